Background: an optimization exercise with open tools, aiming at small area. Do not read the settings as production practice. Where RTL was checked, it was by simulation tests only, not by an equivalence proof against the original. The runs stand in the order in which they began. Some may have run side by side, so a run need not build on the results above it, and the first need not be the original design. Not every run is shown, and edits may drop behaviour that the tests do not exercise. Only the layout flow was run in runs 4, 7, 9 to 16, 22, 26, 27, 37 to 39, 46 and 47; the RTL was not checked for function there. Power figures rest on the tool's default switching activity, not on a simulated workload.

## flow/run.sh

```bash
#!/bin/bash
# synth_recipe.tcl (not shown) runs the flow's synth.tcl, then flattens the netlist and writes it again
# the make line also repeats each setting of config.mk as NAME=value (left out here)
make -C /OpenROAD-flow-scripts/flow DESIGN_CONFIG=/design/flow/config.mk WORK_HOME=/design/flow/orfs CLKGATE_MAP_FILE= SYNTH_SCRIPT=/design/flow/synth_recipe.tcl finish
```

## flow/config.mk

```make
export PLATFORM = sky130hd
export DESIGN_NAME = fp_adder_top
export DESIGN_NICKNAME = fp_adder_top
export VERILOG_FILES = /design/flow/design.v
export SDC_FILE = /design/flow/constraint.sdc
export NUM_CORES = 4
export LEC_CHECK = 0
export CAP_MARGIN = 20
export CORE_MARGIN = 2
export CORE_UTILIZATION = 40
export SLEW_MARGIN = 20
```

## flow/constraint.sdc

```tcl
create_clock -name core_clock -period 15.0 [get_ports {clk}]
set_input_delay 3.0000 -clock core_clock [delete_from_list [all_inputs] [get_ports {clk}]]
set_output_delay 3.0000 -clock core_clock [all_outputs]
set_load 0.01 [all_outputs]
```

## flow/design.v

```verilog
module fp_adder_top ( input  wire        clk,
                      input  wire [31:0] a,
                      input  wire [31:0] b,
                      output wire [31:0] s
                    );
  reg  [31:0] a_q, b_q, s_q;
  wire [31:0] s_d;
  always @(posedge clk) begin
    a_q <= a;
    b_q <= b;
    s_q <= s_d;
  end
  fp_adder u_add ( .a(a_q), .b(b_q), .s(s_d) );
  assign s = s_q;
endmodule

module fp_adder ( input  wire [31:0] a ,
                  input  wire [31:0] b ,
                  output wire [31:0] s 
                );
wire        b_sticky;                   
wire        a_sign  , b_sign, s_sign;
wire [ 7:0] a_exp   , b_exp , d_exp;
wire [ 7:0] s_exp_norm1, s_exp_norm2 ;
wire [22:0] a_mantis, b_mantis;
wire [27:0] oprnd_a, oprnd_norm1, oprnd_norm2, oprnd_round, oprnd_unsigned;
wire [50:0] oprnd_tmp, oprnd_b;
wire [ 4:0] shift_val;
assign  {a_sign  , b_sign  } = (a[30:23] >= b[30:23])? {a[31]   , b[31]   } : {b[31]   , a[31]   }; 
assign  {a_exp   , b_exp   } = (a[30:23] >= b[30:23])? {a[30:23], b[30:23]} : {b[30:23], a[30:23]};
assign  {a_mantis, b_mantis} = (a[30:23] >= b[30:23])? {a[22: 0], b[22: 0]} : {b[22: 0], a[22: 0]};
assign  d_exp     = (a_exp==1 && b_exp==0)? 8'b0 : a_exp - b_exp;
assign  oprnd_tmp = { 1'b0 , {(b_exp==0)? 1'b0 : 1'b1} , b_mantis , {26{1'b0}} } ;
assign  oprnd_b   = ( d_exp >= 50 )? 51'b0 : (oprnd_tmp)>> d_exp ;
assign  b_sticky  = |oprnd_b[23:0];     
assign  oprnd_a   = { 1'b0 , {(a_exp==0)? 1'b0 : 1'b1} , a_mantis , {3{1'b0}} };
assign  oprnd_unsigned[27:0]  = (a_sign == b_sign ) ? oprnd_a + {oprnd_b[50:24],b_sticky} :
                                (a_exp!= b_exp || a_mantis >=  b_mantis) ? oprnd_a - {oprnd_b[50:24],b_sticky} :
                                {oprnd_b[50:24],b_sticky} - oprnd_a;
assign  s_sign    = (a_exp != b_exp || a_mantis >= b_mantis)? a_sign : b_sign;
assign  shift_val   = (oprnd_unsigned[26])? 5'd0  : (oprnd_unsigned[25])? 5'd1  : (oprnd_unsigned[24])? 5'd2  : (oprnd_unsigned[23])? 5'd3  :
                      (oprnd_unsigned[22])? 5'd4  : (oprnd_unsigned[21])? 5'd5  : (oprnd_unsigned[20])? 5'd6  : (oprnd_unsigned[19])? 5'd7  :
                      (oprnd_unsigned[18])? 5'd8  : (oprnd_unsigned[17])? 5'd9  : (oprnd_unsigned[16])? 5'd10 : (oprnd_unsigned[15])? 5'd11 :
                      (oprnd_unsigned[14])? 5'd12 : (oprnd_unsigned[13])? 5'd13 : (oprnd_unsigned[12])? 5'd14 : (oprnd_unsigned[11])? 5'd15 :
                      (oprnd_unsigned[10])? 5'd16 : (oprnd_unsigned[ 9])? 5'd17 : (oprnd_unsigned[ 8])? 5'd18 : (oprnd_unsigned[ 7])? 5'd19 :
                      (oprnd_unsigned[ 6])? 5'd20 : (oprnd_unsigned[ 5])? 5'd21 : (oprnd_unsigned[ 4])? 5'd22 : (oprnd_unsigned[ 3])? 5'd23 :
                      (oprnd_unsigned[ 2])? 5'd24 : (oprnd_unsigned[ 1])? 5'd25 : (oprnd_unsigned[ 0])? 5'd26 : 5'd27 ;    
assign  oprnd_norm1 = ( a_sign != b_sign )? (a_exp==0)? oprnd_unsigned : {((a_exp-1'b1) >= shift_val)? oprnd_unsigned<<shift_val : oprnd_unsigned<<(a_exp-1'b1) } :
                      (oprnd_unsigned[27])? {1'b0, oprnd_unsigned[27:1]} : oprnd_unsigned; 
assign  s_exp_norm1 = ( a_sign != b_sign )? {(oprnd_norm1    [26])? {a_exp-shift_val} : 8'b0 }: 
                                            {(oprnd_unsigned [27])? {a_exp+1'b1     } : a_exp};
assign  oprnd_round =  (~oprnd_norm1[2]                  )? oprnd_norm1 :                             
                       ( oprnd_norm1[1] || oprnd_norm1[0])? oprnd_norm1 + { {25{1'b0}} , 4'b1000 } :  
                         oprnd_norm1 + { {25{1'b0}} , oprnd_norm1[3], 3'b0 } ;                        
assign oprnd_norm2  = (oprnd_round[27])? {1'b0, oprnd_round[27:1]} : oprnd_round;
assign s_exp_norm2  = (oprnd_round[27])? s_exp_norm1 + 1'b1        : s_exp_norm1;
assign s            = {s_sign, s_exp_norm2, oprnd_norm2[25:3]}; 
endmodule
```

==> run notes, run 1 <==
CP peak stage delay 0.61 ns; post-route antenna net violation count 0; top_reg_cell synth dfxtp_1; Final Skew 0.0138 ns; yosys warns 1; Power Dens Cells 134 nW/um^2; leading area contributor after synthesis dfxtp_1; IO buf count 96; Clock Path Buffers 2; crit path launch type flop; Hold Crit Class reg -> reg; H-Tree Depth 3; Skew-Pair Late Insertion Delay 0.39 ns; number of setup violations in the final report 0; vias in the first global route 19.9k; GR peak layer met2; Detailed Routing Iterations Pass 1 7; Data arrival, critical path 14.78 ns; worst setup margin 0.503 ns; Die Ht 213 microns; layout cells sized above 1 13.4%; share of the synthesized area in the top cell type 11.0%; Switching Fraction 54.7%; GRT met3 Usage 6.40%; Avg Inst Size Synth 6.84 sq um; sw power 0.00151 W; post-synthesis register bit count 96; Seq/Total Area, Yosys 11.0%; GRT met1 Usage 50.6%; Root Driver clkbuf_16; Sink Count 96; std cell rows 76; max_slew headroom 24.4%; Int Pwr 0.00125 W; Reg area 1920 sq um; Area after DPL 19,900 sq um; Post-CTS Hold Buffers 0; Fin. Hold Viols 0; synth unique cells 116; gr usage total 36.6%; Fillers 4,466; Logic pwr share 78.8%; die area 45,600 sq um; Req. time, crit path 15.28 ns; largest net degree at the start of global routing 100; Post-DP HPWL 67.6 mm; Post-Synthesis Cells 2,567; period utilization 96.6%; DRT Wirelength 84.7 mm; clock slew at reported path FFs 0.07 ns; Avg WL per Cell 25.7 microns; ys async rst share 0%; pre-CTS WS 0.0734 ns; area grow syn2layout 16.9%; Flop pwr share 12.3%; first-pass GRT wire length 127 mm; Critical Path Fanout Max 11; mapped cell area 17,600 sq um; initial antenna violation count 1; drt drc 0; CP max-delay cell or4b_1; fin. max-slew vios 0; multi-input logic area 14,700 sq um; IO Count 97; Finished Cell Area 20,500 sq um; Initial DRC Count 2,895; core area 43,200 sq um; peak supply drop 0.0898 mV; CTS buffer count 9; GRT Residual Overflow 0; worst-margin pin slew 1.12 ns; RePlAce Congestion 1.05; clock period minus worst slack 14.50 ns; Clk pwr share 8.9%; fmax 69.0 MHz; Crit. End Element flop; routed vias 21.6k; Starting Density 40.7%; nets 2,864; Post-synth EDFFs 0; Via density 6.57; Area contributors post-synth dfxtp_1 11%, ha_1 6.9%, nand2_1 5.9%; Static Leak 8.35 nW; Ant. Diodes 0; die width 213 microns; WS Path Type reg -> reg; met2 usage 55.0%; CTS tree built; status no timing/DRC/antenna violations; crit-path most repeated cell buf_4; max cap viols 0
==> logic make-up (layout without fill, tap and decap cells) <==
kind of cell / count (synthesis) / after routing / synth area share [%]
muxes: 126 / 126 / 7.66
buffers and inverters: 287 / 424 / 7.01
and+or+nand+nor: 989 / 989 / 27.3
AOI/OAI and AO/OA: 872 / 872 / 34.8
adders and majority gates: 113 / 113 / 8.00
DFF: 96 / 96 / 11.0
xor gates and xnor gates: 84 / 84 / 4.28
==> per-stage QoR <==
step | setup TNS [ns] | instances | hold slack, ns | total power [W] | utilization (%)
after CTS | 0 | 3277 | 0.714 | 0.00265 | 46.7
after floorplan | 0 | 2567 | 0.521 | 0.00162 | -
after global placement | 0 | 3261 | 0.683 | 0.00241 | 46.0
final | 0 | 3289 | 0.710 | 0.00275 | 47.5
after global routing | -0.489 | 3289 | 0.738 | 0.00290 | 47.5
after detailed placement | 0 | 3261 | 0.699 | 0.00239 | 46.0
==> sequential cells by signal (all words and copies together), names as in the netlist <==
register / flops
b_q: 32
s_q: 32
a_q: 32
==> cells in the final DEF, fill, tap and decap left out, types with 23 or more instances in the layout <==
cell / count
a211oi_1: 54
a21o_1: 51
a21oi_1: 200
a31oi_1: 28
and2_1: 23
buf_4: 183
clkdlybuf4s50_1: 96
dfxtp_1: 94
ha_1: 92
inv_1: 122
mux2_2: 24
mux2i_1: 95
nand2_1: 277
nand2b_1: 33
nand3_1: 68
nand4_1: 40
nor2_1: 253
nor2b_1: 27
nor3_1: 120
o211ai_1: 32
o21ai_0: 126
o21ai_1: 24
o21bai_1: 26
o22ai_1: 30
o31ai_1: 23
or3_1: 27
xnor2_1: 60
==> synth_stat cells (27+ instances only) <==
library cell and count:
o211ai_1 32, nand2b_1 33, nor2_1 259, a31oi_1 30, a21oi_1 201, a21o_1 51
nand3_1 68, o21ai_0 129, nand4_1 40, dfxtp_1 96, nand2_1 277, nor2b_1 27
or3_1 28, mux2i_1 97, a211oi_1 58, nor3_1 123, ha_1 97, buf_2 37
xnor2_1 61, o22ai_1 30, inv_1 122, clkbuf_1 92
==> layer usage <==
layer	wire length, microns	part of all wire (%)
met2	35900	42
met1	36600	43
met5	13	0.015
met3	7960	9.4
met4	4200	5.0
==> power groups by stage <==
| stage | Clock, W | Combinational, W | Sequential [W] |
|---|---|---|---|
| after floorplan | 0 | 0.00127 | 0.000353 |
| after detailed placement | 0 | 0.00205 | 0.000343 |
| final | 0.000245 | 0.00217 | 0.000338 |
| after global placement | 0 | 0.00206 | 0.000342 |
| after global routing | 0.000262 | 0.00230 | 0.000343 |
| after CTS | 0.000253 | 0.00206 | 0.000337 |
==> cell type report <==
cell class              instances  share of cell area, %
inverters                     124                   2.27
clock buffers                  11                   1.23
clock inverters                 5                  0.262
multi-input cells            2184                   71.5
well taps                     585                   3.57
flip-flops and latches         96                   9.38
repair buffers                284                   11.8
==> final timing paths <==
path	slack, ns	cells after the start	end	from
max reg2reg	0.50	61	s_q[19]	b_q[29]
max	0.50	61	s_q[19]	b_q[29]
min	0.71	1	s_q[31]	a_q[31]
min reg2reg	0.71	1	s_q[31]	a_q[31]
==> critical path, delay by kind of cell, from the launching register on <==
kind / cells / cell delay (ns)
mux: 2 / 0.39
buf+inv: 10 / 1.65
xor+xnor: 2 / 0.58
simple gates: 17 / 4.41
fa+ha+maj: 4 / 1.35
flops: 1 / 0.40
compound gates: 26 / 5.55
==> repair_timing <==
item / CTS / global route
hold endpoints to repair: 0 / 0
pin swaps: 0 / 8
resized for setup: 1 / 61
gates cloned: 0 / 0
endpoints found under the setup margin: 3 / 31
setup buffers: 0 / 12
==> run 2: changes to the inputs <==
==> flow/design.v (replaced) <==
module fp_adder_top ( input  wire        clk,
                      input  wire [31:0] a,
                      input  wire [31:0] b,
                      output wire [31:0] s
                    );
  reg  [31:0] a_q, b_q, s_q;
  wire [31:0] s_d;
  always @(posedge clk) begin
    a_q <= a;
    b_q <= b;
    s_q <= s_d;
  end
  fp_adder u_add ( .a(a_q), .b(b_q), .s(s_d) );
  assign s = s_q;
endmodule

module fp_adder ( input  wire [31:0] a ,
                  input  wire [31:0] b ,
                  output wire [31:0] s
                );
wire        swap = a[30:0] < b[30:0];
wire [31:0] x = swap ? b : a;
wire [31:0] y = swap ? a : b;
wire [7:0]  ex = x[30:23], ey = y[30:23];
wire        hx = |ex, hy = |ey;
wire        sub = x[31] ^ y[31];
wire [7:0]  d = (ex == 8'd1 && ey == 8'd0) ? 8'd0 : ex - ey;
wire        big = |d[7:5];
wire [4:0]  sh = d[4:0] | {5{big}};
wire [25:0] ysig = {hy, y[22:0], 2'b00};
wire [25:0] ysh = ysig >> sh;
wire [25:0] msk = ~(26'h3ffffff << sh);
wire        sticky = |(ysig & msk);
wire [27:0] bs = {1'b0, ysh, sticky};
wire [27:0] aa = {1'b0, hx, x[22:0], 3'b000};
wire [27:0] u = sub ? aa - bs : aa + bs;
reg  [4:0]  lz;
integer i;
always @* begin
  lz = 5'd28;
  for (i = 0; i < 28; i = i + 1)
    if (u[i]) lz = 5'd27 - i;
end
wire [7:0]  cap = (sub && ex != 8'd0) ? ex : 8'd1;
wire [4:0]  t = ({3'b000, lz} <= cap) ? lz : cap[4:0];
wire [28:0] sl = {1'b0, u} << t;
wire [27:0] n1 = sl[28:1];
wire        rnd = n1[2] & (n1[1] | n1[0] | n1[3]);
wire [23:0] mr = {1'b0, n1[25:3]} + rnd;
wire        r27 = mr[23] & n1[26];
wire [7:0]  e1 = n1[26] ? ex + 8'd1 - t : 8'd0;
wire [7:0]  e2 = e1 + r27;
assign s = {x[31], e2, mr[22:0]};
endmodule
--- a/flow/config.mk
+++ b/flow/config.mk
@@ -5,6 +5,7 @@
 export SDC_FILE = /design/flow/constraint.sdc
 export NUM_CORES = 4
 export LEC_CHECK = 0
+export ABC_AREA = 1
 export CAP_MARGIN = 20
 export CORE_MARGIN = 2
 export CORE_UTILIZATION = 40
==> run 2 against run 1 <==
Effect of this change: still clean on timing, DRC and antenna; non-clock buffer count fell by 179; combinational power fell by 44%; hold slack got worse by 0.14 ns.
==> run notes, run 2 <==
Reg area 1920 sq um; initial antenna violation count 0; Sink Count 96; commonest non-fill, non-tap cells in the layout 613 x nand2_1, 299 x nand3_1, 248 x inv_1; mapped cell area 11,700 sq um; utilization after layout 45.5%; ys async rst share 0%; IO Count 97; Finished Cell Area 13,100 sq um; Die Ht 175 microns; Setup crit end s_q[29]; Post-Synthesis Cells 2,006; share of the synthesized area in the top cell type 19.7%; GR peak layer met2; met2 usage 38.5%; largest net degree at the start of global routing 94; top_reg_cell synth dfxtp_1; Synth top cells by count 613 x nand2_1, 299 x nand3_1, 248 x inv_1, 156 x nor2_1, 105 x ha_1; number of setup violations in the final report 0; Seq/Total Area, Yosys 16.5%; Skew-Pair Late Insertion Delay 0.36 ns; worst-margin pin slew 0.931 ns; drt drc 0; clock slew at reported path FFs 0.07 ns; setup repair bufs after CTS 0; crit-path most repeated cell nand2_1; H-Tree Depth 3; leading area contributor after synthesis nand2_1; fin. max-slew vios 0; Avg Inst Size Synth 5.81 sq um; multi-input logic area 8340 sq um; core area 28,700 sq um; Post-synth EDFFs 0; peak supply drop 0.0534 mV; R2R Path End s_q[29]; Largest regs a_q (32), b_q (32), s_q (32); Static Leak 6.87 nW; GRT met3 Usage 2.35%; max cap viols 0; Post-DP HPWL 28.2 mm; clock period minus worst slack 13.49 ns; Worst R2R Path Depth 84; WS Path Type reg -> reg; reg2reg setup slack 1.51 ns; CP max-delay cell nand2_1; Post-CTS Hold Buffers 0; crit path launch type flop; Starting Density 40.6%; Avg WL per Cell 14.2 microns; GRT met1 Usage 29.7%; post-route antenna net violation count 0; Fin Hold WS 0.575 ns; routed vias 12.6k; Fillers 3,182; std cell rows 62; fmax 74.1 MHz; unrepaired setup endpoints after global routing no; CP peak stage delay 0.54 ns; IO buf count 96; Root Driver clkbuf_16; Req. time, crit path 15.26 ns; first-pass GRT wire length 56.6 mm; Crit. End Element flop; CTS tree built; worst setup margin 1.51 ns; Initial DRC Count 1,143; crit path launch b_q[26]; die width 175 microns; post-synthesis register bit count 96; nets 2,221; Critical Path Fanout Max 35; status no timing/DRC/antenna violations; Setup TNS 0 ns; RePlAce Congestion 0.917; yosys warns 2; most common cell after layout, fill and taps aside nand2_1; GRT Residual Overflow 0; vias in the first global route 11.7k; synth unique cells 54; area grow syn2layout 12.1%; Via density 5.16; Power Dens Cells 136 nW/um^2; Area after DPL 12,800 sq um; Clock Path Buffers 2; Final Skew 0.0123 ns; gr usage total 22.5%; die area 30,500 sq um; Detailed Routing Iterations Pass 1 7; max_slew headroom 37.3%; pre-CTS WS 1.74 ns; DRT Wirelength 34.7 mm; cts repair resizes 0; count leader, synth nand2_1; Data arrival, critical path 13.75 ns; CTS buffer count 9; Critical R2R Launch b_q[26]; layout cells sized above 1 5.45%; Ant. Diodes 0; Hold Crit Class reg -> reg; Fin. Hold Viols 0; period utilization 89.9%; Area contributors post-synth nand2_1 20%, dfxtp_1 16%, nand3_1 13%
## run 2: cell count changes in the layout (fill, tap and decap cells not counted), sizes merged, moves of 99 or more
cell,change
inv,+142
mux2i,-99
a21oi,-120
nand2,+353
buf,-179
nand3,+248
nor3,-120
## run 2: area by class of cell
cell class	count	share of cell area (%)
clock inverters	5	0.498
well taps	384	3.68
multi-input cells	1571	63.8
flip-flops and latches	96	14.7
repair buffers	105	7.87
clock buffers	11	1.78
inverters	266	7.64
## run 2: cell families (layout without fill, tap and decap cells)
logic type / Yosys count / after routing / share of synthesized area (%)
AOI/OAI and AO/OA: 252 / 252 / 12.6
buffers and inverters: 339 / 387 / 12.0
and+or+nand+nor: 1171 / 1171 / 44.2
xor gates and xnor gates: 41 / 41 / 3.14
adders and majority gates: 107 / 107 / 11.6
DFF: 96 / 96 / 16.5
## run 2: worst min-delay path by stage
stage | from | end | slack, ns | depth (start not counted)
final | a_q[31] | s_q[31] | 0.57 | 2
after global routing | a_q[31] | s_q[31] | 0.63 | 2
after CTS | a_q[31] | s_q[31] | 0.57 | 2
after detailed placement | a_q[31] | s_q[31] | 0.56 | 2
after global placement | a_q[31] | s_q[31] | 0.57 | 2
after floorplan | a_q[31] | s_q[31] | 0.43 | 2
## run 2: critical path, delay by kind of cell, from the launching register on
| kind | cells | cell delay [ns] |
|---|---|---|
| and+or+nand+nor | 50 | 6.46 |
| AOI/OAI and AO/OA | 17 | 3.47 |
| adders and majority gates | 6 | 1.70 |
| buffers and inverters | 10 | 1.20 |
| DFF | 1 | 0.34 |
| xor gates and xnor gates | 1 | 0.18 |
## run 2: per-stage QoR
stage / total power, W / std cells
floorplan: 0.00121 / 2006
detailed placement: 0.00153 / 2422
global route: 0.00196 / 2438
global placement: 0.00152 / 2422
finish: 0.00178 / 2438
CTS: 0.00178 / 2438
## run 2: power breakdown
part	internal, W	switching [W]	total, W
clock	0.000131	0.000112	0.000243
combinational	0.000418	0.000790	0.00121
sequential	0.000310	0.0000153	0.000326
total	0.000860	0.000917	0.00178
## run 2: layer usage
metal / wire length [microns] / up-vias / part of all wire, %
li1: - / 6594 / -
met1: 16400 / 5586 / 47
met2: 15900 / 341 / 46
met3: 1490 / 64 / 4.3
met4: 912 / 0 / 2.6
met5: 0 / - / 0
==> run 3: changes to the inputs <==
==> flow/design.v (replaced) <==
module fp_adder_top ( input  wire        clk,
                      input  wire [31:0] a,
                      input  wire [31:0] b,
                      output wire [31:0] s
                    );
  reg  [31:0] a_q, b_q, s_q;
  wire [31:0] s_d;
  always @(posedge clk) begin
    a_q <= a;
    b_q <= b;
    s_q <= s_d;
  end
  fp_adder u_add ( .a(a_q), .b(b_q), .s(s_d) );
  assign s = s_q;
endmodule

module fp_adder ( input  wire [31:0] a ,
                  input  wire [31:0] b ,
                  output wire [31:0] s
                );
genvar i;
wire [7:0]  ea = a[30:23], eb = b[30:23];
wire [22:0] ma = a[22:0],  mb = b[22:0];
wire        sub = a[31] ^ b[31];
wire        hx = |ea | |eb;
wire        hy = |ea & |eb;
wire special = ~(|ea[7:1] | |eb[7:1]) & (ea[0] ^ eb[0]);
wire swap = a[30:0] < b[30:0];
wire [31:0] x = swap ? b : a;
wire [31:0] y = swap ? a : b;
wire [7:0]  ex = x[30:23];
wire [7:0] d = swap ? eb - ea : ea - eb;
wire big = |d[7:5];
wire [4:0] sh = special ? 5'd0 : (d[4:0] | {5{big}});
wire [25:0] r0 = {hy, y[22:0], 2'b00};
wire [25:0] r1 = sh[0] ? {1'b0,  r0[25:1]} : r0;
wire [25:0] r2 = sh[1] ? {2'b0,  r1[25:2]} : r1;
wire [25:0] r3 = sh[2] ? {4'b0,  r2[25:4]} : r2;
wire [25:0] r4 = sh[3] ? {8'b0,  r3[25:8]} : r3;
wire [25:0] r5 = sh[4] ? {16'b0, r4[25:16]} : r4;
wire sticky = (sh[1] & r1[1]) | (sh[2] & |r2[3:0]) | (sh[3] & |r3[7:0]) | (sh[4] & |r4[15:0]);
wire [27:0] aa = {1'b0, hx, x[22:0], 3'b000};
wire [27:0] bb = {1'b0, r5, sticky} ^ {28{sub}};
wire [27:0] u;
wire [28:0] c; wire [27:0] p = aa ^ bb, g = aa & bb;
assign c[0] = sub;
generate for (i = 0; i < 28; i = i + 2) begin : g_add
  assign u[i] = p[i] ^ c[i];
  if (i + 1 < 27) begin : g_u
    assign u[i+1] = p[i+1] ^ (g[i] | (p[i] & c[i]));
  end
  assign c[i+2] = g[i+1] | (p[i+1] & g[i]) | (p[i+1] & p[i] & c[i]);
end endgenerate
assign u[27] = (g[26] | (p[26] & c[26])) & ~sub;
reg  [4:0]  lz;
integer k;
always @* begin
  lz = 5'd28;
  for (k = 0; k < 28; k = k + 1)
    if (u[k]) lz = 5'd27 - k;
end
wire [7:0] cap = (sub && ex != 8'd0) ? ex : 8'd1;
wire       le  = (|cap[7:5]) | ~(lz > cap[4:0]);
wire [4:0] t   = le ? lz : cap[4:0];
wire [27:0] l0 = u;
wire [27:0] l1 = t[0] ? {l0[26:0], 1'b0}  : l0;
wire [27:0] l2 = t[1] ? {l1[25:0], 2'b0}  : l1;
wire [27:0] l3 = t[2] ? {l2[23:0], 4'b0}  : l2;
wire [27:0] l4 = t[3] ? {l3[19:0], 8'b0}  : l3;
wire [27:0] l5 = t[4] ? {l4[11:0], 16'b0} : l4;
wire [26:0] n1 = l5[27:1];
wire rnd = n1[2] & (n1[1] | n1[0] | n1[3]);
wire [22:0] m;
wire r27;
wire [23:0] rc;
wire [6:0] gc;
assign gc[0] = rnd;
generate for (i = 0; i < 6; i = i + 1) begin : g_rg
  assign gc[i+1] = gc[i] & (&n1[3+4*i+3:3+4*i]);
end endgenerate
generate for (i = 0; i < 23; i = i + 1) begin : g_rnd
  if ((i % 4) == 0) begin : g0
    assign rc[i] = gc[i/4];
  end else begin : g1
    assign rc[i] = gc[i/4] & (&n1[3+i-1:3+(i/4)*4]);
  end
  assign m[i] = n1[3+i] ^ rc[i];
end endgenerate
assign r27 = gc[5] & (&n1[25:23]) & n1[26];
wire [7:0] e2;
assign e2 = ex + 8'd1 - t + r27;
assign s = {x[31], e2 & {8{n1[26]}}, m};
endmodule
==> run 3 against run 2 <==
Effect of this change: still clean on timing, DRC and antenna; cell count is 18% lower; core utilization is 1.1 points higher; sequential power is 2% higher; global-route usage is 1.8 points lower; first-iteration DRC count is 47% lower; wire length is 22% lower; design area is 13% lower; highest routed layer unchanged.
==> run notes, run 3 <==
IO Count 97; Initial DRC Count 611; max cap viols 0; met2 routed WL 12.8 mm; reg2reg setup slack 1.48 ns; Power Dens Cells 173 nW/um^2; period utilization 90.2%; first-pass GRT wire length 44.7 mm; Root Driver clkbuf_16; CTS buffer count 9; die width 162 microns; Synth top cells by count 478 x nand2_1, 258 x nand3_1, 182 x inv_1, 104 x nor2_1, 96 x dfxtp_1; std cell rows 57; clock slew at reported path FFs 0.08 ns; WS Path Type reg -> reg; Hold Crit Class reg -> reg; crit-path most repeated cell nand2_1; Sink Count 96; core area 24,400 sq um; H-Tree Depth 3; Static Leak 5.82 nW; peak supply drop 0.0882 mV; Data arrival, critical path 13.77 ns; Crit. End Element flop; CP max-delay cell clkinv_1; post-route antenna net violation count 0; Largest regs a_q (32), b_q (32), s_q (32); Max Used Layer met4; RePlAce Congestion 0.929; crit path launch type flop; Post-Synthesis Cells 1,611; status no timing/DRC/antenna violations; die area 26,200 sq um; gr usage total 20.7%; Area contributors post-synth dfxtp_1 19%, nand2_1 18%, nand3_1 13%; Critical Path Fanout Max 25; Avg Inst Size Synth 6.19 sq um; Critical R2R Launch a_q[25]; commonest non-fill, non-tap cells in the layout 476 x nand2_1, 258 x nand3_1, 181 x inv_1; Fin. Hold Viols 0; multi-input logic area 6950 sq um; post-synthesis register bit count 96; Final Skew 0.0122 ns; Fillers 2,659; Post-DP HPWL 22.0 mm; Avg WL per Cell 13.5 microns; yosys warns 2; wire length on met1 12.8 mm; Ant. Diodes 0; share of the synthesized area in the top cell type 19.3%; Reg area 1920 sq um; Starting Density 40.9%; worst-margin pin slew 0.736 ns; largest net degree at the start of global routing 76; fin. max-slew vios 0; Via density 5.05; Setup TNS 0 ns; nets 1,827; vias in the first global route 9,312; crit path launch a_q[25]; mapped cell area 9980 sq um; max_slew headroom 50.4%; number of setup violations in the final report 0; CP peak stage delay 0.58 ns; Worst R2R Path Depth 89; Clock Path Buffers 2; Post-synth EDFFs 0; pre-CTS WS 1.09 ns; IO buf count 96; Fin Hold WS 0.465 ns; clock period minus worst slack 13.52 ns; worst hold start a_q[31]; layout cells sized above 1 5.58%; setup repair bufs after CTS 0; top_reg_cell synth dfxtp_1; most common cell after layout, fill and taps aside nand2_1; fmax 73.9 MHz; Seq/Total Area, Yosys 19.3%; initial antenna violation count 0; hold path depth 2; ys async rst share 0%; routed vias 10.0k; synth unique cells 49; area grow syn2layout 14.1%; Skew-Pair Late Insertion Delay 0.36 ns; GRT Residual Overflow 0; count leader, synth nand2_1; Detailed Routing Iterations Pass 1 7; metal3 WL 1.00 mm; power after layout 0.00197 W; Die Ht 162 microns; Post-CTS Hold Buffers 0; drt drc 0; worst setup margin 1.48 ns; Req. time, crit path 15.25 ns; leading area contributor after synthesis dfxtp_1; DRT Wirelength 26.9 mm; unrepaired setup endpoints after global routing no; CTS tree built
run 3: where the power goes:
part / leakage, nW / switching, W / total (W) / internal (W)
logic: 4.86 / 0.000902 / 0.00140 / 0.000496
clock network: 0.146 / 0.000106 / 0.000241 / 0.000135
registers: 0.809 / 0.0000158 / 0.000331 / 0.000315
run 3: final timing paths:
kind | to
worst max-delay path | s_q[30]
worst max register to register | s_q[30]
worst min-delay path | s_q[31]
worst min register to register | s_q[31]
run 3: metrics by stage:
stage                     cell area, sq um  utilization [%]  instances
final                                11400             46.7       1991
after global routing                 11400             46.7       1991
after CTS                            11300             46.5       1989
after detailed placement             11000             45.2       1973
after global placement               11000             45.2       1973
after floorplan                       9980                -       1611
run 3: repair_timing:
item                                    4_1_cts  5_1_grt
endpoints found under the setup margin        0        6
hold endpoints to repair                      0        0
resized for setup                             0       11
run 3: cell type report:
type | instances | share of cell area (%)
sequential | 96 | 16.9
multi-input combinational | 1253 | 61.1
timing repair buffer | 106 | 9.23
timing repair inverter | 1 | 0.0659
tap | 324 | 3.56
clock buffer | 11 | 2.13
clock inverter | 5 | 0.560
inverter | 195 | 6.48
run 3: kinds of logic after synthesis:
logic type / after synthesis / synth area share (%)
AND/OR/NAND/NOR: 933 / 41.8
adder cells (fa/ha/maj): 100 / 13.7
flip-flops: 96 / 19.3
buffers and inverters: 262 / 11.2
XOR/XNOR: 54 / 4.74
multiplexers: 3 / 0.301
AO/OA/AOI/OAI: 163 / 9.00
run 3: worst max-delay path: cells and delay by family (launching register included):
family	cells	cell delay [ns]
AOI/OAI and AO/OA	14	2.58
DFF	1	0.38
adders and majority gates	7	2.06
xor gates and xnor gates	1	0.14
buffers and inverters	13	1.95
and+or+nand+nor	54	6.25
run 3: per-layer routing:
metal / GRT usage [%] / up-vias
met5: 0 / -
met4: 4.22 / 0
met3: 2.22 / 19
met2: 36.2 / 195
met1: 27.7 / 4522
li1: - / 5313
==> run 4: changes to the inputs <==
--- a/flow/design.v
+++ b/flow/design.v
@@ -44,14 +44,20 @@
 wire [27:0] u;
 wire [28:0] c; wire [27:0] p = aa ^ bb, g = aa & bb;
 assign c[0] = sub;
-generate for (i = 0; i < 28; i = i + 2) begin : g_add
+generate for (i = 0; i < 28; i = i + 4) begin : g_add
+  wire c1 = g[i] | (p[i] & c[i]);
+  wire c2 = g[i+1] | (p[i+1] & g[i]) | (p[i+1] & p[i] & c[i]);
+  wire c3 = g[i+2] | (p[i+2] & g[i+1]) | (p[i+2] & p[i+1] & g[i]) | (p[i+2] & p[i+1] & p[i] & c[i]);
   assign u[i] = p[i] ^ c[i];
-  if (i + 1 < 27) begin : g_u
-    assign u[i+1] = p[i+1] ^ (g[i] | (p[i] & c[i]));
+  assign u[i+1] = p[i+1] ^ c1;
+  assign u[i+2] = p[i+2] ^ c2;
+  if (i + 3 < 27) begin : g_u
+    assign u[i+3] = p[i+3] ^ c3;
+  end else begin : g_u27
+    assign u[27] = c3 & ~sub;
   end
-  assign c[i+2] = g[i+1] | (p[i+1] & g[i]) | (p[i+1] & p[i] & c[i]);
+  assign c[i+4] = g[i+3] | (p[i+3] & g[i+2]) | (p[i+3] & p[i+2] & g[i+1]) | (p[i+3] & p[i+2] & p[i+1] & g[i]) | (p[i+3] & p[i+2] & p[i+1] & p[i] & c[i]);
 end endgenerate
-assign u[27] = (g[26] | (p[26] & c[26])) & ~sub;
 reg  [4:0]  lz;
 integer k;
 always @* begin
==> run 4 against run 3 <==
Effect of this change: sequential cell count unchanged; highest routed layer unchanged; largest cell class unchanged; largest power group unchanged; clock skew down 0.0024 ns; combinational power rose by 6%; still clean on timing, DRC and antenna.
==> run notes, run 4 <==
WS Path Type reg -> reg; vias in the first global route 9,575; commonest non-fill, non-tap cells in the layout 506 x nand2_1, 262 x nand3_1, 182 x inv_1; CTS tree built; status no timing/DRC/antenna violations; area share of and/or/nand/nor cells after synthesis 42.5%; Avg WL per Cell 13.5 microns; Hold Crit Class reg -> reg; die area 27,000 sq um; Data arrival, critical path 13.47 ns; Largest regs a_q (32), b_q (32), s_q (32); CTS buffer count 9; wire length on met1 13.8 mm; DRT Wirelength 27.6 mm; compound-gate portion of the synthesized area 10.8%; top_reg_cell synth dfxtp_1; most common cell after layout, fill and taps aside nand2_1; std cell rows 58; Fin. Hold Viols 0; Max Used Layer met4; die width 164 microns; Die Ht 164 microns; cts repair resizes 0; met2 usage 34.2%; layout cells sized above 1 6.32%; yosys warns 2; post-route antenna net violation count 0; utilization after layout 46.2%; largest family of logic cells by synthesized area simple AND/OR/NAND/NOR gates; Static Leak 5.84 nW; clock period minus worst slack 13.22 ns; Post-synth EDFFs 0; Crit. End Element flop; routed vias 10.4k; IO Count 97; Ant. Diodes 0; period utilization 88.2%; nets 1,867; GR peak layer met2; core area 25,200 sq um; RePlAce Congestion 0.927; Fillers 2,694; mapped cell area 10,300 sq um; max cap viols 0; Critical Path Fanout Max 114; Avg Inst Size Synth 6.19 sq um; peak supply drop 0.119 mV; crit path launch type flop; largest net degree at the start of global routing 115; Req. time, crit path 15.25 ns; Finished Cell Area 11,600 sq um; clock slew at reported path FFs 0.07 ns; GRT met1 Usage 28.9%; H-Tree Depth 3; worst-margin pin slew 0.995 ns; Area contributors post-synth dfxtp_1 19%, nand2_1 18%, nand3_1 13%; met2 routed WL 12.4 mm; Post-CTS Hold Buffers 0; Root Driver clkbuf_16; GRT Residual Overflow 0; first-pass GRT wire length 45.6 mm; Via density 5.09; count leader, synth nand2_1; Seq/Total Area, Yosys 18.7%; Post-Synthesis Cells 1,659; synth unique cells 52; Detailed Routing Iterations Pass 1 5; fmax 75.6 MHz; post-synthesis mux area share 0%; ys async rst share 0%; leading area contributor after synthesis dfxtp_1; Adder-Cell Fraction of Synth Area 12.2%; Power Dens Cells 177 nW/um^2; Skew-Pair Late Insertion Delay 0.36 ns; Synth Area in XOR/XNOR 4.60%; share of the synthesized area in the top cell type 18.7%; CP peak stage delay 0.39 ns; fin. max-slew vios 0; crit-path most repeated cell nand2_1; post-synthesis register bit count 96; Clock Path Buffers 2; Area after DPL 11,300 sq um; Initial DRC Count 846; gr usage total 20.7%; setup repair bufs after CTS 0; metal3 WL 968 microns; Synth top cells by count 506 x nand2_1, 262 x nand3_1, 182 x inv_1, 96 x dfxtp_1, 91 x o21ai_0; Setup TNS 0 ns; IO buf count 96; number of setup violations in the final report 0; Starting Density 40.8%; GRT met3 Usage 2.40%; initial antenna violation count 0; drt drc 0; unrepaired setup endpoints after global routing no; max_slew headroom 33.2%; CP max-delay cell ha_1; area grow syn2layout 13.2%; Final Skew 0.00984 ns; Sink Count 96; Post-DP HPWL 22.3 mm
[run 4: changes by cell type after synthesis, sizes merged, moves of 3 or more]
cell	delta
o21ai	+14
buf	+8
nand2	+27
fa	-6
a21oi	+16
nand3b	+4
clkbuf	-6
nor2	-14
nand3	+7
mux2i	-3
[run 4: per-stage QoR]
| step | setup WS, ns | std cells | total power [W] | hold WS (ns) |
|---|---|---|---|---|
| 3_3_place_gp | 1.61 | 2025 | 0.00181 | 0.459 |
| 2_1_floorplan | 4.11 | 1659 | 0.00147 | 0.433 |
| 6_report | 1.78 | 2040 | 0.00206 | 0.462 |
| 3_5_place_dp | 1.21 | 2025 | 0.00181 | 0.460 |
| 5_1_grt | 0.106 | 2040 | 0.00229 | 0.485 |
| 4_1_cts | 1.15 | 2039 | 0.00206 | 0.469 |
[run 4: power breakdown]
part | switching [W] | total [W] | internal [W]
Sequential | 0.0000155 | 0.000329 | 0.000314
Combinational | 0.000971 | 0.00149 | 0.000515
Clock | 0.000108 | 0.000241 | 0.000133
Total | 0.00109 | 0.00206 | 0.000962
[run 4: final cells by class]
cell class	instances	area (sq um)	share of cell area, %
tap	330	413	3.55
sequential	96	1920	16.5
clock buffer	10	239	2.05
clock inverter	4	55.1	0.473
timing repair buffer	105	1030	8.84
multi-input combinational	1299	7240	62.2
inverter	196	736	6.32
[run 4: worst max-delay path: cells and delay by family, from the launching register on]
family                   cells  cell delay (ns)
XOR/XNOR                     2             0.43
AO/OA/AOI/OAI               13             2.56
AND/OR/NAND/NOR             50             6.51
adder cells (fa/ha/maj)      7             1.90
flip-flops                   1             0.34
buffers and inverters       12             1.32
[run 4: cells by family (layout without fill, tap and decap cells)]
| logic type | Yosys count | after routing |
|---|---|---|
| AND/OR/NAND/NOR | 956 | 956 |
| buffers and inverters | 265 | 315 |
| AO/OA/AOI/OAI | 193 | 194 |
| flip-flops | 96 | 96 |
| adder cells (fa/ha/maj) | 95 | 95 |
| XOR/XNOR | 54 | 54 |
[run 4: path summary, 6_finish.rpt]
| kind | from | slack (ns) | depth (start not counted) | end |
|---|---|---|---|---|
| min reg2reg | b_q[31] | 0.46 | 2 | s_q[31] |
| min | b_q[31] | 0.46 | 2 | s_q[31] |
| max | a_q[28] | 1.78 | 84 | s_q[30] |
| max reg2reg | a_q[28] | 1.78 | 84 | s_q[30] |
==> run 5: changes to the inputs <==
--- a/flow/design.v
+++ b/flow/design.v
@@ -44,20 +44,14 @@
 wire [27:0] u;
 wire [28:0] c; wire [27:0] p = aa ^ bb, g = aa & bb;
 assign c[0] = sub;
-generate for (i = 0; i < 28; i = i + 4) begin : g_add
-  wire c1 = g[i] | (p[i] & c[i]);
-  wire c2 = g[i+1] | (p[i+1] & g[i]) | (p[i+1] & p[i] & c[i]);
-  wire c3 = g[i+2] | (p[i+2] & g[i+1]) | (p[i+2] & p[i+1] & g[i]) | (p[i+2] & p[i+1] & p[i] & c[i]);
+generate for (i = 0; i < 28; i = i + 2) begin : g_add
   assign u[i] = p[i] ^ c[i];
-  assign u[i+1] = p[i+1] ^ c1;
-  assign u[i+2] = p[i+2] ^ c2;
-  if (i + 3 < 27) begin : g_u
-    assign u[i+3] = p[i+3] ^ c3;
-  end else begin : g_u27
-    assign u[27] = c3 & ~sub;
+  if (i + 1 < 27) begin : g_u
+    assign u[i+1] = p[i+1] ^ (g[i] | (p[i] & c[i]));
   end
-  assign c[i+4] = g[i+3] | (p[i+3] & g[i+2]) | (p[i+3] & p[i+2] & g[i+1]) | (p[i+3] & p[i+2] & p[i+1] & g[i]) | (p[i+3] & p[i+2] & p[i+1] & p[i] & c[i]);
+  assign c[i+2] = g[i+1] | (p[i+1] & g[i]) | (p[i+1] & p[i] & c[i]);
 end endgenerate
+assign u[27] = (g[26] | (p[26] & c[26])) & ~sub;
 reg  [4:0]  lz;
 integer k;
 always @* begin
==> flow/flow/run.sh (new file) <==
#!/bin/bash
# Layout flow: the standard ORFS flow with two changes:
#  - synthesis maps logic with the ABC script in flow/abc_area.script (ABC_AREA=1),
#  - port buffers are sky130_fd_sc_hd__buf_1.
# Each tool's output stays in orfs/logs/; make's own output goes to flow_make.log.
set -euo pipefail
F=$(pwd)
mkdir -p "$F/scripts"
for f in "$FLOW_HOME"/scripts/*; do ln -sf "$f" "$F/scripts/"; done
rm -f "$F/scripts/abc_area.script"
cp "$F/flow/abc_area.script" "$F/scripts/abc_area.script"
EXTRA=$(cat "$F/flow/extra_make_args" 2>/dev/null || true)
sed "s#\"\${@:-finish}\"#SCRIPTS_DIR=$F/scripts ABC_AREA=1 BUFFER_PORTS_ARGS='-buffer_cell sky130_fd_sc_hd__buf_1' $EXTRA \"\${@:-finish}\"#" standard.sh > "$F/my_standard.sh"
bash "$F/my_standard.sh" > "$F/flow_make.log" 2>&1
==> flow/flow/abc_area.script (new file) <==
strash
dch -f
amap
topo
stime -c
buffer -c
upsize -c
dnsize -c
==> flow/standard.sh (new file) <==
#!/bin/bash
# synth_recipe.tcl (not shown) runs the flow's synth.tcl, then flattens the netlist and writes it again
# the make line also repeats each setting of config.mk as NAME=value (left out here)
make -C /OpenROAD-flow-scripts/flow DESIGN_CONFIG=/design/flow/config.mk WORK_HOME=/design/flow/orfs CLKGATE_MAP_FILE= SYNTH_SCRIPT=/design/flow/synth_recipe.tcl "${@:-finish}"
--- a/flow/config.mk
+++ b/flow/config.mk
@@ -5,7 +5,6 @@
 export SDC_FILE = /design/flow/constraint.sdc
 export NUM_CORES = 4
 export LEC_CHECK = 0
-export ABC_AREA = 1
 export CAP_MARGIN = 20
 export CORE_MARGIN = 2
 export CORE_UTILIZATION = 40
removed: flow/run.sh
==> run 5 against run 4 <==
Effect of this change: wire length down 13%; register-to-register slack worse by 1.3 ns; core utilization up 4.6 points; clock skew up 0.0062 ns; power down 5.9%; non-clock buffer count up 82.
==> run notes, run 5 <==
worst-margin pin slew 0.940 ns; power after layout 0.00194 W; Post-Synthesis Cells 1,121; layout cells sized above 1 19.0%; die width 148 microns; IO Count 97; setup repair bufs after CTS 17; crit-path most repeated cell nor2_1; commonest non-fill, non-tap cells in the layout 181 x nor2_1, 124 x o22ai_1, 109 x inv_1; unrepaired setup endpoints after global routing yes; synth unique cells 66; compound-gate portion of the synthesized area 33.0%; gr usage total 21.2%; area share of and/or/nand/nor cells after synthesis 18.3%; Post-DP HPWL 18.2 mm; Largest regs a_q (32), b_q (32), s_q (32); Logic pwr share 70.2%; Critical Path Fanout Max 15; routed vias 8,656; CP peak stage delay 0.50 ns; Cells after DPL 1,478; fin. max-slew vios 0; largest family of logic cells by synthesized area compound AO/OA/AOI/OAI gates; Synth top cells by count 191 x nor2_1, 134 x o22ai_1, 113 x inv_1, 104 x a21oi_1, 96 x dfxtp_1; Final Non-Filler Cells 1,531; CP max-delay cell fa_2; CTS tree built; crit path launch type flop; Fin. Hold Viols 0; WS Path Type reg -> reg; die area 21,800 sq um; H-Tree Depth 3; clock period minus worst slack 14.51 ns; share of the synthesized area in the top cell type 23.3%; Power Dens Cells 188 nW/um^2; yosys warns 2; Avg WL per Cell 15.8 microns; Static Leak 4.39 nW; sw power 0.000936 W; CTS buffer count 9; Final Skew 0.0161 ns; leading area contributor after synthesis dfxtp_1; cts repair resizes 16; Seq/Total Area, Yosys 23.3%; Req. time, crit path 15.27 ns; post-route antenna net violation count 0; Via density 5.65; count leader, synth nor2_1; nets 1,421; Ant. Diodes 0; number of setup violations in the final report 0; std cell rows 52; max cap viols 0; post-synthesis mux area share 0%; Synth Area in XOR/XNOR 0.106%; Setup TNS 0 ns; multi-input logic area 6130 sq um; Post-synth EDFFs 0; Die Ht 148 microns; Initial DRC Count 612; Skew-Pair Late Insertion Delay 0.37 ns; initial antenna violation count 0; max_slew headroom 37.3%; Starting Density 40.7%; fmax 68.9 MHz; Switching Fraction 48.4%; status no timing/DRC/antenna violations; mapped cell area 8240 sq um; IO buf count 96; DRT Wirelength 24.1 mm; period utilization 96.7%; Clock Path Buffers 2; Area contributors post-synth dfxtp_1 23%, ha_1 13%, o22ai_1 10%; Root Driver clkbuf_16; top_reg_cell synth dfxtp_1; Adder-Cell Fraction of Synth Area 16.5%; Avg Inst Size Synth 7.35 sq um; Sink Count 96; core area 20,200 sq um; peak supply drop 0.0810 mV; RePlAce Congestion 0.917; ys async rst share 0%; Post-CTS Hold Buffers 0; Crit. End Element flop; GRT Residual Overflow 0; Clk pwr share 12.8%; area grow syn2layout 24.6%; clock slew at reported path FFs 0.07 ns; Data arrival, critical path 14.78 ns; vias in the first global route 7,721; most common cell after layout, fill and taps aside nor2_1; Fillers 1,978; first-pass GRT wire length 37.7 mm; largest net degree at the start of global routing 51; Int Pwr 0.000999 W; Hold Crit Class reg -> reg; post-synthesis register bit count 96; Reg area 1930 sq um; Flop pwr share 17.0%; drt drc 0; Detailed Routing Iterations Pass 1 5
run 5: changes by cell type after synthesis, sizes merged, moves of 57 or more:
| cell | before | now |
|---|---|---|
| nor2 | 101 | 191 |
| a21oi | 51 | 108 |
| o21ai | 113 | 19 |
| inv | 193 | 119 |
| nand2 | 525 | 59 |
| o22ai | 1 | 135 |
| nand3 | 276 | 17 |
| o22a | 0 | 78 |
run 5: final cells by class:
class	count	area share, %
clock buffers	10	2.23
clock inverters	6	0.743
inverters	120	4.47
multi-input cells	840	59.7
flip-flops and latches	96	18.8
well taps	270	3.29
repair buffers	187	10.7
repair inverters	2	0.122
run 5: cells by family (layout without fill, tap and decap cells):
group / Yosys count / count (layout)
fa+ha+maj: 100 / 100
flops: 96 / 96
compound gates: 402 / 402
buf+inv: 185 / 325
simple gates: 337 / 337
xor+xnor: 1 / 1
run 5: worst paths after layout:
check                               end  depth (start not counted)  slack [ns]    start
worst max-delay path            s_q[30]                         94        0.49  b_q[23]
worst min-delay path            s_q[31]                          1        0.57  b_q[31]
worst max register to register  s_q[30]                         94        0.49  b_q[23]
worst min register to register  s_q[31]                          1        0.57  b_q[31]
run 5: power groups by stage:
stage | Sequential (W) | Combinational, W | Clock (W)
6_report | 0.000329 | 0.00136 | 0.000248
4_1_cts | 0.000329 | 0.00123 | 0.000255
3_5_place_dp | 0.000335 | 0.00121 | 0
5_1_grt | 0.000334 | 0.00150 | 0.000266
2_1_floorplan | 0.000356 | 0.000874 | 0
3_3_place_gp | 0.000334 | 0.00122 | 0
run 5: layer usage:
layer / up-vias / part of all wire, % / track usage (%)
met4: 0 / 2.4 / 6.54
met5: - / 0 / 0
li1: 4371 / - / -
met3: 46 / 5.1 / 3.52
met1: 3972 / 46 / 29.0
met2: 267 / 46 / 34.3
run 5: critical path, delay by kind of cell (launching register included):
family / cells / cell delay [ns]
buffers and inverters: 12 / 1.48
and+or+nand+nor: 49 / 5.97
adders and majority gates: 8 / 2.38
DFF: 1 / 0.37
AOI/OAI and AO/OA: 25 / 4.19
run 5: metrics by stage:
step | instance area, sq um | util (%) | hold WS [ns] | setup WS (ns)
finish | 10300 | 50.8 | 0.567 | 0.489
global route | 10300 | 50.8 | 0.600 | -0.608
CTS | 9650 | 47.7 | 0.571 | 0.0106
detailed placement | 9160 | 45.3 | 0.558 | -0.353
global placement | 9160 | 45.3 | 0.565 | -0.148
floorplan | 8240 | - | 0.474 | 0.625
==> run 6: changes to the inputs <==
==> flow/flow/abc_area.script (replaced) <==
strash
&get -n
&st
&dch -f
&nf -R 1000
&put
topo
stime -c
buffer -c
upsize -c
dnsize -c
==> run 6 against run 5 <==
Effect of this change: sequential share of layout area barely moved; critical endpoint unchanged; combinational power increased by 7%; sequential cell count unchanged; wire length decreased by 9.0%; clock power decreased by 11%; via count is 7.5% lower; still clean on timing, DRC and antenna; core utilization decreased by 3.3 points; highest routed layer unchanged.
==> run notes, run 6 <==
Final Skew 0.00867 ns; Int Pwr 0.00100 W; top_reg_cell synth dfxtp_1; post-synthesis register bit count 96; yosys warns 2; Data arrival, critical path 14.41 ns; Req. time, crit path 15.22 ns; Die Ht 152 microns; area grow syn2layout 17.4%; Initial DRC Count 433; CP peak stage delay 0.59 ns; initial antenna violation count 0; Post-DP HPWL 17.4 mm; leading area contributor after synthesis dfxtp_1; core area 21,600 sq um; status no timing/DRC/antenna violations; Starting Density 40.4%; Critical R2R Launch a_q[26]; R2R Path End s_q[30]; RePlAce Congestion 0.869; CTS tree built; Setup crit end s_q[30]; Detailed Routing Iterations Pass 1 5; die width 152 microns; Largest regs a_q (32), b_q (32), s_q (32); period utilization 94.6%; Setup TNS 0 ns; layout cells sized above 1 12.9%; share of the synthesized area in the top cell type 22.0%; Clk pwr share 11.0%; Post-Synthesis Cells 1,165; Area contributors post-synth dfxtp_1 22%, ha_1 12%, mux2i_1 8.7%; Crit path depth 86; multi-input logic area 6600 sq um; CTS buffer count 9; post-route antenna net violation count 0; clock period minus worst slack 14.19 ns; largest power group combinational logic; most common cell after layout, fill and taps aside nor2_1; max_slew headroom 39.9%; fmax 70.5 MHz; Critical Path Fanout Max 10; clock group power 0.000221 W; fin. max-slew vios 0; Seq group 0.000332 W; IO buf count 96; Crit. End Element flop; Flop pwr share 16.5%; Area after DPL 9420 sq um; crit path launch a_q[26]; count leader, synth nor2_1; Seq/Total Area, Yosys 22.0%; Static Leak 4.62 nW; sw power 0.00101 W; drt drc 0; max cap viols 0; DRT Wirelength 22.0 mm; Avg WL per Cell 14.1 microns; Worst R2R Path Depth 86; crit path launch type flop; Clock Path Buffers 2; Avg Inst Size Synth 7.51 sq um; nets 1,435; IO Count 97; WS Path Type reg -> reg; Hold Crit Class reg -> reg; die area 23,100 sq um; Fillers 2,223; Fin. Hold Viols 0; Via density 5.15; worst path bufs/invs 10; combinational power 0.00146 W; std cell rows 54; Reg area 1920 sq um; ys async rst share 0%; Switching Fraction 50.1%; Post-synth EDFFs 0; worst-margin pin slew 0.898 ns; peak supply drop 0.0986 mV; Skew-Pair Late Insertion Delay 0.36 ns; Finished Cell Area 10,300 sq um; worst hold start b_q[31]; mapped cell area 8740 sq um; commonest non-fill, non-tap cells in the layout 179 x nor2_1, 132 x a21oi_1, 113 x nand2_1; number of setup violations in the final report 0; H-Tree Depth 3; Power Dens Cells 196 nW/um^2; delay-heaviest family, CP simple AND/OR/NAND/NOR gates; vias in the first global route 7,121; Logic pwr share 72.6%; first-pass GRT wire length 34.3 mm; reg2reg setup slack 0.81 ns; routed vias 8,003; gr usage total 17.8%; largest net degree at the start of global routing 97; Synth top cells by count 184 x nor2_1, 143 x a21oi_1, 120 x nand2_1, 96 x dfxtp_1, 85 x ha_1; Root Driver clkbuf_16; GRT Residual Overflow 0; clock slew at reported path FFs 0.07 ns; Sink Count 96; Ant. Diodes 0; CP max-delay cell fa_1; synth unique cells 72
run 6: cell types whose count changed after synthesis, sizes merged, moves of 55 or more:
cell and change:
o22ai -133, o22a -78, mux2i +77, nand2 +64, o21ai +64, inv -55
run 6: routing by layer:
layer  wire (microns)  global-route usage [%]
met1            10500                    23.7
met2            10300                    29.8
met3              704                    2.77
met4              506                    5.52
met5                0                       0
run 6: worst register-to-register path, delay by kind of cell (launching register included):
| kind | cells | cell delay (ns) |
|---|---|---|
| AOI/OAI and AO/OA | 24 | 4.08 |
| xor gates and xnor gates | 2 | 0.27 |
| adders and majority gates | 7 | 1.94 |
| buffers and inverters | 10 | 1.29 |
| DFF | 1 | 0.36 |
| muxes | 3 | 0.45 |
| and+or+nand+nor | 40 | 5.60 |
run 6: worst min path at each step:
| stage | slack [ns] | cells past startpoint | end |
|---|---|---|---|
| 5_1_grt | 0.59 | 1 | s_q[31] |
| 2_1_floorplan | 0.48 | 1 | s_q[31] |
| 6_report | 0.57 | 1 | s_q[31] |
| 3_5_place_dp | 0.55 | 1 | s_q[31] |
| 3_3_place_gp | 0.54 | 1 | s_q[31] |
| 4_1_cts | 0.57 | 1 | s_q[31] |
run 6: timing repair:
action,in CTS,in global routing
buffers inserted,0,28
hold buffers,0,0
setup endpoints to repair,0,8
resized for setup,0,73
run 6: through the flow:
step | setup WS (ns) | std cells | utilization, % | hold slack [ns] | total power, W
3_3_place_gp | 0.443 | 1509 | 43.6 | 0.536 | 0.00168
4_1_cts | 0.104 | 1525 | 44.9 | 0.568 | 0.00191
5_1_grt | -0.138 | 1555 | 47.5 | 0.586 | 0.00220
6_report | 0.808 | 1555 | 47.5 | 0.567 | 0.00201
3_5_place_dp | 0.146 | 1509 | 43.6 | 0.549 | 0.00168
2_1_floorplan | 1.52 | 1165 | - | 0.478 | 0.00137
run 6: cell type report:
type | count | area share, %
Sequential cell | 96 | 18.7
Timing Repair Buffer | 149 | 8.30
Multi-Input combinational cell | 946 | 64.3
Clock buffer | 10 | 2.23
Clock inverter | 6 | 0.487
Inverter | 68 | 2.53
Tap cell | 280 | 3.41
run 6: logic make-up after synthesis:
group | Yosys count | synth area share, %
flops | 96 | 22.0
simple gates | 410 | 21.0
xor+xnor | 69 | 7.17
buf+inv | 125 | 5.89
mux | 81 | 9.37
fa+ha+maj | 100 | 15.6
compound gates | 284 | 19.0
==> run 7: changes to the inputs <==
==> flow/design.v (replaced) <==
module fp_adder_top ( input  wire        clk,
                      input  wire [31:0] a,
                      input  wire [31:0] b,
                      output wire [31:0] s
                    );
  reg  [31:0] a_q, b_q, s_q;
  wire [31:0] s_d;
  always @(posedge clk) begin
    a_q <= a;
    b_q <= b;
    s_q <= s_d;
  end
  fp_adder u_add ( .a(a_q), .b(b_q), .s(s_d) );
  assign s = s_q;
endmodule

module fp_adder ( input  wire [31:0] a ,
                  input  wire [31:0] b ,
                  output wire [31:0] s
                );
wire [7:0]  ea = a[30:23], eb = b[30:23];
wire        sub = a[31] ^ b[31];
wire        hx  = |ea | |eb;            
wire        hy  = |ea & |eb;            
wire        special = ~(|ea[7:1] | |eb[7:1]) & (ea[0] ^ eb[0]);
wire        ge = ea >= eb;
wire [7:0]  ex = ge ? ea : eb;
wire [22:0] mx = ge ? a[22:0] : b[22:0];
wire [22:0] my = ge ? b[22:0] : a[22:0];
wire [7:0]  dab = ea - eb, dba = eb - ea;
wire [7:0]  d = ge ? dab : dba;
wire [4:0]  sh = special ? 5'd0 : (d[4:0] | {5{|d[7:5]}});
wire        mlt;
fpa_lt23 u_lt (.a(a[22:0]), .b(b[22:0]), .lt(mlt));
wire        neg = (ea == eb) & mlt;
wire        sgn = (ge & ~neg) ? a[31] : b[31];
wire [25:0] aln;
wire        sticky;
fpa_align u_aln (.m({hy, my, 2'b00}), .sh(sh), .qn(aln), .sticky(sticky));
wire [27:0] u;
fpa_addsub u_add (.aa({1'b0, hx, mx, 3'b000} ^ {28{sub & neg}}),
                  .bb({1'b0, ~aln, sticky} ^ {28{sub & ~neg}}), .sub(sub), .u(u));
wire [4:0]  t;
fpa_lzcap u_lzc (.u(u), .ex(ex), .sub(sub), .t(t));
wire [26:0] n1;
fpa_norm u_nrm (.u(u), .t(t), .n(n1));
wire [22:0] m;
wire        r27;
fpa_round u_rnd (.n(n1), .m(m), .r27(r27));
wire [7:0]  e2 = ex + 8'd1 - t + r27;
assign s = {sgn, e2 & {8{n1[26]}}, m};
endmodule
module fpa_lt23 ( input wire [22:0] a, input wire [22:0] b, output wire lt );
wire [23:0] bw;
assign bw[0] = 1'b0;
genvar i;
generate for (i = 0; i < 23; i = i + 1) begin : g_lt
  assign bw[i+1] = (~a[i] & b[i]) | (~(a[i] ^ b[i]) & bw[i]);
end endgenerate
assign lt = bw[23];
endmodule
module fpa_align ( input wire [25:0] m, input wire [4:0] sh,
                   output wire [25:0] qn, output wire sticky );
wire [4:0]  shn = ~sh;
wire [25:0] r1n, r2, r3n, r4;
fpa_rsh #(.W(26), .S(1),  .INV(0)) u_s1 (.d(m),   .s(sh[0]), .sn(shn[0]), .q(r1n));
fpa_rsh #(.W(26), .S(2),  .INV(1)) u_s2 (.d(r1n), .s(sh[1]), .sn(shn[1]), .q(r2));
fpa_rsh #(.W(26), .S(4),  .INV(0)) u_s3 (.d(r2),  .s(sh[2]), .sn(shn[2]), .q(r3n));
fpa_rsh #(.W(26), .S(8),  .INV(1)) u_s4 (.d(r3n), .s(sh[3]), .sn(shn[3]), .q(r4));
fpa_rsh #(.W(26), .S(16), .INV(0)) u_s5 (.d(r4),  .s(sh[4]), .sn(shn[4]), .q(qn));
assign sticky = (sh[1] & ~r1n[1]) | (sh[2] & |r2[3:0]) | (sh[3] & ~&r3n[7:0]) | (sh[4] & |r4[15:0]);
endmodule
module fpa_rsh #(parameter W = 26, parameter S = 1, parameter INV = 0)
                ( input wire [W-1:0] d, input wire s, input wire sn, output wire [W-1:0] q );
genvar i;
generate for (i = 0; i < W; i = i + 1) begin : g_b
  if (i + S < W) begin : g_m
    fpa_aoi22 u (.a1(d[i+S]), .a2(s), .b1(d[i]), .b2(sn), .y(q[i]));
  end else if (INV == 0) begin : g_z
    fpa_nand2 u (.a(d[i]), .b(sn), .y(q[i]));
  end else begin : g_o
    fpa_aoi21 u (.a1(d[i]), .a2(sn), .b(s), .y(q[i]));
  end
end endgenerate
endmodule
module fpa_aoi22 ( input wire a1, input wire a2, input wire b1, input wire b2, output wire y );
assign y = ~((a1 & a2) | (b1 & b2));
endmodule
module fpa_aoi21 ( input wire a1, input wire a2, input wire b, output wire y );
assign y = ~((a1 & a2) | b);
endmodule
module fpa_nand2 ( input wire a, input wire b, output wire y );
assign y = ~(a & b);
endmodule
module fpa_addsub ( input wire [27:0] aa, input wire [27:0] bb, input wire sub,
                    output wire [27:0] u );
wire [27:0] p = aa ^ bb, g = aa & bb;
wire [28:0] c;
assign c[0] = sub;
genvar i;
generate for (i = 0; i < 26; i = i + 2) begin : g_add
  assign u[i]   = p[i] ^ c[i];
  assign u[i+1] = p[i+1] ^ (g[i] | (p[i] & c[i]));
  assign c[i+2] = g[i+1] | (p[i+1] & g[i]) | (p[i+1] & p[i] & c[i]);
end endgenerate
assign u[26] = p[26] ^ c[26];
assign u[27] = (g[26] | (p[26] & c[26])) & ~sub;    
endmodule
module fpa_lzcap ( input wire [27:0] u, input wire [7:0] ex, input wire sub,
                   output wire [4:0] t );
reg  [4:0] lz;
integer k;
always @* begin
  lz = 5'd28;
  for (k = 0; k < 28; k = k + 1)
    if (u[k]) lz = 5'd27 - k;
end
wire [7:0] cap = (sub && ex != 8'd0) ? ex : 8'd1;
wire       le  = (|cap[7:5]) | ~(lz > cap[4:0]);
assign t = le ? lz : cap[4:0];
endmodule
module fpa_norm ( input wire [27:0] u, input wire [4:0] t, output wire [26:0] n );
wire [27:0] l1 = t[0] ? {u[26:0],  1'b0}  : u;
wire [27:0] l2 = t[1] ? {l1[25:0], 2'b0}  : l1;
wire [27:0] l3 = t[2] ? {l2[23:0], 4'b0}  : l2;
wire [27:0] l4 = t[3] ? {l3[19:0], 8'b0}  : l3;
wire [27:0] l5 = t[4] ? {l4[11:0], 16'b0} : l4;
assign n = l5[27:1];
endmodule
module fpa_round ( input wire [26:0] n, output wire [22:0] m, output wire r27 );
wire rnd = n[2] & (n[1] | n[0] | n[3]);
wire [22:0] x = n[25:3];
wire [6:0]  gc;                         
assign gc[0] = rnd;
genvar i;
generate for (i = 0; i < 6; i = i + 1) begin : g_grp
  if (i < 5) begin : g_full
    assign gc[i+1] = gc[i] & (&x[4*i+3:4*i]);
  end else begin : g_last
    assign gc[i+1] = gc[i] & (&x[22:20]);
  end
end endgenerate
generate for (i = 0; i < 23; i = i + 1) begin : g_bit
  if ((i % 4) == 0) begin : g0
    assign m[i] = x[i] ^ gc[i/4];
  end else begin : g1
    assign m[i] = x[i] ^ (gc[i/4] & (&x[i-1:(i/4)*4]));
  end
end endgenerate
assign r27 = gc[6] & n[26];
endmodule
==> flow/flow/abc_area.script (replaced) <==
strash
&get -n
&st
&dch -f
&nf -R 1000
&put
--- a/flow/config.mk
+++ b/flow/config.mk
@@ -9,3 +9,5 @@
 export CORE_MARGIN = 2
 export CORE_UTILIZATION = 40
 export SLEW_MARGIN = 20
+export SYNTH_HIERARCHICAL = 1
+export SYNTH_MINIMUM_KEEP_SIZE = 0
==> run 7 against run 6 <==
Effect of this change: still clean on timing, DRC and antenna; register-to-register slack improved by 0.20 ns; worst setup slack improved by 0.20 ns; sequential share of layout area increased by 0.20 points; global-route usage increased by 1.8 points; synthesized cell count decreased by 13%; sequential power about the same; maximum frequency increased by 1.4%; clock skew increased by 0.0010 ns; sequential cell count unchanged; power increased by 2.0%; combinational power about the same; critical path type unchanged; highest routed layer unchanged.
==> run notes, run 7 <==
Largest regs a_q (32), b_q (32), s_q (32); hold path depth 1; crit path launch type flop; Crit. End Element flop; CTS buffer count 9; fin. max-slew vios 0; Area after DPL 9630 sq um; post-route antenna net violation count 0; Seq/Total Area, Yosys 23.0%; power after layout 0.00205 W; H-Tree Depth 3; Static Leak 4.03 nW; RePlAce Congestion 0.937; peak supply drop 0.0825 mV; leading area contributor after synthesis dfxtp_1; IO Count 97; GRT met3 Usage 3.01%; period utilization 93.3%; CTS tree built; commonest non-fill, non-tap cells in the layout 96 x buf_1, 91 x dfxtp_1, 90 x nand2_1; Cells after DPL 1,400; WS Path Type reg -> reg; Power Dens Cells 202 nW/um^2; IO buf count 96; CP peak stage delay 0.39 ns; Post-synth EDFFs 0; std cell rows 52; Sink Count 96; worst setup margin 1.01 ns; worst-margin pin slew 1.05 ns; Fillers 2,039; status no timing/DRC/antenna violations; metal3 WL 896 microns; max_slew headroom 30.2%; Finished Cell Area 10,200 sq um; ys async rst share 0%; synth unique cells 45; Die Ht 148 microns; Synth top cells by count 99 x a22oi_1, 96 x dfxtp_1, 93 x nand2_1, 87 x a21oi_1; initial antenna violation count 0; met2 usage 32.9%; fmax 71.5 MHz; Post-DP HPWL 17.6 mm; utilization after layout 50.0%; max cap viols 0; clock slew at reported path FFs 0.07 ns; Skew-Pair Late Insertion Delay 0.36 ns; largest net degree at the start of global routing 53; core area 20,400 sq um; die area 22,000 sq um; die width 148 microns; Critical Path Fanout Max 26; GR peak layer met2; share of the synthesized area in the top cell type 23.0%; post-synthesis register bit count 96; routed vias 7,770; CP max-delay cell fa_1; DRT Wirelength 21.9 mm; top_reg_cell synth dfxtp_1; Avg Inst Size Synth 8.26 sq um; most common cell after layout, fill and taps aside buf_1; Data arrival, critical path 14.25 ns; first-pass GRT wire length 35.4 mm; crit-path most repeated cell nand2_1; count leader, synth a22oi_1; Starting Density 41.0%; Area contributors post-synth dfxtp_1 23%, ha_1 12%, a22oi_1 8.9%; GRT Residual Overflow 0; Setup TNS 0 ns; number of setup violations in the final report 0; clock period minus worst slack 13.99 ns; Max Used Layer met4; pre-CTS WS 0.678 ns; nets 1,326; Hold Crit Class reg -> reg; area grow syn2layout 21.9%; GRT met1 Usage 26.0%; Post-Synthesis Cells 1,010; Root Driver clkbuf_16; Via density 5.42; wire length on met1 10.3 mm; Fin. Hold Viols 0; mapped cell area 8350 sq um; Fin Hold WS 0.488 ns; Initial DRC Count 439; Post-CTS Hold Buffers 0; Avg WL per Cell 15.2 microns; gr usage total 19.6%; Worst R2R Path Depth 87; Ant. Diodes 0; Detailed Routing Iterations Pass 1 5; layout cells sized above 1 12.1%; yosys warns 8; vias in the first global route 7,169; met2 routed WL 10.2 mm; Clock Path Buffers 2; Req. time, crit path 15.26 ns; Final Skew 0.00968 ns; drt drc 0; Final Non-Filler Cells 1,434
## run 7: cell count changes after synthesis, sizes merged, moves of 10 or more
| cell | delta |
|---|---|
| a21oi | -61 |
| a22oi | +99 |
| buf | -26 |
| clkbuf | -30 |
| clkinv | +64 |
| inv | -64 |
| mux2 | +37 |
| mux2i | -34 |
| nand2 | -30 |
| nor2 | -104 |
| nor3 | +10 |
| o21ai | -22 |
| xnor2 | +16 |
## run 7: critical path: cells and delay by family, from the launching register on
kind,cells,cell delay [ns]
fa+ha+maj,8,2.43
simple gates,52,5.98
buf+inv,5,0.76
mux,1,0.31
flops,1,0.36
compound gates,18,3.40
xor+xnor,3,0.66
## run 7: layout make-up
cell class	count	area (sq um)	area share, %
clock inverters	5	106	1.04
repair buffers	139	708	6.96
well taps	270	338	3.32
clock buffers	9	225	2.21
multi-input cells	847	6600	64.9
flip-flops and latches	96	1930	18.9
inverters	68	269	2.64
## run 7: power breakdown
part	internal (W)	switching, W
logic	0.000585	0.000872
registers	0.000317	0.0000167
clock network	0.000162	0.000102
## run 7: modules after synthesis, one instance, submodules excluded, excerpt
| module | cells inside | area, sq um | times used |
|---|---|---|---|
| fpa_lzcap | 88 | 463 | 1 |
| fpa_aoi22 | 1 | 7.51 | 99 |
| fpa_aoi21 | 1 | 5.00 | 10 |
| fp_adder_top | 96 | 1920 | 1 |
| fpa_addsub | 103 | 946 | 1 |
| fpa_round | 48 | 339 | 1 |
| fpa_norm | 180 | 1090 | 1 |
| fp_adder | 275 | 2100 | 1 |
| fpa_lt23 | 74 | 528 | 1 |
| fpa_align | 16 | 88.8 | 1 |
| fpa_nand2 | 1 | 3.75 | 21 |
## run 7: cells by family after synthesis
kind of cell / synth area share, %
adder cells (fa/ha/maj): 16.6
AND/OR/NAND/NOR: 15.8
multiplexers: 11.0
buffers and inverters: 3.15
XOR/XNOR: 9.13
AO/OA/AOI/OAI: 21.3
flip-flops: 23.0
other: 0.0449
## run 7: final timing paths
check,from,endpoint,slack (ns)
max,a_q[23],s_q[30],1.01
max reg2reg,a_q[23],s_q[30],1.01
min,a_q[31],s_q[31],0.49
min reg2reg,a_q[31],s_q[31],0.49
## run 7: repair_timing
item                       4_1_cts  5_1_grt
buffers inserted                 0       20
setup endpoints to repair        0        6
resized for setup                0       17
==> run 8: changes to the inputs <==
==> flow/design.v (replaced) <==
module fp_adder_top ( input  wire        clk,
                      input  wire [31:0] a,
                      input  wire [31:0] b,
                      output wire [31:0] s
                    );
  reg  [31:0] a_q, b_q, s_q;
  wire [31:0] s_d;
  always @(posedge clk) begin
    a_q <= a;
    b_q <= b;
    s_q <= s_d;
  end
  fp_adder u_add ( .a(a_q), .b(b_q), .s(s_d) );
  assign s = s_q;
endmodule

module fp_adder ( input  wire [31:0] a ,
                  input  wire [31:0] b ,
                  output wire [31:0] s
                );
wire [7:0]  ea = a[30:23], eb = b[30:23];
wire        sub = a[31] ^ b[31];
wire        hx  = |ea | |eb;            
wire        hy  = |ea & |eb;            
wire        special = ~(|ea[7:1] | |eb[7:1]) & (ea[0] ^ eb[0]);
wire        ge = a[30:0] >= b[30:0];
wire [22:0] mxn, myn;
wire [7:0]  exn;
fpa_muxi #(.W(23)) u_mx (.a(a[22:0]), .b(b[22:0]), .s(ge), .sn(~ge), .y(mxn));
fpa_muxi #(.W(23)) u_my (.a(b[22:0]), .b(a[22:0]), .s(ge), .sn(~ge), .y(myn));
fpa_muxi #(.W(8))  u_ex (.a(ea), .b(eb), .s(ge), .sn(~ge), .y(exn));
wire [7:0]  ex = ~exn;
wire [7:0]  dab = ea - eb, dba = eb - ea;
wire [7:0]  d = ge ? dab : dba;
wire [4:0]  sh = special ? 5'd0 : (d[4:0] | {5{|d[7:5]}});
wire        sgn = ge ? a[31] : b[31];
wire [25:0] aln;
wire        sticky;
fpa_align u_aln (.mn({~hy, myn}), .sh(sh), .qn(aln), .sticky(sticky));
wire [27:0] u;
fpa_addsub u_add (.hx(hx), .mxn(mxn), .aln(aln), .sticky(sticky), .sub(sub), .u(u));
wire [4:0]  t;
fpa_lzcap u_lzc (.u(u), .ex(ex), .sub(sub), .t(t));
wire [27:0] n1n;
fpa_norm u_nrm (.u(u), .t(t), .nn(n1n));
wire [30:0] em;
fpa_round u_rnd (.nn(n1n[27:1]), .ex(ex), .t(t), .em(em));
assign s = {sgn, em};
endmodule
module fpa_align ( input wire [23:0] mn, input wire [4:0] sh,
                   output wire [25:0] qn, output wire sticky );
wire [4:0]  shn = ~sh;
wire [25:0] r1, r2n, r3, r4n;
fpa_sh #(.W(26), .S(1),  .INV(1), .ZL(2)) u_s1 (.d({mn, 2'b11}), .s(sh[0]), .sn(shn[0]), .q(r1));
fpa_sh #(.W(26), .S(2),  .INV(0), .ZL(1)) u_s2 (.d(r1),  .s(sh[1]), .sn(shn[1]), .q(r2n));
fpa_sh #(.W(26), .S(4),  .INV(1), .ZL(0)) u_s3 (.d(r2n), .s(sh[2]), .sn(shn[2]), .q(r3));
fpa_sh #(.W(26), .S(8),  .INV(0), .ZL(0)) u_s4 (.d(r3),  .s(sh[3]), .sn(shn[3]), .q(r4n));
wire [25:0] q;
fpa_sh #(.W(26), .S(16), .INV(1), .ZL(0)) u_s5 (.d(r4n), .s(sh[4]), .sn(shn[4]), .q(q));
assign qn = ~q;
assign sticky = (sh[1] & r1[1]) | (sh[2] & ~&r2n[3:0]) | (sh[3] & |r3[7:0]) | (sh[4] & ~&r4n[15:0]);
endmodule
module fpa_norm ( input wire [27:0] u, input wire [4:0] t, output wire [27:0] nn );
wire [4:0]  tn = ~t;
wire [27:0] l1n, l2, l3n, l4;
fpa_sh #(.W(28), .S(1),  .INV(0), .LEFT(1)) u_s1 (.d(u),   .s(t[0]), .sn(tn[0]), .q(l1n));
fpa_sh #(.W(28), .S(2),  .INV(1), .LEFT(1)) u_s2 (.d(l1n), .s(t[1]), .sn(tn[1]), .q(l2));
fpa_sh #(.W(28), .S(4),  .INV(0), .LEFT(1)) u_s3 (.d(l2),  .s(t[2]), .sn(tn[2]), .q(l3n));
fpa_sh #(.W(28), .S(8),  .INV(1), .LEFT(1)) u_s4 (.d(l3n), .s(t[3]), .sn(tn[3]), .q(l4));
fpa_sh #(.W(28), .S(16), .INV(0), .LEFT(1)) u_s5 (.d(l4),  .s(t[4]), .sn(tn[4]), .q(nn));
endmodule
module fpa_sh #(parameter W = 26, parameter S = 1, parameter INV = 0,
                parameter LEFT = 0, parameter ZL = 0)
               ( input wire [W-1:0] d, input wire s, input wire sn, output wire [W-1:0] q );
genvar i;
generate for (i = 0; i < W; i = i + 1) begin : g_b
  localparam integer J = LEFT ? i - S : i + S;
  localparam HAS1 = (J >= 0) && (J < W) && (J >= ZL);
  localparam HAS0 = (i >= ZL);
  if (HAS1 && HAS0) begin : g_m
    fpa_aoi22 u (.a1(d[J]), .a2(s), .b1(d[i]), .b2(sn), .y(q[i]));
  end else if (HAS0) begin : g_0
    if (INV == 0) begin : g_t
      fpa_nand2 u (.a(d[i]), .b(sn), .y(q[i]));
    end else begin : g_i
      fpa_nor2 u (.a(d[i]), .b(s), .y(q[i]));
    end
  end else if (HAS1) begin : g_1
    if (INV == 0) begin : g_t
      fpa_nand2 u (.a(d[J]), .b(s), .y(q[i]));
    end else begin : g_i
      fpa_nor2 u (.a(d[J]), .b(sn), .y(q[i]));
    end
  end else begin : g_c
    assign q[i] = (INV == 0);
  end
end endgenerate
endmodule
module fpa_muxi #(parameter W = 1)
                 ( input wire [W-1:0] a, input wire [W-1:0] b, input wire s, input wire sn,
                   output wire [W-1:0] y );
genvar i;
generate for (i = 0; i < W; i = i + 1) begin : g_b
  fpa_aoi22 u (.a1(a[i]), .a2(s), .b1(b[i]), .b2(sn), .y(y[i]));
end endgenerate
endmodule
module fpa_aoi22 ( input wire a1, input wire a2, input wire b1, input wire b2, output wire y );
assign y = ~((a1 & a2) | (b1 & b2));
endmodule
module fpa_nand2 ( input wire a, input wire b, output wire y );
assign y = ~(a & b);
endmodule
module fpa_nor2 ( input wire a, input wire b, output wire y );
assign y = ~(a | b);
endmodule
module fpa_addsub ( input wire hx, input wire [22:0] mxn, input wire [25:0] aln,
                    input wire sticky, input wire sub,
                    output wire [27:0] u );
wire [27:0] aa = {1'b0, hx, ~mxn, 3'b000};
wire [27:0] bb = {1'b0, ~aln, sticky} ^ {28{sub}};
wire [27:0] p = aa ^ bb, g = aa & bb;
wire [28:0] c;
assign c[0] = sub;
genvar i;
generate for (i = 0; i < 26; i = i + 2) begin : g_add
  assign u[i]   = p[i] ^ c[i];
  assign u[i+1] = p[i+1] ^ (g[i] | (p[i] & c[i]));
  assign c[i+2] = g[i+1] | (p[i+1] & g[i]) | (p[i+1] & p[i] & c[i]);
end endgenerate
assign u[26] = p[26] ^ c[26];
assign u[27] = (g[26] | (p[26] & c[26])) & ~sub;    
endmodule
module fpa_lzcap ( input wire [27:0] u, input wire [7:0] ex, input wire sub,
                   output wire [4:0] t );
reg  [4:0] lz;
integer k;
always @* begin
  lz = 5'd28;
  for (k = 0; k < 28; k = k + 1)
    if (u[k]) lz = 5'd27 - k;
end
wire [7:0] cap = (sub && ex != 8'd0) ? ex : 8'd1;
wire       le  = (|cap[7:5]) | ~(lz > cap[4:0]);
assign t = le ? lz : cap[4:0];
endmodule
module fpa_round ( input wire [26:0] nn, input wire [7:0] ex, input wire [4:0] t,
                   output wire [30:0] em );
wire [26:0] n = ~nn;
wire [22:0] m;
wire        r27;
wire [7:0]  e2 = ex + 8'd1 - t + r27;
assign em = {e2 & {8{n[26]}}, m};
wire rnd = n[2] & (n[1] | n[0] | n[3]);
wire [22:0] x = n[25:3];
wire [6:0]  gc;                         
assign gc[0] = rnd;
genvar i;
generate for (i = 0; i < 6; i = i + 1) begin : g_grp
  if (i < 5) begin : g_full
    assign gc[i+1] = gc[i] & (&x[4*i+3:4*i]);
  end else begin : g_last
    assign gc[i+1] = gc[i] & (&x[22:20]);
  end
end endgenerate
generate for (i = 0; i < 23; i = i + 1) begin : g_bit
  if ((i % 4) == 0) begin : g0
    assign m[i] = x[i] ^ gc[i/4];
  end else begin : g1
    assign m[i] = x[i] ^ (gc[i/4] & (&x[i-1:(i/4)*4]));
  end
end endgenerate
assign r27 = gc[6] & n[26];
endmodule
==> run 8 against run 7 <==
Effect of this change: still clean; combinational power about the same; worst setup slack gained 0.22 ns; cell count fell by 1.3%; clock power down 14%.
==> run notes, run 8 <==
Crit. End Element flop; DRT Wirelength 21.7 mm; yosys warns 8; IO buf count 96; number of setup violations in the final report 0; sw power 0.00101 W; mapped cell area 8030 sq um; drt drc 0; reg2reg setup slack 1.23 ns; worst-margin pin slew 0.705 ns; Clock Path Buffers 2; crit path launch type flop; Critical Path Fanout Max 29; Root Driver clkbuf_16; H-Tree Depth 3; Avg Inst Size Synth 7.98 sq um; die area 21,200 sq um; clock period minus worst slack 13.77 ns; layout cells sized above 1 7.21%; fin. max-slew vios 0; status no timing/DRC/antenna violations; unrepaired setup endpoints after global routing no; RePlAce Congestion 0.926; Req. time, crit path 15.23 ns; Sink Count 96; Flop pwr share 16.7%; max cap viols 0; commonest non-fill, non-tap cells in the layout 250 x a22oi_1, 132 x clkinv_1, 96 x dfxtp_1, 96 x buf_1, 91 x nor2_1; CP max-delay cell fa_1; WS Path Type reg -> reg; metal3 WL 810 microns; Data arrival, critical path 14.00 ns; clock slew at reported path FFs 0.07 ns; worst setup margin 1.23 ns; pre-CTS WS 0.244 ns; Power Dens Cells 211 nW/um^2; CP peak stage delay 0.49 ns; area grow syn2layout 18.3%; Post-Synthesis Cells 1,006; largest net degree at the start of global routing 55; gr usage total 20.2%; initial antenna violation count 0; Int Pwr 0.000992 W; Clk pwr share 11.3%; Logic pwr share 72.0%; peak supply drop 0.103 mV; core area 19,600 sq um; GRT Residual Overflow 0; Switching Fraction 50.5%; wire length on met1 10.3 mm; std cell rows 51; Initial DRC Count 555; fmax 72.6 MHz; utilization after layout 48.5%; nets 1,311; most common cell after layout, fill and taps aside a22oi_1; CTS buffer count 9; Post-DP HPWL 17.5 mm; Skew-Pair Late Insertion Delay 0.36 ns; Detailed Routing Iterations Pass 1 7; first-pass GRT wire length 35.7 mm; Hold Crit Class reg -> reg; Ant. Diodes 0; Fin Hold WS 0.592 ns; Fin. Hold Viols 0; met2 routed WL 9.98 mm; Via density 5.59; post-route antenna net violation count 0; Avg WL per Cell 15.3 microns; max_slew headroom 53.0%; Die Ht 146 microns; routed vias 7,914; Starting Density 41.0%; period utilization 91.8%; Largest regs a_q (32), b_q (32), s_q (32); Final Skew 0.00915 ns; Max Used Layer met4; Setup TNS 0 ns; CTS tree built; vias in the first global route 7,262; Static Leak 3.82 nW; IO Count 97; crit-path most repeated cell nand2_1; die width 146 microns
## run 8: worst paths after layout
kind / startpoint / end / cells past startpoint
worst max-delay path: b_q[2] / s_q[30] / 80
worst min register to register: b_q[31] / s_q[31] / 1
worst min-delay path: b_q[31] / s_q[31] / 1
worst max register to register: b_q[2] / s_q[30] / 80
## run 8: layout make-up
| type | instances | area [sq um] |
|---|---|---|
| tap | 265 | 332 |
| multi-input combinational | 774 | 5770 |
| clock buffer | 10 | 239 |
| clock inverter | 6 | 50.0 |
| fill | 2007 | 10100 |
| timing repair inverter | 1 | 5.00 |
| sequential | 96 | 1920 |
| timing repair buffer | 129 | 666 |
| inverter | 135 | 518 |
## run 8: worst max-delay path: cells and delay by family (launching register included)
family	cells	cell delay [ns]
AOI/OAI and AO/OA	24	4.24
xor gates and xnor gates	1	0.15
adders and majority gates	7	2.26
buffers and inverters	11	1.47
DFF	1	0.36
muxes	1	0.36
and+or+nand+nor	36	4.78
## run 8: power groups by stage
stage | Clock (W) | Sequential [W] | Combinational (W)
detailed placement | 0 | 0.000341 | 0.00138
CTS | 0.000233 | 0.000335 | 0.00139
floorplan | 0 | 0.000361 | 0.00102
global route | 0.000246 | 0.000340 | 0.00162
finish | 0.000227 | 0.000334 | 0.00144
global placement | 0 | 0.000340 | 0.00138
## run 8: what timing repair did
item | 4_1_cts | 5_1_grt
endpoints found under the setup margin | 0 | 7
gates resized for setup | 0 | 34
buffers inserted | 0 | 5
hold buffers | 0 | 0
## run 8: metal layers
metal	global-route usage, %	up-vias
met5	0	-
met4	7.84	0
met3	2.98	40
met2	32.8	208
met1	27.0	3645
li1	-	4021
## run 8: metrics by stage
stage	cells	total power [W]	area [sq um]
detailed placement	1394	0.00172	9030
floorplan	1006	0.00138	8070
global route	1416	0.00221	9500
global placement	1394	0.00172	9030
CTS	1410	0.00195	9320
finish	1416	0.00200	9500
==> run 9: changes to the inputs <==
--- a/flow/design.v
+++ b/flow/design.v
@@ -34,11 +34,11 @@
 wire [7:0]  d = ge ? dab : dba;
 wire [4:0]  sh = special ? 5'd0 : (d[4:0] | {5{|d[7:5]}});
 wire        sgn = ge ? a[31] : b[31];
-wire [25:0] aln;
+wire [25:0] al;
 wire        sticky;
-fpa_align u_aln (.mn({~hy, myn}), .sh(sh), .qn(aln), .sticky(sticky));
+fpa_align u_aln (.mn({~hy, myn}), .sh(sh), .q(al), .sticky(sticky));
 wire [27:0] u;
-fpa_addsub u_add (.hx(hx), .mxn(mxn), .aln(aln), .sticky(sticky), .sub(sub), .u(u));
+fpa_addsub u_add (.hx(hx), .mxn(mxn), .al(al), .sticky(sticky), .sub(sub), .u(u));
 wire [4:0]  t;
 fpa_lzcap u_lzc (.u(u), .ex(ex), .sub(sub), .t(t));
 wire [27:0] n1n;
@@ -48,16 +48,14 @@
 assign s = {sgn, em};
 endmodule
 module fpa_align ( input wire [23:0] mn, input wire [4:0] sh,
-                   output wire [25:0] qn, output wire sticky );
+                   output wire [25:0] q, output wire sticky );
 wire [4:0]  shn = ~sh;
 wire [25:0] r1, r2n, r3, r4n;
 fpa_sh #(.W(26), .S(1),  .INV(1), .ZL(2)) u_s1 (.d({mn, 2'b11}), .s(sh[0]), .sn(shn[0]), .q(r1));
 fpa_sh #(.W(26), .S(2),  .INV(0), .ZL(1)) u_s2 (.d(r1),  .s(sh[1]), .sn(shn[1]), .q(r2n));
 fpa_sh #(.W(26), .S(4),  .INV(1), .ZL(0)) u_s3 (.d(r2n), .s(sh[2]), .sn(shn[2]), .q(r3));
 fpa_sh #(.W(26), .S(8),  .INV(0), .ZL(0)) u_s4 (.d(r3),  .s(sh[3]), .sn(shn[3]), .q(r4n));
-wire [25:0] q;
 fpa_sh #(.W(26), .S(16), .INV(1), .ZL(0)) u_s5 (.d(r4n), .s(sh[4]), .sn(shn[4]), .q(q));
-assign qn = ~q;
 assign sticky = (sh[1] & r1[1]) | (sh[2] & ~&r2n[3:0]) | (sh[3] & |r3[7:0]) | (sh[4] & ~&r4n[15:0]);
 endmodule
 module fpa_norm ( input wire [27:0] u, input wire [4:0] t, output wire [27:0] nn );
@@ -113,11 +111,11 @@
 module fpa_nor2 ( input wire a, input wire b, output wire y );
 assign y = ~(a | b);
 endmodule
-module fpa_addsub ( input wire hx, input wire [22:0] mxn, input wire [25:0] aln,
+module fpa_addsub ( input wire hx, input wire [22:0] mxn, input wire [25:0] al,
                     input wire sticky, input wire sub,
                     output wire [27:0] u );
 wire [27:0] aa = {1'b0, hx, ~mxn, 3'b000};
-wire [27:0] bb = {1'b0, ~aln, sticky} ^ {28{sub}};
+wire [27:0] bb = {1'b0, al, sticky} ^ {28{sub}};
 wire [27:0] p = aa ^ bb, g = aa & bb;
 wire [28:0] c;
 assign c[0] = sub;
==> flow/flow/extra_make_args (new file) <==
ADDER_MAP_FILE=
==> run 9 against run 8 <==
Effect of this change: sequential cell count did not move; highest routed layer unchanged; combinational power fell by 6%; still clean; critical path type unchanged; hold slack improved by 0.0091 ns; cell count fell by 4.3%; largest power group unchanged; critical endpoint unchanged.
==> run notes, run 9 <==
IO Count 97; power after layout 0.00193 W; Fin Hold WS 0.601 ns; area grow syn2layout 23.1%; IO buf count 96; Via density 5.77; Fin. Hold Viols 0; CTS tree built; Skew-Pair Late Insertion Delay 0.36 ns; crit path launch type flop; std cell rows 49; peak supply drop 0.0890 mV; period utilization 92.3%; Sink Count 96; worst path bufs/invs 7; max cap viols 0; status no timing/DRC/antenna violations; Root Driver clkbuf_16; Fillers 1,844; core area 18,100 sq um; Initial DRC Count 475; CTS buffer count 9; drt drc 0; reg2reg setup slack 1.15 ns; Avg Inst Size Synth 7.72 sq um; DRT Wirelength 21.0 mm; yosys warns 8; WS Path Type reg -> reg; CP peak stage delay 0.44 ns; delay-heaviest family, CP simple AND/OR/NAND/NOR gates; Die Ht 141 microns; GRT Residual Overflow 0; nets 1,186; Hold Crit Class reg -> reg; clock slew at reported path FFs 0.07 ns; Post-Synthesis Cells 966; max_slew headroom 52.7%; Post-DP HPWL 16.3 mm; post-route antenna net violation count 0; utilization after layout 50.6%; crit-path most repeated cell nor2_1; fmax 72.2 MHz; Clock Path Buffers 2; number of setup violations in the final report 0; Detailed Routing Iterations Pass 1 5; layout cells sized above 1 12.2%; RePlAce Congestion 0.929; Largest regs a_q (32), b_q (32), s_q (32); clock period minus worst slack 13.85 ns; commonest non-fill, non-tap cells in the layout 229 x a22oi_1, 106 x nor2_1, 96 x dfxtp_1, 96 x buf_1, 78 x xnor2_1; Data arrival, critical path 14.07 ns; H-Tree Depth 3; Starting Density 41.1%; initial antenna violation count 0; Power Dens Cells 210 nW/um^2; die area 19,800 sq um; die width 141 microns; worst-margin pin slew 0.710 ns; Post-CTS Hold Buffers 0; Final Skew 0.00925 ns; routed vias 7,818; CP max-delay cell or3_4; Crit. End Element flop; Ant. Diodes 0; gr usage total 20.6%; Setup TNS 0 ns; Critical Path Fanout Max 56; first-pass GRT wire length 33.7 mm; vias in the first global route 6,979; largest net degree at the start of global routing 57; mapped cell area 7460 sq um; Static Leak 3.35 nW; Req. time, crit path 15.22 ns; most common cell after layout, fill and taps aside a22oi_1; Avg WL per Cell 15.5 microns; fin. max-slew vios 0
## run 9: final cells by class
class | count | area (sq um) | area share [%]
repair buffers | 143 | 721 | 7.85
inverters | 29 | 140 | 1.53
repair inverters | 1 | 5.00 | 0.0545
clock buffers | 9 | 225 | 2.45
well taps | 229 | 287 | 3.12
multi-input cells | 841 | 5810 | 63.2
flip-flops and latches | 96 | 1920 | 20.9
clock inverters | 7 | 78.8 | 0.858
## run 9: path summary, 6_finish.rpt
path | startpoint | to | cells after the start
hold reg to reg | b_q[31] | s_q[31] | 1
setup reg to reg | a_q[25] | s_q[30] | 74
hold / removal | b_q[31] | s_q[31] | 1
setup / recovery | a_q[25] | s_q[30] | 74
## run 9: metrics by stage
step / cells / setup slack, ns / instance area (sq um)
final: 1355 / 1.15 / 9180
after global routing: 1355 / -0.0422 / 9180
after CTS: 1342 / 0.00989 / 8810
after detailed placement: 1325 / -0.210 / 8490
after global placement: 1325 / 0.123 / 8490
after floorplan: 966 / 0.00682 / 7570
## run 9: repair_timing
action / CTS / global route
pin swaps: 2 / 7
gates cloned: 0 / 3
setup endpoints to repair: 3 / 12
gates resized for setup: 1 / 65
setup buffers: 1 / 10
## run 9: layer usage
metal / global-route usage (%) / part of all wire [%] / up-vias
met5: 0 / 0 / -
met1: 27.0 / 46 / 3539
met4: 8.95 / 3.8 / 0
li1: - / - / 3986
met2: 34.0 / 46 / 237
met3: 3.09 / 4.0 / 56
## run 9: power by group
| part | switching (W) | internal (W) | total, W |
|---|---|---|---|
| clock | 0.000104 | 0.000131 | 0.000235 |
| sequential | 0.0000187 | 0.000315 | 0.000334 |
| combinational | 0.000831 | 0.000527 | 0.00136 |
| total | 0.000954 | 0.000973 | 0.00193 |
==> run 10: changes to the inputs <==
==> flow/config.mk (replaced) <==
export PLATFORM = sky130hd
export DESIGN_NAME = fp_adder_top
export DESIGN_NICKNAME = fp_adder_top
export VERILOG_FILES = /design/flow/design.v
export SDC_FILE = /design/flow/constraint.sdc
export NUM_CORES = 4
export LEC_CHECK = 0
export CAP_MARGIN = 10
export CORE_MARGIN = 2
export CORE_UTILIZATION = 75
export SLEW_MARGIN = 10
export SYNTH_HIERARCHICAL = 1
export SYNTH_MINIMUM_KEEP_SIZE = 0
==> run 10 against run 9 <==
Effect of this change: the layout now fails its checks (negative setup slack); power up 3.5%; sequential share of layout area up 0.42 points; clock power down 22%; hold slack better by 0.052 ns; global-route usage up 21 points; clock skew up 0.012 ns; critical path depth down 2; clock-buffer cell count unchanged; core utilization up 42 points; critical endpoint unchanged.
==> run notes, run 10 <==
max cap viols 0; fin. max-slew vios 0; Initial DRC Count 1,973; layout cells sized above 1 13.2%; mapped cell area 7460 sq um; worst setup margin -0.140 ns; Post-DP HPWL 16.2 mm; Largest regs a_q (32), b_q (32), s_q (32); nets 1,173; Data arrival, critical path 15.45 ns; CTS buffer count 9; Fin Hold WS 0.652 ns; Avg WL per Cell 23.1 microns; IO Count 97; Critical Path Fanout Max 24; RePlAce Congestion 1.04; Skew-Pair Late Insertion Delay 0.43 ns; Static Leak 3.31 nW; most common cell after layout, fill and taps aside a22oi_1; crit-path most repeated cell a22oi_1; clock slew at reported path FFs 0.11 ns; Via density 7.66; Sink Count 96; Fin. Hold Viols 0; worst-margin pin slew 0.712 ns; die width 104 microns; Crit. End Element flop; GRT Residual Overflow 0; Finished Cell Area 9030 sq um; layout check failures negative setup slack; Power Dens Cells 221 nW/um^2; drt drc 0; area grow syn2layout 21.0%; post-route antenna net violation count 0; CP peak stage delay 0.46 ns; peak supply drop 0.160 mV; CTS tree built; Avg Inst Size Synth 7.72 sq um; initial antenna violation count 0; fmax 66.1 MHz; Fillers 367; Clock Path Buffers 2; Post-Synthesis Cells 966; std cell rows 36; clock period minus worst slack 15.14 ns; Hold Crit Class reg -> reg; H-Tree Depth 3; pre-CTS WS -0.555 ns; yosys warns 8; vias in the first global route 7,903; worst path bufs/invs 3; Starting Density 76.7%; CP max-delay cell dfxtp_1; WS Path Type reg -> reg; largest net degree at the start of global routing 57; Die Ht 104 microns; delay-heaviest family, CP simple AND/OR/NAND/NOR gates; period utilization 101%; core area 9730 sq um; max_slew headroom 52.6%; Ant. Diodes 0; gr usage total 41.3%; Detailed Routing Iterations Pass 1 17; status complete, but fails checks; Area after DPL 8280 sq um; number of setup violations in the final report 2; Req. time, crit path 15.31 ns; IO buf count 96; Final Skew 0.0212 ns; die area 10,800 sq um; first-pass GRT wire length 37.0 mm; routed vias 9,546; commonest non-fill, non-tap cells in the layout 229 x a22oi_1, 105 x nor2_1, 96 x buf_1; DRT Wirelength 28.7 mm; Root Driver clkbuf_8; crit path launch type flop
[run 10: worst paths after layout]
path	startpoint	to	slack (ns)	cells after the start
setup reg to reg	b_q[24]	s_q[30]	-0.14	72
hold / removal	a_q[31]	s_q[31]	0.65	1
setup / recovery	b_q[24]	s_q[30]	-0.14	72
hold reg to reg	a_q[31]	s_q[31]	0.65	1
[run 10: worst register-to-register path: cells and delay by family, from the launching register on]
kind,cells,cell delay [ns]
simple gates,36,7.38
compound gates,31,6.30
buf+inv,3,0.52
flops,1,0.46
xor+xnor,2,0.35
[run 10: power breakdown]
part	switching [W]	total (W)	leakage (nW)	internal, W
logic	0.000955	0.00147	2.40	0.000514
clock network	0.000105	0.000184	0.101	0.0000790
registers	0.0000250	0.000341	0.809	0.000315
[run 10: through the flow]
step | std cells | utilization (%) | setup TNS, ns | power (W)
floorplan | 966 | - | 0 | 0.00130
global placement | 1217 | 85.1 | 0 | 0.00154
detailed placement | 1217 | 85.1 | -1.97 | 0.00157
CTS | 1239 | 88.3 | 0 | 0.00178
global route | 1246 | 92.8 | -4.10 | 0.00208
finish | 1246 | 92.8 | -0.200 | 0.00199
[run 10: what timing repair did]
action	CTS	global route
pin swaps	4	12
gates resized for setup	18	92
hold buffers	0	0
gates cloned	2	1
setup endpoints to repair	8	12
buffers inserted	4	6
[run 10: routing by layer]
metal  global-route usage [%]  vias up  share of wire [%]
met5                        0        -                  0
met4                     16.3        0                9.3
met3                     11.8      368                 15
met2                     70.2     1028                 43
met1                     49.4     4190                 33
li1                         -     3960                  -
[run 10: layout make-up]
class / instances / area, sq um / area share (%)
clock buffers: 9 / 124 / 1.37
repair buffers: 130 / 636 / 7.04
clock inverters: 7 / 77.6 / 0.859
inverters: 29 / 155 / 1.72
multi-input cells: 842 / 5940 / 65.8
flip-flops and latches: 96 / 1930 / 21.3
well taps: 133 / 166 / 1.84
==> run 11: changes to the inputs <==
--- a/flow/config.mk
+++ b/flow/config.mk
@@ -7,7 +7,8 @@
 export LEC_CHECK = 0
 export CAP_MARGIN = 10
 export CORE_MARGIN = 2
-export CORE_UTILIZATION = 75
+export CORE_UTILIZATION = 65
+export CTS_BUF_LIST = sky130_fd_sc_hd__clkbuf_8
 export SLEW_MARGIN = 10
 export SYNTH_HIERARCHICAL = 1
 export SYNTH_MINIMUM_KEEP_SIZE = 0
==> run 11 against run 10 <==
Effect of this change: now clean on timing, DRC and antenna; die area up 15%; core utilization down 14 points; maximum frequency up 7.2%; synthesized cell count unchanged; combinational power down 7%; wire length down 29%; cell count up 1.5%; critical endpoint unchanged; highest routed layer unchanged.
==> run notes, run 11 <==
status no timing/DRC/antenna violations; Post-Synthesis Cells 966; fin. max-slew vios 0; delay-heaviest family, CP simple AND/OR/NAND/NOR gates; Post-DP HPWL 15.3 mm; Req. time, crit path 15.25 ns; area grow syn2layout 20.2%; Avg WL per Cell 16.2 microns; std cell rows 39; vias in the first global route 7,147; die area 12,400 sq um; Ant. Diodes 0; Final Skew 0.00895 ns; largest net degree at the start of global routing 48; Crit. End Element flop; number of setup violations in the final report 0; clock period minus worst slack 14.13 ns; CTS tree built; Detailed Routing Iterations Pass 1 6; peak supply drop 0.209 mV; CTS buffer count 9; post-route antenna net violation count 0; CP max-delay cell or3_4; max cap viols 0; Post-CTS Hold Buffers 0; mapped cell area 7460 sq um; period utilization 94.2%; Hold Crit Class reg -> reg; crit path launch a_q[25]; IO buf count 96; most common cell after layout, fill and taps aside a22oi_1; core area 11,300 sq um; Critical Path Fanout Max 22; reg2reg setup slack 0.87 ns; max_slew headroom 52.5%; Root Driver clkbuf_8; nets 1,183; Clock Path Buffers 2; H-Tree Depth 3; die width 111 microns; Fin Hold WS 0.599 ns; Power Dens Cells 208 nW/um^2; WS Path Type reg -> reg; IO Count 97; CP peak stage delay 0.45 ns; GRT Residual Overflow 0; Via density 6.45; routed vias 8,165; initial antenna violation count 0; yosys warns 8; worst-margin pin slew 0.713 ns; fmax 70.8 MHz; clock slew at reported path FFs 0.09 ns; drt drc 0; worst path bufs/invs 4; Die Ht 111 microns; layout cells sized above 1 11.9%; Area after DPL 8320 sq um; Final Non-Filler Cells 1,265; RePlAce Congestion 0.943; Cells after DPL 1,231; Largest regs a_q (32), b_q (32), s_q (32); first-pass GRT wire length 32.5 mm; DRT Wirelength 20.5 mm; Initial DRC Count 797; Fin. Hold Viols 0; Crit path depth 73; Starting Density 65.9%; Avg Inst Size Synth 7.72 sq um; Data arrival, critical path 14.38 ns; Static Leak 3.30 nW; Critical R2R Launch a_q[25]; Finished Cell Area 8970 sq um; R2R Path End s_q[30]; Worst R2R Path Depth 73; Skew-Pair Late Insertion Delay 0.38 ns; Setup crit end s_q[30]; utilization after layout 79.3%; commonest non-fill, non-tap cells in the layout 227 x a22oi_1, 106 x nor2_1, 96 x dfxtp_1, 96 x buf_1, 78 x xnor2_1; gr usage total 31.3%; crit path launch type flop; Sink Count 96
==> run 11: layout make-up <==
| cell class | count | area, sq um |
|---|---|---|
| multi-input cells | 841 | 5810 |
| fillers | 843 | 2350 |
| flip-flops and latches | 96 | 1920 |
| repair buffers | 140 | 706 |
| well taps | 143 | 179 |
| clock buffers | 11 | 151 |
| inverters | 29 | 144 |
| clock inverters | 4 | 53.8 |
| repair inverters | 1 | 5.00 |
==> run 11: worst min-delay path by stage <==
stage | startpoint | end | slack, ns | depth (start not counted)
floorplan | a_q[31] | s_q[31] | 0.55 | 2
global placement | b_q[31] | s_q[31] | 0.59 | 1
detailed placement | b_q[31] | s_q[31] | 0.58 | 1
CTS | b_q[31] | s_q[31] | 0.60 | 1
global route | b_q[31] | s_q[31] | 0.63 | 1
finish | b_q[31] | s_q[31] | 0.60 | 1
==> run 11: where the power goes <==
part / switching (W) / total (W) / internal (W) / leakage, nW
clock network: 0.0000893 / 0.000175 / 0.0000854 / 0.0976
logic: 0.000836 / 0.00136 / 0.000521 / 2.39
registers: 0.0000195 / 0.000335 / 0.000315 / 0.809
total: 0.000945 / 0.00187 / 0.000922 / 3.30
==> run 11: what timing repair did <==
item | CTS | global route
gates cloned | 0 | 3
endpoints found under the setup margin | 4 | 12
gates resized for setup | 2 | 70
pin swaps | 1 | 10
buffers inserted | 1 | 15
==> run 11: metal layers <==
layer / vias up / GRT usage [%] / part of all wire [%]
met4: 0 / 15.1 / 4.6
met3: 83 / 4.16 / 6.6
met2: 404 / 53.5 / 47
met5: - / 0 / 0
li1: 3971 / - / -
met1: 3707 / 39.0 / 42
==> run 11: metrics by stage <==
step	worst slack, ns	power (W)	TNS [ns]
after floorplan	0.00682	0.00130	0
after global placement	0.283	0.00155	0
after detailed placement	-0.219	0.00157	-0.428
after CTS	0.0253	0.00175	0
after global routing	-0.230	0.00201	-0.455
final	0.873	0.00187	0
==> run 12: changes to the inputs <==
==> flow/flow/abc_area.script (replaced) <==
strash
&get -n
&st
&deepsyn -T 20
&nf -R 1000
&put
--- a/flow/config.mk
+++ b/flow/config.mk
@@ -8,7 +8,6 @@
 export CAP_MARGIN = 10
 export CORE_MARGIN = 2
 export CORE_UTILIZATION = 65
-export CTS_BUF_LIST = sky130_fd_sc_hd__clkbuf_8
 export SLEW_MARGIN = 10
 export SYNTH_HIERARCHICAL = 1
 export SYNTH_MINIMUM_KEEP_SIZE = 0
==> run 12 against run 11 <==
Effect of this change: the flow now stops in 4_1_cts; synthesized cell count is 7.7% lower; synthesized area shrank 7.4%.
==> run notes, run 12 <==
die width 107 microns; Avg Inst Size Synth 7.74 sq um; cts repair resizes 187; status aborted with a tool error; Post-DP HPWL 18.3 mm; Cells after DPL 1,332; pre-CTS WS -2.19 ns; CTS buffer count 9; Failed at 4_1_cts; yosys warns 8; H-Tree Depth 3; IO Count 97; setup repair bufs after CTS 125; RePlAce Congestion 1.08; mapped cell area 6910 sq um; First Error [ERROR DPL-0038] Utilization greater than 100%, impossible to legalize; Die Ht 107 microns; Sink Count 96; Post-CTS Hold Buffers 0; std cell rows 37; Starting Density 66.9%; Post-Synthesis Cells 892; Clock Path Buffers 2; Root Driver clkbuf_8; IO buf count 96
[run 12: worst max path at each step]
stage | cells after the start | slack (ns) | from | to
3_5_place_dp | 97 | -2.19 | a_q[1] | s_q[30]
3_3_place_gp | 98 | -0.78 | a_q[1] | s_q[30]
2_1_floorplan | 99 | -2.47 | a_q[1] | s_q[30]
[run 12: power groups by stage]
stage / Clock, W / Sequential [W] / Combinational, W
floorplan: 0 / 0.000359 / 0.000838
global placement: 0 / 0.000336 / 0.00145
detailed placement: 0 / 0.000340 / 0.00152
[run 12: metrics by stage]
step                      cell area, sq um  total power (W)
after floorplan                       7060          0.00120
after global placement                9230          0.00179
after detailed placement              9230          0.00186
==> run 13: changes to the inputs <==
==> flow/flow/abc_area.script (replaced) <==
strash
&get -n
&st
&dch -f
&nf -R 1000
&put
==> run 13 against run 12 <==
Effect of this change: the run now finishes clean; synthesized area is 8.0% higher; synthesized cell count up 8.3%.
==> run notes, run 13 <==
status no timing/DRC/antenna violations; IO buf count 96; worst-margin pin slew 0.710 ns; Skew-Pair Late Insertion Delay 0.36 ns; Switching Fraction 49.8%; Fin. Hold Viols 0; Int Pwr 0.000977 W; mapped cell area 7460 sq um; max cap viols 0; die area 12,400 sq um; Finished Cell Area 9050 sq um; worst setup margin 0.906 ns; most common cell after layout, fill and taps aside a22oi_1; peak supply drop 0.210 mV; delay-heaviest family, CP simple AND/OR/NAND/NOR gates; Post-DP HPWL 15.3 mm; core area 11,300 sq um; Clock Path Buffers 2; pre-CTS WS -0.219 ns; commonest non-fill, non-tap cells in the layout 228 x a22oi_1, 106 x nor2_1, 96 x dfxtp_1, 96 x buf_1, 78 x xnor2_1; yosys warns 8; Via density 6.57; worst hold start b_q[31]; vias in the first global route 7,297; DRT Wirelength 21.3 mm; crit path launch type flop; reg2reg setup slack 0.91 ns; hold path depth 1; Initial DRC Count 864; nets 1,182; CTS buffer count 9; worst path bufs/invs 5; gr usage total 32.3%; GRT Residual Overflow 0; initial antenna violation count 0; Power Dens Cells 215 nW/um^2; Root Driver clkbuf_16; Die Ht 111 microns; Post-CTS Hold Buffers 0; Static Leak 3.33 nW; Crit. End Element flop; period utilization 94.0%; IO Count 97; Req. time, crit path 15.22 ns; Hold Crit Endpoint s_q[31]; fmax 70.9 MHz; std cell rows 39; post-route antenna net violation count 0; fin. max-slew vios 0; H-Tree Depth 3; Hold Crit Class reg -> reg; Area after DPL 8320 sq um; Critical R2R Launch a_q[25]; Final Skew 0.00741 ns; RePlAce Congestion 0.943; Crit path depth 71; WS Path Type reg -> reg; Post-Synthesis Cells 966; Data arrival, critical path 14.32 ns; Sink Count 96; Starting Density 65.9%; Clk pwr share 12.0%; CTS tree built; layout cells sized above 1 11.9%; Logic pwr share 70.8%; CP peak stage delay 0.44 ns; area grow syn2layout 21.3%; Ant. Diodes 0; clock period minus worst slack 14.09 ns; first-pass GRT wire length 33.3 mm; Detailed Routing Iterations Pass 1 10; Avg WL per Cell 16.8 microns; R2R Path End s_q[30]; Largest regs a_q (32), b_q (32), s_q (32); Critical Path Fanout Max 47; drt drc 0; number of setup violations in the final report 0; sw power 0.000970 W; routed vias 8,304; CP max-delay cell or3_4; Flop pwr share 17.2%; Worst R2R Path Depth 71; die width 111 microns; Fillers 835; Avg Inst Size Synth 7.72 sq um; largest net degree at the start of global routing 48; max_slew headroom 52.7%; clock slew at reported path FFs 0.06 ns
run 13: worst max-delay path by stage:
stage	from	end	slack (ns)
2_1_floorplan	a_q[25]	s_q[30]	0.007
3_3_place_gp	a_q[25]	s_q[30]	0.28
3_5_place_dp	a_q[25]	s_q[30]	-0.22
4_1_cts	a_q[25]	s_q[30]	0.01
5_1_grt	a_q[25]	s_q[30]	-0.22
6_report	a_q[25]	s_q[30]	0.91
run 13: repair_timing:
item / in CTS / in global routing
setup buffers: 1 / 14
hold endpoints to repair: 0 / 0
gates resized for setup: 3 / 64
cloned: 1 / 2
endpoints found under the setup margin: 5 / 12
pin swaps: 2 / 9
run 13: power by group through the flow:
stage	Sequential [W]	Clock (W)	Combinational [W]
after floorplan	0.000361	0	0.000935
after global placement	0.000339	0	0.00121
after detailed placement	0.000341	0	0.00123
after CTS	0.000335	0.000236	0.00125
after global routing	0.000340	0.000244	0.00150
final	0.000335	0.000234	0.00138
run 13: final cells by class:
class	count	area, sq um	share of cell area [%]
clock inverter	4	53.8	0.594
tap	143	179	1.98
sequential	96	1920	21.2
timing repair buffer	139	694	7.67
clock buffer	11	253	2.79
multi-input combinational	841	5800	64.1
timing repair inverter	1	5.00	0.0553
inverter	29	143	1.58
run 13: per-stage QoR:
stage	total power, W	setup TNS, ns	cells	util, %	hold slack, ns
2_1_floorplan	0.00130	0	966	-	0.546
3_3_place_gp	0.00155	0	1231	73.5	0.587
3_5_place_dp	0.00157	-0.428	1231	73.5	0.583
4_1_cts	0.00182	0	1248	76.5	0.599
5_1_grt	0.00208	-0.440	1264	80.0	0.625
6_report	0.00195	0	1264	80.0	0.592
run 13: metal layers:
metal	GRT usage (%)	wire, microns	vias to the layer above
met4	16.5	835	0
met5	0	0	-
met2	55.7	10200	427
met1	39.4	8810	3818
li1	-	-	3978
met3	4.37	1420	81
run 13: worst reg2reg max path: cells and delay by family (launching register included):
kind / cells / cell delay [ns]
simple gates: 36 / 6.86
compound gates: 28 / 5.15
buf+inv: 5 / 1.07
flops: 1 / 0.38
fa+ha+maj: 1 / 0.35
xor+xnor: 1 / 0.15
==> run 14: changes to the inputs <==
==> flow/config.mk (replaced) <==
export PLATFORM = sky130hd
export DESIGN_NAME = fp_adder_top
export DESIGN_NICKNAME = fp_adder_top
export VERILOG_FILES = /design/flow/design.v
export SDC_FILE = /design/flow/constraint.sdc
export NUM_CORES = 4
export LEC_CHECK = 0
export CAP_MARGIN = 5
export CORE_MARGIN = 2
export CORE_UTILIZATION = 55
export SLEW_MARGIN = 5
export SYNTH_HIERARCHICAL = 1
export SYNTH_MINIMUM_KEEP_SIZE = 0
==> run 14 against run 13 <==
Effect of this change: still clean on timing, DRC and antenna; die area increased by 18%; combinational power about the same; non-clock buffer count increased by 7; register-to-register slack got worse by 0.11 ns.
==> run notes, run 14 <==
status no timing/DRC/antenna violations; Detailed Routing Iterations Pass 1 6; met2 usage 45.8%; Final Non-Filler Cells 1,305; Static Leak 3.39 nW; IO buf count 96; Post-DP HPWL 16.2 mm; CTS tree built; nets 1,189; max_slew headroom 53.5%; CP max-delay cell or3_4; worst-margin pin slew 0.697 ns; period utilization 94.7%; Final Skew 0.00972 ns; number of setup violations in the final report 0; Req. time, crit path 15.22 ns; WS Path Type reg -> reg; crit path launch type flop; CP peak stage delay 0.44 ns; Crit. End Element flop; Hold Crit Class reg -> reg; RePlAce Congestion 0.962; GR peak layer met2; Sink Count 96; Area after DPL 8480 sq um; Ant. Diodes 0; Finished Cell Area 9230 sq um; Fin. Hold Viols 0; Die Ht 120 microns; CTS buffer count 9; Avg Inst Size Synth 7.72 sq um; Post-Synthesis Cells 966; max cap viols 0; GRT met1 Usage 39.6%; Clock Path Buffers 2; die area 14,500 sq um; std cell rows 42; largest net degree at the start of global routing 47; DRT Wirelength 21.6 mm; Cells after DPL 1,278; initial antenna violation count 0; IO Count 97; Power Dens Cells 210 nW/um^2; layout cells sized above 1 13.7%; utilization after layout 69.7%; drt drc 0; crit path launch b_q[10]; Critical R2R Launch b_q[10]; worst hold start b_q[31]; fmax 70.4 MHz; delay-heaviest family, CP simple AND/OR/NAND/NOR gates; routed vias 8,107; core area 13,200 sq um; GRT Residual Overflow 0; mapped cell area 7460 sq um; clock slew at reported path FFs 0.07 ns; yosys warns 8; peak supply drop 0.138 mV; Initial DRC Count 812; Root Driver clkbuf_16; Fin Hold WS 0.591 ns; Avg WL per Cell 16.6 microns; Via density 6.21; clock period minus worst slack 14.20 ns; post-route antenna net violation count 0; vias in the first global route 7,069; Post-CTS Hold Buffers 0; Critical Path Fanout Max 30; GRT met3 Usage 5.75%; worst path bufs/invs 5; most common cell after layout, fill and taps aside a22oi_1; die width 120 microns; Setup TNS 0 ns; reg2reg setup slack 0.80 ns; Starting Density 56.3%; fin. max-slew vios 0; area grow syn2layout 23.7%; Largest regs a_q (32), b_q (32), s_q (32); commonest non-fill, non-tap cells in the layout 220 x a22oi_1, 106 x nor2_1, 96 x dfxtp_1, 96 x buf_1, 78 x xnor2_1; Data arrival, critical path 14.42 ns; first-pass GRT wire length 34.1 mm; H-Tree Depth 3; gr usage total 28.9%; Skew-Pair Late Insertion Delay 0.36 ns
-- run 14: worst register-to-register path: cells and delay by family, from the launching register on --
family,cells,cell delay (ns)
flops,1,0.34
buf+inv,5,1.02
simple gates,36,7.23
xor+xnor,3,0.48
compound gates,28,5.01
-- run 14: worst paths after layout --
check / end / cells past startpoint
max: s_q[30] / 72
min: s_q[31] / 1
max reg2reg: s_q[30] / 72
min reg2reg: s_q[31] / 1
-- run 14: power by group --
group / internal (W) / switching [W]
Sequential: 0.000315 / 0.0000190
Clock: 0.000120 / 0.000106
Combinational: 0.000530 / 0.000848
Total: 0.000965 / 0.000973
-- run 14: per-layer routing --
| layer | routed length, microns | vias to the layer above | part of all wire [%] |
|---|---|---|---|
| li1 | - | 3996 | - |
| met1 | 9880 | 3731 | 46 |
| met2 | 9780 | 333 | 45 |
| met3 | 1510 | 47 | 7.0 |
| met4 | 480 | 0 | 2.2 |
| met5 | 0 | - | 0 |
-- run 14: stage by stage --
| stage | setup WS [ns] | power [W] |
|---|---|---|
| global placement | 0.187 | 0.00160 |
| finish | 0.797 | 0.00194 |
| detailed placement | -0.205 | 0.00161 |
| CTS | 0.0253 | 0.00185 |
| floorplan | 0.00682 | 0.00130 |
| global route | -0.255 | 0.00209 |
-- run 14: area by class of cell --
type / count / area [sq um]
clock buffers: 10 / 239
clock inverters: 6 / 50.0
fillers: 1171 / 4010
inverters: 29 / 143
multi-input cells: 842 / 5890
flip-flops and latches: 96 / 1920
well taps: 176 / 220
repair buffers: 146 / 772
-- run 14: what timing repair did --
| item | in CTS | in global routing |
|---|---|---|
| cloned | 1 | 2 |
| setup buffers | 5 | 3 |
| pin swaps | 3 | 5 |
| endpoints found under the setup margin | 5 | 12 |
| gates resized for setup | 2 | 83 |
==> run 15: changes to the inputs <==
==> flow/config.mk (replaced) <==
export PLATFORM = sky130hd
export DESIGN_NAME = fp_adder_top
export DESIGN_NICKNAME = fp_adder_top
export VERILOG_FILES = /design/flow/design.v
export SDC_FILE = /design/flow/constraint.sdc
export NUM_CORES = 4
export LEC_CHECK = 0
export CAP_MARGIN = 10
export CORE_MARGIN = 2
export CORE_UTILIZATION = 65
export CTS_BUF_LIST = sky130_fd_sc_hd__clkbuf_4 sky130_fd_sc_hd__clkbuf_8
export SLEW_MARGIN = 10
export SYNTH_HIERARCHICAL = 1
export SYNTH_MINIMUM_KEEP_SIZE = 0
==> run 15 against run 14 <==
Effect of this change: die area decreased by 15%; clock power decreased by 22%; sequential share of layout area grew 0.60 points; largest cell class unchanged; largest power group unchanged.
==> run notes, run 15 <==
first-pass GRT wire length 32.5 mm; met2 routed WL 9.62 mm; period utilization 94.2%; max cap viols 0; peak supply drop 0.209 mV; nets 1,183; largest net degree at the start of global routing 48; number of setup violations in the final report 0; Max Used Layer met4; Fillers 843; GRT Residual Overflow 0; Via density 6.45; core area 11,300 sq um; Sink Count 96; Root Driver clkbuf_8; hold path depth 1; post-route antenna net violation count 0; Final Skew 0.00895 ns; CP peak stage delay 0.45 ns; Critical Path Fanout Max 22; layout cells sized above 1 11.9%; fin. max-slew vios 0; Hold Crit Class reg -> reg; multi-input logic area 5810 sq um; max_slew headroom 52.5%; wire length on met1 8.59 mm; crit path launch type flop; Detailed Routing Iterations Pass 1 6; CTS buffer count 9; Fin. Hold Viols 0; clock slew at reported path FFs 0.09 ns; WS Path Type reg -> reg; Worst R2R Path Depth 73; die width 111 microns; commonest non-fill, non-tap cells in the layout 227 x a22oi_1, 106 x nor2_1, 96 x dfxtp_1, 96 x buf_1, 78 x xnor2_1; clock period minus worst slack 14.13 ns; Avg WL per Cell 16.2 microns; DRT Wirelength 20.5 mm; metal3 WL 1.36 mm; initial antenna violation count 0; area grow syn2layout 20.2%; CTS tree built; worst setup margin 0.873 ns; Post-DP HPWL 15.3 mm; die area 12,400 sq um; Finished Cell Area 8970 sq um; status no timing/DRC/antenna violations; Data arrival, critical path 14.38 ns; mapped cell area 7460 sq um; Avg Inst Size Synth 7.72 sq um; Req. time, crit path 15.25 ns; Skew-Pair Late Insertion Delay 0.38 ns; vias in the first global route 7,147; most common cell after layout, fill and taps aside a22oi_1; drt drc 0; Static Leak 3.30 nW; Clock Path Buffers 2; Starting Density 65.9%; Area after DPL 8320 sq um; Ant. Diodes 0; CP max-delay cell or3_4; fmax 70.8 MHz; Initial DRC Count 797; yosys warns 8; Die Ht 111 microns; Crit. End Element flop; routed vias 8,165; std cell rows 39; RePlAce Congestion 0.943; IO Count 97; Fin Hold WS 0.599 ns; gr usage total 31.3%; Post-Synthesis Cells 966; worst-margin pin slew 0.713 ns; Power Dens Cells 208 nW/um^2; H-Tree Depth 3; Largest regs a_q (32), b_q (32), s_q (32); pre-CTS WS -0.219 ns; Reg area 1920 sq um; IO buf count 96
run 15: cell types whose count changed in the layout (fill, tap and decap cells not counted), sizes merged:
cell / before / now
a21oi: 31 / 30
buf: 146 / 140
bufinv: 0 / 1
clkbuf: 10 / 11
clkinv: 27 / 29
clkinvlp: 2 / 3
inv: 6 / 1
run 15: worst max-delay path: cells and delay by family (launching register included):
kind / cells / cell delay, ns
fa+ha+maj: 1 / 0.36
compound gates: 30 / 5.34
xor+xnor: 1 / 0.15
simple gates: 37 / 7.07
flops: 1 / 0.40
buf+inv: 4 / 0.63
run 15: worst paths after layout:
kind | startpoint | endpoint | slack, ns
setup reg to reg | a_q[25] | s_q[30] | 0.87
setup / recovery | a_q[25] | s_q[30] | 0.87
hold / removal | b_q[31] | s_q[31] | 0.60
hold reg to reg | b_q[31] | s_q[31] | 0.60
run 15: timing repair:
| item | CTS | global route |
|---|---|---|
| setup endpoints to repair | 4 | 12 |
| resized for setup | 2 | 70 |
| endpoints found under the hold margin | 0 | 0 |
| buffers inserted | 1 | 15 |
| hold buffers | 0 | 0 |
| pin swaps | 1 | 10 |
| gates cloned | 0 | 3 |
run 15: through the flow:
| step | total power, W | instances | TNS, ns | utilization (%) |
|---|---|---|---|---|
| global route | 0.00201 | 1265 | -0.455 | 79.3 |
| CTS | 0.00175 | 1247 | 0 | 75.5 |
| finish | 0.00187 | 1265 | 0 | 79.3 |
| floorplan | 0.00130 | 966 | 0 | - |
| global placement | 0.00155 | 1231 | 0 | 73.5 |
| detailed placement | 0.00157 | 1231 | -0.428 | 73.5 |
run 15: layout make-up:
cell class	instances	area share, %
well taps	143	1.99
repair buffers	140	7.87
clock buffers	11	1.69
flip-flops and latches	96	21.4
clock inverters	4	0.600
inverters	29	1.60
repair inverters	1	0.0558
multi-input cells	841	64.8
run 15: per-layer routing:
layer	up-vias	track usage, %
li1	3971	-
met1	3707	39.0
met2	404	53.5
met3	83	4.16
met4	0	15.1
met5	-	0
run 15: report_power, final:
group | switching, W | internal (W)
Clock | 0.0000893 | 0.0000854
Sequential | 0.0000195 | 0.000315
Combinational | 0.000836 | 0.000521
==> run 16: changes to the inputs <==
==> flow/flow/extra_make_args (replaced) <==
ADDER_MAP_FILE= SYNTH_INSBUF=0
--- a/flow/config.mk
+++ b/flow/config.mk
@@ -8,7 +8,7 @@
 export CAP_MARGIN = 10
 export CORE_MARGIN = 2
 export CORE_UTILIZATION = 65
-export CTS_BUF_LIST = sky130_fd_sc_hd__clkbuf_4 sky130_fd_sc_hd__clkbuf_8
+export CTS_BUF_LIST = sky130_fd_sc_hd__clkbuf_8
 export SLEW_MARGIN = 10
 export SYNTH_HIERARCHICAL = 1
 export SYNTH_MINIMUM_KEEP_SIZE = 0
==> run 16 against run 15 <==
Effect of this change: clock power decreased by 2%; sequential cell count unchanged; cell count down 0.47%; largest cell class unchanged.
==> run notes, run 16 <==
status no timing/DRC/antenna violations; yosys warns 8; peak supply drop 0.209 mV; gr usage total 32.0%; mapped cell area 7450 sq um; CTS buffer count 9; Area after DPL 8390 sq um; nets 1,176; DRT Wirelength 21.0 mm; Setup TNS 0 ns; die width 111 microns; crit path launch type flop; CTS tree built; met2 routed WL 9.95 mm; initial antenna violation count 0; Req. time, crit path 15.25 ns; delay-heaviest family, CP simple AND/OR/NAND/NOR gates; Skew-Pair Late Insertion Delay 0.39 ns; Root Driver clkbuf_8; Logic pwr share 72.6%; most common cell after layout, fill and taps aside a22oi_1; H-Tree Depth 3; Switching Fraction 50.9%; utilization after layout 78.2%; Critical Path Fanout Max 30; core area 11,300 sq um; vias in the first global route 7,269; Hold Crit Class reg -> reg; clock slew at reported path FFs 0.09 ns; GRT Residual Overflow 0; Starting Density 65.8%; Clk pwr share 9.2%; Max Used Layer met4; fin. max-slew vios 0; metal3 WL 1.41 mm; Ant. Diodes 0; Flop pwr share 18.1%; Final Skew 0.00921 ns; Post-DP HPWL 15.6 mm; CP peak stage delay 0.43 ns; Largest regs a_q (32), b_q (32), s_q (32); worst-margin pin slew 0.742 ns; Finished Cell Area 8860 sq um; CP max-delay cell or3_4; Die Ht 111 microns; Post-Synthesis Cells 965; Avg WL per Cell 16.7 microns; Detailed Routing Iterations Pass 1 7; number of setup violations in the final report 0; clock period minus worst slack 14.25 ns; max cap viols 0; std cell rows 39; Data arrival, critical path 14.50 ns; crit-path most repeated cell nand2_1; Sink Count 96; fmax 70.2 MHz; period utilization 95.0%; layout cells sized above 1 9.86%; area grow syn2layout 18.8%; Clock Path Buffers 2; Crit. End Element flop; drt drc 0; Int Pwr 0.000908 W; Final Non-Filler Cells 1,259; Fin. Hold Viols 0; max_slew headroom 50.2%; worst path bufs/invs 6; sw power 0.000940 W; WS Path Type reg -> reg; commonest non-fill, non-tap cells in the layout 243 x a22oi_1, 106 x nor2_1, 96 x buf_1; IO buf count 96; post-route antenna net violation count 0; wire length on met1 8.74 mm; Static Leak 3.28 nW; die area 12,300 sq um; first-pass GRT wire length 32.9 mm; Initial DRC Count 783; Via density 6.48; Fin Hold WS 0.632 ns; routed vias 8,160; Fillers 822; Power Dens Cells 209 nW/um^2; Cells after DPL 1,235; RePlAce Congestion 0.943; largest net degree at the start of global routing 48; Avg Inst Size Synth 7.73 sq um; IO Count 97
-- run 16: changes by cell type in the layout (fill, tap and decap cells not counted), sizes merged --
cell | before | now
buf | 140 | 134
inv | 1 | 3
clkbuf | 11 | 10
clkinv | 29 | 28
-- run 16: worst paths after layout --
path | cells after the start | startpoint | to | slack (ns)
setup / recovery | 73 | b_q[28] | s_q[30] | 0.75
hold / removal | 1 | b_q[31] | s_q[31] | 0.63
setup reg to reg | 73 | b_q[28] | s_q[30] | 0.75
hold reg to reg | 1 | b_q[31] | s_q[31] | 0.63
-- run 16: routing by layer --
metal,vias up,track usage [%]
li1,3968,-
met1,3751,38.5
met2,362,54.2
met3,79,6.72
met4,0,15.8
met5,-,0
-- run 16: final cells by class --
class | instances | area (sq um) | area share [%]
Multi-Input combinational cell | 841 | 5730 | 64.7
Sequential cell | 96 | 1920 | 21.7
Timing Repair Buffer | 134 | 687 | 7.75
Tap cell | 143 | 179 | 2.02
Inverter | 29 | 141 | 1.60
Clock buffer | 10 | 138 | 1.55
Clock inverter | 6 | 61.3 | 0.692
-- run 16: power groups by stage --
stage	clock [W]	sequential [W]	combinational, W
after floorplan	0	0.000361	0.000935
after global placement	0	0.000339	0.00122
after detailed placement	0	0.000341	0.00124
after CTS	0.000173	0.000335	0.00125
after global routing	0.000185	0.000339	0.00147
final	0.000171	0.000335	0.00134
-- run 16: repair_timing --
item	4_1_cts	5_1_grt
hold buffers	0	0
pin swaps	3	8
resized for setup	1	49
gates cloned	1	1
setup endpoints to repair	5	12
setup buffers	3	3
-- run 16: worst register-to-register path: cells and delay by family, from the launching register on --
| kind | cells | cell delay (ns) |
|---|---|---|
| compound gates | 28 | 5.13 |
| xor+xnor | 1 | 0.17 |
| flops | 1 | 0.39 |
| fa+ha+maj | 1 | 0.37 |
| simple gates | 37 | 6.94 |
| buf+inv | 6 | 1.11 |
-- run 16: metrics by stage --
step,power (W),worst slack (ns)
finish,0.00185,0.754
global route,0.00199,-0.176
CTS,0.00176,0.0181
detailed placement,0.00158,-0.395
global placement,0.00156,0.106
floorplan,0.00130,0.00682
==> run 17: changes to the inputs <==
--- a/flow/design.v
+++ b/flow/design.v
@@ -41,11 +41,15 @@
 fpa_addsub u_add (.hx(hx), .mxn(mxn), .al(al), .sticky(sticky), .sub(sub), .u(u));
 wire [4:0]  t;
 fpa_lzcap u_lzc (.u(u), .ex(ex), .sub(sub), .t(t));
-wire [27:0] n1n;
-fpa_norm u_nrm (.u(u), .t(t), .nn(n1n));
-wire [30:0] em;
-fpa_round u_rnd (.nn(n1n[27:1]), .ex(ex), .t(t), .em(em));
-assign s = {sgn, em};
+wire [27:0] rn;
+wire        rovf, hp01;
+wire [2:0]  tc;
+fpa_pround u_prn (.u(u), .sub(sub), .ex(ex), .rn(rn), .rovf(rovf), .tc(tc), .hp01(hp01));
+wire [27:0] n1;
+fpa_norm u_nrm (.un(rn), .t(t), .n(n1));
+wire [7:0]  e2;
+fpa_final u_fin (.n26(n1[27]), .ex(ex), .t(t), .rovf(rovf), .tc(tc), .hp01(hp01), .e(e2));
+assign s = {sgn, e2, n1[26:4]};
 endmodule
 module fpa_align ( input wire [23:0] mn, input wire [4:0] sh,
                    output wire [25:0] q, output wire sticky );
@@ -58,14 +62,14 @@
 fpa_sh #(.W(26), .S(16), .INV(1), .ZL(0)) u_s5 (.d(r4n), .s(sh[4]), .sn(shn[4]), .q(q));
 assign sticky = (sh[1] & r1[1]) | (sh[2] & ~&r2n[3:0]) | (sh[3] & |r3[7:0]) | (sh[4] & ~&r4n[15:0]);
 endmodule
-module fpa_norm ( input wire [27:0] u, input wire [4:0] t, output wire [27:0] nn );
+module fpa_norm ( input wire [27:0] un, input wire [4:0] t, output wire [27:0] n );
 wire [4:0]  tn = ~t;
-wire [27:0] l1n, l2, l3n, l4;
-fpa_sh #(.W(28), .S(1),  .INV(0), .LEFT(1)) u_s1 (.d(u),   .s(t[0]), .sn(tn[0]), .q(l1n));
-fpa_sh #(.W(28), .S(2),  .INV(1), .LEFT(1)) u_s2 (.d(l1n), .s(t[1]), .sn(tn[1]), .q(l2));
-fpa_sh #(.W(28), .S(4),  .INV(0), .LEFT(1)) u_s3 (.d(l2),  .s(t[2]), .sn(tn[2]), .q(l3n));
-fpa_sh #(.W(28), .S(8),  .INV(1), .LEFT(1)) u_s4 (.d(l3n), .s(t[3]), .sn(tn[3]), .q(l4));
-fpa_sh #(.W(28), .S(16), .INV(0), .LEFT(1)) u_s5 (.d(l4),  .s(t[4]), .sn(tn[4]), .q(nn));
+wire [27:0] l1, l2n, l3, l4n;
+fpa_sh #(.W(28), .S(1),  .INV(1), .LEFT(1)) u_s1 (.d(un),  .s(t[0]), .sn(tn[0]), .q(l1));
+fpa_sh #(.W(28), .S(2),  .INV(0), .LEFT(1)) u_s2 (.d(l1),  .s(t[1]), .sn(tn[1]), .q(l2n));
+fpa_sh #(.W(28), .S(4),  .INV(1), .LEFT(1)) u_s3 (.d(l2n), .s(t[2]), .sn(tn[2]), .q(l3));
+fpa_sh #(.W(28), .S(8),  .INV(0), .LEFT(1)) u_s4 (.d(l3),  .s(t[3]), .sn(tn[3]), .q(l4n));
+fpa_sh #(.W(28), .S(16), .INV(1), .LEFT(1)) u_s5 (.d(l4n), .s(t[4]), .sn(tn[4]), .q(n));
 endmodule
 module fpa_sh #(parameter W = 26, parameter S = 1, parameter INV = 0,
                 parameter LEFT = 0, parameter ZL = 0)
@@ -141,31 +145,45 @@
 wire       le  = (|cap[7:5]) | ~(lz > cap[4:0]);
 assign t = le ? lz : cap[4:0];
 endmodule
-module fpa_round ( input wire [26:0] nn, input wire [7:0] ex, input wire [4:0] t,
-                   output wire [30:0] em );
-wire [26:0] n = ~nn;
-wire [22:0] m;
-wire        r27;
-wire [7:0]  e2 = ex + 8'd1 - t + r27;
-assign em = {e2 & {8{n[26]}}, m};
-wire rnd = n[2] & (n[1] | n[0] | n[3]);
-wire [22:0] x = n[25:3];
+module fpa_pround ( input wire [27:0] u, input wire sub, input wire [7:0] ex,
+                    output wire [27:0] rn, output wire rovf, output wire [2:0] tc,
+                    output wire hp01 );
+wire [27:0] r;
+assign rn = ~r;
+wire t0 = ~sub & u[27];
+wire t1 = sub ? (u[26] | (ex[7:1] == 7'd0)) : ~u[27];
+wire t2 = sub & ~u[26] & u[25] & (ex[7:1] != 7'd0);
+wire rnd0 = u[3] & (u[2] | u[1] | u[4]);
+wire rnd1 = u[2] & (u[1] | u[0] | u[3]);
+wire rnd2 = u[1] & (u[0] | u[2]);
+wire c2 = t2 & rnd2;
+wire c3 = (u[2] & c2) | (t1 & rnd1);
+wire c4 = (u[3] & c3) | (t0 & rnd0);
+assign r[1:0] = u[1:0];
+assign r[2] = u[2] ^ c2;
+assign r[3] = u[3] ^ c3;
+wire [23:0] x = u[27:4];
 wire [6:0]  gc;                         
-assign gc[0] = rnd;
+assign gc[0] = c4;
 genvar i;
 generate for (i = 0; i < 6; i = i + 1) begin : g_grp
-  if (i < 5) begin : g_full
-    assign gc[i+1] = gc[i] & (&x[4*i+3:4*i]);
-  end else begin : g_last
-    assign gc[i+1] = gc[i] & (&x[22:20]);
+  assign gc[i+1] = gc[i] & (&x[4*i+3:4*i]);
+end endgenerate
+generate for (i = 0; i < 24; i = i + 1) begin : g_bit
+  if ((i % 4) == 0) begin : g0
+    assign r[4+i] = x[i] ^ gc[i/4];
+  end else begin : g1
+    assign r[4+i] = x[i] ^ (gc[i/4] & (&x[i-1:(i/4)*4]));
   end
 end endgenerate
-generate for (i = 0; i < 23; i = i + 1) begin : g_bit
-  if ((i % 4) == 0) begin : g0
-    assign m[i] = x[i] ^ gc[i/4];
-  end else begin : g1
-    assign m[i] = x[i] ^ (gc[i/4] & (&x[i-1:(i/4)*4]));
-  end
-end endgenerate
-assign r27 = gc[6] & n[26];
+assign rovf = (t0 & gc[6]) | (t1 & r[27]) | (t2 & r[26]);
+assign tc = {t2, t1, t0};
+assign hp01 = t0 | (t1 & u[26]) | (t2 & u[25]);
 endmodule
+module fpa_final ( input wire n26, input wire [7:0] ex, input wire [4:0] t,
+                   input wire rovf, input wire [2:0] tc, input wire hp01,
+                   output wire [7:0] e );
+wire        hp = hp01 | (~|tc & n26);
+wire [7:0]  e2 = ex + 8'd1 - t + rovf;
+assign e = e2 & {8{hp}};
+endmodule
==> run 17 against run 16 <==
Effect of this change: still clean on timing, DRC and antenna; sequential power barely moved; clock-buffer cell count is 1 lower; combinational power shrank 15%; clock power grew 6%; sequential share of layout area up 0.77 points; non-clock buffer count down 22; maximum frequency grew 4.6%; die area rose by 1.3%; first-iteration DRC count shrank 10%; design area fell by 3.5%; critical endpoint unchanged; largest cell class unchanged.
==> run notes, run 17 <==
Setup TNS 0 ns; GR peak layer met2; IO Count 97; gr usage total 29.7%; Post-CTS Hold Buffers 0; reg2reg setup slack 1.38 ns; std cell rows 39; Hold Crit Class reg -> reg; vias in the first global route 6,854; layout cells sized above 1 4.97%; GRT Residual Overflow 0; GRT met3 Usage 3.48%; RePlAce Congestion 0.950; Via density 6.32; die area 12,500 sq um; GRT met1 Usage 38.1%; Detailed Routing Iterations Pass 1 5; die width 112 microns; Power Dens Cells 193 nW/um^2; Avg Inst Size Synth 7.72 sq um; Data arrival, critical path 13.91 ns; R2R Path End s_q[30]; worst path bufs/invs 4; number of setup violations in the final report 0; Largest regs a_q (32), b_q (32), s_q (32); CTS buffer count 9; Final Skew 0.0145 ns; fin. max-slew vios 0; Critical R2R Launch a_q[25]; routed vias 7,896; Sink Count 96; Root Driver clkbuf_8; Post-DP HPWL 14.5 mm; Hold Crit Endpoint s_q[31]; delay-heaviest family, CP simple AND/OR/NAND/NOR gates; DRT Wirelength 19.0 mm; IO buf count 96; clock period minus worst slack 13.62 ns; drt drc 0; Avg WL per Cell 15.2 microns; crit-path most repeated cell nor2_1; Clock Path Buffers 2; worst hold start b_q[31]; status no timing/DRC/antenna violations; core area 11,400 sq um; Skew-Pair Late Insertion Delay 0.40 ns; worst-margin pin slew 0.828 ns; peak supply drop 0.190 mV; Initial DRC Count 702; Critical Path Fanout Max 26; Crit. End Element flop; CP peak stage delay 0.39 ns; most common cell after layout, fill and taps aside a22oi_1; CTS tree built; clock slew at reported path FFs 0.10 ns; max cap viols 0; Ant. Diodes 0; nets 1,167; crit path launch type flop; Worst R2R Path Depth 69; Die Ht 112 microns; initial antenna violation count 0; first-pass GRT wire length 31.1 mm; H-Tree Depth 3; period utilization 90.8%; Req. time, crit path 15.29 ns; fmax 73.4 MHz; CP max-delay cell dfxtp_1; commonest non-fill, non-tap cells in the layout 259 x a22oi_1, 102 x nor2_1, 96 x dfxtp_1, 96 x buf_1, 78 x xnor2_1; max_slew headroom 44.4%; largest net degree at the start of global routing 56; met2 usage 50.5%; utilization after layout 75.2%; post-route antenna net violation count 0; mapped cell area 7550 sq um; unrepaired setup endpoints after global routing no; area grow syn2layout 13.2%; Post-Synthesis Cells 978; yosys warns 8; Static Leak 3.16 nW; Starting Density 66.4%; WS Path Type reg -> reg; Fin. Hold Viols 0; hold path depth 1
run 17: power by group:
| part | internal, W | switching (W) |
|---|---|---|
| registers | 0.000316 | 0.0000196 |
| logic | 0.000436 | 0.000701 |
| clock network | 0.0000807 | 0.000100 |
| total | 0.000834 | 0.000821 |
run 17: worst max path at each step:
| stage | start | end | slack, ns | cells after the start |
|---|---|---|---|---|
| after floorplan | a_q[25] | s_q[29] | 0.03 | 56 |
| after global placement | a_q[27] | s_q[29] | 0.93 | 61 |
| after detailed placement | a_q[25] | s_q[29] | 0.37 | 66 |
| after CTS | a_q[25] | s_q[29] | 0.25 | 66 |
| after global routing | a_q[25] | s_q[28] | 0.008 | 68 |
| final | a_q[25] | s_q[30] | 1.38 | 69 |
run 17: cell type report:
type | instances | area (sq um)
Timing Repair inverter | 2 | 15.0
Sequential cell | 96 | 1920
Inverter | 33 | 143
Tap cell | 143 | 179
Timing Repair Buffer | 112 | 493
Clock inverter | 7 | 86.3
Clock buffer | 9 | 124
Multi-Input combinational cell | 848 | 5590
Fill cell | 929 | 2820
run 17: what timing repair did:
action | CTS | global route
setup buffers | 0 | 2
resized for setup | 0 | 29
setup endpoints to repair | 0 | 31
run 17: layer usage:
metal	wire [microns]	part of all wire (%)
met3	1030	5.4
met5	0	0
met1	8330	44
met4	603	3.2
met2	9070	48
run 17: metrics by stage:
stage | cells | power, W | hold slack [ns] | area [sq um] | worst slack, ns
finish | 1250 | 0.00165 | 0.613 | 8550 | 1.38
detailed placement | 1230 | 0.00144 | 0.593 | 8240 | 0.372
floorplan | 978 | 0.00122 | 0.455 | 7560 | 0.0323
CTS | 1246 | 0.00162 | 0.617 | 8450 | 0.250
global placement | 1230 | 0.00142 | 0.595 | 8240 | 0.933
global route | 1250 | 0.00180 | 0.648 | 8550 | 0.00758
==> run 18: changes to the inputs <==
==> flow/flow/extra_make_args (replaced) <==
ADDER_MAP_FILE= SYNTH_INSBUF=0 SYNTH_OPERATIONS_ARGS=-noshare
==> run 18 against run 17 <==
Effect of this change: sequential share of layout area rose by 0.15 points; largest power group unchanged; synthesized cell count fell by 2.0%; first-iteration DRC count shrank 5.4%; still clean; largest cell class unchanged; clock-buffer cell count unchanged; wire length decreased by 1.2%.
==> run notes, run 18 <==
status no timing/DRC/antenna violations; fmax 71.9 MHz; core area 11,300 sq um; Post-Synthesis Cells 958; clock slew at reported path FFs 0.10 ns; CP max-delay cell maj3_4; Ant. Diodes 0; Avg WL per Cell 15.3 microns; Critical R2R Launch a_q[0]; area grow syn2layout 13.6%; R2R Path End s_q[30]; routed vias 7,811; nets 1,148; Fin Hold WS 0.518 ns; std cell rows 39; pre-CTS WS 0.0207 ns; Via density 6.35; DRT Wirelength 18.8 mm; Post-DP HPWL 14.2 mm; die area 12,400 sq um; vias in the first global route 6,723; mapped cell area 7480 sq um; period utilization 92.7%; H-Tree Depth 3; Detailed Routing Iterations Pass 1 7; Power Dens Cells 190 nW/um^2; drt drc 0; Avg Inst Size Synth 7.81 sq um; Fin. Hold Viols 0; utilization after layout 75.0%; GRT Residual Overflow 0; IO buf count 96; Hold Crit Endpoint s_q[31]; Setup TNS 0 ns; yosys warns 8; worst hold start b_q[31]; max_slew headroom 52.4%; Final Skew 0.0152 ns; Skew-Pair Late Insertion Delay 0.39 ns; max cap viols 0; Root Driver clkbuf_8; fin. max-slew vios 0; reg2reg setup slack 1.09 ns; Hold Crit Class reg -> reg; Sink Count 96; commonest non-fill, non-tap cells in the layout 259 x a22oi_1, 96 x dfxtp_1, 96 x buf_1; Starting Density 66.1%; Data arrival, critical path 14.20 ns; Clock Path Buffers 2; Initial DRC Count 664; Die Ht 111 microns; die width 111 microns; hold path depth 2; post-route antenna net violation count 0; Largest regs a_q (32), b_q (32), s_q (32); gr usage total 28.9%; Req. time, crit path 15.29 ns; first-pass GRT wire length 30.2 mm; Static Leak 3.14 nW; layout cells sized above 1 5.42%; crit path launch type flop; CTS buffer count 9; RePlAce Congestion 0.958; CP peak stage delay 0.47 ns; number of setup violations in the final report 0; Critical Path Fanout Max 18; Crit. End Element flop; largest net degree at the start of global routing 47; clock period minus worst slack 13.91 ns; Worst R2R Path Depth 70; worst-margin pin slew 0.710 ns; worst setup margin 1.09 ns; WS Path Type reg -> reg; initial antenna violation count 0; CTS tree built; most common cell after layout, fill and taps aside a22oi_1; Post-CTS Hold Buffers 0; IO Count 97; peak supply drop 0.169 mV
run 18: cell count changes in the layout (fill, tap and decap cells not counted), moves of 5 or more:
cell | before | now
a21oi_1 | 32 | 37
a31oi_1 | 8 | 3
clkinv_1 | 28 | 36
nand2_1 | 76 | 64
nand3_1 | 7 | 15
nor2_1 | 102 | 95
o21ai_0 | 29 | 18
or3_1 | 7 | 1
xor2_1 | 63 | 54
run 18: worst max path at each step:
stage	from	end	slack (ns)	depth (start not counted)
after global routing	a_q[0]	s_q[30]	-0.1	70
after floorplan	a_q[0]	s_q[30]	0.06	59
final	a_q[0]	s_q[30]	1.09	70
after global placement	a_q[5]	s_q[30]	0.33	68
after detailed placement	a_q[5]	s_q[30]	0.02	68
after CTS	a_q[0]	s_q[30]	0.04	70
run 18: layer usage:
metal  track usage (%)  share of wire [%]  up-vias  wire length [microns]
li1                  -                  -     3921                      -
met1              37.2                 45     3583                   8490
met2              49.8                 48      266                   9030
met3              3.44                4.2       41                    795
met4              10.8                2.7        0                    504
met5                 0                  0        -                      0
run 18: through the flow:
step | area [sq um] | total power [W] | std cells
after detailed placement | 8180 | 0.00140 | 1212
after floorplan | 7480 | 0.00119 | 958
after global routing | 8500 | 0.00176 | 1231
final | 8500 | 0.00162 | 1231
after global placement | 8180 | 0.00139 | 1212
after CTS | 8390 | 0.00158 | 1228
run 18: critical path: cells and delay by family (launching register included):
| kind | cells | cell delay (ns) |
|---|---|---|
| flip-flops | 1 | 0.33 |
| AO/OA/AOI/OAI | 35 | 6.86 |
| buffers and inverters | 3 | 0.56 |
| AND/OR/NAND/NOR | 28 | 4.68 |
| XOR/XNOR | 1 | 0.19 |
| adder cells (fa/ha/maj) | 3 | 1.18 |
run 18: final cells by class:
cell class	instances	area, sq um
multi-input combinational	823	5520
sequential	96	1920
tap	143	179
clock inverter	7	85.1
clock buffer	9	124
timing repair inverter	1	7.51
inverter	38	148
timing repair buffer	114	508
fill	940	2830
run 18: timing repair:
| action | in CTS | in global routing |
|---|---|---|
| endpoints found under the setup margin | 1 | 31 |
| pin swaps | 0 | 3 |
| setup buffers | 0 | 2 |
| cloned | 0 | 1 |
| resized for setup | 1 | 28 |
run 18: power by group:
part / switching, W / total (W) / internal (W)
Combinational: 0.000673 / 0.00110 / 0.000430
Clock: 0.0000960 / 0.000176 / 0.0000804
Sequential: 0.0000196 / 0.000336 / 0.000317
==> run 19: changes to the inputs <==
--- a/flow/design.v
+++ b/flow/design.v
@@ -163,12 +163,19 @@
 assign r[2] = u[2] ^ c2;
 assign r[3] = u[3] ^ c3;
 wire [23:0] x = u[27:4];
-wire [6:0]  gc;                         
-assign gc[0] = c4;
+wire [5:0]  ag;
 genvar i;
-generate for (i = 0; i < 6; i = i + 1) begin : g_grp
-  assign gc[i+1] = gc[i] & (&x[4*i+3:4*i]);
+generate for (i = 0; i < 6; i = i + 1) begin : g_ag
+  assign ag[i] = &x[4*i+3:4*i];
 end endgenerate
+wire [5:0]  pg;                         
+assign pg[0] = ag[0];
+assign pg[1] = ag[0] & ag[1];
+assign pg[2] = pg[1] & ag[2];
+assign pg[3] = pg[1] & ag[2] & ag[3];
+assign pg[4] = pg[3] & ag[4];
+assign pg[5] = pg[3] & ag[4] & ag[5];
+wire [5:0]  gc = {pg[4:0], 1'b1} & {6{c4}};
 generate for (i = 0; i < 24; i = i + 1) begin : g_bit
   if ((i % 4) == 0) begin : g0
     assign r[4+i] = x[i] ^ gc[i/4];
@@ -176,7 +183,7 @@
     assign r[4+i] = x[i] ^ (gc[i/4] & (&x[i-1:(i/4)*4]));
   end
 end endgenerate
-assign rovf = (t0 & gc[6]) | (t1 & r[27]) | (t2 & r[26]);
+assign rovf = (t0 & rnd0 & (&u[27:4])) | (t1 & rnd1 & (&u[26:3])) | (t2 & rnd2 & (&u[25:2]));
 assign tc = {t2, t1, t0};
 assign hp01 = t0 | (t1 & u[26]) | (t2 & u[25]);
 endmodule
@@ -184,6 +191,6 @@
                    input wire rovf, input wire [2:0] tc, input wire hp01,
                    output wire [7:0] e );
 wire        hp = hp01 | (~|tc & n26);
-wire [7:0]  e2 = ex + 8'd1 - t + rovf;
+wire [7:0]  e2 = (ex + 8'd1 + rovf) - t;
 assign e = e2 & {8{hp}};
 endmodule
--- a/flow/config.mk
+++ b/flow/config.mk
@@ -9,6 +9,7 @@
 export CORE_MARGIN = 2
 export CORE_UTILIZATION = 65
 export CTS_BUF_LIST = sky130_fd_sc_hd__clkbuf_8
+export PLACE_DENSITY = 0.8
 export SLEW_MARGIN = 10
 export SYNTH_HIERARCHICAL = 1
 export SYNTH_MINIMUM_KEEP_SIZE = 0
==> run 19 against run 18 <==
Effect of this change: clock-buffer cell count is the same; clock power is about 10% higher; cell count rose by 0.49%; critical endpoint unchanged; largest power group unchanged.
==> run notes, run 19 <==
status no timing/DRC/antenna violations; Static Leak 3.16 nW; Logic pwr share 67.6%; gr usage total 30.6%; clock period minus worst slack 13.68 ns; clock slew at reported path FFs 0.10 ns; drt drc 0; worst-margin pin slew 0.694 ns; hold path depth 2; crit path launch type flop; Reg area 1920 sq um; Critical R2R Launch a_q[0]; Ant. Diodes 0; Power Dens Cells 193 nW/um^2; utilization after layout 74.9%; Detailed Routing Iterations Pass 1 6; Flop pwr share 20.5%; Die Ht 112 microns; fmax 73.1 MHz; Hold Crit Endpoint s_q[31]; IO Count 97; pre-CTS WS 0.127 ns; WS Path Type reg -> reg; commonest non-fill, non-tap cells in the layout 259 x a22oi_1, 96 x nor2_1, 96 x dfxtp_1, 96 x buf_1, 82 x xnor2_1; number of setup violations in the final report 0; period utilization 91.2%; worst setup margin 1.32 ns; Data arrival, critical path 14.03 ns; yosys warns 8; CP max-delay cell maj3_2; DRT Wirelength 19.3 mm; Setup TNS 0 ns; fin. max-slew vios 0; CTS buffer count 9; Skew-Pair Late Insertion Delay 0.39 ns; Finished Cell Area 8520 sq um; Fin. Hold Viols 0; initial antenna violation count 0; max_slew headroom 53.4%; std cell rows 39; Switching Fraction 48.7%; Req. time, crit path 15.35 ns; nets 1,154; Final Skew 0.0132 ns; Avg WL per Cell 15.6 microns; IO buf count 96; Worst R2R Path Depth 66; Post-DP HPWL 14.9 mm; delay-heaviest family, CP compound AO/OA/AOI/OAI gates; die width 112 microns; Post-Synthesis Cells 965; reg2reg setup slack 1.32 ns; vias in the first global route 7,108; Clock Path Buffers 2; Fin Hold WS 0.544 ns; area grow syn2layout 13.2%; Crit path depth 66; RePlAce Congestion 0.976; Initial DRC Count 619; Post-CTS Hold Buffers 0; sw power 0.000799 W; Area after DPL 8220 sq um; worst path bufs/invs 2; Crit. End Element flop; max cap viols 0; most common cell after layout, fill and taps aside a22oi_1; Root Driver clkbuf_8; mapped cell area 7520 sq um; layout cells sized above 1 4.57%; crit-path most repeated cell a22oi_1; CP peak stage delay 0.48 ns; first-pass GRT wire length 32.1 mm; Critical Path Fanout Max 24; Starting Density 66.1%; Avg Inst Size Synth 7.79 sq um; peak supply drop 0.184 mV; Hold Crit Class reg -> reg; multi-input logic area 5540 sq um; Clk pwr share 11.9%; H-Tree Depth 3; Largest regs a_q (32), b_q (32), s_q (32); Sink Count 96; largest net degree at the start of global routing 55; GRT Residual Overflow 0; R2R Path End s_q[30]; CTS tree built; die area 12,400 sq um; Fillers 979; Int Pwr 0.000841 W; post-route antenna net violation count 0; routed vias 7,924; Via density 6.41; core area 11,400 sq um; worst hold start b_q[31]
run 19: worst max path at each step:
stage	from	slack [ns]	end
floorplan	a_q[0]	0.09	s_q[30]
global placement	a_q[0]	0.69	s_q[30]
detailed placement	a_q[0]	0.13	s_q[30]
CTS	a_q[0]	0.08	s_q[30]
global route	a_q[0]	-0.10	s_q[30]
finish	a_q[0]	1.32	s_q[30]
run 19: tightest hold or removal path: stages, from the launching register on:
cell and delay [ns]:
dfxtp_1 0.37, nand2_1 0.07, nand2_1 0.06
run 19: timing repair:
action / in CTS / in global routing
endpoints found under the setup margin: 0 / 31
buffers inserted: 0 / 0
gates resized for setup: 0 / 22
run 19: power groups by stage:
stage	combinational [W]	sequential (W)	clock (W)
finish	0.00111	0.000336	0.000194
global route	0.00124	0.000341	0.000206
CTS	0.00108	0.000337	0.000197
detailed placement	0.00107	0.000343	0
global placement	0.00106	0.000341	0
floorplan	0.000831	0.000365	0
run 19: routing by layer:
| metal | up-vias | part of all wire, % | wire length (microns) | global-route usage, % |
|---|---|---|---|---|
| li1 | 3956 | - | - | - |
| met4 | 0 | 3.1 | 603 | 12.5 |
| met1 | 3676 | 44 | 8600 | 38.6 |
| met2 | 244 | 48 | 9360 | 53.8 |
| met3 | 48 | 4.0 | 767 | 3.16 |
| met5 | - | 0 | 0 | 0 |
run 19: through the flow:
step | power (W) | cells
after global placement | 0.00140 | 1220
after detailed placement | 0.00142 | 1220
final | 0.00164 | 1237
after global routing | 0.00179 | 1237
after floorplan | 0.00120 | 965
after CTS | 0.00161 | 1236
run 19: area by class of cell:
cell class | instances | area share (%)
inverters | 37 | 1.67
well taps | 143 | 2.10
clock inverters | 7 | 1.26
repair inverters | 1 | 0.0881
repair buffers | 113 | 5.77
clock buffers | 9 | 1.45
multi-input cells | 831 | 65.1
flip-flops and latches | 96 | 22.6
==> run 20: changes to the inputs <==
==> flow/config.mk (replaced) <==
export PLATFORM = sky130hd
export DESIGN_NAME = fp_adder_top
export DESIGN_NICKNAME = fp_adder_top
export VERILOG_FILES = /design/flow/design.v
export SDC_FILE = /design/flow/constraint.sdc
export NUM_CORES = 4
export LEC_CHECK = 0
export CAP_MARGIN = 0
export CORE_MARGIN = 2
export CORE_UTILIZATION = 65
export CTS_BUF_LIST = sky130_fd_sc_hd__clkbuf_8
export SLEW_MARGIN = 0
export SYNTH_HIERARCHICAL = 1
export SYNTH_MINIMUM_KEEP_SIZE = 0
==> run 20 against run 19 <==
Effect of this change: via count grew 0.42%; power down 1.7%; register-to-register slack improved by 0.05 ns; design area fell by 0.60%; critical path type unchanged; maximum frequency grew 0.40%; sequential cell count is the same.
==> run notes, run 20 <==
max cap viols 0; die area 12,400 sq um; CP max-delay cell maj3_2; clock slew at reported path FFs 0.11 ns; Clk pwr share 10.3%; DRT Wirelength 19.0 mm; Reg area 1920 sq um; fmax 73.4 MHz; CTS buffer count 9; Req. time, crit path 15.35 ns; Post-Synthesis Cells 965; RePlAce Congestion 0.961; nets 1,154; Die Ht 112 microns; commonest non-fill, non-tap cells in the layout 259 x a22oi_1, 96 x nor2_1, 96 x dfxtp_1, 96 x buf_1, 82 x xnor2_1; Fillers 939; Initial DRC Count 604; pre-CTS WS 0.275 ns; Fin. Hold Viols 0; Static Leak 3.13 nW; cts repair resizes 0; Avg Inst Size Synth 7.79 sq um; Data arrival, critical path 13.97 ns; layout cells sized above 1 4.39%; max_slew headroom 51.5%; routed vias 7,957; H-Tree Depth 3; sw power 0.000803 W; first-pass GRT wire length 31.0 mm; Via density 6.43; Flop pwr share 20.9%; std cell rows 39; Clock Path Buffers 2; peak supply drop 0.179 mV; CP peak stage delay 0.45 ns; multi-input logic area 5530 sq um; Critical Path Fanout Max 52; setup repair bufs after CTS 0; WS Path Type reg -> reg; core area 11,400 sq um; Fin Hold WS 0.530 ns; Largest regs a_q (32), b_q (32), s_q (32); Ant. Diodes 0; Post-DP HPWL 14.8 mm; drt drc 0; Detailed Routing Iterations Pass 1 5; GRT Residual Overflow 0; vias in the first global route 6,940; Power Dens Cells 190 nW/um^2; Avg WL per Cell 15.4 microns; worst setup margin 1.38 ns; period utilization 90.8%; worst-margin pin slew 0.723 ns; Final Skew 0.0134 ns; Hold Crit Class reg -> reg; largest net degree at the start of global routing 55; Logic pwr share 68.8%; CTS tree built; post-route antenna net violation count 0; Root Driver clkbuf_8; Switching Fraction 49.8%; Int Pwr 0.000809 W; most common cell after layout, fill and taps aside a22oi_1; gr usage total 29.5%; Starting Density 66.1%; Sink Count 96; Skew-Pair Late Insertion Delay 0.40 ns; IO Count 97; yosys warns 8; die width 112 microns; crit path launch type flop; IO buf count 96; fin. max-slew vios 0; status no timing/DRC/antenna violations; clock period minus worst slack 13.62 ns; initial antenna violation count 0; area grow syn2layout 12.6%; mapped cell area 7520 sq um; number of setup violations in the final report 0; Post-CTS Hold Buffers 0; Crit. End Element flop
-- run 20: layout make-up --
class	count	area share, %
inverters	37	1.68
repair buffers	113	5.81
clock buffers	9	1.46
flip-flops and latches	96	22.7
clock inverters	7	0.813
multi-input cells	831	65.3
well taps	143	2.11
repair inverters	1	0.0887
-- run 20: worst paths after layout --
kind	start	endpoint	slack [ns]	cells after the start
max	a_q[0]	s_q[30]	1.38	66
min	b_q[31]	s_q[31]	0.53	2
max reg2reg	a_q[0]	s_q[30]	1.38	66
min reg2reg	b_q[31]	s_q[31]	0.53	2
-- run 20: power by group through the flow --
stage | clock network (W) | registers (W) | logic, W
after floorplan | 0 | 0.000365 | 0.000831
after global placement | 0 | 0.000341 | 0.00106
after detailed placement | 0 | 0.000343 | 0.00108
after CTS | 0.000169 | 0.000337 | 0.00108
after global routing | 0.000177 | 0.000341 | 0.00123
final | 0.000166 | 0.000336 | 0.00111
-- run 20: through the flow --
step	area, sq um	cells	power [W]	utilization, %	setup TNS (ns)
6_report	8470	1237	0.00161	74.5	0
5_1_grt	8470	1237	0.00175	74.5	-0.00246
4_1_cts	8410	1236	0.00158	74.0	0
3_5_place_dp	8220	1220	0.00142	72.3	0
3_3_place_gp	8220	1220	0.00140	72.3	0
2_1_floorplan	7520	965	0.00120	-	0
-- run 20: per-layer routing --
layer | part of all wire, % | global-route usage, %
met4 | 2.8 | 12.1
met3 | 5.3 | 4.14
met2 | 49 | 51.8
met1 | 43 | 36.5
met5 | 0 | 0
-- run 20: critical path, delay by kind of cell, from the launching register on --
kind | cells | cell delay [ns]
simple gates | 24 | 4.56
xor+xnor | 2 | 0.41
mux | 1 | 0.22
buf+inv | 3 | 0.64
compound gates | 34 | 6.61
fa+ha+maj | 2 | 0.82
flops | 1 | 0.33
==> run 21: changes to the inputs <==
--- a/flow/config.mk
+++ b/flow/config.mk
@@ -5,10 +5,10 @@
 export SDC_FILE = /design/flow/constraint.sdc
 export NUM_CORES = 4
 export LEC_CHECK = 0
-export CAP_MARGIN = 0
+export CAP_MARGIN = 10
 export CORE_MARGIN = 2
 export CORE_UTILIZATION = 65
 export CTS_BUF_LIST = sky130_fd_sc_hd__clkbuf_8
-export SLEW_MARGIN = 0
+export SLEW_MARGIN = 10
 export SYNTH_HIERARCHICAL = 1
 export SYNTH_MINIMUM_KEEP_SIZE = 0
==> run 21 against run 20 <==
Effect of this change: still clean on timing, DRC and antenna; clock power is essentially flat; clock-buffer cell count is the same; critical path depth unchanged.
==> run notes, run 21 <==
Post-CTS Hold Buffers 0; core area 11,400 sq um; multi-input logic area 5530 sq um; Final Skew 0.0134 ns; largest net degree at the start of global routing 55; die width 112 microns; Clk pwr share 10.3%; peak supply drop 0.179 mV; Req. time, crit path 15.35 ns; status no timing/DRC/antenna violations; RePlAce Congestion 0.961; CTS buffer count 9; worst setup margin 1.38 ns; commonest non-fill, non-tap cells in the layout 259 x a22oi_1, 96 x nor2_1, 96 x dfxtp_1, 96 x buf_1, 82 x xnor2_1; most common cell after layout, fill and taps aside a22oi_1; initial antenna violation count 0; power after layout 0.00161 W; Cells after DPL 1,220; Power Dens Cells 190 nW/um^2; Fin. Hold Viols 0; pre-CTS WS 0.275 ns; layout cells sized above 1 4.39%; number of setup violations in the final report 0; post-route antenna net violation count 0; Initial DRC Count 604; IO Count 97; vias in the first global route 6,940; Worst R2R Path Depth 66; Critical Path Fanout Max 52; period utilization 90.8%; Switching Fraction 49.8%; max cap viols 0; Largest regs a_q (32), b_q (32), s_q (32); Reg area 1920 sq um; Final Non-Filler Cells 1,237; Clock Path Buffers 2; CTS tree built; Post-Synthesis Cells 965; DRT Wirelength 19.0 mm; Data arrival, critical path 13.97 ns; std cell rows 39; Sink Count 96; Post-DP HPWL 14.8 mm; sw power 0.000803 W; Detailed Routing Iterations Pass 1 5; gr usage total 29.5%; Via density 6.43; H-Tree Depth 3; Static Leak 3.13 nW; routed vias 7,957; CP peak stage delay 0.45 ns; Crit. End Element flop; Root Driver clkbuf_8; Avg WL per Cell 15.4 microns; reg2reg setup slack 1.38 ns; Critical R2R Launch a_q[0]; first-pass GRT wire length 31.0 mm; Setup crit end s_q[30]; die area 12,400 sq um; crit path launch type flop; Flop pwr share 20.9%; Skew-Pair Late Insertion Delay 0.40 ns; yosys warns 8; worst-margin pin slew 0.723 ns; Starting Density 66.1%; mapped cell area 7520 sq um; Avg Inst Size Synth 7.79 sq um; CP max-delay cell maj3_2; Hold Crit Class reg -> reg; max_slew headroom 51.5%; IO buf count 96; GRT Residual Overflow 0; Fin Hold WS 0.530 ns; nets 1,154; fmax 73.4 MHz; drt drc 0; Int Pwr 0.000809 W; Die Ht 112 microns; clock period minus worst slack 13.62 ns; WS Path Type reg -> reg; clock slew at reported path FFs 0.11 ns; area grow syn2layout 12.6%; crit path launch a_q[0]; Logic pwr share 68.8%; Ant. Diodes 0; R2R Path End s_q[30]; Fillers 939; fin. max-slew vios 0
run 21: power by group through the flow:
| stage | Clock (W) | Combinational [W] | Sequential [W] |
|---|---|---|---|
| after floorplan | 0 | 0.000831 | 0.000365 |
| after global placement | 0 | 0.00106 | 0.000341 |
| after detailed placement | 0 | 0.00108 | 0.000343 |
| after CTS | 0.000169 | 0.00108 | 0.000337 |
| after global routing | 0.000177 | 0.00123 | 0.000341 |
| final | 0.000166 | 0.00111 | 0.000336 |
run 21: timing repair:
item / CTS / global route
setup endpoints to repair: 0 / 29
setup buffers: 0 / 0
endpoints found under the hold margin: 0 / 0
resized for setup: 0 / 20
run 21: through the flow:
stage	instance area, sq um	TNS, ns	util [%]
finish	8470	0	74.5
detailed placement	8220	0	72.3
global route	8470	-0.00246	74.5
floorplan	7520	0	-
CTS	8410	0	74.0
global placement	8220	0	72.3
run 21: cell type report:
| class | count | area share (%) |
|---|---|---|
| multi-input cells | 831 | 65.3 |
| flip-flops and latches | 96 | 22.7 |
| repair buffers | 113 | 5.81 |
| well taps | 143 | 2.11 |
| inverters | 37 | 1.68 |
| clock buffers | 9 | 1.46 |
| clock inverters | 7 | 0.813 |
| repair inverters | 1 | 0.0887 |
run 21: routing by layer:
layer	GRT usage, %	share of wire [%]	up-vias
met4	12.1	2.8	0
met1	36.5	43	3649
met3	4.14	5.3	46
met5	0	0	-
li1	-	-	3952
met2	51.8	49	310
run 21: how the worst min path moves through the flow:
| stage | startpoint | end | slack [ns] | cells past startpoint |
|---|---|---|---|---|
| global route | b_q[31] | s_q[31] | 0.55 | 2 |
| CTS | b_q[31] | s_q[31] | 0.54 | 2 |
| floorplan | a_q[31] | s_q[31] | 0.43 | 2 |
| global placement | b_q[31] | s_q[31] | 0.51 | 2 |
| detailed placement | b_q[31] | s_q[31] | 0.52 | 2 |
| finish | b_q[31] | s_q[31] | 0.53 | 2 |
run 21: critical path, delay by kind of cell, from the launching register on:
family                   cells  cell delay [ns]
AO/OA/AOI/OAI               34             6.61
multiplexers                 1             0.22
AND/OR/NAND/NOR             24             4.56
XOR/XNOR                     2             0.41
flip-flops                   1             0.33
adder cells (fa/ha/maj)      2             0.82
buffers and inverters        3             0.64
==> run 22: changes to the inputs <==
--- a/flow/design.v
+++ b/flow/design.v
@@ -30,9 +30,12 @@
 fpa_muxi #(.W(23)) u_my (.a(b[22:0]), .b(a[22:0]), .s(ge), .sn(~ge), .y(myn));
 fpa_muxi #(.W(8))  u_ex (.a(ea), .b(eb), .s(ge), .sn(~ge), .y(exn));
 wire [7:0]  ex = ~exn;
-wire [7:0]  dab = ea - eb, dba = eb - ea;
-wire [7:0]  d = ge ? dab : dba;
-wire [4:0]  sh = special ? 5'd0 : (d[4:0] | {5{|d[7:5]}});
+wire [8:0]  dab = {1'b0, ea} - {1'b0, eb};
+wire [4:0]  ng  = ~dab[4:0] + 5'd1;
+wire        bign = ~((dab[8:5] == 4'b1111) & (|dab[4:0])) & (|dab);
+wire [4:0]  d5  = ge ? dab[4:0] : ng;
+wire        big = ge ? |dab[7:5] : bign;
+wire [4:0]  sh  = special ? 5'd0 : (d5 | {5{big}});
 wire        sgn = ge ? a[31] : b[31];
 wire [25:0] al;
 wire        sticky;
@@ -65,11 +68,11 @@
 module fpa_norm ( input wire [27:0] un, input wire [4:0] t, output wire [27:0] n );
 wire [4:0]  tn = ~t;
 wire [27:0] l1, l2n, l3, l4n;
-fpa_sh #(.W(28), .S(1),  .INV(1), .LEFT(1)) u_s1 (.d(un),  .s(t[0]), .sn(tn[0]), .q(l1));
-fpa_sh #(.W(28), .S(2),  .INV(0), .LEFT(1)) u_s2 (.d(l1),  .s(t[1]), .sn(tn[1]), .q(l2n));
-fpa_sh #(.W(28), .S(4),  .INV(1), .LEFT(1)) u_s3 (.d(l2n), .s(t[2]), .sn(tn[2]), .q(l3));
-fpa_sh #(.W(28), .S(8),  .INV(0), .LEFT(1)) u_s4 (.d(l3),  .s(t[3]), .sn(tn[3]), .q(l4n));
-fpa_sh #(.W(28), .S(16), .INV(1), .LEFT(1)) u_s5 (.d(l4n), .s(t[4]), .sn(tn[4]), .q(n));
+fpa_sh #(.W(28), .S(1),  .INV(1), .LEFT(1), .ZL(2)) u_s1 (.d(un),  .s(t[0]), .sn(tn[0]), .q(l1));
+fpa_sh #(.W(28), .S(2),  .INV(0), .LEFT(1), .ZL(2)) u_s2 (.d(l1),  .s(t[1]), .sn(tn[1]), .q(l2n));
+fpa_sh #(.W(28), .S(4),  .INV(1), .LEFT(1), .ZL(2)) u_s3 (.d(l2n), .s(t[2]), .sn(tn[2]), .q(l3));
+fpa_sh #(.W(28), .S(8),  .INV(0), .LEFT(1), .ZL(2)) u_s4 (.d(l3),  .s(t[3]), .sn(tn[3]), .q(l4n));
+fpa_sh #(.W(28), .S(16), .INV(1), .LEFT(1), .ZL(2)) u_s5 (.d(l4n), .s(t[4]), .sn(tn[4]), .q(n));
 endmodule
 module fpa_sh #(parameter W = 26, parameter S = 1, parameter INV = 0,
                 parameter LEFT = 0, parameter ZL = 0)
@@ -109,6 +112,12 @@
 module fpa_aoi22 ( input wire a1, input wire a2, input wire b1, input wire b2, output wire y );
 assign y = ~((a1 & a2) | (b1 & b2));
 endmodule
+module fpa_aoi21 ( input wire a1, input wire a2, input wire b, output wire y );
+assign y = ~((a1 & a2) | b);
+endmodule
+module fpa_oai21 ( input wire a1, input wire a2, input wire b1, output wire y );
+assign y = ~((a1 | a2) & b1);
+endmodule
 module fpa_nand2 ( input wire a, input wire b, output wire y );
 assign y = ~(a & b);
 endmodule
@@ -120,17 +129,23 @@
                     output wire [27:0] u );
 wire [27:0] aa = {1'b0, hx, ~mxn, 3'b000};
 wire [27:0] bb = {1'b0, al, sticky} ^ {28{sub}};
-wire [27:0] p = aa ^ bb, g = aa & bb;
-wire [28:0] c;
-assign c[0] = sub;
-genvar i;
-generate for (i = 0; i < 26; i = i + 2) begin : g_add
-  assign u[i]   = p[i] ^ c[i];
-  assign u[i+1] = p[i+1] ^ (g[i] | (p[i] & c[i]));
-  assign c[i+2] = g[i+1] | (p[i+1] & g[i]) | (p[i+1] & p[i] & c[i]);
-end endgenerate
-assign u[26] = p[26] ^ c[26];
-assign u[27] = (g[26] | (p[26] & c[26])) & ~sub;    
+assign u[0] = bb[0] ^ sub;
+assign u[1] = bb[1] ^ (bb[0] & sub);
+assign u[2] = bb[2] ^ (bb[1] & bb[0] & sub);
+wire [27:3] p = aa[26:3] ^ bb[26:3], g = aa[26:3] & bb[26:3];
+wire [27:3] c;                         
+assign c[3] = bb[2] & bb[1] & bb[0] & sub;
+genvar i;
+generate for (i = 3; i < 27; i = i + 1) begin : g_add
+  if ((i % 2) == 1) begin : g_t           
+    assign u[i] = p[i] ^ c[i];
+    fpa_aoi21 u_c (.a1(p[i]), .a2(c[i]), .b(g[i]), .y(c[i+1]));
+  end else begin : g_n                    
+    assign u[i] = ~(p[i] ^ c[i]);
+    fpa_oai21 u_c (.a1(~p[i]), .a2(c[i]), .b1(~g[i]), .y(c[i+1]));
+  end
+end endgenerate
+assign u[27] = c[27] & ~sub;           
 endmodule
 module fpa_lzcap ( input wire [27:0] u, input wire [7:0] ex, input wire sub,
                    output wire [4:0] t );
@@ -138,7 +153,7 @@
 integer k;
 always @* begin
   lz = 5'd28;
-  for (k = 0; k < 28; k = k + 1)
+  for (k = 2; k < 28; k = k + 1)        
     if (u[k]) lz = 5'd27 - k;
 end
 wire [7:0] cap = (sub && ex != 8'd0) ? ex : 8'd1;
==> run 22 against run 21 <==
Effect of this change: wire length down 2.3%; non-clock buffer count up 14; sequential share of layout area down 0.12 points; critical path type unchanged; maximum frequency down 0.26%.
==> run notes, run 22 <==
Final Non-Filler Cells 1,211; met2 usage 53.5%; status no timing/DRC/antenna violations; max cap viols 0; yosys warns 8; Clock Path Buffers 2; initial antenna violation count 0; Flop pwr share 20.1%; Ant. Diodes 0; WS Path Type reg -> reg; IO Count 97; Cells after DPL 1,192; Critical Path Fanout Max 25; period utilization 91.1%; Final Skew 0.0117 ns; Clk pwr share 11.3%; Setup TNS 0 ns; pre-CTS WS -0.174 ns; Root Driver clkbuf_8; worst setup margin 1.34 ns; sw power 0.000821 W; largest net degree at the start of global routing 48; crit-path most repeated cell a21oi_1; die area 12,100 sq um; GRT Residual Overflow 0; area grow syn2layout 16.6%; first-pass GRT wire length 30.0 mm; Detailed Routing Iterations Pass 1 5; CTS tree built; GRT met1 Usage 38.8%; crit path launch type flop; worst-margin pin slew 0.998 ns; Crit. End Element flop; CP peak stage delay 0.53 ns; Post-DP HPWL 14.4 mm; CP max-delay cell or4_1; std cell rows 38; fmax 73.2 MHz; Avg WL per Cell 15.4 microns; Hold Crit Class reg -> reg; DRT Wirelength 18.6 mm; Power Dens Cells 198 nW/um^2; Skew-Pair Late Insertion Delay 0.38 ns; Post-CTS Hold Buffers 0; power after layout 0.00168 W; clock period minus worst slack 13.66 ns; Logic pwr share 68.6%; GR peak layer met2; Sink Count 96; IO buf count 96; Data arrival, critical path 14.00 ns; Critical R2R Launch b_q[24]; Int Pwr 0.000862 W; core area 10,900 sq um; commonest non-fill, non-tap cells in the layout 239 x a22oi_1, 97 x nor2_1, 96 x dfxtp_1, 96 x buf_1, 83 x xor2_1; Fin Hold WS 0.540 ns; worst hold start b_q[31]; Post-Synthesis Cells 929; die width 110 microns; Avg Inst Size Synth 7.86 sq um; CTS buffer count 9; vias in the first global route 6,631; routed vias 7,708; drt drc 0; mapped cell area 7300 sq um; Die Ht 110 microns; most common cell after layout, fill and taps aside a22oi_1; peak supply drop 0.166 mV; clock slew at reported path FFs 0.10 ns; RePlAce Congestion 0.985; hold path depth 2; crit path launch b_q[24]; max_slew headroom 33.3%; Largest regs a_q (32), b_q (32), s_q (32); Fin. Hold Viols 0; post-route antenna net violation count 0; gr usage total 30.9%; H-Tree Depth 3; fin. max-slew vios 0; number of setup violations in the final report 0; Starting Density 67.0%; Req. time, crit path 15.34 ns; Worst R2R Path Depth 74; Via density 6.36; Initial DRC Count 689; layout cells sized above 1 7.75%; nets 1,131; Switching Fraction 48.8%; GRT met3 Usage 4.39%; Static Leak 3.23 nW
[run 22: metal layers]
metal | vias to the layer above | part of all wire [%]
met5 | - | 0
met4 | 0 | 2.7
met3 | 44 | 4.6
met2 | 258 | 48
met1 | 3578 | 45
li1 | 3828 | -
[run 22: worst paths after layout]
check	endpoint	slack, ns
max	s_q[30]	1.34
min	s_q[31]	0.54
max reg2reg	s_q[30]	1.34
min reg2reg	s_q[31]	0.54
[run 22: worst max-delay path, delay by kind of cell (launching register included)]
family,cells,cell delay [ns]
buffers and inverters,3,0.58
adders and majority gates,1,0.38
and+or+nand+nor,25,5.05
AOI/OAI and AO/OA,41,6.51
DFF,1,0.36
xor gates and xnor gates,4,0.74
[run 22: stage by stage]
step | utilization [%] | instance area, sq um
finish | 78.2 | 8510
floorplan | - | 7340
global route | 78.2 | 8510
detailed placement | 74.8 | 8140
CTS | 76.9 | 8370
global placement | 74.8 | 8140
[run 22: power groups by stage]
stage / Clock, W / Sequential, W / Combinational [W]
global placement: 0 / 0.000341 / 0.00109
CTS: 0.000194 / 0.000338 / 0.00111
detailed placement: 0 / 0.000344 / 0.00111
floorplan: 0 / 0.000364 / 0.000847
global route: 0.000202 / 0.000347 / 0.00129
finish: 0.000191 / 0.000337 / 0.00115
[run 22: layout make-up]
class,count,area [sq um]
tap,140,175
clock buffer,9,124
inverter,33,135
sequential,96,1920
clock inverter,7,103
fill,810,2380
timing repair buffer,127,634
multi-input combinational,799,5420
[run 22: timing repair]
action                     CTS  global route
resized for setup            2            41
hold endpoints to repair     0             0
setup endpoints to repair    8            31
pin swaps                    0             6
buffers inserted             0             3
==> run 23: changes to the inputs <==
--- a/flow/design.v
+++ b/flow/design.v
@@ -23,14 +23,14 @@
 wire        hx  = |ea | |eb;            
 wire        hy  = |ea & |eb;            
 wire        special = ~(|ea[7:1] | |eb[7:1]) & (ea[0] ^ eb[0]);
-wire        ge = a[30:0] >= b[30:0];
+wire [8:0]  dab = {1'b0, ea} - {1'b0, eb};
+wire        ge = ~dab[8] & ((|dab[7:0]) | (a[22:0] >= b[22:0]));
 wire [22:0] mxn, myn;
 wire [7:0]  exn;
 fpa_muxi #(.W(23)) u_mx (.a(a[22:0]), .b(b[22:0]), .s(ge), .sn(~ge), .y(mxn));
 fpa_muxi #(.W(23)) u_my (.a(b[22:0]), .b(a[22:0]), .s(ge), .sn(~ge), .y(myn));
 fpa_muxi #(.W(8))  u_ex (.a(ea), .b(eb), .s(ge), .sn(~ge), .y(exn));
 wire [7:0]  ex = ~exn;
-wire [8:0]  dab = {1'b0, ea} - {1'b0, eb};
 wire [4:0]  ng  = ~dab[4:0] + 5'd1;
 wire        bign = ~((dab[8:5] == 4'b1111) & (|dab[4:0])) & (|dab);
 wire [4:0]  d5  = ge ? dab[4:0] : ng;
@@ -129,33 +129,43 @@
                     output wire [27:0] u );
 wire [27:0] aa = {1'b0, hx, ~mxn, 3'b000};
 wire [27:0] bb = {1'b0, al, sticky} ^ {28{sub}};
-assign u[0] = bb[0] ^ sub;
-assign u[1] = bb[1] ^ (bb[0] & sub);
-assign u[2] = bb[2] ^ (bb[1] & bb[0] & sub);
-wire [27:3] p = aa[26:3] ^ bb[26:3], g = aa[26:3] & bb[26:3];
-wire [27:3] c;                         
-assign c[3] = bb[2] & bb[1] & bb[0] & sub;
-genvar i;
-generate for (i = 3; i < 27; i = i + 1) begin : g_add
-  if ((i % 2) == 1) begin : g_t           
-    assign u[i] = p[i] ^ c[i];
-    fpa_aoi21 u_c (.a1(p[i]), .a2(c[i]), .b(g[i]), .y(c[i+1]));
-  end else begin : g_n                    
-    assign u[i] = ~(p[i] ^ c[i]);
-    fpa_oai21 u_c (.a1(~p[i]), .a2(c[i]), .b1(~g[i]), .y(c[i+1]));
-  end
-end endgenerate
-assign u[27] = c[27] & ~sub;           
+wire [27:0] p = aa ^ bb, g = aa & bb;
+wire [28:0] c;
+assign c[0] = sub;
+genvar i;
+generate for (i = 0; i < 26; i = i + 2) begin : g_add
+  assign u[i]   = p[i] ^ c[i];
+  assign u[i+1] = p[i+1] ^ (g[i] | (p[i] & c[i]));
+  assign c[i+2] = g[i+1] | (p[i+1] & g[i]) | (p[i+1] & p[i] & c[i]);
+end endgenerate
+assign u[26] = p[26] ^ c[26];
+assign u[27] = (g[26] | (p[26] & c[26])) & ~sub;    
 endmodule
 module fpa_lzcap ( input wire [27:0] u, input wire [7:0] ex, input wire sub,
                    output wire [4:0] t );
-reg  [4:0] lz;
-integer k;
-always @* begin
-  lz = 5'd28;
-  for (k = 2; k < 28; k = k + 1)        
-    if (u[k]) lz = 5'd27 - k;
-end
+wire [31:0] x = {u[27:2], 6'b100000};
+wire [15:0] v1; wire [15:0] p1;
+wire [7:0]  v2; wire [15:0] p2;
+wire [3:0]  v3; wire [11:0] p3;
+wire [1:0]  v4; wire [7:0]  p4;
+genvar j;
+generate for (j = 0; j < 16; j = j + 1) begin : l1
+  assign v1[j] = x[2*j+1] | x[2*j];
+  assign p1[j] = ~x[2*j+1];
+end endgenerate
+generate for (j = 0; j < 8; j = j + 1) begin : l2
+  assign v2[j] = v1[2*j+1] | v1[2*j];
+  assign p2[2*j+1:2*j] = v1[2*j+1] ? {1'b0, p1[2*j+1]} : {1'b1, p1[2*j]};
+end endgenerate
+generate for (j = 0; j < 4; j = j + 1) begin : l3
+  assign v3[j] = v2[2*j+1] | v2[2*j];
+  assign p3[3*j+2:3*j] = v2[2*j+1] ? {1'b0, p2[4*j+3:4*j+2]} : {1'b1, p2[4*j+1:4*j]};
+end endgenerate
+generate for (j = 0; j < 2; j = j + 1) begin : l4
+  assign v4[j] = v3[2*j+1] | v3[2*j];
+  assign p4[4*j+3:4*j] = v3[2*j+1] ? {1'b0, p3[6*j+5:6*j+3]} : {1'b1, p3[6*j+2:6*j]};
+end endgenerate
+wire [4:0] lz = v4[1] ? {1'b0, p4[7:4]} : {1'b1, p4[3:0]};
 wire [7:0] cap = (sub && ex != 8'd0) ? ex : 8'd1;
 wire       le  = (|cap[7:5]) | ~(lz > cap[4:0]);
 assign t = le ? lz : cap[4:0];
==> run 23 against run 22 <==
Effect of this change: global-route usage rose by 1.2 points; highest routed layer unchanged; combinational power barely moved; largest power group unchanged; critical endpoint is now s_q[23]; maximum frequency fell by 1.8%.
==> run notes, run 23 <==
CP max-delay cell or4_1; Hold Crit Class reg -> reg; Ant. Diodes 0; worst hold start b_q[31]; IO buf count 96; Crit. End Element flop; vias in the first global route 6,747; drt drc 0; fmax 71.9 MHz; yosys warns 7; routed vias 7,703; Static Leak 3.05 nW; reg2reg setup slack 1.09 ns; fin. max-slew vios 0; core area 10,900 sq um; status no timing/DRC/antenna violations; gr usage total 32.1%; Critical Path Fanout Max 27; clock slew at reported path FFs 0.09 ns; first-pass GRT wire length 30.7 mm; nets 1,114; Fin. Hold Viols 0; Die Ht 110 microns; Fin Hold WS 0.531 ns; area grow syn2layout 14.6%; DRT Wirelength 19.6 mm; crit path launch type flop; mapped cell area 7300 sq um; Via density 6.46; CP peak stage delay 0.62 ns; layout cells sized above 1 6.17%; Data arrival, critical path 14.19 ns; Initial DRC Count 765; GRT Residual Overflow 0; Skew-Pair Late Insertion Delay 0.39 ns; clock period minus worst slack 13.91 ns; Clock Path Buffers 2; crit-path most repeated cell a22oi_1; IO Count 97; Detailed Routing Iterations Pass 1 6; Req. time, crit path 15.29 ns; Avg Inst Size Synth 7.92 sq um; Root Driver clkbuf_8; Largest regs a_q (32), b_q (32), s_q (32); initial antenna violation count 0; period utilization 92.7%; Fillers 838; CTS buffer count 9; Setup TNS 0 ns; max cap viols 0; post-route antenna net violation count 0; peak supply drop 0.154 mV; number of setup violations in the final report 0; RePlAce Congestion 1.03; worst-margin pin slew 1.19 ns; std cell rows 38; Power Dens Cells 200 nW/um^2; Starting Density 67.1%; WS Path Type reg -> reg; CTS tree built; die area 12,100 sq um; H-Tree Depth 3; most common cell after layout, fill and taps aside a22oi_1; Hold Crit Endpoint s_q[31]; largest net degree at the start of global routing 56; Post-CTS Hold Buffers 0; max_slew headroom 20.7%; commonest non-fill, non-tap cells in the layout 250 x a22oi_1, 96 x dfxtp_1, 96 x buf_1; Sink Count 96; die width 110 microns; Final Skew 0.0144 ns; Post-DP HPWL 14.8 mm; hold path depth 2; R2R Path End s_q[23]; Post-Synthesis Cells 922; Worst R2R Path Depth 64; Avg WL per Cell 16.4 microns; Critical R2R Launch b_q[23]
[run 23: through the flow]
| stage | cells | setup WS, ns | total power (W) | instance area [sq um] | util [%] |
|---|---|---|---|---|---|
| 6_report | 1193 | 1.09 | 0.00167 | 8370 | 76.8 |
| 5_1_grt | 1193 | -0.148 | 0.00182 | 8370 | 76.8 |
| 4_1_cts | 1185 | 0.0534 | 0.00163 | 8210 | 75.4 |
| 3_5_place_dp | 1170 | -0.212 | 0.00145 | 7990 | 73.4 |
| 3_3_place_gp | 1170 | 0.205 | 0.00143 | 7990 | 73.4 |
| 2_1_floorplan | 922 | 0.188 | 0.00121 | 7330 | - |
[run 23: power by group]
| part | total (W) | leakage (nW) | switching (W) | internal (W) |
|---|---|---|---|---|
| Clock | 0.000176 | 0.0976 | 0.0000910 | 0.0000854 |
| Sequential | 0.000335 | 0.810 | 0.0000203 | 0.000315 |
| Combinational | 0.00116 | 2.14 | 0.000719 | 0.000443 |
[run 23: metal layers]
layer	vias up	part of all wire [%]	track usage, %
li1	3771	-	-
met4	0	3.2	14.2
met5	-	0	0
met1	3555	42	38.6
met3	56	6.0	6.41
met2	321	49	55.1
[run 23: critical path: cells and delay by family (launching register included)]
| kind | cells | cell delay, ns |
|---|---|---|
| flip-flops | 1 | 0.35 |
| XOR/XNOR | 1 | 0.16 |
| adder cells (fa/ha/maj) | 3 | 1.17 |
| AND/OR/NAND/NOR | 21 | 3.61 |
| AO/OA/AOI/OAI | 33 | 7.12 |
| buffers and inverters | 6 | 1.32 |
[run 23: cell type report]
cell class | count | area, sq um | share of cell area, %
clock buffers | 11 | 151 | 1.81
clock inverters | 4 | 53.8 | 0.643
inverters | 37 | 156 | 1.87
multi-input cells | 788 | 5370 | 64.2
flip-flops and latches | 96 | 1920 | 23.0
well taps | 140 | 175 | 2.09
repair buffers | 115 | 523 | 6.25
repair inverters | 2 | 15.0 | 0.179
[run 23: worst max path at each step]
stage,startpoint,to,cells past startpoint
floorplan,b_q[23],s_q[30],59
global placement,b_q[23],s_q[30],63
detailed placement,a_q[24],s_q[30],67
CTS,a_q[24],s_q[30],67
global route,a_q[24],s_q[24],69
finish,b_q[23],s_q[23],64
[run 23: repair_timing]
item                       in CTS  in global routing
setup buffers                   0                  6
gates resized for setup         4                 32
pin swaps                       0                  1
setup endpoints to repair       8                 31
gates cloned                    0                  2
==> run 24: changes to the inputs <==
==> flow/flow/abc_area.script (replaced) <==
strash
&get -n
&st
&dch -f
&nf -R 1000 -p
&put
==> run 24 against run 23 <==
Effect of this change: clock skew decreased by 0.0041 ns; sequential power about the same; critical path depth increased by 6.
==> run notes, run 24 <==
first-pass GRT wire length 30.6 mm; Via density 6.39; delay-heaviest family, CP compound AO/OA/AOI/OAI gates; Clock Path Buffers 2; Worst R2R Path Depth 70; Switching Fraction 49.1%; R2R Path End s_q[26]; Finished Cell Area 8320 sq um; Detailed Routing Iterations Pass 1 5; Root Driver clkbuf_8; Req. time, crit path 15.30 ns; GRT Residual Overflow 0; largest net degree at the start of global routing 62; most common cell after layout, fill and taps aside a22oi_1; core area 10,900 sq um; reg2reg setup slack 1.21 ns; Critical R2R Launch b_q[23]; RePlAce Congestion 0.988; initial antenna violation count 0; vias in the first global route 6,656; GR peak layer met2; period utilization 92.0%; layout cells sized above 1 5.68%; area grow syn2layout 14.0%; Skew-Pair Late Insertion Delay 0.39 ns; Avg WL per Cell 15.9 microns; GRT met3 Usage 3.94%; WS Path Type reg -> reg; clock slew at reported path FFs 0.09 ns; fmax 72.5 MHz; Static Leak 3.04 nW; Final Skew 0.0103 ns; Int Pwr 0.000818 W; Area after DPL 8010 sq um; worst-margin pin slew 0.631 ns; Ant. Diodes 0; die width 110 microns; nets 1,116; sw power 0.000789 W; CP peak stage delay 0.39 ns; Sink Count 96; yosys warns 7; commonest non-fill, non-tap cells in the layout 250 x a22oi_1, 96 x dfxtp_1, 96 x buf_1; peak supply drop 0.134 mV; utilization after layout 76.4%; status no timing/DRC/antenna violations; clock period minus worst slack 13.79 ns; Initial DRC Count 768; max cap viols 0; Logic pwr share 68.2%; Fin. Hold Viols 0; number of setup violations in the final report 0; post-route antenna net violation count 0; Avg Inst Size Synth 7.92 sq um; met2 usage 54.1%; Largest regs a_q (32), b_q (32), s_q (32); Critical Path Fanout Max 8; GRT met1 Usage 40.1%; Die Ht 110 microns; crit path launch type flop; worst setup margin 1.21 ns; DRT Wirelength 19.1 mm; routed vias 7,640; Starting Density 67.1%; worst hold start a_q[31]; drt drc 0; std cell rows 38; worst path bufs/invs 3; Post-Synthesis Cells 922; Flop pwr share 20.8%; Hold Crit Endpoint s_q[31]; CP max-delay cell maj3_1; Post-DP HPWL 14.4 mm; fin. max-slew vios 0; Crit. End Element flop; Data arrival, critical path 14.09 ns; H-Tree Depth 3; Clk pwr share 11.0%; CTS buffer count 9; Hold Crit Class reg -> reg; hold path depth 1; Power Dens Cells 193 nW/um^2; CTS tree built; crit-path most repeated cell a22oi_1; gr usage total 31.6%; pre-CTS WS -0.0433 ns; IO buf count 96; IO Count 97; mapped cell area 7300 sq um; max_slew headroom 56.8%; die area 12,100 sq um
[run 24: cell count changes in the layout (fill, tap and decap cells not counted), moves of 2 or more]
cell      delta
o21ai_0      +7
nor2_1       -4
nor2b_1      +4
xnor2_1      -3
clkinv_1     -2
clkinv_4     -2
mux2_1       +2
nand4_1      -2
nor2_2       -2
[run 24: layout make-up]
cell class	instances	area [sq um]
clock buffer	11	151
clock inverter	5	55.1
fill	828	2570
inverter	33	134
multi-input combinational	792	5340
sequential	96	1920
tap	140	175
timing repair buffer	116	522
timing repair inverter	3	20.0
[run 24: worst max-delay path by stage]
stage,end,start,depth (start not counted),slack (ns)
finish,s_q[26],b_q[23],70,1.21
global route,s_q[26],a_q[24],70,-0.06
CTS,s_q[26],b_q[23],68,0.13
detailed placement,s_q[26],b_q[23],68,-0.04
global placement,s_q[26],b_q[23],68,0.64
floorplan,s_q[26],b_q[23],61,0.04
[run 24: metal layers]
metal / share of wire, % / vias up
met5: 0 / -
met1: 44 / 3528
li1: - / 3785
met4: 2.9 / 0
met2: 48 / 281
met3: 4.8 / 46
[run 24: power by group through the flow]
stage / registers, W / clock network (W) / logic, W
6_report: 0.000335 / 0.000176 / 0.00110
2_1_floorplan: 0.000363 / 0 / 0.000800
3_3_place_gp: 0.000339 / 0 / 0.00103
3_5_place_dp: 0.000341 / 0 / 0.00105
4_1_cts: 0.000335 / 0.000178 / 0.00105
5_1_grt: 0.000344 / 0.000186 / 0.00121
[run 24: metrics by stage]
step	power (W)	hold WS (ns)	TNS, ns	std cells
6_report	0.00161	0.601	0	1196
5_1_grt	0.00174	0.620	-0.118	1196
4_1_cts	0.00157	0.615	0	1192
3_5_place_dp	0.00139	0.595	-0.0779	1176
3_3_place_gp	0.00137	0.571	0	1176
2_1_floorplan	0.00116	0.455	0	922
[run 24: timing repair]
action | 4_1_cts | 5_1_grt
setup buffers | 0 | 1
gates resized for setup | 1 | 26
hold buffers | 0 | 0
endpoints found under the setup margin | 2 | 31
gates cloned | 0 | 3
pin swaps | 0 | 2
==> run 25: changes to the inputs <==
==> flow/flow/abc_area.script (replaced) <==
strash
&get -n
&st
&dch -f
&nf -R 50
&put
==> run 25 against run 24 <==
Effect of this change: largest power group unchanged; first-iteration DRC count decreased by 4.7%; critical path type unchanged; cell count increased by 1.4%; synthesized cell count increased by 1.4%; die area increased by 0.96%; critical path depth decreased by 8; global-route usage decreased by 1.1 points; hold slack got worse by 0.073 ns; maximum frequency increased by 0.20%.
==> run notes, run 25 <==
fmax 72.6 MHz; crit path launch type flop; layout cells sized above 1 5.96%; CP peak stage delay 0.48 ns; Logic pwr share 69.0%; Setup crit end s_q[23]; commonest non-fill, non-tap cells in the layout 250 x a22oi_1, 96 x dfxtp_1, 96 x buf_1; core area 10,900 sq um; multi-input logic area 5400 sq um; largest net degree at the start of global routing 64; drt drc 0; DRT Wirelength 19.8 mm; initial antenna violation count 0; RePlAce Congestion 1.02; IO Count 97; reg2reg setup slack 1.23 ns; sw power 0.000813 W; Fin. Hold Viols 0; crit-path most repeated cell a22oi_1; max cap viols 0; Req. time, crit path 15.31 ns; Sink Count 96; Avg Inst Size Synth 7.89 sq um; std cell rows 38; WS Path Type reg -> reg; Setup TNS 0 ns; Skew-Pair Late Insertion Delay 0.40 ns; mapped cell area 7370 sq um; Crit. End Element flop; Fillers 854; number of setup violations in the final report 0; H-Tree Depth 3; status no timing/DRC/antenna violations; Detailed Routing Iterations Pass 1 6; Die Ht 111 microns; Avg WL per Cell 16.4 microns; clock slew at reported path FFs 0.11 ns; max_slew headroom 40.9%; Clk pwr share 10.4%; yosys warns 7; utilization after layout 76.9%; Int Pwr 0.000806 W; Via density 6.46; Initial DRC Count 732; die width 111 microns; clock period minus worst slack 13.77 ns; Clock Path Buffers 2; Post-CTS Hold Buffers 0; pre-CTS WS 0.167 ns; Hold Crit Class reg -> reg; CTS tree built; peak supply drop 0.134 mV; Root Driver clkbuf_8; area grow syn2layout 14.0%; Fin Hold WS 0.528 ns; period utilization 91.8%; Power Dens Cells 193 nW/um^2; Starting Density 67.4%; fin. max-slew vios 0; Flop pwr share 20.7%; Post-DP HPWL 14.6 mm; GRT Residual Overflow 0; routed vias 7,842; Worst R2R Path Depth 62; die area 12,200 sq um; Switching Fraction 50.2%; IO buf count 96; gr usage total 30.5%; CTS buffer count 9; Critical R2R Launch b_q[23]; Static Leak 3.05 nW; crit path launch b_q[23]; Ant. Diodes 0; Final Skew 0.0167 ns; R2R Path End s_q[23]; vias in the first global route 7,009; Critical Path Fanout Max 28; post-route antenna net violation count 0; Data arrival, critical path 14.08 ns; Reg area 1920 sq um; first-pass GRT wire length 31.7 mm; worst setup margin 1.23 ns; Post-Synthesis Cells 935; most common cell after layout, fill and taps aside a22oi_1; CP max-delay cell xnor2_1; Largest regs a_q (32), b_q (32), s_q (32); nets 1,133; worst-margin pin slew 0.864 ns
==> run 25: changes by cell type in the layout (fill, tap and decap cells not counted), moves of 5 or more <==
cell     before  now
nor2_1       76   86
nand2_1      61   69
o21ai_0      31   23
xnor2_1      85   90
==> run 25: power by group through the flow <==
stage               registers, W  clock network, W  logic (W)
finish                  0.000335          0.000168    0.00112
floorplan               0.000363                 0   0.000812
global placement        0.000339                 0    0.00105
detailed placement      0.000341                 0    0.00106
CTS                     0.000335          0.000170    0.00107
global route            0.000340          0.000179    0.00123
==> run 25: final cells by class <==
type                       instances  area share (%)
clock inverter                     7           0.819
multi-input combinational        800            64.2
sequential                        96            22.9
tap                              140            2.08
timing repair inverter             4           0.298
clock buffer                       9            1.47
inverter                          40            2.10
timing repair buffer             117            6.16
==> run 25: how the worst min path moves through the flow <==
stage                          to  cells after the start  slack [ns]    start
after floorplan           s_q[31]                      2        0.43  b_q[31]
after global placement    s_q[31]                      2        0.51  a_q[31]
after detailed placement  s_q[31]                      2        0.52  a_q[31]
after CTS                 s_q[31]                      2        0.53  a_q[31]
after global routing      s_q[31]                      2        0.55  a_q[31]
final                     s_q[31]                      2        0.53  a_q[31]
==> run 25: worst max-delay path: cells and delay by family, from the launching register on <==
kind / cells / cell delay, ns
compound gates: 32 / 6.51
xor+xnor: 2 / 0.63
fa+ha+maj: 3 / 1.03
buf+inv: 5 / 0.89
flops: 1 / 0.35
mux: 1 / 0.41
simple gates: 19 / 3.83
==> run 25: through the flow <==
stage,instances,total power (W),instance area (sq um)
2_1_floorplan,935,0.00117,7410
3_3_place_gp,1186,0.00139,8090
3_5_place_dp,1186,0.00141,8090
4_1_cts,1202,0.00158,8280
5_1_grt,1213,0.00175,8410
6_report,1213,0.00162,8410
==> run 25: timing repair <==
item                       in CTS  in global routing
resized for setup               0                 21
setup endpoints to repair       0                 31
setup buffers                   0                  5
hold endpoints to repair        0                  0
==> run 25: routing by layer <==
| layer | global-route usage, % | up-vias | wire length [microns] |
|---|---|---|---|
| li1 | - | 3819 | - |
| met4 | 12.0 | 0 | 796 |
| met1 | 37.3 | 3624 | 8340 |
| met5 | 0 | - | 0 |
| met2 | 53.6 | 328 | 9520 |
| met3 | 5.05 | 71 | 1190 |
==> run 26: changes to the inputs <==
--- a/flow/design.v
+++ b/flow/design.v
@@ -118,6 +118,15 @@
 module fpa_oai21 ( input wire a1, input wire a2, input wire b1, output wire y );
 assign y = ~((a1 | a2) & b1);
 endmodule
+module fpa_and2 ( input wire a, input wire b, output wire y );
+assign y = a & b;
+endmodule
+module fpa_and3 ( input wire a, input wire b, input wire c, output wire y );
+assign y = a & b & c;
+endmodule
+module fpa_and4 ( input wire a, input wire b, input wire c, input wire d, output wire y );
+assign y = a & b & c & d;
+endmodule
 module fpa_nand2 ( input wire a, input wire b, output wire y );
 assign y = ~(a & b);
 endmodule
@@ -188,18 +197,17 @@
 assign r[2] = u[2] ^ c2;
 assign r[3] = u[3] ^ c3;
 wire [23:0] x = u[27:4];
-wire [5:0]  ag;
+wire [5:0]  ag, pg;                     
 genvar i;
 generate for (i = 0; i < 6; i = i + 1) begin : g_ag
-  assign ag[i] = &x[4*i+3:4*i];
-end endgenerate
-wire [5:0]  pg;                         
+  fpa_and4 u_a (.a(x[4*i]), .b(x[4*i+1]), .c(x[4*i+2]), .d(x[4*i+3]), .y(ag[i]));
+end endgenerate
 assign pg[0] = ag[0];
-assign pg[1] = ag[0] & ag[1];
-assign pg[2] = pg[1] & ag[2];
-assign pg[3] = pg[1] & ag[2] & ag[3];
-assign pg[4] = pg[3] & ag[4];
-assign pg[5] = pg[3] & ag[4] & ag[5];
+fpa_and2 u_p1 (.a(ag[0]), .b(ag[1]), .y(pg[1]));
+fpa_and2 u_p2 (.a(pg[1]), .b(ag[2]), .y(pg[2]));
+fpa_and3 u_p3 (.a(pg[1]), .b(ag[2]), .c(ag[3]), .y(pg[3]));
+fpa_and2 u_p4 (.a(pg[3]), .b(ag[4]), .y(pg[4]));
+fpa_and3 u_p5 (.a(pg[3]), .b(ag[4]), .c(ag[5]), .y(pg[5]));
 wire [5:0]  gc = {pg[4:0], 1'b1} & {6{c4}};
 generate for (i = 0; i < 24; i = i + 1) begin : g_bit
   if ((i % 4) == 0) begin : g0
@@ -208,7 +216,9 @@
     assign r[4+i] = x[i] ^ (gc[i/4] & (&x[i-1:(i/4)*4]));
   end
 end endgenerate
-assign rovf = (t0 & rnd0 & (&u[27:4])) | (t1 & rnd1 & (&u[26:3])) | (t2 & rnd2 & (&u[25:2]));
+wire        a22_0 = pg[4] & x[20] & x[21] & x[22];       
+assign rovf = (t0 & rnd0 & pg[5]) | (t1 & rnd1 & u[3] & a22_0) |
+              (t2 & rnd2 & u[3] & u[2] & pg[4] & x[20] & x[21]);
 assign tc = {t2, t1, t0};
 assign hp01 = t0 | (t1 & u[26]) | (t2 & u[25]);
 endmodule
==> flow/flow/abc_area.script (replaced) <==
strash
&get -n
&st
&dch -f
&nf -R 1000 -p
&put
==> run 26 against run 25 <==
Effect of this change: critical path depth unchanged; clock-buffer cell count increased by 1; clock skew decreased by 0.0032 ns; hold slack improved by 0.090 ns; design area decreased by 0.88%; highest routed layer unchanged; maximum frequency increased by 0.69%; first-iteration DRC count decreased by 11%; still clean on timing, DRC and antenna; global-route usage increased by 1.6 points; critical path type unchanged; register-to-register slack improved by 0.09 ns; wire length decreased by 0.65%; cell count decreased by 0.74%.
==> run notes, run 26 <==
Initial DRC Count 648; Int Pwr 0.000796 W; routed vias 7,836; max cap viols 0; H-Tree Depth 3; IO buf count 96; worst-margin pin slew 0.771 ns; Fillers 863; Hold Crit Endpoint s_q[31]; nets 1,124; CTS tree built; Critical Path Fanout Max 63; peak supply drop 0.140 mV; Max Used Layer met4; Post-DP HPWL 15.1 mm; fmax 73.1 MHz; wire length on met1 8.25 mm; RePlAce Congestion 1.00; gr usage total 32.1%; Logic pwr share 69.0%; sw power 0.000801 W; Crit. End Element flop; Power Dens Cells 192 nW/um^2; initial antenna violation count 0; met2 routed WL 9.55 mm; Final Skew 0.0134 ns; crit-path most repeated cell a22oi_1; Critical R2R Launch a_q[24]; Avg WL per Cell 16.4 microns; Switching Fraction 50.2%; Clock Path Buffers 2; max_slew headroom 48.2%; Hold Crit Class reg -> reg; status no timing/DRC/antenna violations; Clk pwr share 10.1%; mapped cell area 7350 sq um; R2R Path End s_q[26]; reg2reg setup slack 1.33 ns; number of setup violations in the final report 0; Starting Density 67.2%; CTS buffer count 9; fin. max-slew vios 0; Cells after DPL 1,180; clock period minus worst slack 13.67 ns; Avg Inst Size Synth 7.92 sq um; Detailed Routing Iterations Pass 1 5; most common cell after layout, fill and taps aside a22oi_1; DRT Wirelength 19.7 mm; Worst R2R Path Depth 62; core area 10,900 sq um; Data arrival, critical path 14.00 ns; clock slew at reported path FFs 0.09 ns; largest net degree at the start of global routing 64; drt drc 0; IO Count 97; area grow syn2layout 13.4%; Fin. Hold Viols 0; Via density 6.51; Final Non-Filler Cells 1,204; std cell rows 38; Flop pwr share 21.0%; crit path launch type flop; CP peak stage delay 0.50 ns; commonest non-fill, non-tap cells in the layout 250 x a22oi_1, 96 x dfxtp_1, 96 x buf_1; vias in the first global route 6,808; hold path depth 1; layout cells sized above 1 5.26%; die width 110 microns; first-pass GRT wire length 30.9 mm; Fin Hold WS 0.618 ns; Post-Synthesis Cells 928; Root Driver clkbuf_8; WS Path Type reg -> reg; Largest regs a_q (32), b_q (32), s_q (32); CP max-delay cell or4_1; GRT Residual Overflow 0; Post-CTS Hold Buffers 0; Req. time, crit path 15.33 ns; Ant. Diodes 0; post-route antenna net violation count 0; Die Ht 110 microns; Sink Count 96; worst hold start a_q[31]; Static Leak 3.00 nW; yosys warns 7; period utilization 91.1%; Skew-Pair Late Insertion Delay 0.40 ns; die area 12,200 sq um; metal3 WL 1.23 mm
-- run 26: final cells by class --
cell class                      count  area, sq um  area share (%)
Tap cell                          140          175            2.10
Clock inverter                      6         43.8           0.526
Sequential cell                    96         1920            23.1
Inverter                           34          149            1.79
Multi-Input combinational cell    798         5360            64.3
Timing Repair inverter              4         27.5           0.330
Clock buffer                       10          138            1.65
Timing Repair Buffer              116          517            6.20
-- run 26: per-stage QoR --
step / utilization (%) / total power (W) / setup WS [ns] / setup TNS (ns) / cell area, sq um
floorplan: - / 0.00116 / 0.00952 / 0 / 7360
global route: 76.2 / 0.00174 / -0.000554 / -0.000554 / 8330
CTS: 75.2 / 0.00156 / 0.113 / 0 / 8220
global placement: 73.5 / 0.00138 / 0.756 / 0 / 8040
detailed placement: 73.5 / 0.00140 / 0.162 / 0 / 8040
finish: 76.2 / 0.00160 / 1.33 / 0 / 8330
-- run 26: how the worst max path moves through the flow --
stage                       start       to  slack (ns)  cells past startpoint
final                     a_q[24]  s_q[26]        1.33                     62
after global routing      a_q[23]  s_q[26]     -0.0006                     62
after CTS                 b_q[23]  s_q[26]        0.11                     62
after detailed placement  b_q[23]  s_q[26]        0.16                     62
after global placement    b_q[23]  s_q[26]        0.76                     62
after floorplan           b_q[23]  s_q[26]        0.01                     61
-- run 26: power by group through the flow --
stage / Clock (W) / Sequential (W) / Combinational [W]
detailed placement: 0 / 0.000342 / 0.00106
floorplan: 0 / 0.000363 / 0.000800
CTS: 0.000161 / 0.000335 / 0.00106
global placement: 0 / 0.000339 / 0.00104
finish: 0.000161 / 0.000335 / 0.00110
global route: 0.000169 / 0.000345 / 0.00122
-- run 26: worst max-delay path: cells and delay by family, from the launching register on --
kind	cells	cell delay, ns
muxes	1	0.43
adders and majority gates	2	0.77
buffers and inverters	5	1.14
and+or+nand+nor	20	3.63
DFF	1	0.44
xor gates and xnor gates	2	0.45
AOI/OAI and AO/OA	32	6.70
-- run 26: metal layers --
layer / track usage, % / vias up
met2: 56.8 / 326
met5: 0 / -
met4: 12.5 / 0
met1: 37.9 / 3636
met3: 6.58 / 61
li1: - / 3813
-- run 26: timing repair --
action | CTS | global route
setup endpoints to repair | 0 | 31
buffers inserted | 0 | 3
gates resized for setup | 0 | 18
==> run 27: changes to the inputs <==
--- a/flow/design.v
+++ b/flow/design.v
@@ -138,17 +138,23 @@
                     output wire [27:0] u );
 wire [27:0] aa = {1'b0, hx, ~mxn, 3'b000};
 wire [27:0] bb = {1'b0, al, sticky} ^ {28{sub}};
-wire [27:0] p = aa ^ bb, g = aa & bb;
-wire [28:0] c;
-assign c[0] = sub;
-genvar i;
-generate for (i = 0; i < 26; i = i + 2) begin : g_add
-  assign u[i]   = p[i] ^ c[i];
-  assign u[i+1] = p[i+1] ^ (g[i] | (p[i] & c[i]));
-  assign c[i+2] = g[i+1] | (p[i+1] & g[i]) | (p[i+1] & p[i] & c[i]);
-end endgenerate
-assign u[26] = p[26] ^ c[26];
-assign u[27] = (g[26] | (p[26] & c[26])) & ~sub;    
+assign u[0] = bb[0] ^ sub;
+assign u[1] = bb[1] ^ (bb[0] & sub);
+assign u[2] = bb[2] ^ (bb[1] & bb[0] & sub);
+wire [27:3] p = aa[26:3] ^ bb[26:3], g = aa[26:3] & bb[26:3];
+wire [27:3] c;                         
+assign c[3] = bb[2] & bb[1] & bb[0] & sub;
+genvar i;
+generate for (i = 3; i < 27; i = i + 1) begin : g_add
+  if ((i % 2) == 1) begin : g_t           
+    assign u[i] = p[i] ^ c[i];
+    fpa_aoi21 u_c (.a1(p[i]), .a2(c[i]), .b(g[i]), .y(c[i+1]));
+  end else begin : g_n                    
+    assign u[i] = ~(p[i] ^ c[i]);
+    fpa_oai21 u_c (.a1(~p[i]), .a2(c[i]), .b1(~g[i]), .y(c[i+1]));
+  end
+end endgenerate
+assign u[27] = c[27] & ~sub;           
 endmodule
 module fpa_lzcap ( input wire [27:0] u, input wire [7:0] ex, input wire sub,
                    output wire [4:0] t );
==> run 27 against run 26 <==
Effect of this change: still clean on timing, DRC and antenna; hold slack lost 0.00084 ns; combinational power is essentially flat; synthesized area shrank 1.6%; first-iteration DRC count grew 5.1%; sequential cell count is the same; cell count shrank 0.17%; via count shrank 2.1%.
==> run notes, run 27 <==
period utilization 91.1%; routed vias 7,673; first-pass GRT wire length 30.7 mm; die width 110 microns; Critical Path Fanout Max 28; CP max-delay cell or4_1; gr usage total 31.8%; commonest non-fill, non-tap cells in the layout 241 x a22oi_1, 96 x dfxtp_1, 96 x buf_1; Reg area 1920 sq um; nets 1,122; WS Path Type reg -> reg; Root Driver clkbuf_8; drt drc 0; Starting Density 66.7%; fin. max-slew vios 0; DRT Wirelength 19.1 mm; CTS tree built; peak supply drop 0.168 mV; Area after DPL 8110 sq um; Largest regs a_q (32), b_q (32), s_q (32); Data arrival, critical path 13.99 ns; Clock Path Buffers 2; Static Leak 3.15 nW; Post-Synthesis Cells 912; clock period minus worst slack 13.66 ns; Fin. Hold Viols 0; initial antenna violation count 0; number of setup violations in the final report 0; H-Tree Depth 3; status no timing/DRC/antenna violations; max cap viols 0; mapped cell area 7230 sq um; CTS buffer count 9; fmax 73.2 MHz; clock slew at reported path FFs 0.09 ns; Ant. Diodes 0; largest net degree at the start of global routing 62; layout cells sized above 1 7.91%; Worst R2R Path Depth 70; core area 10,800 sq um; RePlAce Congestion 0.942; Avg Inst Size Synth 7.93 sq um; CP peak stage delay 0.57 ns; Die Ht 110 microns; crit path launch type flop; Sink Count 96; Crit. End Element flop; Avg WL per Cell 15.9 microns; Final Skew 0.00877 ns; crit-path most repeated cell a21oi_1; worst-margin pin slew 0.740 ns; std cell rows 38; utilization after layout 77.9%; multi-input logic area 5320 sq um; Req. time, crit path 15.33 ns; most common cell after layout, fill and taps aside a22oi_1; Via density 6.38; vias in the first global route 6,822; Fillers 803; Finished Cell Area 8440 sq um; Hold Crit Class reg -> reg; IO Count 97; die area 12,000 sq um; Detailed Routing Iterations Pass 1 5; post-route antenna net violation count 0; Post-CTS Hold Buffers 0; Skew-Pair Late Insertion Delay 0.38 ns; Initial DRC Count 681; IO buf count 96; hold path depth 1; yosys warns 7; Post-DP HPWL 14.5 mm; area grow syn2layout 16.7%; GRT Residual Overflow 0; Power Dens Cells 192 nW/um^2; max_slew headroom 50.2%
-- run 27: power breakdown --
group / switching, W / internal [W] / total (W)
combinational: 0.000685 / 0.000426 / 0.00111
clock: 0.0000917 / 0.0000824 / 0.000174
sequential: 0.0000204 / 0.000314 / 0.000335
-- run 27: repair_timing --
action	CTS	global route
endpoints found under the setup margin	0	31
buffers inserted	0	1
resized for setup	0	35
-- run 27: critical path: cells and delay by family, from the launching register on --
kind / cells / cell delay (ns)
buf+inv: 4 / 0.69
compound gates: 45 / 7.97
mux: 1 / 0.36
fa+ha+maj: 2 / 0.79
xor+xnor: 2 / 0.37
simple gates: 16 / 3.08
flops: 1 / 0.35
-- run 27: through the flow --
step / std cells / setup slack, ns / setup TNS, ns / hold slack (ns) / total power, W
6_report: 1202 / 1.34 / 0 / 0.617 / 0.00162
5_1_grt: 1202 / -0.000872 / -0.000872 / 0.646 / 0.00176
4_1_cts: 1199 / 0.400 / 0 / 0.630 / 0.00158
3_5_place_dp: 1183 / 0.457 / 0 / 0.608 / 0.00140
3_3_place_gp: 1183 / 0.974 / 0 / 0.587 / 0.00139
2_1_floorplan: 912 / 0.0737 / 0 / 0.455 / 0.00115
-- run 27: routing by layer --
| layer | GRT usage, % | share of wire (%) |
|---|---|---|
| met5 | 0 | 0 |
| met4 | 13.9 | 3.6 |
| met3 | 3.44 | 4.1 |
| met2 | 54.8 | 49 |
| met1 | 40.0 | 43 |
-- run 27: layout make-up --
type / count / area share (%)
clock buffers: 10 / 1.63
clock inverters: 6 / 0.786
inverters: 35 / 1.79
multi-input cells: 780 / 63.0
flip-flops and latches: 96 / 22.8
well taps: 140 / 2.07
repair buffers: 133 / 7.74
repair inverters: 2 / 0.178
-- run 27: worst paths after layout --
check	start	endpoint	slack, ns
max	b_q[23]	s_q[26]	1.34
min	a_q[31]	s_q[31]	0.62
max reg2reg	b_q[23]	s_q[26]	1.34
min reg2reg	a_q[31]	s_q[31]	0.62
==> run 28: changes to the inputs <==
==> flow/design.v: back to that of run 23 <==
==> flow/flow/extra_make_args (replaced) <==
ADDER_MAP_FILE= SYNTH_INSBUF=0 SYNTH_OPERATIONS_ARGS=-noshare CTS_ARGS='-sink_clustering_enable -repair_clock_nets -buf_list sky130_fd_sc_hd__clkbuf_8 -dont_use_dummy_load'
==> run 28 against run 27 <==
Effect of this change: register-to-register slack got worse by 0.15 ns; largest cell class unchanged; synthesized cell count increased by 1.1%; via count decreased by 0.57%; sequential cell count unchanged; critical path depth unchanged; synthesized area increased by 0.92%; power decreased by 3.6%; core utilization decreased by 2.2 points; still clean; worst setup slack got worse by 0.15 ns; non-clock buffer count decreased by 17; die area increased by 0.88%.
==> run notes, run 28 <==
status no timing/DRC/antenna violations; multi-input logic area 5340 sq um; Initial DRC Count 649; RePlAce Congestion 0.988; Post-CTS Hold Buffers 0; Ant. Diodes 0; period utilization 92.1%; core area 10,900 sq um; crit-path most repeated cell a22oi_1; Fin. Hold Viols 0; fmax 72.4 MHz; routed vias 7,629; CP peak stage delay 0.39 ns; Hold Crit Class reg -> reg; yosys warns 7; largest net degree at the start of global routing 62; fin. max-slew vios 0; IO Count 97; worst-margin pin slew 0.683 ns; most common cell after layout, fill and taps aside a22oi_1; Sink Count 96; Post-Synthesis Cells 922; Final Skew 0.0276 ns; Die Ht 110 microns; sw power 0.000775 W; drt drc 0; Avg WL per Cell 15.9 microns; Static Leak 3.00 nW; gr usage total 31.4%; area grow syn2layout 12.9%; Via density 6.42; Fillers 846; power after layout 0.00156 W; CTS buffer count 9; Critical Path Fanout Max 8; Power Dens Cells 189 nW/um^2; Crit. End Element flop; CTS tree built; vias in the first global route 6,638; post-route antenna net violation count 0; Clock Path Buffers 2; Detailed Routing Iterations Pass 1 6; Flop pwr share 21.4%; GRT met1 Usage 39.3%; DRT Wirelength 18.9 mm; Clk pwr share 8.5%; clock slew at reported path FFs 0.09 ns; layout cells sized above 1 5.15%; met2 usage 53.9%; Req. time, crit path 15.29 ns; std cell rows 38; Post-DP HPWL 14.4 mm; clock period minus worst slack 13.81 ns; worst setup margin 1.19 ns; IO buf count 96; Switching Fraction 49.6%; die area 12,100 sq um; Avg Inst Size Synth 7.92 sq um; initial antenna violation count 0; peak supply drop 0.129 mV; Reg area 1920 sq um; pre-CTS WS -0.0433 ns; H-Tree Depth 3; first-pass GRT wire length 30.3 mm; mapped cell area 7300 sq um; Logic pwr share 70.1%; Starting Density 67.1%; commonest non-fill, non-tap cells in the layout 250 x a22oi_1, 96 x dfxtp_1, 96 x buf_1; GRT met3 Usage 4.23%; Data arrival, critical path 14.10 ns; GRT Residual Overflow 0; max_slew headroom 53.3%; GR peak layer met2; WS Path Type reg -> reg; Int Pwr 0.000786 W; Largest regs a_q (32), b_q (32), s_q (32); number of setup violations in the final report 0; nets 1,116; max cap viols 0; die width 110 microns; CP max-delay cell maj3_1; crit path launch type flop; Root Driver clkbuf_8; Skew-Pair Late Insertion Delay 0.39 ns
## run 28: cell type report
| type | count | area share, % |
|---|---|---|
| Clock buffer | 9 | 1.50 |
| Inverter | 33 | 1.62 |
| Multi-Input combinational cell | 792 | 64.8 |
| Sequential cell | 96 | 23.3 |
| Tap cell | 140 | 2.13 |
| Timing Repair Buffer | 116 | 6.33 |
| Timing Repair inverter | 3 | 0.243 |
## run 28: metal layers
metal,wire [microns],vias to the layer above
li1,-,3781
met1,8190,3515
met2,9160,285
met4,548,0
met3,1030,48
met5,0,-
## run 28: worst paths after layout
| kind | from | slack [ns] | to | cells after the start |
|---|---|---|---|---|
| max | b_q[23] | 1.19 | s_q[26] | 70 |
| max reg2reg | b_q[23] | 1.19 | s_q[26] | 70 |
| min | a_q[31] | 0.61 | s_q[31] | 1 |
| min reg2reg | a_q[31] | 0.61 | s_q[31] | 1 |
## run 28: through the flow
stage          util, %  instances  hold WS, ns  instance area (sq um)  TNS (ns)
4_1_cts           74.7       1185        0.620                   8140         0
3_3_place_gp      73.5       1176        0.571                   8010         0
6_report          75.7       1189        0.609                   8240         0
2_1_floorplan        -        922        0.455                   7310         0
5_1_grt           75.7       1189        0.629                   8240   -0.0964
3_5_place_dp      73.5       1176        0.595                   8010   -0.0779
## run 28: worst max-delay path: cells and delay by family (launching register included)
kind	cells	cell delay (ns)
xor gates and xnor gates	2	0.37
and+or+nand+nor	29	4.89
buffers and inverters	3	0.60
adders and majority gates	3	1.13
AOI/OAI and AO/OA	33	6.35
DFF	1	0.35
## run 28: power groups by stage
stage               registers [W]  clock network (W)  logic, W
floorplan                0.000363                  0  0.000800
global placement         0.000339                  0   0.00103
detailed placement       0.000341                  0   0.00105
CTS                      0.000335           0.000135   0.00105
global route             0.000344           0.000141   0.00121
finish                   0.000335           0.000133   0.00109
## run 28: timing repair
| action | CTS | global route |
|---|---|---|
| cloned | 0 | 3 |
| pin swaps | 0 | 2 |
| setup endpoints to repair | 2 | 31 |
| resized for setup | 1 | 26 |
| buffers inserted | 0 | 1 |
==> run 29: changes to the inputs <==
==> flow/flow/extra_make_args (replaced) <==
ADDER_MAP_FILE= SYNTH_INSBUF=0 SYNTH_OPERATIONS_ARGS=-noshare CTS_ARGS='-sink_clustering_enable -repair_clock_nets -buf_list sky130_fd_sc_hd__clkbuf_8 -dont_use_dummy_load -sink_clustering_size 24 -sink_clustering_max_diameter 80'
==> run 29 against run 28 <==
Effect of this change: sequential cell count unchanged; sequential power about the same; wire length unchanged; hold slack unchanged; via count unchanged; first-iteration DRC count stayed put; die area is the same; power unchanged; critical endpoint unchanged.
==> run notes, run 29 <==
vias in the first global route 6,638; drt drc 0; IO buf count 96; crit path launch type flop; first-pass GRT wire length 30.3 mm; Post-Synthesis Cells 922; Avg WL per Cell 15.9 microns; CP peak stage delay 0.39 ns; Avg Inst Size Synth 7.92 sq um; Skew-Pair Late Insertion Delay 0.39 ns; CTS tree built; number of setup violations in the final report 0; yosys warns 7; most common cell after layout, fill and taps aside a22oi_1; Via density 6.42; Area after DPL 8010 sq um; Finished Cell Area 8240 sq um; Sink Count 96; worst-margin pin slew 0.683 ns; largest net degree at the start of global routing 62; GRT Residual Overflow 0; layout cells sized above 1 5.15%; clock slew at reported path FFs 0.09 ns; max cap viols 0; WS Path Type reg -> reg; Hold Crit Class reg -> reg; Largest regs a_q (32), b_q (32), s_q (32); period utilization 92.1%; mapped cell area 7300 sq um; Starting Density 67.1%; Final Non-Filler Cells 1,189; Fin. Hold Viols 0; nets 1,116; status no timing/DRC/antenna violations; post-route antenna net violation count 0; crit-path most repeated cell a22oi_1; Crit. End Element flop; IO Count 97; Post-DP HPWL 14.4 mm; RePlAce Congestion 0.988; Initial DRC Count 649; die width 110 microns; Cells after DPL 1,176; Root Driver clkbuf_8; Clock Path Buffers 2; gr usage total 31.4%; initial antenna violation count 0; area grow syn2layout 12.9%; core area 10,900 sq um; DRT Wirelength 18.9 mm; Static Leak 3.00 nW; Post-CTS Hold Buffers 0; clock period minus worst slack 13.81 ns; Data arrival, critical path 14.10 ns; Ant. Diodes 0; CP max-delay cell maj3_1; fmax 72.4 MHz; commonest non-fill, non-tap cells in the layout 250 x a22oi_1, 96 x dfxtp_1, 96 x buf_1; Req. time, crit path 15.29 ns; H-Tree Depth 3; Power Dens Cells 189 nW/um^2; routed vias 7,629; peak supply drop 0.129 mV; Fin Hold WS 0.609 ns; Critical Path Fanout Max 8; Detailed Routing Iterations Pass 1 6; die area 12,100 sq um; std cell rows 38; Final Skew 0.0276 ns; max_slew headroom 53.3%; Die Ht 110 microns; fin. max-slew vios 0; CTS buffer count 9
-- run 29: cell counts in the layout (fill, tap and decap cells not counted) --
Identical to the previous run, type by type.
-- run 29: layer usage --
layer	global-route usage, %	part of all wire [%]
met1	39.3	43
met2	53.9	48
met3	4.23	5.4
met4	13.0	2.9
met5	0	0
-- run 29: worst paths after layout --
| kind | end | from | slack [ns] | cells after the start |
|---|---|---|---|---|
| max | s_q[26] | b_q[23] | 1.19 | 70 |
| min | s_q[31] | a_q[31] | 0.61 | 1 |
| max reg2reg | s_q[26] | b_q[23] | 1.19 | 70 |
| min reg2reg | s_q[31] | a_q[31] | 0.61 | 1 |
-- run 29: where the power goes --
| group | internal, W | switching [W] | total [W] |
|---|---|---|---|
| clock network | 0.0000538 | 0.0000787 | 0.000133 |
| logic | 0.000418 | 0.000676 | 0.00109 |
| registers | 0.000315 | 0.0000198 | 0.000335 |
| total | 0.000786 | 0.000775 | 0.00156 |
-- run 29: through the flow --
step	setup slack (ns)	utilization, %	power [W]	setup TNS (ns)
after global routing	-0.0540	75.7	0.00170	-0.0964
final	1.19	75.7	0.00156	0
after detailed placement	-0.0433	73.5	0.00139	-0.0779
after global placement	0.644	73.5	0.00137	0
after floorplan	0.0352	-	0.00116	0
after CTS	0.139	74.7	0.00152	0
-- run 29: critical path: cells and delay by family, from the launching register on --
family,cells,cell delay (ns)
buffers and inverters,3,0.60
AO/OA/AOI/OAI,33,6.35
flip-flops,1,0.35
adder cells (fa/ha/maj),3,1.13
AND/OR/NAND/NOR,29,4.89
XOR/XNOR,2,0.37
-- run 29: repair_timing --
item                                   in CTS  in global routing
gates resized for setup                     1                 26
setup buffers                               0                  1
pin swaps                                   0                  2
endpoints found under the hold margin       0                  0
setup endpoints to repair                   2                 31
gates cloned                                0                  3
-- run 29: layout make-up --
type                    instances  area (sq um)
well taps                     140           175
repair inverters                3          20.0
repair buffers                116           522
fillers                       846          2650
flip-flops and latches         96          1920
inverters                      33           134
multi-input cells             792          5340
clock buffers                   9           124
==> run 30: changes to the inputs <==
==> flow/flow/extra_make_args (replaced) <==
ADDER_MAP_FILE= SYNTH_INSBUF=0 SYNTH_OPERATIONS_ARGS=-noshare CTS_ARGS='-sink_clustering_enable -repair_clock_nets -buf_list sky130_fd_sc_hd__clkbuf_8 -dont_use_dummy_load'
--- a/flow/config.mk
+++ b/flow/config.mk
@@ -9,6 +9,7 @@
 export CORE_MARGIN = 2
 export CORE_UTILIZATION = 65
 export CTS_BUF_LIST = sky130_fd_sc_hd__clkbuf_8
+export SETUP_SLACK_MARGIN = -0.5
 export SLEW_MARGIN = 10
 export SYNTH_HIERARCHICAL = 1
 export SYNTH_MINIMUM_KEEP_SIZE = 0
==> run 30 against run 29 <==
Effect of this change: still clean on timing, DRC and antenna; design area decreased by 0.53%; hold slack lost 0.0019 ns; sequential power hardly changed; register-to-register slack worse by 0.42 ns; largest power group unchanged.
==> run notes, run 30 <==
period utilization 94.9%; Largest regs a_q (32), b_q (32), s_q (32); Cells after DPL 1,174; clock slew at reported path FFs 0.10 ns; DRT Wirelength 18.8 mm; pre-CTS WS -0.128 ns; Critical Path Fanout Max 25; Avg WL per Cell 15.8 microns; Via density 6.41; initial antenna violation count 0; R2R Path End s_q[26]; drt drc 0; die area 12,100 sq um; crit-path most repeated cell a22oi_1; Root Driver clkbuf_8; post-route antenna net violation count 0; Crit. End Element flop; WS Path Type reg -> reg; nets 1,114; worst-margin pin slew 0.648 ns; Critical R2R Launch b_q[23]; status no timing/DRC/antenna violations; peak supply drop 0.154 mV; fin. max-slew vios 0; Starting Density 67.1%; Fillers 879; largest net degree at the start of global routing 55; core area 10,900 sq um; Post-Synthesis Cells 922; max cap viols 0; Sink Count 96; die width 110 microns; routed vias 7,612; RePlAce Congestion 1.01; Setup crit end s_q[26]; most common cell after layout, fill and taps aside a22oi_1; Avg Inst Size Synth 7.92 sq um; Ant. Diodes 0; area grow syn2layout 12.3%; Worst R2R Path Depth 64; Static Leak 3.00 nW; worst setup margin 0.767 ns; CP max-delay cell or4_1; Detailed Routing Iterations Pass 1 7; H-Tree Depth 3; CTS tree built; Post-CTS Hold Buffers 0; Die Ht 110 microns; Clock Path Buffers 2; crit path launch type flop; GRT Residual Overflow 0; Power Dens Cells 189 nW/um^2; commonest non-fill, non-tap cells in the layout 250 x a22oi_1, 96 x dfxtp_1, 96 x buf_1; clock period minus worst slack 14.23 ns; Fin. Hold Viols 0; yosys warns 7; std cell rows 38; Req. time, crit path 15.30 ns; IO buf count 96; number of setup violations in the final report 0; CTS buffer count 9; reg2reg setup slack 0.77 ns; mapped cell area 7300 sq um; gr usage total 31.4%; worst hold start a_q[31]; power after layout 0.00155 W; Data arrival, critical path 14.54 ns; max_slew headroom 56.5%; Skew-Pair Late Insertion Delay 0.39 ns; layout cells sized above 1 4.49%; crit path launch b_q[23]; Initial DRC Count 717; Post-DP HPWL 14.3 mm; CP peak stage delay 0.56 ns; first-pass GRT wire length 30.4 mm; Hold Crit Class reg -> reg; Final Skew 0.0366 ns; IO Count 97; fmax 70.3 MHz; Final Non-Filler Cells 1,187; vias in the first global route 6,710
-- run 30: layout make-up --
class | instances | area, sq um | area share (%)
clock buffers | 9 | 124 | 1.51
inverters | 33 | 133 | 1.62
multi-input cells | 792 | 5320 | 64.9
flip-flops and latches | 96 | 1920 | 23.5
well taps | 140 | 175 | 2.14
repair buffers | 116 | 514 | 6.27
repair inverters | 1 | 7.51 | 0.0916
-- run 30: critical path: cells and delay by family, from the launching register on --
kind,cells,cell delay [ns]
flip-flops,1,0.35
buffers and inverters,5,1.23
multiplexers,1,0.16
AND/OR/NAND/NOR,20,3.57
XOR/XNOR,1,0.20
adder cells (fa/ha/maj),3,1.15
AO/OA/AOI/OAI,34,7.48
-- run 30: worst min-delay path by stage --
stage	to	slack, ns	cells after the start
finish	s_q[31]	0.61	1
global placement	s_q[31]	0.57	1
global route	s_q[31]	0.63	1
detailed placement	s_q[31]	0.60	1
CTS	s_q[31]	0.62	1
floorplan	s_q[31]	0.45	1
-- run 30: metal layers --
layer / track usage (%) / vias to the layer above / part of all wire (%)
met4: 11.7 / 0 / 2.9
li1: - / 3779 / -
met2: 54.1 / 302 / 48
met3: 5.35 / 58 / 5.6
met5: 0 / - / 0
met1: 39.2 / 3473 / 44
-- run 30: where the power goes --
part	switching, W	internal (W)
registers	0.0000207	0.000315
clock network	0.0000782	0.0000538
logic	0.000667	0.000418
total	0.000766	0.000787
-- run 30: what timing repair did --
action	CTS	global route
setup buffers	0	3
endpoints found under the hold margin	0	0
endpoints found under the setup margin	0	31
gates resized for setup	0	19
-- run 30: stage by stage --
step	TNS, ns	hold WS, ns	util, %	cell area, sq um
2_1_floorplan	-1.65	0.455	-	7310
3_3_place_gp	0	0.573	73.4	7990
3_5_place_dp	-0.545	0.595	73.4	7990
4_1_cts	-0.827	0.621	74.5	8120
5_1_grt	-3.77	0.626	75.3	8200
6_report	0	0.607	75.3	8200
==> run 31: changes to the inputs <==
--- a/flow/config.mk
+++ b/flow/config.mk
@@ -7,9 +7,7 @@
 export LEC_CHECK = 0
 export CAP_MARGIN = 10
 export CORE_MARGIN = 2
-export CORE_UTILIZATION = 65
-export CTS_BUF_LIST = sky130_fd_sc_hd__clkbuf_8
-export SETUP_SLACK_MARGIN = -0.5
+export CORE_UTILIZATION = 55
 export SLEW_MARGIN = 10
 export SYNTH_HIERARCHICAL = 1
 export SYNTH_MINIMUM_KEEP_SIZE = 0
==> run 31 against run 30 <==
Effect of this change: combinational power barely moved; maximum frequency rose by 4.7%; critical path depth fell by 1; critical endpoint unchanged; largest cell class unchanged; highest routed layer unchanged.
==> run notes, run 31 <==
routed vias 7,320; number of setup violations in the final report 0; RePlAce Congestion 0.934; multi-input logic area 5390 sq um; worst-margin pin slew 1.13 ns; max_slew headroom 24.5%; Initial DRC Count 561; Setup TNS 0 ns; CTS tree built; status no timing/DRC/antenna violations; fmax 73.6 MHz; commonest non-fill, non-tap cells in the layout 248 x a22oi_1, 96 x dfxtp_1, 96 x buf_1; Largest regs a_q (32), b_q (32), s_q (32); std cell rows 42; Req. time, crit path 15.31 ns; IO buf count 96; unrepaired setup endpoints after global routing no; Area after DPL 8010 sq um; CTS buffer count 9; Fin. Hold Viols 0; Post-Synthesis Cells 922; Post-CTS Hold Buffers 0; Crit. End Element flop; GRT Residual Overflow 0; Hold Crit Class reg -> reg; Die Ht 119 microns; Final Skew 0.0282 ns; Data arrival, critical path 13.90 ns; H-Tree Depth 3; Sink Count 96; Clock Path Buffers 2; die width 119 microns; drt drc 0; most common cell after layout, fill and taps aside a22oi_1; Fin Hold WS 0.607 ns; mapped cell area 7300 sq um; Detailed Routing Iterations Pass 1 6; Root Driver clkbuf_8; nets 1,108; Starting Density 55.8%; Reg area 1920 sq um; layout cells sized above 1 5.38%; CP max-delay cell or4_1; gr usage total 25.8%; Via density 6.01; Final Non-Filler Cells 1,217; worst hold start a_q[31]; vias in the first global route 6,459; clock slew at reported path FFs 0.10 ns; Fillers 1,276; fin. max-slew vios 0; crit path launch b_q[23]; period utilization 90.6%; Critical Path Fanout Max 29; pre-CTS WS -0.125 ns; crit path launch type flop; Post-DP HPWL 14.5 mm; worst setup margin 1.41 ns; area grow syn2layout 13.3%; Ant. Diodes 0; Avg WL per Cell 15.1 microns; CP peak stage delay 0.57 ns; peak supply drop 0.0774 mV; post-route antenna net violation count 0; max cap viols 0; yosys warns 7; die area 14,200 sq um; Static Leak 2.99 nW; Avg Inst Size Synth 7.92 sq um; first-pass GRT wire length 30.2 mm; clock period minus worst slack 13.59 ns; crit-path most repeated cell a22oi_1; Power Dens Cells 188 nW/um^2; Skew-Pair Late Insertion Delay 0.38 ns; largest net degree at the start of global routing 55; Finished Cell Area 8270 sq um; IO Count 97; WS Path Type reg -> reg; core area 13,100 sq um; Critical R2R Launch b_q[23]; DRT Wirelength 18.4 mm; Cells after DPL 1,206; initial antenna violation count 0
[run 31: timing repair]
item / in CTS / in global routing
buffers inserted: 0 / 2
gates resized for setup: 2 / 34
pin swaps: 1 / 2
endpoints found under the setup margin: 8 / 31
[run 31: worst paths after layout]
check | to | slack [ns] | cells past startpoint
max | s_q[26] | 1.41 | 63
min | s_q[31] | 0.61 | 1
max reg2reg | s_q[26] | 1.41 | 63
min reg2reg | s_q[31] | 0.61 | 1
[run 31: layout make-up]
cell class | instances | share of cell area (%)
well taps | 176 | 2.66
inverters | 33 | 1.68
repair buffers | 111 | 5.76
flip-flops and latches | 96 | 23.2
multi-input cells | 792 | 65.2
clock buffers | 9 | 1.50
[run 31: critical path: cells and delay by family (launching register included)]
family          cells  cell delay, ns
compound gates     34            6.83
simple gates       20            3.74
fa+ha+maj           3            1.14
buf+inv             4            1.01
flops               1            0.35
mux                 1            0.23
xor+xnor            1            0.18
[run 31: routing by layer]
| layer | part of all wire, % | GRT usage [%] | wire [microns] | vias up |
|---|---|---|---|---|
| met1 | 46 | 32.5 | 8420 | 3319 |
| met4 | 3.0 | 9.97 | 556 | 0 |
| met3 | 4.4 | 5.08 | 814 | 43 |
| met2 | 47 | 43.4 | 8640 | 196 |
| li1 | - | - | - | 3762 |
| met5 | 0 | 0 | 0 | - |
[run 31: metrics by stage]
| step | total power (W) | util [%] |
|---|---|---|
| global placement | 0.00138 | 61.2 |
| global route | 0.00170 | 63.2 |
| floorplan | 0.00116 | - |
| CTS | 0.00152 | 62.2 |
| finish | 0.00155 | 63.2 |
| detailed placement | 0.00139 | 61.2 |
[run 31: where the power goes]
part           internal (W)  total (W)  switching, W
clock             0.0000538   0.000131     0.0000776
combinational      0.000418    0.00109      0.000670
sequential         0.000315   0.000335     0.0000199
total              0.000787    0.00155      0.000768
==> run 32: changes to the inputs <==
--- a/flow/config.mk
+++ b/flow/config.mk
@@ -7,7 +7,9 @@
 export LEC_CHECK = 0
 export CAP_MARGIN = 10
 export CORE_MARGIN = 2
-export CORE_UTILIZATION = 55
+export CORE_UTILIZATION = 65
+export CTS_BUF_LIST = sky130_fd_sc_hd__clkbuf_8
+export SETUP_SLACK_MARGIN = -0.9
 export SLEW_MARGIN = 10
 export SYNTH_HIERARCHICAL = 1
 export SYNTH_MINIMUM_KEEP_SIZE = 0
==> run 32 against run 31 <==
Effect of this change: cell count decreased by 2.0%; first-iteration DRC count increased by 26%; clock power about the same; non-clock buffer count increased by 9; worst setup slack got worse by 0.90 ns; hold slack got worse by 0.020 ns; critical endpoint unchanged.
==> run notes, run 32 <==
status no timing/DRC/antenna violations; core area 10,900 sq um; Detailed Routing Iterations Pass 1 6; Data arrival, critical path 14.82 ns; max cap viols 0; Static Leak 3.01 nW; Die Ht 110 microns; fmax 69.0 MHz; post-route antenna net violation count 0; IO Count 97; max_slew headroom 52.9%; WS Path Type reg -> reg; std cell rows 38; clock slew at reported path FFs 0.09 ns; peak supply drop 0.148 mV; die area 12,100 sq um; Skew-Pair Late Insertion Delay 0.39 ns; Initial DRC Count 705; initial antenna violation count 0; yosys warns 7; CTS tree built; Root Driver clkbuf_8; area grow syn2layout 12.4%; first-pass GRT wire length 30.7 mm; commonest non-fill, non-tap cells in the layout 250 x a22oi_1, 96 x dfxtp_1, 96 x buf_1; Req. time, crit path 15.33 ns; CP max-delay cell clkinv_1; delay-heaviest family, CP simple AND/OR/NAND/NOR gates; drt drc 0; CTS buffer count 9; worst path bufs/invs 2; die width 110 microns; largest net degree at the start of global routing 55; Largest regs a_q (32), b_q (32), s_q (32); CP peak stage delay 0.72 ns; Final Skew 0.0291 ns; Cells after DPL 1,181; Power Dens Cells 190 nW/um^2; Hold Crit Class reg -> reg; DRT Wirelength 19.4 mm; Avg Inst Size Synth 7.92 sq um; Ant. Diodes 0; crit path launch type flop; most common cell after layout, fill and taps aside a22oi_1; Crit. End Element flop; crit-path most repeated cell o21ai_0; Area after DPL 8040 sq um; mapped cell area 7300 sq um; Sink Count 96; Final Non-Filler Cells 1,193; vias in the first global route 6,729; layout cells sized above 1 4.46%; Post-Synthesis Cells 922; Starting Density 67.1%; routed vias 7,705; Clock Path Buffers 2; Avg WL per Cell 16.3 microns; period utilization 96.6%; Via density 6.46; worst-margin pin slew 0.700 ns; Critical Path Fanout Max 27; Finished Cell Area 8210 sq um; gr usage total 31.6%; RePlAce Congestion 0.995; number of setup violations in the final report 0; fin. max-slew vios 0; H-Tree Depth 3; IO buf count 96; Fin. Hold Viols 0; clock period minus worst slack 14.49 ns; utilization after layout 75.4%; Post-DP HPWL 14.7 mm; GRT Residual Overflow 0; nets 1,120
-- run 32: worst register-to-register path, delay by kind of cell (launching register included) --
| family | cells | cell delay (ns) |
|---|---|---|
| AND/OR/NAND/NOR | 30 | 6.29 |
| AO/OA/AOI/OAI | 28 | 5.59 |
| buffers and inverters | 2 | 0.90 |
| adder cells (fa/ha/maj) | 2 | 0.80 |
| XOR/XNOR | 3 | 0.55 |
| flip-flops | 1 | 0.35 |
-- run 32: area by class of cell --
type                    count  area, sq um
flip-flops and latches     96         1920
clock buffers               9          124
multi-input cells         794         5310
fillers                   876         2680
well taps                 140          175
repair buffers            120          541
repair inverters            1         7.51
inverters                  33          133
-- run 32: per-layer routing --
layer / track usage [%] / up-vias / wire length (microns)
met5: 0 / - / 0
met4: 12.5 / 0 / 526
met3: 3.64 / 47 / 864
met2: 55.5 / 256 / 9490
met1: 39.3 / 3606 / 8550
li1: - / 3796 / -
-- run 32: stage by stage --
stage | setup slack, ns | power, W | hold slack [ns] | setup TNS (ns)
floorplan | -0.548 | 0.00116 | 0.455 | -3.92
global placement | 1.01 | 0.00138 | 0.570 | 0
detailed placement | 0.504 | 0.00140 | 0.570 | 0
CTS | 0.467 | 0.00153 | 0.593 | 0
global route | -1.01 | 0.00170 | 0.615 | -8.71
finish | 0.505 | 0.00156 | 0.587 | 0
-- run 32: worst paths after layout --
check / start / to / slack [ns] / cells past startpoint
worst max-delay path: b_q[23] / s_q[26] / 0.51 / 65
worst min-delay path: a_q[31] / s_q[31] / 0.59 / 1
worst max register to register: b_q[23] / s_q[26] / 0.51 / 65
worst min register to register: a_q[31] / s_q[31] / 0.59 / 1
-- run 32: power breakdown --
| part | leakage, nW | switching (W) | internal (W) |
|---|---|---|---|
| registers | 0.810 | 0.0000200 | 0.000315 |
| clock network | 0.0647 | 0.0000776 | 0.0000537 |
| logic | 2.13 | 0.000672 | 0.000420 |
| total | 3.01 | 0.000770 | 0.000789 |
-- run 32: timing repair --
item	4_1_cts	5_1_grt
gates resized for setup	0	9
setup endpoints to repair	0	9
setup buffers	0	1
hold buffers	0	0
==> run 33: changes to the inputs <==
--- a/flow/config.mk
+++ b/flow/config.mk
@@ -7,9 +7,8 @@
 export LEC_CHECK = 0
 export CAP_MARGIN = 10
 export CORE_MARGIN = 2
-export CORE_UTILIZATION = 65
-export CTS_BUF_LIST = sky130_fd_sc_hd__clkbuf_8
-export SETUP_SLACK_MARGIN = -0.9
+export CORE_UTILIZATION = 72
+export SETUP_SLACK_MARGIN = -0.5
 export SLEW_MARGIN = 10
 export SYNTH_HIERARCHICAL = 1
 export SYNTH_MINIMUM_KEEP_SIZE = 0
==> run 33 against run 32 <==
Effect of this change: sequential share of layout area barely moved; power rose by 0.79%; clock skew barely moved; worst setup slack improved by 0.40 ns; die area fell by 9.4%; largest cell class unchanged; design area rose by 0.18%; global-route usage rose by 2.6 points; first-iteration DRC count fell by 23%; via count rose by 1.7%.
==> run notes, run 33 <==
status no timing/DRC/antenna violations; area grow syn2layout 12.6%; Skew-Pair Late Insertion Delay 0.38 ns; Via density 6.60; Avg WL per Cell 16.0 microns; CTS tree built; IO Count 97; Critical Path Fanout Max 51; std cell rows 36; Die Ht 105 microns; Final Skew 0.0294 ns; vias in the first global route 7,120; Post-DP HPWL 14.6 mm; die width 105 microns; max cap viols 0; Data arrival, critical path 14.41 ns; worst-margin pin slew 0.675 ns; WS Path Type reg -> reg; Crit. End Element flop; Root Driver clkbuf_8; power after layout 0.00157 W; period utilization 94.0%; yosys warns 7; max_slew headroom 54.6%; Sink Count 96; clock period minus worst slack 14.09 ns; Starting Density 74.4%; drt drc 0; largest net degree at the start of global routing 55; Detailed Routing Iterations Pass 1 7; GRT Residual Overflow 0; Fin. Hold Viols 0; DRT Wirelength 19.0 mm; Avg Inst Size Synth 7.92 sq um; commonest non-fill, non-tap cells in the layout 250 x a22oi_1, 96 x dfxtp_1, 96 x buf_1; CTS buffer count 9; Hold Crit Class reg -> reg; Final Non-Filler Cells 1,187; Largest regs a_q (32), b_q (32), s_q (32); fin. max-slew vios 0; most common cell after layout, fill and taps aside a22oi_1; fmax 71.0 MHz; Static Leak 3.01 nW; CP max-delay cell or2_2; core area 9820 sq um; CP peak stage delay 0.43 ns; Power Dens Cells 191 nW/um^2; IO buf count 96; mapped cell area 7300 sq um; Fillers 643; Req. time, crit path 15.32 ns; routed vias 7,834; die area 11,000 sq um; Cells after DPL 1,177; RePlAce Congestion 0.998; clock slew at reported path FFs 0.10 ns; first-pass GRT wire length 31.5 mm; layout cells sized above 1 4.74%; Initial DRC Count 544; post-route antenna net violation count 0; Clock Path Buffers 2; nets 1,121; crit path launch type flop; Post-CTS Hold Buffers 0; gr usage total 34.2%; H-Tree Depth 3; number of setup violations in the final report 0; initial antenna violation count 0; peak supply drop 0.115 mV; Ant. Diodes 0; Post-Synthesis Cells 922
## run 33: what timing repair did
action,in CTS,in global routing
endpoints found under the setup margin,0,11
setup buffers,0,0
gates resized for setup,0,13
## run 33: worst paths after layout
kind	endpoint	startpoint	slack, ns	cells past startpoint
hold / removal	s_q[31]	a_q[31]	0.60	1
hold reg to reg	s_q[31]	a_q[31]	0.60	1
setup / recovery	s_q[26]	a_q[23]	0.91	70
setup reg to reg	s_q[26]	a_q[23]	0.91	70
## run 33: final cells by class
type                            count  area, sq um  share of cell area, %
Clock buffer                        9          124                   1.51
Inverter                           33          136                   1.66
Multi-Input combinational cell    792         5300                   64.5
Sequential cell                    96         1920                   23.4
Tap cell                          133          166                   2.02
Timing Repair Buffer              123          567                   6.89
Timing Repair inverter              1         7.51                 0.0913
## run 33: per-stage QoR
step / setup TNS (ns) / hold slack, ns / setup WS [ns] / util, % / cell area [sq um]
2_1_floorplan: -1.65 / 0.455 / -0.266 / - / 7310
3_3_place_gp: 0 / 0.594 / 0.997 / 82.1 / 8060
3_5_place_dp: 0 / 0.579 / 0.349 / 82.1 / 8060
4_1_cts: 0 / 0.602 / 0.321 / 83.3 / 8180
5_1_grt: -2.98 / 0.634 / -0.487 / 83.8 / 8220
6_report: 0 / 0.600 / 0.907 / 83.8 / 8220
## run 33: worst max-delay path: cells and delay by family (launching register included)
family | cells | cell delay [ns]
AO/OA/AOI/OAI | 31 | 6.04
XOR/XNOR | 3 | 0.48
flip-flops | 1 | 0.40
buffers and inverters | 4 | 0.87
AND/OR/NAND/NOR | 30 | 5.44
adder cells (fa/ha/maj) | 2 | 0.78
## run 33: per-layer routing
layer | vias up | part of all wire, % | track usage (%)
li1 | 3796 | - | -
met1 | 3596 | 42 | 41.8
met2 | 373 | 49 | 60.1
met3 | 69 | 5.9 | 3.81
met4 | 0 | 3.7 | 15.9
met5 | - | 0 | 0
## run 33: report_power, final
group	switching (W)	leakage [nW]	internal (W)	total (W)
Clock	0.0000803	0.0647	0.0000539	0.000134
Sequential	0.0000201	0.810	0.000315	0.000335
Combinational	0.000677	2.14	0.000424	0.00110
Total	0.000778	3.01	0.000793	0.00157
==> run 34: changes to the inputs <==
--- a/flow/config.mk
+++ b/flow/config.mk
@@ -7,7 +7,7 @@
 export LEC_CHECK = 0
 export CAP_MARGIN = 10
 export CORE_MARGIN = 2
-export CORE_UTILIZATION = 72
+export CORE_UTILIZATION = 55
 export SETUP_SLACK_MARGIN = -0.5
 export SLEW_MARGIN = 10
 export SYNTH_HIERARCHICAL = 1
==> run 34 against run 33 <==
Effect of this change: wire length fell by 2.2%; synthesized area did not move; design area barely moved; sequential share of layout area barely moved; clock-buffer cell count did not move; power fell by 1.6%; clock skew rose by 0.0024 ns; core utilization fell by 21 points; register-to-register slack improved by 0.17 ns; largest cell class unchanged.
==> run notes, run 34 <==
Power Dens Cells 188 nW/um^2; largest net degree at the start of global routing 62; most common cell after layout, fill and taps aside a22oi_1; Int Pwr 0.000782 W; Final Non-Filler Cells 1,219; Area after DPL 8030 sq um; IO buf count 96; mapped cell area 7300 sq um; crit path launch b_q[23]; drt drc 0; H-Tree Depth 3; Skew-Pair Late Insertion Delay 0.39 ns; die width 119 microns; Ant. Diodes 0; routed vias 7,359; period utilization 92.8%; max cap viols 0; sw power 0.000764 W; Flop pwr share 21.6%; CP peak stage delay 0.40 ns; utilization after layout 62.8%; Avg Inst Size Synth 7.92 sq um; Fin Hold WS 0.596 ns; Cells after DPL 1,209; Clock Path Buffers 2; fmax 71.8 MHz; Hold Crit Endpoint s_q[31]; Starting Density 55.8%; Critical Path Fanout Max 24; R2R Path End s_q[26]; initial antenna violation count 0; fin. max-slew vios 0; Via density 6.04; reg2reg setup slack 1.08 ns; Static Leak 2.97 nW; Req. time, crit path 15.32 ns; Worst R2R Path Depth 68; crit-path most repeated cell a22oi_1; core area 13,100 sq um; area grow syn2layout 12.6%; WS Path Type reg -> reg; CTS buffer count 9; Fin. Hold Viols 0; vias in the first global route 6,538; clock period minus worst slack 13.92 ns; Die Ht 119 microns; DRT Wirelength 18.6 mm; worst hold start a_q[31]; peak supply drop 0.0616 mV; number of setup violations in the final report 0; Detailed Routing Iterations Pass 1 6; Post-Synthesis Cells 922; Initial DRC Count 488; Post-DP HPWL 14.5 mm; Critical R2R Launch b_q[23]; layout cells sized above 1 4.03%; Root Driver clkbuf_8; post-route antenna net violation count 0; hold path depth 1; Final Skew 0.0318 ns; CP max-delay cell maj3_1; Largest regs a_q (32), b_q (32), s_q (32); Sink Count 96; clock slew at reported path FFs 0.10 ns; Data arrival, critical path 14.24 ns; worst-margin pin slew 0.896 ns; Crit. End Element flop; yosys warns 7; nets 1,110; first-pass GRT wire length 30.2 mm; GRT Residual Overflow 0; RePlAce Congestion 0.964; std cell rows 42; status no timing/DRC/antenna violations; Clk pwr share 8.6%; power after layout 0.00155 W; setup repair bufs after CTS 0; Switching Fraction 49.4%; IO Count 97; crit path launch type flop; commonest non-fill, non-tap cells in the layout 250 x a22oi_1, 96 x dfxtp_1, 96 x buf_1; Avg WL per Cell 15.2 microns; max_slew headroom 39.7%; CTS tree built; die area 14,200 sq um; Finished Cell Area 8220 sq um; gr usage total 26.0%; Hold Crit Class reg -> reg; Logic pwr share 69.8%
## run 34: how the worst max path moves through the flow
stage / end / slack [ns] / depth (start not counted)
global route: s_q[26] / -0.49 / 68
finish: s_q[26] / 1.08 / 68
floorplan: s_q[26] / -0.27 / 61
global placement: s_q[26] / 0.36 / 67
CTS: s_q[26] / -0.09 / 68
detailed placement: s_q[30] / -0.008 / 68
## run 34: power groups by stage
stage               Combinational (W)  Sequential [W]  Clock [W]
detailed placement            0.00105        0.000341          0
CTS                           0.00105        0.000335   0.000136
global placement              0.00105        0.000340          0
finish                        0.00108        0.000334   0.000133
global route                  0.00121        0.000339   0.000144
floorplan                    0.000799        0.000363          0
## run 34: worst max-delay path, delay by kind of cell (launching register included)
family / cells / cell delay (ns)
flip-flops: 1 / 0.35
XOR/XNOR: 3 / 0.58
adder cells (fa/ha/maj): 2 / 0.79
AO/OA/AOI/OAI: 32 / 6.30
AND/OR/NAND/NOR: 29 / 5.40
buffers and inverters: 2 / 0.38
## run 34: cell type report
cell class / instances / area (sq um)
clock buffers: 9 / 124
fillers: 1276 / 4870
inverters: 33 / 136
multi-input cells: 792 / 5320
flip-flops and latches: 96 / 1920
well taps: 176 / 220
repair buffers: 112 / 488
repair inverters: 1 / 7.51
## run 34: per-layer routing
| metal | global-route usage [%] | wire [microns] | vias to the layer above |
|---|---|---|---|
| met3 | 3.02 | 704 | 50 |
| met2 | 43.0 | 8610 | 213 |
| met4 | 12.5 | 703 | 0 |
| met5 | 0 | 0 | - |
| met1 | 33.6 | 8550 | 3325 |
| li1 | - | - | 3771 |
## run 34: through the flow
step	setup WS, ns	setup TNS, ns
6_report	1.08	0
4_1_cts	-0.0878	-0.205
3_5_place_dp	-0.00751	-0.0108
3_3_place_gp	0.361	0
2_1_floorplan	-0.266	-1.65
5_1_grt	-0.490	-3.07
## run 34: what timing repair did
| item | 4_1_cts | 5_1_grt |
|---|---|---|
| hold buffers | 0 | 0 |
| resized for setup | 0 | 21 |
| endpoints found under the setup margin | 0 | 31 |
==> run 35: changes to the inputs <==
--- a/flow/config.mk
+++ b/flow/config.mk
@@ -7,7 +7,7 @@
 export LEC_CHECK = 0
 export CAP_MARGIN = 10
 export CORE_MARGIN = 2
-export CORE_UTILIZATION = 55
+export CORE_UTILIZATION = 45
 export SETUP_SLACK_MARGIN = -0.5
 export SLEW_MARGIN = 10
 export SYNTH_HIERARCHICAL = 1
==> run 35 against run 34 <==
Effect of this change: still clean on timing, DRC and antenna; via count rose by 0.12%; core utilization shrank 10 points; hold slack better by 0.016 ns; first-iteration DRC count up 34%; synthesized cell count unchanged; maximum frequency is 0.63% higher; cell count increased by 3.7%; clock power hardly changed; wire length is 2.5% higher; sequential cell count is the same; critical path type unchanged; critical endpoint unchanged; largest cell class unchanged; highest routed layer unchanged.
==> run notes, run 35 <==
Data arrival, critical path 14.17 ns; first-pass GRT wire length 31.5 mm; number of setup violations in the final report 0; CTS tree built; Avg Inst Size Synth 7.92 sq um; Detailed Routing Iterations Pass 1 5; nets 1,115; setup repair bufs after CTS 0; max_slew headroom 44.7%; crit path launch type flop; Final Skew 0.0386 ns; Initial DRC Count 654; period utilization 92.2%; std cell rows 46; RePlAce Congestion 0.891; DRT Wirelength 19.0 mm; Static Leak 3.00 nW; CP max-delay cell maj3_1; GRT met1 Usage 28.9%; fmax 72.3 MHz; max cap viols 0; Post-DP HPWL 15.0 mm; worst-margin pin slew 0.821 ns; largest net degree at the start of global routing 64; clock period minus worst slack 13.83 ns; Via density 5.83; die area 17,300 sq um; Fin. Hold Viols 0; Ant. Diodes 0; power after layout 0.00156 W; clock slew at reported path FFs 0.11 ns; Finished Cell Area 8330 sq um; core area 15,900 sq um; Fin Hold WS 0.612 ns; Skew-Pair Late Insertion Delay 0.40 ns; CP peak stage delay 0.40 ns; area grow syn2layout 14.1%; gr usage total 21.9%; Clock Path Buffers 2; Sink Count 96; Hold Crit Class reg -> reg; Critical Path Fanout Max 24; layout cells sized above 1 4.77%; die width 131 microns; crit-path most repeated cell a22oi_1; CTS buffer count 9; GRT Residual Overflow 0; GR peak layer met2; H-Tree Depth 3; delay-heaviest family, CP compound AO/OA/AOI/OAI gates; Post-CTS Hold Buffers 0; mapped cell area 7300 sq um; Setup TNS 0 ns; vias in the first global route 6,524; yosys warns 7; GRT met3 Usage 2.66%; fin. max-slew vios 0; drt drc 0; Root Driver clkbuf_8; Starting Density 46.0%; most common cell after layout, fill and taps aside a22oi_1; Req. time, crit path 15.34 ns; utilization after layout 52.4%; initial antenna violation count 0; Avg WL per Cell 15.1 microns; worst path bufs/invs 2; Crit. End Element flop; Post-Synthesis Cells 922; post-route antenna net violation count 0; WS Path Type reg -> reg; IO Count 97; Power Dens Cells 187 nW/um^2; routed vias 7,368; Largest regs a_q (32), b_q (32), s_q (32); Die Ht 131 microns; peak supply drop 0.0758 mV; IO buf count 96; Area after DPL 8120 sq um; status no timing/DRC/antenna violations; met2 usage 35.7%; commonest non-fill, non-tap cells in the layout 250 x a22oi_1, 96 x dfxtp_1, 96 x buf_1
run 35: per-stage QoR:
stage	cells	worst slack, ns
after floorplan	922	-0.266
after global placement	1254	0.256
after detailed placement	1254	0.0227
after CTS	1263	-0.0201
after global routing	1264	-0.444
final	1264	1.17
run 35: final timing paths:
kind | from | to | slack (ns) | depth (start not counted)
hold / removal | a_q[31] | s_q[31] | 0.61 | 1
setup reg to reg | b_q[23] | s_q[26] | 1.17 | 68
setup / recovery | b_q[23] | s_q[26] | 1.17 | 68
hold reg to reg | a_q[31] | s_q[31] | 0.61 | 1
run 35: routing by layer:
layer	share of wire (%)	vias to the layer above
met5	0	-
met4	3.1	0
met3	3.6	39
met2	46	204
met1	48	3353
li1	-	3772
run 35: repair_timing:
action	CTS	global route
hold endpoints to repair	0	0
endpoints found under the setup margin	0	31
resized for setup	0	25
run 35: report_power, final:
| group | leakage, nW | internal, W | switching [W] | total, W |
|---|---|---|---|---|
| combinational | 2.13 | 0.000419 | 0.000675 | 0.00109 |
| clock | 0.0647 | 0.0000538 | 0.0000792 | 0.000133 |
| sequential | 0.810 | 0.000315 | 0.0000190 | 0.000334 |
| total | 3.00 | 0.000787 | 0.000774 | 0.00156 |
run 35: final cells by class:
cell class | instances | area (sq um)
Clock buffer | 9 | 124
Fill cell | 1619 | 7550
Inverter | 33 | 136
Multi-Input combinational cell | 792 | 5340
Sequential cell | 96 | 1920
Tap cell | 216 | 270
Timing Repair Buffer | 117 | 529
Timing Repair inverter | 1 | 7.51
==> run 36: changes to the inputs <==
--- a/flow/flow/run.sh
+++ b/flow/flow/run.sh
@@ -1,8 +1,9 @@
 #!/bin/bash
-# Layout flow: the standard ORFS flow with two changes:
-#  - synthesis maps logic with the ABC script in flow/abc_area.script (ABC_AREA=1),
-#  - port buffers are sky130_fd_sc_hd__buf_1.
-# Each tool's output stays in orfs/logs/; make's own output goes to flow_make.log.
+# Layout flow: the standard ORFS flow (standard.sh), with these changes:
+#  - synthesis maps each module with the ABC script flow/abc_area.script
+#    (ABC_AREA=1; the script replaces ORFS's abc_area.script in a scripts
+#    folder of links to ORFS's scripts),
+#  - port buffers are sky130_fd_sc_hd__buf_1,
 set -euo pipefail
 F=$(pwd)
 mkdir -p "$F/scripts"
--- a/flow/config.mk
+++ b/flow/config.mk
@@ -7,7 +7,7 @@
 export LEC_CHECK = 0
 export CAP_MARGIN = 10
 export CORE_MARGIN = 2
-export CORE_UTILIZATION = 45
+export CORE_UTILIZATION = 55
 export SETUP_SLACK_MARGIN = -0.5
 export SLEW_MARGIN = 10
 export SYNTH_HIERARCHICAL = 1
==> run 36 against run 35 <==
Effect of this change: still clean; cell count fell by 3.6%; design area fell by 1.4%; core utilization rose by 10 points.
==> run notes, run 36 <==
yosys warns 7; Static Leak 2.97 nW; CP peak stage delay 0.40 ns; hold path depth 1; Avg Inst Size Synth 7.92 sq um; Clock Path Buffers 2; CTS tree built; Final Non-Filler Cells 1,219; fin. max-slew vios 0; commonest non-fill, non-tap cells in the layout 250 x a22oi_1, 96 x dfxtp_1, 96 x buf_1; drt drc 0; Ant. Diodes 0; WS Path Type reg -> reg; period utilization 92.8%; vias in the first global route 6,538; IO buf count 96; Crit. End Element flop; Power Dens Cells 188 nW/um^2; Hold Crit Class reg -> reg; peak supply drop 0.0616 mV; gr usage total 26.0%; Post-Synthesis Cells 922; nets 1,110; Req. time, crit path 15.32 ns; Via density 6.04; crit path launch type flop; CTS buffer count 9; Root Driver clkbuf_8; Setup TNS 0 ns; fmax 71.8 MHz; Largest regs a_q (32), b_q (32), s_q (32); first-pass GRT wire length 30.2 mm; die width 119 microns; Critical Path Fanout Max 24; std cell rows 42; pre-CTS WS -0.00751 ns; H-Tree Depth 3; Skew-Pair Late Insertion Delay 0.39 ns; Detailed Routing Iterations Pass 1 6; Starting Density 55.8%; mapped cell area 7300 sq um; core area 13,100 sq um; Worst R2R Path Depth 68; Post-DP HPWL 14.5 mm; DRT Wirelength 18.6 mm; area grow syn2layout 12.6%; layout cells sized above 1 4.03%; clock slew at reported path FFs 0.10 ns; Final Skew 0.0318 ns; worst-margin pin slew 0.896 ns; clock period minus worst slack 13.92 ns; IO Count 97; Initial DRC Count 488; utilization after layout 62.8%; routed vias 7,359; GRT Residual Overflow 0; Fillers 1,276; post-route antenna net violation count 0; max cap viols 0; max_slew headroom 39.7%; die area 14,200 sq um; number of setup violations in the final report 0; crit-path most repeated cell a22oi_1; largest net degree at the start of global routing 62; status no timing/DRC/antenna violations; initial antenna violation count 0; worst setup margin 1.08 ns; Fin. Hold Viols 0; most common cell after layout, fill and taps aside a22oi_1; Die Ht 119 microns; Avg WL per Cell 15.2 microns; RePlAce Congestion 0.964; Cells after DPL 1,209; Data arrival, critical path 14.24 ns; CP max-delay cell maj3_1; Sink Count 96
-- run 36: per-stage QoR --
stage	instance area [sq um]	hold slack, ns	power [W]
after floorplan	7310	0.455	0.00116
after global placement	8030	0.573	0.00139
after detailed placement	8030	0.581	0.00139
after CTS	8150	0.605	0.00152
after global routing	8220	0.619	0.00169
final	8220	0.596	0.00155
-- run 36: final cells by class --
| class | count | area (sq um) | area share, % |
|---|---|---|---|
| clock buffer | 9 | 124 | 1.51 |
| multi-input combinational | 792 | 5320 | 64.7 |
| tap | 176 | 220 | 2.68 |
| timing repair buffer | 112 | 488 | 5.94 |
| inverter | 33 | 136 | 1.66 |
| timing repair inverter | 1 | 7.51 | 0.0914 |
| sequential | 96 | 1920 | 23.4 |
-- run 36: worst max-delay path: cells and delay by family (launching register included) --
family | cells | cell delay (ns)
AOI/OAI and AO/OA | 32 | 6.30
xor gates and xnor gates | 3 | 0.58
adders and majority gates | 2 | 0.79
buffers and inverters | 2 | 0.38
DFF | 1 | 0.35
and+or+nand+nor | 29 | 5.40
-- run 36: final timing paths --
check                           startpoint      end  slack [ns]
worst max-delay path               b_q[23]  s_q[26]        1.08
worst min-delay path               a_q[31]  s_q[31]        0.60
worst max register to register     b_q[23]  s_q[26]        1.08
worst min register to register     a_q[31]  s_q[31]        0.60
-- run 36: repair_timing --
action	in CTS	in global routing
endpoints found under the setup margin	0	31
buffers inserted	0	0
hold buffers	0	0
resized for setup	0	21
endpoints found under the hold margin	0	0
-- run 36: per-layer routing --
| layer | global-route usage, % | wire length, microns | share of wire [%] | vias up |
|---|---|---|---|---|
| li1 | - | - | - | 3771 |
| met3 | 3.02 | 704 | 3.8 | 50 |
| met1 | 33.6 | 8550 | 46 | 3325 |
| met2 | 43.0 | 8610 | 46 | 213 |
| met5 | 0 | 0 | 0 | - |
| met4 | 12.5 | 703 | 3.8 | 0 |
-- run 36: where the power goes --
| group | internal, W | switching, W |
|---|---|---|
| Combinational | 0.000413 | 0.000666 |
| Clock | 0.0000538 | 0.0000789 |
| Sequential | 0.000315 | 0.0000195 |
==> run 37: changes to the inputs <==
--- a/flow/design.v
+++ b/flow/design.v
@@ -118,6 +118,15 @@
 module fpa_oai21 ( input wire a1, input wire a2, input wire b1, output wire y );
 assign y = ~((a1 | a2) & b1);
 endmodule
+module fpa_and2 ( input wire a, input wire b, output wire y );
+assign y = a & b;
+endmodule
+module fpa_and3 ( input wire a, input wire b, input wire c, output wire y );
+assign y = a & b & c;
+endmodule
+module fpa_and4 ( input wire a, input wire b, input wire c, input wire d, output wire y );
+assign y = a & b & c & d;
+endmodule
 module fpa_nand2 ( input wire a, input wire b, output wire y );
 assign y = ~(a & b);
 endmodule
@@ -188,18 +197,17 @@
 assign r[2] = u[2] ^ c2;
 assign r[3] = u[3] ^ c3;
 wire [23:0] x = u[27:4];
-wire [5:0]  ag;
+wire [5:0]  ag, pg;                     
 genvar i;
 generate for (i = 0; i < 6; i = i + 1) begin : g_ag
-  assign ag[i] = &x[4*i+3:4*i];
-end endgenerate
-wire [5:0]  pg;                         
+  fpa_and4 u_a (.a(x[4*i]), .b(x[4*i+1]), .c(x[4*i+2]), .d(x[4*i+3]), .y(ag[i]));
+end endgenerate
 assign pg[0] = ag[0];
-assign pg[1] = ag[0] & ag[1];
-assign pg[2] = pg[1] & ag[2];
-assign pg[3] = pg[1] & ag[2] & ag[3];
-assign pg[4] = pg[3] & ag[4];
-assign pg[5] = pg[3] & ag[4] & ag[5];
+fpa_and2 u_p1 (.a(ag[0]), .b(ag[1]), .y(pg[1]));
+fpa_and2 u_p2 (.a(pg[1]), .b(ag[2]), .y(pg[2]));
+fpa_and3 u_p3 (.a(pg[1]), .b(ag[2]), .c(ag[3]), .y(pg[3]));
+fpa_and2 u_p4 (.a(pg[3]), .b(ag[4]), .y(pg[4]));
+fpa_and3 u_p5 (.a(pg[3]), .b(ag[4]), .c(ag[5]), .y(pg[5]));
 wire [5:0]  gc = {pg[4:0], 1'b1} & {6{c4}};
 generate for (i = 0; i < 24; i = i + 1) begin : g_bit
   if ((i % 4) == 0) begin : g0
@@ -208,7 +216,9 @@
     assign r[4+i] = x[i] ^ (gc[i/4] & (&x[i-1:(i/4)*4]));
   end
 end endgenerate
-assign rovf = (t0 & rnd0 & (&u[27:4])) | (t1 & rnd1 & (&u[26:3])) | (t2 & rnd2 & (&u[25:2]));
+wire        a22_0 = pg[4] & x[20] & x[21] & x[22];       
+assign rovf = (t0 & rnd0 & pg[5]) | (t1 & rnd1 & u[3] & a22_0) |
+              (t2 & rnd2 & u[3] & u[2] & pg[4] & x[20] & x[21]);
 assign tc = {t2, t1, t0};
 assign hp01 = t0 | (t1 & u[26]) | (t2 & u[25]);
 endmodule
==> run 37 against run 36 <==
Effect of this change: design area increased by 0.27%; combinational power about the same; worst setup slack got worse by 0.11 ns; register-to-register slack got worse by 0.11 ns; critical path depth decreased by 8; critical path type unchanged; still clean; sequential share of layout area decreased by 0.064 points; via count increased by 0.61%; die area increased by 0.66%.
==> run notes, run 37 <==
routed vias 7,404; Die Ht 120 microns; CP max-delay cell clkinvlp_4; clock slew at reported path FFs 0.10 ns; Detailed Routing Iterations Pass 1 6; Skew-Pair Late Insertion Delay 0.38 ns; Via density 6.04; Initial DRC Count 530; setup repair bufs after CTS 0; die width 120 microns; initial antenna violation count 0; Setup TNS 0 ns; GRT met3 Usage 3.85%; layout cells sized above 1 3.52%; number of setup violations in the final report 0; Post-CTS Hold Buffers 0; gr usage total 25.7%; Root Driver clkbuf_8; max cap viols 0; Post-Synthesis Cells 928; core area 13,100 sq um; Hold Crit Class reg -> reg; Final Skew 0.0313 ns; first-pass GRT wire length 30.5 mm; largest net degree at the start of global routing 56; Fin. Hold Viols 0; met2 usage 43.1%; area grow syn2layout 12.1%; Starting Density 56.0%; R2R Path End s_q[26]; std cell rows 42; vias in the first global route 6,483; fin. max-slew vios 0; Crit. End Element flop; Avg WL per Cell 15.1 microns; GRT Residual Overflow 0; Post-DP HPWL 14.6 mm; H-Tree Depth 3; crit-path most repeated cell a22oi_1; peak supply drop 0.0689 mV; drt drc 0; reg2reg setup slack 0.97 ns; die area 14,300 sq um; IO buf count 96; Critical Path Fanout Max 55; WS Path Type reg -> reg; Avg Inst Size Synth 7.92 sq um; power after layout 0.00155 W; fmax 71.3 MHz; RePlAce Congestion 0.943; yosys warns 7; DRT Wirelength 18.5 mm; Req. time, crit path 15.32 ns; GR peak layer met2; mapped cell area 7350 sq um; Setup crit end s_q[26]; commonest non-fill, non-tap cells in the layout 250 x a22oi_1, 96 x dfxtp_1, 96 x buf_1; post-route antenna net violation count 0; crit path launch b_q[23]; crit path launch type flop; nets 1,117; period utilization 93.6%; Worst R2R Path Depth 60; Data arrival, critical path 14.35 ns; CP peak stage delay 0.57 ns; worst-margin pin slew 0.788 ns; Ant. Diodes 0; Sink Count 96; Power Dens Cells 188 nW/um^2; CTS buffer count 9; max_slew headroom 47.4%; GRT met1 Usage 33.9%; most common cell after layout, fill and taps aside a22oi_1; clock period minus worst slack 14.03 ns; Clock Path Buffers 2; CTS tree built; Largest regs a_q (32), b_q (32), s_q (32); status no timing/DRC/antenna violations; Static Leak 2.95 nW; Critical R2R Launch b_q[23]; IO Count 97
==> run 37: layer usage <==
| metal | share of wire [%] | routed length [microns] | up-vias |
|---|---|---|---|
| met1 | 47 | 8680 | 3364 |
| met2 | 47 | 8630 | 222 |
| met5 | 0 | 0 | - |
| li1 | - | - | 3781 |
| met4 | 2.5 | 456 | 0 |
| met3 | 4.1 | 765 | 37 |
==> run 37: worst min path at each step <==
stage                       start      end  slack [ns]  cells after the start
after CTS                 a_q[31]  s_q[31]        0.63                      1
final                     a_q[31]  s_q[31]        0.61                      1
after detailed placement  a_q[31]  s_q[31]        0.60                      1
after floorplan           a_q[31]  s_q[31]        0.45                      1
after global placement    a_q[31]  s_q[31]        0.58                      1
after global routing      a_q[31]  s_q[31]        0.66                      1
==> run 37: layout make-up <==
class	instances	area, sq um
Clock buffer	9	124
Fill cell	1267	4900
Inverter	34	140
Multi-Input combinational cell	797	5340
Sequential cell	96	1920
Tap cell	176	220
Timing Repair Buffer	114	495
==> run 37: repair_timing <==
action / in CTS / in global routing
endpoints found under the setup margin: 0 / 26
hold endpoints to repair: 0 / 0
gates resized for setup: 0 / 8
==> run 37: critical path: cells and delay by family, from the launching register on <==
family,cells,cell delay (ns)
AO/OA/AOI/OAI,29,6.13
XOR/XNOR,2,0.46
adder cells (fa/ha/maj),2,0.79
buffers and inverters,4,1.46
flip-flops,1,0.35
multiplexers,1,0.39
AND/OR/NAND/NOR,22,4.33
==> run 37: stage by stage <==
step | hold slack, ns | instance area, sq um | setup WS [ns] | instances | utilization (%)
CTS | 0.628 | 8220 | 0.410 | 1226 | 62.6
floorplan | 0.455 | 7360 | -0.291 | 928 | -
detailed placement | 0.605 | 8090 | 0.449 | 1217 | 61.6
global route | 0.659 | 8240 | -0.429 | 1226 | 62.7
global placement | 0.579 | 8090 | 0.640 | 1217 | 61.6
finish | 0.615 | 8240 | 0.966 | 1226 | 62.7
==> run 37: power by group <==
group | leakage (nW) | internal (W) | switching (W) | total, W
combinational | 2.08 | 0.000414 | 0.000667 | 0.00108
clock | 0.0647 | 0.0000539 | 0.0000800 | 0.000134
sequential | 0.810 | 0.000315 | 0.0000196 | 0.000334
total | 2.95 | 0.000783 | 0.000767 | 0.00155
==> run 38: changes to the inputs <==
--- a/flow/design.v
+++ b/flow/design.v
@@ -24,7 +24,7 @@
 wire        hy  = |ea & |eb;            
 wire        special = ~(|ea[7:1] | |eb[7:1]) & (ea[0] ^ eb[0]);
 wire [8:0]  dab = {1'b0, ea} - {1'b0, eb};
-wire        ge = ~dab[8] & ((|dab[7:0]) | (a[22:0] >= b[22:0]));
+wire        ge = ~dab[8];
 wire [22:0] mxn, myn;
 wire [7:0]  exn;
 fpa_muxi #(.W(23)) u_mx (.a(a[22:0]), .b(b[22:0]), .s(ge), .sn(~ge), .y(mxn));
@@ -36,22 +36,23 @@
 wire [4:0]  d5  = ge ? dab[4:0] : ng;
 wire        big = ge ? |dab[7:5] : bign;
 wire [4:0]  sh  = special ? 5'd0 : (d5 | {5{big}});
-wire        sgn = ge ? a[31] : b[31];
 wire [25:0] al;
 wire        sticky;
 fpa_align u_aln (.mn({~hy, myn}), .sh(sh), .q(al), .sticky(sticky));
 wire [27:0] u;
-fpa_addsub u_add (.hx(hx), .mxn(mxn), .al(al), .sticky(sticky), .sub(sub), .u(u));
+wire        neg;
+fpa_addsub u_add (.hx(hx), .mxn(mxn), .al(al), .sticky(sticky), .sub(sub), .u(u), .neg(neg));
+wire        sgn = (ge ? a[31] : b[31]) ^ neg;
 wire [4:0]  t;
 fpa_lzcap u_lzc (.u(u), .ex(ex), .sub(sub), .t(t));
 wire [27:0] rn;
 wire        rovf, hp01;
 wire [2:0]  tc;
-fpa_pround u_prn (.u(u), .sub(sub), .ex(ex), .rn(rn), .rovf(rovf), .tc(tc), .hp01(hp01));
-wire [27:0] n1;
-fpa_norm u_nrm (.un(rn), .t(t), .n(n1));
+fpa_pround u_prn (.u(u), .sub(sub), .neg(neg), .ex(ex), .rn(rn), .rovf(rovf), .tc(tc), .hp01(hp01));
+wire [28:0] n1;
+fpa_norm u_nrm (.un({1'b1, rn}), .t(t), .n(n1));
 wire [7:0]  e2;
-fpa_final u_fin (.n26(n1[27]), .ex(ex), .t(t), .rovf(rovf), .tc(tc), .hp01(hp01), .e(e2));
+fpa_final u_fin (.n28(n1[28]), .n27(n1[27]), .ex(ex), .t(t), .rovf(rovf), .tc(tc), .hp01(hp01), .e(e2));
 assign s = {sgn, e2, n1[26:4]};
 endmodule
 module fpa_align ( input wire [23:0] mn, input wire [4:0] sh,
@@ -65,14 +66,14 @@
 fpa_sh #(.W(26), .S(16), .INV(1), .ZL(0)) u_s5 (.d(r4n), .s(sh[4]), .sn(shn[4]), .q(q));
 assign sticky = (sh[1] & r1[1]) | (sh[2] & ~&r2n[3:0]) | (sh[3] & |r3[7:0]) | (sh[4] & ~&r4n[15:0]);
 endmodule
-module fpa_norm ( input wire [27:0] un, input wire [4:0] t, output wire [27:0] n );
+module fpa_norm ( input wire [28:0] un, input wire [4:0] t, output wire [28:0] n );
 wire [4:0]  tn = ~t;
-wire [27:0] l1, l2n, l3, l4n;
-fpa_sh #(.W(28), .S(1),  .INV(1), .LEFT(1), .ZL(2)) u_s1 (.d(un),  .s(t[0]), .sn(tn[0]), .q(l1));
-fpa_sh #(.W(28), .S(2),  .INV(0), .LEFT(1), .ZL(2)) u_s2 (.d(l1),  .s(t[1]), .sn(tn[1]), .q(l2n));
-fpa_sh #(.W(28), .S(4),  .INV(1), .LEFT(1), .ZL(2)) u_s3 (.d(l2n), .s(t[2]), .sn(tn[2]), .q(l3));
-fpa_sh #(.W(28), .S(8),  .INV(0), .LEFT(1), .ZL(2)) u_s4 (.d(l3),  .s(t[3]), .sn(tn[3]), .q(l4n));
-fpa_sh #(.W(28), .S(16), .INV(1), .LEFT(1), .ZL(2)) u_s5 (.d(l4n), .s(t[4]), .sn(tn[4]), .q(n));
+wire [28:0] l1, l2n, l3, l4n;
+fpa_sh #(.W(29), .S(1),  .INV(1), .LEFT(1), .ZL(2)) u_s1 (.d(un),  .s(t[0]), .sn(tn[0]), .q(l1));
+fpa_sh #(.W(29), .S(2),  .INV(0), .LEFT(1), .ZL(2)) u_s2 (.d(l1),  .s(t[1]), .sn(tn[1]), .q(l2n));
+fpa_sh #(.W(29), .S(4),  .INV(1), .LEFT(1), .ZL(2)) u_s3 (.d(l2n), .s(t[2]), .sn(tn[2]), .q(l3));
+fpa_sh #(.W(29), .S(8),  .INV(0), .LEFT(1), .ZL(2)) u_s4 (.d(l3),  .s(t[3]), .sn(tn[3]), .q(l4n));
+fpa_sh #(.W(29), .S(16), .INV(1), .LEFT(1), .ZL(2)) u_s5 (.d(l4n), .s(t[4]), .sn(tn[4]), .q(n));
 endmodule
 module fpa_sh #(parameter W = 26, parameter S = 1, parameter INV = 0,
                 parameter LEFT = 0, parameter ZL = 0)
@@ -118,15 +119,6 @@
 module fpa_oai21 ( input wire a1, input wire a2, input wire b1, output wire y );
 assign y = ~((a1 | a2) & b1);
 endmodule
-module fpa_and2 ( input wire a, input wire b, output wire y );
-assign y = a & b;
-endmodule
-module fpa_and3 ( input wire a, input wire b, input wire c, output wire y );
-assign y = a & b & c;
-endmodule
-module fpa_and4 ( input wire a, input wire b, input wire c, input wire d, output wire y );
-assign y = a & b & c & d;
-endmodule
 module fpa_nand2 ( input wire a, input wire b, output wire y );
 assign y = ~(a & b);
 endmodule
@@ -135,20 +127,23 @@
 endmodule
 module fpa_addsub ( input wire hx, input wire [22:0] mxn, input wire [25:0] al,
                     input wire sticky, input wire sub,
-                    output wire [27:0] u );
+                    output wire [27:0] u, output wire neg );
 wire [27:0] aa = {1'b0, hx, ~mxn, 3'b000};
 wire [27:0] bb = {1'b0, al, sticky} ^ {28{sub}};
 wire [27:0] p = aa ^ bb, g = aa & bb;
 wire [28:0] c;
 assign c[0] = sub;
 genvar i;
+wire [26:0] w;
 generate for (i = 0; i < 26; i = i + 2) begin : g_add
-  assign u[i]   = p[i] ^ c[i];
-  assign u[i+1] = p[i+1] ^ (g[i] | (p[i] & c[i]));
+  assign w[i]   = p[i] ^ c[i];
+  assign w[i+1] = p[i+1] ^ (g[i] | (p[i] & c[i]));
   assign c[i+2] = g[i+1] | (p[i+1] & g[i]) | (p[i+1] & p[i] & c[i]);
 end endgenerate
-assign u[26] = p[26] ^ c[26];
-assign u[27] = (g[26] | (p[26] & c[26])) & ~sub;    
+assign w[26] = p[26] ^ c[26];
+wire   c27 = g[26] | (p[26] & c[26]);
+assign neg = sub & ~c27;               
+assign u = {c27 & ~sub, w ^ {27{neg}}};
 endmodule
 module fpa_lzcap ( input wire [27:0] u, input wire [7:0] ex, input wire sub,
                    output wire [4:0] t );
@@ -179,35 +174,36 @@
 wire       le  = (|cap[7:5]) | ~(lz > cap[4:0]);
 assign t = le ? lz : cap[4:0];
 endmodule
-module fpa_pround ( input wire [27:0] u, input wire sub, input wire [7:0] ex,
+module fpa_pround ( input wire [27:0] u, input wire sub, input wire neg, input wire [7:0] ex,
                     output wire [27:0] rn, output wire rovf, output wire [2:0] tc,
                     output wire hp01 );
 wire [27:0] r;
 assign rn = ~r;
 wire t0 = ~sub & u[27];
-wire t1 = sub ? (u[26] | (ex[7:1] == 7'd0)) : ~u[27];
-wire t2 = sub & ~u[26] & u[25] & (ex[7:1] != 7'd0);
+wire t1 = sub ? (~neg & (u[26] | (ex[7:1] == 7'd0))) : ~u[27];
+wire t2 = sub & ~neg & ~u[26] & u[25] & (ex[7:1] != 7'd0);
 wire rnd0 = u[3] & (u[2] | u[1] | u[4]);
 wire rnd1 = u[2] & (u[1] | u[0] | u[3]);
 wire rnd2 = u[1] & (u[0] | u[2]);
 wire c2 = t2 & rnd2;
-wire c3 = (u[2] & c2) | (t1 & rnd1);
+wire c3 = (u[2] & c2) | (t1 & rnd1) | neg;    
 wire c4 = (u[3] & c3) | (t0 & rnd0);
 assign r[1:0] = u[1:0];
-assign r[2] = u[2] ^ c2;
+assign r[2] = (u[2] ^ c2) & ~neg;
 assign r[3] = u[3] ^ c3;
 wire [23:0] x = u[27:4];
-wire [5:0]  ag, pg;                     
+wire [5:0]  ag;
 genvar i;
 generate for (i = 0; i < 6; i = i + 1) begin : g_ag
-  fpa_and4 u_a (.a(x[4*i]), .b(x[4*i+1]), .c(x[4*i+2]), .d(x[4*i+3]), .y(ag[i]));
-end endgenerate
+  assign ag[i] = &x[4*i+3:4*i];
+end endgenerate
+wire [5:0]  pg;                         
 assign pg[0] = ag[0];
-fpa_and2 u_p1 (.a(ag[0]), .b(ag[1]), .y(pg[1]));
-fpa_and2 u_p2 (.a(pg[1]), .b(ag[2]), .y(pg[2]));
-fpa_and3 u_p3 (.a(pg[1]), .b(ag[2]), .c(ag[3]), .y(pg[3]));
-fpa_and2 u_p4 (.a(pg[3]), .b(ag[4]), .y(pg[4]));
-fpa_and3 u_p5 (.a(pg[3]), .b(ag[4]), .c(ag[5]), .y(pg[5]));
+assign pg[1] = ag[0] & ag[1];
+assign pg[2] = pg[1] & ag[2];
+assign pg[3] = pg[1] & ag[2] & ag[3];
+assign pg[4] = pg[3] & ag[4];
+assign pg[5] = pg[3] & ag[4] & ag[5];
 wire [5:0]  gc = {pg[4:0], 1'b1} & {6{c4}};
 generate for (i = 0; i < 24; i = i + 1) begin : g_bit
   if ((i % 4) == 0) begin : g0
@@ -216,16 +212,15 @@
     assign r[4+i] = x[i] ^ (gc[i/4] & (&x[i-1:(i/4)*4]));
   end
 end endgenerate
-wire        a22_0 = pg[4] & x[20] & x[21] & x[22];       
-assign rovf = (t0 & rnd0 & pg[5]) | (t1 & rnd1 & u[3] & a22_0) |
-              (t2 & rnd2 & u[3] & u[2] & pg[4] & x[20] & x[21]);
+assign rovf = (t0 & rnd0 & (&u[27:4])) | (t1 & rnd1 & (&u[26:3])) | (t2 & rnd2 & (&u[25:2]));
 assign tc = {t2, t1, t0};
 assign hp01 = t0 | (t1 & u[26]) | (t2 & u[25]);
 endmodule
-module fpa_final ( input wire n26, input wire [7:0] ex, input wire [4:0] t,
+module fpa_final ( input wire n28, input wire n27, input wire [7:0] ex, input wire [4:0] t,
                    input wire rovf, input wire [2:0] tc, input wire hp01,
                    output wire [7:0] e );
-wire        hp = hp01 | (~|tc & n26);
-wire [7:0]  e2 = (ex + 8'd1 + rovf) - t;
+wire        ov = rovf | n28;
+wire        hp = hp01 | (~|tc & (n27 | n28));
+wire [7:0]  e2 = (ex + 8'd1 + ov) - t;
 assign e = e2 & {8{hp}};
 endmodule
==> run 38 against run 37 <==
Effect of this change: clock power barely moved; design area is 1.8% higher; global-route usage grew 2.9 points; non-clock buffer count grew 26; die area shrank 2.2%; clock-buffer cell count unchanged; synthesized cell count decreased by 3.8%; first-iteration DRC count increased by 0.19%; worst setup slack got worse by 0.17 ns; combinational power rose by 28%; power rose by 19%; sequential share of layout area decreased by 0.41 points.
==> run notes, run 38 <==
Worst R2R Path Depth 66; vias in the first global route 7,201; most common cell after layout, fill and taps aside a22oi_1; Avg WL per Cell 16.8 microns; clock group power 0.000131 W; Clk pwr share 7.1%; sw power 0.000920 W; area grow syn2layout 16.8%; clock slew at reported path FFs 0.10 ns; Via density 6.25; WS Path Type reg -> reg; Fin. Hold Viols 0; Root Driver clkbuf_8; pre-CTS WS -0.319 ns; fin. max-slew vios 0; die width 118 microns; Setup TNS 0 ns; Seq group 0.000333 W; nets 1,111; routed vias 7,603; Flop pwr share 18.1%; worst setup margin 0.792 ns; Critical Path Fanout Max 29; reg2reg setup slack 0.79 ns; RePlAce Congestion 1.05; Req. time, crit path 15.33 ns; period utilization 94.7%; CTS buffer count 9; Fin Hold WS 0.679 ns; worst-margin pin slew 0.678 ns; Crit. End Element flop; mapped cell area 7180 sq um; Logic pwr share 74.8%; CP max-delay cell or4_1; core area 12,700 sq um; Sink Count 96; IO Count 97; die area 14,000 sq um; Data arrival, critical path 14.54 ns; Post-DP HPWL 16.1 mm; combinational power 0.00138 W; Hold Crit Endpoint s_q[31]; max_slew headroom 54.5%; Int Pwr 0.000922 W; Initial DRC Count 531; CTS tree built; Avg Inst Size Synth 8.04 sq um; peak supply drop 0.0879 mV; yosys warns 7; GRT Residual Overflow 0; Skew-Pair Late Insertion Delay 0.38 ns; first-pass GRT wire length 33.5 mm; Largest regs a_q (32), b_q (32), s_q (32); Post-Synthesis Cells 893; Hold Crit Class reg -> reg; DRT Wirelength 20.4 mm; Critical R2R Launch b_q[24]; IO buf count 96; clock period minus worst slack 14.21 ns; hold path depth 2; Post-CTS Hold Buffers 0; H-Tree Depth 3; crit path launch type flop; Clock Path Buffers 2; initial antenna violation count 0; largest net degree at the start of global routing 56; Final Skew 0.0313 ns; Die Ht 118 microns; Switching Fraction 49.9%; std cell rows 41; largest power group combinational logic; Starting Density 56.7%; Static Leak 3.05 nW; max cap viols 0; Ant. Diodes 0; Detailed Routing Iterations Pass 1 7; fmax 70.4 MHz; status no timing/DRC/antenna violations; commonest non-fill, non-tap cells in the layout 255 x a22oi_1, 106 x xnor2_1, 96 x dfxtp_1, 96 x buf_1, 87 x nor2_1; worst hold start b_q[31]; gr usage total 28.7%; drt drc 0; number of setup violations in the final report 0; crit-path most repeated cell a22oi_1; post-route antenna net violation count 0; R2R Path End s_q[30]; Power Dens Cells 220 nW/um^2; CP peak stage delay 0.56 ns; layout cells sized above 1 7.09%
==> run 38: cell count changes in the layout (fill, tap and decap cells not counted), moves of 6 or more <==
cell	before	now
buf_4	18	40
o21ai_0	32	23
nor2_1	77	87
xnor2_1	82	106
nand2_1	70	58
nand2b_1	27	17
a31o_1	7	0
nand3b_1	6	0
and4_1	6	0
xor2_1	61	45
==> run 38: through the flow <==
| step | area (sq um) | utilization (%) | total power, W | std cells |
|---|---|---|---|---|
| 2_1_floorplan | 7220 | - | 0.00130 | 893 |
| 3_3_place_gp | 8190 | 64.6 | 0.00163 | 1205 |
| 3_5_place_dp | 8190 | 64.6 | 0.00166 | 1205 |
| 4_1_cts | 8310 | 65.6 | 0.00180 | 1214 |
| 5_1_grt | 8390 | 66.2 | 0.00200 | 1216 |
| 6_report | 8390 | 66.2 | 0.00184 | 1216 |
==> run 38: per-layer routing <==
metal | vias to the layer above | global-route usage, % | wire (microns)
li1 | 3716 | - | -
met1 | 3547 | 33.0 | 8320
met2 | 278 | 51.8 | 10200
met3 | 62 | 4.68 | 989
met4 | 0 | 12.8 | 817
met5 | - | 0 | 0
==> run 38: repair_timing <==
action	CTS	global route
endpoints found under the hold margin	0	0
endpoints found under the setup margin	0	30
buffers inserted	0	0
gates resized for setup	0	20
==> run 38: worst max path at each step <==
stage,end,start,slack (ns)
2_1_floorplan,s_q[30],a_q[24],-0.47
3_3_place_gp,s_q[30],b_q[24],0.26
3_5_place_dp,s_q[30],b_q[24],-0.32
4_1_cts,s_q[30],b_q[24],-0.38
5_1_grt,s_q[30],a_q[24],-0.54
6_report,s_q[30],b_q[24],0.79
==> run 38: worst max-delay path, delay by kind of cell (launching register included) <==
| family | cells | cell delay, ns |
|---|---|---|
| buffers and inverters | 5 | 1.02 |
| AND/OR/NAND/NOR | 17 | 3.33 |
| flip-flops | 1 | 0.36 |
| XOR/XNOR | 2 | 0.50 |
| multiplexers | 2 | 0.62 |
| adder cells (fa/ha/maj) | 1 | 0.42 |
| AO/OA/AOI/OAI | 39 | 7.82 |
==> run 38: cell type report <==
cell class	instances	area, sq um
sequential	96	1920
timing repair inverter	2	12.5
clock buffer	9	124
timing repair buffer	140	732
inverter	29	126
multi-input combinational	768	5260
tap	172	215
fill	1135	4280
==> run 39: changes to the inputs <==
--- a/flow/design.v
+++ b/flow/design.v
@@ -221,6 +221,13 @@
                    output wire [7:0] e );
 wire        ov = rovf | n28;
 wire        hp = hp01 | (~|tc & (n27 | n28));
-wire [7:0]  e2 = (ex + 8'd1 + ov) - t;
+wire [7:0]  e0 = (ex + 8'd1) - t;
+wire [7:0]  pa;
+assign pa[0] = 1'b1;
+genvar j;
+generate for (j = 1; j < 8; j = j + 1) begin : g_pa
+  assign pa[j] = pa[j-1] & e0[j-1];
+end endgenerate
+wire [7:0]  e2 = e0 ^ (pa & {8{ov}});
 assign e = e2 & {8{hp}};
 endmodule
==> run 39 against run 38 <==
Effect of this change: die area rose by 0.87%; design area fell by 1.8%; hold slack improved by 0.18 ns; via count fell by 1.7%; clock power barely moved; core utilization fell by 1.5 points; synthesized cell count rose by 1.3%; combinational power fell by 7%; synthesized area rose by 0.91%; cell count fell by 0.49%; worst setup slack improved by 0.077 ns; power fell by 4.4%; critical endpoint unchanged.
==> run notes, run 39 <==
gr usage total 27.4%; fmax 70.8 MHz; largest net degree at the start of global routing 56; CTS buffer count 9; drt drc 0; peak supply drop 0.0763 mV; Avg Inst Size Synth 8.01 sq um; clock period minus worst slack 14.13 ns; most common cell after layout, fill and taps aside a22oi_1; CTS tree built; Static Leak 2.98 nW; pre-CTS WS -0.0837 ns; Post-Synthesis Cells 905; Initial DRC Count 468; Die Ht 119 microns; nets 1,105; Data arrival, critical path 14.45 ns; std cell rows 41; Area after DPL 8080 sq um; IO Count 97; core area 12,700 sq um; Starting Density 57.0%; max_slew headroom 54.6%; Clock Path Buffers 2; CP peak stage delay 0.58 ns; DRT Wirelength 19.8 mm; Power Dens Cells 214 nW/um^2; multi-input logic area 5290 sq um; Crit. End Element flop; Setup TNS 0 ns; mapped cell area 7250 sq um; Critical Path Fanout Max 29; commonest non-fill, non-tap cells in the layout 255 x a22oi_1, 109 x xnor2_1, 96 x dfxtp_1, 96 x buf_1, 87 x nor2_1; initial antenna violation count 0; routed vias 7,473; Finished Cell Area 8240 sq um; Skew-Pair Late Insertion Delay 0.39 ns; utilization after layout 64.7%; clock slew at reported path FFs 0.10 ns; area grow syn2layout 13.6%; delay-heaviest family, CP compound AO/OA/AOI/OAI gates; Sink Count 96; period utilization 94.2%; die width 119 microns; worst setup margin 0.869 ns; vias in the first global route 6,735; crit path launch b_q[24]; Root Driver clkbuf_8; crit-path most repeated cell a22oi_1; crit path launch type flop; Fillers 1,141; GRT Residual Overflow 0; Final Skew 0.0331 ns; yosys warns 7; Fin Hold WS 0.857 ns; WS Path Type reg -> reg; Post-CTS Hold Buffers 0; max cap viols 0; worst hold start a_q[31]; Largest regs a_q (32), b_q (32), s_q (32); worst path bufs/invs 2; Via density 6.18; Post-DP HPWL 15.6 mm; Ant. Diodes 0; layout cells sized above 1 4.82%; status no timing/DRC/antenna violations; first-pass GRT wire length 31.8 mm; worst-margin pin slew 0.675 ns; Req. time, crit path 15.32 ns; fin. max-slew vios 0; H-Tree Depth 3; IO buf count 96; die area 14,100 sq um; number of setup violations in the final report 0; Avg WL per Cell 16.4 microns; Detailed Routing Iterations Pass 1 6; Hold Crit Class reg -> reg; Reg area 1920 sq um; RePlAce Congestion 0.966; CP max-delay cell or4_1; post-route antenna net violation count 0; Fin. Hold Viols 0; Critical R2R Launch b_q[24]
run 39: cell count changes in the layout (fill, tap and decap cells not counted), moves of 2 or more:
cell	before	now
buf_4	40	26
nand2_1	58	62
nor3_1	12	16
buf_12	3	0
nor4_1	13	16
nor4_2	3	0
xnor2_1	106	109
and2_0	6	8
and3_1	3	5
clkinv_2	0	2
o21a_1	3	1
o21ai_0	23	21
xnor2_2	2	0
run 39: through the flow:
| stage | instances | total power, W |
|---|---|---|
| floorplan | 905 | 0.00131 |
| global placement | 1200 | 0.00160 |
| detailed placement | 1200 | 0.00161 |
| CTS | 1209 | 0.00174 |
| global route | 1210 | 0.00191 |
| finish | 1210 | 0.00176 |
run 39: what timing repair did:
item | 4_1_cts | 5_1_grt
resized for setup | 0 | 13
setup endpoints to repair | 0 | 8
buffers inserted | 0 | 0
run 39: power breakdown:
part	switching, W	internal [W]	total, W	leakage (nW)
combinational	0.000791	0.000504	0.00129	2.11
clock	0.0000789	0.0000538	0.000133	0.0647
sequential	0.0000161	0.000317	0.000333	0.809
total	0.000886	0.000875	0.00176	2.98
run 39: final timing paths:
check / end / slack, ns / depth (start not counted)
setup / recovery: s_q[30] / 0.87 / 63
hold / removal: s_q[31] / 0.86 / 2
setup reg to reg: s_q[30] / 0.87 / 63
hold reg to reg: s_q[31] / 0.86 / 2
run 39: cell type report:
type                            count  area share, %
Multi-Input combinational cell    781           64.2
Sequential cell                    96           23.3
Timing Repair Buffer              123           6.88
Tap cell                          172           2.61
Clock buffer                        9           1.50
Inverter                           28           1.41
Timing Repair inverter              1         0.0911
run 39: worst register-to-register path: cells and delay by family, from the launching register on:
kind            cells  cell delay (ns)
buf+inv             2             0.48
simple gates       21             4.75
xor+xnor            2             0.55
mux                 2             0.53
flops               1             0.35
fa+ha+maj           1             0.43
compound gates     35             6.98
run 39: metal layers:
metal	vias to the layer above	wire length [microns]	GRT usage (%)
met3	47	1020	3.91
met2	251	9720	48.5
met1	3448	8350	32.5
met5	-	0	0
met4	0	761	13.0
li1	3727	-	-
==> run 40: changes to the inputs <==
==> flow/design.v: back to that of run 23 <==
--- a/flow/config.mk
+++ b/flow/config.mk
@@ -7,7 +7,7 @@
 export LEC_CHECK = 0
 export CAP_MARGIN = 10
 export CORE_MARGIN = 2
-export CORE_UTILIZATION = 55
+export CORE_UTILIZATION = 60
 export SETUP_SLACK_MARGIN = -0.5
 export SLEW_MARGIN = 10
 export SYNTH_HIERARCHICAL = 1
==> run 40 against run 39 <==
Effect of this change: non-clock buffer count fell by 7; die area fell by 7.4%; synthesized cell count rose by 1.9%; sequential cell count did not move; still clean on timing, DRC and antenna.
==> run notes, run 40 <==
clock period minus worst slack 14.03 ns; worst path bufs/invs 3; Final Skew 0.0315 ns; status no timing/DRC/antenna violations; Post-DP HPWL 14.3 mm; Root Driver clkbuf_8; delay-heaviest family, CP compound AO/OA/AOI/OAI gates; Critical R2R Launch b_q[23]; RePlAce Congestion 0.987; drt drc 0; layout cells sized above 1 4.20%; Clock Path Buffers 2; Critical Path Fanout Max 12; Sink Count 96; Final Non-Filler Cells 1,194; DRT Wirelength 18.4 mm; Avg Inst Size Synth 7.92 sq um; setup repair bufs after CTS 0; Cells after DPL 1,184; max cap viols 0; worst-margin pin slew 0.653 ns; Skew-Pair Late Insertion Delay 0.39 ns; peak supply drop 0.0691 mV; gr usage total 28.5%; Largest regs a_q (32), b_q (32), s_q (32); Post-Synthesis Cells 922; Die Ht 114 microns; reg2reg setup slack 0.97 ns; die width 114 microns; yosys warns 7; H-Tree Depth 3; GRT Residual Overflow 0; power after layout 0.00155 W; period utilization 93.5%; IO buf count 96; most common cell after layout, fill and taps aside a22oi_1; crit path launch type flop; crit-path most repeated cell a22oi_1; fin. max-slew vios 0; Area after DPL 8020 sq um; Via density 6.24; Fin. Hold Viols 0; Avg WL per Cell 15.4 microns; Detailed Routing Iterations Pass 1 6; number of setup violations in the final report 0; largest net degree at the start of global routing 57; Static Leak 2.99 nW; Post-CTS Hold Buffers 0; nets 1,114; Worst R2R Path Depth 70; max_slew headroom 56.1%; Initial DRC Count 588; core area 12,000 sq um; R2R Path End s_q[26]; post-route antenna net violation count 0; Setup TNS 0 ns; CP peak stage delay 0.39 ns; CTS buffer count 9; Hold Crit Endpoint s_q[31]; initial antenna violation count 0; IO Count 97; Req. time, crit path 15.34 ns; Crit. End Element flop; Data arrival, critical path 14.36 ns; vias in the first global route 6,545; routed vias 7,445; WS Path Type reg -> reg; Ant. Diodes 0; commonest non-fill, non-tap cells in the layout 250 x a22oi_1, 96 x dfxtp_1, 96 x buf_1; Finished Cell Area 8190 sq um; Fin Hold WS 0.596 ns; mapped cell area 7300 sq um; Starting Density 61.0%; worst hold start a_q[31]; first-pass GRT wire length 30.3 mm; CP max-delay cell maj3_1; CTS tree built; area grow syn2layout 12.2%; hold path depth 1; die area 13,100 sq um; fmax 71.3 MHz; Power Dens Cells 189 nW/um^2; cts repair resizes 0; std cell rows 40; clock slew at reported path FFs 0.10 ns; Hold Crit Class reg -> reg
-- run 40: worst register-to-register path, delay by kind of cell (launching register included) --
| family | cells | cell delay (ns) |
|---|---|---|
| buffers and inverters | 3 | 0.62 |
| AO/OA/AOI/OAI | 33 | 6.62 |
| AND/OR/NAND/NOR | 29 | 4.90 |
| flip-flops | 1 | 0.35 |
| XOR/XNOR | 2 | 0.33 |
| adder cells (fa/ha/maj) | 3 | 1.15 |
-- run 40: area by class of cell --
| class | count | area [sq um] |
|---|---|---|
| flip-flops and latches | 96 | 1920 |
| fillers | 1063 | 3770 |
| repair inverters | 1 | 7.51 |
| inverters | 33 | 133 |
| repair buffers | 116 | 510 |
| multi-input cells | 792 | 5310 |
| clock buffers | 9 | 124 |
| well taps | 147 | 184 |
-- run 40: power by group --
| group | total, W | leakage (nW) | switching [W] | internal, W |
|---|---|---|---|---|
| Sequential | 0.000334 | 0.810 | 0.0000198 | 0.000315 |
| Clock | 0.000132 | 0.0647 | 0.0000786 | 0.0000538 |
| Combinational | 0.00108 | 2.11 | 0.000664 | 0.000417 |
-- run 40: worst max-delay path by stage --
stage                       start      end  slack (ns)  cells past startpoint
after floorplan           b_q[23]  s_q[26]       -0.27                     61
after detailed placement  b_q[23]  s_q[30]         0.1                     68
after CTS                 b_q[23]  s_q[30]        0.05                     68
after global routing      b_q[23]  s_q[26]       -0.53                     70
after global placement    b_q[23]  s_q[26]        0.56                     68
final                     b_q[23]  s_q[26]        0.97                     70
-- run 40: stage by stage --
step | setup slack, ns | util [%]
after floorplan | -0.266 | -
after global placement | 0.559 | 67.1
after detailed placement | 0.0979 | 67.1
after CTS | 0.0469 | 68.1
after global routing | -0.532 | 68.5
final | 0.973 | 68.5
-- run 40: layer usage --
| metal | vias up | wire (microns) | track usage (%) |
|---|---|---|---|
| li1 | 3765 | - | - |
| met1 | 3376 | 8380 | 36.5 |
| met2 | 248 | 8520 | 48.0 |
| met3 | 56 | 780 | 3.23 |
| met4 | 0 | 667 | 13.3 |
| met5 | - | 0 | 0 |
==> run 41: changes to the inputs <==
--- a/flow/config.mk
+++ b/flow/config.mk
@@ -7,7 +7,7 @@
 export LEC_CHECK = 0
 export CAP_MARGIN = 10
 export CORE_MARGIN = 2
-export CORE_UTILIZATION = 60
+export CORE_UTILIZATION = 50
 export SETUP_SLACK_MARGIN = -0.5
 export SLEW_MARGIN = 10
 export SYNTH_HIERARCHICAL = 1
==> run 41 against run 40 <==
Effect of this change: still clean; sequential power is essentially flat; clock power barely moved; via count is 0.13% lower; hold slack improved by 0.0023 ns; cell count increased by 3.2%; critical path type unchanged; largest power group unchanged.
==> run notes, run 41 <==
status no timing/DRC/antenna violations; Avg Inst Size Synth 7.92 sq um; Post-DP HPWL 14.7 mm; fmax 71.6 MHz; routed vias 7,435; cts repair resizes 0; Via density 6.03; Crit. End Element flop; Static Leak 2.99 nW; most common cell after layout, fill and taps aside a22oi_1; post-route antenna net violation count 0; crit-path most repeated cell a22oi_1; Starting Density 50.6%; clock slew at reported path FFs 0.10 ns; fin. max-slew vios 0; Ant. Diodes 0; drt drc 0; gr usage total 23.8%; Sink Count 96; layout cells sized above 1 4.48%; Flop pwr share 21.4%; number of setup violations in the final report 0; yosys warns 7; mapped cell area 7300 sq um; Detailed Routing Iterations Pass 1 5; crit path launch type flop; Final Skew 0.0338 ns; setup repair bufs after CTS 0; Data arrival, critical path 14.24 ns; Initial DRC Count 660; worst-margin pin slew 0.729 ns; H-Tree Depth 3; Req. time, crit path 15.28 ns; vias in the first global route 6,628; GRT Residual Overflow 0; Post-CTS Hold Buffers 0; first-pass GRT wire length 31.2 mm; commonest non-fill, non-tap cells in the layout 247 x a22oi_1, 96 x dfxtp_1, 96 x buf_1; Skew-Pair Late Insertion Delay 0.39 ns; CTS tree built; WS Path Type reg -> reg; core area 14,400 sq um; CP max-delay cell or4_1; largest net degree at the start of global routing 55; Int Pwr 0.000787 W; CTS buffer count 9; Fin. Hold Viols 0; period utilization 93.0%; Clock Path Buffers 2; initial antenna violation count 0; Logic pwr share 70.0%; CP peak stage delay 0.54 ns; Die Ht 125 microns; Largest regs a_q (32), b_q (32), s_q (32); Hold Crit Class reg -> reg; nets 1,115; std cell rows 44; Fin Hold WS 0.599 ns; power after layout 0.00156 W; Switching Fraction 49.5%; Root Driver clkbuf_8; die area 15,600 sq um; Clk pwr share 8.6%; area grow syn2layout 13.3%; IO Count 97; utilization after layout 57.3%; sw power 0.000773 W; Power Dens Cells 189 nW/um^2; max cap viols 0; DRT Wirelength 18.9 mm; Critical Path Fanout Max 27; peak supply drop 0.0658 mV; Post-Synthesis Cells 922; clock period minus worst slack 13.96 ns; die width 125 microns; RePlAce Congestion 0.940; Avg WL per Cell 15.3 microns; max_slew headroom 50.9%; IO buf count 96
run 41: cell types whose count changed in the layout (fill, tap and decap cells not counted), sizes merged:
| cell | change |
|---|---|
| buf | +1 |
run 41: final cells by class:
| class | count | area (sq um) |
|---|---|---|
| clock buffer | 9 | 124 |
| fill | 1405 | 6150 |
| inverter | 33 | 133 |
| multi-input combinational | 792 | 5320 |
| sequential | 96 | 1920 |
| tap | 184 | 230 |
| timing repair buffer | 117 | 531 |
| timing repair inverter | 1 | 7.51 |
run 41: per-stage QoR:
step                      instances  TNS [ns]  setup WS, ns  instance area, sq um
after floorplan                 922     -1.65        -0.266                  7310
after CTS                      1231    -0.128       -0.0607                  8200
after detailed placement       1222   -0.0413       -0.0219                  8080
after global routing           1232     -3.82        -0.505                  8270
after global placement         1222         0         0.272                  8080
final                          1232         0          1.04                  8270
run 41: final timing paths:
check	slack (ns)	end	depth (start not counted)	from
hold reg to reg	0.60	s_q[31]	1	a_q[31]
setup reg to reg	1.04	s_q[30]	64	a_q[23]
setup / recovery	1.04	s_q[30]	64	a_q[23]
hold / removal	0.60	s_q[31]	1	a_q[31]
run 41: power groups by stage:
stage	sequential (W)	combinational (W)	clock [W]
finish	0.000334	0.00109	0.000134
global route	0.000340	0.00121	0.000150
CTS	0.000335	0.00106	0.000139
detailed placement	0.000341	0.00106	0
global placement	0.000340	0.00106	0
floorplan	0.000363	0.000799	0
run 41: critical path, delay by kind of cell (launching register included):
family                   cells  cell delay, ns
AO/OA/AOI/OAI               35            7.32
buffers and inverters        5            1.27
adder cells (fa/ha/maj)      3            1.16
flip-flops                   1            0.42
XOR/XNOR                     1            0.15
AND/OR/NAND/NOR             20            3.54
run 41: metal layers:
layer / wire (microns) / vias up / global-route usage, %
met5: 0 / - / 0
met4: 472 / 0 / 7.39
met3: 768 / 43 / 3.69
met2: 8810 / 229 / 40.6
met1: 8810 / 3382 / 31.1
li1: - / 3781 / -
==> run 42: changes to the inputs <==
==> flow/flow/abc_area.script (replaced) <==
strash
&get -n
&st
&dch -f
&nf -R 1000
&put
strash
&get -n
&st
&dch -f
&nf -R 1000
&put
--- a/flow/config.mk
+++ b/flow/config.mk
@@ -7,7 +7,7 @@
 export LEC_CHECK = 0
 export CAP_MARGIN = 10
 export CORE_MARGIN = 2
-export CORE_UTILIZATION = 50
+export CORE_UTILIZATION = 55
 export SETUP_SLACK_MARGIN = -0.5
 export SLEW_MARGIN = 10
 export SYNTH_HIERARCHICAL = 1
==> run 42 against run 41 <==
Effect of this change: still clean; sequential power hardly changed; clock power down 3%; sequential cell count stayed put; synthesized cell count rose by 0.11%; critical path depth fell by 3; clock-buffer cell count unchanged; core utilization rose by 7.4 points; critical endpoint unchanged; largest cell class unchanged; largest power group unchanged.
==> run notes, run 42 <==
CP peak stage delay 0.62 ns; vias in the first global route 6,698; initial antenna violation count 0; Starting Density 57.0%; pre-CTS WS 0.602 ns; die area 14,100 sq um; Req. time, crit path 15.31 ns; wire length on met1 8.66 mm; Fin. Hold Viols 0; Post-Synthesis Cells 923; routed vias 7,444; Skew-Pair Late Insertion Delay 0.38 ns; Critical R2R Launch a_q[23]; most common cell after layout, fill and taps aside a22oi_1; number of setup violations in the final report 0; reg2reg setup slack 1.06 ns; IO buf count 96; drt drc 0; Via density 6.09; WS Path Type reg -> reg; Clock Path Buffers 2; power after layout 0.00147 W; R2R Path End s_q[30]; max cap viols 0; crit path launch a_q[23]; clock slew at reported path FFs 0.09 ns; Avg Inst Size Synth 7.85 sq um; max_slew headroom 47.6%; largest net degree at the start of global routing 57; Root Driver clkbuf_8; layout cells sized above 1 4.38%; hold path depth 2; Die Ht 119 microns; worst setup margin 1.06 ns; commonest non-fill, non-tap cells in the layout 250 x a22oi_1, 96 x dfxtp_1, 96 x buf_1; H-Tree Depth 3; post-route antenna net violation count 0; Initial DRC Count 586; utilization after layout 64.7%; peak supply drop 0.0626 mV; metal3 WL 845 microns; Detailed Routing Iterations Pass 1 5; clock period minus worst slack 13.94 ns; nets 1,118; CP max-delay cell or4_1; Largest regs a_q (32), b_q (32), s_q (32); fmax 71.7 MHz; Fillers 1,156; Static Leak 3.04 nW; IO Count 97; first-pass GRT wire length 31.2 mm; Worst R2R Path Depth 61; Data arrival, critical path 14.25 ns; std cell rows 41; die width 119 microns; RePlAce Congestion 1.06; Final Non-Filler Cells 1,223; period utilization 92.9%; Cells after DPL 1,213; core area 12,700 sq um; worst-margin pin slew 0.784 ns; Crit. End Element flop; crit-path most repeated cell a22oi_1; Max Used Layer met4; crit path launch type flop; mapped cell area 7250 sq um; Hold Crit Class reg -> reg; Sink Count 96; area grow syn2layout 13.5%; multi-input logic area 5250 sq um; GRT Residual Overflow 0; Ant. Diodes 0; yosys warns 7; Final Skew 0.0275 ns; Critical Path Fanout Max 29; status no timing/DRC/antenna violations; Power Dens Cells 178 nW/um^2; DRT Wirelength 18.9 mm; Reg area 1920 sq um; gr usage total 26.6%; Setup crit end s_q[30]; met2 routed WL 8.88 mm; fin. max-slew vios 0; Avg WL per Cell 15.5 microns; Post-DP HPWL 14.8 mm; CTS tree built; CTS buffer count 9
-- run 42: critical path, delay by kind of cell (launching register included) --
family / cells / cell delay [ns]
AND/OR/NAND/NOR: 14 / 2.75
AO/OA/AOI/OAI: 36 / 7.33
multiplexers: 1 / 0.40
flip-flops: 1 / 0.35
buffers and inverters: 5 / 1.26
XOR/XNOR: 1 / 0.19
adder cells (fa/ha/maj): 4 / 1.57
-- run 42: how the worst min path moves through the flow --
stage / start / endpoint / slack (ns)
global placement: a_q[31] / s_q[31] / 0.50
finish: a_q[31] / s_q[31] / 0.52
detailed placement: a_q[31] / s_q[31] / 0.51
CTS: a_q[31] / s_q[31] / 0.52
floorplan: b_q[31] / s_q[31] / 0.43
global route: a_q[31] / s_q[31] / 0.56
-- run 42: cell type report --
type | count | share of cell area [%]
Multi-Input combinational cell | 782 | 63.8
Sequential cell | 96 | 23.3
Timing Repair Buffer | 119 | 6.52
Tap cell | 172 | 2.61
Inverter | 44 | 2.13
Clock buffer | 9 | 1.50
Timing Repair inverter | 1 | 0.0608
-- run 42: through the flow --
stage                     hold slack, ns  cell area, sq um  setup TNS, ns
after floorplan                    0.430              7290          -2.80
after global placement             0.504              8060              0
after detailed placement           0.506              8060              0
after CTS                          0.520              8190              0
after global routing               0.559              8230          -2.55
final                              0.517              8230              0
-- run 42: repair_timing --
| action | 4_1_cts | 5_1_grt |
|---|---|---|
| hold buffers | 0 | 0 |
| buffers inserted | 0 | 0 |
| setup endpoints to repair | 0 | 18 |
| gates resized for setup | 0 | 8 |
-- run 42: per-layer routing --
layer | up-vias | GRT usage, %
met2 | 219 | 44.8
met5 | - | 0
met3 | 40 | 3.81
li1 | 3782 | -
met1 | 3403 | 33.7
met4 | 0 | 11.5
-- run 42: power breakdown --
group	total (W)	leakage (nW)	switching [W]	internal [W]
sequential	0.000334	0.810	0.0000196	0.000315
combinational	0.00100	2.16	0.000619	0.000382
clock	0.000130	0.0647	0.0000765	0.0000537
total	0.00147	3.04	0.000715	0.000750
==> run 43: changes to the inputs <==
==> flow/flow/abc_area.script (replaced) <==
strash
&get -n
&st
&dch -f
&nf -R 1000 -p
&put
--- a/flow/config.mk
+++ b/flow/config.mk
@@ -8,7 +8,7 @@
 export CAP_MARGIN = 10
 export CORE_MARGIN = 2
 export CORE_UTILIZATION = 55
-export SETUP_SLACK_MARGIN = -0.5
+export SETUP_SLACK_MARGIN = -0.3
 export SLEW_MARGIN = 10
 export SYNTH_HIERARCHICAL = 1
 export SYNTH_MINIMUM_KEEP_SIZE = 0
==> run 43 against run 42 <==
Effect of this change: design area increased by 0.17%; sequential power about the same; largest power group unchanged; highest routed layer unchanged; via count decreased by 0.85%; still clean on timing, DRC and antenna.
==> run notes, run 43 <==
worst hold start a_q[31]; std cell rows 42; IO buf count 96; Clock Path Buffers 2; Post-Synthesis Cells 922; area grow syn2layout 12.9%; WS Path Type reg -> reg; die width 119 microns; gr usage total 26.0%; Hold Crit Endpoint s_q[31]; nets 1,110; fin. max-slew vios 0; Detailed Routing Iterations Pass 1 6; RePlAce Congestion 0.964; number of setup violations in the final report 0; Initial DRC Count 510; Req. time, crit path 15.31 ns; Skew-Pair Late Insertion Delay 0.39 ns; Fin. Hold Viols 0; Fillers 1,275; fmax 72.5 MHz; drt drc 0; Finished Cell Area 8250 sq um; status no timing/DRC/antenna violations; power after layout 0.00155 W; Flop pwr share 21.6%; worst setup margin 1.21 ns; layout cells sized above 1 4.51%; vias in the first global route 6,538; Ant. Diodes 0; Logic pwr share 69.9%; Via density 6.05; Final Skew 0.0318 ns; Worst R2R Path Depth 69; IO Count 97; first-pass GRT wire length 30.2 mm; multi-input logic area 5340 sq um; CTS buffer count 9; Avg WL per Cell 15.2 microns; GRT Residual Overflow 0; die area 14,200 sq um; Switching Fraction 49.4%; setup repair bufs after CTS 0; Reg area 1920 sq um; clock period minus worst slack 13.79 ns; CP peak stage delay 0.40 ns; Root Driver clkbuf_8; worst-margin pin slew 0.903 ns; sw power 0.000764 W; cts repair resizes 0; routed vias 7,381; CTS tree built; H-Tree Depth 3; Crit. End Element flop; clock slew at reported path FFs 0.10 ns; Critical Path Fanout Max 12; reg2reg setup slack 1.21 ns; Data arrival, critical path 14.10 ns; Sink Count 96; R2R Path End s_q[26]; post-route antenna net violation count 0; Clk pwr share 8.5%; DRT Wirelength 18.5 mm; Avg Inst Size Synth 7.92 sq um; Hold Crit Class reg -> reg; Static Leak 2.98 nW; max_slew headroom 39.3%; initial antenna violation count 0; Starting Density 55.8%; Area after DPL 8030 sq um; Die Ht 119 microns; Largest regs a_q (32), b_q (32), s_q (32); core area 13,100 sq um; yosys warns 7; Int Pwr 0.000783 W; pre-CTS WS -0.00751 ns; mapped cell area 7300 sq um; largest net degree at the start of global routing 62; Post-CTS Hold Buffers 0; Power Dens Cells 188 nW/um^2; Critical R2R Launch b_q[23]; commonest non-fill, non-tap cells in the layout 250 x a22oi_1, 96 x dfxtp_1, 96 x buf_1; crit path launch type flop; period utilization 91.9%; max cap viols 0; peak supply drop 0.0618 mV; Post-DP HPWL 14.5 mm; CP max-delay cell maj3_1; crit-path most repeated cell a22oi_1; most common cell after layout, fill and taps aside a22oi_1; hold path depth 1
-- run 43: how the worst max path moves through the flow --
stage               slack [ns]  depth (start not counted)    start  endpoint
floorplan                -0.27                         61  b_q[23]   s_q[26]
detailed placement      -0.008                         68  b_q[23]   s_q[30]
global route             -0.28                         68  a_q[24]   s_q[26]
global placement          0.36                         67  b_q[23]   s_q[26]
CTS                      -0.09                         68  b_q[23]   s_q[26]
finish                    1.21                         69  b_q[23]   s_q[26]
-- run 43: power groups by stage --
stage	Sequential, W	Clock (W)	Combinational [W]
2_1_floorplan	0.000363	0	0.000799
3_3_place_gp	0.000340	0	0.00105
3_5_place_dp	0.000341	0	0.00105
4_1_cts	0.000335	0.000136	0.00105
5_1_grt	0.000339	0.000144	0.00121
6_report	0.000334	0.000132	0.00108
-- run 43: layout make-up --
type                       instances  share of cell area (%)
inverter                          33                    1.65
timing repair buffer             112                    5.96
tap                              176                    2.67
timing repair inverter             1                  0.0910
clock buffer                       9                    1.50
sequential                        96                    23.3
multi-input combinational        792                    64.8
-- run 43: critical path: cells and delay by family, from the launching register on --
kind	cells	cell delay, ns
AND/OR/NAND/NOR	29	5.02
flip-flops	1	0.35
XOR/XNOR	2	0.35
AO/OA/AOI/OAI	33	6.47
adder cells (fa/ha/maj)	3	1.14
buffers and inverters	2	0.39
-- run 43: routing by layer --
layer  track usage, %  vias to the layer above  routed length (microns)
li1                 -                     3764                        -
met1             33.6                     3335                     8400
met2             43.0                      236                     8630
met3             3.02                       46                      758
met4             12.5                        0                      694
met5                0                        -                        0
-- run 43: stage by stage --
| stage | hold slack (ns) | utilization [%] | setup TNS (ns) | cells |
|---|---|---|---|---|
| final | 0.596 | 63.0 | 0 | 1219 |
| after global routing | 0.619 | 63.0 | -1.43 | 1219 |
| after CTS | 0.605 | 62.3 | -0.205 | 1218 |
| after detailed placement | 0.581 | 61.4 | -0.0108 | 1209 |
| after global placement | 0.573 | 61.4 | 0 | 1209 |
| after floorplan | 0.455 | - | -1.65 | 922 |
==> run 44: changes to the inputs <==
--- a/flow/config.mk
+++ b/flow/config.mk
@@ -8,7 +8,8 @@
 export CAP_MARGIN = 10
 export CORE_MARGIN = 2
 export CORE_UTILIZATION = 55
-export SETUP_SLACK_MARGIN = -0.3
+export GPL_ROUTABILITY_DRIVEN = 0
+export SETUP_SLACK_MARGIN = -0.7
 export SLEW_MARGIN = 10
 export SYNTH_HIERARCHICAL = 1
 export SYNTH_MINIMUM_KEEP_SIZE = 0
==> run 44 against run 43 <==
Effect of this change: hold slack gained 0.011 ns; worst setup slack lost 0.25 ns; still clean; largest cell class unchanged; non-clock buffer count grew 11; clock skew is essentially flat; global-route usage grew 0.56 points; critical path depth shrank 2; maximum frequency shrank 1.8%; synthesized area is the same; core utilization is the same; wire length is essentially flat.
==> run notes, run 44 <==
status no timing/DRC/antenna violations; yosys warns 7; period utilization 93.6%; peak supply drop 0.0662 mV; Die Ht 119 microns; H-Tree Depth 3; fin. max-slew vios 0; DRT Wirelength 18.5 mm; GRT Residual Overflow 0; Via density 6.07; Finished Cell Area 8250 sq um; Post-Synthesis Cells 922; Power Dens Cells 188 nW/um^2; nets 1,120; IO buf count 96; gr usage total 26.5%; CTS buffer count 9; crit-path most repeated cell a22oi_1; area grow syn2layout 12.9%; Clock Path Buffers 2; Root Driver clkbuf_8; largest net degree at the start of global routing 55; hold path depth 1; layout cells sized above 1 4.27%; Hold Crit Class reg -> reg; Area after DPL 8110 sq um; Fin Hold WS 0.607 ns; first-pass GRT wire length 31.3 mm; Worst R2R Path Depth 67; CP max-delay cell maj3_1; Detailed Routing Iterations Pass 1 7; max cap viols 0; Initial DRC Count 656; cts repair resizes 0; Critical Path Fanout Max 24; IO Count 97; worst-margin pin slew 0.680 ns; number of setup violations in the final report 0; vias in the first global route 6,739; commonest non-fill, non-tap cells in the layout 250 x a22oi_1, 96 x dfxtp_1, 96 x buf_1; most common cell after layout, fill and taps aside a22oi_1; Fillers 1,218; Req. time, crit path 15.28 ns; clock slew at reported path FFs 0.10 ns; Largest regs a_q (32), b_q (32), s_q (32); mapped cell area 7300 sq um; Starting Density 55.8%; drt drc 0; die width 119 microns; std cell rows 42; clock period minus worst slack 14.04 ns; Fin. Hold Viols 0; max_slew headroom 53.5%; Avg Inst Size Synth 7.92 sq um; Post-CTS Hold Buffers 0; Skew-Pair Late Insertion Delay 0.38 ns; Avg WL per Cell 15.0 microns; Crit. End Element flop; crit path launch type flop; Static Leak 3.01 nW; CTS tree built; initial antenna violation count 0; Ant. Diodes 0; Final Skew 0.0318 ns; Data arrival, critical path 14.32 ns; fmax 71.2 MHz; die area 14,200 sq um; post-route antenna net violation count 0; WS Path Type reg -> reg; Post-DP HPWL 14.5 mm; setup repair bufs after CTS 0; routed vias 7,460; Sink Count 96; core area 13,100 sq um; CP peak stage delay 0.40 ns
==> run 44: worst max-delay path: cells and delay by family, from the launching register on <==
| family | cells | cell delay [ns] |
|---|---|---|
| AOI/OAI and AO/OA | 32 | 6.18 |
| buffers and inverters | 2 | 0.42 |
| adders and majority gates | 3 | 1.02 |
| DFF | 1 | 0.35 |
| and+or+nand+nor | 28 | 5.56 |
| xor gates and xnor gates | 2 | 0.40 |
==> run 44: layer usage <==
layer	track usage, %	share of wire (%)	up-vias
met5	0	0	-
met4	10.1	2.9	0
met3	2.92	4.2	41
met2	45.4	47	216
met1	34.2	45	3425
li1	-	-	3778
==> run 44: worst paths after layout <==
check        slack [ns]       to     from
max                0.96  s_q[30]  b_q[23]
max reg2reg        0.96  s_q[30]  b_q[23]
min                0.61  s_q[31]  a_q[31]
min reg2reg        0.61  s_q[31]  a_q[31]
==> run 44: report_power, final <==
part	internal [W]	total, W	switching [W]	leakage, nW
clock	0.0000539	0.000134	0.0000799	0.0647
sequential	0.000315	0.000335	0.0000206	0.810
combinational	0.000421	0.00108	0.000661	2.14
total	0.000790	0.00155	0.000762	3.01
==> run 44: stage by stage <==
| stage | TNS [ns] | setup WS [ns] | util (%) | power (W) | std cells |
|---|---|---|---|---|---|
| 2_1_floorplan | -3.92 | -0.548 | - | 0.00116 | 922 |
| 3_3_place_gp | 0 | 1.15 | 62.0 | 0.00140 | 1220 |
| 3_5_place_dp | 0 | 0.731 | 62.0 | 0.00140 | 1220 |
| 4_1_cts | 0 | 0.685 | 62.9 | 0.00154 | 1229 |
| 5_1_grt | -5.09 | -0.639 | 63.0 | 0.00170 | 1229 |
| 6_report | 0 | 0.960 | 63.0 | 0.00155 | 1229 |
==> run 44: layout make-up <==
class | count | area (sq um) | share of cell area (%)
clock buffers | 9 | 124 | 1.50
inverters | 33 | 133 | 1.61
multi-input cells | 792 | 5280 | 64.1
flip-flops and latches | 96 | 1920 | 23.3
well taps | 176 | 220 | 2.67
repair buffers | 123 | 563 | 6.83
==> run 45: changes to the inputs <==
--- a/flow/design.v
+++ b/flow/design.v
@@ -30,7 +30,6 @@
 fpa_muxi #(.W(23)) u_mx (.a(a[22:0]), .b(b[22:0]), .s(ge), .sn(~ge), .y(mxn));
 fpa_muxi #(.W(23)) u_my (.a(b[22:0]), .b(a[22:0]), .s(ge), .sn(~ge), .y(myn));
 fpa_muxi #(.W(8))  u_ex (.a(ea), .b(eb), .s(ge), .sn(~ge), .y(exn));
-wire [7:0]  ex = ~exn;
 wire [4:0]  ng  = ~dab[4:0] + 5'd1;
 wire        bign = ~((dab[8:5] == 4'b1111) & (|dab[4:0])) & (|dab);
 wire [4:0]  d5  = ge ? dab[4:0] : ng;
@@ -43,15 +42,15 @@
 wire [27:0] u;
 fpa_addsub u_add (.hx(hx), .mxn(mxn), .al(al), .sticky(sticky), .sub(sub), .u(u));
 wire [4:0]  t;
-fpa_lzcap u_lzc (.u(u), .ex(ex), .sub(sub), .t(t));
+fpa_lzcap u_lzc (.u(u), .exn(exn), .sub(sub), .t(t));
 wire [27:0] rn;
 wire        rovf, hp01;
 wire [2:0]  tc;
-fpa_pround u_prn (.u(u), .sub(sub), .ex(ex), .rn(rn), .rovf(rovf), .tc(tc), .hp01(hp01));
+fpa_pround u_prn (.u(u), .sub(sub), .exn(exn), .rn(rn), .rovf(rovf), .tc(tc), .hp01(hp01));
 wire [27:0] n1;
 fpa_norm u_nrm (.un(rn), .t(t), .n(n1));
 wire [7:0]  e2;
-fpa_final u_fin (.n26(n1[27]), .ex(ex), .t(t), .rovf(rovf), .tc(tc), .hp01(hp01), .e(e2));
+fpa_final u_fin (.n26(n1[27]), .exn(exn), .t(t), .rovf(rovf), .tc(tc), .hp01(hp01), .e(e2));
 assign s = {sgn, e2, n1[26:4]};
 endmodule
 module fpa_align ( input wire [23:0] mn, input wire [4:0] sh,
@@ -141,8 +140,9 @@
 assign u[26] = p[26] ^ c[26];
 assign u[27] = (g[26] | (p[26] & c[26])) & ~sub;    
 endmodule
-module fpa_lzcap ( input wire [27:0] u, input wire [7:0] ex, input wire sub,
+module fpa_lzcap ( input wire [27:0] u, input wire [7:0] exn, input wire sub,
                    output wire [4:0] t );
+wire [7:0] ex = ~exn;
 wire [31:0] x = {u[27:2], 6'b100000};
 wire [15:0] v1; wire [15:0] p1;
 wire [7:0]  v2; wire [15:0] p2;
@@ -170,11 +170,12 @@
 wire       le  = (|cap[7:5]) | ~(lz > cap[4:0]);
 assign t = le ? lz : cap[4:0];
 endmodule
-module fpa_pround ( input wire [27:0] u, input wire sub, input wire [7:0] ex,
+module fpa_pround ( input wire [27:0] u, input wire sub, input wire [7:0] exn,
                     output wire [27:0] rn, output wire rovf, output wire [2:0] tc,
                     output wire hp01 );
 wire [27:0] r;
 assign rn = ~r;
+wire [7:0] ex = ~exn;
 wire t0 = ~sub & u[27];
 wire t1 = sub ? (u[26] | (ex[7:1] == 7'd0)) : ~u[27];
 wire t2 = sub & ~u[26] & u[25] & (ex[7:1] != 7'd0);
@@ -212,9 +213,10 @@
 assign tc = {t2, t1, t0};
 assign hp01 = t0 | (t1 & u[26]) | (t2 & u[25]);
 endmodule
-module fpa_final ( input wire n26, input wire [7:0] ex, input wire [4:0] t,
+module fpa_final ( input wire n26, input wire [7:0] exn, input wire [4:0] t,
                    input wire rovf, input wire [2:0] tc, input wire hp01,
                    output wire [7:0] e );
+wire [7:0]  ex = ~exn;
 wire        hp = hp01 | (~|tc & n26);
 wire [7:0]  e2 = (ex + 8'd1 + rovf) - t;
 assign e = e2 & {8{hp}};
--- a/flow/config.mk
+++ b/flow/config.mk
@@ -9,7 +9,7 @@
 export CORE_MARGIN = 2
 export CORE_UTILIZATION = 55
 export GPL_ROUTABILITY_DRIVEN = 0
-export SETUP_SLACK_MARGIN = -0.7
+export SETUP_SLACK_MARGIN = -0.5
 export SLEW_MARGIN = 10
 export SYNTH_HIERARCHICAL = 1
 export SYNTH_MINIMUM_KEEP_SIZE = 0
==> run 45 against run 44 <==
Effect of this change: non-clock buffer count fell by 6; synthesized cell count stayed put; clock-buffer cell count stayed put; cell count decreased by 0.49%; still clean on timing, DRC and antenna; critical endpoint unchanged; register-to-register slack improved by 0.35 ns; combinational power about the same; die area increased by 0.19%.
==> run notes, run 45 <==
Static Leak 3.01 nW; routed vias 7,438; Area after DPL 8100 sq um; CTS tree built; mapped cell area 7320 sq um; number of setup violations in the final report 0; setup repair bufs after CTS 0; die area 14,200 sq um; power after layout 0.00152 W; Avg WL per Cell 15.3 microns; Hold Crit Class reg -> reg; period utilization 91.2%; worst path bufs/invs 5; Via density 6.08; die width 119 microns; largest net degree at the start of global routing 60; cts repair resizes 0; Detailed Routing Iterations Pass 1 5; IO Count 97; yosys warns 7; post-route antenna net violation count 0; area grow syn2layout 12.6%; Fin Hold WS 0.602 ns; H-Tree Depth 3; status no timing/DRC/antenna violations; WS Path Type reg -> reg; Final Non-Filler Cells 1,223; Data arrival, critical path 13.96 ns; CP max-delay cell or4_1; wire length on met1 8.64 mm; worst-margin pin slew 0.929 ns; max cap viols 0; Final Skew 0.0186 ns; Fin. Hold Viols 0; Initial DRC Count 510; DRT Wirelength 18.7 mm; crit-path most repeated cell o21ai_0; first-pass GRT wire length 31.4 mm; Ant. Diodes 0; most common cell after layout, fill and taps aside a22oi_1; Crit. End Element flop; fin. max-slew vios 0; CP peak stage delay 0.49 ns; Avg Inst Size Synth 7.93 sq um; Largest regs a_q (32), b_q (32), s_q (32); core area 13,100 sq um; multi-input logic area 5330 sq um; vias in the first global route 6,653; drt drc 0; CTS buffer count 9; Starting Density 55.7%; layout cells sized above 1 3.63%; Post-Synthesis Cells 922; Skew-Pair Late Insertion Delay 0.38 ns; Fillers 1,227; fmax 73.1 MHz; commonest non-fill, non-tap cells in the layout 250 x a22oi_1, 96 x dfxtp_1, 96 x buf_1; Critical Path Fanout Max 59; initial antenna violation count 0; Max Used Layer met4; Finished Cell Area 8240 sq um; utilization after layout 62.7%; Post-DP HPWL 14.7 mm; delay-heaviest family, CP compound AO/OA/AOI/OAI gates; gr usage total 26.6%; nets 1,114; Root Driver clkbuf_8; clock slew at reported path FFs 0.09 ns; Cells after DPL 1,214; Req. time, crit path 15.28 ns; max_slew headroom 36.4%; std cell rows 42; Die Ht 119 microns; GRT Residual Overflow 0; Reg area 1920 sq um; Power Dens Cells 185 nW/um^2; clock period minus worst slack 13.69 ns; Post-CTS Hold Buffers 0; metal3 WL 950 microns; peak supply drop 0.0656 mV; IO buf count 96; crit path launch type flop; Clock Path Buffers 2; met2 routed WL 8.55 mm; Sink Count 96
-- run 45: final timing paths --
path         startpoint       to  slack, ns  depth (start not counted)
max             b_q[23]  s_q[30]       1.31                         59
min             a_q[31]  s_q[31]       0.60                          1
max reg2reg     b_q[23]  s_q[30]       1.31                         59
min reg2reg     a_q[31]  s_q[31]       0.60                          1
-- run 45: stage by stage --
step | setup slack [ns] | setup TNS, ns
2_1_floorplan | -0.416 | -3.32
3_3_place_gp | 1.04 | 0
3_5_place_dp | 0.758 | 0
4_1_cts | 0.703 | 0
5_1_grt | -0.400 | -3.20
6_report | 1.31 | 0
-- run 45: per-layer routing --
metal,vias to the layer above,track usage [%]
met5,-,0
met4,0,10.3
met3,37,4.79
met2,249,43.7
met1,3366,34.8
li1,3786,-
-- run 45: power breakdown --
part	internal (W)	switching, W	total [W]
clock network	0.0000538	0.0000784	0.000132
logic	0.000406	0.000651	0.00106
registers	0.000314	0.0000197	0.000334
-- run 45: final cells by class --
type                            count  share of cell area (%)
Timing Repair Buffer              117                    6.38
Multi-Input combinational cell    796                    64.7
Clock buffer                        9                    1.50
Sequential cell                    96                    23.3
Tap cell                          176                    2.67
Inverter                           29                    1.41
==> run 46: changes to the inputs <==
==> flow/design.v: back to that of run 26 <==
==> run 46 against run 45 <==
Effect of this change: still clean on timing, DRC and antenna; wire length decreased by 1.6%; sequential power about the same; sequential cell count unchanged; clock skew increased by 0.015 ns; core utilization about the same; synthesized cell count increased by 0.65%; critical endpoint is now s_q[26]; highest routed layer unchanged.
==> run notes, run 46 <==
status no timing/DRC/antenna violations; Via density 6.02; largest net degree at the start of global routing 55; Clock Path Buffers 2; crit-path most repeated cell o21ai_0; GRT Residual Overflow 0; H-Tree Depth 3; CTS buffer count 9; clock slew at reported path FFs 0.10 ns; Largest regs a_q (32), b_q (32), s_q (32); Req. time, crit path 15.28 ns; R2R Path End s_q[26]; Critical R2R Launch a_q[24]; Data arrival, critical path 14.34 ns; Final Skew 0.0336 ns; Static Leak 2.96 nW; first-pass GRT wire length 29.7 mm; max cap viols 0; Finished Cell Area 8240 sq um; worst-margin pin slew 0.694 ns; Setup crit end s_q[26]; period utilization 93.7%; CTS tree built; Setup TNS 0 ns; Critical Path Fanout Max 53; Fin. Hold Viols 0; Sink Count 96; Die Ht 120 microns; Fillers 1,261; yosys warns 7; Worst R2R Path Depth 62; post-route antenna net violation count 0; drt drc 0; peak supply drop 0.0616 mV; core area 13,100 sq um; crit path launch type flop; layout cells sized above 1 3.71%; Hold Crit Class reg -> reg; mapped cell area 7350 sq um; power after layout 0.00155 W; Avg Inst Size Synth 7.92 sq um; clock period minus worst slack 14.06 ns; IO buf count 96; max_slew headroom 53.3%; Root Driver clkbuf_8; Initial DRC Count 569; number of setup violations in the final report 0; reg2reg setup slack 0.94 ns; Ant. Diodes 0; Skew-Pair Late Insertion Delay 0.39 ns; std cell rows 42; Starting Density 56.0%; commonest non-fill, non-tap cells in the layout 250 x a22oi_1, 96 x dfxtp_1, 96 x buf_1; setup repair bufs after CTS 0; vias in the first global route 6,452; WS Path Type reg -> reg; fin. max-slew vios 0; die area 14,300 sq um; utilization after layout 62.8%; Detailed Routing Iterations Pass 1 7; area grow syn2layout 12.2%; routed vias 7,387; crit path launch a_q[24]; hold path depth 1; most common cell after layout, fill and taps aside a22oi_1; Reg area 1920 sq um; Crit. End Element flop; die width 120 microns; CP peak stage delay 0.56 ns; DRT Wirelength 18.4 mm; multi-input logic area 5340 sq um; Post-Synthesis Cells 928; nets 1,118; Post-DP HPWL 14.4 mm; Avg WL per Cell 15.0 microns; fmax 71.1 MHz; initial antenna violation count 0; Power Dens Cells 188 nW/um^2; Area after DPL 8100 sq um; gr usage total 25.1%; CP max-delay cell clkinvlp_4; IO Count 97
run 46: how the worst min path moves through the flow:
stage	start	endpoint
after CTS	a_q[31]	s_q[31]
after global routing	a_q[31]	s_q[31]
after floorplan	a_q[31]	s_q[31]
final	a_q[31]	s_q[31]
after global placement	a_q[31]	s_q[31]
after detailed placement	a_q[31]	s_q[31]
run 46: layout make-up:
class / instances / share of cell area [%]
multi-input cells: 797 / 64.7
flip-flops and latches: 96 / 23.3
repair buffers: 115 / 6.10
well taps: 176 / 2.67
inverters: 34 / 1.70
clock buffers: 9 / 1.50
run 46: per-layer routing:
layer	GRT usage (%)	vias up	part of all wire, %
li1	-	3795	-
met1	32.3	3367	46
met2	43.0	190	47
met3	4.09	35	4.1
met4	7.87	0	2.3
met5	0	-	0
run 46: what timing repair did:
| item | in CTS | in global routing |
|---|---|---|
| endpoints found under the hold margin | 0 | 0 |
| gates resized for setup | 0 | 6 |
| hold buffers | 0 | 0 |
| setup endpoints to repair | 0 | 8 |
run 46: worst max-delay path, delay by kind of cell (launching register included):
kind / cells / cell delay [ns]
XOR/XNOR: 2 / 0.29
flip-flops: 1 / 0.45
buffers and inverters: 8 / 2.08
AND/OR/NAND/NOR: 20 / 3.90
adder cells (fa/ha/maj): 2 / 0.76
AO/OA/AOI/OAI: 30 / 6.40
run 46: power by group:
group / switching (W) / total, W / internal (W)
combinational: 0.000670 / 0.00108 / 0.000414
clock: 0.0000800 / 0.000134 / 0.0000538
sequential: 0.0000198 / 0.000334 / 0.000315
run 46: per-stage QoR:
stage	hold slack [ns]	setup slack, ns	instances
2_1_floorplan	0.455	-0.291	928
3_3_place_gp	0.598	0.880	1218
3_5_place_dp	0.590	0.539	1218
4_1_cts	0.616	0.484	1227
5_1_grt	0.633	-0.441	1227
6_report	0.604	0.939	1227
==> run 47: changes to the inputs <==
==> flow/design.v: back to that of run 39 <==
==> run 47 against run 46 <==
Effect of this change: still clean on timing, DRC and antenna; cell count is 1.5% lower; non-clock buffer count is 6 higher; clock power hardly changed; via count is 0.53% lower; register-to-register slack better by 0.16 ns; critical path type unchanged; largest cell class unchanged.
==> run notes, run 47 <==
GRT Residual Overflow 0; Fin. Hold Viols 0; worst-margin pin slew 0.684 ns; Ant. Diodes 0; Die Ht 119 microns; number of setup violations in the final report 0; Via density 6.08; Sink Count 96; power after layout 0.00175 W; Initial DRC Count 486; Crit. End Element flop; fin. max-slew vios 0; routed vias 7,348; gr usage total 26.5%; CP peak stage delay 0.56 ns; nets 1,103; Largest regs a_q (32), b_q (32), s_q (32); Finished Cell Area 8220 sq um; Post-Synthesis Cells 905; CP max-delay cell or4_1; H-Tree Depth 3; post-route antenna net violation count 0; Avg Inst Size Synth 8.01 sq um; Avg WL per Cell 15.7 microns; Power Dens Cells 212 nW/um^2; largest net degree at the start of global routing 56; worst setup margin 1.10 ns; period utilization 92.7%; die width 119 microns; std cell rows 41; status no timing/DRC/antenna violations; first-pass GRT wire length 31.0 mm; max cap viols 0; DRT Wirelength 18.9 mm; setup repair bufs after CTS 0; Fillers 1,196; clock slew at reported path FFs 0.09 ns; Clock Path Buffers 2; commonest non-fill, non-tap cells in the layout 255 x a22oi_1, 109 x xnor2_1, 96 x dfxtp_1, 96 x buf_1, 87 x nor2_1; CTS tree built; most common cell after layout, fill and taps aside a22oi_1; WS Path Type reg -> reg; Hold Crit Class reg -> reg; Detailed Routing Iterations Pass 1 5; Critical Path Fanout Max 29; IO buf count 96; layout cells sized above 1 4.63%; clock period minus worst slack 13.90 ns; core area 12,700 sq um; die area 14,100 sq um; pre-CTS WS 0.237 ns; crit path launch type flop; drt drc 0; Skew-Pair Late Insertion Delay 0.37 ns; utilization after layout 64.6%; Starting Density 57.0%; Root Driver clkbuf_8; initial antenna violation count 0; peak supply drop 0.0710 mV; IO Count 97; area grow syn2layout 13.5%; Final Skew 0.0236 ns; Post-DP HPWL 14.8 mm; multi-input logic area 5290 sq um; fmax 71.9 MHz; vias in the first global route 6,563; Reg area 1920 sq um; crit-path most repeated cell a22oi_1; Data arrival, critical path 14.22 ns; max_slew headroom 54.1%; mapped cell area 7250 sq um; Static Leak 2.97 nW; CTS buffer count 9; Area after DPL 8070 sq um; Req. time, crit path 15.32 ns; yosys warns 7
[run 47: area by class of cell]
type / count / share of cell area (%)
clock buffer: 9 / 1.51
inverter: 28 / 1.41
multi-input combinational: 781 / 64.3
sequential: 96 / 23.4
tap: 172 / 2.62
timing repair buffer: 121 / 6.71
timing repair inverter: 1 / 0.0913
[run 47: timing repair]
action,in CTS,in global routing
setup endpoints to repair,0,8
resized for setup,0,12
hold buffers,0,0
[run 47: worst paths after layout]
kind | startpoint | endpoint | slack (ns) | cells past startpoint
setup reg to reg | b_q[24] | s_q[30] | 1.10 | 64
hold / removal | b_q[31] | s_q[31] | 0.85 | 2
hold reg to reg | b_q[31] | s_q[31] | 0.85 | 2
setup / recovery | b_q[24] | s_q[30] | 1.10 | 64
[run 47: per-stage QoR]
stage          std cells  setup TNS [ns]  hold slack (ns)
2_1_floorplan        905           -1.54            0.538
3_3_place_gp        1198               0            0.835
3_5_place_dp        1198               0            0.837
4_1_cts             1207               0            0.849
5_1_grt             1208           -1.42            0.859
6_report            1208               0            0.847
[run 47: critical path, delay by kind of cell, from the launching register on]
| family | cells | cell delay (ns) |
|---|---|---|
| compound gates | 35 | 7.12 |
| xor+xnor | 2 | 0.79 |
| fa+ha+maj | 1 | 0.42 |
| buf+inv | 3 | 0.76 |
| flops | 1 | 0.34 |
| mux | 2 | 0.53 |
| simple gates | 21 | 3.82 |
[run 47: layer usage]
layer  part of all wire (%)  vias up  global-route usage, %
li1                       -     3732                      -
met1                     44     3328                   33.6
met2                     48      242                   45.2
met3                    4.0       46                   2.65
met4                    3.9        0                   12.2
met5                      0        -                      0
[run 47: report_power, final]
part | switching [W] | internal (W)
clock network | 0.0000779 | 0.0000538
logic | 0.000785 | 0.000497
registers | 0.0000159 | 0.000317
total | 0.000879 | 0.000868
==> run 48: changes to the inputs <==
==> flow/design.v: back to that of run 23 <==
==> run 48 against run 47 <==
Effect of this change: still clean; via count shrank 0.15%; register-to-register slack lost 0.27 ns; sequential power is essentially flat; worst setup slack worse by 0.27 ns; synthesized cell count grew 1.9%; clock skew grew 0.0065 ns; design area fell by 0.20%; largest power group unchanged; highest routed layer unchanged.
==> run notes, run 48 <==
yosys warns 7; Crit. End Element flop; Detailed Routing Iterations Pass 1 5; routed vias 7,337; clock slew at reported path FFs 0.09 ns; Post-CTS Hold Buffers 0; gr usage total 25.9%; core area 13,100 sq um; Final Non-Filler Cells 1,221; Flop pwr share 21.7%; Int Pwr 0.000782 W; Root Driver clkbuf_8; post-route antenna net violation count 0; cts repair resizes 0; Ant. Diodes 0; Req. time, crit path 15.31 ns; Logic pwr share 69.8%; first-pass GRT wire length 30.3 mm; Power Dens Cells 188 nW/um^2; die width 119 microns; CP peak stage delay 0.39 ns; power after layout 0.00154 W; Post-Synthesis Cells 922; IO Count 97; number of setup violations in the final report 0; CTS buffer count 9; Static Leak 2.98 nW; layout cells sized above 1 3.83%; worst-margin pin slew 0.745 ns; Skew-Pair Late Insertion Delay 0.38 ns; die area 14,200 sq um; max_slew headroom 49.9%; largest net degree at the start of global routing 55; Clk pwr share 8.5%; CP max-delay cell maj3_1; most common cell after layout, fill and taps aside a22oi_1; peak supply drop 0.0624 mV; max cap viols 0; Critical Path Fanout Max 24; nets 1,112; Via density 6.01; crit-path most repeated cell a22oi_1; worst setup margin 0.833 ns; setup repair bufs after CTS 0; Fin Hold WS 0.605 ns; GRT Residual Overflow 0; Final Skew 0.0301 ns; fmax 70.6 MHz; IO buf count 96; Avg WL per Cell 14.9 microns; Post-DP HPWL 14.3 mm; delay-heaviest family, CP compound AO/OA/AOI/OAI gates; worst path bufs/invs 2; Largest regs a_q (32), b_q (32), s_q (32); initial antenna violation count 0; Starting Density 55.8%; Hold Crit Class reg -> reg; DRT Wirelength 18.2 mm; Sink Count 96; drt drc 0; Switching Fraction 49.2%; WS Path Type reg -> reg; Fin. Hold Viols 0; commonest non-fill, non-tap cells in the layout 250 x a22oi_1, 96 x dfxtp_1, 96 x buf_1; Data arrival, critical path 14.48 ns; clock period minus worst slack 14.17 ns; CTS tree built; Cells after DPL 1,211; mapped cell area 7300 sq um; Avg Inst Size Synth 7.92 sq um; std cell rows 42; fin. max-slew vios 0; sw power 0.000758 W; crit path launch type flop; Clock Path Buffers 2; pre-CTS WS 0.125 ns; Initial DRC Count 608; vias in the first global route 6,475; Fillers 1,287; period utilization 94.4%; status no timing/DRC/antenna violations; area grow syn2layout 12.4%; H-Tree Depth 3; Die Ht 119 microns
[run 48: metrics by stage]
step	TNS, ns	util (%)	area, sq um
after global routing	-3.09	62.7	8210
after global placement	0	61.5	8040
final	0	62.7	8210
after CTS	0	62.4	8170
after detailed placement	0	61.5	8040
after floorplan	-1.65	-	7310
[run 48: power by group through the flow]
stage	Clock (W)	Sequential, W	Combinational, W
global route	0.000145	0.000339	0.00121
global placement	0	0.000340	0.00105
floorplan	0	0.000363	0.000799
finish	0.000132	0.000334	0.00107
detailed placement	0	0.000340	0.00105
CTS	0.000136	0.000334	0.00105
[run 48: final timing paths]
path | slack (ns) | depth (start not counted) | startpoint | end
max | 0.83 | 67 | b_q[23] | s_q[26]
min | 0.60 | 1 | a_q[31] | s_q[31]
max reg2reg | 0.83 | 67 | b_q[23] | s_q[26]
min reg2reg | 0.60 | 1 | a_q[31] | s_q[31]
[run 48: routing by layer]
metal / GRT usage, % / up-vias / share of wire, %
met3: 3.11 / 33 / 4.6
li1: - / 3768 / -
met2: 44.6 / 210 / 48
met4: 9.23 / 0 / 2.2
met1: 33.4 / 3326 / 45
met5: 0 / - / 0
[run 48: layout make-up]
type,count,area [sq um],share of cell area (%)
timing repair inverter,1,7.51,0.0915
tap,176,220,2.68
multi-input combinational,792,5310,64.6
sequential,96,1920,23.4
clock buffer,9,124,1.51
inverter,33,133,1.62
timing repair buffer,114,495,6.04
==> run 49: changes to the inputs <==
==> flow/flow/abc_area.script (replaced) <==
strash
&get -n
&st
&dc2
&dch -f
&nf -R 1000 -p -C 32 -F 8
&put
==> run 49 against run 48 <==
Effect of this change: die area fell by 1.7%; worst setup slack got worse by 0.29 ns; critical path depth rose by 6; sequential share of layout area fell by 0.90 points; global-route usage fell by 0.10 points; power fell by 2.8%.
==> run notes, run 49 <==
Hold Crit Class reg -> reg; die area 14,000 sq um; Critical Path Fanout Max 12; Largest regs a_q (32), b_q (32), s_q (32); R2R Path End s_q[30]; CTS buffer count 9; CP peak stage delay 0.59 ns; DRT Wirelength 19.9 mm; IO Count 97; WS Path Type reg -> reg; area grow syn2layout 19.2%; status no timing/DRC/antenna violations; drt drc 0; Data arrival, critical path 14.74 ns; Root Driver clkbuf_8; hold path depth 1; Post-Synthesis Cells 923; crit-path most repeated cell o21a_1; clock slew at reported path FFs 0.09 ns; met2 usage 42.7%; Clock Path Buffers 2; Avg WL per Cell 16.0 microns; GRT met3 Usage 4.01%; mapped cell area 7170 sq um; crit path launch b_q[23]; GR peak layer met2; Fillers 1,127; CP max-delay cell or4_1; Post-DP HPWL 14.2 mm; Final Skew 0.0245 ns; Post-CTS Hold Buffers 0; Critical R2R Launch b_q[23]; layout cells sized above 1 10.1%; period utilization 96.4%; max cap viols 0; largest net degree at the start of global routing 56; gr usage total 25.8%; IO buf count 96; Avg Inst Size Synth 7.77 sq um; Crit. End Element flop; Fin. Hold Viols 0; Die Ht 118 microns; GRT met1 Usage 33.2%; vias in the first global route 6,606; initial antenna violation count 0; post-route antenna net violation count 0; Worst R2R Path Depth 73; reg2reg setup slack 0.55 ns; utilization after layout 67.5%; commonest non-fill, non-tap cells in the layout 223 x a22oi_1, 110 x nor2_1, 96 x buf_1; worst-margin pin slew 0.706 ns; fmax 69.2 MHz; Static Leak 3.06 nW; most common cell after layout, fill and taps aside a22oi_1; Ant. Diodes 0; Finished Cell Area 8550 sq um; Sink Count 96; CTS tree built; number of setup violations in the final report 0; nets 1,139; core area 12,700 sq um; Skew-Pair Late Insertion Delay 0.38 ns; fin. max-slew vios 0; Req. time, crit path 15.28 ns; Initial DRC Count 613; Via density 6.22; Fin Hold WS 0.596 ns; max_slew headroom 52.6%; H-Tree Depth 3; Area after DPL 7950 sq um; std cell rows 41; die width 118 microns; yosys warns 7; routed vias 7,734; Power Dens Cells 175 nW/um^2; Setup crit end s_q[30]; Starting Density 56.6%; crit path launch type flop; first-pass GRT wire length 30.2 mm; Detailed Routing Iterations Pass 1 7; GRT Residual Overflow 0; peak supply drop 0.0675 mV; clock period minus worst slack 14.45 ns
==> run 49: repair_timing <==
| item | 4_1_cts | 5_1_grt |
|---|---|---|
| resized for setup | 0 | 71 |
| endpoints found under the setup margin | 0 | 31 |
| setup buffers | 0 | 15 |
| endpoints found under the hold margin | 0 | 0 |
==> run 49: worst max-delay path: cells and delay by family, from the launching register on <==
| kind | cells | cell delay, ns |
|---|---|---|
| AOI/OAI and AO/OA | 40 | 7.51 |
| xor gates and xnor gates | 2 | 0.33 |
| adders and majority gates | 6 | 2.23 |
| buffers and inverters | 6 | 1.01 |
| DFF | 1 | 0.34 |
| and+or+nand+nor | 19 | 2.92 |
==> run 49: final cells by class <==
cell class	count	area, sq um	area share, %
Tap cell	172	215	2.52
Timing Repair inverter	12	82.6	0.966
Inverter	50	219	2.56
Timing Repair Buffer	128	636	7.44
Sequential cell	96	1920	22.5
Multi-Input combinational cell	777	5350	62.6
Clock buffer	9	124	1.45
==> run 49: stage by stage <==
stage                     power, W  TNS (ns)  worst slack, ns  instances
final                      0.00150         0            0.545       1244
after global routing       0.00162     -4.75           -0.630       1244
after CTS                  0.00141     -3.37           -0.438       1215
after detailed placement   0.00128     -2.93           -0.383       1206
after global placement     0.00128   -0.0703          -0.0279       1206
after floorplan            0.00107     -3.52           -0.456        923
==> run 49: worst min-delay path by stage <==
stage,start,endpoint,slack (ns)
2_1_floorplan,b_q[31],s_q[31],0.46
3_3_place_gp,a_q[31],s_q[31],0.58
3_5_place_dp,a_q[31],s_q[31],0.58
4_1_cts,a_q[31],s_q[31],0.60
5_1_grt,a_q[31],s_q[31],0.62
6_report,a_q[31],s_q[31],0.60
==> run 49: power by group <==
part / total, W / switching, W / leakage [nW] / internal (W)
Sequential: 0.000331 / 0.0000186 / 0.810 / 0.000313
Combinational: 0.00104 / 0.000643 / 2.19 / 0.000394
Clock: 0.000129 / 0.0000751 / 0.0647 / 0.0000537
Total: 0.00150 / 0.000737 / 3.06 / 0.000761
==> run 49: per-layer routing <==
metal | wire length (microns) | share of wire [%]
met1 | 8580 | 43
met2 | 9310 | 47
met3 | 1170 | 5.9
met4 | 858 | 4.3
met5 | 0 | 0
==> run 50: changes to the inputs <==
==> flow/flow/abc_area.script (replaced) <==
strash
dc2
&get -n
&st
&dch -f
&nf -R 1000 -p
&put
==> run 50 against run 49 <==
Effect of this change: core utilization decreased by 1.1 points; combinational power decreased by 6%; cell count increased by 0.24%; synthesized area up 0.17%; still clean on timing, DRC and antenna.
==> run notes, run 50 <==
Data arrival, critical path 14.77 ns; Critical Path Fanout Max 27; layout cells sized above 1 8.47%; Post-DP HPWL 14.6 mm; worst hold start a_q[31]; Final Non-Filler Cells 1,247; die width 118 microns; Cells after DPL 1,223; core area 12,700 sq um; Worst R2R Path Depth 79; H-Tree Depth 3; nets 1,142; yosys warns 7; period utilization 96.5%; Critical R2R Launch a_q[0]; Final Skew 0.0279 ns; Via density 6.25; Avg Inst Size Synth 7.69 sq um; fmax 69.1 MHz; worst path bufs/invs 5; mapped cell area 7180 sq um; Fillers 1,169; clock period minus worst slack 14.48 ns; status no timing/DRC/antenna violations; pre-CTS WS -0.0628 ns; largest net degree at the start of global routing 55; std cell rows 41; R2R Path End s_q[30]; Hold Crit Endpoint s_q[31]; most common cell after layout, fill and taps aside a22oi_1; die area 14,000 sq um; commonest non-fill, non-tap cells in the layout 239 x a22oi_1, 115 x nor2_1, 96 x dfxtp_1, 96 x buf_1, 59 x xnor2_1; Initial DRC Count 671; routed vias 7,794; delay-heaviest family, CP compound AO/OA/AOI/OAI gates; Reg area 1920 sq um; hold path depth 1; multi-input logic area 5290 sq um; Root Driver clkbuf_8; DRT Wirelength 19.5 mm; peak supply drop 0.0650 mV; CTS tree built; Area after DPL 7990 sq um; Req. time, crit path 15.30 ns; max cap viols 0; crit-path most repeated cell o21a_1; Avg WL per Cell 15.6 microns; GRT Residual Overflow 0; number of setup violations in the final report 0; IO Count 97; Fin Hold WS 0.598 ns; gr usage total 26.3%; max_slew headroom 52.7%; crit path launch type flop; Detailed Routing Iterations Pass 1 7; Finished Cell Area 8410 sq um; fin. max-slew vios 0; IO buf count 96; Post-Synthesis Cells 934; post-route antenna net violation count 0; reg2reg setup slack 0.52 ns; Static Leak 3.02 nW; Sink Count 96; Hold Crit Class reg -> reg; worst-margin pin slew 0.704 ns; CP peak stage delay 0.40 ns; initial antenna violation count 0; Ant. Diodes 0; Die Ht 118 microns; first-pass GRT wire length 30.7 mm; worst setup margin 0.525 ns; Power Dens Cells 172 nW/um^2; Starting Density 56.7%; Post-CTS Hold Buffers 0; Fin. Hold Viols 0; CP max-delay cell maj3_1; area grow syn2layout 17.1%; Clock Path Buffers 2; Skew-Pair Late Insertion Delay 0.38 ns; vias in the first global route 6,639; clock slew at reported path FFs 0.09 ns; Largest regs a_q (32), b_q (32), s_q (32); CTS buffer count 9; WS Path Type reg -> reg; Setup TNS 0 ns; drt drc 0; Crit. End Element flop
## run 50: worst max path at each step
stage,startpoint,endpoint,slack [ns],cells past startpoint
2_1_floorplan,a_q[0],s_q[29],-0.48,69
3_3_place_gp,a_q[0],s_q[30],0.22,78
3_5_place_dp,a_q[0],s_q[30],-0.06,75
4_1_cts,a_q[0],s_q[30],-0.16,75
5_1_grt,a_q[0],s_q[30],-0.58,79
6_report,a_q[0],s_q[30],0.52,79
## run 50: layout make-up
| type | instances | area share (%) |
|---|---|---|
| clock buffers | 9 | 1.47 |
| inverters | 46 | 2.29 |
| multi-input cells | 791 | 62.9 |
| flip-flops and latches | 96 | 22.9 |
| well taps | 172 | 2.56 |
| repair buffers | 126 | 7.34 |
| repair inverters | 7 | 0.595 |
## run 50: where the power goes
| part | internal (W) | total [W] | switching, W |
|---|---|---|---|
| clock network | 0.0000538 | 0.000133 | 0.0000794 |
| logic | 0.000375 | 0.000978 | 0.000603 |
| registers | 0.000313 | 0.000331 | 0.0000187 |
| total | 0.000741 | 0.00144 | 0.000701 |
## run 50: routing by layer
metal / track usage, % / wire length, microns / vias up
met3: 3.09 / 975 / 53
met4: 10.9 / 691 / 0
met1: 34.1 / 8660 / 3579
met2: 44.1 / 9180 / 288
met5: 0 / 0 / -
li1: - / - / 3874
## run 50: timing repair
action / in CTS / in global routing
setup endpoints to repair: 0 / 31
buffers inserted: 0 / 9
hold endpoints to repair: 0 / 0
gates resized for setup: 0 / 57
## run 50: worst register-to-register path, delay by kind of cell (launching register included)
family	cells	cell delay, ns
compound gates	48	8.04
xor+xnor	1	0.20
fa+ha+maj	5	1.72
buf+inv	5	0.98
flops	1	0.33
simple gates	20	3.14
## run 50: through the flow
stage               power [W]  util (%)
global placement      0.00125      63.0
floorplan             0.00104         -
detailed placement    0.00125      63.0
finish                0.00144      66.3
CTS                   0.00138      64.0
global route          0.00156      66.3
==> run 51: changes to the inputs <==
==> flow/flow/abc_area.script (replaced) <==
strash
&get -n
&st
&dc2
&dch -f
&nf -R 1000 -p -C 32 -F 8
&put
strash
&get -n
&st
&dc2
&dch -f
&nf -R 1000 -p -C 32 -F 8
&put
==> run 51 against run 50 <==
Effect of this change: still clean; clock skew fell by 0.0073 ns; clock power barely moved; die area fell by 1.9%; combinational power fell by 11%; synthesized area fell by 1.9%; non-clock buffer count fell by 3; maximum frequency rose by 0.47%; sequential cell count did not move; sequential share of layout area rose by 0.51 points; design area fell by 2.2%; critical path depth fell by 3; highest routed layer unchanged.
==> run notes, run 51 <==
status no timing/DRC/antenna violations; Req. time, crit path 15.24 ns; Die Ht 117 microns; Via density 6.25; Final Skew 0.0206 ns; core area 12,600 sq um; routed vias 7,639; vias in the first global route 6,398; crit path launch type flop; GRT Residual Overflow 0; utilization after layout 65.4%; nets 1,117; Critical Path Fanout Max 50; IO buf count 96; max_slew headroom 49.6%; Crit. End Element flop; H-Tree Depth 3; drt drc 0; layout cells sized above 1 7.24%; Post-Synthesis Cells 915; Root Driver clkbuf_8; Largest regs a_q (32), b_q (32), s_q (32); Fin Hold WS 0.615 ns; worst setup margin 0.592 ns; largest net degree at the start of global routing 51; met2 usage 42.3%; Cells after DPL 1,206; max cap viols 0; period utilization 96.1%; Sink Count 96; Static Leak 2.97 nW; worst-margin pin slew 0.751 ns; GR peak layer met1; number of setup violations in the final report 0; first-pass GRT wire length 31.8 mm; Fillers 1,193; Final Non-Filler Cells 1,222; Power Dens Cells 162 nW/um^2; Data arrival, critical path 14.65 ns; Fin. Hold Viols 0; mapped cell area 7040 sq um; clock period minus worst slack 14.41 ns; Avg WL per Cell 16.1 microns; Skew-Pair Late Insertion Delay 0.39 ns; crit-path most repeated cell o21a_1; Post-DP HPWL 15.1 mm; Avg Inst Size Synth 7.70 sq um; Starting Density 56.0%; most common cell after layout, fill and taps aside a22oi_1; gr usage total 29.2%; initial antenna violation count 0; post-route antenna net violation count 0; GRT met1 Usage 43.6%; CP peak stage delay 0.41 ns; GRT met3 Usage 5.66%; clock slew at reported path FFs 0.09 ns; IO Count 97; Hold Crit Class reg -> reg; die area 13,700 sq um; power after layout 0.00133 W; Initial DRC Count 879; peak supply drop 0.106 mV; WS Path Type reg -> reg; area grow syn2layout 16.8%; Clock Path Buffers 2; die width 117 microns; commonest non-fill, non-tap cells in the layout 245 x a22oi_1, 103 x nor2_1, 96 x dfxtp_1, 96 x buf_1, 62 x nand2_1; delay-heaviest family, CP compound AO/OA/AOI/OAI gates; pre-CTS WS -0.0749 ns; fin. max-slew vios 0; std cell rows 41; CTS tree built; CTS buffer count 9; yosys warns 7; Detailed Routing Iterations Pass 1 6; DRT Wirelength 19.7 mm; worst path bufs/invs 7; fmax 69.4 MHz; CP max-delay cell a22oi_1; Ant. Diodes 0
[run 51: worst paths after layout]
path | start | to | slack, ns | cells after the start
hold / removal | a_q[31] | s_q[31] | 0.62 | 1
setup reg to reg | a_q[23] | s_q[30] | 0.59 | 76
setup / recovery | a_q[23] | s_q[30] | 0.59 | 76
hold reg to reg | a_q[31] | s_q[31] | 0.62 | 1
[run 51: cell type report]
type                            count  area (sq um)  area share, %
Clock buffer                        9           124           1.51
Inverter                           54           225           2.74
Multi-Input combinational cell    765          5110           62.2
Sequential cell                    96          1920           23.4
Tap cell                          172           215           2.62
Timing Repair Buffer              123           603           7.33
Timing Repair inverter              3          20.0          0.243
[run 51: what timing repair did]
item,in CTS,in global routing
endpoints found under the setup margin,0,31
resized for setup,0,44
buffers inserted,0,4
hold buffers,0,0
[run 51: through the flow]
stage | cell area [sq um] | setup TNS, ns
4_1_cts | 8010 | -0.663
5_1_grt | 8220 | -3.96
6_report | 8220 | 0
3_3_place_gp | 7890 | 0
3_5_place_dp | 7890 | -0.0917
2_1_floorplan | 7090 | -3.46
[run 51: metal layers]
metal,share of wire [%],vias up
met3,7.5,23
met5,0,-
met4,1.6,0
met1,49,3502
met2,41,299
li1,-,3815
[run 51: report_power, final]
part / internal (W) / switching (W)
registers: 0.000312 / 0.0000191
clock network: 0.0000537 / 0.0000784
logic: 0.000329 / 0.000541
total: 0.000694 / 0.000639
==> run 52: changes to the inputs <==
==> flow/flow/abc_area.script (replaced) <==
strash
&get -n
&st
&dc2
&dc2
&dch -f
&nf -R 1000 -p -C 32 -F 8
&put
==> run 52 against run 51 <==
Effect of this change: sequential cell count is the same; combinational power grew 18%; synthesized cell count grew 0.98%; cell count grew 0.98%; worst setup slack lost 0.013 ns; core utilization grew 2.1 points; critical endpoint unchanged; highest routed layer unchanged.
==> run notes, run 52 <==
status no timing/DRC/antenna violations; GRT Residual Overflow 0; post-route antenna net violation count 0; peak supply drop 0.0669 mV; gr usage total 26.5%; max_slew headroom 53.2%; number of setup violations in the final report 0; die area 13,900 sq um; power after layout 0.00150 W; Static Leak 3.04 nW; layout cells sized above 1 10.5%; IO Count 97; crit-path most repeated cell o21a_1; Detailed Routing Iterations Pass 1 5; Fillers 1,127; Cells after DPL 1,209; core area 12,600 sq um; Die Ht 118 microns; clock slew at reported path FFs 0.09 ns; Sink Count 96; Hold Crit Class reg -> reg; most common cell after layout, fill and taps aside a22oi_1; WS Path Type reg -> reg; Largest regs a_q (32), b_q (32), s_q (32); Hold Crit Endpoint s_q[31]; vias in the first global route 6,459; CTS buffer count 9; Initial DRC Count 579; H-Tree Depth 3; Ant. Diodes 0; Starting Density 56.5%; crit path launch type flop; Crit. End Element flop; Post-CTS Hold Buffers 0; multi-input logic area 5390 sq um; Final Non-Filler Cells 1,234; Avg WL per Cell 15.7 microns; fin. max-slew vios 0; worst path bufs/invs 7; die width 118 microns; yosys warns 7; commonest non-fill, non-tap cells in the layout 216 x a22oi_1, 110 x nor2_1, 96 x buf_1; std cell rows 41; worst hold start a_q[31]; CP max-delay cell maj3_1; Power Dens Cells 176 nW/um^2; first-pass GRT wire length 30.7 mm; Post-Synthesis Cells 924; routed vias 7,602; area grow syn2layout 19.5%; IO buf count 96; delay-heaviest family, CP compound AO/OA/AOI/OAI gates; clock period minus worst slack 14.42 ns; worst-margin pin slew 0.697 ns; CP peak stage delay 0.41 ns; Data arrival, critical path 14.74 ns; Reg area 1920 sq um; Via density 6.16; Critical R2R Launch b_q[24]; Final Skew 0.0199 ns; Fin. Hold Viols 0; hold path depth 1; Skew-Pair Late Insertion Delay 0.39 ns; Clock Path Buffers 2; max cap viols 0; drt drc 0; Setup TNS 0 ns; Post-DP HPWL 14.2 mm; Critical Path Fanout Max 29; DRT Wirelength 19.4 mm; initial antenna violation count 0; nets 1,129; utilization after layout 67.6%; largest net degree at the start of global routing 47; Fin Hold WS 0.600 ns; mapped cell area 7140 sq um; Root Driver clkbuf_8; Avg Inst Size Synth 7.72 sq um; CTS tree built; Req. time, crit path 15.31 ns; period utilization 96.1%; fmax 69.3 MHz; reg2reg setup slack 0.58 ns; R2R Path End s_q[30]; Worst R2R Path Depth 75
## run 52: cell types whose count changed in the layout (fill, tap and decap cells not counted), sizes merged, moves of 4 or more
cell / change
xnor2: +9
nand3: -7
o21ai: -4
nor2: +9
nor2b: +4
o221ai: -4
## run 52: repair_timing
item | 4_1_cts | 5_1_grt
pin swaps | 0 | 8
hold endpoints to repair | 0 | 0
gates resized for setup | 2 | 85
gates cloned | 0 | 6
setup buffers | 0 | 10
endpoints found under the setup margin | 8 | 31
## run 52: layout make-up
type,count,area share [%]
Multi-Input combinational cell,774,63.2
Sequential cell,96,22.6
Timing Repair Buffer,124,7.18
Inverter,55,2.77
Tap cell,172,2.52
Clock buffer,9,1.45
Timing Repair inverter,4,0.323
## run 52: worst max path at each step
stage / start / depth (start not counted) / endpoint
global placement: b_q[24] / 72 / s_q[29]
CTS: a_q[24] / 72 / s_q[29]
finish: b_q[24] / 75 / s_q[30]
floorplan: b_q[24] / 68 / s_q[29]
global route: b_q[24] / 77 / s_q[30]
detailed placement: a_q[24] / 72 / s_q[30]
## run 52: where the power goes
group	total [W]	internal, W	switching, W
sequential	0.000331	0.000313	0.0000185
combinational	0.00103	0.000399	0.000633
clock	0.000134	0.0000538	0.0000800
total	0.00150	0.000766	0.000732
## run 52: metal layers
layer	vias up	wire length (microns)	GRT usage, %
li1	3839	-	-
met1	3448	8890	35.4
met3	53	832	3.15
met4	0	663	10.5
met5	-	0	0
met2	262	9030	43.5
## run 52: through the flow
| step | setup WS (ns) | cell area [sq um] |
|---|---|---|
| 2_1_floorplan | -0.473 | 7170 |
| 3_3_place_gp | -0.578 | 7910 |
| 3_5_place_dp | -0.974 | 7910 |
| 4_1_cts | -0.351 | 8050 |
| 5_1_grt | -0.637 | 8530 |
| 6_report | 0.578 | 8530 |
## run 52: worst reg2reg max path, delay by kind of cell, from the launching register on
family | cells | cell delay (ns)
flip-flops | 1 | 0.36
adder cells (fa/ha/maj) | 6 | 2.22
AO/OA/AOI/OAI | 37 | 6.70
AND/OR/NAND/NOR | 20 | 2.86
XOR/XNOR | 5 | 0.86
buffers and inverters | 7 | 1.37
==> run 53: changes to the inputs <==
==> flow/flow/abc_area.script (replaced) <==
strash
&get -n
&st
&dch -f
&nf -R 1000 -p -C 32
&put
==> run 53 against run 52 <==
Effect of this change: sequential cell count did not move; design area decreased by 2.9%; worst setup slack gained 0.55 ns; critical endpoint is now s_q[26]; largest cell class unchanged; still clean; sequential share of layout area grew 0.64 points.
==> run notes, run 53 <==
nets 1,114; CTS tree built; mapped cell area 7250 sq um; crit path launch type flop; Largest regs a_q (32), b_q (32), s_q (32); period utilization 92.5%; routed vias 7,397; Ant. Diodes 0; largest net degree at the start of global routing 57; Logic pwr share 67.8%; gr usage total 26.0%; first-pass GRT wire length 30.6 mm; Power Dens Cells 175 nW/um^2; Post-DP HPWL 14.1 mm; Setup crit end s_q[26]; Critical Path Fanout Max 56; crit path launch a_q[0]; yosys warns 7; DRT Wirelength 18.2 mm; die area 14,100 sq um; Via density 6.07; pre-CTS WS 0.627 ns; number of setup violations in the final report 0; clock period minus worst slack 13.87 ns; Avg WL per Cell 14.9 microns; worst setup margin 1.13 ns; crit-path most repeated cell nand3_1; Die Ht 119 microns; CTS buffer count 9; commonest non-fill, non-tap cells in the layout 247 x a22oi_1, 99 x xnor2_1, 96 x dfxtp_1, 96 x buf_1, 81 x nor2_1; std cell rows 41; vias in the first global route 6,629; area grow syn2layout 14.2%; Worst R2R Path Depth 73; core area 12,700 sq um; H-Tree Depth 3; IO Count 97; delay-heaviest family, CP compound AO/OA/AOI/OAI gates; sw power 0.000702 W; post-route antenna net violation count 0; initial antenna violation count 0; CP peak stage delay 0.50 ns; reg2reg setup slack 1.13 ns; fmax 72.1 MHz; max cap viols 0; GRT Residual Overflow 0; fin. max-slew vios 0; Skew-Pair Late Insertion Delay 0.39 ns; Clk pwr share 9.1%; IO buf count 96; Int Pwr 0.000747 W; Data arrival, critical path 14.19 ns; Sink Count 96; worst-margin pin slew 0.731 ns; Static Leak 2.96 nW; Root Driver clkbuf_8; Post-CTS Hold Buffers 0; R2R Path End s_q[26]; layout cells sized above 1 5.54%; peak supply drop 0.0771 mV; CP max-delay cell a2111oi_0; Clock Path Buffers 2; Cells after DPL 1,204; clock slew at reported path FFs 0.10 ns; most common cell after layout, fill and taps aside a22oi_1; Hold Crit Class reg -> reg; Final Skew 0.0374 ns; WS Path Type reg -> reg; Fin. Hold Viols 0; Flop pwr share 23.1%; status no timing/DRC/antenna violations; Final Non-Filler Cells 1,219; max_slew headroom 51.1%; Critical R2R Launch a_q[0]; drt drc 0; Switching Fraction 48.4%; Crit path depth 73; Avg Inst Size Synth 7.86 sq um; Post-Synthesis Cells 922; Crit. End Element flop; Starting Density 57.0%; Detailed Routing Iterations Pass 1 6; Initial DRC Count 476; worst path bufs/invs 3; Req. time, crit path 15.32 ns; die width 119 microns
-- run 53: worst min-delay path by stage --
stage	start	endpoint	slack (ns)	cells after the start
6_report	a_q[31]	s_q[31]	0.60	1
5_1_grt	a_q[31]	s_q[31]	0.63	1
4_1_cts	a_q[31]	s_q[31]	0.61	1
3_5_place_dp	a_q[31]	s_q[31]	0.58	1
3_3_place_gp	a_q[31]	s_q[31]	0.58	1
2_1_floorplan	a_q[31]	s_q[31]	0.45	1
-- run 53: power groups by stage --
stage / clock [W] / sequential (W) / combinational, W
floorplan: 0 / 0.000362 / 0.000731
global placement: 0 / 0.000339 / 0.000947
detailed placement: 0 / 0.000341 / 0.000952
CTS: 0.000136 / 0.000335 / 0.000954
global route: 0.000147 / 0.000340 / 0.00110
finish: 0.000132 / 0.000335 / 0.000983
-- run 53: final cells by class --
type | count | area, sq um
multi-input combinational | 780 | 5300
fill | 1194 | 4440
sequential | 96 | 1920
timing repair buffer | 116 | 531
tap | 172 | 215
inverter | 45 | 184
clock buffer | 9 | 124
timing repair inverter | 1 | 7.51
-- run 53: repair_timing --
action	4_1_cts	5_1_grt
setup endpoints to repair	0	19
resized for setup	0	27
buffers inserted	0	6
-- run 53: worst register-to-register path: cells and delay by family (launching register included) --
kind	cells	cell delay, ns
AOI/OAI and AO/OA	34	6.90
xor gates and xnor gates	1	0.21
adders and majority gates	1	0.36
buffers and inverters	3	0.48
DFF	1	0.33
and+or+nand+nor	34	5.58
-- run 53: metrics by stage --
stage                     area (sq um)  util, %  total power [W]  setup TNS [ns]  hold WS (ns)
after floorplan                   7300        -          0.00109           -3.02         0.455
after global routing              8280     65.1          0.00159           -3.65         0.634
after detailed placement          8000     62.9          0.00129               0         0.576
final                             8280     65.1          0.00145               0         0.600
after CTS                         8130     63.9          0.00143               0         0.606
after global placement            8000     62.9          0.00129               0         0.579
-- run 53: layer usage --
layer,vias to the layer above,track usage (%),wire length (microns)
met3,42,4.15,868
met2,235,43.1,8470
li1,3791,-,-
met1,3329,33.7,8370
met5,-,0,0
met4,0,10.5,487
==> run 54: changes to the inputs <==
==> flow/flow/abc_area.script (replaced) <==
strash
&get -n
&st
&dch -f
&nf -R 1000 -p -F 10 -A 5
&put
==> run 54 against run 53 <==
Effect of this change: global-route usage is 0.31 points lower; cell count shrank 0.25%; first-iteration DRC count increased by 10%; combinational power grew 9%.
==> run notes, run 54 <==
Initial DRC Count 525; IO Count 97; Largest regs a_q (32), b_q (32), s_q (32); WS Path Type reg -> reg; Clock Path Buffers 2; worst path bufs/invs 2; Post-CTS Hold Buffers 0; initial antenna violation count 0; std cell rows 42; worst setup margin 1.12 ns; crit path launch type flop; CTS tree built; CP max-delay cell maj3_1; Critical Path Fanout Max 24; post-route antenna net violation count 0; status no timing/DRC/antenna violations; Avg WL per Cell 14.9 microns; CTS buffer count 9; Sink Count 96; Final Non-Filler Cells 1,216; pre-CTS WS 0.227 ns; Hold Crit Class reg -> reg; clock period minus worst slack 13.88 ns; crit-path most repeated cell a22oi_1; Crit. End Element flop; fmax 72.0 MHz; core area 13,100 sq um; Power Dens Cells 187 nW/um^2; Data arrival, critical path 14.17 ns; Skew-Pair Late Insertion Delay 0.38 ns; number of setup violations in the final report 0; die area 14,200 sq um; Avg Inst Size Synth 7.93 sq um; Die Ht 119 microns; DRT Wirelength 18.1 mm; Fin. Hold Viols 0; max cap viols 0; delay-heaviest family, CP compound AO/OA/AOI/OAI gates; clock slew at reported path FFs 0.10 ns; Post-DP HPWL 14.3 mm; H-Tree Depth 3; period utilization 92.6%; reg2reg setup slack 1.12 ns; fin. max-slew vios 0; most common cell after layout, fill and taps aside a22oi_1; CP peak stage delay 0.40 ns; peak supply drop 0.0720 mV; die width 119 microns; nets 1,107; Detailed Routing Iterations Pass 1 6; mapped cell area 7290 sq um; Root Driver clkbuf_8; Via density 5.98; vias in the first global route 6,456; worst-margin pin slew 1.13 ns; Fillers 1,251; largest net degree at the start of global routing 62; layout cells sized above 1 3.75%; Post-Synthesis Cells 920; commonest non-fill, non-tap cells in the layout 250 x a22oi_1, 96 x dfxtp_1, 96 x buf_1; Static Leak 3.01 nW; Starting Density 55.7%; yosys warns 7; first-pass GRT wire length 30.2 mm; area grow syn2layout 12.5%; Final Skew 0.0306 ns; Req. time, crit path 15.29 ns; routed vias 7,270; Cells after DPL 1,206; GRT Residual Overflow 0; IO buf count 96; Ant. Diodes 0; drt drc 0; max_slew headroom 24.7%; gr usage total 25.7%
-- run 54: cell type report --
cell class | count | area, sq um | area share (%)
clock buffer | 9 | 124 | 1.51
timing repair inverter | 1 | 7.51 | 0.0915
timing repair buffer | 111 | 477 | 5.81
inverter | 33 | 138 | 1.68
sequential | 96 | 1920 | 23.4
multi-input combinational | 790 | 5320 | 64.8
tap | 176 | 220 | 2.68
-- run 54: what timing repair did --
item                       4_1_cts  5_1_grt
buffers inserted                 0        0
gates resized for setup          0       16
setup endpoints to repair        0       31
-- run 54: path summary, 6_finish.rpt --
path,from,end,cells after the start
setup / recovery,b_q[23],s_q[25],67
hold / removal,a_q[31],s_q[31],1
setup reg to reg,b_q[23],s_q[25],67
hold reg to reg,a_q[31],s_q[31],1
-- run 54: stage by stage --
stage	power [W]	TNS (ns)	instance area (sq um)	util, %	hold slack (ns)
final	0.00153	0	8200	62.7	0.599
after global routing	0.00169	-3.71	8200	62.7	0.653
after CTS	0.00152	0	8150	62.3	0.608
after detailed placement	0.00139	0	8020	61.3	0.580
after global placement	0.00138	0	8020	61.3	0.574
after floorplan	0.00116	-2.51	7310	-	0.455
-- run 54: metal layers --
| layer | up-vias | track usage (%) | part of all wire, % |
|---|---|---|---|
| met4 | 0 | 10.7 | 2.7 |
| met3 | 37 | 2.83 | 3.9 |
| met5 | - | 0 | 0 |
| met1 | 3286 | 33.2 | 46 |
| li1 | 3739 | - | - |
| met2 | 208 | 43.6 | 47 |
-- run 54: report_power, final --
part,internal (W),switching (W)
sequential,0.000315,0.0000197
clock,0.0000538,0.0000776
combinational,0.000412,0.000656

[port drivers added, routing unchanged]
How much do the figures lean on ideal ports? The routed layouts below were timed once more, with nothing changed but the port constraints.
Step 1, drivers: a clkbuf_16 drives clk and a buf_2 each remaining input, both assumed.
Step 2, shift: input delay + t, output delay - t, t = (earliest + latest rising clock arrival at the registers) / 2. This alone moves slack from input paths to output paths.
Slacks: ideal ports / drivers / drivers and shift; pairs: ideal ports / drivers.
| run | t, ns | slack for setup (ns) | worst setup path after step 2 | clock arrival spread, ns | worst data-port slew with drivers (ns) |
|---|---|---|---|---|---|
| run 1 | 0.433 | 0.503 / 0.503 / 0.503 | register to register | 0.014 / 0.013 | 0.05 |
| run 2 | 0.410 | 1.511 / 1.511 / 1.511 | register to register | 0.013 / 0.012 | 0.05 |
| run 3 | 0.405 | 1.477 / 1.477 / 1.477 | register to register | 0.013 / 0.012 | 0.04 |
| run 4 | 0.402 | 1.776 / 1.776 / 1.776 | register to register | 0.011 / 0.010 | 0.03 |
| run 5 | 0.409 | 0.489 / 0.489 / 0.489 | register to register | 0.016 / 0.016 | 0.04 |
| run 6 | 0.397 | 0.808 / 0.808 / 0.808 | register to register | 0.009 / 0.008 | 0.04 |
| run 7 | 0.398 | 1.007 / 1.007 / 1.007 | register to register | 0.011 / 0.011 | 0.04 |
| run 8 | 0.401 | 1.231 / 1.231 / 1.231 | register to register | 0.009 / 0.009 | 0.04 |
| run 9 | 0.398 | 1.152 / 1.152 / 1.152 | register to register | 0.010 / 0.009 | 0.03 |
| run 10 | 0.460 | -0.140 / -0.140 / -0.140 | register to register | 0.021 / 0.022 | 0.05 |
| run 11 | 0.415 | 0.873 / 0.873 / 0.873 | register to register | 0.009 / 0.009 | 0.04 |
| run 13 | 0.396 | 0.906 / 0.906 / 0.906 | register to register | 0.008 / 0.008 | 0.04 |
| run 14 | 0.396 | 0.797 / 0.797 / 0.797 | register to register | 0.011 / 0.011 | 0.04 |
| run 15 | 0.415 | 0.873 / 0.873 / 0.873 | register to register | 0.009 / 0.009 | 0.04 |
| run 16 | 0.418 | 0.754 / 0.754 / 0.754 | register to register | 0.010 / 0.009 | 0.03 |
| run 17 | 0.427 | 1.381 / 1.381 / 1.381 | register to register | 0.015 / 0.014 | 0.04 |
| run 18 | 0.415 | 1.088 / 1.088 / 1.088 | register to register | 0.016 / 0.015 | 0.04 |
| run 19 | 0.425 | 1.321 / 1.321 / 1.321 | register to register | 0.014 / 0.013 | 0.04 |
| run 20 | 0.426 | 1.375 / 1.375 / 1.375 | register to register | 0.014 / 0.013 | 0.03 |
| run 21 | 0.426 | 1.375 / 1.375 / 1.375 | register to register | 0.014 / 0.013 | 0.03 |
| run 22 | 0.414 | 1.341 / 1.341 / 1.341 | register to register | 0.012 / 0.012 | 0.03 |
| run 23 | 0.420 | 1.093 / 1.093 / 1.093 | register to register | 0.015 / 0.015 | 0.04 |
| run 24 | 0.421 | 1.206 / 1.206 / 1.206 | register to register | 0.011 / 0.011 | 0.03 |
| run 25 | 0.422 | 1.234 / 1.234 / 1.234 | register to register | 0.017 / 0.017 | 0.04 |
| run 26 | 0.423 | 1.329 / 1.329 / 1.329 | register to register | 0.014 / 0.013 | 0.04 |
| run 27 | 0.414 | 1.339 / 1.339 / 1.339 | register to register | 0.009 / 0.008 | 0.04 |
| run 28 | 0.410 | 1.187 / 1.187 / 1.187 | register to register | 0.028 / 0.028 | 0.03 |
| run 29 | 0.410 | 1.187 / 1.187 / 1.187 | register to register | 0.028 / 0.028 | 0.03 |
| run 30 | 0.408 | 0.767 / 0.767 / 0.767 | register to register | 0.037 / 0.036 | 0.04 |
| run 31 | 0.405 | 1.408 / 1.408 / 1.408 | register to register | 0.028 / 0.028 | 0.03 |
| run 32 | 0.406 | 0.505 / 0.505 / 0.505 | register to register | 0.029 / 0.029 | 0.03 |
| run 33 | 0.401 | 0.907 / 0.907 / 0.907 | register to register | 0.030 / 0.030 | 0.04 |
| run 34 | 0.414 | 1.078 / 1.078 / 1.078 | register to register | 0.032 / 0.032 | 0.03 |
| run 35 | 0.420 | 1.166 / 1.166 / 1.166 | register to register | 0.038 / 0.039 | 0.04 |
| run 36 | 0.414 | 1.078 / 1.078 / 1.078 | register to register | 0.032 / 0.032 | 0.03 |
| run 37 | 0.407 | 0.966 / 0.966 / 0.966 | register to register | 0.032 / 0.032 | 0.04 |
| run 38 | 0.400 | 0.792 / 0.792 / 0.792 | register to register | 0.032 / 0.031 | 0.03 |
| run 39 | 0.411 | 0.869 / 0.869 / 0.869 | register to register | 0.033 / 0.034 | 0.04 |
| run 40 | 0.415 | 0.973 / 0.973 / 0.973 | register to register | 0.031 / 0.031 | 0.04 |
| run 41 | 0.410 | 1.043 / 1.043 / 1.043 | register to register | 0.033 / 0.034 | 0.03 |
| run 42 | 0.407 | 1.060 / 1.060 / 1.060 | register to register | 0.028 / 0.028 | 0.03 |
| run 43 | 0.409 | 1.209 / 1.209 / 1.209 | register to register | 0.032 / 0.032 | 0.03 |
| run 44 | 0.400 | 0.960 / 0.960 / 0.960 | register to register | 0.032 / 0.032 | 0.04 |
| run 45 | 0.402 | 1.314 / 1.314 / 1.314 | register to register | 0.022 / 0.023 | 0.04 |
| run 46 | 0.412 | 0.939 / 0.939 / 0.939 | register to register | 0.034 / 0.034 | 0.04 |
| run 47 | 0.400 | 1.098 / 1.098 / 1.098 | register to register | 0.024 / 0.024 | 0.03 |
| run 48 | 0.407 | 0.833 / 0.833 / 0.833 | register to register | 0.031 / 0.031 | 0.03 |
| run 49 | 0.403 | 0.545 / 0.545 / 0.545 | register to register | 0.027 / 0.027 | 0.04 |
| run 50 | 0.405 | 0.525 / 0.525 / 0.525 | register to register | 0.028 / 0.028 | 0.03 |
| run 51 | 0.415 | 0.592 / 0.592 / 0.592 | register to register | 0.021 / 0.021 | 0.03 |
| run 52 | 0.415 | 0.578 / 0.578 / 0.578 | register to register | 0.020 / 0.020 | 0.03 |
| run 53 | 0.408 | 1.129 / 1.129 / 1.129 | register to register | 0.038 / 0.038 | 0.03 |
| run 54 | 0.402 | 1.117 / 1.117 / 1.117 | register to register | 0.031 / 0.031 | 0.04 |
